This design comes from an exercise in tuning for a short achievable clock period and few clock cycles on the open sky130 flow, not from production work. The RTL was checked by simulation tests, not by an equivalence proof against the original design. Runs are listed by start time; runs that overlapped did not see each other's results, and the first one shown may already differ from the original design. The series may have gaps, and a smaller design here may also do less where the tests do not look.

**flow/design.v**
```verilog
module CPU
  ( input             clk
  , input             rst
  , output     [15:0] addr
  , input      [ 7:0] data_in
  , output     [ 7:0] data_out
  , output            rd_enable
  , output            wr_enable
  , input      [7:0]  int_pending
  , output     [7:0]  int_clear
  );
  localparam U_RD    = 0;
  localparam U_WR    = 1;
  localparam U_FETCH = 2;
  localparam U_CBRD  = 3;
  localparam A_PC    = 4;
  localparam A_HL    = 5;
  localparam A_BC    = 6;
  localparam A_DE    = 7;
  localparam A_SP    = 8;
  localparam A_SPM1  = 9;
  localparam A_FFC   = 10;
  localparam A_FFZ   = 11;
  localparam A_WZ    = 12;
  localparam D_A     = 13;
  localparam D_B     = 14;
  localparam D_C     = 15;
  localparam D_D     = 16;
  localparam D_E     = 17;
  localparam D_H     = 18;
  localparam D_L     = 19;
  localparam D_F     = 20;
  localparam D_Z     = 21;
  localparam D_PCH   = 22;
  localparam D_PCL   = 23;
  localparam D_SPL   = 24;
  localparam D_SPH   = 25;
  localparam I_Z     = 26;
  localparam I_W     = 27;
  localparam I_A     = 28;
  localparam I_B     = 29;
  localparam I_C     = 30;
  localparam I_D     = 31;
  localparam I_E     = 32;
  localparam I_H     = 33;
  localparam I_L     = 34;
  localparam I_F     = 35;
  localparam I_SPL   = 36;
  localparam I_SPH   = 37;
  localparam I_ZINC  = 38;
  localparam I_ZDEC  = 39;
  localparam I_ZRES  = 40;
  localparam I_ZSET  = 41;
  localparam I_ZROT  = 42;
  localparam P_INC   = 43;
  localparam P_DZ    = 44;
  localparam P_WZ    = 45;
  localparam P_RST   = 46;
  localparam P_INT   = 47;
  localparam P_JR    = 48;
  localparam P_HL1   = 49;
  localparam S_INC   = 50;
  localparam S_DEC   = 51;
  localparam S_INCC  = 52;
  localparam H_INC   = 53;
  localparam H_DEC   = 54;
  localparam WZ_INC  = 55;
  localparam IME_SET = 56;
  localparam U_TAIL  = 57;
  localparam U_DISP0 = 58;
  localparam U_WAIT  = 59;
  localparam U_HANG  = 60;
  localparam U_DISP1 = 61;
  localparam U_DISP2 = 62;
  localparam U_ACK   = 63;
  localparam U_BND   = 64;    
  localparam U_STEP  = 65;    
  localparam I_ZDAA  = 66;    
  localparam IME_CLR = 67;
  localparam UW      = 68;
  reg [15:0] pc;
  reg [15:0] sp;
  reg [15:0] spm1;     
  reg [7:0]  a, b, c, d, e, h, l;
  reg        zf, nf, hf, cf;
  reg        ime;
  reg [UW-1:0] u;      
  reg        bub;      
  reg [7:0]  ir;       
  reg        cb;
  reg [2:0]  t;        
  reg [7:0]  z, w;     
  reg        tc;       
  reg        irq_r;    
  reg [15:0] addr_r;
  reg [7:0]  dout_r;
  reg        rd_r, wr_r;
  reg [7:0]  iclr;
  assign addr      = addr_r;
  assign data_out  = dout_r;
  assign rd_enable = rd_r;
  assign wr_enable = wr_r;
  assign int_clear = iclr;
  wire [15:0] bc = {b, c};
  wire [15:0] de = {d, e};
  wire [15:0] hl = {h, l};
  wire [15:0] wz = {w, z};
  function [16:0] add16;         
    input [15:0] x;
    input [15:0] y;
    input        ci;
    reg   [15:0] g, p, gg, pp, gn, pn;
    integer i, k;
    begin
      g = x & y;
      p = x ^ y;
      gg = g;
      pp = p;
      gg[0] = g[0] | (p[0] & ci);
      for (k = 1; k < 16; k = k * 2) begin
        gn = gg;
        pn = pp;
        for (i = k; i < 16; i = i + 1) begin
          gn[i] = gg[i] | (pp[i] & gg[i-k]);
          pn[i] = pp[i] & pp[i-k];
        end
        gg = gn;
        pp = pn;
      end
      add16 = {gg[15], p ^ {gg[14:0], ci}};
    end
  endfunction
  function [9:0] add8;           
    input [7:0] x;
    input [7:0] y;
    input       ci;
    reg   [7:0] g, p, gg, pp, gn, pn;
    integer i, k;
    begin
      g = x & y;
      p = x ^ y;
      gg = g;
      pp = p;
      gg[0] = g[0] | (p[0] & ci);
      for (k = 1; k < 8; k = k * 2) begin
        gn = gg;
        pn = pp;
        for (i = k; i < 8; i = i + 1) begin
          gn[i] = gg[i] | (pp[i] & gg[i-k]);
          pn[i] = pp[i] & pp[i-k];
        end
        gg = gn;
        pp = pn;
      end
      add8 = {gg[7], gg[3], p ^ {gg[6:0], ci}};
    end
  endfunction
  function [15:0] inc16;
    input [15:0] x;
    integer i;
    begin
      for (i = 0; i < 16; i = i + 1)
        inc16[i] = x[i] ^ ((x & ((16'd1 << i) - 16'd1)) == ((16'd1 << i) - 16'd1));
    end
  endfunction
  function [15:0] dec16;
    input [15:0] x;
    integer i;
    begin
      for (i = 0; i < 16; i = i + 1)
        dec16[i] = x[i] ^ ((x & ((16'd1 << i) - 16'd1)) == 16'd0);
    end
  endfunction
  function [7:0] inc8;
    input [7:0] x;
    integer i;
    begin
      for (i = 0; i < 8; i = i + 1)
        inc8[i] = x[i] ^ ((x & ((8'd1 << i) - 8'd1)) == ((8'd1 << i) - 8'd1));
    end
  endfunction
  function [7:0] dec8;
    input [7:0] x;
    integer i;
    begin
      for (i = 0; i < 8; i = i + 1)
        dec8[i] = x[i] ^ ((x & ((8'd1 << i) - 8'd1)) == 8'd0);
    end
  endfunction
  function [UW-1:0] ucode;
    input [7:0] op;
    input       cbf;
    input [2:0] st;
    input       cnd;
    reg   [UW-1:0] m;
    reg   [2:0] y;
    reg   [2:0] zz;
    reg   [1:0] p;
    begin
      m  = {UW{1'b0}};
      y  = op[5:3];
      zz = op[2:0];
      p  = op[5:4];
      if (cbf) begin
        if (zz != 3'd6) m[U_BND] = 1'b1;
        else if (op[7:6] == 2'b01) begin
          if (st == 3'd0) begin m[U_RD] = 1; m[A_HL] = 1; m[I_Z] = 1; end
          else m[U_BND] = 1;
        end else begin
          case (st)
            3'd0: begin
              m[U_RD] = 1; m[A_HL] = 1;
              case (op[7:6])
                2'b00: m[I_ZROT] = 1;
                2'b10: m[I_ZRES] = 1;
                default: m[I_ZSET] = 1;
              endcase
            end
            3'd1: begin m[U_WR] = 1; m[A_HL] = 1; m[D_Z] = 1; end
            default: m[U_BND] = 1;
          endcase
        end
      end else begin
        casez (op)
          8'b00??0001: begin
            case (st)
              3'd0: begin
                m[U_RD] = 1; m[A_PC] = 1; m[P_INC] = 1;
                case (p)
                  2'd0: m[I_C] = 1;
                  2'd1: m[I_E] = 1;
                  2'd2: m[I_L] = 1;
                  default: m[I_SPL] = 1;
                endcase
              end
              3'd1: begin
                m[U_RD] = 1; m[A_PC] = 1; m[P_INC] = 1;
                case (p)
                  2'd0: m[I_B] = 1;
                  2'd1: m[I_D] = 1;
                  2'd2: m[I_H] = 1;
                  default: m[I_SPH] = 1;
                endcase
              end
              default: m[U_BND] = 1;
            endcase
          end
          8'b000?0010: begin
            if (st == 3'd0) begin
              m[U_WR] = 1; m[D_A] = 1;
              if (op[4]) m[A_DE] = 1; else m[A_BC] = 1;
            end else m[U_BND] = 1;
          end
          8'b001?0010: begin
            if (st == 3'd0) begin
              m[U_WR] = 1; m[D_A] = 1; m[A_HL] = 1;
              if (op[4]) m[H_DEC] = 1; else m[H_INC] = 1;
            end else m[U_BND] = 1;
          end
          8'b000?1010: begin
            if (st == 3'd0) begin
              m[U_RD] = 1; m[I_A] = 1;
              if (op[4]) m[A_DE] = 1; else m[A_BC] = 1;
            end else m[U_BND] = 1;
          end
          8'b001?1010: begin
            if (st == 3'd0) begin
              m[U_RD] = 1; m[I_A] = 1; m[A_HL] = 1;
              if (op[4]) m[H_DEC] = 1; else m[H_INC] = 1;
            end else m[U_BND] = 1;
          end
          8'b0011010?: begin
            case (st)
              3'd0: begin
                m[U_RD] = 1; m[A_HL] = 1;
                if (op[0]) m[I_ZDEC] = 1; else m[I_ZINC] = 1;
              end
              3'd1: begin m[U_WR] = 1; m[A_HL] = 1; m[D_Z] = 1; end
              default: m[U_BND] = 1;
            endcase
          end
          8'b00110110: begin
            case (st)
              3'd0: begin m[U_RD] = 1; m[A_PC] = 1; m[P_INC] = 1; m[I_Z] = 1; end
              3'd1: begin m[U_WR] = 1; m[A_HL] = 1; m[D_Z] = 1; end
              default: m[U_BND] = 1;
            endcase
          end
          8'b00???110: begin
            if (st == 3'd0) begin
              m[U_RD] = 1; m[A_PC] = 1; m[P_INC] = 1;
              case (y)
                3'd0: m[I_B] = 1;
                3'd1: m[I_C] = 1;
                3'd2: m[I_D] = 1;
                3'd3: m[I_E] = 1;
                3'd4: m[I_H] = 1;
                3'd5: m[I_L] = 1;
                default: m[I_A] = 1;
              endcase
            end else m[U_BND] = 1;
          end
          8'b00001000: begin
            case (st)
              3'd0: begin m[U_RD] = 1; m[A_PC] = 1; m[P_INC] = 1; m[I_Z] = 1; end
              3'd1: begin m[U_RD] = 1; m[A_PC] = 1; m[P_INC] = 1; m[I_W] = 1; end
              3'd2: begin m[U_WR] = 1; m[A_WZ] = 1; m[D_SPL] = 1; m[WZ_INC] = 1; end
              3'd3: begin m[U_WR] = 1; m[A_WZ] = 1; m[D_SPH] = 1; end
              default: m[U_BND] = 1;
            endcase
          end
          8'b00011000, 8'b001??000: begin
            case (st)
              3'd0: begin m[U_RD] = 1; m[A_PC] = 1; m[P_INC] = 1; m[I_Z] = 1; end
              3'd1: begin
                if (cnd || !op[5]) m[P_JR] = 1;
                else m[U_BND] = 1;
              end
              default: m[U_BND] = 1;
            endcase
          end
          8'b00100111: begin
            if (st == 3'd0) m[I_ZDAA] = 1;
            else m[U_BND] = 1;
          end
          8'b00000000, 8'b00???011, 8'b00??1001, 8'b00???10?, 8'b00???111: begin
            m[U_BND] = 1;
          end
          8'b01110110: begin
            m[U_WAIT] = 1;
          end
          8'b01110???: begin
            if (st == 3'd0) begin
              m[U_WR] = 1; m[A_HL] = 1;
              case (zz)
                3'd0: m[D_B] = 1;
                3'd1: m[D_C] = 1;
                3'd2: m[D_D] = 1;
                3'd3: m[D_E] = 1;
                3'd4: m[D_H] = 1;
                3'd5: m[D_L] = 1;
                default: m[D_A] = 1;
              endcase
            end else m[U_BND] = 1;
          end
          8'b01???110: begin
            if (st == 3'd0) begin
              m[U_RD] = 1; m[A_HL] = 1;
              case (y)
                3'd0: m[I_B] = 1;
                3'd1: m[I_C] = 1;
                3'd2: m[I_D] = 1;
                3'd3: m[I_E] = 1;
                3'd4: m[I_H] = 1;
                3'd5: m[I_L] = 1;
                default: m[I_A] = 1;
              endcase
            end else m[U_BND] = 1;
          end
          8'b01??????: m[U_BND] = 1;
          8'b10???110: begin
            if (st == 3'd0) begin m[U_RD] = 1; m[A_HL] = 1; m[I_Z] = 1; end
            else m[U_BND] = 1;
          end
          8'b10??????: m[U_BND] = 1;
          8'b110??000: begin
            case (st)
              3'd0: begin m[U_RD] = 1; m[A_SP] = 1; m[I_Z] = 1; m[S_INCC] = 1; end
              3'd1: begin
                if (cnd) begin m[U_RD] = 1; m[A_SP] = 1; m[S_INC] = 1; m[P_DZ] = 1; end
                else m[U_BND] = 1;
              end
              default: m[U_BND] = 1;
            endcase
          end
          8'b11??0001: begin
            case (st)
              3'd0: begin
                m[U_RD] = 1; m[A_SP] = 1; m[S_INC] = 1;
                case (p)
                  2'd0: m[I_C] = 1;
                  2'd1: m[I_E] = 1;
                  2'd2: m[I_L] = 1;
                  default: m[I_F] = 1;
                endcase
              end
              3'd1: begin
                m[U_RD] = 1; m[A_SP] = 1; m[S_INC] = 1;
                case (p)
                  2'd0: m[I_B] = 1;
                  2'd1: m[I_D] = 1;
                  2'd2: m[I_H] = 1;
                  default: m[I_A] = 1;
                endcase
              end
              default: m[U_BND] = 1;
            endcase
          end
          8'b110??010, 8'b11000011: begin
            case (st)
              3'd0: begin m[U_RD] = 1; m[A_PC] = 1; m[P_INC] = 1; m[I_Z] = 1; end
              3'd1: begin
                m[U_RD] = 1; m[A_PC] = 1;
                if (cnd || op[0]) m[P_DZ] = 1; else m[P_INC] = 1;
              end
              default: m[U_BND] = 1;
            endcase
          end
          8'b110??100, 8'b11001101: begin
            case (st)
              3'd0: begin m[U_RD] = 1; m[A_PC] = 1; m[P_INC] = 1; m[I_Z] = 1; end
              3'd1: begin m[U_RD] = 1; m[A_PC] = 1; m[P_INC] = 1; m[I_W] = 1; end
              3'd2: begin
                if (cnd || op[0]) begin
                  m[U_WR] = 1; m[A_SPM1] = 1; m[D_PCH] = 1; m[S_DEC] = 1;
                end else m[U_BND] = 1;
              end
              3'd3: begin m[U_WR] = 1; m[A_SPM1] = 1; m[D_PCL] = 1; m[S_DEC] = 1; m[P_WZ] = 1; end
              default: m[U_BND] = 1;
            endcase
          end
          8'b11??0101: begin
            case (st)
              3'd0: begin
                m[U_WR] = 1; m[A_SPM1] = 1; m[S_DEC] = 1;
                case (p)
                  2'd0: m[D_B] = 1;
                  2'd1: m[D_D] = 1;
                  2'd2: m[D_H] = 1;
                  default: m[D_A] = 1;
                endcase
              end
              3'd1: begin
                m[U_WR] = 1; m[A_SPM1] = 1; m[S_DEC] = 1;
                case (p)
                  2'd0: m[D_C] = 1;
                  2'd1: m[D_E] = 1;
                  2'd2: m[D_L] = 1;
                  default: m[D_F] = 1;
                endcase
              end
              default: m[U_BND] = 1;
            endcase
          end
          8'b11???110, 8'b11101000, 8'b11111000: begin
            if (st == 3'd0) begin m[U_RD] = 1; m[A_PC] = 1; m[P_INC] = 1; m[I_Z] = 1; end
            else m[U_BND] = 1;
          end
          8'b11???111: begin
            case (st)
              3'd0: begin m[U_WR] = 1; m[A_SPM1] = 1; m[D_PCH] = 1; m[S_DEC] = 1; end
              3'd1: begin m[U_WR] = 1; m[A_SPM1] = 1; m[D_PCL] = 1; m[S_DEC] = 1; m[P_RST] = 1; end
              default: m[U_BND] = 1;
            endcase
          end
          8'b110?1001: begin
            case (st)
              3'd0: begin m[U_RD] = 1; m[A_SP] = 1; m[S_INC] = 1; m[I_Z] = 1; end
              3'd1: begin
                m[U_RD] = 1; m[A_SP] = 1; m[S_INC] = 1; m[P_DZ] = 1;
                if (op[4]) m[IME_SET] = 1;
              end
              default: m[U_BND] = 1;
            endcase
          end
          8'b11001011: begin
            m[U_RD] = 1; m[A_PC] = 1; m[P_INC] = 1; m[U_CBRD] = 1;
          end
          8'b111?0000: begin
            case (st)
              3'd0: begin m[U_RD] = 1; m[A_PC] = 1; m[P_INC] = 1; m[I_Z] = 1; end
              3'd1: begin
                m[A_FFZ] = 1;
                if (op[4]) begin m[U_RD] = 1; m[I_A] = 1; end
                else begin m[U_WR] = 1; m[D_A] = 1; end
              end
              default: m[U_BND] = 1;
            endcase
          end
          8'b111?0010: begin
            if (st == 3'd0) begin
              m[A_FFC] = 1;
              if (op[4]) begin m[U_RD] = 1; m[I_A] = 1; end
              else begin m[U_WR] = 1; m[D_A] = 1; end
            end else m[U_BND] = 1;
          end
          8'b111?1001: m[U_BND] = 1;
          8'b1111?011: begin
            if (st == 3'd0) begin
              if (op[3]) m[IME_SET] = 1; else m[IME_CLR] = 1;
            end else m[U_BND] = 1;
          end
          8'b111?1010: begin
            case (st)
              3'd0: begin m[U_RD] = 1; m[A_PC] = 1; m[P_INC] = 1; m[I_Z] = 1; end
              3'd1: begin m[U_RD] = 1; m[A_PC] = 1; m[P_INC] = 1; m[I_W] = 1; end
              3'd2: begin
                m[A_WZ] = 1;
                if (op[4]) begin m[U_RD] = 1; m[I_A] = 1; end
                else begin m[U_WR] = 1; m[D_A] = 1; end
              end
              default: m[U_BND] = 1;
            endcase
          end
          default: m[U_HANG] = 1;
        endcase
      end
      ucode = m;
    end
  endfunction
  function [UW-1:0] resolve;
    input [UW-1:0] mi;
    input          dsp;
    input          jhl;
    reg   [UW-1:0] m;
    begin
      m = mi;
      if (mi[U_BND]) begin
        m = {UW{1'b0}};
        m[U_TAIL] = 1'b1;
        if (dsp) m[U_DISP0] = 1'b1;
        else begin
          m[U_RD] = 1; m[U_FETCH] = 1;
          if (jhl) begin m[A_HL] = 1; m[P_HL1] = 1; end
          else begin m[A_PC] = 1; m[P_INC] = 1; end
        end
      end else if (!mi[U_WAIT] && !mi[U_HANG] && !mi[U_CBRD]) begin
        m[U_STEP] = 1'b1;
      end
      resolve = m;
    end
  endfunction
  localparam R_A = 0;
  localparam N_A = 8;
  localparam X_SUB = 16, X_CINC = 17, X_CINNC = 18, X_CIN1 = 19, X_DEC = 20;
  localparam Y_A = 21;
  localparam S_A = 28;
  localparam C_ADD = 36, C_AND = 37, C_XOR = 38, C_OR = 39, C_IDU = 40, C_ROT = 41,
             C_RES = 42, C_SET = 43, C_CPL = 44, C_MOV = 45;
  localparam W_A = 46;
  localparam F_ALU = 53, F_INCDEC = 54, F_ROTA = 55, F_CBROT = 56, F_BIT = 57, F_DAA = 58,
             F_CPL = 59, F_SCF = 60, F_CCF = 61, F_ADDHL = 62, F_ADDSP = 63, F_HLID = 64,
             F_CBHL = 65;
  localparam Q_INC16 = 66, Q_DEC16 = 67, Q_BC = 68, Q_DE = 69, Q_HL = 70, Q_SP = 71,
             Q_ADDHL = 72, Q_ADDSP = 73, Q_LDHLSP = 74, Q_LDSPHL = 75;
  localparam T_A = 76;
  localparam TW = 83;
  function [2:0] ridx;
    input [2:0] r;
    begin
      case (r)
        3'd0: ridx = 3'd1;
        3'd1: ridx = 3'd2;
        3'd2: ridx = 3'd3;
        3'd3: ridx = 3'd4;
        3'd4: ridx = 3'd5;
        3'd5: ridx = 3'd6;
        3'd6: ridx = 3'd7;    
        default: ridx = 3'd0;
      endcase
    end
  endfunction
  function [TW-1:0] tdec;
    input [7:0] op;
    input       cbf;
    reg   [TW-1:0] m;
    reg   [2:0] y;
    reg   [2:0] zz;
    reg   [1:0] p;
    begin
      m  = {TW{1'b0}};
      y  = op[5:3];
      zz = op[2:0];
      p  = op[5:4];
      if (cbf) begin
        m[S_A + ridx(zz)] = 1'b1;
        if (zz != 3'd6) begin
          if (op[7:6] != 2'b01) m[W_A + ridx(zz)] = 1'b1;
          case (op[7:6])
            2'b00: begin m[C_ROT] = 1; m[F_CBROT] = 1; end
            2'b01: m[F_BIT] = 1;
            2'b10: m[C_RES] = 1;
            default: m[C_SET] = 1;
          endcase
        end else begin
          case (op[7:6])
            2'b00: m[F_CBHL] = 1;
            2'b01: m[F_BIT] = 1;
            default: ;
          endcase
        end
      end else begin
        casez (op)
          8'b10??????, 8'b11???110: begin
            m[(y == 3'd2 || y == 3'd3 || y == 3'd7 ? N_A : R_A)
              + (op[7:6] == 2'b11 ? 3'd7 : ridx(zz))] = 1'b1;
            case (y)
              3'd0: begin m[C_ADD] = 1; end
              3'd1: begin m[C_ADD] = 1; m[X_CINC] = 1; end
              3'd2: begin m[C_ADD] = 1; m[X_SUB] = 1; m[X_CIN1] = 1; end
              3'd3: begin m[C_ADD] = 1; m[X_SUB] = 1; m[X_CINNC] = 1; end
              3'd4: m[C_AND] = 1;
              3'd5: m[C_XOR] = 1;
              3'd6: m[C_OR] = 1;
              default: begin m[C_ADD] = 1; m[X_SUB] = 1; m[X_CIN1] = 1; end
            endcase
            if (y != 3'd7) m[W_A] = 1;
            m[F_ALU] = 1;
          end
          8'b0011010?: begin
            m[F_HLID] = 1;
          end
          8'b00???10?: begin
            m[Y_A + ridx(y)] = 1'b1;
            m[W_A + ridx(y)] = 1'b1;
            m[C_IDU] = 1; m[F_INCDEC] = 1;
            if (op[0]) m[X_DEC] = 1;
          end
          8'b000??111: begin
            m[S_A] = 1; m[W_A] = 1; m[C_ROT] = 1; m[F_ROTA] = 1;
          end
          8'b00100111: begin m[R_A + 7] = 1; m[W_A] = 1; m[C_ADD] = 1; m[F_DAA] = 1; end
          8'b00101111: begin m[W_A] = 1; m[C_CPL] = 1; m[F_CPL] = 1; end
          8'b00110111: m[F_SCF] = 1;
          8'b00111111: m[F_CCF] = 1;
          8'b00??0011, 8'b00??1011: begin
            if (op[3]) m[Q_DEC16] = 1; else m[Q_INC16] = 1;
            case (p)
              2'd0: m[Q_BC] = 1;
              2'd1: m[Q_DE] = 1;
              2'd2: m[Q_HL] = 1;
              default: m[Q_SP] = 1;
            endcase
          end
          8'b00??1001: begin
            m[Q_ADDHL] = 1; m[F_ADDHL] = 1;
            case (p)
              2'd0: m[Q_BC] = 1;
              2'd1: m[Q_DE] = 1;
              2'd2: m[Q_HL] = 1;
              default: m[Q_SP] = 1;
            endcase
          end
          8'b01110110: ;
          8'b01??????: begin
            if (zz != 3'd6 && y != 3'd6) begin
              m[S_A + ridx(zz)] = 1'b1;
              m[W_A + ridx(y)] = 1'b1;
              m[C_MOV] = 1;
            end
          end
          8'b11101000: begin m[Q_ADDSP] = 1; m[F_ADDSP] = 1; end
          8'b11111000: begin m[Q_LDHLSP] = 1; m[F_ADDSP] = 1; end
          8'b11111001: m[Q_LDSPHL] = 1;
          default: ;
        endcase
      end
      m[T_A + 6:T_A] = m[W_A + 6:W_A];
      if (m[Q_INC16] || m[Q_DEC16]) begin
        if (m[Q_BC]) begin m[T_A + 1] = 1; m[T_A + 2] = 1; end
        if (m[Q_DE]) begin m[T_A + 3] = 1; m[T_A + 4] = 1; end
        if (m[Q_HL]) begin m[T_A + 5] = 1; m[T_A + 6] = 1; end
      end
      if (m[Q_ADDHL] || m[Q_LDHLSP]) begin m[T_A + 5] = 1; m[T_A + 6] = 1; end
      tdec = m;
    end
  endfunction
  reg [TW-1:0] td;      
  wire [UW-1:0] uc_f0, uc_f1, uc_c0, uc_c1;
  wire [TW-1:0] td_f, td_c;
  CPU_dec dec
    ( .d(data_in)
    , .uc_f0(uc_f0), .uc_f1(uc_f1), .uc_c0(uc_c0), .uc_c1(uc_c1)
    , .td_f(td_f), .td_c(td_c)
    );
  wire [7:0] rhs_x = ({8{td[R_A]}}   & a) | ({8{td[R_A+1]}} & b) | ({8{td[R_A+2]}} & c)
                   | ({8{td[R_A+3]}} & d) | ({8{td[R_A+4]}} & e) | ({8{td[R_A+5]}} & h)
                   | ({8{td[R_A+6]}} & l) | ({8{td[R_A+7]}} & z)
                   | ({8{td[N_A]}}   & ~a) | ({8{td[N_A+1]}} & ~b) | ({8{td[N_A+2]}} & ~c)
                   | ({8{td[N_A+3]}} & ~d) | ({8{td[N_A+4]}} & ~e) | ({8{td[N_A+5]}} & ~h)
                   | ({8{td[N_A+6]}} & ~l) | ({8{td[N_A+7]}} & ~z);
  wire       cin    = td[X_CIN1] | (td[X_CINC] & cf) | (td[X_CINNC] & !cf);
  wire [9:0] sum_x  = add8(a, rhs_x, cin);
  wire [7:0] sum    = sum_x[7:0];
  wire       sum_h  = sum_x[8] ^ td[X_SUB];
  wire       sum_c  = sum_x[9] ^ td[X_SUB];
  wire [7:0] add_p  = a ^ rhs_x;
  wire [7:0] add_k  = a | rhs_x;
  wire       z_add  = &(add_p ~^ {add_k[6:0], cin});
  wire [7:0] src_y = ({8{td[Y_A]}}   & a) | ({8{td[Y_A+1]}} & b) | ({8{td[Y_A+2]}} & c)
                   | ({8{td[Y_A+3]}} & d) | ({8{td[Y_A+4]}} & e) | ({8{td[Y_A+5]}} & h)
                   | ({8{td[Y_A+6]}} & l);
  wire [7:0] idu_r = td[X_DEC] ? dec8(src_y) : inc8(src_y);
  wire       z_idu = td[X_DEC] ? (src_y == 8'h01) : (src_y == 8'hff);
  wire       h_idu = td[X_DEC] ? (src_y[3:0] == 4'h0) : (src_y[3:0] == 4'hf);
  wire [7:0] src_r = ({8{td[S_A]}}   & a) | ({8{td[S_A+1]}} & b) | ({8{td[S_A+2]}} & c)
                   | ({8{td[S_A+3]}} & d) | ({8{td[S_A+4]}} & e) | ({8{td[S_A+5]}} & h)
                   | ({8{td[S_A+6]}} & l) | ({8{td[S_A+7]}} & z);
  wire [2:0] rop = cb ? ir[5:3] : {1'b0, ir[4:3]};
  reg  [7:0] rot_r;
  reg        rot_c;
  always @* begin
    case (rop)
      3'd0: begin rot_r = {src_r[6:0], src_r[7]}; rot_c = src_r[7]; end
      3'd1: begin rot_r = {src_r[0], src_r[7:1]}; rot_c = src_r[0]; end
      3'd2: begin rot_r = {src_r[6:0], cf};       rot_c = src_r[7]; end
      3'd3: begin rot_r = {cf, src_r[7:1]};       rot_c = src_r[0]; end
      3'd4: begin rot_r = {src_r[6:0], 1'b0};     rot_c = src_r[7]; end
      3'd5: begin rot_r = {src_r[7], src_r[7:1]}; rot_c = src_r[0]; end
      3'd6: begin rot_r = {src_r[3:0], src_r[7:4]}; rot_c = 1'b0; end
      default: begin rot_r = {1'b0, src_r[7:1]};  rot_c = src_r[0]; end
    endcase
  end
  wire [7:0] bmask = 8'd1 << ir[5:3];
  wire       bit_z = (src_r & bmask) == 8'h00;
  wire [7:0] res8 = ({8{td[C_ADD]}} & sum)
                  | ({8{td[C_AND]}} & (a & rhs_x))
                  | ({8{td[C_XOR]}} & (a ^ rhs_x))
                  | ({8{td[C_OR]}}  & (a | rhs_x))
                  | ({8{td[C_IDU]}} & idu_r)
                  | ({8{td[C_ROT]}} & rot_r)
                  | ({8{td[C_RES]}} & (src_r & ~bmask))
                  | ({8{td[C_SET]}} & (src_r | bmask))
                  | ({8{td[C_CPL]}} & ~a)
                  | ({8{td[C_MOV]}} & src_r);
  wire       res_z = (td[C_ADD] & z_add)
                   | (td[C_AND] & ((a & rhs_x) == 8'h00))
                   | (td[C_XOR] & (a == rhs_x))
                   | (td[C_OR]  & ((a | rhs_x) == 8'h00))
                   | (td[C_IDU] & z_idu)
                   | (td[C_ROT] & (rot_r == 8'h00));
  wire       z_z   = z == 8'h00;
  reg [7:0] daa_k;
  reg       daa_c;
  always @* begin
    daa_k = 8'h00;
    daa_c = cf;
    if (nf) begin
      if (cf && hf)  daa_k = 8'h9a;
      else if (cf)   daa_k = 8'ha0;
      else if (hf)   daa_k = 8'hfa;
    end else begin
      if (cf || a > 8'h99) begin
        daa_c = 1'b1;
        if (hf || a[3:0] > 4'h9) daa_k = 8'h66;
        else                     daa_k = 8'h60;
      end else if (hf || a[3:0] > 4'h9) begin
        daa_k = 8'h06;
      end
    end
  end
  wire [15:0] q_rr = ({16{td[Q_BC]}} & bc) | ({16{td[Q_DE]}} & de)
                   | ({16{td[Q_HL]}} & hl) | ({16{td[Q_SP]}} & sp);
  wire [15:0] q_id    = td[Q_DEC16] ? dec16(q_rr) : inc16(q_rr);
  wire [16:0] q_addhl = add16(hl, q_rr, 1'b0);
  wire [16:0] q_addlo = add16({4'd0, hl[11:0]}, {4'd0, q_rr[11:0]}, 1'b0);
  wire        q_h12   = q_addlo[12];
  wire [15:0] sext_z  = {{8{z[7]}}, z};
  wire [16:0] q_spe_x = add16(sp, sext_z, 1'b0);
  wire [15:0] q_spe   = q_spe_x[15:0];
  wire [9:0]  q_spe_l = add8(sp[7:0], z, 1'b0);
  wire [15:0] sext_zm1 = {z == 8'h00 ? 8'hff : {8{z[7]}}, dec8(z)};
  wire [16:0] q_spem1x = add16(sp, sext_zm1, 1'b0);
  wire [15:0] q_spem1  = q_spem1x[15:0];
  wire [UW-1:0] ue   = u & {UW{!bub}};      
  wire          tail = ue[U_TAIL];
  reg ime_n;
  always @* begin
    ime_n = ime;
    if (ue[IME_SET]) ime_n = 1'b1;
    if (ue[IME_CLR]) ime_n = 1'b0;
    if (ue[U_DISP0]) ime_n = 1'b0;
  end
  reg cond;
  always @* begin
    case (ir[4:3])
      2'd0: cond = !zf;
      2'd1: cond = zf;
      2'd2: cond = !cf;
      default: cond = cf;
    endcase
  end
  wire          disp = ime & irq_r;
  wire [UW-1:0] uc_f = disp ? uc_f1 : uc_f0;
  wire [UW-1:0] uc_c = disp ? uc_c1 : uc_c0;
  wire          disp_n = ((ime | u[IME_SET]) & !u[IME_CLR]) & irq_r;
  wire [UW-1:0] uc_s00, uc_s01, uc_s10, uc_s11;
  CPU_seq seq
    ( .s({cb, t, ir})
    , .uc_s00(uc_s00), .uc_s01(uc_s01), .uc_s10(uc_s10), .uc_s11(uc_s11)
    );
  wire [UW-1:0] uc_b0, uc_b1;
  CPU_dec dec_b
    ( .d(ir)
    , .uc_f0(uc_b0), .uc_f1(uc_b1), .uc_c0(), .uc_c1()
    , .td_f(), .td_c()
    );
  reg [UW-1:0] u_w;       
  reg [UW-1:0] u_d;       
  always @* begin
    u_w = {UW{1'b0}};
    if (irq_r) begin
      if (ime) u_w[U_DISP0] = 1'b1;
      else begin u_w[U_RD] = 1; u_w[U_FETCH] = 1; u_w[A_PC] = 1; u_w[P_INC] = 1; end
    end else u_w[U_WAIT] = 1'b1;
    u_d = {UW{1'b0}};
    if (u[U_HANG]) u_d[U_HANG] = 1'b1;
    if (u[U_DISP0]) begin
      u_d[U_WR] = 1; u_d[A_SPM1] = 1; u_d[D_PCH] = 1; u_d[S_DEC] = 1; u_d[U_DISP1] = 1;
    end
    if (u[U_DISP1]) begin
      u_d[U_WR] = 1; u_d[A_SPM1] = 1; u_d[D_PCL] = 1; u_d[S_DEC] = 1; u_d[P_INT] = 1; u_d[U_DISP2] = 1;
    end
    if (u[U_DISP2]) begin
      u_d[U_RD] = 1; u_d[U_FETCH] = 1; u_d[A_PC] = 1; u_d[P_INC] = 1; u_d[U_TAIL] = 1; u_d[U_ACK] = 1;
    end
  end
  wire g_b0 = bub & !disp;
  wire g_b1 = bub &  disp;
  wire g_f0 = !bub & u[U_FETCH] & !disp;
  wire g_f1 = !bub & u[U_FETCH] &  disp;
  wire g_c0 = !bub & u[U_CBRD]  & !disp;
  wire g_c1 = !bub & u[U_CBRD]  &  disp;
  wire g_n00 = !bub & u[U_STEP] & !cond & !disp_n;
  wire g_n01 = !bub & u[U_STEP] & !cond &  disp_n;
  wire g_n10 = !bub & u[U_STEP] &  cond & !disp_n;
  wire g_n11 = !bub & u[U_STEP] &  cond &  disp_n;
  wire g_w  = !bub & u[U_WAIT];
  wire [UW-1:0] u_n;
  wire [15:0]   addr_n;
  wire [7:0]    dout_n;
  wire          rd_n, wr_n, hz;
  reg [7:0] vec;
  reg [7:0] vbit;
  always @* begin
    vec  = pc[7:0];
    vbit = 8'h00;
    if (int_pending[0])      begin vec = 8'h40; vbit = 8'h01; end
    else if (int_pending[1]) begin vec = 8'h48; vbit = 8'h02; end
    else if (int_pending[2]) begin vec = 8'h50; vbit = 8'h04; end
    else if (int_pending[3]) begin vec = 8'h58; vbit = 8'h08; end
    else if (int_pending[4]) begin vec = 8'h60; vbit = 8'h10; end
  end
  wire [15:0] pc1   = inc16(pc);
  wire [15:0] hl1   = inc16(hl);
  wire [15:0] hlm1  = dec16(hl);
  wire [15:0] sp1   = inc16(sp);
  wire [15:0] spm2  = dec16(spm1);
  wire [15:0] spd   = dec16(sp);
  wire [16:0] pc_jrx = add16(pc, sext_z, 1'b0);
  wire [15:0] pc_jr = pc_jrx[15:0];
  wire [15:0] wz1   = inc16(wz);
  reg [7:0] zrot;
  reg       zrot_c;
  always @* begin
    case (ir[5:3])
      3'd0: begin zrot = {data_in[6:0], data_in[7]}; zrot_c = data_in[7]; end
      3'd1: begin zrot = {data_in[0], data_in[7:1]}; zrot_c = data_in[0]; end
      3'd2: begin zrot = {data_in[6:0], cf};         zrot_c = data_in[7]; end
      3'd3: begin zrot = {cf, data_in[7:1]};         zrot_c = data_in[0]; end
      3'd4: begin zrot = {data_in[6:0], 1'b0};       zrot_c = data_in[7]; end
      3'd5: begin zrot = {data_in[7], data_in[7:1]}; zrot_c = data_in[0]; end
      3'd6: begin zrot = {data_in[3:0], data_in[7:4]}; zrot_c = 1'b0; end
      default: begin zrot = {1'b0, data_in[7:1]};    zrot_c = data_in[0]; end
    endcase
  end
  reg [15:0] pc_n, sp_n, spm1_n;
  reg [7:0]  z_n;
  always @* begin
    pc_n = pc;
    if (ue[P_INC])      pc_n = pc1;
    if (ue[P_DZ])       pc_n = {data_in, z};
    if (ue[P_WZ])       pc_n = wz;
    if (ue[P_RST])      pc_n = {10'd0, ir[5:3], 3'b000};
    if (ue[P_INT])      pc_n = {8'h00, vec};
    if (ue[P_JR])       pc_n = pc_jr;
    if (ue[P_HL1])      pc_n = hl1;
    sp_n = sp;
    spm1_n = spd;
    if (ue[S_INC] || (ue[S_INCC] && cond)) begin sp_n = sp1; spm1_n = sp; end
    if (ue[S_DEC])  begin sp_n = spm1; spm1_n = spm2; end
    if (ue[I_SPL])  sp_n = {sp[15:8], data_in};
    if (ue[I_SPH])  sp_n = {data_in, sp[7:0]};
    if (tail && td[Q_SP] && td[Q_INC16]) begin sp_n = sp1; spm1_n = sp; end
    if (tail && td[Q_SP] && td[Q_DEC16]) begin sp_n = spm1; spm1_n = spm2; end
    if (tail && td[Q_ADDSP])  begin sp_n = q_spe; spm1_n = q_spem1; end
    if (tail && td[Q_LDSPHL]) begin sp_n = hl; spm1_n = hlm1; end
    z_n = z;
    if (ue[I_Z])    z_n = data_in;
    if (ue[I_ZINC]) z_n = inc8(data_in);
    if (ue[I_ZDEC]) z_n = dec8(data_in);
    if (ue[I_ZRES]) z_n = data_in & ~bmask;
    if (ue[I_ZSET]) z_n = data_in | bmask;
    if (ue[I_ZROT]) z_n = zrot;
    if (ue[I_ZDAA]) z_n = daa_k;
    if (ue[WZ_INC]) z_n = wz1[7:0];
  end
  CPU_nxt nxt
    ( .uc_f0(uc_f0), .uc_f1(uc_f1), .uc_c0(uc_c0), .uc_c1(uc_c1)
    , .uc_b0(uc_b0), .uc_b1(uc_b1), .uc_s00(uc_s00), .uc_s01(uc_s01), .uc_s10(uc_s10), .uc_s11(uc_s11)
    , .u_w(u_w), .u_d(u_d)
    , .g_f0(g_f0), .g_f1(g_f1), .g_c0(g_c0), .g_c1(g_c1), .g_b0(g_b0), .g_b1(g_b1)
    , .g_n00(g_n00), .g_n01(g_n01), .g_n10(g_n10), .g_n11(g_n11), .g_w(g_w)
    , .tw(td[T_A+6:T_A])
    , .pc_n(pc_n), .hl(hl), .bc(bc), .de(de), .sp_n(sp_n), .spm1_n(spm1_n)
    , .wza(u[WZ_INC] ? wz1 : {data_in, z}), .ffz(data_in)
    , .a(a), .b(b), .c(c), .d(d), .e(e), .h(h), .l(l), .f({zf, nf, hf, cf, 4'h0})
    , .z_n(z_n), .sp(sp)
    , .u_n(u_n), .addr_n(addr_n), .dout_n(dout_n), .rd_n(rd_n), .wr_n(wr_n), .hz(hz)
    );
  always @(posedge clk) begin
    if (rst) begin
      pc <= 16'h0000; sp <= 16'h0000; spm1 <= 16'hffff;
      a <= 8'h00; b <= 8'h00; c <= 8'h00; d <= 8'h00;
      e <= 8'h00; h <= 8'h00; l <= 8'h00;
      zf <= 1'b0; nf <= 1'b0; hf <= 1'b0; cf <= 1'b0;
      ime <= 1'b0;
      u <= {UW{1'b0}};
      u[U_FETCH] <= 1'b1; u[P_INC] <= 1'b1;
      bub <= 1'b0;
      irq_r <= 1'b0;
      ir <= 8'h00; cb <= 1'b0; t <= 3'd0;
      td <= {TW{1'b0}};
      iclr <= 8'h00;
      addr_r <= 16'h0000; dout_r <= 8'h00; rd_r <= 1'b1; wr_r <= 1'b0;
    end else begin
      u     <= u_n;
      bub   <= hz;
      ime   <= ime_n;
      irq_r <= |(int_pending & ~iclr & ~(u[U_DISP2] ? vbit : 8'h00));
      iclr  <= u[U_DISP2] ? vbit : 8'h00;
      addr_r <= addr_n;
      dout_r <= dout_n;
      rd_r   <= rd_n;
      wr_r   <= wr_n;
      if (ue[U_FETCH]) begin
        ir <= data_in; cb <= 1'b0; t <= 3'd0;
        td <= td_f;
      end else if (ue[U_CBRD]) begin
        ir <= data_in; cb <= 1'b1; t <= 3'd0;
        td <= td_c;
      end else if (ue[U_DISP0]) begin
        ir <= 8'h00; cb <= 1'b0; t <= 3'd0;
        td <= {TW{1'b0}};
      end else if (!bub && !u[U_WAIT] && !u[U_HANG]) begin
        t <= t + 3'd1;
      end
      pc   <= pc_n;
      sp   <= sp_n;
      spm1 <= spm1_n;
      z    <= z_n;
      if (ue[I_ZROT]) tc <= zrot_c;
      if (ue[I_ZDAA]) tc <= daa_c;
      if (ue[I_W])    w <= data_in;
      if (ue[WZ_INC]) w <= wz1[15:8];
      if (ue[I_A]) a <= data_in;
      else if (tail && td[W_A]) a <= res8;
      if (ue[I_B]) b <= data_in;
      else if (tail && td[W_A+1]) b <= res8;
      else if (tail && td[Q_BC] && (td[Q_INC16] || td[Q_DEC16])) b <= q_id[15:8];
      if (ue[I_C]) c <= data_in;
      else if (tail && td[W_A+2]) c <= res8;
      else if (tail && td[Q_BC] && (td[Q_INC16] || td[Q_DEC16])) c <= q_id[7:0];
      if (ue[I_D]) d <= data_in;
      else if (tail && td[W_A+3]) d <= res8;
      else if (tail && td[Q_DE] && (td[Q_INC16] || td[Q_DEC16])) d <= q_id[15:8];
      if (ue[I_E]) e <= data_in;
      else if (tail && td[W_A+4]) e <= res8;
      else if (tail && td[Q_DE] && (td[Q_INC16] || td[Q_DEC16])) e <= q_id[7:0];
      if (ue[I_H]) h <= data_in;
      else if (ue[H_INC]) h <= hl1[15:8];
      else if (ue[H_DEC]) h <= hlm1[15:8];
      else if (tail && td[W_A+5]) h <= res8;
      else if (tail && td[Q_HL] && (td[Q_INC16] || td[Q_DEC16])) h <= q_id[15:8];
      else if (tail && td[Q_ADDHL]) h <= q_addhl[15:8];
      else if (tail && td[Q_LDHLSP]) h <= q_spe[15:8];
      if (ue[I_L]) l <= data_in;
      else if (ue[H_INC]) l <= hl1[7:0];
      else if (ue[H_DEC]) l <= hlm1[7:0];
      else if (tail && td[W_A+6]) l <= res8;
      else if (tail && td[Q_HL] && (td[Q_INC16] || td[Q_DEC16])) l <= q_id[7:0];
      else if (tail && td[Q_ADDHL]) l <= q_addhl[7:0];
      else if (tail && td[Q_LDHLSP]) l <= q_spe[7:0];
      if (ue[I_F]) begin
        zf <= data_in[7]; nf <= data_in[6]; hf <= data_in[5]; cf <= data_in[4];
      end else if (tail) begin
        if (td[F_ALU]) begin
          zf <= res_z; nf <= td[X_SUB];
          hf <= td[C_ADD] ? sum_h : td[C_AND];
          cf <= td[C_ADD] & sum_c;
        end
        if (td[F_INCDEC]) begin
          zf <= res_z; nf <= td[X_DEC]; hf <= h_idu;
        end
        if (td[F_ROTA]) begin
          zf <= 1'b0; nf <= 1'b0; hf <= 1'b0; cf <= rot_c;
        end
        if (td[F_CBROT]) begin
          zf <= res_z; nf <= 1'b0; hf <= 1'b0; cf <= rot_c;
        end
        if (td[F_BIT]) begin
          zf <= bit_z; nf <= 1'b0; hf <= 1'b1;
        end
        if (td[F_DAA]) begin
          zf <= res_z; hf <= 1'b0; cf <= tc;
        end
        if (td[F_CPL]) begin nf <= 1'b1; hf <= 1'b1; end
        if (td[F_SCF]) begin nf <= 1'b0; hf <= 1'b0; cf <= 1'b1; end
        if (td[F_CCF]) begin nf <= 1'b0; hf <= 1'b0; cf <= !cf; end
        if (td[F_ADDHL]) begin nf <= 1'b0; hf <= q_h12; cf <= q_addhl[16]; end
        if (td[F_ADDSP]) begin zf <= 1'b0; nf <= 1'b0; hf <= q_spe_l[8]; cf <= q_spe_l[9]; end
        if (td[F_HLID]) begin
          zf <= z_z; nf <= ir[0];
          hf <= ir[0] ? (z[3:0] == 4'hf) : (z[3:0] == 4'h0);
        end
        if (td[F_CBHL]) begin
          zf <= z_z; nf <= 1'b0; hf <= 1'b0; cf <= tc;
        end
      end
    end
  end
endmodule
module CPU_nxt
  ( input  [67:0] uc_f0, uc_f1, uc_c0, uc_c1, uc_b0, uc_b1, uc_s00, uc_s01, uc_s10, uc_s11
  , input  [67:0] u_w, u_d
  , input         g_f0, g_f1, g_c0, g_c1, g_b0, g_b1, g_n00, g_n01, g_n10, g_n11, g_w
  , input  [6:0]  tw         
  , input  [15:0] pc_n, hl, bc, de, sp_n, spm1_n, wza
  , input  [7:0]  ffz
  , input  [7:0]  a, b, c, d, e, h, l, f, z_n
  , input  [15:0] sp
  , output [67:0] u_n
  , output [15:0] addr_n
  , output [7:0]  dout_n
  , output        rd_n, wr_n, hz
  );
  localparam U_RD    = 0;
  localparam U_WR    = 1;
  localparam U_FETCH = 2;
  localparam U_CBRD  = 3;
  localparam A_PC    = 4;
  localparam A_HL    = 5;
  localparam A_BC    = 6;
  localparam A_DE    = 7;
  localparam A_SP    = 8;
  localparam A_SPM1  = 9;
  localparam A_FFC   = 10;
  localparam A_FFZ   = 11;
  localparam A_WZ    = 12;
  localparam D_A     = 13;
  localparam D_B     = 14;
  localparam D_C     = 15;
  localparam D_D     = 16;
  localparam D_E     = 17;
  localparam D_H     = 18;
  localparam D_L     = 19;
  localparam D_F     = 20;
  localparam D_Z     = 21;
  localparam D_PCH   = 22;
  localparam D_PCL   = 23;
  localparam D_SPL   = 24;
  localparam D_SPH   = 25;
  localparam I_Z     = 26;
  localparam I_W     = 27;
  localparam I_A     = 28;
  localparam I_B     = 29;
  localparam I_C     = 30;
  localparam I_D     = 31;
  localparam I_E     = 32;
  localparam I_H     = 33;
  localparam I_L     = 34;
  localparam I_F     = 35;
  localparam I_SPL   = 36;
  localparam I_SPH   = 37;
  localparam I_ZINC  = 38;
  localparam I_ZDEC  = 39;
  localparam I_ZRES  = 40;
  localparam I_ZSET  = 41;
  localparam I_ZROT  = 42;
  localparam P_INC   = 43;
  localparam P_DZ    = 44;
  localparam P_WZ    = 45;
  localparam P_RST   = 46;
  localparam P_INT   = 47;
  localparam P_JR    = 48;
  localparam P_HL1   = 49;
  localparam S_INC   = 50;
  localparam S_DEC   = 51;
  localparam S_INCC  = 52;
  localparam H_INC   = 53;
  localparam H_DEC   = 54;
  localparam WZ_INC  = 55;
  localparam IME_SET = 56;
  localparam U_TAIL  = 57;
  localparam U_DISP0 = 58;
  localparam U_WAIT  = 59;
  localparam U_HANG  = 60;
  localparam U_DISP1 = 61;
  localparam U_DISP2 = 62;
  localparam U_ACK   = 63;
  localparam U_BND   = 64;    
  localparam U_STEP  = 65;    
  localparam I_ZDAA  = 66;    
  localparam IME_CLR = 67;
  localparam UW      = 68;
  assign u_n = ({UW{g_f0}} & uc_f0) | ({UW{g_f1}} & uc_f1)
             | ({UW{g_c0}} & uc_c0) | ({UW{g_c1}} & uc_c1)
             | ({UW{g_b0}} & uc_b0) | ({UW{g_b1}} & uc_b1)
             | ({UW{g_n00}} & uc_s00) | ({UW{g_n01}} & uc_s01)
             | ({UW{g_n10}} & uc_s10) | ({UW{g_n11}} & uc_s11)
             | ({UW{g_w}}  & u_w)   | u_d;
  function hzd;
    input [UW-1:0] m;
    begin
      hzd = (m[A_HL]  & (tw[5] | tw[6]))
          | (m[A_BC]  & (tw[1] | tw[2]))
          | (m[A_DE]  & (tw[3] | tw[4]))
          | (m[A_FFC] &  tw[2])
          | (m[D_A]   &  tw[0])
          | (m[D_B]   &  tw[1])
          | (m[D_C]   &  tw[2])
          | (m[D_D]   &  tw[3])
          | (m[D_E]   &  tw[4])
          | (m[D_H]   &  tw[5])
          | (m[D_L]   &  tw[6]);
    end
  endfunction
  assign hz = (g_f0 & hzd(uc_f0)) | (g_f1 & hzd(uc_f1));
  assign addr_n = ({16{u_n[A_PC]}}   & pc_n)
                | ({16{u_n[A_HL]}}   & hl)
                | ({16{u_n[A_BC]}}   & bc)
                | ({16{u_n[A_DE]}}   & de)
                | ({16{u_n[A_SP]}}   & sp_n)
                | ({16{u_n[A_SPM1]}} & spm1_n)
                | ({16{u_n[A_FFC]}}  & {8'hff, c})
                | ({16{u_n[A_FFZ]}}  & {8'hff, ffz})
                | ({16{u_n[A_WZ]}}   & wza);
  assign dout_n = ({8{u_n[D_A]}}   & a)
                | ({8{u_n[D_B]}}   & b)
                | ({8{u_n[D_C]}}   & c)
                | ({8{u_n[D_D]}}   & d)
                | ({8{u_n[D_E]}}   & e)
                | ({8{u_n[D_H]}}   & h)
                | ({8{u_n[D_L]}}   & l)
                | ({8{u_n[D_F]}}   & f)
                | ({8{u_n[D_Z]}}   & z_n)
                | ({8{u_n[D_PCH]}} & pc_n[15:8])
                | ({8{u_n[D_PCL]}} & pc_n[7:0])
                | ({8{u_n[D_SPL]}} & sp[7:0])
                | ({8{u_n[D_SPH]}} & sp[15:8]);
  assign rd_n = u_n[U_RD] & !hz;
  assign wr_n = u_n[U_WR] & !hz;
endmodule
module CPU_dec
  ( input  [7:0] d
  , output [67:0] uc_f0
  , output [67:0] uc_f1
  , output [67:0] uc_c0
  , output [67:0] uc_c1
  , output [82:0] td_f
  , output [82:0] td_c
  );
  assign uc_f0[0] = ((d & 8'h92) == 8'h0) | ((d & 8'ha1) == 8'h1) | ((d & 8'h45) == 8'h1) | ((d & 8'h45) == 8'h4) | ((d & 8'h88) == 8'h8) | ((d & 8'h3a) == 8'h8) | ((d & 8'hb) == 8'ha) | ((d & 8'h51) == 8'h11) | ((d & 8'h62) == 8'h20) | ((d & 8'hd0) == 8'h40) | ((d & 8'h61) == 8'h40) | ((d & 8'hc0) == 8'h80) | ((d & 8'hb4) == 8'h80) | ((d & 8'h86) == 8'h80) | ((d & 8'h87) == 8'h86) | ((d & 8'h93) == 8'h92);
  assign uc_f0[1] = ((d & 8'hcf) == 8'h2) | ((d & 8'hfc) == 8'h70) | ((d & 8'hfa) == 8'h70) | ((d & 8'hf9) == 8'h71) | ((d & 8'hcd) == 8'hc5) | ((d & 8'hc7) == 8'hc7) | ((d & 8'hff) == 8'he2);
  assign uc_f0[2] = ((d & 8'hbb) == 8'h0) | ((d & 8'ha3) == 8'h3) | ((d & 8'h47) == 8'h3) | ((d & 8'ha6) == 8'h4) | ((d & 8'h96) == 8'h4) | ((d & 8'h89) == 8'h9) | ((d & 8'h8e) == 8'hc) | ((d & 8'h53) == 8'h13) | ((d & 8'h2f) == 8'h29) | ((d & 8'he4) == 8'h40) | ((d & 8'hd4) == 8'h40) | ((d & 8'hd1) == 8'h41) | ((d & 8'hcc) == 8'h48) | ((d & 8'hc4) == 8'h80) | ((d & 8'hc2) == 8'h80) | ((d & 8'hc1) == 8'h81);
  assign uc_f0[3] = ((d & 8'hff) == 8'hcb);
  assign uc_f0[4] = ((d & 8'h92) == 8'h0) | ((d & 8'ha1) == 8'h1) | ((d & 8'h45) == 8'h1) | ((d & 8'h37) == 8'h3) | ((d & 8'h27) == 8'h4) | ((d & 8'hc7) == 8'h6) | ((d & 8'h8a) == 8'h8) | ((d & 8'h89) == 8'h9) | ((d & 8'h3e) == 8'hc) | ((d & 8'h53) == 8'h13) | ((d & 8'h66) == 8'h20) | ((d & 8'h3e) == 8'h38) | ((d & 8'he2) == 8'h40) | ((d & 8'hd4) == 8'h40) | ((d & 8'hd1) == 8'h41) | ((d & 8'h67) == 8'h42) | ((d & 8'h4f) == 8'h4a) | ((d & 8'hc4) == 8'h80) | ((d & 8'hc2) == 8'h80) | ((d & 8'hc1) == 8'h81) | ((d & 8'ha7) == 8'ha0) | ((d & 8'hc7) == 8'hc6);
  assign uc_f0[5] = ((d & 8'he7) == 8'h22) | ((d & 8'hbe) == 8'h34) | ((d & 8'he7) == 8'h46) | ((d & 8'hd7) == 8'h46) | ((d & 8'hcf) == 8'h4e) | ((d & 8'hfc) == 8'h70) | ((d & 8'hf9) == 8'h71) | ((d & 8'hc7) == 8'h86) | ((d & 8'hff) == 8'he9);
  assign uc_f0[6] = ((d & 8'hf7) == 8'h2);
  assign uc_f0[7] = ((d & 8'hf7) == 8'h12);
  assign uc_f0[8] = ((d & 8'he6) == 8'hc0) | ((d & 8'hcf) == 8'hc1);
  assign uc_f0[9] = ((d & 8'hcd) == 8'hc5) | ((d & 8'hc7) == 8'hc7);
  assign uc_f0[10] = ((d & 8'hef) == 8'he2);
  assign uc_f0[11] = 1'b0;
  assign uc_f0[12] = 1'b0;
  assign uc_f0[13] = ((d & 8'hcf) == 8'h2) | ((d & 8'hff) == 8'h77) | ((d & 8'hff) == 8'he2) | ((d & 8'hff) == 8'hf5);
  assign uc_f0[14] = ((d & 8'hff) == 8'h70) | ((d & 8'hff) == 8'hc5);
  assign uc_f0[15] = ((d & 8'hff) == 8'h71);
  assign uc_f0[16] = ((d & 8'hff) == 8'h72) | ((d & 8'hff) == 8'hd5);
  assign uc_f0[17] = ((d & 8'hff) == 8'h73);
  assign uc_f0[18] = ((d & 8'hff) == 8'h74) | ((d & 8'hff) == 8'he5);
  assign uc_f0[19] = ((d & 8'hff) == 8'h75);
  assign uc_f0[20] = 1'b0;
  assign uc_f0[21] = 1'b0;
  assign uc_f0[22] = ((d & 8'hc7) == 8'hc7);
  assign uc_f0[23] = 1'b0;
  assign uc_f0[24] = 1'b0;
  assign uc_f0[25] = 1'b0;
  assign uc_f0[26] = ((d & 8'hcf) == 8'h8) | ((d & 8'he7) == 8'h20) | ((d & 8'h7f) == 8'h36) | ((d & 8'h87) == 8'h86) | ((d & 8'he1) == 8'hc0) | ((d & 8'hc7) == 8'hc0) | ((d & 8'hfe) == 8'hc2) | ((d & 8'hfa) == 8'hc8) | ((d & 8'hee) == 8'hc8) | ((d & 8'hcb) == 8'hca);
  assign uc_f0[27] = 1'b0;
  assign uc_f0[28] = ((d & 8'hcf) == 8'ha) | ((d & 8'hbf) == 8'h3e) | ((d & 8'hff) == 8'hf2);
  assign uc_f0[29] = ((d & 8'hbf) == 8'h6);
  assign uc_f0[30] = ((d & 8'hff) == 8'h1) | ((d & 8'hbf) == 8'he) | ((d & 8'hff) == 8'hc1);
  assign uc_f0[31] = ((d & 8'hbf) == 8'h16);
  assign uc_f0[32] = ((d & 8'hff) == 8'h11) | ((d & 8'hbf) == 8'h1e) | ((d & 8'hff) == 8'hd1);
  assign uc_f0[33] = ((d & 8'hbf) == 8'h26);
  assign uc_f0[34] = ((d & 8'hff) == 8'h21) | ((d & 8'hbf) == 8'h2e) | ((d & 8'hff) == 8'he1);
  assign uc_f0[35] = ((d & 8'hff) == 8'hf1);
  assign uc_f0[36] = ((d & 8'hff) == 8'h31);
  assign uc_f0[37] = 1'b0;
  assign uc_f0[38] = ((d & 8'hff) == 8'h34);
  assign uc_f0[39] = ((d & 8'hff) == 8'h35);
  assign uc_f0[40] = 1'b0;
  assign uc_f0[41] = 1'b0;
  assign uc_f0[42] = 1'b0;
  assign uc_f0[43] = ((d & 8'h92) == 8'h0) | ((d & 8'ha1) == 8'h1) | ((d & 8'h45) == 8'h1) | ((d & 8'h37) == 8'h3) | ((d & 8'h27) == 8'h4) | ((d & 8'hc7) == 8'h6) | ((d & 8'h8a) == 8'h8) | ((d & 8'h89) == 8'h9) | ((d & 8'h3e) == 8'hc) | ((d & 8'h53) == 8'h13) | ((d & 8'h66) == 8'h20) | ((d & 8'h3e) == 8'h38) | ((d & 8'he2) == 8'h40) | ((d & 8'hd4) == 8'h40) | ((d & 8'hd1) == 8'h41) | ((d & 8'h67) == 8'h42) | ((d & 8'h4f) == 8'h4a) | ((d & 8'hc4) == 8'h80) | ((d & 8'hc2) == 8'h80) | ((d & 8'hc1) == 8'h81) | ((d & 8'ha7) == 8'ha0) | ((d & 8'hc7) == 8'hc6);
  assign uc_f0[44] = 1'b0;
  assign uc_f0[45] = 1'b0;
  assign uc_f0[46] = 1'b0;
  assign uc_f0[47] = 1'b0;
  assign uc_f0[48] = 1'b0;
  assign uc_f0[49] = ((d & 8'hff) == 8'he9);
  assign uc_f0[50] = ((d & 8'he7) == 8'hc1) | ((d & 8'hcf) == 8'hc1);
  assign uc_f0[51] = ((d & 8'hcd) == 8'hc5) | ((d & 8'hc7) == 8'hc7);
  assign uc_f0[52] = ((d & 8'he7) == 8'hc0);
  assign uc_f0[53] = ((d & 8'hf7) == 8'h22);
  assign uc_f0[54] = ((d & 8'hf7) == 8'h32);
  assign uc_f0[55] = 1'b0;
  assign uc_f0[56] = ((d & 8'hff) == 8'hfb);
  assign uc_f0[57] = ((d & 8'hbb) == 8'h0) | ((d & 8'ha3) == 8'h3) | ((d & 8'h47) == 8'h3) | ((d & 8'ha6) == 8'h4) | ((d & 8'h96) == 8'h4) | ((d & 8'h89) == 8'h9) | ((d & 8'h8e) == 8'hc) | ((d & 8'h53) == 8'h13) | ((d & 8'h2f) == 8'h29) | ((d & 8'he4) == 8'h40) | ((d & 8'hd4) == 8'h40) | ((d & 8'hd1) == 8'h41) | ((d & 8'hcc) == 8'h48) | ((d & 8'hc4) == 8'h80) | ((d & 8'hc2) == 8'h80) | ((d & 8'hc1) == 8'h81);
  assign uc_f0[58] = 1'b0;
  assign uc_f0[59] = ((d & 8'hff) == 8'h76);
  assign uc_f0[60] = ((d & 8'hff) == 8'h10) | ((d & 8'hf7) == 8'hd3) | ((d & 8'hdf) == 8'hdd) | ((d & 8'hf7) == 8'he3) | ((d & 8'he7) == 8'he4) | ((d & 8'hee) == 8'hec);
  assign uc_f0[61] = 1'b0;
  assign uc_f0[62] = 1'b0;
  assign uc_f0[63] = 1'b0;
  assign uc_f0[64] = 1'b0;
  assign uc_f0[65] = ((d & 8'hcf) == 8'h1) | ((d & 8'hc3) == 8'h2) | ((d & 8'h47) == 8'h6) | ((d & 8'h27) == 8'h6) | ((d & 8'h17) == 8'h6) | ((d & 8'hcd) == 8'h8) | ((d & 8'hf) == 8'he) | ((d & 8'he5) == 8'h20) | ((d & 8'hfe) == 8'h26) | ((d & 8'hba) == 8'h30) | ((d & 8'h7c) == 8'h70) | ((d & 8'h79) == 8'h71) | ((d & 8'hf8) == 8'hc0) | ((d & 8'he6) == 8'hc0) | ((d & 8'he1) == 8'hc0) | ((d & 8'hc5) == 8'hc0) | ((d & 8'hcb) == 8'hc1) | ((d & 8'hf4) == 8'hc4) | ((d & 8'hc6) == 8'hc6) | ((d & 8'hf2) == 8'hf2);
  assign uc_f0[66] = ((d & 8'hff) == 8'h27);
  assign uc_f0[67] = ((d & 8'hff) == 8'hf3);
  assign uc_f1[0] = ((d & 8'hcf) == 8'h1) | ((d & 8'h47) == 8'h6) | ((d & 8'h27) == 8'h6) | ((d & 8'h17) == 8'h6) | ((d & 8'hcd) == 8'h8) | ((d & 8'hf) == 8'he) | ((d & 8'hee) == 8'h20) | ((d & 8'hfa) == 8'h30) | ((d & 8'hf4) == 8'hc0) | ((d & 8'he6) == 8'hc0) | ((d & 8'he1) == 8'hc0) | ((d & 8'hce) == 8'hc0) | ((d & 8'hfa) == 8'hc8) | ((d & 8'hcd) == 8'hc8) | ((d & 8'hd3) == 8'hd2);
  assign uc_f1[1] = ((d & 8'hcf) == 8'h2) | ((d & 8'hfc) == 8'h70) | ((d & 8'hfa) == 8'h70) | ((d & 8'hf9) == 8'h71) | ((d & 8'hcd) == 8'hc5) | ((d & 8'hc7) == 8'hc7) | ((d & 8'hff) == 8'he2);
  assign uc_f1[2] = 1'b0;
  assign uc_f1[3] = ((d & 8'hff) == 8'hcb);
  assign uc_f1[4] = ((d & 8'hcf) == 8'h1) | ((d & 8'hc7) == 8'h6) | ((d & 8'hcf) == 8'h8) | ((d & 8'he7) == 8'h20) | ((d & 8'hf6) == 8'hc2) | ((d & 8'he3) == 8'hc2) | ((d & 8'he5) == 8'hc4) | ((d & 8'hc7) == 8'hc6) | ((d & 8'hcb) == 8'hca) | ((d & 8'hfe) == 8'hcc) | ((d & 8'he7) == 8'he0);
  assign uc_f1[5] = ((d & 8'he7) == 8'h22) | ((d & 8'hbe) == 8'h34) | ((d & 8'he7) == 8'h46) | ((d & 8'hd7) == 8'h46) | ((d & 8'hcf) == 8'h4e) | ((d & 8'hfc) == 8'h70) | ((d & 8'hf9) == 8'h71) | ((d & 8'hc7) == 8'h86);
  assign uc_f1[6] = ((d & 8'hf7) == 8'h2);
  assign uc_f1[7] = ((d & 8'hf7) == 8'h12);
  assign uc_f1[8] = ((d & 8'he6) == 8'hc0) | ((d & 8'hcf) == 8'hc1);
  assign uc_f1[9] = ((d & 8'hcd) == 8'hc5) | ((d & 8'hc7) == 8'hc7);
  assign uc_f1[10] = ((d & 8'hef) == 8'he2);
  assign uc_f1[11] = 1'b0;
  assign uc_f1[12] = 1'b0;
  assign uc_f1[13] = ((d & 8'hcf) == 8'h2) | ((d & 8'hff) == 8'h77) | ((d & 8'hff) == 8'he2) | ((d & 8'hff) == 8'hf5);
  assign uc_f1[14] = ((d & 8'hff) == 8'h70) | ((d & 8'hff) == 8'hc5);
  assign uc_f1[15] = ((d & 8'hff) == 8'h71);
  assign uc_f1[16] = ((d & 8'hff) == 8'h72) | ((d & 8'hff) == 8'hd5);
  assign uc_f1[17] = ((d & 8'hff) == 8'h73);
  assign uc_f1[18] = ((d & 8'hff) == 8'h74) | ((d & 8'hff) == 8'he5);
  assign uc_f1[19] = ((d & 8'hff) == 8'h75);
  assign uc_f1[20] = 1'b0;
  assign uc_f1[21] = 1'b0;
  assign uc_f1[22] = ((d & 8'hc7) == 8'hc7);
  assign uc_f1[23] = 1'b0;
  assign uc_f1[24] = 1'b0;
  assign uc_f1[25] = 1'b0;
  assign uc_f1[26] = ((d & 8'hcf) == 8'h8) | ((d & 8'he7) == 8'h20) | ((d & 8'h7f) == 8'h36) | ((d & 8'h87) == 8'h86) | ((d & 8'he1) == 8'hc0) | ((d & 8'hc7) == 8'hc0) | ((d & 8'hfe) == 8'hc2) | ((d & 8'hfa) == 8'hc8) | ((d & 8'hee) == 8'hc8) | ((d & 8'hcb) == 8'hca);
  assign uc_f1[27] = 1'b0;
  assign uc_f1[28] = ((d & 8'hcf) == 8'ha) | ((d & 8'hbf) == 8'h3e) | ((d & 8'hff) == 8'hf2);
  assign uc_f1[29] = ((d & 8'hbf) == 8'h6);
  assign uc_f1[30] = ((d & 8'hff) == 8'h1) | ((d & 8'hbf) == 8'he) | ((d & 8'hff) == 8'hc1);
  assign uc_f1[31] = ((d & 8'hbf) == 8'h16);
  assign uc_f1[32] = ((d & 8'hff) == 8'h11) | ((d & 8'hbf) == 8'h1e) | ((d & 8'hff) == 8'hd1);
  assign uc_f1[33] = ((d & 8'hbf) == 8'h26);
  assign uc_f1[34] = ((d & 8'hff) == 8'h21) | ((d & 8'hbf) == 8'h2e) | ((d & 8'hff) == 8'he1);
  assign uc_f1[35] = ((d & 8'hff) == 8'hf1);
  assign uc_f1[36] = ((d & 8'hff) == 8'h31);
  assign uc_f1[37] = 1'b0;
  assign uc_f1[38] = ((d & 8'hff) == 8'h34);
  assign uc_f1[39] = ((d & 8'hff) == 8'h35);
  assign uc_f1[40] = 1'b0;
  assign uc_f1[41] = 1'b0;
  assign uc_f1[42] = 1'b0;
  assign uc_f1[43] = ((d & 8'hcf) == 8'h1) | ((d & 8'hc7) == 8'h6) | ((d & 8'hcf) == 8'h8) | ((d & 8'he7) == 8'h20) | ((d & 8'hf6) == 8'hc2) | ((d & 8'he3) == 8'hc2) | ((d & 8'he5) == 8'hc4) | ((d & 8'hc7) == 8'hc6) | ((d & 8'hcb) == 8'hca) | ((d & 8'hfe) == 8'hcc) | ((d & 8'he7) == 8'he0);
  assign uc_f1[44] = 1'b0;
  assign uc_f1[45] = 1'b0;
  assign uc_f1[46] = 1'b0;
  assign uc_f1[47] = 1'b0;
  assign uc_f1[48] = 1'b0;
  assign uc_f1[49] = 1'b0;
  assign uc_f1[50] = ((d & 8'he7) == 8'hc1) | ((d & 8'hcf) == 8'hc1);
  assign uc_f1[51] = ((d & 8'hcd) == 8'hc5) | ((d & 8'hc7) == 8'hc7);
  assign uc_f1[52] = ((d & 8'he7) == 8'hc0);
  assign uc_f1[53] = ((d & 8'hf7) == 8'h22);
  assign uc_f1[54] = ((d & 8'hf7) == 8'h32);
  assign uc_f1[55] = 1'b0;
  assign uc_f1[56] = ((d & 8'hff) == 8'hfb);
  assign uc_f1[57] = ((d & 8'hbb) == 8'h0) | ((d & 8'ha3) == 8'h3) | ((d & 8'h47) == 8'h3) | ((d & 8'ha6) == 8'h4) | ((d & 8'h96) == 8'h4) | ((d & 8'h89) == 8'h9) | ((d & 8'h8e) == 8'hc) | ((d & 8'h53) == 8'h13) | ((d & 8'h2f) == 8'h29) | ((d & 8'he4) == 8'h40) | ((d & 8'hd4) == 8'h40) | ((d & 8'hd1) == 8'h41) | ((d & 8'hcc) == 8'h48) | ((d & 8'hc4) == 8'h80) | ((d & 8'hc2) == 8'h80) | ((d & 8'hc1) == 8'h81);
  assign uc_f1[58] = ((d & 8'hbb) == 8'h0) | ((d & 8'ha3) == 8'h3) | ((d & 8'h47) == 8'h3) | ((d & 8'ha6) == 8'h4) | ((d & 8'h96) == 8'h4) | ((d & 8'h89) == 8'h9) | ((d & 8'h8e) == 8'hc) | ((d & 8'h53) == 8'h13) | ((d & 8'h2f) == 8'h29) | ((d & 8'he4) == 8'h40) | ((d & 8'hd4) == 8'h40) | ((d & 8'hd1) == 8'h41) | ((d & 8'hcc) == 8'h48) | ((d & 8'hc4) == 8'h80) | ((d & 8'hc2) == 8'h80) | ((d & 8'hc1) == 8'h81);
  assign uc_f1[59] = ((d & 8'hff) == 8'h76);
  assign uc_f1[60] = ((d & 8'hff) == 8'h10) | ((d & 8'hf7) == 8'hd3) | ((d & 8'hdf) == 8'hdd) | ((d & 8'hf7) == 8'he3) | ((d & 8'he7) == 8'he4) | ((d & 8'hee) == 8'hec);
  assign uc_f1[61] = 1'b0;
  assign uc_f1[62] = 1'b0;
  assign uc_f1[63] = 1'b0;
  assign uc_f1[64] = 1'b0;
  assign uc_f1[65] = ((d & 8'hcf) == 8'h1) | ((d & 8'hc3) == 8'h2) | ((d & 8'h47) == 8'h6) | ((d & 8'h27) == 8'h6) | ((d & 8'h17) == 8'h6) | ((d & 8'hcd) == 8'h8) | ((d & 8'hf) == 8'he) | ((d & 8'he5) == 8'h20) | ((d & 8'hfe) == 8'h26) | ((d & 8'hba) == 8'h30) | ((d & 8'h7c) == 8'h70) | ((d & 8'h79) == 8'h71) | ((d & 8'hf8) == 8'hc0) | ((d & 8'he6) == 8'hc0) | ((d & 8'he1) == 8'hc0) | ((d & 8'hc5) == 8'hc0) | ((d & 8'hcb) == 8'hc1) | ((d & 8'hf4) == 8'hc4) | ((d & 8'hc6) == 8'hc6) | ((d & 8'hf2) == 8'hf2);
  assign uc_f1[66] = ((d & 8'hff) == 8'h27);
  assign uc_f1[67] = ((d & 8'hff) == 8'hf3);
  assign uc_c0[0] = 1'b1;
  assign uc_c0[1] = 1'b0;
  assign uc_c0[2] = ((d & 8'h4) == 8'h0) | ((d & 8'h2) == 8'h0) | ((d & 8'h1) == 8'h1);
  assign uc_c0[3] = 1'b0;
  assign uc_c0[4] = ((d & 8'h4) == 8'h0) | ((d & 8'h2) == 8'h0) | ((d & 8'h1) == 8'h1);
  assign uc_c0[5] = ((d & 8'h7) == 8'h6);
  assign uc_c0[6] = 1'b0;
  assign uc_c0[7] = 1'b0;
  assign uc_c0[8] = 1'b0;
  assign uc_c0[9] = 1'b0;
  assign uc_c0[10] = 1'b0;
  assign uc_c0[11] = 1'b0;
  assign uc_c0[12] = 1'b0;
  assign uc_c0[13] = 1'b0;
  assign uc_c0[14] = 1'b0;
  assign uc_c0[15] = 1'b0;
  assign uc_c0[16] = 1'b0;
  assign uc_c0[17] = 1'b0;
  assign uc_c0[18] = 1'b0;
  assign uc_c0[19] = 1'b0;
  assign uc_c0[20] = 1'b0;
  assign uc_c0[21] = 1'b0;
  assign uc_c0[22] = 1'b0;
  assign uc_c0[23] = 1'b0;
  assign uc_c0[24] = 1'b0;
  assign uc_c0[25] = 1'b0;
  assign uc_c0[26] = ((d & 8'hc7) == 8'h46);
  assign uc_c0[27] = 1'b0;
  assign uc_c0[28] = 1'b0;
  assign uc_c0[29] = 1'b0;
  assign uc_c0[30] = 1'b0;
  assign uc_c0[31] = 1'b0;
  assign uc_c0[32] = 1'b0;
  assign uc_c0[33] = 1'b0;
  assign uc_c0[34] = 1'b0;
  assign uc_c0[35] = 1'b0;
  assign uc_c0[36] = 1'b0;
  assign uc_c0[37] = 1'b0;
  assign uc_c0[38] = 1'b0;
  assign uc_c0[39] = 1'b0;
  assign uc_c0[40] = ((d & 8'hc7) == 8'h86);
  assign uc_c0[41] = ((d & 8'hc7) == 8'hc6);
  assign uc_c0[42] = ((d & 8'hc7) == 8'h6);
  assign uc_c0[43] = ((d & 8'h4) == 8'h0) | ((d & 8'h2) == 8'h0) | ((d & 8'h1) == 8'h1);
  assign uc_c0[44] = 1'b0;
  assign uc_c0[45] = 1'b0;
  assign uc_c0[46] = 1'b0;
  assign uc_c0[47] = 1'b0;
  assign uc_c0[48] = 1'b0;
  assign uc_c0[49] = 1'b0;
  assign uc_c0[50] = 1'b0;
  assign uc_c0[51] = 1'b0;
  assign uc_c0[52] = 1'b0;
  assign uc_c0[53] = 1'b0;
  assign uc_c0[54] = 1'b0;
  assign uc_c0[55] = 1'b0;
  assign uc_c0[56] = 1'b0;
  assign uc_c0[57] = ((d & 8'h4) == 8'h0) | ((d & 8'h2) == 8'h0) | ((d & 8'h1) == 8'h1);
  assign uc_c0[58] = 1'b0;
  assign uc_c0[59] = 1'b0;
  assign uc_c0[60] = 1'b0;
  assign uc_c0[61] = 1'b0;
  assign uc_c0[62] = 1'b0;
  assign uc_c0[63] = 1'b0;
  assign uc_c0[64] = 1'b0;
  assign uc_c0[65] = ((d & 8'h7) == 8'h6);
  assign uc_c0[66] = 1'b0;
  assign uc_c0[67] = 1'b0;
  assign uc_c1[0] = ((d & 8'h7) == 8'h6);
  assign uc_c1[1] = 1'b0;
  assign uc_c1[2] = 1'b0;
  assign uc_c1[3] = 1'b0;
  assign uc_c1[4] = 1'b0;
  assign uc_c1[5] = ((d & 8'h7) == 8'h6);
  assign uc_c1[6] = 1'b0;
  assign uc_c1[7] = 1'b0;
  assign uc_c1[8] = 1'b0;
  assign uc_c1[9] = 1'b0;
  assign uc_c1[10] = 1'b0;
  assign uc_c1[11] = 1'b0;
  assign uc_c1[12] = 1'b0;
  assign uc_c1[13] = 1'b0;
  assign uc_c1[14] = 1'b0;
  assign uc_c1[15] = 1'b0;
  assign uc_c1[16] = 1'b0;
  assign uc_c1[17] = 1'b0;
  assign uc_c1[18] = 1'b0;
  assign uc_c1[19] = 1'b0;
  assign uc_c1[20] = 1'b0;
  assign uc_c1[21] = 1'b0;
  assign uc_c1[22] = 1'b0;
  assign uc_c1[23] = 1'b0;
  assign uc_c1[24] = 1'b0;
  assign uc_c1[25] = 1'b0;
  assign uc_c1[26] = ((d & 8'hc7) == 8'h46);
  assign uc_c1[27] = 1'b0;
  assign uc_c1[28] = 1'b0;
  assign uc_c1[29] = 1'b0;
  assign uc_c1[30] = 1'b0;
  assign uc_c1[31] = 1'b0;
  assign uc_c1[32] = 1'b0;
  assign uc_c1[33] = 1'b0;
  assign uc_c1[34] = 1'b0;
  assign uc_c1[35] = 1'b0;
  assign uc_c1[36] = 1'b0;
  assign uc_c1[37] = 1'b0;
  assign uc_c1[38] = 1'b0;
  assign uc_c1[39] = 1'b0;
  assign uc_c1[40] = ((d & 8'hc7) == 8'h86);
  assign uc_c1[41] = ((d & 8'hc7) == 8'hc6);
  assign uc_c1[42] = ((d & 8'hc7) == 8'h6);
  assign uc_c1[43] = 1'b0;
  assign uc_c1[44] = 1'b0;
  assign uc_c1[45] = 1'b0;
  assign uc_c1[46] = 1'b0;
  assign uc_c1[47] = 1'b0;
  assign uc_c1[48] = 1'b0;
  assign uc_c1[49] = 1'b0;
  assign uc_c1[50] = 1'b0;
  assign uc_c1[51] = 1'b0;
  assign uc_c1[52] = 1'b0;
  assign uc_c1[53] = 1'b0;
  assign uc_c1[54] = 1'b0;
  assign uc_c1[55] = 1'b0;
  assign uc_c1[56] = 1'b0;
  assign uc_c1[57] = ((d & 8'h4) == 8'h0) | ((d & 8'h2) == 8'h0) | ((d & 8'h1) == 8'h1);
  assign uc_c1[58] = ((d & 8'h4) == 8'h0) | ((d & 8'h2) == 8'h0) | ((d & 8'h1) == 8'h1);
  assign uc_c1[59] = 1'b0;
  assign uc_c1[60] = 1'b0;
  assign uc_c1[61] = 1'b0;
  assign uc_c1[62] = 1'b0;
  assign uc_c1[63] = 1'b0;
  assign uc_c1[64] = 1'b0;
  assign uc_c1[65] = ((d & 8'h7) == 8'h6);
  assign uc_c1[66] = 1'b0;
  assign uc_c1[67] = 1'b0;
  assign td_f[0] = ((d & 8'hd7) == 8'h87) | ((d & 8'hef) == 8'ha7);
  assign td_f[1] = ((d & 8'hd7) == 8'h80) | ((d & 8'hef) == 8'ha0);
  assign td_f[2] = ((d & 8'hd7) == 8'h81) | ((d & 8'hef) == 8'ha1);
  assign td_f[3] = ((d & 8'hd7) == 8'h82) | ((d & 8'hef) == 8'ha2);
  assign td_f[4] = ((d & 8'hd7) == 8'h83) | ((d & 8'hef) == 8'ha3);
  assign td_f[5] = ((d & 8'hd7) == 8'h84) | ((d & 8'hef) == 8'ha4);
  assign td_f[6] = ((d & 8'hd7) == 8'h85) | ((d & 8'hef) == 8'ha5);
  assign td_f[7] = ((d & 8'hff) == 8'h27) | ((d & 8'h97) == 8'h86) | ((d & 8'haf) == 8'ha6);
  assign td_f[8] = ((d & 8'hf7) == 8'h97) | ((d & 8'hdf) == 8'h9f);
  assign td_f[9] = ((d & 8'hf7) == 8'h90) | ((d & 8'hdf) == 8'h98);
  assign td_f[10] = ((d & 8'hf7) == 8'h91) | ((d & 8'hdf) == 8'h99);
  assign td_f[11] = ((d & 8'hf7) == 8'h92) | ((d & 8'hdf) == 8'h9a);
  assign td_f[12] = ((d & 8'hf7) == 8'h93) | ((d & 8'hdf) == 8'h9b);
  assign td_f[13] = ((d & 8'hf7) == 8'h94) | ((d & 8'hdf) == 8'h9c);
  assign td_f[14] = ((d & 8'hf7) == 8'h95) | ((d & 8'hdf) == 8'h9d);
  assign td_f[15] = ((d & 8'hb7) == 8'h96) | ((d & 8'h9f) == 8'h9e);
  assign td_f[16] = ((d & 8'hf0) == 8'h90) | ((d & 8'hb7) == 8'h96) | ((d & 8'hd8) == 8'h98) | ((d & 8'h9f) == 8'h9e);
  assign td_f[17] = ((d & 8'hf8) == 8'h88) | ((d & 8'hbf) == 8'h8e);
  assign td_f[18] = ((d & 8'hf8) == 8'h98) | ((d & 8'hbf) == 8'h9e);
  assign td_f[19] = ((d & 8'hf8) == 8'h90) | ((d & 8'hbf) == 8'h96) | ((d & 8'hf8) == 8'hb8) | ((d & 8'hbf) == 8'hbe);
  assign td_f[20] = ((d & 8'he7) == 8'h5) | ((d & 8'hd7) == 8'h5) | ((d & 8'hcf) == 8'hd);
  assign td_f[21] = ((d & 8'hfe) == 8'h3c);
  assign td_f[22] = ((d & 8'hfe) == 8'h4);
  assign td_f[23] = ((d & 8'hfe) == 8'hc);
  assign td_f[24] = ((d & 8'hfe) == 8'h14);
  assign td_f[25] = ((d & 8'hfe) == 8'h1c);
  assign td_f[26] = ((d & 8'hfe) == 8'h24);
  assign td_f[27] = ((d & 8'hfe) == 8'h2c);
  assign td_f[28] = ((d & 8'ha7) == 8'h7) | ((d & 8'hd7) == 8'h47) | ((d & 8'hcf) == 8'h4f);
  assign td_f[29] = ((d & 8'he7) == 8'h40) | ((d & 8'hd7) == 8'h40) | ((d & 8'hcf) == 8'h48);
  assign td_f[30] = ((d & 8'he7) == 8'h41) | ((d & 8'hd7) == 8'h41) | ((d & 8'hcf) == 8'h49);
  assign td_f[31] = ((d & 8'he7) == 8'h42) | ((d & 8'hd7) == 8'h42) | ((d & 8'hcf) == 8'h4a);
  assign td_f[32] = ((d & 8'he7) == 8'h43) | ((d & 8'hd7) == 8'h43) | ((d & 8'hcf) == 8'h4b);
  assign td_f[33] = ((d & 8'he7) == 8'h44) | ((d & 8'hd7) == 8'h44) | ((d & 8'hcf) == 8'h4c);
  assign td_f[34] = ((d & 8'he7) == 8'h45) | ((d & 8'hd7) == 8'h45) | ((d & 8'hcf) == 8'h4d);
  assign td_f[35] = 1'b0;
  assign td_f[36] = ((d & 8'hff) == 8'h27) | ((d & 8'he0) == 8'h80) | ((d & 8'ha7) == 8'h86) | ((d & 8'hd8) == 8'h98) | ((d & 8'h9f) == 8'h9e);
  assign td_f[37] = ((d & 8'hf8) == 8'ha0) | ((d & 8'hbf) == 8'ha6);
  assign td_f[38] = ((d & 8'hf8) == 8'ha8) | ((d & 8'hbf) == 8'hae);
  assign td_f[39] = ((d & 8'hf8) == 8'hb0) | ((d & 8'hbf) == 8'hb6);
  assign td_f[40] = ((d & 8'he6) == 8'h4) | ((d & 8'hd6) == 8'h4) | ((d & 8'hce) == 8'hc);
  assign td_f[41] = ((d & 8'he7) == 8'h7);
  assign td_f[42] = 1'b0;
  assign td_f[43] = 1'b0;
  assign td_f[44] = ((d & 8'hff) == 8'h2f);
  assign td_f[45] = ((d & 8'he4) == 8'h40) | ((d & 8'he2) == 8'h40) | ((d & 8'hd4) == 8'h40) | ((d & 8'hd2) == 8'h40) | ((d & 8'he1) == 8'h41) | ((d & 8'hd1) == 8'h41) | ((d & 8'hcc) == 8'h48) | ((d & 8'hca) == 8'h48) | ((d & 8'hc9) == 8'h49);
  assign td_f[46] = ((d & 8'h67) == 8'h7) | ((d & 8'h57) == 8'h7) | ((d & 8'hbe) == 8'h3c) | ((d & 8'hfc) == 8'h78) | ((d & 8'hf9) == 8'h79) | ((d & 8'he0) == 8'h80) | ((d & 8'hd0) == 8'h80) | ((d & 8'hc8) == 8'h80) | ((d & 8'ha7) == 8'h86) | ((d & 8'h97) == 8'h86) | ((d & 8'h8f) == 8'h86);
  assign td_f[47] = ((d & 8'hbe) == 8'h4) | ((d & 8'hfc) == 8'h40) | ((d & 8'hf9) == 8'h41);
  assign td_f[48] = ((d & 8'hbe) == 8'hc) | ((d & 8'hfc) == 8'h48) | ((d & 8'hf9) == 8'h49);
  assign td_f[49] = ((d & 8'hbe) == 8'h14) | ((d & 8'hfc) == 8'h50) | ((d & 8'hf9) == 8'h51);
  assign td_f[50] = ((d & 8'hbe) == 8'h1c) | ((d & 8'hfc) == 8'h58) | ((d & 8'hf9) == 8'h59);
  assign td_f[51] = ((d & 8'hbe) == 8'h24) | ((d & 8'hfc) == 8'h60) | ((d & 8'hf9) == 8'h61);
  assign td_f[52] = ((d & 8'hbe) == 8'h2c) | ((d & 8'hfc) == 8'h68) | ((d & 8'hf9) == 8'h69);
  assign td_f[53] = ((d & 8'hc0) == 8'h80) | ((d & 8'h87) == 8'h86);
  assign td_f[54] = ((d & 8'he6) == 8'h4) | ((d & 8'hd6) == 8'h4) | ((d & 8'hce) == 8'hc);
  assign td_f[55] = ((d & 8'he7) == 8'h7);
  assign td_f[56] = 1'b0;
  assign td_f[57] = 1'b0;
  assign td_f[58] = ((d & 8'hff) == 8'h27);
  assign td_f[59] = ((d & 8'hff) == 8'h2f);
  assign td_f[60] = ((d & 8'hff) == 8'h37);
  assign td_f[61] = ((d & 8'hff) == 8'h3f);
  assign td_f[62] = ((d & 8'hcf) == 8'h9);
  assign td_f[63] = ((d & 8'hef) == 8'he8);
  assign td_f[64] = ((d & 8'hfe) == 8'h34);
  assign td_f[65] = 1'b0;
  assign td_f[66] = ((d & 8'hcf) == 8'h3);
  assign td_f[67] = ((d & 8'hcf) == 8'hb);
  assign td_f[68] = ((d & 8'hf7) == 8'h3) | ((d & 8'hfd) == 8'h9);
  assign td_f[69] = ((d & 8'hf7) == 8'h13) | ((d & 8'hfd) == 8'h19);
  assign td_f[70] = ((d & 8'hf7) == 8'h23) | ((d & 8'hfd) == 8'h29);
  assign td_f[71] = ((d & 8'hf7) == 8'h33) | ((d & 8'hfd) == 8'h39);
  assign td_f[72] = ((d & 8'hcf) == 8'h9);
  assign td_f[73] = ((d & 8'hff) == 8'he8);
  assign td_f[74] = ((d & 8'hff) == 8'hf8);
  assign td_f[75] = ((d & 8'hff) == 8'hf9);
  assign td_f[76] = ((d & 8'h67) == 8'h7) | ((d & 8'h57) == 8'h7) | ((d & 8'hbe) == 8'h3c) | ((d & 8'hfc) == 8'h78) | ((d & 8'hf9) == 8'h79) | ((d & 8'he0) == 8'h80) | ((d & 8'hd0) == 8'h80) | ((d & 8'hc8) == 8'h80) | ((d & 8'ha7) == 8'h86) | ((d & 8'h97) == 8'h86) | ((d & 8'h8f) == 8'h86);
  assign td_f[77] = ((d & 8'hf7) == 8'h3) | ((d & 8'hbe) == 8'h4) | ((d & 8'hfc) == 8'h40) | ((d & 8'hf9) == 8'h41);
  assign td_f[78] = ((d & 8'hf7) == 8'h3) | ((d & 8'hbe) == 8'hc) | ((d & 8'hfc) == 8'h48) | ((d & 8'hf9) == 8'h49);
  assign td_f[79] = ((d & 8'hf7) == 8'h13) | ((d & 8'hbe) == 8'h14) | ((d & 8'hfc) == 8'h50) | ((d & 8'hf9) == 8'h51);
  assign td_f[80] = ((d & 8'hf7) == 8'h13) | ((d & 8'hbe) == 8'h1c) | ((d & 8'hfc) == 8'h58) | ((d & 8'hf9) == 8'h59);
  assign td_f[81] = ((d & 8'hcf) == 8'h9) | ((d & 8'hf7) == 8'h23) | ((d & 8'hbe) == 8'h24) | ((d & 8'hfc) == 8'h60) | ((d & 8'hf9) == 8'h61) | ((d & 8'hff) == 8'hf8);
  assign td_f[82] = ((d & 8'hcf) == 8'h9) | ((d & 8'hf7) == 8'h23) | ((d & 8'hbe) == 8'h2c) | ((d & 8'hfc) == 8'h68) | ((d & 8'hf9) == 8'h69) | ((d & 8'hff) == 8'hf8);
  assign td_c[0] = 1'b0;
  assign td_c[1] = 1'b0;
  assign td_c[2] = 1'b0;
  assign td_c[3] = 1'b0;
  assign td_c[4] = 1'b0;
  assign td_c[5] = 1'b0;
  assign td_c[6] = 1'b0;
  assign td_c[7] = 1'b0;
  assign td_c[8] = 1'b0;
  assign td_c[9] = 1'b0;
  assign td_c[10] = 1'b0;
  assign td_c[11] = 1'b0;
  assign td_c[12] = 1'b0;
  assign td_c[13] = 1'b0;
  assign td_c[14] = 1'b0;
  assign td_c[15] = 1'b0;
  assign td_c[16] = 1'b0;
  assign td_c[17] = 1'b0;
  assign td_c[18] = 1'b0;
  assign td_c[19] = 1'b0;
  assign td_c[20] = 1'b0;
  assign td_c[21] = 1'b0;
  assign td_c[22] = 1'b0;
  assign td_c[23] = 1'b0;
  assign td_c[24] = 1'b0;
  assign td_c[25] = 1'b0;
  assign td_c[26] = 1'b0;
  assign td_c[27] = 1'b0;
  assign td_c[28] = ((d & 8'h7) == 8'h7);
  assign td_c[29] = ((d & 8'h7) == 8'h0);
  assign td_c[30] = ((d & 8'h7) == 8'h1);
  assign td_c[31] = ((d & 8'h7) == 8'h2);
  assign td_c[32] = ((d & 8'h7) == 8'h3);
  assign td_c[33] = ((d & 8'h7) == 8'h4);
  assign td_c[34] = ((d & 8'h7) == 8'h5);
  assign td_c[35] = ((d & 8'h7) == 8'h6);
  assign td_c[36] = 1'b0;
  assign td_c[37] = 1'b0;
  assign td_c[38] = 1'b0;
  assign td_c[39] = 1'b0;
  assign td_c[40] = 1'b0;
  assign td_c[41] = ((d & 8'hc4) == 8'h0) | ((d & 8'hc2) == 8'h0) | ((d & 8'hc1) == 8'h1);
  assign td_c[42] = ((d & 8'hc4) == 8'h80) | ((d & 8'hc2) == 8'h80) | ((d & 8'hc1) == 8'h81);
  assign td_c[43] = ((d & 8'hc4) == 8'hc0) | ((d & 8'hc2) == 8'hc0) | ((d & 8'hc1) == 8'hc1);
  assign td_c[44] = 1'b0;
  assign td_c[45] = 1'b0;
  assign td_c[46] = ((d & 8'h47) == 8'h7) | ((d & 8'h87) == 8'h87);
  assign td_c[47] = ((d & 8'h47) == 8'h0) | ((d & 8'h87) == 8'h80);
  assign td_c[48] = ((d & 8'h47) == 8'h1) | ((d & 8'h87) == 8'h81);
  assign td_c[49] = ((d & 8'h47) == 8'h2) | ((d & 8'h87) == 8'h82);
  assign td_c[50] = ((d & 8'h47) == 8'h3) | ((d & 8'h87) == 8'h83);
  assign td_c[51] = ((d & 8'h47) == 8'h4) | ((d & 8'h87) == 8'h84);
  assign td_c[52] = ((d & 8'h47) == 8'h5) | ((d & 8'h87) == 8'h85);
  assign td_c[53] = 1'b0;
  assign td_c[54] = 1'b0;
  assign td_c[55] = 1'b0;
  assign td_c[56] = ((d & 8'hc4) == 8'h0) | ((d & 8'hc2) == 8'h0) | ((d & 8'hc1) == 8'h1);
  assign td_c[57] = ((d & 8'hc0) == 8'h40);
  assign td_c[58] = 1'b0;
  assign td_c[59] = 1'b0;
  assign td_c[60] = 1'b0;
  assign td_c[61] = 1'b0;
  assign td_c[62] = 1'b0;
  assign td_c[63] = 1'b0;
  assign td_c[64] = 1'b0;
  assign td_c[65] = ((d & 8'hc7) == 8'h6);
  assign td_c[66] = 1'b0;
  assign td_c[67] = 1'b0;
  assign td_c[68] = 1'b0;
  assign td_c[69] = 1'b0;
  assign td_c[70] = 1'b0;
  assign td_c[71] = 1'b0;
  assign td_c[72] = 1'b0;
  assign td_c[73] = 1'b0;
  assign td_c[74] = 1'b0;
  assign td_c[75] = 1'b0;
  assign td_c[76] = ((d & 8'h47) == 8'h7) | ((d & 8'h87) == 8'h87);
  assign td_c[77] = ((d & 8'h47) == 8'h0) | ((d & 8'h87) == 8'h80);
  assign td_c[78] = ((d & 8'h47) == 8'h1) | ((d & 8'h87) == 8'h81);
  assign td_c[79] = ((d & 8'h47) == 8'h2) | ((d & 8'h87) == 8'h82);
  assign td_c[80] = ((d & 8'h47) == 8'h3) | ((d & 8'h87) == 8'h83);
  assign td_c[81] = ((d & 8'h47) == 8'h4) | ((d & 8'h87) == 8'h84);
  assign td_c[82] = ((d & 8'h47) == 8'h5) | ((d & 8'h87) == 8'h85);
endmodule
module CPU_seq
  ( input  [11:0] s    
  , output [67:0] uc_s00
  , output [67:0] uc_s01
  , output [67:0] uc_s10
  , output [67:0] uc_s11
  );
  assign uc_s00[0] = ((s & 12'hb90) == 12'h0) | ((s & 12'h5) == 12'h1) | ((s & 12'h8a2) == 12'h2) | ((s & 12'h88c) == 12'hc) | ((s & 12'h30e) == 12'hc) | ((s & 12'h2a) == 12'h28) | ((s & 12'h34) == 12'h30) | ((s & 12'ha61) == 12'h40) | ((s & 12'hc0) == 12'h40) | ((s & 12'h983) == 12'h82) | ((s & 12'h108) == 12'h100) | ((s & 12'h106) == 12'h106) | ((s & 12'h110) == 12'h110) | ((s & 12'h300) == 12'h300);
  assign uc_s00[1] = ((s & 12'h1fc) == 12'h34) | ((s & 12'h18d) == 12'h85) | ((s & 12'h187) == 12'h87) | ((s & 12'h1bb) == 12'ha0) | ((s & 12'h3ba) == 12'h108) | ((s & 12'h30f) == 12'h10d) | ((s & 12'h136) == 12'h122) | ((s & 12'h302) == 12'h200) | ((s & 12'h940) == 12'h800) | ((s & 12'h980) == 12'h880);
  assign uc_s00[2] = ((s & 12'h8a2) == 12'h2) | ((s & 12'h894) == 12'h4) | ((s & 12'h88c) == 12'hc) | ((s & 12'ha5) == 12'h20) | ((s & 12'h2e) == 12'h22) | ((s & 12'h27) == 12'h23) | ((s & 12'h2a) == 12'h28) | ((s & 12'hc0) == 12'h40) | ((s & 12'h67) == 12'h40) | ((s & 12'h887) == 12'h86) | ((s & 12'h108) == 12'h100) | ((s & 12'h105) == 12'h101) | ((s & 12'h106) == 12'h106) | ((s & 12'h190) == 12'h110) | ((s & 12'h1a1) == 12'h180) | ((s & 12'h220) == 12'h220) | ((s & 12'h300) == 12'h300);
  assign uc_s00[3] = 1'b0;
  assign uc_s00[4] = ((s & 12'hb90) == 12'h0) | ((s & 12'h85) == 12'h1) | ((s & 12'h106) == 12'h2) | ((s & 12'h8a4) == 12'h4) | ((s & 12'h30e) == 12'hc) | ((s & 12'ha4) == 12'h20) | ((s & 12'h929) == 12'h28) | ((s & 12'ha61) == 12'h40) | ((s & 12'hc0) == 12'h40) | ((s & 12'h983) == 12'h82) | ((s & 12'h108) == 12'h100) | ((s & 12'h105) == 12'h101) | ((s & 12'h106) == 12'h106) | ((s & 12'h112) == 12'h110) | ((s & 12'h300) == 12'h300);
  assign uc_s00[5] = ((s & 12'h1fc) == 12'h34) | ((s & 12'h940) == 12'h800) | ((s & 12'h980) == 12'h880);
  assign uc_s00[6] = 1'b0;
  assign uc_s00[7] = 1'b0;
  assign uc_s00[8] = ((s & 12'h187) == 12'h81);
  assign uc_s00[9] = ((s & 12'h18d) == 12'h85) | ((s & 12'h187) == 12'h87) | ((s & 12'h30f) == 12'h10d) | ((s & 12'h304) == 12'h204);
  assign uc_s00[10] = 1'b0;
  assign uc_s00[11] = ((s & 12'h1ab) == 12'ha0);
  assign uc_s00[12] = ((s & 12'h3ba) == 12'h108) | ((s & 12'h126) == 12'h122) | ((s & 12'h380) == 12'h200);
  assign uc_s00[13] = ((s & 12'h1bb) == 12'ha0) | ((s & 12'h136) == 12'h122);
  assign uc_s00[14] = 1'b0;
  assign uc_s00[15] = ((s & 12'h13f) == 12'h5);
  assign uc_s00[16] = 1'b0;
  assign uc_s00[17] = ((s & 12'h137) == 12'h15);
  assign uc_s00[18] = 1'b0;
  assign uc_s00[19] = ((s & 12'h136) == 12'h24);
  assign uc_s00[20] = ((s & 12'h1b6) == 12'hb4);
  assign uc_s00[21] = ((s & 12'h1fc) == 12'h34) | ((s & 12'h940) == 12'h800) | ((s & 12'h980) == 12'h880);
  assign uc_s00[22] = ((s & 12'h30f) == 12'h10d);
  assign uc_s00[23] = ((s & 12'h187) == 12'h87) | ((s & 12'h304) == 12'h204);
  assign uc_s00[24] = ((s & 12'h3ba) == 12'h108);
  assign uc_s00[25] = ((s & 12'h380) == 12'h200);
  assign uc_s00[26] = 1'b0;
  assign uc_s00[27] = ((s & 12'h327) == 12'h4) | ((s & 12'h3ba) == 12'h8) | ((s & 12'h30e) == 12'hc) | ((s & 12'h3af) == 12'haa);
  assign uc_s00[28] = ((s & 12'h1be) == 12'hb0) | ((s & 12'h136) == 12'h132);
  assign uc_s00[29] = ((s & 12'h13f) == 12'h1);
  assign uc_s00[30] = 1'b0;
  assign uc_s00[31] = ((s & 12'h13d) == 12'h11);
  assign uc_s00[32] = 1'b0;
  assign uc_s00[33] = ((s & 12'h135) == 12'h21);
  assign uc_s00[34] = 1'b0;
  assign uc_s00[35] = 1'b0;
  assign uc_s00[36] = 1'b0;
  assign uc_s00[37] = ((s & 12'h175) == 12'h31);
  assign uc_s00[38] = 1'b0;
  assign uc_s00[39] = 1'b0;
  assign uc_s00[40] = 1'b0;
  assign uc_s00[41] = 1'b0;
  assign uc_s00[42] = 1'b0;
  assign uc_s00[43] = ((s & 12'hb90) == 12'h0) | ((s & 12'h85) == 12'h1) | ((s & 12'h8a2) == 12'h2) | ((s & 12'h88c) == 12'hc) | ((s & 12'h30e) == 12'hc) | ((s & 12'h1e) == 12'h12) | ((s & 12'ha4) == 12'h20) | ((s & 12'h12c) == 12'h28) | ((s & 12'ha61) == 12'h40) | ((s & 12'hc0) == 12'h40) | ((s & 12'h983) == 12'h82) | ((s & 12'h108) == 12'h100) | ((s & 12'h105) == 12'h101) | ((s & 12'h106) == 12'h106) | ((s & 12'h112) == 12'h110) | ((s & 12'h300) == 12'h300);
  assign uc_s00[44] = ((s & 12'h117) == 12'h3) | ((s & 12'h12d) == 12'h9);
  assign uc_s00[45] = ((s & 12'h304) == 12'h204);
  assign uc_s00[46] = ((s & 12'h187) == 12'h87);
  assign uc_s00[47] = 1'b0;
  assign uc_s00[48] = ((s & 12'h1ba) == 12'h18);
  assign uc_s00[49] = 1'b0;
  assign uc_s00[50] = ((s & 12'h187) == 12'h81);
  assign uc_s00[51] = ((s & 12'h18d) == 12'h85) | ((s & 12'h187) == 12'h87) | ((s & 12'h30f) == 12'h10d) | ((s & 12'h304) == 12'h204);
  assign uc_s00[52] = 1'b0;
  assign uc_s00[53] = 1'b0;
  assign uc_s00[54] = 1'b0;
  assign uc_s00[55] = ((s & 12'h3ba) == 12'h108);
  assign uc_s00[56] = ((s & 12'h11b) == 12'h19);
  assign uc_s00[57] = ((s & 12'h8a2) == 12'h2) | ((s & 12'h894) == 12'h4) | ((s & 12'h88c) == 12'hc) | ((s & 12'ha5) == 12'h20) | ((s & 12'h2e) == 12'h22) | ((s & 12'h27) == 12'h23) | ((s & 12'h2a) == 12'h28) | ((s & 12'hc0) == 12'h40) | ((s & 12'h67) == 12'h40) | ((s & 12'h887) == 12'h86) | ((s & 12'h108) == 12'h100) | ((s & 12'h105) == 12'h101) | ((s & 12'h106) == 12'h106) | ((s & 12'h190) == 12'h110) | ((s & 12'h1a1) == 12'h180) | ((s & 12'h220) == 12'h220) | ((s & 12'h300) == 12'h300);
  assign uc_s00[58] = 1'b0;
  assign uc_s00[59] = 1'b0;
  assign uc_s00[60] = 1'b0;
  assign uc_s00[61] = 1'b0;
  assign uc_s00[62] = 1'b0;
  assign uc_s00[63] = 1'b0;
  assign uc_s00[64] = 1'b0;
  assign uc_s00[65] = ((s & 12'h2b3) == 12'h0) | ((s & 12'h1a2) == 12'h0) | ((s & 12'h143) == 12'h1) | ((s & 12'h121) == 12'h1) | ((s & 12'h126) == 12'h4) | ((s & 12'h20f) == 12'hd) | ((s & 12'h1fc) == 12'h34) | ((s & 12'h166) == 12'h42) | ((s & 12'h185) == 12'h85) | ((s & 12'h1aa) == 12'ha0) | ((s & 12'h2af) == 12'haa) | ((s & 12'h940) == 12'h800) | ((s & 12'h980) == 12'h880);
  assign uc_s00[66] = 1'b0;
  assign uc_s00[67] = 1'b0;
  assign uc_s01[0] = ((s & 12'h3b2) == 12'h0) | ((s & 12'h145) == 12'h1) | ((s & 12'h327) == 12'h4) | ((s & 12'h30e) == 12'hc) | ((s & 12'h166) == 12'h42) | ((s & 12'h187) == 12'h81) | ((s & 12'h38f) == 12'h8a) | ((s & 12'h1bb) == 12'hb0) | ((s & 12'h136) == 12'h132);
  assign uc_s01[1] = ((s & 12'h1fc) == 12'h34) | ((s & 12'h18d) == 12'h85) | ((s & 12'h187) == 12'h87) | ((s & 12'h1bb) == 12'ha0) | ((s & 12'h3ba) == 12'h108) | ((s & 12'h30f) == 12'h10d) | ((s & 12'h136) == 12'h122) | ((s & 12'h302) == 12'h200) | ((s & 12'h940) == 12'h800) | ((s & 12'h980) == 12'h880);
  assign uc_s01[2] = 1'b0;
  assign uc_s01[3] = 1'b0;
  assign uc_s01[4] = ((s & 12'h3b2) == 12'h0) | ((s & 12'h145) == 12'h1) | ((s & 12'h327) == 12'h4) | ((s & 12'h30e) == 12'hc) | ((s & 12'h166) == 12'h42) | ((s & 12'h38f) == 12'h8a);
  assign uc_s01[5] = ((s & 12'h1fc) == 12'h34) | ((s & 12'h940) == 12'h800) | ((s & 12'h980) == 12'h880);
  assign uc_s01[6] = 1'b0;
  assign uc_s01[7] = 1'b0;
  assign uc_s01[8] = ((s & 12'h187) == 12'h81);
  assign uc_s01[9] = ((s & 12'h18d) == 12'h85) | ((s & 12'h187) == 12'h87) | ((s & 12'h30f) == 12'h10d) | ((s & 12'h304) == 12'h204);
  assign uc_s01[10] = 1'b0;
  assign uc_s01[11] = ((s & 12'h1ab) == 12'ha0);
  assign uc_s01[12] = ((s & 12'h3ba) == 12'h108) | ((s & 12'h126) == 12'h122) | ((s & 12'h380) == 12'h200);
  assign uc_s01[13] = ((s & 12'h1bb) == 12'ha0) | ((s & 12'h136) == 12'h122);
  assign uc_s01[14] = 1'b0;
  assign uc_s01[15] = ((s & 12'h13f) == 12'h5);
  assign uc_s01[16] = 1'b0;
  assign uc_s01[17] = ((s & 12'h137) == 12'h15);
  assign uc_s01[18] = 1'b0;
  assign uc_s01[19] = ((s & 12'h136) == 12'h24);
  assign uc_s01[20] = ((s & 12'h1b6) == 12'hb4);
  assign uc_s01[21] = ((s & 12'h1fc) == 12'h34) | ((s & 12'h940) == 12'h800) | ((s & 12'h980) == 12'h880);
  assign uc_s01[22] = ((s & 12'h30f) == 12'h10d);
  assign uc_s01[23] = ((s & 12'h187) == 12'h87) | ((s & 12'h304) == 12'h204);
  assign uc_s01[24] = ((s & 12'h3ba) == 12'h108);
  assign uc_s01[25] = ((s & 12'h380) == 12'h200);
  assign uc_s01[26] = 1'b0;
  assign uc_s01[27] = ((s & 12'h327) == 12'h4) | ((s & 12'h3ba) == 12'h8) | ((s & 12'h30e) == 12'hc) | ((s & 12'h3af) == 12'haa);
  assign uc_s01[28] = ((s & 12'h1be) == 12'hb0) | ((s & 12'h136) == 12'h132);
  assign uc_s01[29] = ((s & 12'h13f) == 12'h1);
  assign uc_s01[30] = 1'b0;
  assign uc_s01[31] = ((s & 12'h13d) == 12'h11);
  assign uc_s01[32] = 1'b0;
  assign uc_s01[33] = ((s & 12'h135) == 12'h21);
  assign uc_s01[34] = 1'b0;
  assign uc_s01[35] = 1'b0;
  assign uc_s01[36] = 1'b0;
  assign uc_s01[37] = ((s & 12'h175) == 12'h31);
  assign uc_s01[38] = 1'b0;
  assign uc_s01[39] = 1'b0;
  assign uc_s01[40] = 1'b0;
  assign uc_s01[41] = 1'b0;
  assign uc_s01[42] = 1'b0;
  assign uc_s01[43] = ((s & 12'h3b2) == 12'h0) | ((s & 12'h145) == 12'h1) | ((s & 12'h327) == 12'h4) | ((s & 12'h30e) == 12'hc) | ((s & 12'h1a7) == 12'h82) | ((s & 12'h38f) == 12'h8a);
  assign uc_s01[44] = ((s & 12'h117) == 12'h3) | ((s & 12'h12d) == 12'h9);
  assign uc_s01[45] = ((s & 12'h304) == 12'h204);
  assign uc_s01[46] = ((s & 12'h187) == 12'h87);
  assign uc_s01[47] = 1'b0;
  assign uc_s01[48] = ((s & 12'h1ba) == 12'h18);
  assign uc_s01[49] = 1'b0;
  assign uc_s01[50] = ((s & 12'h187) == 12'h81);
  assign uc_s01[51] = ((s & 12'h18d) == 12'h85) | ((s & 12'h187) == 12'h87) | ((s & 12'h30f) == 12'h10d) | ((s & 12'h304) == 12'h204);
  assign uc_s01[52] = 1'b0;
  assign uc_s01[53] = 1'b0;
  assign uc_s01[54] = 1'b0;
  assign uc_s01[55] = ((s & 12'h3ba) == 12'h108);
  assign uc_s01[56] = ((s & 12'h11b) == 12'h19);
  assign uc_s01[57] = ((s & 12'h8a2) == 12'h2) | ((s & 12'h894) == 12'h4) | ((s & 12'h88c) == 12'hc) | ((s & 12'ha5) == 12'h20) | ((s & 12'h2e) == 12'h22) | ((s & 12'h27) == 12'h23) | ((s & 12'h2a) == 12'h28) | ((s & 12'hc0) == 12'h40) | ((s & 12'h67) == 12'h40) | ((s & 12'h887) == 12'h86) | ((s & 12'h108) == 12'h100) | ((s & 12'h105) == 12'h101) | ((s & 12'h106) == 12'h106) | ((s & 12'h190) == 12'h110) | ((s & 12'h1a1) == 12'h180) | ((s & 12'h220) == 12'h220) | ((s & 12'h300) == 12'h300);
  assign uc_s01[58] = ((s & 12'h8a2) == 12'h2) | ((s & 12'h894) == 12'h4) | ((s & 12'h88c) == 12'hc) | ((s & 12'ha5) == 12'h20) | ((s & 12'h2e) == 12'h22) | ((s & 12'h27) == 12'h23) | ((s & 12'h2a) == 12'h28) | ((s & 12'hc0) == 12'h40) | ((s & 12'h67) == 12'h40) | ((s & 12'h887) == 12'h86) | ((s & 12'h108) == 12'h100) | ((s & 12'h105) == 12'h101) | ((s & 12'h106) == 12'h106) | ((s & 12'h190) == 12'h110) | ((s & 12'h1a1) == 12'h180) | ((s & 12'h220) == 12'h220) | ((s & 12'h300) == 12'h300);
  assign uc_s01[59] = 1'b0;
  assign uc_s01[60] = 1'b0;
  assign uc_s01[61] = 1'b0;
  assign uc_s01[62] = 1'b0;
  assign uc_s01[63] = 1'b0;
  assign uc_s01[64] = 1'b0;
  assign uc_s01[65] = ((s & 12'h2b3) == 12'h0) | ((s & 12'h1a2) == 12'h0) | ((s & 12'h143) == 12'h1) | ((s & 12'h121) == 12'h1) | ((s & 12'h126) == 12'h4) | ((s & 12'h20f) == 12'hd) | ((s & 12'h1fc) == 12'h34) | ((s & 12'h166) == 12'h42) | ((s & 12'h185) == 12'h85) | ((s & 12'h1aa) == 12'ha0) | ((s & 12'h2af) == 12'haa) | ((s & 12'h940) == 12'h800) | ((s & 12'h980) == 12'h880);
  assign uc_s01[66] = 1'b0;
  assign uc_s01[67] = 1'b0;
  assign uc_s10[0] = ((s & 12'h334) == 12'h0) | ((s & 12'h5) == 12'h1) | ((s & 12'h892) == 12'h2) | ((s & 12'hb25) == 12'h4) | ((s & 12'h88c) == 12'hc) | ((s & 12'h16) == 12'h12) | ((s & 12'hc0) == 12'h40) | ((s & 12'h64) == 12'h40) | ((s & 12'h34a) == 12'h48) | ((s & 12'h54) == 12'h50) | ((s & 12'h983) == 12'h82) | ((s & 12'h109) == 12'h101) | ((s & 12'h106) == 12'h106) | ((s & 12'h114) == 12'h110) | ((s & 12'h122) == 12'h120) | ((s & 12'h300) == 12'h300);
  assign uc_s10[1] = ((s & 12'h1fc) == 12'h34) | ((s & 12'h18d) == 12'h85) | ((s & 12'h187) == 12'h87) | ((s & 12'h1bb) == 12'ha0) | ((s & 12'h3ba) == 12'h108) | ((s & 12'h30e) == 12'h10c) | ((s & 12'h136) == 12'h122) | ((s & 12'h387) == 12'h184) | ((s & 12'h302) == 12'h200) | ((s & 12'h940) == 12'h800) | ((s & 12'h980) == 12'h880);
  assign uc_s10[2] = ((s & 12'h892) == 12'h2) | ((s & 12'h86) == 12'h2) | ((s & 12'h8a4) == 12'h4) | ((s & 12'h88c) == 12'hc) | ((s & 12'h2e) == 12'h22) | ((s & 12'h27) == 12'h23) | ((s & 12'hc0) == 12'h40) | ((s & 12'h6a) == 12'h68) | ((s & 12'h887) == 12'h86) | ((s & 12'h109) == 12'h101) | ((s & 12'h106) == 12'h106) | ((s & 12'h190) == 12'h110) | ((s & 12'h122) == 12'h120) | ((s & 12'h164) == 12'h140) | ((s & 12'h220) == 12'h220) | ((s & 12'h300) == 12'h300);
  assign uc_s10[3] = 1'b0;
  assign uc_s10[4] = ((s & 12'hb70) == 12'h0) | ((s & 12'h85) == 12'h1) | ((s & 12'h823) == 12'h2) | ((s & 12'h106) == 12'h2) | ((s & 12'h894) == 12'h4) | ((s & 12'h88c) == 12'hc) | ((s & 12'h30e) == 12'hc) | ((s & 12'hc0) == 12'h40) | ((s & 12'h347) == 12'h44) | ((s & 12'h6a) == 12'h68) | ((s & 12'h983) == 12'h82) | ((s & 12'h109) == 12'h101) | ((s & 12'h106) == 12'h106) | ((s & 12'h190) == 12'h110) | ((s & 12'h1a0) == 12'h120) | ((s & 12'h146) == 12'h140) | ((s & 12'h300) == 12'h300);
  assign uc_s10[5] = ((s & 12'h1fc) == 12'h34) | ((s & 12'h940) == 12'h800) | ((s & 12'h980) == 12'h880);
  assign uc_s10[6] = 1'b0;
  assign uc_s10[7] = 1'b0;
  assign uc_s10[8] = ((s & 12'h166) == 12'h40) | ((s & 12'h187) == 12'h81);
  assign uc_s10[9] = ((s & 12'h18d) == 12'h85) | ((s & 12'h187) == 12'h87) | ((s & 12'h30e) == 12'h10c) | ((s & 12'h387) == 12'h184) | ((s & 12'h304) == 12'h204);
  assign uc_s10[10] = 1'b0;
  assign uc_s10[11] = ((s & 12'h1ab) == 12'ha0);
  assign uc_s10[12] = ((s & 12'h3ba) == 12'h108) | ((s & 12'h126) == 12'h122) | ((s & 12'h380) == 12'h200);
  assign uc_s10[13] = ((s & 12'h1bb) == 12'ha0) | ((s & 12'h136) == 12'h122);
  assign uc_s10[14] = 1'b0;
  assign uc_s10[15] = ((s & 12'h13f) == 12'h5);
  assign uc_s10[16] = 1'b0;
  assign uc_s10[17] = ((s & 12'h137) == 12'h15);
  assign uc_s10[18] = 1'b0;
  assign uc_s10[19] = ((s & 12'h136) == 12'h24);
  assign uc_s10[20] = ((s & 12'h1b6) == 12'hb4);
  assign uc_s10[21] = ((s & 12'h1fc) == 12'h34) | ((s & 12'h940) == 12'h800) | ((s & 12'h980) == 12'h880);
  assign uc_s10[22] = ((s & 12'h30e) == 12'h10c) | ((s & 12'h387) == 12'h184);
  assign uc_s10[23] = ((s & 12'h187) == 12'h87) | ((s & 12'h304) == 12'h204);
  assign uc_s10[24] = ((s & 12'h3ba) == 12'h108);
  assign uc_s10[25] = ((s & 12'h380) == 12'h200);
  assign uc_s10[26] = 1'b0;
  assign uc_s10[27] = ((s & 12'h327) == 12'h4) | ((s & 12'h3ba) == 12'h8) | ((s & 12'h30e) == 12'hc) | ((s & 12'h3af) == 12'haa);
  assign uc_s10[28] = ((s & 12'h1be) == 12'hb0) | ((s & 12'h136) == 12'h132);
  assign uc_s10[29] = ((s & 12'h13f) == 12'h1);
  assign uc_s10[30] = 1'b0;
  assign uc_s10[31] = ((s & 12'h13d) == 12'h11);
  assign uc_s10[32] = 1'b0;
  assign uc_s10[33] = ((s & 12'h135) == 12'h21);
  assign uc_s10[34] = 1'b0;
  assign uc_s10[35] = 1'b0;
  assign uc_s10[36] = 1'b0;
  assign uc_s10[37] = ((s & 12'h175) == 12'h31);
  assign uc_s10[38] = 1'b0;
  assign uc_s10[39] = 1'b0;
  assign uc_s10[40] = 1'b0;
  assign uc_s10[41] = 1'b0;
  assign uc_s10[42] = 1'b0;
  assign uc_s10[43] = ((s & 12'hb70) == 12'h0) | ((s & 12'h85) == 12'h1) | ((s & 12'h8a2) == 12'h2) | ((s & 12'h894) == 12'h4) | ((s & 12'h88c) == 12'hc) | ((s & 12'h30e) == 12'hc) | ((s & 12'h126) == 12'h22) | ((s & 12'hc0) == 12'h40) | ((s & 12'h6a) == 12'h68) | ((s & 12'hb85) == 12'h84) | ((s & 12'h109) == 12'h101) | ((s & 12'h106) == 12'h106) | ((s & 12'h190) == 12'h110) | ((s & 12'h122) == 12'h120) | ((s & 12'h164) == 12'h140) | ((s & 12'h300) == 12'h300);
  assign uc_s10[44] = ((s & 12'h117) == 12'h3) | ((s & 12'h12d) == 12'h9) | ((s & 12'h1a5) == 12'h80);
  assign uc_s10[45] = ((s & 12'h304) == 12'h204);
  assign uc_s10[46] = ((s & 12'h187) == 12'h87);
  assign uc_s10[47] = 1'b0;
  assign uc_s10[48] = ((s & 12'h19a) == 12'h18) | ((s & 12'h167) == 12'h20);
  assign uc_s10[49] = 1'b0;
  assign uc_s10[50] = ((s & 12'h166) == 12'h40) | ((s & 12'h187) == 12'h81);
  assign uc_s10[51] = ((s & 12'h18d) == 12'h85) | ((s & 12'h187) == 12'h87) | ((s & 12'h30e) == 12'h10c) | ((s & 12'h387) == 12'h184) | ((s & 12'h304) == 12'h204);
  assign uc_s10[52] = 1'b0;
  assign uc_s10[53] = 1'b0;
  assign uc_s10[54] = 1'b0;
  assign uc_s10[55] = ((s & 12'h3ba) == 12'h108);
  assign uc_s10[56] = ((s & 12'h11b) == 12'h19);
  assign uc_s10[57] = ((s & 12'h892) == 12'h2) | ((s & 12'h86) == 12'h2) | ((s & 12'h8a4) == 12'h4) | ((s & 12'h88c) == 12'hc) | ((s & 12'h2e) == 12'h22) | ((s & 12'h27) == 12'h23) | ((s & 12'hc0) == 12'h40) | ((s & 12'h6a) == 12'h68) | ((s & 12'h887) == 12'h86) | ((s & 12'h109) == 12'h101) | ((s & 12'h106) == 12'h106) | ((s & 12'h190) == 12'h110) | ((s & 12'h122) == 12'h120) | ((s & 12'h164) == 12'h140) | ((s & 12'h220) == 12'h220) | ((s & 12'h300) == 12'h300);
  assign uc_s10[58] = 1'b0;
  assign uc_s10[59] = 1'b0;
  assign uc_s10[60] = 1'b0;
  assign uc_s10[61] = 1'b0;
  assign uc_s10[62] = 1'b0;
  assign uc_s10[63] = 1'b0;
  assign uc_s10[64] = 1'b0;
  assign uc_s10[65] = ((s & 12'h2b3) == 12'h0) | ((s & 12'h142) == 12'h0) | ((s & 12'h227) == 12'h4) | ((s & 12'h20e) == 12'hc) | ((s & 12'h1fc) == 12'h34) | ((s & 12'h164) == 12'h40) | ((s & 12'h18a) == 12'h80) | ((s & 12'h185) == 12'h85) | ((s & 12'h2af) == 12'haa) | ((s & 12'h302) == 12'h200) | ((s & 12'h940) == 12'h800) | ((s & 12'h980) == 12'h880);
  assign uc_s10[66] = 1'b0;
  assign uc_s10[67] = 1'b0;
  assign uc_s11[0] = ((s & 12'h145) == 12'h1) | ((s & 12'h33a) == 12'h8) | ((s & 12'h164) == 12'h40) | ((s & 12'h3a3) == 12'h80) | ((s & 12'h187) == 12'h81) | ((s & 12'h38f) == 12'h8a) | ((s & 12'h19e) == 12'h90) | ((s & 12'h136) == 12'h132);
  assign uc_s11[1] = ((s & 12'h1fc) == 12'h34) | ((s & 12'h18d) == 12'h85) | ((s & 12'h187) == 12'h87) | ((s & 12'h1bb) == 12'ha0) | ((s & 12'h3ba) == 12'h108) | ((s & 12'h30e) == 12'h10c) | ((s & 12'h136) == 12'h122) | ((s & 12'h387) == 12'h184) | ((s & 12'h302) == 12'h200) | ((s & 12'h940) == 12'h800) | ((s & 12'h980) == 12'h880);
  assign uc_s11[2] = 1'b0;
  assign uc_s11[3] = 1'b0;
  assign uc_s11[4] = ((s & 12'h3b2) == 12'h0) | ((s & 12'h145) == 12'h1) | ((s & 12'h327) == 12'h4) | ((s & 12'h30e) == 12'hc) | ((s & 12'h166) == 12'h42) | ((s & 12'h38f) == 12'h8a);
  assign uc_s11[5] = ((s & 12'h1fc) == 12'h34) | ((s & 12'h940) == 12'h800) | ((s & 12'h980) == 12'h880);
  assign uc_s11[6] = 1'b0;
  assign uc_s11[7] = 1'b0;
  assign uc_s11[8] = ((s & 12'h166) == 12'h40) | ((s & 12'h187) == 12'h81);
  assign uc_s11[9] = ((s & 12'h18d) == 12'h85) | ((s & 12'h187) == 12'h87) | ((s & 12'h30e) == 12'h10c) | ((s & 12'h387) == 12'h184) | ((s & 12'h304) == 12'h204);
  assign uc_s11[10] = 1'b0;
  assign uc_s11[11] = ((s & 12'h1ab) == 12'ha0);
  assign uc_s11[12] = ((s & 12'h3ba) == 12'h108) | ((s & 12'h126) == 12'h122) | ((s & 12'h380) == 12'h200);
  assign uc_s11[13] = ((s & 12'h1bb) == 12'ha0) | ((s & 12'h136) == 12'h122);
  assign uc_s11[14] = 1'b0;
  assign uc_s11[15] = ((s & 12'h13f) == 12'h5);
  assign uc_s11[16] = 1'b0;
  assign uc_s11[17] = ((s & 12'h137) == 12'h15);
  assign uc_s11[18] = 1'b0;
  assign uc_s11[19] = ((s & 12'h136) == 12'h24);
  assign uc_s11[20] = ((s & 12'h1b6) == 12'hb4);
  assign uc_s11[21] = ((s & 12'h1fc) == 12'h34) | ((s & 12'h940) == 12'h800) | ((s & 12'h980) == 12'h880);
  assign uc_s11[22] = ((s & 12'h30e) == 12'h10c) | ((s & 12'h387) == 12'h184);
  assign uc_s11[23] = ((s & 12'h187) == 12'h87) | ((s & 12'h304) == 12'h204);
  assign uc_s11[24] = ((s & 12'h3ba) == 12'h108);
  assign uc_s11[25] = ((s & 12'h380) == 12'h200);
  assign uc_s11[26] = 1'b0;
  assign uc_s11[27] = ((s & 12'h327) == 12'h4) | ((s & 12'h3ba) == 12'h8) | ((s & 12'h30e) == 12'hc) | ((s & 12'h3af) == 12'haa);
  assign uc_s11[28] = ((s & 12'h1be) == 12'hb0) | ((s & 12'h136) == 12'h132);
  assign uc_s11[29] = ((s & 12'h13f) == 12'h1);
  assign uc_s11[30] = 1'b0;
  assign uc_s11[31] = ((s & 12'h13d) == 12'h11);
  assign uc_s11[32] = 1'b0;
  assign uc_s11[33] = ((s & 12'h135) == 12'h21);
  assign uc_s11[34] = 1'b0;
  assign uc_s11[35] = 1'b0;
  assign uc_s11[36] = 1'b0;
  assign uc_s11[37] = ((s & 12'h175) == 12'h31);
  assign uc_s11[38] = 1'b0;
  assign uc_s11[39] = 1'b0;
  assign uc_s11[40] = 1'b0;
  assign uc_s11[41] = 1'b0;
  assign uc_s11[42] = 1'b0;
  assign uc_s11[43] = ((s & 12'h3b2) == 12'h0) | ((s & 12'h145) == 12'h1) | ((s & 12'h327) == 12'h4) | ((s & 12'h30e) == 12'hc) | ((s & 12'h3af) == 12'haa);
  assign uc_s11[44] = ((s & 12'h117) == 12'h3) | ((s & 12'h12d) == 12'h9) | ((s & 12'h1a5) == 12'h80);
  assign uc_s11[45] = ((s & 12'h304) == 12'h204);
  assign uc_s11[46] = ((s & 12'h187) == 12'h87);
  assign uc_s11[47] = 1'b0;
  assign uc_s11[48] = ((s & 12'h19a) == 12'h18) | ((s & 12'h167) == 12'h20);
  assign uc_s11[49] = 1'b0;
  assign uc_s11[50] = ((s & 12'h166) == 12'h40) | ((s & 12'h187) == 12'h81);
  assign uc_s11[51] = ((s & 12'h18d) == 12'h85) | ((s & 12'h187) == 12'h87) | ((s & 12'h30e) == 12'h10c) | ((s & 12'h387) == 12'h184) | ((s & 12'h304) == 12'h204);
  assign uc_s11[52] = 1'b0;
  assign uc_s11[53] = 1'b0;
  assign uc_s11[54] = 1'b0;
  assign uc_s11[55] = ((s & 12'h3ba) == 12'h108);
  assign uc_s11[56] = ((s & 12'h11b) == 12'h19);
  assign uc_s11[57] = ((s & 12'h892) == 12'h2) | ((s & 12'h86) == 12'h2) | ((s & 12'h8a4) == 12'h4) | ((s & 12'h88c) == 12'hc) | ((s & 12'h2e) == 12'h22) | ((s & 12'h27) == 12'h23) | ((s & 12'hc0) == 12'h40) | ((s & 12'h6a) == 12'h68) | ((s & 12'h887) == 12'h86) | ((s & 12'h109) == 12'h101) | ((s & 12'h106) == 12'h106) | ((s & 12'h190) == 12'h110) | ((s & 12'h122) == 12'h120) | ((s & 12'h164) == 12'h140) | ((s & 12'h220) == 12'h220) | ((s & 12'h300) == 12'h300);
  assign uc_s11[58] = ((s & 12'h892) == 12'h2) | ((s & 12'h86) == 12'h2) | ((s & 12'h8a4) == 12'h4) | ((s & 12'h88c) == 12'hc) | ((s & 12'h2e) == 12'h22) | ((s & 12'h27) == 12'h23) | ((s & 12'hc0) == 12'h40) | ((s & 12'h6a) == 12'h68) | ((s & 12'h887) == 12'h86) | ((s & 12'h109) == 12'h101) | ((s & 12'h106) == 12'h106) | ((s & 12'h190) == 12'h110) | ((s & 12'h122) == 12'h120) | ((s & 12'h164) == 12'h140) | ((s & 12'h220) == 12'h220) | ((s & 12'h300) == 12'h300);
  assign uc_s11[59] = 1'b0;
  assign uc_s11[60] = 1'b0;
  assign uc_s11[61] = 1'b0;
  assign uc_s11[62] = 1'b0;
  assign uc_s11[63] = 1'b0;
  assign uc_s11[64] = 1'b0;
  assign uc_s11[65] = ((s & 12'h2b3) == 12'h0) | ((s & 12'h142) == 12'h0) | ((s & 12'h227) == 12'h4) | ((s & 12'h20e) == 12'hc) | ((s & 12'h1fc) == 12'h34) | ((s & 12'h164) == 12'h40) | ((s & 12'h18a) == 12'h80) | ((s & 12'h185) == 12'h85) | ((s & 12'h2af) == 12'haa) | ((s & 12'h302) == 12'h200) | ((s & 12'h940) == 12'h800) | ((s & 12'h980) == 12'h880);
  assign uc_s11[66] = 1'b0;
  assign uc_s11[67] = 1'b0;
endmodule
```
**flow/flow/run.sh**
```bash
#!/bin/bash
# Standard ORFS layout (standard.sh, standard synthesis), with a
# tighter setup target for the timing repair steps so that the layout is
# optimised beyond the 10 ns clock. Make's output goes to flow_make.log.
set -euo pipefail
bash standard.sh SETUP_SLACK_MARGIN=8 finish > flow_make.log 2>&1
```
**flow/standard.sh**
```bash
#!/bin/bash
# synth_recipe.tcl (not shown) runs the flow's synth.tcl, then flattens the netlist and writes it again
# the make line also repeats each setting of config.mk as NAME=value (left out here)
make -C /OpenROAD-flow-scripts/flow DESIGN_CONFIG=/design/flow/config.mk WORK_HOME=/design/flow/orfs CLKGATE_MAP_FILE= SYNTH_SCRIPT=/design/flow/synth_recipe.tcl "${@:-finish}"
```
**flow/config.mk**
```make
export PLATFORM = sky130hd
export DESIGN_NAME = CPU
export DESIGN_NICKNAME = CPU
export VERILOG_FILES = /design/flow/design.v
export SDC_FILE = /design/flow/constraint.sdc
export NUM_CORES = 8
export LEC_CHECK = 0
export CAP_MARGIN = 20
export CORE_MARGIN = 2
export CORE_UTILIZATION = 45
export SLEW_MARGIN = 20
export SYNTH_HIERARCHICAL = 1
```
**flow/constraint.sdc**
```tcl
create_clock -name core_clock -period 10.0 [get_ports {clk}]
set_input_delay 2.0000 -clock core_clock [delete_from_list [all_inputs] [get_ports {clk}]]
set_output_delay 2.0000 -clock core_clock [all_outputs]
set_load 0.01 [all_outputs]
```
==> results.ini, run 1 <==
[timing]
fin_skew_ns = 0.03654
tightest_slew_ns = 1.190
setup_viol = 0
finalMaxSlewViolations = 0
min_period_ns = 4.565
timing.final.crit_share = 0.4565
rsz0062_at_grt = true
fin_setup_tns_ns = 0
timing.fmax_mhz = 219.1
timing.slew.headroom = 0.2007
hold_viol_final = 0

[worst_setup_path]
crit_path_start_kind = input port
cp_top_family = compound AO/OA/AOI/OAI gates
slowest_delay_ns = 0.84
cp_cell_sequence = buf_16, buf_6, clkinvlp_4, buf_8, nor2_1, a311oi_1, o211ai_1, a22oi_2, buf_6, nand3_4, buf_6, a22oi_2, nand4_1, nor2b_1
required_ns = 10.52
critPathMostFrequentCell = buf_6
crit_path_start = data_in[2]
critical_path_buf_inv_count = 6
cp_max_fo = 7
critPathArrivalTime_ns = 5.08
regToRegStartpoint = z[0]
end_kind = register
worstSetupPathType = input port to register
slowest_stage = o211ai_1

[final_layout]
stdcell_count = 6803
stdcell_area_um2 = 51690
drive_gt1_frac = 0.3079
final_nets = 5751
area_growth_pct = 31.20

[logic_synthesis]
ys_warn_count = 8
mappedNetlistArea_um2 = 39400
syn_avg_cell_area_um2 = 7.225
syn_inst = 5453

[cts]
clock_latency_ns = 0.62
cts_htree_levels = 2
numCtsBuffers = 39
cts.sinks = 295
cts-root-buf = clkbuf_16
cts_tree = yes
path_clk_slew_ns = 0.06
ctsHoldBuffers = 0
clk_path_buf_depth = 3

[grt]
grt_overflow = 0
track_usage = 0.4946
grt_pass1_vias = 44240
grt_first_pass_wirelength_um = 326800
antenna_found_initial = 13
grt_max_degree = 86

[floorplan]
io_pins = 52
num_rows = 108
start_util = 0.4542
core_um2 = 86750
fp.dieW_um = 299.9
die_y_um = 299.9
dieArea_um2 = 89940

[hold_path]
min_from = td[17]
hold_class = register to register

[detailed_routing]
routedWlPerCell_um = 34.91
viasPerCell = 7.202
drtIter0Drc = 10890
ant_nets = 0
vias = 49000
wirelength_um = 237500
drc = 0
dr.pass1.iters = 14

[place]
dp_hpwl_um = 142000
placed_area_um2 = 38630
gp_congestion = 1.073
dpl.cell_count = 6192
port_buffers = 48

[flow_run]
maxCapViolCount = 0

[outcome]
status = timing/DRC/antenna clean

through the flow:
stage	setup WS (ns)	hold slack, ns	utilization
3_3_place_gp	4.130	0.5071	0.4453
6_report	5.435	0.5563	0.5959
4_1_cts	5.965	0.5434	0.5687
3_5_place_dp	4.093	0.5269	0.4453
2_1_floorplan	5.894	0.4792	-
5_1_grt	5.482	0.5890	0.5956
per-layer routing:
layer / part of all wire / global-route usage
met1: 0.34 / 0.5896
met2: 0.39 / 0.6897
met3: 0.16 / 0.2025
met4: 0.11 / 0.4071
met5: 0.0017 / 0.01481
state kept, by name (all words and copies together), names as in the netlist, 2 cells and up:
register,cells
sp,16
iclr,5
dout_r,8
c,8
l,8
pc,16
w,8
spm1,16
u,42
td,83
z,8
d,8
a,8
addr_r,16
b,8
ir,8
h,8
t,2
e,8
layout by cell type (no fill, tap or decap), types with 48 or more instances in the layout:
cell,n
nand2_1,292
ha_1,71
nand3_1,145
o211ai_1,68
buf_4,333
nor3_1,78
xor2_1,63
a21oi_1,242
buf_16,51
a22oi_1,418
nor2_1,404
o21ai_0,138
a222oi_1,139
dfxtp_2,58
xnor2_1,67
nand4_1,64
inv_1,101
and4_1,76
dfxtp_1,172
mux2i_1,57
dfxtp_4,48
buf_12,78
nor2b_1,85
a22oi_2,70
conb_1,499
nor2_4,53
buf_6,155
nand2b_1,68
cell type report:
type / instances / area (um2)
inverters: 143 / 685.7
well taps: 1155 / 1445
clock buffers: 52 / 1157
repair buffers: 674 / 8363
diodes: 10 / 25.02
clock inverters: 18 / 260.3
repair inverters: 5 / 55.05
fillers: 7570 / 35060
multi-input cells: 4451 / 33370
flip-flops and latches: 295 / 6329
worst register-to-register path: cells and delay by family (launching register included):
kind | cells | cell delay, ns
mux | 1 | 0.24
simple gates | 1 | 0.54
flops | 1 | 0.47
xor+xnor | 1 | 0.16
compound gates | 9 | 1.69
fa+ha+maj | 2 | 0.56
buf+inv | 3 | 0.31
path summary, 6_finish.rpt:
path,to,slack (ns),cells after the start
hold / removal,td[17],0.56,2
setup reg to reg,h[6],5.90,17
setup / recovery,addr_r[13],5.43,14
hold reg to reg,td[17],0.56,2
timing repair:
action                                   CTS  global route
cloned                                    65             4
endpoints found under the setup margin   343           343
pin swaps                                363           262
resized for setup                       1283           282
setup buffers                            354           107
Testbench counts, summed over its fixed seeds: cycles 1,293,434.
Power of run 1 is not shown: the default activity estimate is doubtful for this run.
==> run 2, diff against run 1 <==
--- a/flow/design.v
+++ b/flow/design.v
@@ -78,5 +78,6 @@
   localparam I_ZDAA  = 66;    
   localparam IME_CLR = 67;
-  localparam UW      = 68;
+  localparam U_BOOT  = 68;    
+  localparam UW      = 69;
   reg [15:0] pc;
   reg [15:0] sp;
@@ -93,4 +94,5 @@
   reg        tc;       
   reg        irq_r;    
+  reg [7:0]  opb;      
   reg [15:0] addr_r;
   reg [7:0]  dout_r;
@@ -531,19 +533,17 @@
     end
   endfunction
-  localparam R_A = 0;
-  localparam N_A = 8;
-  localparam X_SUB = 16, X_CINC = 17, X_CINNC = 18, X_CIN1 = 19, X_DEC = 20;
-  localparam Y_A = 21;
-  localparam S_A = 28;
-  localparam C_ADD = 36, C_AND = 37, C_XOR = 38, C_OR = 39, C_IDU = 40, C_ROT = 41,
-             C_RES = 42, C_SET = 43, C_CPL = 44, C_MOV = 45;
-  localparam W_A = 46;
-  localparam F_ALU = 53, F_INCDEC = 54, F_ROTA = 55, F_CBROT = 56, F_BIT = 57, F_DAA = 58,
-             F_CPL = 59, F_SCF = 60, F_CCF = 61, F_ADDHL = 62, F_ADDSP = 63, F_HLID = 64,
-             F_CBHL = 65;
-  localparam Q_INC16 = 66, Q_DEC16 = 67, Q_BC = 68, Q_DE = 69, Q_HL = 70, Q_SP = 71,
-             Q_ADDHL = 72, Q_ADDSP = 73, Q_LDHLSP = 74, Q_LDSPHL = 75;
-  localparam T_A = 76;
-  localparam TW = 83;
+  localparam X_SUB = 0, X_CINC = 1, X_CINNC = 2, X_CIN1 = 3, X_DEC = 4;
+  localparam C_ADD = 5, C_AND = 6, C_XOR = 7, C_OR = 8, C_IDU = 9, C_ROT = 10,
+             C_RES = 11, C_SET = 12, C_CPL = 13, C_MOV = 14;
+  localparam W_A = 15;
+  localparam F_ALU = 22, F_INCDEC = 23, F_ROTA = 24, F_CBROT = 25, F_BIT = 26, F_DAA = 27,
+             F_CPL = 28, F_SCF = 29, F_CCF = 30, F_ADDHL = 31, F_ADDSP = 32, F_HLID = 33,
+             F_CBHL = 34;
+  localparam Q_INC16 = 35, Q_DEC16 = 36, Q_BC = 37, Q_DE = 38, Q_HL = 39, Q_SP = 40,
+             Q_ADDHL = 41, Q_ADDSP = 42, Q_LDHLSP = 43, Q_LDSPHL = 44;
+  localparam T_A = 45;
+  localparam TQ_A = 52;
+  localparam B_A = 59;
+  localparam TW = 66;
   function [2:0] ridx;
     input [2:0] r;
@@ -556,5 +556,4 @@
         3'd4: ridx = 3'd5;
         3'd5: ridx = 3'd6;
-        3'd6: ridx = 3'd7;    
         default: ridx = 3'd0;
       endcase
@@ -574,6 +573,6 @@
       p  = op[5:4];
       if (cbf) begin
-        m[S_A + ridx(zz)] = 1'b1;
         if (zz != 3'd6) begin
+          m[B_A + ridx(zz)] = 1'b1;
           if (op[7:6] != 2'b01) m[W_A + ridx(zz)] = 1'b1;
           case (op[7:6])
@@ -593,6 +592,5 @@
         casez (op)
           8'b10??????, 8'b11???110: begin
-            m[(y == 3'd2 || y == 3'd3 || y == 3'd7 ? N_A : R_A)
-              + (op[7:6] == 2'b11 ? 3'd7 : ridx(zz))] = 1'b1;
+            if (op[7:6] == 2'b10 && zz != 3'd6) m[B_A + ridx(zz)] = 1'b1;
             case (y)
               3'd0: begin m[C_ADD] = 1; end
@@ -612,5 +610,5 @@
           end
           8'b00???10?: begin
-            m[Y_A + ridx(y)] = 1'b1;
+            m[B_A + ridx(y)] = 1'b1;
             m[W_A + ridx(y)] = 1'b1;
             m[C_IDU] = 1; m[F_INCDEC] = 1;
@@ -618,7 +616,7 @@
           end
           8'b000??111: begin
-            m[S_A] = 1; m[W_A] = 1; m[C_ROT] = 1; m[F_ROTA] = 1;
+            m[B_A] = 1; m[W_A] = 1; m[C_ROT] = 1; m[F_ROTA] = 1;
           end
-          8'b00100111: begin m[R_A + 7] = 1; m[W_A] = 1; m[C_ADD] = 1; m[F_DAA] = 1; end
+          8'b00100111: begin m[W_A] = 1; m[C_ADD] = 1; m[F_DAA] = 1; end
           8'b00101111: begin m[W_A] = 1; m[C_CPL] = 1; m[F_CPL] = 1; end
           8'b00110111: m[F_SCF] = 1;
@@ -645,5 +643,5 @@
           8'b01??????: begin
             if (zz != 3'd6 && y != 3'd6) begin
-              m[S_A + ridx(zz)] = 1'b1;
+              m[B_A + ridx(zz)] = 1'b1;
               m[W_A + ridx(y)] = 1'b1;
               m[C_MOV] = 1;
@@ -656,28 +654,24 @@
         endcase
       end
-      m[T_A + 6:T_A] = m[W_A + 6:W_A];
       if (m[Q_INC16] || m[Q_DEC16]) begin
-        if (m[Q_BC]) begin m[T_A + 1] = 1; m[T_A + 2] = 1; end
-        if (m[Q_DE]) begin m[T_A + 3] = 1; m[T_A + 4] = 1; end
-        if (m[Q_HL]) begin m[T_A + 5] = 1; m[T_A + 6] = 1; end
+        if (m[Q_BC]) begin m[TQ_A + 1] = 1; m[TQ_A + 2] = 1; end
+        if (m[Q_DE]) begin m[TQ_A + 3] = 1; m[TQ_A + 4] = 1; end
+        if (m[Q_HL]) begin m[TQ_A + 5] = 1; m[TQ_A + 6] = 1; end
       end
-      if (m[Q_ADDHL] || m[Q_LDHLSP]) begin m[T_A + 5] = 1; m[T_A + 6] = 1; end
+      if (m[Q_ADDHL] || m[Q_LDHLSP]) begin m[TQ_A + 5] = 1; m[TQ_A + 6] = 1; end
+      m[T_A + 6:T_A] = m[W_A + 6:W_A] | m[TQ_A + 6:TQ_A];
       tdec = m;
     end
   endfunction
   reg [TW-1:0] td;      
-  wire [UW-1:0] uc_f0, uc_f1, uc_c0, uc_c1;
-  wire [TW-1:0] td_f, td_c;
+  wire          g_f = !bub & u[U_FETCH];
+  wire          g_c = !bub & u[U_CBRD];
+  wire [UW-1:0] lu;
+  wire [TW-1:0] ltd;
   CPU_dec dec
-    ( .d(data_in)
-    , .uc_f0(uc_f0), .uc_f1(uc_f1), .uc_c0(uc_c0), .uc_c1(uc_c1)
-    , .td_f(td_f), .td_c(td_c)
+    ( .x({g_f, g_c, disp, data_in})
+    , .lu(lu), .ltd(ltd)
     );
-  wire [7:0] rhs_x = ({8{td[R_A]}}   & a) | ({8{td[R_A+1]}} & b) | ({8{td[R_A+2]}} & c)
-                   | ({8{td[R_A+3]}} & d) | ({8{td[R_A+4]}} & e) | ({8{td[R_A+5]}} & h)
-                   | ({8{td[R_A+6]}} & l) | ({8{td[R_A+7]}} & z)
-                   | ({8{td[N_A]}}   & ~a) | ({8{td[N_A+1]}} & ~b) | ({8{td[N_A+2]}} & ~c)
-                   | ({8{td[N_A+3]}} & ~d) | ({8{td[N_A+4]}} & ~e) | ({8{td[N_A+5]}} & ~h)
-                   | ({8{td[N_A+6]}} & ~l) | ({8{td[N_A+7]}} & ~z);
+  wire [7:0] rhs_x  = opb ^ {8{td[X_SUB]}};
   wire       cin    = td[X_CIN1] | (td[X_CINC] & cf) | (td[X_CINNC] & !cf);
   wire [9:0] sum_x  = add8(a, rhs_x, cin);
@@ -688,13 +682,8 @@
   wire [7:0] add_k  = a | rhs_x;
   wire       z_add  = &(add_p ~^ {add_k[6:0], cin});
-  wire [7:0] src_y = ({8{td[Y_A]}}   & a) | ({8{td[Y_A+1]}} & b) | ({8{td[Y_A+2]}} & c)
-                   | ({8{td[Y_A+3]}} & d) | ({8{td[Y_A+4]}} & e) | ({8{td[Y_A+5]}} & h)
-                   | ({8{td[Y_A+6]}} & l);
-  wire [7:0] idu_r = td[X_DEC] ? dec8(src_y) : inc8(src_y);
-  wire       z_idu = td[X_DEC] ? (src_y == 8'h01) : (src_y == 8'hff);
-  wire       h_idu = td[X_DEC] ? (src_y[3:0] == 4'h0) : (src_y[3:0] == 4'hf);
-  wire [7:0] src_r = ({8{td[S_A]}}   & a) | ({8{td[S_A+1]}} & b) | ({8{td[S_A+2]}} & c)
-                   | ({8{td[S_A+3]}} & d) | ({8{td[S_A+4]}} & e) | ({8{td[S_A+5]}} & h)
-                   | ({8{td[S_A+6]}} & l) | ({8{td[S_A+7]}} & z);
+  wire [7:0] idu_r = td[X_DEC] ? dec8(opb) : inc8(opb);
+  wire       z_idu = td[X_DEC] ? (opb == 8'h01) : (opb == 8'hff);
+  wire       h_idu = td[X_DEC] ? (opb[3:0] == 4'h0) : (opb[3:0] == 4'hf);
+  wire [7:0] src_r = opb;
   wire [2:0] rop = cb ? ir[5:3] : {1'b0, ir[4:3]};
   reg  [7:0] rot_r;
@@ -715,7 +704,7 @@
   wire       bit_z = (src_r & bmask) == 8'h00;
   wire [7:0] res8 = ({8{td[C_ADD]}} & sum)
-                  | ({8{td[C_AND]}} & (a & rhs_x))
-                  | ({8{td[C_XOR]}} & (a ^ rhs_x))
-                  | ({8{td[C_OR]}}  & (a | rhs_x))
+                  | ({8{td[C_AND]}} & (a & opb))
+                  | ({8{td[C_XOR]}} & (a ^ opb))
+                  | ({8{td[C_OR]}}  & (a | opb))
                   | ({8{td[C_IDU]}} & idu_r)
                   | ({8{td[C_ROT]}} & rot_r)
@@ -725,7 +714,7 @@
                   | ({8{td[C_MOV]}} & src_r);
   wire       res_z = (td[C_ADD] & z_add)
-                   | (td[C_AND] & ((a & rhs_x) == 8'h00))
-                   | (td[C_XOR] & (a == rhs_x))
-                   | (td[C_OR]  & ((a | rhs_x) == 8'h00))
+                   | (td[C_AND] & ((a & opb) == 8'h00))
+                   | (td[C_XOR] & (a == opb))
+                   | (td[C_OR]  & ((a | opb) == 8'h00))
                    | (td[C_IDU] & z_idu)
                    | (td[C_ROT] & (rot_r == 8'h00));
@@ -782,6 +771,4 @@
   end
   wire          disp = ime & irq_r;
-  wire [UW-1:0] uc_f = disp ? uc_f1 : uc_f0;
-  wire [UW-1:0] uc_c = disp ? uc_c1 : uc_c0;
   wire          disp_n = ((ime | u[IME_SET]) & !u[IME_CLR]) & irq_r;
   wire [UW-1:0] uc_s00, uc_s01, uc_s10, uc_s11;
@@ -791,8 +778,8 @@
     );
   wire [UW-1:0] uc_b0, uc_b1;
-  CPU_dec dec_b
+  wire [TW-1:0] td_b;
+  CPU_decb dec_b
     ( .d(ir)
-    , .uc_f0(uc_b0), .uc_f1(uc_b1), .uc_c0(), .uc_c1()
-    , .td_f(), .td_c()
+    , .uc_f0(uc_b0), .uc_f1(uc_b1), .td_f(td_b)
     );
   reg [UW-1:0] u_w;       
@@ -805,4 +792,5 @@
     end else u_w[U_WAIT] = 1'b1;
     u_d = {UW{1'b0}};
+    if (u[U_BOOT]) begin u_d[U_RD] = 1; u_d[U_FETCH] = 1; u_d[A_PC] = 1; u_d[P_INC] = 1; end
     if (u[U_HANG]) u_d[U_HANG] = 1'b1;
     if (u[U_DISP0]) begin
@@ -818,8 +806,4 @@
   wire g_b0 = bub & !disp;
   wire g_b1 = bub &  disp;
-  wire g_f0 = !bub & u[U_FETCH] & !disp;
-  wire g_f1 = !bub & u[U_FETCH] &  disp;
-  wire g_c0 = !bub & u[U_CBRD]  & !disp;
-  wire g_c1 = !bub & u[U_CBRD]  &  disp;
   wire g_n00 = !bub & u[U_STEP] & !cond & !disp_n;
   wire g_n01 = !bub & u[U_STEP] & !cond &  disp_n;
@@ -828,4 +812,6 @@
   wire g_w  = !bub & u[U_WAIT];
   wire [UW-1:0] u_n;
+  wire [7:0]    z_n, opb_n;
+  wire          tc_n;
   wire [15:0]   addr_n;
   wire [7:0]    dout_n;
@@ -851,20 +837,5 @@
   wire [15:0] pc_jr = pc_jrx[15:0];
   wire [15:0] wz1   = inc16(wz);
-  reg [7:0] zrot;
-  reg       zrot_c;
-  always @* begin
-    case (ir[5:3])
-      3'd0: begin zrot = {data_in[6:0], data_in[7]}; zrot_c = data_in[7]; end
-      3'd1: begin zrot = {data_in[0], data_in[7:1]}; zrot_c = data_in[0]; end
-      3'd2: begin zrot = {data_in[6:0], cf};         zrot_c = data_in[7]; end
-      3'd3: begin zrot = {cf, data_in[7:1]};         zrot_c = data_in[0]; end
-      3'd4: begin zrot = {data_in[6:0], 1'b0};       zrot_c = data_in[7]; end
-      3'd5: begin zrot = {data_in[7], data_in[7:1]}; zrot_c = data_in[0]; end
-      3'd6: begin zrot = {data_in[3:0], data_in[7:4]}; zrot_c = 1'b0; end
-      default: begin zrot = {1'b0, data_in[7:1]};    zrot_c = data_in[0]; end
-    endcase
-  end
   reg [15:0] pc_n, sp_n, spm1_n;
-  reg [7:0]  z_n;
   always @* begin
     pc_n = pc;
@@ -886,28 +857,38 @@
     if (tail && td[Q_ADDSP])  begin sp_n = q_spe; spm1_n = q_spem1; end
     if (tail && td[Q_LDSPHL]) begin sp_n = hl; spm1_n = hlm1; end
-    z_n = z;
-    if (ue[I_Z])    z_n = data_in;
-    if (ue[I_ZINC]) z_n = inc8(data_in);
-    if (ue[I_ZDEC]) z_n = dec8(data_in);
-    if (ue[I_ZRES]) z_n = data_in & ~bmask;
-    if (ue[I_ZSET]) z_n = data_in | bmask;
-    if (ue[I_ZROT]) z_n = zrot;
-    if (ue[I_ZDAA]) z_n = daa_k;
-    if (ue[WZ_INC]) z_n = wz1[7:0];
   end
   CPU_nxt nxt
-    ( .uc_f0(uc_f0), .uc_f1(uc_f1), .uc_c0(uc_c0), .uc_c1(uc_c1)
+    ( .lu(lu)
     , .uc_b0(uc_b0), .uc_b1(uc_b1), .uc_s00(uc_s00), .uc_s01(uc_s01), .uc_s10(uc_s10), .uc_s11(uc_s11)
     , .u_w(u_w), .u_d(u_d)
-    , .g_f0(g_f0), .g_f1(g_f1), .g_c0(g_c0), .g_c1(g_c1), .g_b0(g_b0), .g_b1(g_b1)
+    , .g_b0(g_b0), .g_b1(g_b1)
     , .g_n00(g_n00), .g_n01(g_n01), .g_n10(g_n10), .g_n11(g_n11), .g_w(g_w)
-    , .tw(td[T_A+6:T_A])
+    , .tw(td[T_A+6:T_A]), .tq(td[TQ_A+6:TQ_A]), .bsel(ltd[B_A+6:B_A])
     , .pc_n(pc_n), .hl(hl), .bc(bc), .de(de), .sp_n(sp_n), .spm1_n(spm1_n)
     , .wza(u[WZ_INC] ? wz1 : {data_in, z}), .ffz(data_in)
     , .a(a), .b(b), .c(c), .d(d), .e(e), .h(h), .l(l), .f({zf, nf, hf, cf, 4'h0})
-    , .z_n(z_n), .sp(sp)
+    , .sp(sp)
+    , .din(data_in), .z(z), .opb(opb), .res8(res8), .daa_k(daa_k), .wz1lo(wz1[7:0])
+    , .rop(ir[5:3]), .cf(cf)
+    , .s_z(ue[I_Z]), .s_zinc(ue[I_ZINC]), .s_zdec(ue[I_ZDEC]), .s_zres(ue[I_ZRES])
+    , .s_zset(ue[I_ZSET]), .s_zrot(ue[I_ZROT]), .s_zdaa(ue[I_ZDAA]), .s_wzinc(ue[WZ_INC])
+    , .s_fetch(ue[U_FETCH]), .s_cbrd(ue[U_CBRD]), .s_bub(bub), .tail(tail)
+    , .wsel(td[W_A+6:W_A]), .bsel_l(ltd[B_A+6:B_A]), .bsel_b(td_b[B_A+6:B_A])
     , .u_n(u_n), .addr_n(addr_n), .dout_n(dout_n), .rd_n(rd_n), .wr_n(wr_n), .hz(hz)
+    , .z_n(z_n), .tc_n(tc_n), .opb_n(opb_n)
     );
+  function [7:0] rsel7;
+    input [6:0] sel;
+    input [7:0] ra, rb, rc, rd, re, rh, rl;
+    begin
+      rsel7 = ({8{sel[0]}} & ra) | ({8{sel[1]}} & rb) | ({8{sel[2]}} & rc)
+            | ({8{sel[3]}} & rd) | ({8{sel[4]}} & re) | ({8{sel[5]}} & rh)
+            | ({8{sel[6]}} & rl);
+    end
+  endfunction
   always @(posedge clk) begin
+    addr_r <= addr_n;
+    dout_r <= dout_n;
+    opb    <= opb_n;
     if (rst) begin
       pc <= 16'h0000; sp <= 16'h0000; spm1 <= 16'hffff;
@@ -917,5 +898,5 @@
       ime <= 1'b0;
       u <= {UW{1'b0}};
-      u[U_FETCH] <= 1'b1; u[P_INC] <= 1'b1;
+      u[U_BOOT] <= 1'b1;
       bub <= 1'b0;
       irq_r <= 1'b0;
@@ -923,5 +904,5 @@
       td <= {TW{1'b0}};
       iclr <= 8'h00;
-      addr_r <= 16'h0000; dout_r <= 8'h00; rd_r <= 1'b1; wr_r <= 1'b0;
+      rd_r <= 1'b0; wr_r <= 1'b0;
     end else begin
       u     <= u_n;
@@ -930,17 +911,13 @@
       irq_r <= |(int_pending & ~iclr & ~(u[U_DISP2] ? vbit : 8'h00));
       iclr  <= u[U_DISP2] ? vbit : 8'h00;
-      addr_r <= addr_n;
-      dout_r <= dout_n;
       rd_r   <= rd_n;
       wr_r   <= wr_n;
+      td <= ltd | ({TW{!(ue[U_FETCH] | ue[U_CBRD] | ue[U_DISP0])}} & td);
       if (ue[U_FETCH]) begin
         ir <= data_in; cb <= 1'b0; t <= 3'd0;
-        td <= td_f;
       end else if (ue[U_CBRD]) begin
         ir <= data_in; cb <= 1'b1; t <= 3'd0;
-        td <= td_c;
       end else if (ue[U_DISP0]) begin
         ir <= 8'h00; cb <= 1'b0; t <= 3'd0;
-        td <= {TW{1'b0}};
       end else if (!bub && !u[U_WAIT] && !u[U_HANG]) begin
         t <= t + 3'd1;
@@ -950,5 +927,5 @@
       spm1 <= spm1_n;
       z    <= z_n;
-      if (ue[I_ZROT]) tc <= zrot_c;
+      if (ue[I_ZROT]) tc <= tc_n;
       if (ue[I_ZDAA]) tc <= daa_c;
       if (ue[I_W])    w <= data_in;
@@ -1022,16 +999,27 @@
 endmodule
 module CPU_nxt
-  ( input  [67:0] uc_f0, uc_f1, uc_c0, uc_c1, uc_b0, uc_b1, uc_s00, uc_s01, uc_s10, uc_s11
-  , input  [67:0] u_w, u_d
-  , input         g_f0, g_f1, g_c0, g_c1, g_b0, g_b1, g_n00, g_n01, g_n10, g_n11, g_w
+  ( input  [68:0] lu, uc_b0, uc_b1, uc_s00, uc_s01, uc_s10, uc_s11
+  , input  [68:0] u_w, u_d
+  , input         g_b0, g_b1, g_n00, g_n01, g_n10, g_n11, g_w
   , input  [6:0]  tw         
+  , input  [6:0]  tq         
+  , input  [6:0]  bsel       
   , input  [15:0] pc_n, hl, bc, de, sp_n, spm1_n, wza
   , input  [7:0]  ffz
-  , input  [7:0]  a, b, c, d, e, h, l, f, z_n
+  , input  [7:0]  a, b, c, d, e, h, l, f
   , input  [15:0] sp
-  , output [67:0] u_n
+  , input  [7:0]  din, z, opb, res8, daa_k, wz1lo
+  , input  [2:0]  rop
+  , input         cf
+  , input         s_z, s_zinc, s_zdec, s_zres, s_zset, s_zrot, s_zdaa, s_wzinc
+  , input         s_fetch, s_cbrd, s_bub, tail
+  , input  [6:0]  wsel, bsel_l, bsel_b
+  , output [68:0] u_n
   , output [15:0] addr_n
   , output [7:0]  dout_n
   , output        rd_n, wr_n, hz
+  , output [7:0]  z_n
+  , output        tc_n
+  , output [7:0]  opb_n
   );
   localparam U_RD    = 0;
@@ -1103,7 +1091,72 @@
   localparam I_ZDAA  = 66;    
   localparam IME_CLR = 67;
-  localparam UW      = 68;
-  assign u_n = ({UW{g_f0}} & uc_f0) | ({UW{g_f1}} & uc_f1)
-             | ({UW{g_c0}} & uc_c0) | ({UW{g_c1}} & uc_c1)
+  localparam U_BOOT  = 68;    
+  localparam UW      = 69;
+  wire [7:0] bmask = 8'd1 << rop;
+  reg  [7:0] zrot;
+  reg        zrot_c;
+  always @* begin
+    case (rop)
+      3'd0: begin zrot = {din[6:0], din[7]}; zrot_c = din[7]; end
+      3'd1: begin zrot = {din[0], din[7:1]}; zrot_c = din[0]; end
+      3'd2: begin zrot = {din[6:0], cf};     zrot_c = din[7]; end
+      3'd3: begin zrot = {cf, din[7:1]};     zrot_c = din[0]; end
+      3'd4: begin zrot = {din[6:0], 1'b0};   zrot_c = din[7]; end
+      3'd5: begin zrot = {din[7], din[7:1]}; zrot_c = din[0]; end
+      3'd6: begin zrot = {din[3:0], din[7:4]}; zrot_c = 1'b0; end
+      default: begin zrot = {1'b0, din[7:1]}; zrot_c = din[0]; end
+    endcase
+  end
+  function [7:0] inc8;
+    input [7:0] x;
+    integer i;
+    begin
+      for (i = 0; i < 8; i = i + 1)
+        inc8[i] = x[i] ^ ((x & ((8'd1 << i) - 8'd1)) == ((8'd1 << i) - 8'd1));
+    end
+  endfunction
+  function [7:0] dec8;
+    input [7:0] x;
+    integer i;
+    begin
+      for (i = 0; i < 8; i = i + 1)
+        dec8[i] = x[i] ^ ((x & ((8'd1 << i) - 8'd1)) == 8'd0);
+    end
+  endfunction
+  wire s_zhold = !(s_z | s_zinc | s_zdec | s_zres | s_zset | s_zrot | s_zdaa | s_wzinc);
+  assign z_n = ({8{s_z}}    & din)
+             | ({8{s_zinc}} & inc8(din))
+             | ({8{s_zdec}} & dec8(din))
+             | ({8{s_zres}} & (din & ~bmask))
+             | ({8{s_zset}} & (din | bmask))
+             | ({8{s_zrot}} & zrot)
+             | ({8{s_zdaa}} & daa_k)
+             | ({8{s_wzinc}} & wz1lo)
+             | ({8{s_zhold}} & z);
+  assign tc_n = zrot_c;
+  wire [6:0] wt = wsel & {7{tail}};
+  wire [7:0] fa = wt[0] ? res8 : a;
+  wire [7:0] fb = wt[1] ? res8 : b;
+  wire [7:0] fc = wt[2] ? res8 : c;
+  wire [7:0] fd = wt[3] ? res8 : d;
+  wire [7:0] fe = wt[4] ? res8 : e;
+  wire [7:0] fh = wt[5] ? res8 : h;
+  wire [7:0] fl = wt[6] ? res8 : l;
+  function [7:0] rsel7;
+    input [6:0] sel;
+    input [7:0] ra, rb, rc, rd, re, rh, rl;
+    begin
+      rsel7 = ({8{sel[0]}} & ra) | ({8{sel[1]}} & rb) | ({8{sel[2]}} & rc)
+            | ({8{sel[3]}} & rd) | ({8{sel[4]}} & re) | ({8{sel[5]}} & rh)
+            | ({8{sel[6]}} & rl);
+    end
+  endfunction
+  wire s_ohold = !(s_fetch | s_cbrd | s_bub | s_z | s_zdaa);
+  assign opb_n = rsel7(bsel_l, fa, fb, fc, fd, fe, fh, fl)
+               | ({8{s_bub}}   & rsel7(bsel_b, a, b, c, d, e, h, l))
+               | ({8{s_z}}     & din)
+               | ({8{s_zdaa}}  & daa_k)
+               | ({8{s_ohold}} & opb);
+  assign u_n = lu
              | ({UW{g_b0}} & uc_b0) | ({UW{g_b1}} & uc_b1)
              | ({UW{g_n00}} & uc_s00) | ({UW{g_n01}} & uc_s01)
@@ -1126,5 +1179,5 @@
     end
   endfunction
-  assign hz = (g_f0 & hzd(uc_f0)) | (g_f1 & hzd(uc_f1));
+  assign hz = hzd(lu) | |(bsel & tq);
   assign addr_n = ({16{u_n[A_PC]}}   & pc_n)
                 | ({16{u_n[A_HL]}}   & hl)
@@ -1153,11 +1206,150 @@
 endmodule
 module CPU_dec
+  ( input  [10:0] x    
+  , output [68:0] lu
+  , output [65:0] ltd
+  );
+  assign lu[0] = ((x & 11'h300) == 11'h200) | ((x & 11'h207) == 11'h206) | ((x & 11'h592) == 11'h400) | ((x & 11'h5a1) == 11'h401) | ((x & 11'h545) == 11'h401) | ((x & 11'h4cf) == 11'h401) | ((x & 11'h447) == 11'h406) | ((x & 11'h427) == 11'h406) | ((x & 11'h417) == 11'h406) | ((x & 11'h588) == 11'h408) | ((x & 11'h50e) == 11'h408) | ((x & 11'h4cd) == 11'h408) | ((x & 11'h40f) == 11'h40e) | ((x & 11'h554) == 11'h414) | ((x & 11'h4e7) == 11'h420) | ((x & 11'h4fa) == 11'h430) | ((x & 11'h5e0) == 11'h440) | ((x & 11'h5d0) == 11'h440) | ((x & 11'h5c0) == 11'h480) | ((x & 11'h4f4) == 11'h4c0) | ((x & 11'h4e6) == 11'h4c0) | ((x & 11'h4e1) == 11'h4c0) | ((x & 11'h4ce) == 11'h4c0) | ((x & 11'h4fa) == 11'h4c8) | ((x & 11'h4cd) == 11'h4c8) | ((x & 11'h4d3) == 11'h4d2);
+  assign lu[1] = ((x & 11'h4cf) == 11'h402) | ((x & 11'h4fc) == 11'h470) | ((x & 11'h4fa) == 11'h470) | ((x & 11'h4f9) == 11'h471) | ((x & 11'h4cd) == 11'h4c5) | ((x & 11'h4c7) == 11'h4c7) | ((x & 11'h4ff) == 11'h4e2);
+  assign lu[2] = ((x & 11'h304) == 11'h200) | ((x & 11'h302) == 11'h200) | ((x & 11'h301) == 11'h201) | ((x & 11'h5bb) == 11'h400) | ((x & 11'h5a3) == 11'h403) | ((x & 11'h547) == 11'h403) | ((x & 11'h5a6) == 11'h404) | ((x & 11'h596) == 11'h404) | ((x & 11'h589) == 11'h409) | ((x & 11'h58e) == 11'h40c) | ((x & 11'h553) == 11'h413) | ((x & 11'h52f) == 11'h429) | ((x & 11'h5e4) == 11'h440) | ((x & 11'h5d4) == 11'h440) | ((x & 11'h5d1) == 11'h441) | ((x & 11'h5cc) == 11'h448) | ((x & 11'h5c4) == 11'h480) | ((x & 11'h5c2) == 11'h480) | ((x & 11'h5c1) == 11'h481);
+  assign lu[3] = ((x & 11'h4ff) == 11'h4cb);
+  assign lu[4] = ((x & 11'h304) == 11'h200) | ((x & 11'h302) == 11'h200) | ((x & 11'h301) == 11'h201) | ((x & 11'h592) == 11'h400) | ((x & 11'h5a1) == 11'h401) | ((x & 11'h545) == 11'h401) | ((x & 11'h4cf) == 11'h401) | ((x & 11'h527) == 11'h404) | ((x & 11'h4c7) == 11'h406) | ((x & 11'h58a) == 11'h408) | ((x & 11'h4cf) == 11'h408) | ((x & 11'h589) == 11'h409) | ((x & 11'h553) == 11'h413) | ((x & 11'h4e7) == 11'h420) | ((x & 11'h53e) == 11'h438) | ((x & 11'h5e4) == 11'h440) | ((x & 11'h5d4) == 11'h440) | ((x & 11'h5d1) == 11'h441) | ((x & 11'h5cc) == 11'h448) | ((x & 11'h5c4) == 11'h480) | ((x & 11'h5c2) == 11'h480) | ((x & 11'h5c1) == 11'h481) | ((x & 11'h4f6) == 11'h4c2) | ((x & 11'h4e3) == 11'h4c2) | ((x & 11'h4e5) == 11'h4c4) | ((x & 11'h4c7) == 11'h4c6) | ((x & 11'h4cb) == 11'h4ca) | ((x & 11'h4fe) == 11'h4cc) | ((x & 11'h4e7) == 11'h4e0);
+  assign lu[5] = ((x & 11'h207) == 11'h206) | ((x & 11'h4e7) == 11'h422) | ((x & 11'h4be) == 11'h434) | ((x & 11'h4e7) == 11'h446) | ((x & 11'h4d7) == 11'h446) | ((x & 11'h4cf) == 11'h44e) | ((x & 11'h4fc) == 11'h470) | ((x & 11'h4f9) == 11'h471) | ((x & 11'h4c7) == 11'h486) | ((x & 11'h5ff) == 11'h4e9);
+  assign lu[6] = ((x & 11'h4f7) == 11'h402);
+  assign lu[7] = ((x & 11'h4f7) == 11'h412);
+  assign lu[8] = ((x & 11'h4e6) == 11'h4c0) | ((x & 11'h4cf) == 11'h4c1);
+  assign lu[9] = ((x & 11'h4cd) == 11'h4c5) | ((x & 11'h4c7) == 11'h4c7);
+  assign lu[10] = ((x & 11'h4ef) == 11'h4e2);
+  assign lu[11] = 1'b0;
+  assign lu[12] = 1'b0;
+  assign lu[13] = ((x & 11'h4cf) == 11'h402) | ((x & 11'h4ff) == 11'h477) | ((x & 11'h4ff) == 11'h4e2) | ((x & 11'h4ff) == 11'h4f5);
+  assign lu[14] = ((x & 11'h4ff) == 11'h470) | ((x & 11'h4ff) == 11'h4c5);
+  assign lu[15] = ((x & 11'h4ff) == 11'h471);
+  assign lu[16] = ((x & 11'h4ff) == 11'h472) | ((x & 11'h4ff) == 11'h4d5);
+  assign lu[17] = ((x & 11'h4ff) == 11'h473);
+  assign lu[18] = ((x & 11'h4ff) == 11'h474) | ((x & 11'h4ff) == 11'h4e5);
+  assign lu[19] = ((x & 11'h4ff) == 11'h475);
+  assign lu[20] = 1'b0;
+  assign lu[21] = 1'b0;
+  assign lu[22] = ((x & 11'h4c7) == 11'h4c7);
+  assign lu[23] = 1'b0;
+  assign lu[24] = 1'b0;
+  assign lu[25] = 1'b0;
+  assign lu[26] = ((x & 11'h2c7) == 11'h246) | ((x & 11'h4cf) == 11'h408) | ((x & 11'h4e7) == 11'h420) | ((x & 11'h47f) == 11'h436) | ((x & 11'h487) == 11'h486) | ((x & 11'h4e1) == 11'h4c0) | ((x & 11'h4c7) == 11'h4c0) | ((x & 11'h4fe) == 11'h4c2) | ((x & 11'h4fa) == 11'h4c8) | ((x & 11'h4ee) == 11'h4c8) | ((x & 11'h4cb) == 11'h4ca);
+  assign lu[27] = 1'b0;
+  assign lu[28] = ((x & 11'h4cf) == 11'h40a) | ((x & 11'h4bf) == 11'h43e) | ((x & 11'h4ff) == 11'h4f2);
+  assign lu[29] = ((x & 11'h4bf) == 11'h406);
+  assign lu[30] = ((x & 11'h4ff) == 11'h401) | ((x & 11'h4bf) == 11'h40e) | ((x & 11'h4ff) == 11'h4c1);
+  assign lu[31] = ((x & 11'h4bf) == 11'h416);
+  assign lu[32] = ((x & 11'h4ff) == 11'h411) | ((x & 11'h4bf) == 11'h41e) | ((x & 11'h4ff) == 11'h4d1);
+  assign lu[33] = ((x & 11'h4bf) == 11'h426);
+  assign lu[34] = ((x & 11'h4ff) == 11'h421) | ((x & 11'h4bf) == 11'h42e) | ((x & 11'h4ff) == 11'h4e1);
+  assign lu[35] = ((x & 11'h4ff) == 11'h4f1);
+  assign lu[36] = ((x & 11'h4ff) == 11'h431);
+  assign lu[37] = 1'b0;
+  assign lu[38] = ((x & 11'h4ff) == 11'h434);
+  assign lu[39] = ((x & 11'h4ff) == 11'h435);
+  assign lu[40] = ((x & 11'h2c7) == 11'h286);
+  assign lu[41] = ((x & 11'h2c7) == 11'h2c6);
+  assign lu[42] = ((x & 11'h2c7) == 11'h206);
+  assign lu[43] = ((x & 11'h304) == 11'h200) | ((x & 11'h302) == 11'h200) | ((x & 11'h301) == 11'h201) | ((x & 11'h592) == 11'h400) | ((x & 11'h5a1) == 11'h401) | ((x & 11'h545) == 11'h401) | ((x & 11'h4cf) == 11'h401) | ((x & 11'h527) == 11'h404) | ((x & 11'h4c7) == 11'h406) | ((x & 11'h58a) == 11'h408) | ((x & 11'h4cf) == 11'h408) | ((x & 11'h589) == 11'h409) | ((x & 11'h553) == 11'h413) | ((x & 11'h4e7) == 11'h420) | ((x & 11'h53e) == 11'h438) | ((x & 11'h5e4) == 11'h440) | ((x & 11'h5d4) == 11'h440) | ((x & 11'h5d1) == 11'h441) | ((x & 11'h5cc) == 11'h448) | ((x & 11'h5c4) == 11'h480) | ((x & 11'h5c2) == 11'h480) | ((x & 11'h5c1) == 11'h481) | ((x & 11'h4f6) == 11'h4c2) | ((x & 11'h4e3) == 11'h4c2) | ((x & 11'h4e5) == 11'h4c4) | ((x & 11'h4c7) == 11'h4c6) | ((x & 11'h4cb) == 11'h4ca) | ((x & 11'h4fe) == 11'h4cc) | ((x & 11'h4e7) == 11'h4e0);
+  assign lu[44] = 1'b0;
+  assign lu[45] = 1'b0;
+  assign lu[46] = 1'b0;
+  assign lu[47] = 1'b0;
+  assign lu[48] = 1'b0;
+  assign lu[49] = ((x & 11'h5ff) == 11'h4e9);
+  assign lu[50] = ((x & 11'h4e7) == 11'h4c1) | ((x & 11'h4cf) == 11'h4c1);
+  assign lu[51] = ((x & 11'h4cd) == 11'h4c5) | ((x & 11'h4c7) == 11'h4c7);
+  assign lu[52] = ((x & 11'h4e7) == 11'h4c0);
+  assign lu[53] = ((x & 11'h4f7) == 11'h422);
+  assign lu[54] = ((x & 11'h4f7) == 11'h432);
+  assign lu[55] = 1'b0;
+  assign lu[56] = ((x & 11'h4ff) == 11'h4fb);
+  assign lu[57] = ((x & 11'h204) == 11'h200) | ((x & 11'h202) == 11'h200) | ((x & 11'h201) == 11'h201) | ((x & 11'h4bb) == 11'h400) | ((x & 11'h4a3) == 11'h403) | ((x & 11'h447) == 11'h403) | ((x & 11'h4a6) == 11'h404) | ((x & 11'h496) == 11'h404) | ((x & 11'h489) == 11'h409) | ((x & 11'h48e) == 11'h40c) | ((x & 11'h453) == 11'h413) | ((x & 11'h42f) == 11'h429) | ((x & 11'h4e4) == 11'h440) | ((x & 11'h4d4) == 11'h440) | ((x & 11'h4d1) == 11'h441) | ((x & 11'h4cc) == 11'h448) | ((x & 11'h4c4) == 11'h480) | ((x & 11'h4c2) == 11'h480) | ((x & 11'h4c1) == 11'h481);
+  assign lu[58] = ((x & 11'h304) == 11'h300) | ((x & 11'h302) == 11'h300) | ((x & 11'h301) == 11'h301) | ((x & 11'h5bb) == 11'h500) | ((x & 11'h5a3) == 11'h503) | ((x & 11'h547) == 11'h503) | ((x & 11'h5a6) == 11'h504) | ((x & 11'h596) == 11'h504) | ((x & 11'h589) == 11'h509) | ((x & 11'h58e) == 11'h50c) | ((x & 11'h553) == 11'h513) | ((x & 11'h52f) == 11'h529) | ((x & 11'h5e4) == 11'h540) | ((x & 11'h5d4) == 11'h540) | ((x & 11'h5d1) == 11'h541) | ((x & 11'h5cc) == 11'h548) | ((x & 11'h5c4) == 11'h580) | ((x & 11'h5c2) == 11'h580) | ((x & 11'h5c1) == 11'h581);
+  assign lu[59] = ((x & 11'h4ff) == 11'h476);
+  assign lu[60] = ((x & 11'h4ff) == 11'h410) | ((x & 11'h4f7) == 11'h4d3) | ((x & 11'h4df) == 11'h4dd) | ((x & 11'h4f7) == 11'h4e3) | ((x & 11'h4e7) == 11'h4e4) | ((x & 11'h4ee) == 11'h4ec);
+  assign lu[61] = 1'b0;
+  assign lu[62] = 1'b0;
+  assign lu[63] = 1'b0;
+  assign lu[64] = 1'b0;
+  assign lu[65] = ((x & 11'h207) == 11'h206) | ((x & 11'h4cf) == 11'h401) | ((x & 11'h4c3) == 11'h402) | ((x & 11'h427) == 11'h406) | ((x & 11'h417) == 11'h406) | ((x & 11'h4cd) == 11'h408) | ((x & 11'h40f) == 11'h40e) | ((x & 11'h4e5) == 11'h420) | ((x & 11'h4fe) == 11'h426) | ((x & 11'h4ba) == 11'h430) | ((x & 11'h47c) == 11'h470) | ((x & 11'h479) == 11'h471) | ((x & 11'h487) == 11'h486) | ((x & 11'h4f8) == 11'h4c0) | ((x & 11'h4f2) == 11'h4c0) | ((x & 11'h4e6) == 11'h4c0) | ((x & 11'h4e1) == 11'h4c0) | ((x & 11'h4c5) == 11'h4c0) | ((x & 11'h4cb) == 11'h4c1) | ((x & 11'h4c6) == 11'h4c6) | ((x & 11'h4f2) == 11'h4f2) | ((x & 11'h600) == 11'h600);
+  assign lu[66] = ((x & 11'h4ff) == 11'h427);
+  assign lu[67] = ((x & 11'h4ff) == 11'h4f3);
+  assign lu[68] = 1'b0;
+  wire [9:0] y = {x[10:9], x[7:0]};
+  assign ltd[0] = ((y & 10'h2f0) == 10'h290) | ((y & 10'h2b7) == 10'h296) | ((y & 10'h2d8) == 10'h298) | ((y & 10'h29f) == 10'h29e);
+  assign ltd[1] = ((y & 10'h2f8) == 10'h288) | ((y & 10'h2bf) == 10'h28e);
+  assign ltd[2] = ((y & 10'h2f8) == 10'h298) | ((y & 10'h2bf) == 10'h29e);
+  assign ltd[3] = ((y & 10'h2f8) == 10'h290) | ((y & 10'h2bf) == 10'h296) | ((y & 10'h2f8) == 10'h2b8) | ((y & 10'h2bf) == 10'h2be);
+  assign ltd[4] = ((y & 10'h2e7) == 10'h205) | ((y & 10'h2d7) == 10'h205) | ((y & 10'h2cf) == 10'h20d);
+  assign ltd[5] = ((y & 10'h2ff) == 10'h227) | ((y & 10'h2e0) == 10'h280) | ((y & 10'h2a7) == 10'h286) | ((y & 10'h2d8) == 10'h298) | ((y & 10'h29f) == 10'h29e);
+  assign ltd[6] = ((y & 10'h2f8) == 10'h2a0) | ((y & 10'h2bf) == 10'h2a6);
+  assign ltd[7] = ((y & 10'h2f8) == 10'h2a8) | ((y & 10'h2bf) == 10'h2ae);
+  assign ltd[8] = ((y & 10'h2f8) == 10'h2b0) | ((y & 10'h2bf) == 10'h2b6);
+  assign ltd[9] = ((y & 10'h2e6) == 10'h204) | ((y & 10'h2d6) == 10'h204) | ((y & 10'h2ce) == 10'h20c);
+  assign ltd[10] = ((y & 10'h1c4) == 10'h100) | ((y & 10'h1c2) == 10'h100) | ((y & 10'h1c1) == 10'h101) | ((y & 10'h2e7) == 10'h207);
+  assign ltd[11] = ((y & 10'h1c4) == 10'h180) | ((y & 10'h1c2) == 10'h180) | ((y & 10'h1c1) == 10'h181);
+  assign ltd[12] = ((y & 10'h1c4) == 10'h1c0) | ((y & 10'h1c2) == 10'h1c0) | ((y & 10'h1c1) == 10'h1c1);
+  assign ltd[13] = ((y & 10'h2ff) == 10'h22f);
+  assign ltd[14] = ((y & 10'h2e4) == 10'h240) | ((y & 10'h2e2) == 10'h240) | ((y & 10'h2d4) == 10'h240) | ((y & 10'h2d2) == 10'h240) | ((y & 10'h2e1) == 10'h241) | ((y & 10'h2d1) == 10'h241) | ((y & 10'h2cc) == 10'h248) | ((y & 10'h2ca) == 10'h248) | ((y & 10'h2c9) == 10'h249);
+  assign ltd[15] = ((y & 10'h147) == 10'h107) | ((y & 10'h187) == 10'h187) | ((y & 10'h267) == 10'h207) | ((y & 10'h257) == 10'h207) | ((y & 10'h2be) == 10'h23c) | ((y & 10'h2fc) == 10'h278) | ((y & 10'h2f9) == 10'h279) | ((y & 10'h2e0) == 10'h280) | ((y & 10'h2d0) == 10'h280) | ((y & 10'h2c8) == 10'h280) | ((y & 10'h2a7) == 10'h286) | ((y & 10'h297) == 10'h286) | ((y & 10'h28f) == 10'h286);
+  assign ltd[16] = ((y & 10'h147) == 10'h100) | ((y & 10'h187) == 10'h180) | ((y & 10'h2be) == 10'h204) | ((y & 10'h2fc) == 10'h240) | ((y & 10'h2f9) == 10'h241);
+  assign ltd[17] = ((y & 10'h147) == 10'h101) | ((y & 10'h187) == 10'h181) | ((y & 10'h2be) == 10'h20c) | ((y & 10'h2fc) == 10'h248) | ((y & 10'h2f9) == 10'h249);
+  assign ltd[18] = ((y & 10'h147) == 10'h102) | ((y & 10'h187) == 10'h182) | ((y & 10'h2be) == 10'h214) | ((y & 10'h2fc) == 10'h250) | ((y & 10'h2f9) == 10'h251);
+  assign ltd[19] = ((y & 10'h147) == 10'h103) | ((y & 10'h187) == 10'h183) | ((y & 10'h2be) == 10'h21c) | ((y & 10'h2fc) == 10'h258) | ((y & 10'h2f9) == 10'h259);
+  assign ltd[20] = ((y & 10'h147) == 10'h104) | ((y & 10'h187) == 10'h184) | ((y & 10'h2be) == 10'h224) | ((y & 10'h2fc) == 10'h260) | ((y & 10'h2f9) == 10'h261);
+  assign ltd[21] = ((y & 10'h147) == 10'h105) | ((y & 10'h187) == 10'h185) | ((y & 10'h2be) == 10'h22c) | ((y & 10'h2fc) == 10'h268) | ((y & 10'h2f9) == 10'h269);
+  assign ltd[22] = ((y & 10'h2c0) == 10'h280) | ((y & 10'h287) == 10'h286);
+  assign ltd[23] = ((y & 10'h2e6) == 10'h204) | ((y & 10'h2d6) == 10'h204) | ((y & 10'h2ce) == 10'h20c);
+  assign ltd[24] = ((y & 10'h2e7) == 10'h207);
+  assign ltd[25] = ((y & 10'h1c4) == 10'h100) | ((y & 10'h1c2) == 10'h100) | ((y & 10'h1c1) == 10'h101);
+  assign ltd[26] = ((y & 10'h1c0) == 10'h140);
+  assign ltd[27] = ((y & 10'h2ff) == 10'h227);
+  assign ltd[28] = ((y & 10'h2ff) == 10'h22f);
+  assign ltd[29] = ((y & 10'h2ff) == 10'h237);
+  assign ltd[30] = ((y & 10'h2ff) == 10'h23f);
+  assign ltd[31] = ((y & 10'h2cf) == 10'h209);
+  assign ltd[32] = ((y & 10'h2ef) == 10'h2e8);
+  assign ltd[33] = ((y & 10'h2fe) == 10'h234);
+  assign ltd[34] = ((y & 10'h1c7) == 10'h106);
+  assign ltd[35] = ((y & 10'h2cf) == 10'h203);
+  assign ltd[36] = ((y & 10'h2cf) == 10'h20b);
+  assign ltd[37] = ((y & 10'h2f7) == 10'h203) | ((y & 10'h2fd) == 10'h209);
+  assign ltd[38] = ((y & 10'h2f7) == 10'h213) | ((y & 10'h2fd) == 10'h219);
+  assign ltd[39] = ((y & 10'h2f7) == 10'h223) | ((y & 10'h2fd) == 10'h229);
+  assign ltd[40] = ((y & 10'h2f7) == 10'h233) | ((y & 10'h2fd) == 10'h239);
+  assign ltd[41] = ((y & 10'h2cf) == 10'h209);
+  assign ltd[42] = ((y & 10'h2ff) == 10'h2e8);
+  assign ltd[43] = ((y & 10'h2ff) == 10'h2f8);
+  assign ltd[44] = ((y & 10'h2ff) == 10'h2f9);
+  assign ltd[45] = ((y & 10'h147) == 10'h107) | ((y & 10'h187) == 10'h187) | ((y & 10'h267) == 10'h207) | ((y & 10'h257) == 10'h207) | ((y & 10'h2be) == 10'h23c) | ((y & 10'h2fc) == 10'h278) | ((y & 10'h2f9) == 10'h279) | ((y & 10'h2e0) == 10'h280) | ((y & 10'h2d0) == 10'h280) | ((y & 10'h2c8) == 10'h280) | ((y & 10'h2a7) == 10'h286) | ((y & 10'h297) == 10'h286) | ((y & 10'h28f) == 10'h286);
+  assign ltd[46] = ((y & 10'h147) == 10'h100) | ((y & 10'h187) == 10'h180) | ((y & 10'h2f7) == 10'h203) | ((y & 10'h2be) == 10'h204) | ((y & 10'h2fc) == 10'h240) | ((y & 10'h2f9) == 10'h241);
+  assign ltd[47] = ((y & 10'h147) == 10'h101) | ((y & 10'h187) == 10'h181) | ((y & 10'h2f7) == 10'h203) | ((y & 10'h2be) == 10'h20c) | ((y & 10'h2fc) == 10'h248) | ((y & 10'h2f9) == 10'h249);
+  assign ltd[48] = ((y & 10'h147) == 10'h102) | ((y & 10'h187) == 10'h182) | ((y & 10'h2f7) == 10'h213) | ((y & 10'h2be) == 10'h214) | ((y & 10'h2fc) == 10'h250) | ((y & 10'h2f9) == 10'h251);
+  assign ltd[49] = ((y & 10'h147) == 10'h103) | ((y & 10'h187) == 10'h183) | ((y & 10'h2f7) == 10'h213) | ((y & 10'h2be) == 10'h21c) | ((y & 10'h2fc) == 10'h258) | ((y & 10'h2f9) == 10'h259);
+  assign ltd[50] = ((y & 10'h147) == 10'h104) | ((y & 10'h187) == 10'h184) | ((y & 10'h2cf) == 10'h209) | ((y & 10'h2f7) == 10'h223) | ((y & 10'h2be) == 10'h224) | ((y & 10'h2fc) == 10'h260) | ((y & 10'h2f9) == 10'h261) | ((y & 10'h2ff) == 10'h2f8);
+  assign ltd[51] = ((y & 10'h147) == 10'h105) | ((y & 10'h187) == 10'h185) | ((y & 10'h2cf) == 10'h209) | ((y & 10'h2f7) == 10'h223) | ((y & 10'h2be) == 10'h22c) | ((y & 10'h2fc) == 10'h268) | ((y & 10'h2f9) == 10'h269) | ((y & 10'h2ff) == 10'h2f8);
+  assign ltd[52] = 1'b0;
+  assign ltd[53] = ((y & 10'h2f7) == 10'h203);
+  assign ltd[54] = ((y & 10'h2f7) == 10'h203);
+  assign ltd[55] = ((y & 10'h2f7) == 10'h213);
+  assign ltd[56] = ((y & 10'h2f7) == 10'h213);
+  assign ltd[57] = ((y & 10'h2cf) == 10'h209) | ((y & 10'h2f7) == 10'h223) | ((y & 10'h2ff) == 10'h2f8);
+  assign ltd[58] = ((y & 10'h2cf) == 10'h209) | ((y & 10'h2f7) == 10'h223) | ((y & 10'h2ff) == 10'h2f8);
+  assign ltd[59] = ((y & 10'h107) == 10'h107) | ((y & 10'h2a7) == 10'h207) | ((y & 10'h2fe) == 10'h23c) | ((y & 10'h2d7) == 10'h247) | ((y & 10'h2cf) == 10'h24f) | ((y & 10'h2c7) == 10'h287);
+  assign ltd[60] = ((y & 10'h107) == 10'h100) | ((y & 10'h2fe) == 10'h204) | ((y & 10'h2e7) == 10'h240) | ((y & 10'h2d7) == 10'h240) | ((y & 10'h2cf) == 10'h248) | ((y & 10'h2c7) == 10'h280);
+  assign ltd[61] = ((y & 10'h107) == 10'h101) | ((y & 10'h2fe) == 10'h20c) | ((y & 10'h2e7) == 10'h241) | ((y & 10'h2d7) == 10'h241) | ((y & 10'h2cf) == 10'h249) | ((y & 10'h2c7) == 10'h281);
+  assign ltd[62] = ((y & 10'h107) == 10'h102) | ((y & 10'h2fe) == 10'h214) | ((y & 10'h2e7) == 10'h242) | ((y & 10'h2d7) == 10'h242) | ((y & 10'h2cf) == 10'h24a) | ((y & 10'h2c7) == 10'h282);
+  assign ltd[63] = ((y & 10'h107) == 10'h103) | ((y & 10'h2fe) == 10'h21c) | ((y & 10'h2e7) == 10'h243) | ((y & 10'h2d7) == 10'h243) | ((y & 10'h2cf) == 10'h24b) | ((y & 10'h2c7) == 10'h283);
+  assign ltd[64] = ((y & 10'h107) == 10'h104) | ((y & 10'h2fe) == 10'h224) | ((y & 10'h2e7) == 10'h244) | ((y & 10'h2d7) == 10'h244) | ((y & 10'h2cf) == 10'h24c) | ((y & 10'h2c7) == 10'h284);
+  assign ltd[65] = ((y & 10'h107) == 10'h105) | ((y & 10'h2fe) == 10'h22c) | ((y & 10'h2e7) == 10'h245) | ((y & 10'h2d7) == 10'h245) | ((y & 10'h2cf) == 10'h24d) | ((y & 10'h2c7) == 10'h285);
+endmodule
+module CPU_decb
   ( input  [7:0] d
-  , output [67:0] uc_f0
-  , output [67:0] uc_f1
-  , output [67:0] uc_c0
-  , output [67:0] uc_c1
-  , output [82:0] td_f
-  , output [82:0] td_c
+  , output [68:0] uc_f0
+  , output [68:0] uc_f1
+  , output [65:0] td_f
   );
   assign uc_f0[0] = ((d & 8'h92) == 8'h0) | ((d & 8'ha1) == 8'h1) | ((d & 8'h45) == 8'h1) | ((d & 8'h45) == 8'h4) | ((d & 8'h88) == 8'h8) | ((d & 8'h3a) == 8'h8) | ((d & 8'hb) == 8'ha) | ((d & 8'h51) == 8'h11) | ((d & 8'h62) == 8'h20) | ((d & 8'hd0) == 8'h40) | ((d & 8'h61) == 8'h40) | ((d & 8'hc0) == 8'h80) | ((d & 8'hb4) == 8'h80) | ((d & 8'h86) == 8'h80) | ((d & 8'h87) == 8'h86) | ((d & 8'h93) == 8'h92);
@@ -1229,4 +1421,5 @@
   assign uc_f0[66] = ((d & 8'hff) == 8'h27);
   assign uc_f0[67] = ((d & 8'hff) == 8'hf3);
+  assign uc_f0[68] = 1'b0;
   assign uc_f1[0] = ((d & 8'hcf) == 8'h1) | ((d & 8'h47) == 8'h6) | ((d & 8'h27) == 8'h6) | ((d & 8'h17) == 8'h6) | ((d & 8'hcd) == 8'h8) | ((d & 8'hf) == 8'he) | ((d & 8'hee) == 8'h20) | ((d & 8'hfa) == 8'h30) | ((d & 8'hf4) == 8'hc0) | ((d & 8'he6) == 8'hc0) | ((d & 8'he1) == 8'hc0) | ((d & 8'hce) == 8'hc0) | ((d & 8'hfa) == 8'hc8) | ((d & 8'hcd) == 8'hc8) | ((d & 8'hd3) == 8'hd2);
   assign uc_f1[1] = ((d & 8'hcf) == 8'h2) | ((d & 8'hfc) == 8'h70) | ((d & 8'hfa) == 8'h70) | ((d & 8'hf9) == 8'h71) | ((d & 8'hcd) == 8'hc5) | ((d & 8'hc7) == 8'hc7) | ((d & 8'hff) == 8'he2);
@@ -1297,313 +1490,78 @@
   assign uc_f1[66] = ((d & 8'hff) == 8'h27);
   assign uc_f1[67] = ((d & 8'hff) == 8'hf3);
-  assign uc_c0[0] = 1'b1;
-  assign uc_c0[1] = 1'b0;
-  assign uc_c0[2] = ((d & 8'h4) == 8'h0) | ((d & 8'h2) == 8'h0) | ((d & 8'h1) == 8'h1);
-  assign uc_c0[3] = 1'b0;
-  assign uc_c0[4] = ((d & 8'h4) == 8'h0) | ((d & 8'h2) == 8'h0) | ((d & 8'h1) == 8'h1);
-  assign uc_c0[5] = ((d & 8'h7) == 8'h6);
-  assign uc_c0[6] = 1'b0;
-  assign uc_c0[7] = 1'b0;
-  assign uc_c0[8] = 1'b0;
-  assign uc_c0[9] = 1'b0;
-  assign uc_c0[10] = 1'b0;
-  assign uc_c0[11] = 1'b0;
-  assign uc_c0[12] = 1'b0;
-  assign uc_c0[13] = 1'b0;
-  assign uc_c0[14] = 1'b0;
-  assign uc_c0[15] = 1'b0;
-  assign uc_c0[16] = 1'b0;
-  assign uc_c0[17] = 1'b0;
-  assign uc_c0[18] = 1'b0;
-  assign uc_c0[19] = 1'b0;
-  assign uc_c0[20] = 1'b0;
-  assign uc_c0[21] = 1'b0;
-  assign uc_c0[22] = 1'b0;
-  assign uc_c0[23] = 1'b0;
-  assign uc_c0[24] = 1'b0;
-  assign uc_c0[25] = 1'b0;
-  assign uc_c0[26] = ((d & 8'hc7) == 8'h46);
-  assign uc_c0[27] = 1'b0;
-  assign uc_c0[28] = 1'b0;
-  assign uc_c0[29] = 1'b0;
-  assign uc_c0[30] = 1'b0;
-  assign uc_c0[31] = 1'b0;
-  assign uc_c0[32] = 1'b0;
-  assign uc_c0[33] = 1'b0;
-  assign uc_c0[34] = 1'b0;
-  assign uc_c0[35] = 1'b0;
-  assign uc_c0[36] = 1'b0;
-  assign uc_c0[37] = 1'b0;
-  assign uc_c0[38] = 1'b0;
-  assign uc_c0[39] = 1'b0;
-  assign uc_c0[40] = ((d & 8'hc7) == 8'h86);
-  assign uc_c0[41] = ((d & 8'hc7) == 8'hc6);
-  assign uc_c0[42] = ((d & 8'hc7) == 8'h6);
-  assign uc_c0[43] = ((d & 8'h4) == 8'h0) | ((d & 8'h2) == 8'h0) | ((d & 8'h1) == 8'h1);
-  assign uc_c0[44] = 1'b0;
-  assign uc_c0[45] = 1'b0;
-  assign uc_c0[46] = 1'b0;
-  assign uc_c0[47] = 1'b0;
-  assign uc_c0[48] = 1'b0;
-  assign uc_c0[49] = 1'b0;
-  assign uc_c0[50] = 1'b0;
-  assign uc_c0[51] = 1'b0;
-  assign uc_c0[52] = 1'b0;
-  assign uc_c0[53] = 1'b0;
-  assign uc_c0[54] = 1'b0;
-  assign uc_c0[55] = 1'b0;
-  assign uc_c0[56] = 1'b0;
-  assign uc_c0[57] = ((d & 8'h4) == 8'h0) | ((d & 8'h2) == 8'h0) | ((d & 8'h1) == 8'h1);
-  assign uc_c0[58] = 1'b0;
-  assign uc_c0[59] = 1'b0;
-  assign uc_c0[60] = 1'b0;
-  assign uc_c0[61] = 1'b0;
-  assign uc_c0[62] = 1'b0;
-  assign uc_c0[63] = 1'b0;
-  assign uc_c0[64] = 1'b0;
-  assign uc_c0[65] = ((d & 8'h7) == 8'h6);
-  assign uc_c0[66] = 1'b0;
-  assign uc_c0[67] = 1'b0;
-  assign uc_c1[0] = ((d & 8'h7) == 8'h6);
-  assign uc_c1[1] = 1'b0;
-  assign uc_c1[2] = 1'b0;
-  assign uc_c1[3] = 1'b0;
-  assign uc_c1[4] = 1'b0;
-  assign uc_c1[5] = ((d & 8'h7) == 8'h6);
-  assign uc_c1[6] = 1'b0;
-  assign uc_c1[7] = 1'b0;
-  assign uc_c1[8] = 1'b0;
-  assign uc_c1[9] = 1'b0;
-  assign uc_c1[10] = 1'b0;
-  assign uc_c1[11] = 1'b0;
-  assign uc_c1[12] = 1'b0;
-  assign uc_c1[13] = 1'b0;
-  assign uc_c1[14] = 1'b0;
-  assign uc_c1[15] = 1'b0;
-  assign uc_c1[16] = 1'b0;
-  assign uc_c1[17] = 1'b0;
-  assign uc_c1[18] = 1'b0;
-  assign uc_c1[19] = 1'b0;
-  assign uc_c1[20] = 1'b0;
-  assign uc_c1[21] = 1'b0;
-  assign uc_c1[22] = 1'b0;
-  assign uc_c1[23] = 1'b0;
-  assign uc_c1[24] = 1'b0;
-  assign uc_c1[25] = 1'b0;
-  assign uc_c1[26] = ((d & 8'hc7) == 8'h46);
-  assign uc_c1[27] = 1'b0;
-  assign uc_c1[28] = 1'b0;
-  assign uc_c1[29] = 1'b0;
-  assign uc_c1[30] = 1'b0;
-  assign uc_c1[31] = 1'b0;
-  assign uc_c1[32] = 1'b0;
-  assign uc_c1[33] = 1'b0;
-  assign uc_c1[34] = 1'b0;
-  assign uc_c1[35] = 1'b0;
-  assign uc_c1[36] = 1'b0;
-  assign uc_c1[37] = 1'b0;
-  assign uc_c1[38] = 1'b0;
-  assign uc_c1[39] = 1'b0;
-  assign uc_c1[40] = ((d & 8'hc7) == 8'h86);
-  assign uc_c1[41] = ((d & 8'hc7) == 8'hc6);
-  assign uc_c1[42] = ((d & 8'hc7) == 8'h6);
-  assign uc_c1[43] = 1'b0;
-  assign uc_c1[44] = 1'b0;
-  assign uc_c1[45] = 1'b0;
-  assign uc_c1[46] = 1'b0;
-  assign uc_c1[47] = 1'b0;
-  assign uc_c1[48] = 1'b0;
-  assign uc_c1[49] = 1'b0;
-  assign uc_c1[50] = 1'b0;
-  assign uc_c1[51] = 1'b0;
-  assign uc_c1[52] = 1'b0;
-  assign uc_c1[53] = 1'b0;
-  assign uc_c1[54] = 1'b0;
-  assign uc_c1[55] = 1'b0;
-  assign uc_c1[56] = 1'b0;
-  assign uc_c1[57] = ((d & 8'h4) == 8'h0) | ((d & 8'h2) == 8'h0) | ((d & 8'h1) == 8'h1);
-  assign uc_c1[58] = ((d & 8'h4) == 8'h0) | ((d & 8'h2) == 8'h0) | ((d & 8'h1) == 8'h1);
-  assign uc_c1[59] = 1'b0;
-  assign uc_c1[60] = 1'b0;
-  assign uc_c1[61] = 1'b0;
-  assign uc_c1[62] = 1'b0;
-  assign uc_c1[63] = 1'b0;
-  assign uc_c1[64] = 1'b0;
-  assign uc_c1[65] = ((d & 8'h7) == 8'h6);
-  assign uc_c1[66] = 1'b0;
-  assign uc_c1[67] = 1'b0;
-  assign td_f[0] = ((d & 8'hd7) == 8'h87) | ((d & 8'hef) == 8'ha7);
-  assign td_f[1] = ((d & 8'hd7) == 8'h80) | ((d & 8'hef) == 8'ha0);
-  assign td_f[2] = ((d & 8'hd7) == 8'h81) | ((d & 8'hef) == 8'ha1);
-  assign td_f[3] = ((d & 8'hd7) == 8'h82) | ((d & 8'hef) == 8'ha2);
-  assign td_f[4] = ((d & 8'hd7) == 8'h83) | ((d & 8'hef) == 8'ha3);
-  assign td_f[5] = ((d & 8'hd7) == 8'h84) | ((d & 8'hef) == 8'ha4);
-  assign td_f[6] = ((d & 8'hd7) == 8'h85) | ((d & 8'hef) == 8'ha5);
-  assign td_f[7] = ((d & 8'hff) == 8'h27) | ((d & 8'h97) == 8'h86) | ((d & 8'haf) == 8'ha6);
-  assign td_f[8] = ((d & 8'hf7) == 8'h97) | ((d & 8'hdf) == 8'h9f);
-  assign td_f[9] = ((d & 8'hf7) == 8'h90) | ((d & 8'hdf) == 8'h98);
-  assign td_f[10] = ((d & 8'hf7) == 8'h91) | ((d & 8'hdf) == 8'h99);
-  assign td_f[11] = ((d & 8'hf7) == 8'h92) | ((d & 8'hdf) == 8'h9a);
-  assign td_f[12] = ((d & 8'hf7) == 8'h93) | ((d & 8'hdf) == 8'h9b);
-  assign td_f[13] = ((d & 8'hf7) == 8'h94) | ((d & 8'hdf) == 8'h9c);
-  assign td_f[14] = ((d & 8'hf7) == 8'h95) | ((d & 8'hdf) == 8'h9d);
-  assign td_f[15] = ((d & 8'hb7) == 8'h96) | ((d & 8'h9f) == 8'h9e);
-  assign td_f[16] = ((d & 8'hf0) == 8'h90) | ((d & 8'hb7) == 8'h96) | ((d & 8'hd8) == 8'h98) | ((d & 8'h9f) == 8'h9e);
-  assign td_f[17] = ((d & 8'hf8) == 8'h88) | ((d & 8'hbf) == 8'h8e);
-  assign td_f[18] = ((d & 8'hf8) == 8'h98) | ((d & 8'hbf) == 8'h9e);
-  assign td_f[19] = ((d & 8'hf8) == 8'h90) | ((d & 8'hbf) == 8'h96) | ((d & 8'hf8) == 8'hb8) | ((d & 8'hbf) == 8'hbe);
-  assign td_f[20] = ((d & 8'he7) == 8'h5) | ((d & 8'hd7) == 8'h5) | ((d & 8'hcf) == 8'hd);
-  assign td_f[21] = ((d & 8'hfe) == 8'h3c);
-  assign td_f[22] = ((d & 8'hfe) == 8'h4);
-  assign td_f[23] = ((d & 8'hfe) == 8'hc);
-  assign td_f[24] = ((d & 8'hfe) == 8'h14);
-  assign td_f[25] = ((d & 8'hfe) == 8'h1c);
-  assign td_f[26] = ((d & 8'hfe) == 8'h24);
-  assign td_f[27] = ((d & 8'hfe) == 8'h2c);
-  assign td_f[28] = ((d & 8'ha7) == 8'h7) | ((d & 8'hd7) == 8'h47) | ((d & 8'hcf) == 8'h4f);
-  assign td_f[29] = ((d & 8'he7) == 8'h40) | ((d & 8'hd7) == 8'h40) | ((d & 8'hcf) == 8'h48);
-  assign td_f[30] = ((d & 8'he7) == 8'h41) | ((d & 8'hd7) == 8'h41) | ((d & 8'hcf) == 8'h49);
-  assign td_f[31] = ((d & 8'he7) == 8'h42) | ((d & 8'hd7) == 8'h42) | ((d & 8'hcf) == 8'h4a);
-  assign td_f[32] = ((d & 8'he7) == 8'h43) | ((d & 8'hd7) == 8'h43) | ((d & 8'hcf) == 8'h4b);
-  assign td_f[33] = ((d & 8'he7) == 8'h44) | ((d & 8'hd7) == 8'h44) | ((d & 8'hcf) == 8'h4c);
-  assign td_f[34] = ((d & 8'he7) == 8'h45) | ((d & 8'hd7) == 8'h45) | ((d & 8'hcf) == 8'h4d);
-  assign td_f[35] = 1'b0;
-  assign td_f[36] = ((d & 8'hff) == 8'h27) | ((d & 8'he0) == 8'h80) | ((d & 8'ha7) == 8'h86) | ((d & 8'hd8) == 8'h98) | ((d & 8'h9f) == 8'h9e);
-  assign td_f[37] = ((d & 8'hf8) == 8'ha0) | ((d & 8'hbf) == 8'ha6);
-  assign td_f[38] = ((d & 8'hf8) == 8'ha8) | ((d & 8'hbf) == 8'hae);
-  assign td_f[39] = ((d & 8'hf8) == 8'hb0) | ((d & 8'hbf) == 8'hb6);
-  assign td_f[40] = ((d & 8'he6) == 8'h4) | ((d & 8'hd6) == 8'h4) | ((d & 8'hce) == 8'hc);
-  assign td_f[41] = ((d & 8'he7) == 8'h7);
-  assign td_f[42] = 1'b0;
-  assign td_f[43] = 1'b0;
-  assign td_f[44] = ((d & 8'hff) == 8'h2f);
-  assign td_f[45] = ((d & 8'he4) == 8'h40) | ((d & 8'he2) == 8'h40) | ((d & 8'hd4) == 8'h40) | ((d & 8'hd2) == 8'h40) | ((d & 8'he1) == 8'h41) | ((d & 8'hd1) == 8'h41) | ((d & 8'hcc) == 8'h48) | ((d & 8'hca) == 8'h48) | ((d & 8'hc9) == 8'h49);
-  assign td_f[46] = ((d & 8'h67) == 8'h7) | ((d & 8'h57) == 8'h7) | ((d & 8'hbe) == 8'h3c) | ((d & 8'hfc) == 8'h78) | ((d & 8'hf9) == 8'h79) | ((d & 8'he0) == 8'h80) | ((d & 8'hd0) == 8'h80) | ((d & 8'hc8) == 8'h80) | ((d & 8'ha7) == 8'h86) | ((d & 8'h97) == 8'h86) | ((d & 8'h8f) == 8'h86);
-  assign td_f[47] = ((d & 8'hbe) == 8'h4) | ((d & 8'hfc) == 8'h40) | ((d & 8'hf9) == 8'h41);
-  assign td_f[48] = ((d & 8'hbe) == 8'hc) | ((d & 8'hfc) == 8'h48) | ((d & 8'hf9) == 8'h49);
-  assign td_f[49] = ((d & 8'hbe) == 8'h14) | ((d & 8'hfc) == 8'h50) | ((d & 8'hf9) == 8'h51);
-  assign td_f[50] = ((d & 8'hbe) == 8'h1c) | ((d & 8'hfc) == 8'h58) | ((d & 8'hf9) == 8'h59);
-  assign td_f[51] = ((d & 8'hbe) == 8'h24) | ((d & 8'hfc) == 8'h60) | ((d & 8'hf9) == 8'h61);
-  assign td_f[52] = ((d & 8'hbe) == 8'h2c) | ((d & 8'hfc) == 8'h68) | ((d & 8'hf9) == 8'h69);
-  assign td_f[53] = ((d & 8'hc0) == 8'h80) | ((d & 8'h87) == 8'h86);
-  assign td_f[54] = ((d & 8'he6) == 8'h4) | ((d & 8'hd6) == 8'h4) | ((d & 8'hce) == 8'hc);
-  assign td_f[55] = ((d & 8'he7) == 8'h7);
-  assign td_f[56] = 1'b0;
-  assign td_f[57] = 1'b0;
-  assign td_f[58] = ((d & 8'hff) == 8'h27);
-  assign td_f[59] = ((d & 8'hff) == 8'h2f);
-  assign td_f[60] = ((d & 8'hff) == 8'h37);
-  assign td_f[61] = ((d & 8'hff) == 8'h3f);
-  assign td_f[62] = ((d & 8'hcf) == 8'h9);
-  assign td_f[63] = ((d & 8'hef) == 8'he8);
-  assign td_f[64] = ((d & 8'hfe) == 8'h34);
-  assign td_f[65] = 1'b0;
-  assign td_f[66] = ((d & 8'hcf) == 8'h3);
-  assign td_f[67] = ((d & 8'hcf) == 8'hb);
-  assign td_f[68] = ((d & 8'hf7) == 8'h3) | ((d & 8'hfd) == 8'h9);
-  assign td_f[69] = ((d & 8'hf7) == 8'h13) | ((d & 8'hfd) == 8'h19);
-  assign td_f[70] = ((d & 8'hf7) == 8'h23) | ((d & 8'hfd) == 8'h29);
-  assign td_f[71] = ((d & 8'hf7) == 8'h33) | ((d & 8'hfd) == 8'h39);
-  assign td_f[72] = ((d & 8'hcf) == 8'h9);
-  assign td_f[73] = ((d & 8'hff) == 8'he8);
-  assign td_f[74] = ((d & 8'hff) == 8'hf8);
-  assign td_f[75] = ((d & 8'hff) == 8'hf9);
-  assign td_f[76] = ((d & 8'h67) == 8'h7) | ((d & 8'h57) == 8'h7) | ((d & 8'hbe) == 8'h3c) | ((d & 8'hfc) == 8'h78) | ((d & 8'hf9) == 8'h79) | ((d & 8'he0) == 8'h80) | ((d & 8'hd0) == 8'h80) | ((d & 8'hc8) == 8'h80) | ((d & 8'ha7) == 8'h86) | ((d & 8'h97) == 8'h86) | ((d & 8'h8f) == 8'h86);
-  assign td_f[77] = ((d & 8'hf7) == 8'h3) | ((d & 8'hbe) == 8'h4) | ((d & 8'hfc) == 8'h40) | ((d & 8'hf9) == 8'h41);
-  assign td_f[78] = ((d & 8'hf7) == 8'h3) | ((d & 8'hbe) == 8'hc) | ((d & 8'hfc) == 8'h48) | ((d & 8'hf9) == 8'h49);
-  assign td_f[79] = ((d & 8'hf7) == 8'h13) | ((d & 8'hbe) == 8'h14) | ((d & 8'hfc) == 8'h50) | ((d & 8'hf9) == 8'h51);
-  assign td_f[80] = ((d & 8'hf7) == 8'h13) | ((d & 8'hbe) == 8'h1c) | ((d & 8'hfc) == 8'h58) | ((d & 8'hf9) == 8'h59);
-  assign td_f[81] = ((d & 8'hcf) == 8'h9) | ((d & 8'hf7) == 8'h23) | ((d & 8'hbe) == 8'h24) | ((d & 8'hfc) == 8'h60) | ((d & 8'hf9) == 8'h61) | ((d & 8'hff) == 8'hf8);
-  assign td_f[82] = ((d & 8'hcf) == 8'h9) | ((d & 8'hf7) == 8'h23) | ((d & 8'hbe) == 8'h2c) | ((d & 8'hfc) == 8'h68) | ((d & 8'hf9) == 8'h69) | ((d & 8'hff) == 8'hf8);
-  assign td_c[0] = 1'b0;
-  assign td_c[1] = 1'b0;
-  assign td_c[2] = 1'b0;
-  assign td_c[3] = 1'b0;
-  assign td_c[4] = 1'b0;
-  assign td_c[5] = 1'b0;
-  assign td_c[6] = 1'b0;
-  assign td_c[7] = 1'b0;
-  assign td_c[8] = 1'b0;
-  assign td_c[9] = 1'b0;
-  assign td_c[10] = 1'b0;
-  assign td_c[11] = 1'b0;
-  assign td_c[12] = 1'b0;
-  assign td_c[13] = 1'b0;
-  assign td_c[14] = 1'b0;
-  assign td_c[15] = 1'b0;
-  assign td_c[16] = 1'b0;
-  assign td_c[17] = 1'b0;
-  assign td_c[18] = 1'b0;
-  assign td_c[19] = 1'b0;
-  assign td_c[20] = 1'b0;
-  assign td_c[21] = 1'b0;
-  assign td_c[22] = 1'b0;
-  assign td_c[23] = 1'b0;
-  assign td_c[24] = 1'b0;
-  assign td_c[25] = 1'b0;
-  assign td_c[26] = 1'b0;
-  assign td_c[27] = 1'b0;
-  assign td_c[28] = ((d & 8'h7) == 8'h7);
-  assign td_c[29] = ((d & 8'h7) == 8'h0);
-  assign td_c[30] = ((d & 8'h7) == 8'h1);
-  assign td_c[31] = ((d & 8'h7) == 8'h2);
-  assign td_c[32] = ((d & 8'h7) == 8'h3);
-  assign td_c[33] = ((d & 8'h7) == 8'h4);
-  assign td_c[34] = ((d & 8'h7) == 8'h5);
-  assign td_c[35] = ((d & 8'h7) == 8'h6);
-  assign td_c[36] = 1'b0;
-  assign td_c[37] = 1'b0;
-  assign td_c[38] = 1'b0;
-  assign td_c[39] = 1'b0;
-  assign td_c[40] = 1'b0;
-  assign td_c[41] = ((d & 8'hc4) == 8'h0) | ((d & 8'hc2) == 8'h0) | ((d & 8'hc1) == 8'h1);
-  assign td_c[42] = ((d & 8'hc4) == 8'h80) | ((d & 8'hc2) == 8'h80) | ((d & 8'hc1) == 8'h81);
-  assign td_c[43] = ((d & 8'hc4) == 8'hc0) | ((d & 8'hc2) == 8'hc0) | ((d & 8'hc1) == 8'hc1);
-  assign td_c[44] = 1'b0;
-  assign td_c[45] = 1'b0;
-  assign td_c[46] = ((d & 8'h47) == 8'h7) | ((d & 8'h87) == 8'h87);
-  assign td_c[47] = ((d & 8'h47) == 8'h0) | ((d & 8'h87) == 8'h80);
-  assign td_c[48] = ((d & 8'h47) == 8'h1) | ((d & 8'h87) == 8'h81);
-  assign td_c[49] = ((d & 8'h47) == 8'h2) | ((d & 8'h87) == 8'h82);
-  assign td_c[50] = ((d & 8'h47) == 8'h3) | ((d & 8'h87) == 8'h83);
-  assign td_c[51] = ((d & 8'h47) == 8'h4) | ((d & 8'h87) == 8'h84);
-  assign td_c[52] = ((d & 8'h47) == 8'h5) | ((d & 8'h87) == 8'h85);
-  assign td_c[53] = 1'b0;
-  assign td_c[54] = 1'b0;
-  assign td_c[55] = 1'b0;
-  assign td_c[56] = ((d & 8'hc4) == 8'h0) | ((d & 8'hc2) == 8'h0) | ((d & 8'hc1) == 8'h1);
-  assign td_c[57] = ((d & 8'hc0) == 8'h40);
-  assign td_c[58] = 1'b0;
-  assign td_c[59] = 1'b0;
-  assign td_c[60] = 1'b0;
-  assign td_c[61] = 1'b0;
-  assign td_c[62] = 1'b0;
-  assign td_c[63] = 1'b0;
-  assign td_c[64] = 1'b0;
-  assign td_c[65] = ((d & 8'hc7) == 8'h6);
-  assign td_c[66] = 1'b0;
-  assign td_c[67] = 1'b0;
-  assign td_c[68] = 1'b0;
-  assign td_c[69] = 1'b0;
-  assign td_c[70] = 1'b0;
-  assign td_c[71] = 1'b0;
-  assign td_c[72] = 1'b0;
-  assign td_c[73] = 1'b0;
-  assign td_c[74] = 1'b0;
-  assign td_c[75] = 1'b0;
-  assign td_c[76] = ((d & 8'h47) == 8'h7) | ((d & 8'h87) == 8'h87);
-  assign td_c[77] = ((d & 8'h47) == 8'h0) | ((d & 8'h87) == 8'h80);
-  assign td_c[78] = ((d & 8'h47) == 8'h1) | ((d & 8'h87) == 8'h81);
-  assign td_c[79] = ((d & 8'h47) == 8'h2) | ((d & 8'h87) == 8'h82);
-  assign td_c[80] = ((d & 8'h47) == 8'h3) | ((d & 8'h87) == 8'h83);
-  assign td_c[81] = ((d & 8'h47) == 8'h4) | ((d & 8'h87) == 8'h84);
-  assign td_c[82] = ((d & 8'h47) == 8'h5) | ((d & 8'h87) == 8'h85);
+  assign uc_f1[68] = 1'b0;
+  assign td_f[0] = ((d & 8'hf0) == 8'h90) | ((d & 8'hb7) == 8'h96) | ((d & 8'hd8) == 8'h98) | ((d & 8'h9f) == 8'h9e);
+  assign td_f[1] = ((d & 8'hf8) == 8'h88) | ((d & 8'hbf) == 8'h8e);
+  assign td_f[2] = ((d & 8'hf8) == 8'h98) | ((d & 8'hbf) == 8'h9e);
+  assign td_f[3] = ((d & 8'hf8) == 8'h90) | ((d & 8'hbf) == 8'h96) | ((d & 8'hf8) == 8'hb8) | ((d & 8'hbf) == 8'hbe);
+  assign td_f[4] = ((d & 8'he7) == 8'h5) | ((d & 8'hd7) == 8'h5) | ((d & 8'hcf) == 8'hd);
+  assign td_f[5] = ((d & 8'hff) == 8'h27) | ((d & 8'he0) == 8'h80) | ((d & 8'ha7) == 8'h86) | ((d & 8'hd8) == 8'h98) | ((d & 8'h9f) == 8'h9e);
+  assign td_f[6] = ((d & 8'hf8) == 8'ha0) | ((d & 8'hbf) == 8'ha6);
+  assign td_f[7] = ((d & 8'hf8) == 8'ha8) | ((d & 8'hbf) == 8'hae);
+  assign td_f[8] = ((d & 8'hf8) == 8'hb0) | ((d & 8'hbf) == 8'hb6);
+  assign td_f[9] = ((d & 8'he6) == 8'h4) | ((d & 8'hd6) == 8'h4) | ((d & 8'hce) == 8'hc);
+  assign td_f[10] = ((d & 8'he7) == 8'h7);
+  assign td_f[11] = 1'b0;
+  assign td_f[12] = 1'b0;
+  assign td_f[13] = ((d & 8'hff) == 8'h2f);
+  assign td_f[14] = ((d & 8'he4) == 8'h40) | ((d & 8'he2) == 8'h40) | ((d & 8'hd4) == 8'h40) | ((d & 8'hd2) == 8'h40) | ((d & 8'he1) == 8'h41) | ((d & 8'hd1) == 8'h41) | ((d & 8'hcc) == 8'h48) | ((d & 8'hca) == 8'h48) | ((d & 8'hc9) == 8'h49);
+  assign td_f[15] = ((d & 8'h67) == 8'h7) | ((d & 8'h57) == 8'h7) | ((d & 8'hbe) == 8'h3c) | ((d & 8'hfc) == 8'h78) | ((d & 8'hf9) == 8'h79) | ((d & 8'he0) == 8'h80) | ((d & 8'hd0) == 8'h80) | ((d & 8'hc8) == 8'h80) | ((d & 8'ha7) == 8'h86) | ((d & 8'h97) == 8'h86) | ((d & 8'h8f) == 8'h86);
+  assign td_f[16] = ((d & 8'hbe) == 8'h4) | ((d & 8'hfc) == 8'h40) | ((d & 8'hf9) == 8'h41);
+  assign td_f[17] = ((d & 8'hbe) == 8'hc) | ((d & 8'hfc) == 8'h48) | ((d & 8'hf9) == 8'h49);
+  assign td_f[18] = ((d & 8'hbe) == 8'h14) | ((d & 8'hfc) == 8'h50) | ((d & 8'hf9) == 8'h51);
+  assign td_f[19] = ((d & 8'hbe) == 8'h1c) | ((d & 8'hfc) == 8'h58) | ((d & 8'hf9) == 8'h59);
+  assign td_f[20] = ((d & 8'hbe) == 8'h24) | ((d & 8'hfc) == 8'h60) | ((d & 8'hf9) == 8'h61);
+  assign td_f[21] = ((d & 8'hbe) == 8'h2c) | ((d & 8'hfc) == 8'h68) | ((d & 8'hf9) == 8'h69);
+  assign td_f[22] = ((d & 8'hc0) == 8'h80) | ((d & 8'h87) == 8'h86);
+  assign td_f[23] = ((d & 8'he6) == 8'h4) | ((d & 8'hd6) == 8'h4) | ((d & 8'hce) == 8'hc);
+  assign td_f[24] = ((d & 8'he7) == 8'h7);
+  assign td_f[25] = 1'b0;
+  assign td_f[26] = 1'b0;
+  assign td_f[27] = ((d & 8'hff) == 8'h27);
+  assign td_f[28] = ((d & 8'hff) == 8'h2f);
+  assign td_f[29] = ((d & 8'hff) == 8'h37);
+  assign td_f[30] = ((d & 8'hff) == 8'h3f);
+  assign td_f[31] = ((d & 8'hcf) == 8'h9);
+  assign td_f[32] = ((d & 8'hef) == 8'he8);
+  assign td_f[33] = ((d & 8'hfe) == 8'h34);
+  assign td_f[34] = 1'b0;
+  assign td_f[35] = ((d & 8'hcf) == 8'h3);
+  assign td_f[36] = ((d & 8'hcf) == 8'hb);
+  assign td_f[37] = ((d & 8'hf7) == 8'h3) | ((d & 8'hfd) == 8'h9);
+  assign td_f[38] = ((d & 8'hf7) == 8'h13) | ((d & 8'hfd) == 8'h19);
+  assign td_f[39] = ((d & 8'hf7) == 8'h23) | ((d & 8'hfd) == 8'h29);
+  assign td_f[40] = ((d & 8'hf7) == 8'h33) | ((d & 8'hfd) == 8'h39);
+  assign td_f[41] = ((d & 8'hcf) == 8'h9);
+  assign td_f[42] = ((d & 8'hff) == 8'he8);
+  assign td_f[43] = ((d & 8'hff) == 8'hf8);
+  assign td_f[44] = ((d & 8'hff) == 8'hf9);
+  assign td_f[45] = ((d & 8'h67) == 8'h7) | ((d & 8'h57) == 8'h7) | ((d & 8'hbe) == 8'h3c) | ((d & 8'hfc) == 8'h78) | ((d & 8'hf9) == 8'h79) | ((d & 8'he0) == 8'h80) | ((d & 8'hd0) == 8'h80) | ((d & 8'hc8) == 8'h80) | ((d & 8'ha7) == 8'h86) | ((d & 8'h97) == 8'h86) | ((d & 8'h8f) == 8'h86);
+  assign td_f[46] = ((d & 8'hf7) == 8'h3) | ((d & 8'hbe) == 8'h4) | ((d & 8'hfc) == 8'h40) | ((d & 8'hf9) == 8'h41);
+  assign td_f[47] = ((d & 8'hf7) == 8'h3) | ((d & 8'hbe) == 8'hc) | ((d & 8'hfc) == 8'h48) | ((d & 8'hf9) == 8'h49);
+  assign td_f[48] = ((d & 8'hf7) == 8'h13) | ((d & 8'hbe) == 8'h14) | ((d & 8'hfc) == 8'h50) | ((d & 8'hf9) == 8'h51);
+  assign td_f[49] = ((d & 8'hf7) == 8'h13) | ((d & 8'hbe) == 8'h1c) | ((d & 8'hfc) == 8'h58) | ((d & 8'hf9) == 8'h59);
+  assign td_f[50] = ((d & 8'hcf) == 8'h9) | ((d & 8'hf7) == 8'h23) | ((d & 8'hbe) == 8'h24) | ((d & 8'hfc) == 8'h60) | ((d & 8'hf9) == 8'h61) | ((d & 8'hff) == 8'hf8);
+  assign td_f[51] = ((d & 8'hcf) == 8'h9) | ((d & 8'hf7) == 8'h23) | ((d & 8'hbe) == 8'h2c) | ((d & 8'hfc) == 8'h68) | ((d & 8'hf9) == 8'h69) | ((d & 8'hff) == 8'hf8);
+  assign td_f[52] = 1'b0;
+  assign td_f[53] = ((d & 8'hf7) == 8'h3);
+  assign td_f[54] = ((d & 8'hf7) == 8'h3);
+  assign td_f[55] = ((d & 8'hf7) == 8'h13);
+  assign td_f[56] = ((d & 8'hf7) == 8'h13);
+  assign td_f[57] = ((d & 8'hcf) == 8'h9) | ((d & 8'hf7) == 8'h23) | ((d & 8'hff) == 8'hf8);
+  assign td_f[58] = ((d & 8'hcf) == 8'h9) | ((d & 8'hf7) == 8'h23) | ((d & 8'hff) == 8'hf8);
+  assign td_f[59] = ((d & 8'ha7) == 8'h7) | ((d & 8'hfe) == 8'h3c) | ((d & 8'hd7) == 8'h47) | ((d & 8'hcf) == 8'h4f) | ((d & 8'hc7) == 8'h87);
+  assign td_f[60] = ((d & 8'hfe) == 8'h4) | ((d & 8'he7) == 8'h40) | ((d & 8'hd7) == 8'h40) | ((d & 8'hcf) == 8'h48) | ((d & 8'hc7) == 8'h80);
+  assign td_f[61] = ((d & 8'hfe) == 8'hc) | ((d & 8'he7) == 8'h41) | ((d & 8'hd7) == 8'h41) | ((d & 8'hcf) == 8'h49) | ((d & 8'hc7) == 8'h81);
+  assign td_f[62] = ((d & 8'hfe) == 8'h14) | ((d & 8'he7) == 8'h42) | ((d & 8'hd7) == 8'h42) | ((d & 8'hcf) == 8'h4a) | ((d & 8'hc7) == 8'h82);
+  assign td_f[63] = ((d & 8'hfe) == 8'h1c) | ((d & 8'he7) == 8'h43) | ((d & 8'hd7) == 8'h43) | ((d & 8'hcf) == 8'h4b) | ((d & 8'hc7) == 8'h83);
+  assign td_f[64] = ((d & 8'hfe) == 8'h24) | ((d & 8'he7) == 8'h44) | ((d & 8'hd7) == 8'h44) | ((d & 8'hcf) == 8'h4c) | ((d & 8'hc7) == 8'h84);
+  assign td_f[65] = ((d & 8'hfe) == 8'h2c) | ((d & 8'he7) == 8'h45) | ((d & 8'hd7) == 8'h45) | ((d & 8'hcf) == 8'h4d) | ((d & 8'hc7) == 8'h85);
 endmodule
 module CPU_seq
   ( input  [11:0] s    
-  , output [67:0] uc_s00
-  , output [67:0] uc_s01
-  , output [67:0] uc_s10
-  , output [67:0] uc_s11
+  , output [68:0] uc_s00
+  , output [68:0] uc_s01
+  , output [68:0] uc_s10
+  , output [68:0] uc_s11
   );
   assign uc_s00[0] = ((s & 12'hb90) == 12'h0) | ((s & 12'h5) == 12'h1) | ((s & 12'h8a2) == 12'h2) | ((s & 12'h88c) == 12'hc) | ((s & 12'h30e) == 12'hc) | ((s & 12'h2a) == 12'h28) | ((s & 12'h34) == 12'h30) | ((s & 12'ha61) == 12'h40) | ((s & 12'hc0) == 12'h40) | ((s & 12'h983) == 12'h82) | ((s & 12'h108) == 12'h100) | ((s & 12'h106) == 12'h106) | ((s & 12'h110) == 12'h110) | ((s & 12'h300) == 12'h300);
@@ -1675,4 +1633,5 @@
   assign uc_s00[66] = 1'b0;
   assign uc_s00[67] = 1'b0;
+  assign uc_s00[68] = 1'b0;
   assign uc_s01[0] = ((s & 12'h3b2) == 12'h0) | ((s & 12'h145) == 12'h1) | ((s & 12'h327) == 12'h4) | ((s & 12'h30e) == 12'hc) | ((s & 12'h166) == 12'h42) | ((s & 12'h187) == 12'h81) | ((s & 12'h38f) == 12'h8a) | ((s & 12'h1bb) == 12'hb0) | ((s & 12'h136) == 12'h132);
   assign uc_s01[1] = ((s & 12'h1fc) == 12'h34) | ((s & 12'h18d) == 12'h85) | ((s & 12'h187) == 12'h87) | ((s & 12'h1bb) == 12'ha0) | ((s & 12'h3ba) == 12'h108) | ((s & 12'h30f) == 12'h10d) | ((s & 12'h136) == 12'h122) | ((s & 12'h302) == 12'h200) | ((s & 12'h940) == 12'h800) | ((s & 12'h980) == 12'h880);
@@ -1743,4 +1702,5 @@
   assign uc_s01[66] = 1'b0;
   assign uc_s01[67] = 1'b0;
+  assign uc_s01[68] = 1'b0;
   assign uc_s10[0] = ((s & 12'h334) == 12'h0) | ((s & 12'h5) == 12'h1) | ((s & 12'h892) == 12'h2) | ((s & 12'hb25) == 12'h4) | ((s & 12'h88c) == 12'hc) | ((s & 12'h16) == 12'h12) | ((s & 12'hc0) == 12'h40) | ((s & 12'h64) == 12'h40) | ((s & 12'h34a) == 12'h48) | ((s & 12'h54) == 12'h50) | ((s & 12'h983) == 12'h82) | ((s & 12'h109) == 12'h101) | ((s & 12'h106) == 12'h106) | ((s & 12'h114) == 12'h110) | ((s & 12'h122) == 12'h120) | ((s & 12'h300) == 12'h300);
   assign uc_s10[1] = ((s & 12'h1fc) == 12'h34) | ((s & 12'h18d) == 12'h85) | ((s & 12'h187) == 12'h87) | ((s & 12'h1bb) == 12'ha0) | ((s & 12'h3ba) == 12'h108) | ((s & 12'h30e) == 12'h10c) | ((s & 12'h136) == 12'h122) | ((s & 12'h387) == 12'h184) | ((s & 12'h302) == 12'h200) | ((s & 12'h940) == 12'h800) | ((s & 12'h980) == 12'h880);
@@ -1811,4 +1771,5 @@
   assign uc_s10[66] = 1'b0;
   assign uc_s10[67] = 1'b0;
+  assign uc_s10[68] = 1'b0;
   assign uc_s11[0] = ((s & 12'h145) == 12'h1) | ((s & 12'h33a) == 12'h8) | ((s & 12'h164) == 12'h40) | ((s & 12'h3a3) == 12'h80) | ((s & 12'h187) == 12'h81) | ((s & 12'h38f) == 12'h8a) | ((s & 12'h19e) == 12'h90) | ((s & 12'h136) == 12'h132);
   assign uc_s11[1] = ((s & 12'h1fc) == 12'h34) | ((s & 12'h18d) == 12'h85) | ((s & 12'h187) == 12'h87) | ((s & 12'h1bb) == 12'ha0) | ((s & 12'h3ba) == 12'h108) | ((s & 12'h30e) == 12'h10c) | ((s & 12'h136) == 12'h122) | ((s & 12'h387) == 12'h184) | ((s & 12'h302) == 12'h200) | ((s & 12'h940) == 12'h800) | ((s & 12'h980) == 12'h880);
@@ -1879,3 +1840,4 @@
   assign uc_s11[66] = 1'b0;
   assign uc_s11[67] = 1'b0;
+  assign uc_s11[68] = 1'b0;
 endmodule
==> flow/flow/run.sh (replaced) <==
#!/bin/bash
set -euo pipefail
bash standard.sh SETUP_SLACK_MARGIN=8 ADDER_MAP_FILE= finish > flow_make.log 2>&1
==> run 2 against run 1 <==
Compared with the run above:
- worst setup slack better by 0.59 ns
- area after synthesis is 9.2% lower
- largest cell class unchanged
- global-route usage is 1.4 points higher
- still clean
- register-to-register slack better by 0.17 ns
==> results.ini, run 2 <==
[worst_setup_path]
cp_max_fo = 8  ; was 7
reg2reg_depth = 14  ; was 17
regToRegStartpoint = l[1]  ; was z[0]
critPathMostFrequentCell = buf_12  ; was buf_6
rrSetupSlack_ns = 6.07  ; was 5.90 ns
critical_path_buf_inv_count = 5  ; was 6
crit_path_start_kind = input port  ; unchanged
cp_cell_sequence = buf_12, buf_16, buf_12, clkinvlp_4, nand2_4, or3_4, a21oi_2, a2111o_1, a211oi_2, nand4_1, buf_6, a22o_1, a221oi_2, nand3_1  ; was buf_16, buf_6, clkinvlp_4, buf_8, nor2_1, a311oi_1, o211ai_1, a22oi_2, buf_6, nand3_4, buf_6, a22oi_2, nand4_1, nor2b_1
end_kind = register  ; unchanged
timing.rr.end = addr_r[14]  ; was h[6]
worstSetupPathType = input port to register  ; unchanged
slowest_stage = a2111o_1  ; was o211ai_1
required_ns = 10.45  ; was 10.52 ns
cp_top_family = compound AO/OA/AOI/OAI gates  ; unchanged
slowest_delay_ns = 0.50  ; was 0.84 ns
critPathArrivalTime_ns = 4.43  ; was 5.08 ns

[floorplan]
dieArea_um2 = 81760  ; was 89940 um2
io_pins = 52  ; unchanged
start_util = 0.4535  ; was 0.4542
fp.dieW_um = 285.9  ; was 299.9 um
num_rows = 103  ; was 108
core_um2 = 78870  ; was 86750 um2
die_y_um = 285.9  ; was 299.9 um

[cts]
clk_path_buf_depth = 3  ; unchanged
path_clk_slew_ns = 0.06  ; about the same
cts-root-buf = clkbuf_16  ; unchanged
clock_latency_ns = 0.60  ; was 0.62 ns
numCtsBuffers = 36  ; was 39
cts_tree = yes  ; unchanged
cts.sinks = 280  ; was 295
cts_htree_levels = 2  ; unchanged

[grt]
grt.busiest_layer = met2  ; unchanged
grt_overflow = 0  ; unchanged
grt_pass1_vias = 42170  ; was 44.24k
grt_max_degree = 67  ; was 86
met2_usage = 0.7025  ; was 0.6897
grt_util_met3 = 0.2252  ; was 0.2025
met1_usage = 0.6085  ; was 0.5896
track_usage = 0.5086  ; was 0.4946
grt_first_pass_wirelength_um = 306500  ; was 326800 um
antenna_found_initial = 14  ; was 13

[detailed_routing]
drc = 0  ; unchanged
drtIter0Drc = 8393  ; was 10.89k
vias = 46500  ; was 49.00k
viasPerCell = 7.204  ; was 7.202
routedWlPerCell_um = 34.20  ; was 34.91 um
ant_nets = 0  ; unchanged
dr.pass1.iters = 15  ; was 14
wirelength_um = 220700  ; was 237500 um

[final_layout]
biggestRegsByFlops = td (59), u (43)  ; was td (83), u (42)
largest_register_ffs = 59  ; was 83
regMostFlops = td  ; unchanged
fill_cells = 6619  ; was 7570
final_util = 0.6370  ; was 0.5959
area_growth_pct = 40.47  ; was 31.20%
final_nets = 5391  ; was 5751
final_cell_mix = nor2_1, nand2_1, buf_4, conb_1, a21oi_1  ; was conb_1, a22oi_1, nor2_1, buf_4, nand2_1
drive_gt1_frac = 0.3335  ; was 0.3079
stdcell_area_um2 = 50240  ; was 51690 um2
final_common_cell = nor2_1  ; was conb_1

[timing]
timing.slew.headroom = 0.08036  ; was 0.2007
min_period_ns = 3.972  ; was 4.565 ns
fin_setup_tns_ns = 0  ; unchanged
timing.final.crit_share = 0.3972  ; was 0.4565
setup_viol = 0  ; unchanged
finalMaxSlewViolations = 0  ; unchanged
timing.fmax_mhz = 251.8  ; was 219.1 MHz
rsz0062_at_grt = true  ; unchanged
fin_skew_ns = 0.02596  ; was 0.03654 ns
hold_viol_final = 0  ; unchanged
tightest_slew_ns = 1.377  ; was 1.190 ns

[place]
port_buffers = 48  ; unchanged
gp_congestion = 1.048  ; was 1.073
dp_hpwl_um = 133500  ; was 142000 um
placed_area_um2 = 36350  ; was 38630 um2

[hold_path]
min_to = td[1]  ; was td[17]
hold_class = register to register  ; unchanged
hold_path_depth = 1  ; was 2
min_from = td[1]  ; was td[17]

[logic_synthesis]
ys_warn_count = 8  ; unchanged
mappedNetlistArea_um2 = 35770  ; was 39400 um2
syn_avg_cell_area_um2 = 7.016  ; was 7.225 um2
syn_inst = 5098  ; was 5453

[outcome]
status = timing/DRC/antenna clean  ; unchanged

[flow_run]
maxCapViolCount = 0  ; unchanged

[run 2: cell type report]
type                       instances  area, um2  share of cell area
clock inverter                    14      167.7            0.003337
tap                             1050       1314             0.02615
timing repair buffer             732       8992              0.1790
antenna                            7      17.52           0.0003486
sequential                       280       5951              0.1184
inverter                          94      427.9            0.008517
timing repair inverter            10      203.9            0.004059
multi-input combinational       4219      32110              0.6390
clock buffer                      49       1064             0.02117
[run 2: per-stage QoR]
stage          setup slack (ns)  hold WS (ns)  cells
2_1_floorplan             5.934        0.4424   5405
3_3_place_gp              3.647        0.4584   5802
3_5_place_dp              3.641        0.4650   5803
4_1_cts                   6.079        0.4779   6309
5_1_grt                   5.975        0.5059   6453
6_report                  6.028        0.4817   6455
[run 2: how the worst max path moves through the flow]
stage	start	to	slack, ns	depth (start not counted)
2_1_floorplan	data_in[7]	addr_r[7]	5.93	12
3_3_place_gp	data_in[4]	addr_r[2]	3.65	12
3_5_place_dp	data_in[4]	addr_r[2]	3.64	12
4_1_cts	data_in[4]	addr_r[1]	6.08	12
5_1_grt	data_in[7]	addr_r[5]	5.97	13
6_report	data_in[7]	addr_r[1]	6.03	14
[run 2: what timing repair did]
| item | in CTS | in global routing |
|---|---|---|
| cloned | 56 | 7 |
| setup buffers | 387 | 132 |
| setup endpoints to repair | 328 | 328 |
| hold buffers | 0 | 0 |
| gates resized for setup | 1310 | 386 |
| pin swaps | 350 | 309 |
[run 2: metal layers]
| layer | wire length, um | share of wire | up-vias |
|---|---|---|---|
| met5 | 99 | 0.00045 | - |
| met4 | 23370 | 0.11 | 12 |
| met3 | 36170 | 0.16 | 1274 |
| met2 | 85070 | 0.39 | 4217 |
| met1 | 76030 | 0.34 | 21870 |
| li1 | - | - | 19130 |
Testbench counts for the RTL of run 2, summed over its fixed seeds: cycles 1,298,802.
Power of run 2 is not shown: the default activity estimate is doubtful for this run.
==> run 3: too many edits to list; what changed since run 2 <==
flow/design.v: 1843 -> 1633 lines; modules unchanged: 0
  CPU: edited, 999 -> 982 lines, shown in part
  CPU_nxt: edited, 207 -> 252 lines
  CPU_act: new, 154 lines, not shown
  CPU_nxp: new, 83 lines
  CPU_seq: edited, 284 -> 162 lines
  removed: CPU_dec, CPU_decb
==> module CPU, changes in run 3, first 65 of 548 lines <==
@@ -10,75 +10,84 @@
   , output     [7:0]  int_clear
   );
-  localparam U_RD    = 0;
-  localparam U_WR    = 1;
-  localparam U_FETCH = 2;
-  localparam U_CBRD  = 3;
-  localparam A_PC    = 4;
-  localparam A_HL    = 5;
-  localparam A_BC    = 6;
-  localparam A_DE    = 7;
-  localparam A_SP    = 8;
-  localparam A_SPM1  = 9;
-  localparam A_FFC   = 10;
-  localparam A_FFZ   = 11;
-  localparam A_WZ    = 12;
-  localparam D_A     = 13;
-  localparam D_B     = 14;
-  localparam D_C     = 15;
-  localparam D_D     = 16;
-  localparam D_E     = 17;
-  localparam D_H     = 18;
-  localparam D_L     = 19;
-  localparam D_F     = 20;
-  localparam D_Z     = 21;
-  localparam D_PCH   = 22;
-  localparam D_PCL   = 23;
-  localparam D_SPL   = 24;
-  localparam D_SPH   = 25;
-  localparam I_Z     = 26;
-  localparam I_W     = 27;
-  localparam I_A     = 28;
-  localparam I_B     = 29;
-  localparam I_C     = 30;
-  localparam I_D     = 31;
-  localparam I_E     = 32;
-  localparam I_H     = 33;
-  localparam I_L     = 34;
-  localparam I_F     = 35;
-  localparam I_SPL   = 36;
-  localparam I_SPH   = 37;
-  localparam I_ZINC  = 38;
-  localparam I_ZDEC  = 39;
-  localparam I_ZRES  = 40;
-  localparam I_ZSET  = 41;
-  localparam I_ZROT  = 42;
-  localparam P_INC   = 43;
-  localparam P_DZ    = 44;
-  localparam P_WZ    = 45;
-  localparam P_RST   = 46;
-  localparam P_INT   = 47;
-  localparam P_JR    = 48;
-  localparam P_HL1   = 49;
-  localparam S_INC   = 50;
-  localparam S_DEC   = 51;
-  localparam S_INCC  = 52;
-  localparam H_INC   = 53;
-  localparam H_DEC   = 54;
-  localparam WZ_INC  = 55;
-  localparam IME_SET = 56;
-  localparam U_TAIL  = 57;
-  localparam U_DISP0 = 58;
-  localparam U_WAIT  = 59;
-  localparam U_HANG  = 60;
-  localparam U_DISP1 = 61;
==> module CPU_nxt as of run 3 <==
module CPU_nxt
  ( input  [77:0] u
  , input         bub
  , input  [77:0] nx_ir, nx_nb, sq0, sq1
  , input         cond, irq, disp, nbv_n
  , input  [6:0]  tw         
  , input  [6:0]  tq         
  , input  [6:0]  bsel_ir, bsel_nb   
  , input  [15:0] pc_n, pc, pc1, pc2, hl, bc, de, sp_n, spm1_n, wza
  , input  [7:0]  ffz
  , input  [7:0]  a, b, c, d, e, h, l, f
  , input  [15:0] sp
  , input  [7:0]  din, z, opb, res8, daa_k, wz1lo
  , input  [2:0]  rop
  , input         cf
  , input         s_z, s_zinc, s_zdec, s_zres, s_zset, s_zrot, s_zdaa, s_wzinc
  , input         tail
  , input  [6:0]  wsel
  , output [77:0] u_n
  , output [15:0] addr_n
  , output [7:0]  dout_n
  , output        rd_n, wr_n, hz
  , output [7:0]  z_n
  , output        tc_n
  , output [7:0]  opb_n
  );
  localparam U_RD    = 0;     
  localparam U_WR    = 1;     
  localparam U_FB    = 2;     
  localparam U_PF    = 3;     
  localparam U_FNB   = 4;     
  localparam A_PC    = 5;
  localparam A_HL    = 6;
  localparam A_BC    = 7;
  localparam A_DE    = 8;
  localparam A_SP    = 9;
  localparam A_SPM1  = 10;
  localparam A_FFC   = 11;
  localparam A_FFZ   = 12;
  localparam A_WZ    = 13;
  localparam A_PC1   = 14;    
  localparam D_A     = 15;
  localparam D_B     = 16;
  localparam D_C     = 17;
  localparam D_D     = 18;
  localparam D_E     = 19;
  localparam D_H     = 20;
  localparam D_L     = 21;
  localparam D_F     = 22;
  localparam D_Z     = 23;
  localparam D_PCH   = 24;
  localparam D_PCL   = 25;
  localparam D_SPL   = 26;
  localparam D_SPH   = 27;
  localparam I_Z     = 28;
  localparam I_W     = 29;
  localparam I_A     = 30;
  localparam I_B     = 31;
  localparam I_C     = 32;
  localparam I_D     = 33;
  localparam I_E     = 34;
  localparam I_H     = 35;
  localparam I_L     = 36;
  localparam I_F     = 37;
  localparam I_SPL   = 38;
  localparam I_SPH   = 39;
  localparam I_ZINC  = 40;
  localparam I_ZDEC  = 41;
  localparam I_ZRES  = 42;
  localparam I_ZSET  = 43;
  localparam I_ZROT  = 44;
  localparam I_ZDAA  = 45;    
  localparam I_NB    = 46;    
  localparam P_INC   = 47;
  localparam P_DZ    = 48;
  localparam P_WZ    = 49;
  localparam P_RST   = 50;
  localparam P_INT   = 51;
  localparam P_JR    = 52;
  localparam P_HL1   = 53;
  localparam P_JRC   = 54;    
  localparam P_DZC   = 55;    
  localparam S_INC   = 56;
  localparam S_DEC   = 57;
  localparam S_INCC  = 58;    
  localparam H_INC   = 59;
  localparam H_DEC   = 60;
  localparam WZ_INC  = 61;
  localparam IME_SET = 62;
  localparam IME_CLR = 63;
  localparam U_TAIL  = 64;    
  localparam U_DISP0 = 65;
  localparam U_DISP1 = 66;
  localparam U_DISP2 = 67;
  localparam U_ACK   = 68;
  localparam U_WAIT  = 69;
  localparam U_HANG  = 70;
  localparam U_BOOT  = 71;
  localparam U_STEP  = 72;    
  localparam U_CBRD  = 73;    
  localparam U_BND   = 74;    
  localparam U_JPHL  = 75;    
  localparam P_HL0   = 76;    
  localparam U_DISPX = 77;    
  localparam UW      = 78;
  wire [UW-1:0] ue = u & {UW{!bub}};
  wire          g_pf  = ue[U_PF];
  wire          g_fnb = ue[U_FNB];
  wire          pfx   = g_pf | g_fnb;
  wire [UW-1:0] sq = cond ? sq1 : sq0;
  reg [UW-1:0] m;
  always @* begin
    m = {UW{1'b0}};
    if (ue[U_FB]) begin
      m[U_RD] = 1'b1; m[U_PF] = 1'b1; m[A_PC] = 1'b1;
    end
    if (ue[U_STEP]) m = m | sq;
    if (ue[U_WAIT]) begin
      if (irq) m[U_BND] = 1'b1; else m[U_WAIT] = 1'b1;
    end
    if (ue[U_HANG]) m[U_HANG] = 1'b1;
    if (ue[U_BOOT]) m[U_BND] = 1'b1;
    if (ue[U_DISP0]) m[U_DISPX] = 1'b1;
    if (ue[U_DISPX]) begin
      m[U_WR] = 1; m[A_SPM1] = 1; m[D_PCH] = 1; m[S_DEC] = 1; m[U_DISP1] = 1;
    end
    if (ue[U_DISP1]) begin
      m[U_WR] = 1; m[A_SPM1] = 1; m[D_PCL] = 1; m[S_DEC] = 1; m[P_INT] = 1; m[U_DISP2] = 1;
    end
    if (ue[U_DISP2]) m[U_BND] = 1'b1;
  end
  reg [UW-1:0] r;
  always @* begin
    r = m;
    r[U_BND] = 1'b0; r[U_JPHL] = 1'b0; r[U_CBRD] = 1'b0;
    if (m[U_BND]) begin
      r = {UW{1'b0}};
      if (!ue[U_BOOT] && !ue[U_DISP2] && !ue[U_WAIT]) r[U_TAIL] = 1'b1;
      if (ue[U_DISP2]) begin r[U_TAIL] = 1'b1; r[U_ACK] = 1'b1; end
      if (disp && !ue[U_BOOT] && !ue[U_DISP2]) r[U_DISP0] = 1'b1;
      else if (nbv_n) begin r[U_RD] = 1; r[U_FNB] = 1; r[A_PC1] = 1; end
      else begin r[U_RD] = 1; r[U_FB] = 1; r[A_PC] = 1; r[P_INC] = 1; end
    end
    r = r | ({UW{g_pf}} & nx_ir) | ({UW{g_fnb}} & nx_nb);
  end
  assign u_n = bub ? u : r;
  assign hz = tail & (
              (u_n[A_HL]  & (tw[5] | tw[6]))
            | (u_n[A_BC]  & (tw[1] | tw[2]))
            | (u_n[A_DE]  & (tw[3] | tw[4]))
            | (u_n[A_FFC] &  tw[2])
            | (u_n[D_A]   &  tw[0])
            | (u_n[D_B]   &  tw[1])
            | (u_n[D_C]   &  tw[2])
            | (u_n[D_D]   &  tw[3])
            | (u_n[D_E]   &  tw[4])
            | (u_n[D_H]   &  tw[5])
            | (u_n[D_L]   &  tw[6])
            | (g_fnb & |(bsel_nb & tq)));
  wire [15:0] pcx   = g_pf ? pc1 : pc2;
  wire [15:0] pc_rd = pfx ? pcx : pc_n;
  wire [15:0] pc_f1 = pfx ? pcx : pc1;
  wire [15:0] pc_wr = g_pf ? pc : ((g_fnb | ue[P_INC]) ? pc1 : pc);
  assign addr_n = ({16{u_n[A_PC]}}   & pc_rd)
                | ({16{u_n[A_PC1]}}  & pc_f1)
                | ({16{u_n[A_HL]}}   & hl)
                | ({16{u_n[A_BC]}}   & bc)
                | ({16{u_n[A_DE]}}   & de)
                | ({16{u_n[A_SP]}}   & sp_n)
                | ({16{u_n[A_SPM1]}} & spm1_n)
                | ({16{u_n[A_FFC]}}  & {8'hff, c})
                | ({16{u_n[A_FFZ]}}  & {8'hff, ffz})
                | ({16{u_n[A_WZ]}}   & wza);
  assign dout_n = ({8{u_n[D_A]}}   & a)
                | ({8{u_n[D_B]}}   & b)
                | ({8{u_n[D_C]}}   & c)
                | ({8{u_n[D_D]}}   & d)
                | ({8{u_n[D_E]}}   & e)
                | ({8{u_n[D_H]}}   & h)
                | ({8{u_n[D_L]}}   & l)
                | ({8{u_n[D_F]}}   & f)
                | ({8{u_n[D_Z]}}   & (pfx ? din : z_w))
                | ({8{u_n[D_PCH]}} & pc_wr[15:8])
                | ({8{u_n[D_PCL]}} & pc_wr[7:0])
                | ({8{u_n[D_SPL]}} & sp[7:0])
                | ({8{u_n[D_SPH]}} & sp[15:8]);
  assign rd_n = u_n[U_RD];
  assign wr_n = u_n[U_WR] & !hz;
  wire [7:0] bmask = 8'd1 << rop;
  reg  [7:0] zrot;
  reg        zrot_c;
  always @* begin
    case (rop)
      3'd0: begin zrot = {din[6:0], din[7]}; zrot_c = din[7]; end
      3'd1: begin zrot = {din[0], din[7:1]}; zrot_c = din[0]; end
      3'd2: begin zrot = {din[6:0], cf};     zrot_c = din[7]; end
      3'd3: begin zrot = {cf, din[7:1]};     zrot_c = din[0]; end
      3'd4: begin zrot = {din[6:0], 1'b0};   zrot_c = din[7]; end
      3'd5: begin zrot = {din[7], din[7:1]}; zrot_c = din[0]; end
      3'd6: begin zrot = {din[3:0], din[7:4]}; zrot_c = 1'b0; end
      default: begin zrot = {1'b0, din[7:1]}; zrot_c = din[0]; end
    endcase
  end
  function [7:0] inc8;
    input [7:0] x;
    integer i;
    begin
      for (i = 0; i < 8; i = i + 1)
        inc8[i] = x[i] ^ ((x & ((8'd1 << i) - 8'd1)) == ((8'd1 << i) - 8'd1));
    end
  endfunction
  function [7:0] dec8;
    input [7:0] x;
    integer i;
    begin
      for (i = 0; i < 8; i = i + 1)
        dec8[i] = x[i] ^ ((x & ((8'd1 << i) - 8'd1)) == 8'd0);
    end
  endfunction
  wire s_zhold = !(s_z | s_zinc | s_zdec | s_zres | s_zset | s_zrot | s_zdaa | s_wzinc);
  assign z_n = ({8{s_z}}    & din)
             | ({8{s_zinc}} & inc8(din))
             | ({8{s_zdec}} & dec8(din))
             | ({8{s_zres}} & (din & ~bmask))
             | ({8{s_zset}} & (din | bmask))
             | ({8{s_zrot}} & zrot)
             | ({8{s_zdaa}} & daa_k)
             | ({8{s_wzinc}} & wz1lo)
             | ({8{s_zhold}} & z);
  assign tc_n = zrot_c;
  wire [7:0] z_w = ({8{ue[I_Z]}}   & din)
                 | ({8{s_zinc}} & inc8(din))
                 | ({8{s_zdec}} & dec8(din))
                 | ({8{s_zres}} & (din & ~bmask))
                 | ({8{s_zset}} & (din | bmask))
                 | ({8{s_zrot}} & zrot)
                 | ({8{s_zdaa}} & daa_k)
                 | ({8{s_wzinc}} & wz1lo)
                 | ({8{!(ue[I_Z] | s_zinc | s_zdec | s_zres | s_zset | s_zrot | s_zdaa | s_wzinc)}} & z);
  wire [6:0] wt = wsel & {7{tail}};
  wire [6:0] bs = (bsel_ir & {7{g_pf | bub}}) | (bsel_nb & {7{g_fnb}});
  wire       s_rsel = |bs;
  wire       s_fwd  = |(bs & wt);      
  wire s_ohold = !(s_rsel | s_z | s_zdaa);
  wire [7:0] rsel = ({8{bs[0]}} & a) | ({8{bs[1]}} & b) | ({8{bs[2]}} & c)
                  | ({8{bs[3]}} & d) | ({8{bs[4]}} & e) | ({8{bs[5]}} & h)
                  | ({8{bs[6]}} & l);
  assign opb_n = (s_fwd ? res8 : rsel)
               | ({8{s_z & !s_rsel}}    & din)
               | ({8{s_zdaa}} & daa_k)
               | ({8{s_ohold}} & opb);
endmodule
==> module CPU_nxp as of run 3 <==
module CPU_nxp
  ( input  [9:0] x    
  , output [77:0] m
  );
  assign m[0] = ((x & 10'h292) == 10'h0) | ((x & 10'h2a1) == 10'h1) | ((x & 10'h245) == 10'h1) | ((x & 10'h1cf) == 10'h1) | ((x & 10'h2a4) == 10'h4) | ((x & 10'h295) == 10'h4) | ((x & 10'h1dd) == 10'h8) | ((x & 10'h1cf) == 10'ha) | ((x & 10'h251) == 10'h11) | ((x & 10'h1e7) == 10'h20) | ((x & 10'h2a8) == 10'h28) | ((x & 10'h1fa) == 10'h30) | ((x & 10'h2d0) == 10'h40) | ((x & 10'h261) == 10'h40) | ((x & 10'he7) == 10'h46) | ((x & 10'hd7) == 10'h46) | ((x & 10'h24e) == 10'h48) | ((x & 10'hcf) == 10'h4e) | ((x & 10'h2c0) == 10'h80) | ((x & 10'h287) == 10'h86) | ((x & 10'hc7) == 10'h86) | ((x & 10'h1f4) == 10'hc0) | ((x & 10'h1e6) == 10'hc0) | ((x & 10'h1e3) == 10'hc0) | ((x & 10'h1cf) == 10'hc1) | ((x & 10'h1fa) == 10'hc8) | ((x & 10'h1cf) == 10'hca) | ((x & 10'h1dd) == 10'hd0) | ((x & 10'h300) == 10'h100) | ((x & 10'h107) == 10'h106);
  assign m[1] = ((x & 10'h1cf) == 10'h2) | ((x & 10'h1fb) == 10'h32) | ((x & 10'h1fc) == 10'h70) | ((x & 10'h1fa) == 10'h70) | ((x & 10'h17d) == 10'h75) | ((x & 10'h1cd) == 10'hc5) | ((x & 10'h1c7) == 10'hc7) | ((x & 10'h1fd) == 10'he0);
  assign m[2] = ((x & 10'h3e7) == 10'h6) | ((x & 10'h3d7) == 10'h6) | ((x & 10'h3cf) == 10'he) | ((x & 10'h3c7) == 10'hc6) | ((x & 10'h3fe) == 10'he8) | ((x & 10'h3ef) == 10'he8);
  assign m[3] = ((x & 10'h1ff) == 10'hcb);
  assign m[4] = ((x & 10'h2bb) == 10'h0) | ((x & 10'h2a3) == 10'h3) | ((x & 10'h247) == 10'h3) | ((x & 10'h2a6) == 10'h4) | ((x & 10'h296) == 10'h4) | ((x & 10'h289) == 10'h9) | ((x & 10'h28e) == 10'hc) | ((x & 10'h253) == 10'h13) | ((x & 10'h23f) == 10'h39) | ((x & 10'h2e4) == 10'h40) | ((x & 10'h2d4) == 10'h40) | ((x & 10'h2d1) == 10'h41) | ((x & 10'h2cc) == 10'h48) | ((x & 10'h2c4) == 10'h80) | ((x & 10'h2c2) == 10'h80) | ((x & 10'h2c1) == 10'h81) | ((x & 10'h304) == 10'h100) | ((x & 10'h302) == 10'h100) | ((x & 10'h301) == 10'h101);
  assign m[5] = ((x & 10'h1cf) == 10'h1) | ((x & 10'h3e7) == 10'h6) | ((x & 10'h3d7) == 10'h6) | ((x & 10'h1df) == 10'h8) | ((x & 10'h3cf) == 10'he) | ((x & 10'h1e7) == 10'h20) | ((x & 10'h1f6) == 10'hc2) | ((x & 10'h1e7) == 10'hc2) | ((x & 10'h1e7) == 10'hc4) | ((x & 10'h3c7) == 10'hc6) | ((x & 10'h1cf) == 10'hca) | ((x & 10'h1fe) == 10'hcc) | ((x & 10'h3ed) == 10'he8);
  assign m[6] = ((x & 10'h1e7) == 10'h22) | ((x & 10'h1be) == 10'h34) | ((x & 10'h7f) == 10'h36) | ((x & 10'he7) == 10'h46) | ((x & 10'hd7) == 10'h46) | ((x & 10'hcf) == 10'h4e) | ((x & 10'h1fc) == 10'h70) | ((x & 10'h1f9) == 10'h71) | ((x & 10'hc7) == 10'h86) | ((x & 10'h3ff) == 10'he9) | ((x & 10'h107) == 10'h106);
  assign m[7] = ((x & 10'h1f7) == 10'h2);
  assign m[8] = ((x & 10'h1f7) == 10'h12);
  assign m[9] = ((x & 10'h1e6) == 10'hc0) | ((x & 10'h1cf) == 10'hc1);
  assign m[10] = ((x & 10'h1cd) == 10'hc5) | ((x & 10'h1c7) == 10'hc7);
  assign m[11] = ((x & 10'h1ef) == 10'he2);
  assign m[12] = ((x & 10'h1ef) == 10'he0);
  assign m[13] = 1'b0;
  assign m[14] = ((x & 10'h2bb) == 10'h0) | ((x & 10'h2a3) == 10'h3) | ((x & 10'h247) == 10'h3) | ((x & 10'h2a6) == 10'h4) | ((x & 10'h296) == 10'h4) | ((x & 10'h289) == 10'h9) | ((x & 10'h28e) == 10'hc) | ((x & 10'h253) == 10'h13) | ((x & 10'h23f) == 10'h39) | ((x & 10'h2e4) == 10'h40) | ((x & 10'h2d4) == 10'h40) | ((x & 10'h2d1) == 10'h41) | ((x & 10'h2cc) == 10'h48) | ((x & 10'h2c4) == 10'h80) | ((x & 10'h2c2) == 10'h80) | ((x & 10'h2c1) == 10'h81) | ((x & 10'h304) == 10'h100) | ((x & 10'h302) == 10'h100) | ((x & 10'h301) == 10'h101);
  assign m[15] = ((x & 10'h1cf) == 10'h2) | ((x & 10'h1ff) == 10'h77) | ((x & 10'h1fd) == 10'he0) | ((x & 10'h1ff) == 10'hf5);
  assign m[16] = ((x & 10'h1ff) == 10'h70) | ((x & 10'h1ff) == 10'hc5);
  assign m[17] = ((x & 10'h1ff) == 10'h71);
  assign m[18] = ((x & 10'h1ff) == 10'h72) | ((x & 10'h1ff) == 10'hd5);
  assign m[19] = ((x & 10'h1ff) == 10'h73);
  assign m[20] = ((x & 10'h1ff) == 10'h74) | ((x & 10'h1ff) == 10'he5);
  assign m[21] = ((x & 10'h1ff) == 10'h75);
  assign m[22] = 1'b0;
  assign m[23] = ((x & 10'h1ff) == 10'h36);
  assign m[24] = ((x & 10'h1c7) == 10'hc7);
  assign m[25] = 1'b0;
  assign m[26] = 1'b0;
  assign m[27] = 1'b0;
  assign m[28] = ((x & 10'h1c7) == 10'h86) | ((x & 10'h1e7) == 10'hc0) | ((x & 10'h1ee) == 10'hc8) | ((x & 10'h1c7) == 10'h146);
  assign m[29] = ((x & 10'h1ff) == 10'h8) | ((x & 10'h1e7) == 10'hc4) | ((x & 10'h1fe) == 10'hcc) | ((x & 10'h1ef) == 10'hea);
  assign m[30] = ((x & 10'h1cf) == 10'ha) | ((x & 10'h1ff) == 10'h7e) | ((x & 10'h1fd) == 10'hf0);
  assign m[31] = ((x & 10'h1ff) == 10'h1) | ((x & 10'h1ff) == 10'h46);
  assign m[32] = ((x & 10'h1ff) == 10'h4e) | ((x & 10'h1ff) == 10'hc1);
  assign m[33] = ((x & 10'h1ff) == 10'h11) | ((x & 10'h1ff) == 10'h56);
  assign m[34] = ((x & 10'h1ff) == 10'h5e) | ((x & 10'h1ff) == 10'hd1);
  assign m[35] = ((x & 10'h1ff) == 10'h21) | ((x & 10'h1ff) == 10'h66);
  assign m[36] = ((x & 10'h1ff) == 10'h6e) | ((x & 10'h1ff) == 10'he1);
  assign m[37] = ((x & 10'h1ff) == 10'hf1);
  assign m[38] = 1'b0;
  assign m[39] = ((x & 10'h1ff) == 10'h31);
  assign m[40] = ((x & 10'h1ff) == 10'h34);
  assign m[41] = ((x & 10'h1ff) == 10'h35);
  assign m[42] = ((x & 10'h1c7) == 10'h186);
  assign m[43] = ((x & 10'h1c7) == 10'h1c6);
  assign m[44] = ((x & 10'h1c7) == 10'h106);
  assign m[45] = ((x & 10'h1ff) == 10'h27);
  assign m[46] = ((x & 10'h1e7) == 10'h20);
  assign m[47] = ((x & 10'h1cf) == 10'h1) | ((x & 10'h3e7) == 10'h6) | ((x & 10'h3d7) == 10'h6) | ((x & 10'h1ff) == 10'h8) | ((x & 10'h3cf) == 10'he) | ((x & 10'h1e7) == 10'hc4) | ((x & 10'h3c7) == 10'hc6) | ((x & 10'h1fe) == 10'hcc) | ((x & 10'h3ed) == 10'he8) | ((x & 10'h1ef) == 10'hea);
  assign m[48] = ((x & 10'h1ff) == 10'hc3);
  assign m[49] = 1'b0;
  assign m[50] = 1'b0;
  assign m[51] = 1'b0;
  assign m[52] = ((x & 10'h1ff) == 10'h18);
  assign m[53] = ((x & 10'h3ff) == 10'he9);
  assign m[54] = ((x & 10'h1e7) == 10'h20);
  assign m[55] = ((x & 10'h1e7) == 10'hc2);
  assign m[56] = ((x & 10'h1e7) == 10'hc1) | ((x & 10'h1cf) == 10'hc1);
  assign m[57] = ((x & 10'h1cd) == 10'hc5) | ((x & 10'h1c7) == 10'hc7);
  assign m[58] = ((x & 10'h1e7) == 10'hc0);
  assign m[59] = ((x & 10'h1f7) == 10'h22);
  assign m[60] = ((x & 10'h1f7) == 10'h32);
  assign m[61] = 1'b0;
  assign m[62] = ((x & 10'h1ff) == 10'hfb);
  assign m[63] = ((x & 10'h1ff) == 10'hf3);
  assign m[64] = ((x & 10'hbb) == 10'h0) | ((x & 10'h47) == 10'h3) | ((x & 10'h1e4) == 10'h4) | ((x & 10'h1d5) == 10'h4) | ((x & 10'ha6) == 10'h4) | ((x & 10'h96) == 10'h4) | ((x & 10'ha5) == 10'h5) | ((x & 10'h89) == 10'h9) | ((x & 10'h1cc) == 10'hc) | ((x & 10'h8e) == 10'hc) | ((x & 10'h53) == 10'h13) | ((x & 10'he4) == 10'h40) | ((x & 10'hd4) == 10'h40) | ((x & 10'hd1) == 10'h41) | ((x & 10'hcc) == 10'h48) | ((x & 10'hc4) == 10'h80) | ((x & 10'hc2) == 10'h80) | ((x & 10'hc1) == 10'h81) | ((x & 10'hae) == 10'ha8) | ((x & 10'h1c7) == 10'hc6) | ((x & 10'h104) == 10'h100) | ((x & 10'h102) == 10'h100) | ((x & 10'h101) == 10'h101);
  assign m[65] = ((x & 10'h2bb) == 10'h200) | ((x & 10'h247) == 10'h203) | ((x & 10'h3e4) == 10'h204) | ((x & 10'h3d5) == 10'h204) | ((x & 10'h2a6) == 10'h204) | ((x & 10'h296) == 10'h204) | ((x & 10'h2a5) == 10'h205) | ((x & 10'h289) == 10'h209) | ((x & 10'h3cc) == 10'h20c) | ((x & 10'h253) == 10'h213) | ((x & 10'h2e4) == 10'h240) | ((x & 10'h2d4) == 10'h240) | ((x & 10'h2d1) == 10'h241) | ((x & 10'h2cc) == 10'h248) | ((x & 10'h2ca) == 10'h248) | ((x & 10'h2c4) == 10'h280) | ((x & 10'h2c2) == 10'h280) | ((x & 10'h2c1) == 10'h281) | ((x & 10'h2ae) == 10'h2a8) | ((x & 10'h3c7) == 10'h2c6) | ((x & 10'h304) == 10'h300) | ((x & 10'h302) == 10'h300) | ((x & 10'h301) == 10'h301);
  assign m[66] = 1'b0;
  assign m[67] = 1'b0;
  assign m[68] = 1'b0;
  assign m[69] = ((x & 10'h1ff) == 10'h76);
  assign m[70] = ((x & 10'h1ff) == 10'h10) | ((x & 10'h1f7) == 10'hd3) | ((x & 10'h1df) == 10'hdd) | ((x & 10'h1f7) == 10'he3) | ((x & 10'h1e7) == 10'he4) | ((x & 10'h1ee) == 10'hec);
  assign m[71] = 1'b0;
  assign m[72] = ((x & 10'h1cf) == 10'h1) | ((x & 10'h1c7) == 10'h2) | ((x & 10'h1cd) == 10'h8) | ((x & 10'h1e5) == 10'h20) | ((x & 10'h1ff) == 10'h27) | ((x & 10'h1f9) == 10'h30) | ((x & 10'h1ba) == 10'h30) | ((x & 10'he7) == 10'h46) | ((x & 10'hd7) == 10'h46) | ((x & 10'hcf) == 10'h4e) | ((x & 10'h17c) == 10'h70) | ((x & 10'h179) == 10'h71) | ((x & 10'hc7) == 10'h86) | ((x & 10'h1f2) == 10'hc0) | ((x & 10'h1e6) == 10'hc0) | ((x & 10'h1e3) == 10'hc0) | ((x & 10'h1ce) == 10'hc0) | ((x & 10'h1f9) == 10'hc1) | ((x & 10'h1cb) == 10'hc1) | ((x & 10'h1c7) == 10'hc2) | ((x & 10'h1c7) == 10'hc7) | ((x & 10'h1f6) == 10'hf2) | ((x & 10'h107) == 10'h106);
  assign m[73] = 1'b0;
  assign m[74] = 1'b0;
  assign m[75] = 1'b0;
  assign m[76] = ((x & 10'h3ff) == 10'h2e9);
  assign m[77] = 1'b0;
endmodule
==> module CPU_seq as of run 3 <==
module CPU_seq
  ( input  [11:0] s    
  , output [77:0] uc_s0
  , output [77:0] uc_s1
  );
  assign uc_s0[0] = ((s & 12'h392) == 12'h0) | ((s & 12'h125) == 12'h1) | ((s & 12'h327) == 12'h4) | ((s & 12'h30e) == 12'hc) | ((s & 12'h166) == 12'h20) | ((s & 12'h166) == 12'h42) | ((s & 12'h187) == 12'h81) | ((s & 12'h38f) == 12'h8a) | ((s & 12'h1bb) == 12'hb0) | ((s & 12'h136) == 12'h132);
  assign uc_s0[1] = ((s & 12'h1fc) == 12'h34) | ((s & 12'h18d) == 12'h85) | ((s & 12'h187) == 12'h87) | ((s & 12'h1bb) == 12'ha0) | ((s & 12'h3ba) == 12'h108) | ((s & 12'h30f) == 12'h10d) | ((s & 12'h136) == 12'h122) | ((s & 12'h302) == 12'h200) | ((s & 12'h940) == 12'h800) | ((s & 12'h980) == 12'h880);
  assign uc_s0[2] = 1'b0;
  assign uc_s0[3] = 1'b0;
  assign uc_s0[4] = 1'b0;
  assign uc_s0[5] = ((s & 12'h392) == 12'h0) | ((s & 12'h145) == 12'h1) | ((s & 12'h327) == 12'h4) | ((s & 12'h30e) == 12'hc) | ((s & 12'h166) == 12'h20) | ((s & 12'h166) == 12'h42) | ((s & 12'h38f) == 12'h8a);
  assign uc_s0[6] = ((s & 12'h1fc) == 12'h34) | ((s & 12'h940) == 12'h800) | ((s & 12'h980) == 12'h880);
  assign uc_s0[7] = 1'b0;
  assign uc_s0[8] = 1'b0;
  assign uc_s0[9] = ((s & 12'h187) == 12'h81);
  assign uc_s0[10] = ((s & 12'h18d) == 12'h85) | ((s & 12'h187) == 12'h87) | ((s & 12'h30f) == 12'h10d) | ((s & 12'h304) == 12'h204);
  assign uc_s0[11] = 1'b0;
  assign uc_s0[12] = ((s & 12'h1ab) == 12'ha0);
  assign uc_s0[13] = ((s & 12'h3ba) == 12'h108) | ((s & 12'h126) == 12'h122) | ((s & 12'h380) == 12'h200);
  assign uc_s0[14] = 1'b0;
  assign uc_s0[15] = ((s & 12'h1bb) == 12'ha0) | ((s & 12'h136) == 12'h122);
  assign uc_s0[16] = 1'b0;
  assign uc_s0[17] = ((s & 12'h13f) == 12'h5);
  assign uc_s0[18] = 1'b0;
  assign uc_s0[19] = ((s & 12'h137) == 12'h15);
  assign uc_s0[20] = 1'b0;
  assign uc_s0[21] = ((s & 12'h136) == 12'h24);
  assign uc_s0[22] = ((s & 12'h1b6) == 12'hb4);
  assign uc_s0[23] = ((s & 12'h1fc) == 12'h34) | ((s & 12'h940) == 12'h800) | ((s & 12'h980) == 12'h880);
  assign uc_s0[24] = ((s & 12'h30f) == 12'h10d);
  assign uc_s0[25] = ((s & 12'h187) == 12'h87) | ((s & 12'h304) == 12'h204);
  assign uc_s0[26] = ((s & 12'h3ba) == 12'h108);
  assign uc_s0[27] = ((s & 12'h380) == 12'h200);
  assign uc_s0[28] = 1'b0;
  assign uc_s0[29] = ((s & 12'h327) == 12'h4) | ((s & 12'h3ba) == 12'h8) | ((s & 12'h30e) == 12'hc) | ((s & 12'h3af) == 12'haa);
  assign uc_s0[30] = ((s & 12'h1be) == 12'hb0) | ((s & 12'h136) == 12'h132);
  assign uc_s0[31] = ((s & 12'h13f) == 12'h1);
  assign uc_s0[32] = 1'b0;
  assign uc_s0[33] = ((s & 12'h13d) == 12'h11);
  assign uc_s0[34] = 1'b0;
  assign uc_s0[35] = ((s & 12'h135) == 12'h21);
  assign uc_s0[36] = 1'b0;
  assign uc_s0[37] = 1'b0;
  assign uc_s0[38] = 1'b0;
  assign uc_s0[39] = ((s & 12'h175) == 12'h31);
  assign uc_s0[40] = 1'b0;
  assign uc_s0[41] = 1'b0;
  assign uc_s0[42] = 1'b0;
  assign uc_s0[43] = 1'b0;
  assign uc_s0[44] = 1'b0;
  assign uc_s0[45] = 1'b0;
  assign uc_s0[46] = ((s & 12'h167) == 12'h20);
  assign uc_s0[47] = ((s & 12'h3b2) == 12'h0) | ((s & 12'h145) == 12'h1) | ((s & 12'h327) == 12'h4) | ((s & 12'h30e) == 12'hc) | ((s & 12'h3af) == 12'haa);
  assign uc_s0[48] = ((s & 12'h117) == 12'h3) | ((s & 12'h12d) == 12'h9);
  assign uc_s0[49] = ((s & 12'h304) == 12'h204);
  assign uc_s0[50] = ((s & 12'h187) == 12'h87);
  assign uc_s0[51] = 1'b0;
  assign uc_s0[52] = ((s & 12'h1ba) == 12'h18);
  assign uc_s0[53] = 1'b0;
  assign uc_s0[54] = ((s & 12'h167) == 12'h20);
  assign uc_s0[55] = ((s & 12'h1a7) == 12'h82);
  assign uc_s0[56] = ((s & 12'h187) == 12'h81);
  assign uc_s0[57] = ((s & 12'h18d) == 12'h85) | ((s & 12'h187) == 12'h87) | ((s & 12'h30f) == 12'h10d) | ((s & 12'h304) == 12'h204);
  assign uc_s0[58] = 1'b0;
  assign uc_s0[59] = 1'b0;
  assign uc_s0[60] = 1'b0;
  assign uc_s0[61] = ((s & 12'h3ba) == 12'h108);
  assign uc_s0[62] = ((s & 12'h11b) == 12'h19);
  assign uc_s0[63] = 1'b0;
  assign uc_s0[64] = 1'b0;
  assign uc_s0[65] = 1'b0;
  assign uc_s0[66] = 1'b0;
  assign uc_s0[67] = 1'b0;
  assign uc_s0[68] = 1'b0;
  assign uc_s0[69] = 1'b0;
  assign uc_s0[70] = 1'b0;
  assign uc_s0[71] = 1'b0;
  assign uc_s0[72] = ((s & 12'h2b3) == 12'h0) | ((s & 12'h142) == 12'h0) | ((s & 12'h121) == 12'h1) | ((s & 12'h126) == 12'h4) | ((s & 12'h20f) == 12'hd) | ((s & 12'h1fc) == 12'h34) | ((s & 12'h166) == 12'h42) | ((s & 12'h185) == 12'h85) | ((s & 12'h1aa) == 12'ha0) | ((s & 12'h2af) == 12'haa) | ((s & 12'h940) == 12'h800) | ((s & 12'h980) == 12'h880);
  assign uc_s0[73] = 1'b0;
  assign uc_s0[74] = ((s & 12'h892) == 12'h2) | ((s & 12'h86) == 12'h2) | ((s & 12'h8a4) == 12'h4) | ((s & 12'h88c) == 12'hc) | ((s & 12'h2e) == 12'h22) | ((s & 12'h27) == 12'h23) | ((s & 12'hc0) == 12'h40) | ((s & 12'h67) == 12'h40) | ((s & 12'h6a) == 12'h68) | ((s & 12'h887) == 12'h86) | ((s & 12'h108) == 12'h100) | ((s & 12'h105) == 12'h101) | ((s & 12'h106) == 12'h106) | ((s & 12'h112) == 12'h110) | ((s & 12'h1a0) == 12'h120) | ((s & 12'h1a1) == 12'h180) | ((s & 12'h220) == 12'h220) | ((s & 12'h300) == 12'h300);
  assign uc_s0[75] = 1'b0;
  assign uc_s0[76] = 1'b0;
  assign uc_s0[77] = 1'b0;
  assign uc_s1[0] = ((s & 12'h145) == 12'h1) | ((s & 12'h33a) == 12'h8) | ((s & 12'h166) == 12'h20) | ((s & 12'h164) == 12'h40) | ((s & 12'h3a3) == 12'h80) | ((s & 12'h187) == 12'h81) | ((s & 12'h38f) == 12'h8a) | ((s & 12'h19e) == 12'h90) | ((s & 12'h136) == 12'h132);
  assign uc_s1[1] = ((s & 12'h1fc) == 12'h34) | ((s & 12'h18d) == 12'h85) | ((s & 12'h187) == 12'h87) | ((s & 12'h1bb) == 12'ha0) | ((s & 12'h3ba) == 12'h108) | ((s & 12'h30e) == 12'h10c) | ((s & 12'h136) == 12'h122) | ((s & 12'h387) == 12'h184) | ((s & 12'h302) == 12'h200) | ((s & 12'h940) == 12'h800) | ((s & 12'h980) == 12'h880);
  assign uc_s1[2] = 1'b0;
  assign uc_s1[3] = 1'b0;
  assign uc_s1[4] = 1'b0;
  assign uc_s1[5] = ((s & 12'h392) == 12'h0) | ((s & 12'h145) == 12'h1) | ((s & 12'h327) == 12'h4) | ((s & 12'h30e) == 12'hc) | ((s & 12'h166) == 12'h20) | ((s & 12'h166) == 12'h42) | ((s & 12'h38f) == 12'h8a);
  assign uc_s1[6] = ((s & 12'h1fc) == 12'h34) | ((s & 12'h940) == 12'h800) | ((s & 12'h980) == 12'h880);
  assign uc_s1[7] = 1'b0;
  assign uc_s1[8] = 1'b0;
  assign uc_s1[9] = ((s & 12'h166) == 12'h40) | ((s & 12'h187) == 12'h81);
  assign uc_s1[10] = ((s & 12'h18d) == 12'h85) | ((s & 12'h187) == 12'h87) | ((s & 12'h30e) == 12'h10c) | ((s & 12'h387) == 12'h184) | ((s & 12'h304) == 12'h204);
  assign uc_s1[11] = 1'b0;
  assign uc_s1[12] = ((s & 12'h1ab) == 12'ha0);
  assign uc_s1[13] = ((s & 12'h3ba) == 12'h108) | ((s & 12'h126) == 12'h122) | ((s & 12'h380) == 12'h200);
  assign uc_s1[14] = 1'b0;
  assign uc_s1[15] = ((s & 12'h1bb) == 12'ha0) | ((s & 12'h136) == 12'h122);
  assign uc_s1[16] = 1'b0;
  assign uc_s1[17] = ((s & 12'h13f) == 12'h5);
  assign uc_s1[18] = 1'b0;
  assign uc_s1[19] = ((s & 12'h137) == 12'h15);
  assign uc_s1[20] = 1'b0;
  assign uc_s1[21] = ((s & 12'h136) == 12'h24);
  assign uc_s1[22] = ((s & 12'h1b6) == 12'hb4);
  assign uc_s1[23] = ((s & 12'h1fc) == 12'h34) | ((s & 12'h940) == 12'h800) | ((s & 12'h980) == 12'h880);
  assign uc_s1[24] = ((s & 12'h30e) == 12'h10c) | ((s & 12'h387) == 12'h184);
  assign uc_s1[25] = ((s & 12'h187) == 12'h87) | ((s & 12'h304) == 12'h204);
  assign uc_s1[26] = ((s & 12'h3ba) == 12'h108);
  assign uc_s1[27] = ((s & 12'h380) == 12'h200);
  assign uc_s1[28] = 1'b0;
  assign uc_s1[29] = ((s & 12'h327) == 12'h4) | ((s & 12'h3ba) == 12'h8) | ((s & 12'h30e) == 12'hc) | ((s & 12'h3af) == 12'haa);
  assign uc_s1[30] = ((s & 12'h1be) == 12'hb0) | ((s & 12'h136) == 12'h132);
  assign uc_s1[31] = ((s & 12'h13f) == 12'h1);
  assign uc_s1[32] = 1'b0;
  assign uc_s1[33] = ((s & 12'h13d) == 12'h11);
  assign uc_s1[34] = 1'b0;
  assign uc_s1[35] = ((s & 12'h135) == 12'h21);
  assign uc_s1[36] = 1'b0;
  assign uc_s1[37] = 1'b0;
  assign uc_s1[38] = 1'b0;
  assign uc_s1[39] = ((s & 12'h175) == 12'h31);
  assign uc_s1[40] = 1'b0;
  assign uc_s1[41] = 1'b0;
  assign uc_s1[42] = 1'b0;
  assign uc_s1[43] = 1'b0;
  assign uc_s1[44] = 1'b0;
  assign uc_s1[45] = 1'b0;
  assign uc_s1[46] = ((s & 12'h167) == 12'h20);
  assign uc_s1[47] = ((s & 12'h3b2) == 12'h0) | ((s & 12'h145) == 12'h1) | ((s & 12'h327) == 12'h4) | ((s & 12'h30e) == 12'hc) | ((s & 12'h3af) == 12'haa);
  assign uc_s1[48] = ((s & 12'h117) == 12'h3) | ((s & 12'h12d) == 12'h9) | ((s & 12'h167) == 12'h40);
  assign uc_s1[49] = ((s & 12'h304) == 12'h204);
  assign uc_s1[50] = ((s & 12'h187) == 12'h87);
  assign uc_s1[51] = 1'b0;
  assign uc_s1[52] = ((s & 12'h1ba) == 12'h18);
  assign uc_s1[53] = 1'b0;
  assign uc_s1[54] = ((s & 12'h167) == 12'h20);
  assign uc_s1[55] = ((s & 12'h1a7) == 12'h82);
  assign uc_s1[56] = ((s & 12'h166) == 12'h40) | ((s & 12'h187) == 12'h81);
  assign uc_s1[57] = ((s & 12'h18d) == 12'h85) | ((s & 12'h187) == 12'h87) | ((s & 12'h30e) == 12'h10c) | ((s & 12'h387) == 12'h184) | ((s & 12'h304) == 12'h204);
  assign uc_s1[58] = 1'b0;
  assign uc_s1[59] = 1'b0;
  assign uc_s1[60] = 1'b0;
  assign uc_s1[61] = ((s & 12'h3ba) == 12'h108);
  assign uc_s1[62] = ((s & 12'h11b) == 12'h19);
  assign uc_s1[63] = 1'b0;
  assign uc_s1[64] = 1'b0;
  assign uc_s1[65] = 1'b0;
  assign uc_s1[66] = 1'b0;
  assign uc_s1[67] = 1'b0;
  assign uc_s1[68] = 1'b0;
  assign uc_s1[69] = 1'b0;
  assign uc_s1[70] = 1'b0;
  assign uc_s1[71] = 1'b0;
  assign uc_s1[72] = ((s & 12'h2b3) == 12'h0) | ((s & 12'h142) == 12'h0) | ((s & 12'h227) == 12'h4) | ((s & 12'h20e) == 12'hc) | ((s & 12'h1fc) == 12'h34) | ((s & 12'h164) == 12'h40) | ((s & 12'h18a) == 12'h80) | ((s & 12'h185) == 12'h85) | ((s & 12'h2af) == 12'haa) | ((s & 12'h302) == 12'h200) | ((s & 12'h940) == 12'h800) | ((s & 12'h980) == 12'h880);
  assign uc_s1[73] = 1'b0;
  assign uc_s1[74] = ((s & 12'h892) == 12'h2) | ((s & 12'h86) == 12'h2) | ((s & 12'h8a4) == 12'h4) | ((s & 12'h88c) == 12'hc) | ((s & 12'h2e) == 12'h22) | ((s & 12'h27) == 12'h23) | ((s & 12'hc0) == 12'h40) | ((s & 12'h6a) == 12'h68) | ((s & 12'h887) == 12'h86) | ((s & 12'h109) == 12'h101) | ((s & 12'h106) == 12'h106) | ((s & 12'h190) == 12'h110) | ((s & 12'h122) == 12'h120) | ((s & 12'h164) == 12'h140) | ((s & 12'h220) == 12'h220) | ((s & 12'h300) == 12'h300);
  assign uc_s1[75] = 1'b0;
  assign uc_s1[76] = 1'b0;
  assign uc_s1[77] = 1'b0;
endmodule
==> flow/flow/run.sh (replaced) <==
#!/bin/bash
# Standard ORFS layout through standard.sh (its synthesis script,
# the design's constraints), with a tighter setup target for the timing
# repair steps (SETUP_SLACK_MARGIN=8) so that the layout is optimised well
# beyond the 10 ns clock. Make's output goes to flow_make.log; ORFS writes
# each tool's log under orfs/logs/.
set -euo pipefail
bash standard.sh SETUP_SLACK_MARGIN=8 finish > flow_make.log 2>&1
==> run 3 against run 2 <==
Compared with the run above:
- non-clock buffer count up 276
- critical path type is now register to register
- maximum frequency up 0.47%
- clock-buffer cell count up 20
- sequential share of layout area down 0.064 points
- cell count up 9.6%
- design area up 17%
- synthesized cell count up 4.1%
==> results.ini, run 3 <==
[worst_setup_path]
reg2reg_depth = 16  ; was 14
crit_path_start_kind = register  ; was input port
slowest_stage = a22oi_1  ; was a2111o_1
cp_cell_sequence = buf_4, buf_6, buf_6, clkbuf_16, buf_4, nand2_4, nor4_2, buf_4, a21oi_1, nand4_1, a22oi_1, o21ai_2, o41ai_4, buf_12, o22ai_1, or3_1  ; was buf_12, buf_16, buf_12, clkinvlp_4, nand2_4, or3_4, a21oi_2, a2111o_1, a211oi_2, nand4_1, buf_6, a22o_1, a221oi_2, nand3_1
critPathMostFrequentCell = buf_4  ; was buf_12
critical_path_buf_inv_count = 7  ; was 5
critPathArrivalTime_ns = 4.47  ; was 4.43 ns
timing.rr.end = addr_r[4]  ; was addr_r[14]
end_kind = register  ; unchanged
cp_top_family = compound AO/OA/AOI/OAI gates  ; unchanged
cp_max_fo = 16  ; was 8
required_ns = 10.52  ; was 10.45 ns
regToRegStartpoint = nb[6]  ; was l[1]
rrSetupSlack_ns = 6.05  ; was 6.07 ns
worstSetupPathType = register to register  ; was input port to register
slowest_delay_ns = 0.59  ; was 0.50 ns

[floorplan]
io_pins = 52  ; unchanged
num_rows = 106  ; was 103
die_y_um = 294.7  ; was 285.9 um
start_util = 0.4543  ; was 0.4535
dieArea_um2 = 86820  ; was 81760 um2
core_um2 = 83690  ; was 78870 um2
fp.dieW_um = 294.7  ; was 285.9 um

[flow_run]
maxCapViolCount = 0  ; unchanged

[timing]
tightest_slew_ns = 1.208  ; was 1.377 ns
timing.final.crit_share = 0.3953  ; was 0.3972
setup_viol = 0  ; unchanged
hold_viol_final = 0  ; unchanged
rsz0062_at_grt = true  ; unchanged
fin_skew_ns = 0.02994  ; was 0.02596 ns
timing.fmax_mhz = 253.0  ; was 251.8 MHz
timing.slew.headroom = 0.1719  ; was 0.08036
min_period_ns = 3.953  ; was 3.972 ns
finalMaxSlewViolations = 0  ; unchanged
fin_setup_tns_ns = 0  ; unchanged

[detailed_routing]
vias = 54770  ; was 46.50k
routedWlPerCell_um = 37.78  ; was 34.20 um
drc = 0  ; unchanged
drtIter0Drc = 11980  ; was 8393
wirelength_um = 267200  ; was 220700 um
viasPerCell = 7.745  ; was 7.204
dr.pass1.iters = 17  ; was 15
ant_nets = 0  ; unchanged

[final_layout]
final_common_cell = buf_4  ; was nor2_1
fill_cells = 6216  ; was 6619
multiInputGateArea_um2 = 35530  ; was 32110 um2
drive_gt1_frac = 0.4013  ; was 0.3335
final_nets = 6014  ; was 5391
largest_register_ffs = 73  ; was 59
area_growth_pct = 54.51  ; was 40.47%
regMostFlops = u  ; was td
final_cell_mix = buf_4, nor2_1, nand2_1, buf_6, a21oi_1  ; was nor2_1, nand2_1, buf_4, conb_1, a21oi_1
biggestRegsByFlops = u (73), td (59)  ; was td (59), u (43)
regArea_um2 = 6919  ; was 5951 um2

[cts]
cts.sinks = 319  ; was 280
ctsHoldBuffers = 0  ; unchanged
cts_tree = yes  ; unchanged
clock_latency_ns = 0.65  ; was 0.60 ns
cts_htree_levels = 2  ; unchanged
numCtsBuffers = 44  ; was 36
clk_path_buf_depth = 3  ; unchanged
cts-root-buf = clkbuf_16  ; unchanged
path_clk_slew_ns = 0.06  ; about the same

[grt]
track_usage = 0.5690  ; was 0.5086
antenna_found_initial = 25  ; was 14
grt_max_degree = 71  ; was 67
grt_first_pass_wirelength_um = 359400  ; was 306500 um
grt_pass1_vias = 48350  ; was 42.17k
grt_overflow = 0  ; unchanged

[place]
gp_congestion = 1.050  ; was 1.048
dp_hpwl_um = 147100  ; was 133500 um
port_buffers = 48  ; unchanged

[hold_path]
hold_class = register to register  ; unchanged
min_from = td[56]  ; was td[1]
hold_path_depth = 2  ; was 1
min_to = td[56]  ; was td[1]

[logic_synthesis]
mappedNetlistArea_um2 = 38020  ; was 35770 um2
ys_warn_count = 8  ; unchanged
syn_inst = 5307  ; was 5098
syn_avg_cell_area_um2 = 7.163  ; was 7.016 um2

[outcome]
status = timing/DRC/antenna clean  ; unchanged

-- run 3: cell types whose count changed in the layout (fill, tap and decap cells not counted), moves of 51 or more --
| cell | previous run | this run |
|---|---|---|
| inv_1 | 68 | 143 |
| xnor2_1 | 122 | 66 |
| a22o_1 | 144 | 29 |
| conb_1 | 311 | 122 |
| mux2i_1 | 52 | 106 |
| o21a_1 | 20 | 71 |
| buf_4 | 351 | 540 |
| ha_1 | 0 | 70 |
| nand3_1 | 163 | 90 |
| o211ai_1 | 66 | 120 |
| nor2_1 | 365 | 419 |
| a22oi_1 | 192 | 141 |
-- run 3: tightest hold or removal path, cell delays in order, from the launching register on --
cell and delay [ns]:
dfxtp_1 0.32, a21oi_1 0.12, nor2_1 0.05
-- run 3: final cells by class --
class	count	area share
Multi-Input combinational cell	4305	0.6049
Timing Repair Buffer	1008	0.2092
Sequential cell	319	0.1178
Tap cell	1134	0.02416
Clock buffer	69	0.02350
Inverter	188	0.01468
Timing Repair inverter	8	0.002279
Clock inverter	11	0.002215
Antenna cell	30	0.001278
-- run 3: what timing repair did --
action	in CTS	in global routing
setup endpoints to repair	375	373
gates resized for setup	1667	458
setup buffers	570	200
cloned	112	6
pin swaps	445	330
-- run 3: how the worst max path moves through the flow --
stage	from	end	slack, ns	cells past startpoint
2_1_floorplan	data_in[0]	z[5]	6.10	10
3_3_place_gp	ir[4]	addr_r[11]	4.68	10
3_5_place_dp	ir[4]	addr_r[11]	4.56	10
4_1_cts	nb[3]	addr_r[11]	6.32	18
5_1_grt	nb[3]	addr_r[15]	6.07	18
6_report	nb[6]	addr_r[4]	6.05	16
-- run 3: stage by stage --
| step | util | hold slack [ns] | cell area (um2) | worst slack [ns] | std cells |
|---|---|---|---|---|---|
| finish | 0.7019 | 0.5246 | 58740 | 6.047 | 7072 |
| global route | 0.7013 | 0.5535 | 58690 | 6.069 | 7054 |
| CTS | 0.6533 | 0.5128 | 54670 | 6.321 | 6836 |
| detailed placement | 0.4683 | 0.5030 | 39190 | 4.563 | 6074 |
| global placement | 0.4683 | 0.4909 | 39190 | 4.685 | 6074 |
| floorplan | - | 0.4677 | 40790 | 6.104 | 5423 |
-- run 3: layer usage --
metal,vias to the layer above,GRT usage,share of wire
met5,-,0.03800,0.0042
met4,40,0.4294,0.11
met3,2238,0.2870,0.18
met2,6077,0.7688,0.37
met1,25380,0.6769,0.33
li1,21030,-,-
Testbench counts for the RTL of run 3, summed over its fixed seeds: cycles 1,345,818.
Power of run 3 is not shown: the default activity estimate is doubtful for this run.
==> run 4, diff against run 3 <==
--- a/flow/design.v
+++ b/flow/design.v
@@ -666,16 +666,25 @@
   wire          pfx  = g_pf | g_fnb;
   wire          disp_pf = ime & irq_r;       
-  wire [UW-1:0] dm_ir, dm_nb, nx_ir, nx_nb, fa_ir, fa_nb;
+  reg  [UW-1:0] nx0_ir, nx1_ir, nx0_nb, nx1_nb;
+  reg  [2:0]    cl_ir, cl_nb;
+  wire [UW-1:0] fa_ir, fa_nb;
   wire [TW-1:0] td_ir, td_nb;
-  wire [2:0]    cl_ir, cl_nb;     
-  CPU_act act_i (.x({cb, ir}),   .fa(fa_ir), .cl(cl_ir), .td(td_ir));
-  CPU_act act_n (.x({1'b0, nb}), .fa(fa_nb), .cl(cl_nb), .td(td_nb));
-  CPU_nxp nxp_i (.x({disp_pf, cb, ir}),   .m(nx_ir));
-  CPU_nxp nxp_n (.x({disp_pf, 1'b0, nb}), .m(nx_nb));
+  CPU_act act_i (.x({cb, ir}),   .fa(fa_ir), .cl(), .td(td_ir));
+  CPU_act act_n (.x({1'b0, nb}), .fa(fa_nb), .cl(), .td(td_nb));
+  wire [UW-1:0] nx_ir = disp_pf ? nx1_ir : nx0_ir;
+  wire [UW-1:0] nx_nb = disp_pf ? nx1_nb : nx0_nb;
   wire [TW-1:0] dtd = g_fnb ? td_nb : td_ir;
   wire opnd = g_fnb ? cl_nb[2] : cl_ir[2];   
   wire cbp  = g_fnb ? cl_nb[1] : cl_ir[1];   
-  wire [UW-1:0] sq0, sq1;
-  CPU_seq seq (.s({cb, t, ir}), .uc_s0(sq0), .uc_s1(sq1));
+  wire          cbsel = pfx & cbp;
+  wire [UW-1:0] nx0_d, nx1_d;
+  wire [2:0]    cl_d;
+  CPU_nxp nxp_d (.x({cbsel, data_in}), .m0(nx0_d), .m1(nx1_d), .cl(cl_d));
+  reg  [UW-1:0] sq0, sq1;
+  wire [UW-1:0] sq0_n, sq1_n;
+  wire [7:0]    xop = g_fnb ? nb : ir;
+  wire          xcb = g_fnb ? 1'b0 : cb;
+  CPU_seq seq (.s(pfx ? {xcb, (opnd ? 3'd1 : 3'd0), xop} : {cb, t + 3'd1, ir}),
+               .uc_s0(sq0_n), .uc_s1(sq1_n));
   wire [7:0] rhs_x  = opb ^ {8{td[X_SUB]}};
   wire       cin    = td[X_CIN1] | (td[X_CINC] & cf) | (td[X_CINNC] & !cf);
@@ -779,4 +788,5 @@
   end
   wire disp_n = ime_n & irq_r;
+  reg [7:0] ip_r;
   reg [7:0] vec;
   reg [7:0] vbit;
@@ -784,12 +794,13 @@
     vec  = pc[7:0];
     vbit = 8'h00;
-    if (int_pending[0])      begin vec = 8'h40; vbit = 8'h01; end
-    else if (int_pending[1]) begin vec = 8'h48; vbit = 8'h02; end
-    else if (int_pending[2]) begin vec = 8'h50; vbit = 8'h04; end
-    else if (int_pending[3]) begin vec = 8'h58; vbit = 8'h08; end
-    else if (int_pending[4]) begin vec = 8'h60; vbit = 8'h10; end
+    if (ip_r[0])      begin vec = 8'h40; vbit = 8'h01; end
+    else if (ip_r[1]) begin vec = 8'h48; vbit = 8'h02; end
+    else if (ip_r[2]) begin vec = 8'h50; vbit = 8'h04; end
+    else if (ip_r[3]) begin vec = 8'h58; vbit = 8'h08; end
+    else if (ip_r[4]) begin vec = 8'h60; vbit = 8'h10; end
   end
   wire [15:0] pc1   = inc16(pc);
-  wire [15:0] pc2   = inc16(pc1);
+  wire [15:0] pc2x  = inc16({1'b0, pc[15:1]});
+  wire [15:0] pc2   = {pc2x[14:0], pc[0]};     
   wire [15:0] hl1   = inc16(hl);
   wire [15:0] hlm1  = dec16(hl);
@@ -797,9 +808,12 @@
   wire [15:0] spm2  = dec16(spm1);
   wire [15:0] spd   = dec16(sp);
-  wire [9:0]  pc_jrl = add8(pc[7:0], z, 1'b0);
-  wire [7:0]  pch_p  = inc8(pc[15:8]);
-  wire [7:0]  pch_m  = dec8(pc[15:8]);
-  wire [15:0] pc_jr  = {z[7] ? (pc_jrl[9] ? pc[15:8] : pch_m) : (pc_jrl[9] ? pch_p : pc[15:8]),
-                        pc_jrl[7:0]};
+  wire [15:0] pcx_t  = g_pf ? pc1 : pc2;
+  wire [9:0]  pjr_l  = add8(pcx_t[7:0], data_in, 1'b0);
+  wire [7:0]  pjr_hp = inc8(pcx_t[15:8]);
+  wire [7:0]  pjr_hm = dec8(pcx_t[15:8]);
+  wire [15:0] pjr_n  = {data_in[7] ? (pjr_l[9] ? pcx_t[15:8] : pjr_hm)
+                                   : (pjr_l[9] ? pjr_hp : pcx_t[15:8]), pjr_l[7:0]};
+  reg  [15:0] pjr;
+  wire [15:0] pc_jr = pjr;
   wire [15:0] wz1   = inc16(wz);
   wire [UW-1:0] act = ue | ({UW{g_pf}} & fa_ir) | ({UW{g_fnb}} & fa_nb);
@@ -866,4 +880,14 @@
     opb    <= opb_n;
     if (nb_ld) nb <= data_in;
+    if (pfx) pjr <= pjr_n;
+    if (nb_ld) begin
+      cl_nb <= cl_d; nx0_nb <= nx0_d; nx1_nb <= nx1_d;
+    end
+    if (ue[U_FB] || cbsel) begin
+      cl_ir <= cl_d; nx0_ir <= nx0_d; nx1_ir <= nx1_d;
+    end else if (g_fnb) begin
+      cl_ir <= cl_nb; nx0_ir <= nx0_nb; nx1_ir <= nx1_nb;
+    end
+    if (!bub) begin sq0 <= sq0_n; sq1 <= sq1_n; end
     if (rst) begin
       pc <= 16'h0000; sp <= 16'h0000; spm1 <= 16'hffff;
@@ -876,4 +900,5 @@
       bub <= 1'b0;
       irq_r <= 1'b0;
+      ip_r <= 8'h00;
       nbv <= 1'b0;
       ir <= 8'h00; cb <= 1'b0; t <= 3'd0;
@@ -887,4 +912,5 @@
       nbv   <= nbv_n;
       irq_r <= |(int_pending & ~iclr & ~(u[U_DISP2] ? vbit : 8'h00));
+      ip_r  <= int_pending;
       iclr  <= u[U_DISP2] ? vbit : 8'h00;
       rd_r  <= rd_n;
@@ -1388,85 +1414,168 @@
 endmodule
 module CPU_nxp
-  ( input  [9:0] x    
-  , output [77:0] m
+  ( input  [8:0] x    
+  , output [77:0] m0
+  , output [77:0] m1
+  , output [2:0] cl
   );
-  assign m[0] = ((x & 10'h292) == 10'h0) | ((x & 10'h2a1) == 10'h1) | ((x & 10'h245) == 10'h1) | ((x & 10'h1cf) == 10'h1) | ((x & 10'h2a4) == 10'h4) | ((x & 10'h295) == 10'h4) | ((x & 10'h1dd) == 10'h8) | ((x & 10'h1cf) == 10'ha) | ((x & 10'h251) == 10'h11) | ((x & 10'h1e7) == 10'h20) | ((x & 10'h2a8) == 10'h28) | ((x & 10'h1fa) == 10'h30) | ((x & 10'h2d0) == 10'h40) | ((x & 10'h261) == 10'h40) | ((x & 10'he7) == 10'h46) | ((x & 10'hd7) == 10'h46) | ((x & 10'h24e) == 10'h48) | ((x & 10'hcf) == 10'h4e) | ((x & 10'h2c0) == 10'h80) | ((x & 10'h287) == 10'h86) | ((x & 10'hc7) == 10'h86) | ((x & 10'h1f4) == 10'hc0) | ((x & 10'h1e6) == 10'hc0) | ((x & 10'h1e3) == 10'hc0) | ((x & 10'h1cf) == 10'hc1) | ((x & 10'h1fa) == 10'hc8) | ((x & 10'h1cf) == 10'hca) | ((x & 10'h1dd) == 10'hd0) | ((x & 10'h300) == 10'h100) | ((x & 10'h107) == 10'h106);
-  assign m[1] = ((x & 10'h1cf) == 10'h2) | ((x & 10'h1fb) == 10'h32) | ((x & 10'h1fc) == 10'h70) | ((x & 10'h1fa) == 10'h70) | ((x & 10'h17d) == 10'h75) | ((x & 10'h1cd) == 10'hc5) | ((x & 10'h1c7) == 10'hc7) | ((x & 10'h1fd) == 10'he0);
-  assign m[2] = ((x & 10'h3e7) == 10'h6) | ((x & 10'h3d7) == 10'h6) | ((x & 10'h3cf) == 10'he) | ((x & 10'h3c7) == 10'hc6) | ((x & 10'h3fe) == 10'he8) | ((x & 10'h3ef) == 10'he8);
-  assign m[3] = ((x & 10'h1ff) == 10'hcb);
-  assign m[4] = ((x & 10'h2bb) == 10'h0) | ((x & 10'h2a3) == 10'h3) | ((x & 10'h247) == 10'h3) | ((x & 10'h2a6) == 10'h4) | ((x & 10'h296) == 10'h4) | ((x & 10'h289) == 10'h9) | ((x & 10'h28e) == 10'hc) | ((x & 10'h253) == 10'h13) | ((x & 10'h23f) == 10'h39) | ((x & 10'h2e4) == 10'h40) | ((x & 10'h2d4) == 10'h40) | ((x & 10'h2d1) == 10'h41) | ((x & 10'h2cc) == 10'h48) | ((x & 10'h2c4) == 10'h80) | ((x & 10'h2c2) == 10'h80) | ((x & 10'h2c1) == 10'h81) | ((x & 10'h304) == 10'h100) | ((x & 10'h302) == 10'h100) | ((x & 10'h301) == 10'h101);
-  assign m[5] = ((x & 10'h1cf) == 10'h1) | ((x & 10'h3e7) == 10'h6) | ((x & 10'h3d7) == 10'h6) | ((x & 10'h1df) == 10'h8) | ((x & 10'h3cf) == 10'he) | ((x & 10'h1e7) == 10'h20) | ((x & 10'h1f6) == 10'hc2) | ((x & 10'h1e7) == 10'hc2) | ((x & 10'h1e7) == 10'hc4) | ((x & 10'h3c7) == 10'hc6) | ((x & 10'h1cf) == 10'hca) | ((x & 10'h1fe) == 10'hcc) | ((x & 10'h3ed) == 10'he8);
-  assign m[6] = ((x & 10'h1e7) == 10'h22) | ((x & 10'h1be) == 10'h34) | ((x & 10'h7f) == 10'h36) | ((x & 10'he7) == 10'h46) | ((x & 10'hd7) == 10'h46) | ((x & 10'hcf) == 10'h4e) | ((x & 10'h1fc) == 10'h70) | ((x & 10'h1f9) == 10'h71) | ((x & 10'hc7) == 10'h86) | ((x & 10'h3ff) == 10'he9) | ((x & 10'h107) == 10'h106);
-  assign m[7] = ((x & 10'h1f7) == 10'h2);
-  assign m[8] = ((x & 10'h1f7) == 10'h12);
-  assign m[9] = ((x & 10'h1e6) == 10'hc0) | ((x & 10'h1cf) == 10'hc1);
-  assign m[10] = ((x & 10'h1cd) == 10'hc5) | ((x & 10'h1c7) == 10'hc7);
-  assign m[11] = ((x & 10'h1ef) == 10'he2);
-  assign m[12] = ((x & 10'h1ef) == 10'he0);
-  assign m[13] = 1'b0;
-  assign m[14] = ((x & 10'h2bb) == 10'h0) | ((x & 10'h2a3) == 10'h3) | ((x & 10'h247) == 10'h3) | ((x & 10'h2a6) == 10'h4) | ((x & 10'h296) == 10'h4) | ((x & 10'h289) == 10'h9) | ((x & 10'h28e) == 10'hc) | ((x & 10'h253) == 10'h13) | ((x & 10'h23f) == 10'h39) | ((x & 10'h2e4) == 10'h40) | ((x & 10'h2d4) == 10'h40) | ((x & 10'h2d1) == 10'h41) | ((x & 10'h2cc) == 10'h48) | ((x & 10'h2c4) == 10'h80) | ((x & 10'h2c2) == 10'h80) | ((x & 10'h2c1) == 10'h81) | ((x & 10'h304) == 10'h100) | ((x & 10'h302) == 10'h100) | ((x & 10'h301) == 10'h101);
-  assign m[15] = ((x & 10'h1cf) == 10'h2) | ((x & 10'h1ff) == 10'h77) | ((x & 10'h1fd) == 10'he0) | ((x & 10'h1ff) == 10'hf5);
-  assign m[16] = ((x & 10'h1ff) == 10'h70) | ((x & 10'h1ff) == 10'hc5);
-  assign m[17] = ((x & 10'h1ff) == 10'h71);
-  assign m[18] = ((x & 10'h1ff) == 10'h72) | ((x & 10'h1ff) == 10'hd5);
-  assign m[19] = ((x & 10'h1ff) == 10'h73);
-  assign m[20] = ((x & 10'h1ff) == 10'h74) | ((x & 10'h1ff) == 10'he5);
-  assign m[21] = ((x & 10'h1ff) == 10'h75);
-  assign m[22] = 1'b0;
-  assign m[23] = ((x & 10'h1ff) == 10'h36);
-  assign m[24] = ((x & 10'h1c7) == 10'hc7);
-  assign m[25] = 1'b0;
-  assign m[26] = 1'b0;
-  assign m[27] = 1'b0;
-  assign m[28] = ((x & 10'h1c7) == 10'h86) | ((x & 10'h1e7) == 10'hc0) | ((x & 10'h1ee) == 10'hc8) | ((x & 10'h1c7) == 10'h146);
-  assign m[29] = ((x & 10'h1ff) == 10'h8) | ((x & 10'h1e7) == 10'hc4) | ((x & 10'h1fe) == 10'hcc) | ((x & 10'h1ef) == 10'hea);
-  assign m[30] = ((x & 10'h1cf) == 10'ha) | ((x & 10'h1ff) == 10'h7e) | ((x & 10'h1fd) == 10'hf0);
-  assign m[31] = ((x & 10'h1ff) == 10'h1) | ((x & 10'h1ff) == 10'h46);
-  assign m[32] = ((x & 10'h1ff) == 10'h4e) | ((x & 10'h1ff) == 10'hc1);
-  assign m[33] = ((x & 10'h1ff) == 10'h11) | ((x & 10'h1ff) == 10'h56);
-  assign m[34] = ((x & 10'h1ff) == 10'h5e) | ((x & 10'h1ff) == 10'hd1);
-  assign m[35] = ((x & 10'h1ff) == 10'h21) | ((x & 10'h1ff) == 10'h66);
-  assign m[36] = ((x & 10'h1ff) == 10'h6e) | ((x & 10'h1ff) == 10'he1);
-  assign m[37] = ((x & 10'h1ff) == 10'hf1);
-  assign m[38] = 1'b0;
-  assign m[39] = ((x & 10'h1ff) == 10'h31);
-  assign m[40] = ((x & 10'h1ff) == 10'h34);
-  assign m[41] = ((x & 10'h1ff) == 10'h35);
-  assign m[42] = ((x & 10'h1c7) == 10'h186);
-  assign m[43] = ((x & 10'h1c7) == 10'h1c6);
-  assign m[44] = ((x & 10'h1c7) == 10'h106);
-  assign m[45] = ((x & 10'h1ff) == 10'h27);
-  assign m[46] = ((x & 10'h1e7) == 10'h20);
-  assign m[47] = ((x & 10'h1cf) == 10'h1) | ((x & 10'h3e7) == 10'h6) | ((x & 10'h3d7) == 10'h6) | ((x & 10'h1ff) == 10'h8) | ((x & 10'h3cf) == 10'he) | ((x & 10'h1e7) == 10'hc4) | ((x & 10'h3c7) == 10'hc6) | ((x & 10'h1fe) == 10'hcc) | ((x & 10'h3ed) == 10'he8) | ((x & 10'h1ef) == 10'hea);
-  assign m[48] = ((x & 10'h1ff) == 10'hc3);
-  assign m[49] = 1'b0;
-  assign m[50] = 1'b0;
-  assign m[51] = 1'b0;
-  assign m[52] = ((x & 10'h1ff) == 10'h18);
-  assign m[53] = ((x & 10'h3ff) == 10'he9);
-  assign m[54] = ((x & 10'h1e7) == 10'h20);
-  assign m[55] = ((x & 10'h1e7) == 10'hc2);
-  assign m[56] = ((x & 10'h1e7) == 10'hc1) | ((x & 10'h1cf) == 10'hc1);
-  assign m[57] = ((x & 10'h1cd) == 10'hc5) | ((x & 10'h1c7) == 10'hc7);
-  assign m[58] = ((x & 10'h1e7) == 10'hc0);
-  assign m[59] = ((x & 10'h1f7) == 10'h22);
-  assign m[60] = ((x & 10'h1f7) == 10'h32);
-  assign m[61] = 1'b0;
-  assign m[62] = ((x & 10'h1ff) == 10'hfb);
-  assign m[63] = ((x & 10'h1ff) == 10'hf3);
-  assign m[64] = ((x & 10'hbb) == 10'h0) | ((x & 10'h47) == 10'h3) | ((x & 10'h1e4) == 10'h4) | ((x & 10'h1d5) == 10'h4) | ((x & 10'ha6) == 10'h4) | ((x & 10'h96) == 10'h4) | ((x & 10'ha5) == 10'h5) | ((x & 10'h89) == 10'h9) | ((x & 10'h1cc) == 10'hc) | ((x & 10'h8e) == 10'hc) | ((x & 10'h53) == 10'h13) | ((x & 10'he4) == 10'h40) | ((x & 10'hd4) == 10'h40) | ((x & 10'hd1) == 10'h41) | ((x & 10'hcc) == 10'h48) | ((x & 10'hc4) == 10'h80) | ((x & 10'hc2) == 10'h80) | ((x & 10'hc1) == 10'h81) | ((x & 10'hae) == 10'ha8) | ((x & 10'h1c7) == 10'hc6) | ((x & 10'h104) == 10'h100) | ((x & 10'h102) == 10'h100) | ((x & 10'h101) == 10'h101);
-  assign m[65] = ((x & 10'h2bb) == 10'h200) | ((x & 10'h247) == 10'h203) | ((x & 10'h3e4) == 10'h204) | ((x & 10'h3d5) == 10'h204) | ((x & 10'h2a6) == 10'h204) | ((x & 10'h296) == 10'h204) | ((x & 10'h2a5) == 10'h205) | ((x & 10'h289) == 10'h209) | ((x & 10'h3cc) == 10'h20c) | ((x & 10'h253) == 10'h213) | ((x & 10'h2e4) == 10'h240) | ((x & 10'h2d4) == 10'h240) | ((x & 10'h2d1) == 10'h241) | ((x & 10'h2cc) == 10'h248) | ((x & 10'h2ca) == 10'h248) | ((x & 10'h2c4) == 10'h280) | ((x & 10'h2c2) == 10'h280) | ((x & 10'h2c1) == 10'h281) | ((x & 10'h2ae) == 10'h2a8) | ((x & 10'h3c7) == 10'h2c6) | ((x & 10'h304) == 10'h300) | ((x & 10'h302) == 10'h300) | ((x & 10'h301) == 10'h301);
-  assign m[66] = 1'b0;
-  assign m[67] = 1'b0;
-  assign m[68] = 1'b0;
-  assign m[69] = ((x & 10'h1ff) == 10'h76);
-  assign m[70] = ((x & 10'h1ff) == 10'h10) | ((x & 10'h1f7) == 10'hd3) | ((x & 10'h1df) == 10'hdd) | ((x & 10'h1f7) == 10'he3) | ((x & 10'h1e7) == 10'he4) | ((x & 10'h1ee) == 10'hec);
-  assign m[71] = 1'b0;
-  assign m[72] = ((x & 10'h1cf) == 10'h1) | ((x & 10'h1c7) == 10'h2) | ((x & 10'h1cd) == 10'h8) | ((x & 10'h1e5) == 10'h20) | ((x & 10'h1ff) == 10'h27) | ((x & 10'h1f9) == 10'h30) | ((x & 10'h1ba) == 10'h30) | ((x & 10'he7) == 10'h46) | ((x & 10'hd7) == 10'h46) | ((x & 10'hcf) == 10'h4e) | ((x & 10'h17c) == 10'h70) | ((x & 10'h179) == 10'h71) | ((x & 10'hc7) == 10'h86) | ((x & 10'h1f2) == 10'hc0) | ((x & 10'h1e6) == 10'hc0) | ((x & 10'h1e3) == 10'hc0) | ((x & 10'h1ce) == 10'hc0) | ((x & 10'h1f9) == 10'hc1) | ((x & 10'h1cb) == 10'hc1) | ((x & 10'h1c7) == 10'hc2) | ((x & 10'h1c7) == 10'hc7) | ((x & 10'h1f6) == 10'hf2) | ((x & 10'h107) == 10'h106);
-  assign m[73] = 1'b0;
-  assign m[74] = 1'b0;
-  assign m[75] = 1'b0;
-  assign m[76] = ((x & 10'h3ff) == 10'h2e9);
-  assign m[77] = 1'b0;
+  assign m0[0] = ((x & 9'h92) == 9'h0) | ((x & 9'ha1) == 9'h1) | ((x & 9'h45) == 9'h1) | ((x & 9'h35) == 9'h1) | ((x & 9'h17) == 9'h1) | ((x & 9'ha4) == 9'h4) | ((x & 9'h17) == 9'h6) | ((x & 9'h3a) == 9'h8) | ((x & 9'h8a) == 9'ha) | ((x & 9'hb) == 9'ha) | ((x & 9'h51) == 9'h11) | ((x & 9'h62) == 9'h20) | ((x & 9'ha8) == 9'h28) | ((x & 9'hd0) == 9'h40) | ((x & 9'h61) == 9'h40) | ((x & 9'h4e) == 9'h48) | ((x & 9'hc0) == 9'h80) | ((x & 9'h96) == 9'h90) | ((x & 9'h93) == 9'h92) | ((x & 9'h100) == 9'h100);
+  assign m0[1] = ((x & 9'h1cf) == 9'h2) | ((x & 9'h1fb) == 9'h32) | ((x & 9'h1fc) == 9'h70) | ((x & 9'h1fa) == 9'h70) | ((x & 9'h1f9) == 9'h71) | ((x & 9'h1cd) == 9'hc5) | ((x & 9'h1c7) == 9'hc7) | ((x & 9'h1fd) == 9'he0);
+  assign m0[2] = ((x & 9'h1e7) == 9'h6) | ((x & 9'h1d7) == 9'h6) | ((x & 9'h1cf) == 9'he) | ((x & 9'h1c7) == 9'hc6) | ((x & 9'h1fe) == 9'he8) | ((x & 9'h1ef) == 9'he8);
+  assign m0[3] = ((x & 9'h1ff) == 9'hcb);
+  assign m0[4] = ((x & 9'hbb) == 9'h0) | ((x & 9'ha3) == 9'h3) | ((x & 9'h47) == 9'h3) | ((x & 9'ha6) == 9'h4) | ((x & 9'h96) == 9'h4) | ((x & 9'h89) == 9'h9) | ((x & 9'h8e) == 9'hc) | ((x & 9'h53) == 9'h13) | ((x & 9'h3f) == 9'h39) | ((x & 9'he4) == 9'h40) | ((x & 9'hd4) == 9'h40) | ((x & 9'hd1) == 9'h41) | ((x & 9'hcc) == 9'h48) | ((x & 9'hc4) == 9'h80) | ((x & 9'hc2) == 9'h80) | ((x & 9'hc1) == 9'h81) | ((x & 9'h104) == 9'h100) | ((x & 9'h102) == 9'h100) | ((x & 9'h101) == 9'h101);
+  assign m0[5] = ((x & 9'h1cf) == 9'h1) | ((x & 9'h1e7) == 9'h6) | ((x & 9'h1d7) == 9'h6) | ((x & 9'h1df) == 9'h8) | ((x & 9'h1cf) == 9'he) | ((x & 9'h1e7) == 9'h20) | ((x & 9'h1f6) == 9'hc2) | ((x & 9'h1e3) == 9'hc2) | ((x & 9'h1e5) == 9'hc4) | ((x & 9'h1c7) == 9'hc6) | ((x & 9'h1fe) == 9'hcc) | ((x & 9'h1ed) == 9'he8);
+  assign m0[6] = ((x & 9'h1e7) == 9'h22) | ((x & 9'h1be) == 9'h34) | ((x & 9'h7f) == 9'h36) | ((x & 9'he7) == 9'h46) | ((x & 9'hd7) == 9'h46) | ((x & 9'hcf) == 9'h4e) | ((x & 9'h1fc) == 9'h70) | ((x & 9'h1f9) == 9'h71) | ((x & 9'hc7) == 9'h86) | ((x & 9'h1ff) == 9'he9) | ((x & 9'h107) == 9'h106);
+  assign m0[7] = ((x & 9'h1f7) == 9'h2);
+  assign m0[8] = ((x & 9'h1f7) == 9'h12);
+  assign m0[9] = ((x & 9'h1e6) == 9'hc0) | ((x & 9'h1cf) == 9'hc1);
+  assign m0[10] = ((x & 9'h1cd) == 9'hc5) | ((x & 9'h1c7) == 9'hc7);
+  assign m0[11] = ((x & 9'h1ef) == 9'he2);
+  assign m0[12] = ((x & 9'h1ef) == 9'he0);
+  assign m0[13] = 1'b0;
+  assign m0[14] = ((x & 9'hbb) == 9'h0) | ((x & 9'ha3) == 9'h3) | ((x & 9'h47) == 9'h3) | ((x & 9'ha6) == 9'h4) | ((x & 9'h96) == 9'h4) | ((x & 9'h89) == 9'h9) | ((x & 9'h8e) == 9'hc) | ((x & 9'h53) == 9'h13) | ((x & 9'h3f) == 9'h39) | ((x & 9'he4) == 9'h40) | ((x & 9'hd4) == 9'h40) | ((x & 9'hd1) == 9'h41) | ((x & 9'hcc) == 9'h48) | ((x & 9'hc4) == 9'h80) | ((x & 9'hc2) == 9'h80) | ((x & 9'hc1) == 9'h81) | ((x & 9'h104) == 9'h100) | ((x & 9'h102) == 9'h100) | ((x & 9'h101) == 9'h101);
+  assign m0[15] = ((x & 9'h1cf) == 9'h2) | ((x & 9'h1ff) == 9'h77) | ((x & 9'h1fd) == 9'he0) | ((x & 9'h1ff) == 9'hf5);
+  assign m0[16] = ((x & 9'h1ff) == 9'h70) | ((x & 9'h1ff) == 9'hc5);
+  assign m0[17] = ((x & 9'h1ff) == 9'h71);
+  assign m0[18] = ((x & 9'h1ff) == 9'h72) | ((x & 9'h1ff) == 9'hd5);
+  assign m0[19] = ((x & 9'h1ff) == 9'h73);
+  assign m0[20] = ((x & 9'h1ff) == 9'h74) | ((x & 9'h1ff) == 9'he5);
+  assign m0[21] = ((x & 9'h1ff) == 9'h75);
+  assign m0[22] = 1'b0;
+  assign m0[23] = ((x & 9'h1ff) == 9'h36);
+  assign m0[24] = ((x & 9'h1c7) == 9'hc7);
+  assign m0[25] = 1'b0;
+  assign m0[26] = 1'b0;
+  assign m0[27] = 1'b0;
+  assign m0[28] = ((x & 9'h1c7) == 9'h86) | ((x & 9'h1e7) == 9'hc0) | ((x & 9'h1ee) == 9'hc8) | ((x & 9'h1c7) == 9'h146);
+  assign m0[29] = ((x & 9'h1ff) == 9'h8) | ((x & 9'h1e7) == 9'hc4) | ((x & 9'h1fe) == 9'hcc) | ((x & 9'h1ef) == 9'hea);
+  assign m0[30] = ((x & 9'h1cf) == 9'ha) | ((x & 9'h1ff) == 9'h7e) | ((x & 9'h1fd) == 9'hf0);
+  assign m0[31] = ((x & 9'h1ff) == 9'h1) | ((x & 9'h1ff) == 9'h46);
+  assign m0[32] = ((x & 9'h1ff) == 9'h4e) | ((x & 9'h1ff) == 9'hc1);
+  assign m0[33] = ((x & 9'h1ff) == 9'h11) | ((x & 9'h1ff) == 9'h56);
+  assign m0[34] = ((x & 9'h1ff) == 9'h5e) | ((x & 9'h1ff) == 9'hd1);
+  assign m0[35] = ((x & 9'h1ff) == 9'h21) | ((x & 9'h1ff) == 9'h66);
+  assign m0[36] = ((x & 9'h1ff) == 9'h6e) | ((x & 9'h1ff) == 9'he1);
+  assign m0[37] = ((x & 9'h1ff) == 9'hf1);
+  assign m0[38] = 1'b0;
+  assign m0[39] = ((x & 9'h1ff) == 9'h31);
+  assign m0[40] = ((x & 9'h1ff) == 9'h34);
+  assign m0[41] = ((x & 9'h1ff) == 9'h35);
+  assign m0[42] = ((x & 9'h1c7) == 9'h186);
+  assign m0[43] = ((x & 9'h1c7) == 9'h1c6);
+  assign m0[44] = ((x & 9'h1c7) == 9'h106);
+  assign m0[45] = ((x & 9'h1ff) == 9'h27);
+  assign m0[46] = ((x & 9'h1e7) == 9'h20);
+  assign m0[47] = ((x & 9'h1cf) == 9'h1) | ((x & 9'h1e7) == 9'h6) | ((x & 9'h1d7) == 9'h6) | ((x & 9'h1ff) == 9'h8) | ((x & 9'h1cf) == 9'he) | ((x & 9'h1e5) == 9'hc4) | ((x & 9'h1c7) == 9'hc6) | ((x & 9'h1fe) == 9'hcc) | ((x & 9'h1ed) == 9'he8);
+  assign m0[48] = ((x & 9'h1ff) == 9'hc3);
+  assign m0[49] = 1'b0;
+  assign m0[50] = 1'b0;
+  assign m0[51] = 1'b0;
+  assign m0[52] = ((x & 9'h1ff) == 9'h18);
+  assign m0[53] = ((x & 9'h1ff) == 9'he9);
+  assign m0[54] = ((x & 9'h1e7) == 9'h20);
+  assign m0[55] = ((x & 9'h1e7) == 9'hc2);
+  assign m0[56] = ((x & 9'h1e7) == 9'hc1) | ((x & 9'h1cf) == 9'hc1);
+  assign m0[57] = ((x & 9'h1cd) == 9'hc5) | ((x & 9'h1c7) == 9'hc7);
+  assign m0[58] = ((x & 9'h1e7) == 9'hc0);
+  assign m0[59] = ((x & 9'h1f7) == 9'h22);
+  assign m0[60] = ((x & 9'h1f7) == 9'h32);
+  assign m0[61] = 1'b0;
+  assign m0[62] = ((x & 9'h1ff) == 9'hfb);
+  assign m0[63] = ((x & 9'h1ff) == 9'hf3);
+  assign m0[64] = ((x & 9'hbb) == 9'h0) | ((x & 9'h47) == 9'h3) | ((x & 9'h1e4) == 9'h4) | ((x & 9'h1d5) == 9'h4) | ((x & 9'h96) == 9'h4) | ((x & 9'ha5) == 9'h5) | ((x & 9'h89) == 9'h9) | ((x & 9'h1cc) == 9'hc) | ((x & 9'h8e) == 9'hc) | ((x & 9'h53) == 9'h13) | ((x & 9'he4) == 9'h40) | ((x & 9'he2) == 9'h40) | ((x & 9'hd4) == 9'h40) | ((x & 9'hd1) == 9'h41) | ((x & 9'hcc) == 9'h48) | ((x & 9'h6e) == 9'h68) | ((x & 9'hc4) == 9'h80) | ((x & 9'hc2) == 9'h80) | ((x & 9'hc1) == 9'h81) | ((x & 9'h1c7) == 9'hc6) | ((x & 9'h104) == 9'h100) | ((x & 9'h102) == 9'h100) | ((x & 9'h101) == 9'h101);
+  assign m0[65] = 1'b0;
+  assign m0[66] = 1'b0;
+  assign m0[67] = 1'b0;
+  assign m0[68] = 1'b0;
+  assign m0[69] = ((x & 9'h1ff) == 9'h76);
+  assign m0[70] = ((x & 9'h1ff) == 9'h10) | ((x & 9'h1f7) == 9'hd3) | ((x & 9'h1df) == 9'hdd) | ((x & 9'h1f7) == 9'he3) | ((x & 9'h1e7) == 9'he4) | ((x & 9'h1ee) == 9'hec);
+  assign m0[71] = 1'b0;
+  assign m0[72] = ((x & 9'h1cf) == 9'h1) | ((x & 9'h1c7) == 9'h2) | ((x & 9'h1cd) == 9'h8) | ((x & 9'h1e5) == 9'h20) | ((x & 9'h1ff) == 9'h27) | ((x & 9'h1f9) == 9'h30) | ((x & 9'h1ba) == 9'h30) | ((x & 9'he7) == 9'h46) | ((x & 9'hd7) == 9'h46) | ((x & 9'hcf) == 9'h4e) | ((x & 9'h17c) == 9'h70) | ((x & 9'h179) == 9'h71) | ((x & 9'hc7) == 9'h86) | ((x & 9'h1fc) == 9'hc0) | ((x & 9'h1f2) == 9'hc0) | ((x & 9'h1e6) == 9'hc0) | ((x & 9'h1e3) == 9'hc0) | ((x & 9'h1ce) == 9'hc0) | ((x & 9'h1cb) == 9'hc1) | ((x & 9'h1c7) == 9'hc2) | ((x & 9'h1c7) == 9'hc7) | ((x & 9'h1f6) == 9'hf2) | ((x & 9'h107) == 9'h106);
+  assign m0[73] = 1'b0;
+  assign m0[74] = 1'b0;
+  assign m0[75] = 1'b0;
+  assign m0[76] = 1'b0;
+  assign m0[77] = 1'b0;
+  assign m1[0] = ((x & 9'h1cf) == 9'h1) | ((x & 9'h1dd) == 9'h8) | ((x & 9'h1cf) == 9'ha) | ((x & 9'h1e7) == 9'h20) | ((x & 9'h1fa) == 9'h30) | ((x & 9'he7) == 9'h46) | ((x & 9'hd7) == 9'h46) | ((x & 9'hcf) == 9'h4e) | ((x & 9'hc7) == 9'h86) | ((x & 9'h1f4) == 9'hc0) | ((x & 9'h1e6) == 9'hc0) | ((x & 9'h1e3) == 9'hc0) | ((x & 9'h1cf) == 9'hc1) | ((x & 9'h1fa) == 9'hc8) | ((x & 9'h1cf) == 9'hca) | ((x & 9'h1dd) == 9'hd0) | ((x & 9'h107) == 9'h106);
+  assign m1[1] = ((x & 9'h1cf) == 9'h2) | ((x & 9'h1fb) == 9'h32) | ((x & 9'h1fc) == 9'h70) | ((x & 9'h1fa) == 9'h70) | ((x & 9'h1f9) == 9'h71) | ((x & 9'h1cd) == 9'hc5) | ((x & 9'h1c7) == 9'hc7) | ((x & 9'h1fd) == 9'he0);
+  assign m1[2] = 1'b0;
+  assign m1[3] = ((x & 9'h1ff) == 9'hcb);
+  assign m1[4] = 1'b0;
+  assign m1[5] = ((x & 9'h1cf) == 9'h1) | ((x & 9'h1df) == 9'h8) | ((x & 9'h1e7) == 9'h20) | ((x & 9'h1f6) == 9'hc2) | ((x & 9'h1e7) == 9'hc2) | ((x & 9'h1e7) == 9'hc4) | ((x & 9'h1cf) == 9'hca) | ((x & 9'h1fe) == 9'hcc);
+  assign m1[6] = ((x & 9'h1e7) == 9'h22) | ((x & 9'h1be) == 9'h34) | ((x & 9'h7f) == 9'h36) | ((x & 9'he7) == 9'h46) | ((x & 9'hd7) == 9'h46) | ((x & 9'hcf) == 9'h4e) | ((x & 9'h1fc) == 9'h70) | ((x & 9'h1f9) == 9'h71) | ((x & 9'hc7) == 9'h86) | ((x & 9'h107) == 9'h106);
+  assign m1[7] = ((x & 9'h1f7) == 9'h2);
+  assign m1[8] = ((x & 9'h1f7) == 9'h12);
+  assign m1[9] = ((x & 9'h1e6) == 9'hc0) | ((x & 9'h1cf) == 9'hc1);
+  assign m1[10] = ((x & 9'h1cd) == 9'hc5) | ((x & 9'h1c7) == 9'hc7);
+  assign m1[11] = ((x & 9'h1ef) == 9'he2);
+  assign m1[12] = ((x & 9'h1ef) == 9'he0);
+  assign m1[13] = 1'b0;
+  assign m1[14] = 1'b0;
+  assign m1[15] = ((x & 9'h1cf) == 9'h2) | ((x & 9'h1ff) == 9'h77) | ((x & 9'h1fd) == 9'he0) | ((x & 9'h1ff) == 9'hf5);
+  assign m1[16] = ((x & 9'h1ff) == 9'h70) | ((x & 9'h1ff) == 9'hc5);
+  assign m1[17] = ((x & 9'h1ff) == 9'h71);
+  assign m1[18] = ((x & 9'h1ff) == 9'h72) | ((x & 9'h1ff) == 9'hd5);
+  assign m1[19] = ((x & 9'h1ff) == 9'h73);
+  assign m1[20] = ((x & 9'h1ff) == 9'h74) | ((x & 9'h1ff) == 9'he5);
+  assign m1[21] = ((x & 9'h1ff) == 9'h75);
+  assign m1[22] = 1'b0;
+  assign m1[23] = ((x & 9'h1ff) == 9'h36);
+  assign m1[24] = ((x & 9'h1c7) == 9'hc7);
+  assign m1[25] = 1'b0;
+  assign m1[26] = 1'b0;
+  assign m1[27] = 1'b0;
+  assign m1[28] = ((x & 9'h1c7) == 9'h86) | ((x & 9'h1e7) == 9'hc0) | ((x & 9'h1ee) == 9'hc8) | ((x & 9'h1c7) == 9'h146);
+  assign m1[29] = ((x & 9'h1ff) == 9'h8) | ((x & 9'h1e7) == 9'hc4) | ((x & 9'h1fe) == 9'hcc) | ((x & 9'h1ef) == 9'hea);
+  assign m1[30] = ((x & 9'h1cf) == 9'ha) | ((x & 9'h1ff) == 9'h7e) | ((x & 9'h1fd) == 9'hf0);
+  assign m1[31] = ((x & 9'h1ff) == 9'h1) | ((x & 9'h1ff) == 9'h46);
+  assign m1[32] = ((x & 9'h1ff) == 9'h4e) | ((x & 9'h1ff) == 9'hc1);
+  assign m1[33] = ((x & 9'h1ff) == 9'h11) | ((x & 9'h1ff) == 9'h56);
+  assign m1[34] = ((x & 9'h1ff) == 9'h5e) | ((x & 9'h1ff) == 9'hd1);
+  assign m1[35] = ((x & 9'h1ff) == 9'h21) | ((x & 9'h1ff) == 9'h66);
+  assign m1[36] = ((x & 9'h1ff) == 9'h6e) | ((x & 9'h1ff) == 9'he1);
+  assign m1[37] = ((x & 9'h1ff) == 9'hf1);
+  assign m1[38] = 1'b0;
+  assign m1[39] = ((x & 9'h1ff) == 9'h31);
+  assign m1[40] = ((x & 9'h1ff) == 9'h34);
+  assign m1[41] = ((x & 9'h1ff) == 9'h35);
+  assign m1[42] = ((x & 9'h1c7) == 9'h186);
+  assign m1[43] = ((x & 9'h1c7) == 9'h1c6);
+  assign m1[44] = ((x & 9'h1c7) == 9'h106);
+  assign m1[45] = ((x & 9'h1ff) == 9'h27);
+  assign m1[46] = ((x & 9'h1e7) == 9'h20);
+  assign m1[47] = ((x & 9'h1cf) == 9'h1) | ((x & 9'h1ff) == 9'h8) | ((x & 9'h1e7) == 9'hc4) | ((x & 9'h1fe) == 9'hcc) | ((x & 9'h1ef) == 9'hea);
+  assign m1[48] = ((x & 9'h1ff) == 9'hc3);
+  assign m1[49] = 1'b0;
+  assign m1[50] = 1'b0;
+  assign m1[51] = 1'b0;
+  assign m1[52] = ((x & 9'h1ff) == 9'h18);
+  assign m1[53] = 1'b0;
+  assign m1[54] = ((x & 9'h1e7) == 9'h20);
+  assign m1[55] = ((x & 9'h1e7) == 9'hc2);
+  assign m1[56] = ((x & 9'h1e7) == 9'hc1) | ((x & 9'h1cf) == 9'hc1);
+  assign m1[57] = ((x & 9'h1cd) == 9'hc5) | ((x & 9'h1c7) == 9'hc7);
+  assign m1[58] = ((x & 9'h1e7) == 9'hc0);
+  assign m1[59] = ((x & 9'h1f7) == 9'h22);
+  assign m1[60] = ((x & 9'h1f7) == 9'h32);
+  assign m1[61] = 1'b0;
+  assign m1[62] = ((x & 9'h1ff) == 9'hfb);
+  assign m1[63] = ((x & 9'h1ff) == 9'hf3);
+  assign m1[64] = ((x & 9'hbb) == 9'h0) | ((x & 9'h47) == 9'h3) | ((x & 9'h1e4) == 9'h4) | ((x & 9'h1d5) == 9'h4) | ((x & 9'h96) == 9'h4) | ((x & 9'ha5) == 9'h5) | ((x & 9'h89) == 9'h9) | ((x & 9'h1cc) == 9'hc) | ((x & 9'h8e) == 9'hc) | ((x & 9'h53) == 9'h13) | ((x & 9'he4) == 9'h40) | ((x & 9'he2) == 9'h40) | ((x & 9'hd4) == 9'h40) | ((x & 9'hd1) == 9'h41) | ((x & 9'hcc) == 9'h48) | ((x & 9'h6e) == 9'h68) | ((x & 9'hc4) == 9'h80) | ((x & 9'hc2) == 9'h80) | ((x & 9'hc1) == 9'h81) | ((x & 9'h1c7) == 9'hc6) | ((x & 9'h104) == 9'h100) | ((x & 9'h102) == 9'h100) | ((x & 9'h101) == 9'h101);
+  assign m1[65] = ((x & 9'hbb) == 9'h0) | ((x & 9'h47) == 9'h3) | ((x & 9'h1e4) == 9'h4) | ((x & 9'h1d5) == 9'h4) | ((x & 9'h96) == 9'h4) | ((x & 9'ha5) == 9'h5) | ((x & 9'h89) == 9'h9) | ((x & 9'h1cc) == 9'hc) | ((x & 9'h8e) == 9'hc) | ((x & 9'h53) == 9'h13) | ((x & 9'he4) == 9'h40) | ((x & 9'he2) == 9'h40) | ((x & 9'hd4) == 9'h40) | ((x & 9'hd1) == 9'h41) | ((x & 9'hcc) == 9'h48) | ((x & 9'h6e) == 9'h68) | ((x & 9'hc4) == 9'h80) | ((x & 9'hc2) == 9'h80) | ((x & 9'hc1) == 9'h81) | ((x & 9'h1c7) == 9'hc6) | ((x & 9'h104) == 9'h100) | ((x & 9'h102) == 9'h100) | ((x & 9'h101) == 9'h101);
+  assign m1[66] = 1'b0;
+  assign m1[67] = 1'b0;
+  assign m1[68] = 1'b0;
+  assign m1[69] = ((x & 9'h1ff) == 9'h76);
+  assign m1[70] = ((x & 9'h1ff) == 9'h10) | ((x & 9'h1f7) == 9'hd3) | ((x & 9'h1df) == 9'hdd) | ((x & 9'h1f7) == 9'he3) | ((x & 9'h1e7) == 9'he4) | ((x & 9'h1ee) == 9'hec);
+  assign m1[71] = 1'b0;
+  assign m1[72] = ((x & 9'h1cf) == 9'h1) | ((x & 9'h1c7) == 9'h2) | ((x & 9'h1cd) == 9'h8) | ((x & 9'h1e5) == 9'h20) | ((x & 9'h1ff) == 9'h27) | ((x & 9'h1f9) == 9'h30) | ((x & 9'h1ba) == 9'h30) | ((x & 9'he7) == 9'h46) | ((x & 9'hd7) == 9'h46) | ((x & 9'hcf) == 9'h4e) | ((x & 9'h17c) == 9'h70) | ((x & 9'h179) == 9'h71) | ((x & 9'hc7) == 9'h86) | ((x & 9'h1fc) == 9'hc0) | ((x & 9'h1f2) == 9'hc0) | ((x & 9'h1e6) == 9'hc0) | ((x & 9'h1e3) == 9'hc0) | ((x & 9'h1ce) == 9'hc0) | ((x & 9'h1cb) == 9'hc1) | ((x & 9'h1c7) == 9'hc2) | ((x & 9'h1c7) == 9'hc7) | ((x & 9'h1f6) == 9'hf2) | ((x & 9'h107) == 9'h106);
+  assign m1[73] = 1'b0;
+  assign m1[74] = 1'b0;
+  assign m1[75] = 1'b0;
+  assign m1[76] = ((x & 9'h1ff) == 9'he9);
+  assign m1[77] = 1'b0;
+  assign cl[0] = ((x & 9'hbb) == 9'h0) | ((x & 9'ha3) == 9'h3) | ((x & 9'h47) == 9'h3) | ((x & 9'ha6) == 9'h4) | ((x & 9'h96) == 9'h4) | ((x & 9'h89) == 9'h9) | ((x & 9'h8e) == 9'hc) | ((x & 9'h53) == 9'h13) | ((x & 9'h3f) == 9'h39) | ((x & 9'he4) == 9'h40) | ((x & 9'hd4) == 9'h40) | ((x & 9'hd1) == 9'h41) | ((x & 9'hcc) == 9'h48) | ((x & 9'hc4) == 9'h80) | ((x & 9'hc2) == 9'h80) | ((x & 9'hc1) == 9'h81) | ((x & 9'h104) == 9'h100) | ((x & 9'h102) == 9'h100) | ((x & 9'h101) == 9'h101);
+  assign cl[1] = ((x & 9'h1ff) == 9'hcb);
+  assign cl[2] = ((x & 9'h1cf) == 9'h1) | ((x & 9'h1c7) == 9'h6) | ((x & 9'h1cf) == 9'h8) | ((x & 9'h1e7) == 9'h20) | ((x & 9'h1f6) == 9'hc2) | ((x & 9'h1e3) == 9'hc2) | ((x & 9'h1e5) == 9'hc4) | ((x & 9'h1c7) == 9'hc6) | ((x & 9'h1cb) == 9'hca) | ((x & 9'h1fe) == 9'hcc) | ((x & 9'h1e7) == 9'he0);
 endmodule
 module CPU_seq
==> run 4 against run 3 <==
Compared with the run above:
- still clean
- worst hold slack got worse by 0.0015 ns
- non-clock buffer count up 329
- clock skew increased by 0.0098 ns
- first-iteration DRC count is 14% lower
- worst setup slack improved by 0.18 ns
- cell count grew 21%
- synthesized cell count is 12% higher
- critical path type is now input port to register
- highest routed layer unchanged
==> results.ini, run 4 <==
[hold_path]
hold_path_depth = 2  ; unchanged
hold_class = register to register  ; unchanged
min_from = td[57]  ; was td[56]
min_to = td[57]  ; was td[56]

[timing]
rsz0062_at_grt = true  ; unchanged
tightest_slew_ns = 1.224  ; was 1.208 ns
timing.slew.headroom = 0.1826  ; was 0.1719
timing.fmax_mhz = 265.0  ; was 253.0 MHz
finalMaxSlewViolations = 0  ; unchanged
fin_skew_ns = 0.03977  ; was 0.02994 ns
timing.final.crit_share = 0.3774  ; was 0.3953
min_period_ns = 3.774  ; was 3.953 ns
hold_viol_final = 0  ; unchanged
setup_viol = 0  ; unchanged
fin_setup_tns_ns = 0  ; unchanged

[detailed_routing]
dr.pass1.iters = 15  ; was 17
wl_met1_um = 108100  ; was 88150 um
wl_met2_um = 127100  ; was 99130 um
ant_nets = 0  ; unchanged
viasPerCell = 7.149  ; was 7.745
top_layer = met5  ; unchanged
routedWlPerCell_um = 36.88  ; was 37.78 um
wirelength_um = 316900  ; was 267200 um
drtIter0Drc = 10320  ; was 11.98k
vias = 61420  ; was 54.77k
route.met3.wl_um = 49780  ; was 48220 um
drc = 0  ; unchanged

[cts]
cts-root-buf = clkbuf_16  ; unchanged
numCtsBuffers = 93  ; was 44
path_clk_slew_ns = 0.07  ; was 0.06 ns
ctsHoldBuffers = 0  ; unchanged
cts_tree = yes  ; unchanged
cts.sinks = 784  ; was 319
clock_latency_ns = 0.76  ; was 0.65 ns
clk_path_buf_depth = 3  ; unchanged
cts_htree_levels = 3  ; was 2

[worst_setup_path]
crit_path_start_kind = input port  ; was register
rrSetupSlack_ns = 6.30  ; was 6.05 ns
required_ns = 10.49  ; was 10.52 ns
regToRegStartpoint = cf  ; was nb[6]
critPathArrivalTime_ns = 4.26  ; was 4.47 ns
end_kind = register  ; unchanged
timing.rr.end = addr_r[10]  ; was addr_r[4]
reg2reg_depth = 16  ; unchanged
cp_max_fo = 6  ; was 16
worstSetupPathType = input port to register  ; was register to register

[floorplan]
core_um2 = 121400  ; was 83690 um2
fp.dieW_um = 353.2  ; was 294.7 um
dieArea_um2 = 124700  ; was 86820 um2
die_y_um = 353.2  ; was 294.7 um
num_rows = 128  ; was 106
start_util = 0.4520  ; was 0.4543
io_pins = 52  ; unchanged

[flow_run]
maxCapViolCount = 0  ; unchanged

[final_layout]
final_common_cell = buf_4  ; unchanged
biggestRegsByFlops = sq0 (74), sq1 (74)  ; was u (73), td (59)
final_cell_mix = buf_4, edfxtp_1, nor2_1, buf_6, nand2_1  ; was buf_4, nor2_1, nand2_1, buf_6, a21oi_1
final_nets = 7018  ; was 6014
drive_gt1_frac = 0.4641  ; was 0.4013
area_growth_pct = 53.12  ; was 54.51%

[place]
dp_hpwl_um = 166100  ; was 147100 um
port_buffers = 48  ; unchanged
gp_congestion = 1.054  ; was 1.050

[logic_synthesis]
ys_warn_count = 8  ; unchanged
syn_avg_cell_area_um2 = 9.193  ; was 7.163 um2
syn_inst = 5969  ; was 5307
mappedNetlistArea_um2 = 54870  ; was 38020 um2

[grt]
grt_overflow = 0  ; unchanged
grt_first_pass_wirelength_um = 418100  ; was 359400 um
track_usage = 0.4603  ; was 0.5690
grt_pass1_vias = 56200  ; was 48.35k
grt_max_degree = 64  ; was 71
antenna_found_initial = 18  ; was 25

[outcome]
status = timing/DRC/antenna clean  ; unchanged

-- run 4: timing repair --
action                      CTS  global route
gates cloned                168            22
buffers inserted            749           283
pin swaps                   515           491
resized for setup          1881           595
setup endpoints to repair  1045          1032
-- run 4: final cells by class --
class / instances / area, um2
clock inverter: 46 / 515.5
timing repair buffer: 1337 / 17170
clock buffer: 128 / 2641
fill: 8481 / 37380
multi-input combinational: 4486 / 40000
tap: 1625 / 2033
timing repair inverter: 3 / 25.02
sequential: 784 / 20840
inverter: 172 / 772.0
antenna: 11 / 27.53
-- run 4: how the worst max path moves through the flow --
| stage | start | to | slack [ns] | depth (start not counted) |
|---|---|---|---|---|
| after floorplan | data_in[0] | pjr[15] | 5.75 | 10 |
| after global placement | data_in[5] | nx0_ir[64] | 4.87 | 7 |
| after detailed placement | data_in[5] | nx0_ir[64] | 4.87 | 7 |
| after CTS | data_in[0] | pjr[15] | 6.23 | 11 |
| after global routing | data_in[0] | pjr[15] | 6.24 | 11 |
| final | data_in[0] | nx1_ir[64] | 6.23 | 13 |
-- run 4: stage by stage --
step	instances	worst slack [ns]	util	instance area, um2	hold slack (ns)
floorplan	6090	5.746	-	59510	0.4654
global placement	7183	4.869	0.4744	57590	0.5088
detailed placement	7185	4.874	0.4745	57600	0.5251
CTS	8276	6.232	0.6468	78510	0.5192
global route	8583	6.242	0.6919	83990	0.5448
finish	8592	6.226	0.6921	84020	0.5231
-- run 4: critical path, stage by stage --
cell	delay, ns
buf_16	0.10
buf_4	0.11
buf_6	0.09
buf_12	0.13
buf_12	0.16
buf_12	0.12
buf_16	0.14
nand2b_4	0.18
nor3_2	0.10
nor4_1	0.44
nand4_1	0.21
buf_6	0.19
mux2_2	0.28
-- run 4: per-layer routing --
| metal | global-route usage | vias to the layer above |
|---|---|---|
| li1 | - | 24260 |
| met1 | 0.5640 | 29600 |
| met2 | 0.6560 | 5598 |
| met3 | 0.1879 | 1950 |
| met4 | 0.3199 | 12 |
| met5 | 0 | - |
Testbench counts for the RTL of run 4, summed over its fixed seeds: cycles 1,345,818.
Power of run 4 is not shown: the default activity estimate is doubtful for this run.
==> run 5, diff against run 4 <==
--- a/flow/design.v
+++ b/flow/design.v
@@ -88,5 +88,12 @@
   localparam P_HL0   = 76;    
   localparam U_DISPX = 77;    
-  localparam UW      = 78;
+  localparam U_FNBX  = 78;    
+  localparam K_RST1  = 79;    
+  localparam K_RET1  = 80;    
+  localparam K_RETI1 = 81;    
+  localparam K_RETC1 = 82;    
+  localparam K_END   = 83;    
+  localparam D_PCX   = 84;    
+  localparam UW      = 85;
   reg [15:0] pc;       
   reg [15:0] sp;
@@ -503,9 +510,5 @@
           end
           8'b111?1001: m[U_BND] = 1;
-          8'b1111?011: begin
-            if (st == 3'd0) begin
-              if (op[3]) m[IME_SET] = 1; else m[IME_CLR] = 1;
-            end else m[U_BND] = 1;
-          end
+          8'b1111?011: m[U_BND] = 1;
           8'b111?1010: begin
             case (st)
@@ -665,26 +668,48 @@
   wire          g_fnb = ue[U_FNB];
   wire          pfx  = g_pf | g_fnb;
-  wire          disp_pf = ime & irq_r;       
-  reg  [UW-1:0] nx0_ir, nx1_ir, nx0_nb, nx1_nb;
-  reg  [2:0]    cl_ir, cl_nb;
+  reg  [6:0]    cl_ir, cl_nb;
+  wire          ei_ir = cl_ir[5];
+  wire          di_ir = cl_ir[6];
+  wire          ei_nb = cl_nb[5];
+  wire          di_nb = cl_nb[6];
+  wire          ei_x  = g_fnb ? ei_nb : ei_ir;
+  wire          di_x  = g_fnb ? di_nb : di_ir;
+  wire          disp_ir = irq_r & (ei_ir | (ime & !di_ir));
+  wire          disp_nb = irq_r & (ei_nb | (ime & !di_nb));
+  reg  [UW-1:0] nx0_ir, nx0_nb;
   wire [UW-1:0] fa_ir, fa_nb;
   wire [TW-1:0] td_ir, td_nb;
   CPU_act act_i (.x({cb, ir}),   .fa(fa_ir), .cl(), .td(td_ir));
   CPU_act act_n (.x({1'b0, nb}), .fa(fa_nb), .cl(), .td(td_nb));
-  wire [UW-1:0] nx_ir = disp_pf ? nx1_ir : nx0_ir;
-  wire [UW-1:0] nx_nb = disp_pf ? nx1_nb : nx0_nb;
+  function [UW-1:0] nxd;
+    input [UW-1:0] m0;
+    input          dsp;
+    reg   [UW-1:0] m;
+    begin
+      m = m0;
+      if (dsp && (m0[U_FB] || m0[U_FNB])) begin
+        m = {UW{1'b0}};
+        m[U_DISP0] = 1'b1; m[U_TAIL] = 1'b1;
+        if (m0[A_HL]) m[P_HL0] = 1'b1;
+      end
+      nxd = m;
+    end
+  endfunction
+  wire [UW-1:0] nx_ir = nxd(nx0_ir, disp_ir);
+  wire [UW-1:0] nx_nb = nxd(nx0_nb, disp_nb);
   wire [TW-1:0] dtd = g_fnb ? td_nb : td_ir;
   wire opnd = g_fnb ? cl_nb[2] : cl_ir[2];   
   wire cbp  = g_fnb ? cl_nb[1] : cl_ir[1];   
   wire          cbsel = pfx & cbp;
-  wire [UW-1:0] nx0_d, nx1_d;
-  wire [2:0]    cl_d;
-  CPU_nxp nxp_d (.x({cbsel, data_in}), .m0(nx0_d), .m1(nx1_d), .cl(cl_d));
+  wire [UW-1:0] nx0_d;
+  wire [6:0]    cl_d;
+  CPU_nxp nxp_d (.x({cbsel, data_in}), .m0(nx0_d), .cl(cl_d));
   reg  [UW-1:0] sq0, sq1;
   wire [UW-1:0] sq0_n, sq1_n;
   wire [7:0]    xop = g_fnb ? nb : ir;
   wire          xcb = g_fnb ? 1'b0 : cb;
+  wire [UW-1:0] sqm;     
   CPU_seq seq (.s(pfx ? {xcb, (opnd ? 3'd1 : 3'd0), xop} : {cb, t + 3'd1, ir}),
-               .uc_s0(sq0_n), .uc_s1(sq1_n));
+               .uc_s0(sq0_n), .uc_s1(sq1_n), .dmask(sqm));
   wire [7:0] rhs_x  = opb ^ {8{td[X_SUB]}};
   wire       cin    = td[X_CIN1] | (td[X_CINC] & cf) | (td[X_CINNC] & !cf);
@@ -767,4 +792,5 @@
   wire [15:0] q_spe   = q_spe_x[15:0];
   wire [9:0]  q_spe_l = add8(sp[7:0], z, 1'b0);
+  wire [15:0] q16     = td[Q_ADDHL] ? q_addhl[15:0] : (td[Q_LDHLSP] ? q_spe : q_id);
   function cc;
     input [1:0] sel;
@@ -783,4 +809,6 @@
   always @* begin
     ime_n = ime;
+    if (pfx && ei_x) ime_n = 1'b1;
+    if (pfx && di_x) ime_n = 1'b0;
     if (ue[IME_SET]) ime_n = 1'b1;
     if (ue[IME_CLR]) ime_n = 1'b0;
@@ -810,10 +838,9 @@
   wire [15:0] pcx_t  = g_pf ? pc1 : pc2;
   wire [9:0]  pjr_l  = add8(pcx_t[7:0], data_in, 1'b0);
-  wire [7:0]  pjr_hp = inc8(pcx_t[15:8]);
-  wire [7:0]  pjr_hm = dec8(pcx_t[15:8]);
-  wire [15:0] pjr_n  = {data_in[7] ? (pjr_l[9] ? pcx_t[15:8] : pjr_hm)
-                                   : (pjr_l[9] ? pjr_hp : pcx_t[15:8]), pjr_l[7:0]};
-  reg  [15:0] pjr;
-  wire [15:0] pc_jr = pjr;
+  reg  [7:0]  pjr;
+  reg         pjr_c, pjr_s;
+  wire [7:0]  pch_p  = inc8(pc[15:8]);
+  wire [7:0]  pch_m  = dec8(pc[15:8]);
+  wire [15:0] pc_jr  = {pjr_s ? (pjr_c ? pc[15:8] : pch_m) : (pjr_c ? pch_p : pc[15:8]), pjr};
   wire [15:0] wz1   = inc16(wz);
   wire [UW-1:0] act = ue | ({UW{g_pf}} & fa_ir) | ({UW{g_fnb}} & fa_nb);
@@ -837,5 +864,5 @@
   wire nb_ld = (pfx & !opnd) | ue[I_NB];
   wire nb_wr = wr_r & nbv & (addr_r == pc);   
-  wire nbv_n = !(jump | ue[U_DISP0] | nb_wr) & (nb_ld | (nbv & !ue[U_FNB]));
+  wire nbv_n = !(jump | ue[U_DISP0] | nb_wr) & (nb_ld | (nbv & !ue[U_FNB] & !ue[U_FNBX]));
   reg [15:0] sp_n, spm1_n;
   reg [15:0] sp_b;      
@@ -853,4 +880,52 @@
     if (act[I_SPH]) sp_n = {data_in, sp[7:0]};
   end
+  wire s_rst  = data_in[7:6] == 2'b11 && data_in[2:0] == 3'b111;
+  wire s_ret  = {data_in[7:5], data_in[3:0]} == 7'b1101001;
+  wire s_retc = {data_in[7:5], data_in[2:0]} == 6'b110000;
+  wire s_jphl = data_in == 8'he9;
+  wire s_halt = data_in == 8'h76;
+  wire fb_ok  = ue[U_FB];
+  wire fb_sp  = fb_ok & !(tail & td[Q_ADDSP]);
+  wire fb_hl  = fb_ok & !(tail & (td[TQ_A+5] | td[TQ_A+6])) & !(ime & irq_r);
+  wire nx_fnb = (g_pf & nx_ir[U_FNB]) | (g_fnb & nx_nb[U_FNB]);
+  wire nx_sp  = nx_fnb & !(g_fnb ? cl_nb[3] : cl_ir[3]);
+  wire nx_hl  = nx_fnb & !(g_fnb ? cl_nb[4] : cl_ir[4])
+              & !(tail & (td[TQ_A+5] | td[TQ_A+6]));
+  wire fbr_rst = fb_sp & s_rst;
+  wire fbr_ret = fb_ok & (s_ret | s_retc);
+  wire fbr_jp  = fb_hl & s_jphl;
+  wire nfr_rst = nx_sp & s_rst;
+  wire nfr_ret = nx_sp & s_ret;
+  wire nfr_jp  = nx_hl & s_jphl;
+  wire o_fb  = fbr_rst | fbr_ret | fbr_jp;      
+  wire o_nf  = nfr_rst | nfr_ret | nfr_jp;      
+  wire o_rst = fbr_rst | nfr_rst;
+  wire o_ret = fbr_ret | nfr_ret;
+  wire o_jp  = fbr_jp | nfr_jp;
+  wire o_hlt = (fb_ok | nx_fnb) & s_halt;
+  wire o_nx  = nfr_rst | nfr_ret | (nx_fnb & s_halt);   
+  wire ovr   = o_rst | o_ret | o_jp | o_hlt;
+  reg  [3:0] nbs;       
+  wire       nbs_ok = nbv & !ue[I_NB];
+  wire       td_sp  = (td[Q_SP] & (td[Q_INC16] | td[Q_DEC16])) | td[Q_LDSPHL] | td[Q_ADDSP];
+  wire       td_hl  = td[T_A+5] | td[T_A+6] | ue[I_H] | ue[I_L] | ue[H_INC] | ue[H_DEC];
+  wire [3:0] nsx    = nbs & {4{nbs_ok}} & {!td_sp, !td_sp, !td_hl, 1'b1};
+  reg [UW-1:0] uset, uclr;
+  always @* begin
+    uset = {UW{1'b0}};
+    uclr = {UW{1'b0}};
+    uclr[U_RD] = ovr; uclr[U_PF] = ovr; uclr[U_FNB] = ovr;
+    uclr[A_PC] = ovr; uclr[A_PC1] = ovr;
+    uset[U_WR] = o_rst; uset[A_SPM1] = o_rst; uset[D_PCX] = o_rst; uset[S_DEC] = o_rst;
+    uset[K_RST1] = o_rst;
+    uset[U_RD] = o_ret | o_jp; uset[A_SP] = o_ret; uset[I_Z] = o_ret;
+    uset[S_INC] = o_ret & !s_retc; uset[S_INCC] = o_ret & s_retc;
+    uset[K_RET1] = o_ret & !s_retc & !data_in[4];
+    uset[K_RETI1] = o_ret & !s_retc & data_in[4];
+    uset[K_RETC1] = o_ret & s_retc;
+    uset[U_FB] = o_jp; uset[A_HL] = o_jp; uset[P_HL1] = o_jp; uset[U_TAIL] = nfr_jp;
+    uset[U_WAIT] = o_hlt;
+    uset[U_FNBX] = o_nx; uset[P_INC] = o_nx;
+  end
   wire [UW-1:0] u_n;
   wire [7:0]    z_n, opb_n;
@@ -860,5 +935,5 @@
   wire          rd_n, wr_n, hz;
   CPU_nxt nxt
-    ( .u(u), .bub(bub), .nx_ir(nx_ir), .nx_nb(nx_nb), .sq0(sq0), .sq1(sq1), .cond(cond)
+    ( .u(u), .bub(bub), .nx_ir(nx_ir), .nx_nb(nx_nb), .sq0(sq0), .sq1(sq1), .sqm(sqm), .cond(cond)
     , .irq(irq_r), .disp(disp_n), .nbv_n(nbv_n)
     , .tw(td[T_A+6:T_A]), .tq(td[TQ_A+6:TQ_A]), .bsel_ir(td_ir[B_A+6:B_A]), .bsel_nb(td_nb[B_A+6:B_A])
@@ -872,4 +947,5 @@
     , .s_zset(ue[I_ZSET]), .s_zrot(ue[I_ZROT]), .s_zdaa(ue[I_ZDAA]), .s_wzinc(ue[WZ_INC])
     , .tail(tail), .wsel(td[W_A+6:W_A])
+    , .q16(q16), .nsx(nsx), .nbret(nb[4]), .o_fb(o_fb), .o_nf(o_nf), .o_rst(o_rst), .o_ret(o_ret), .o_jp(o_jp), .o_hlt(o_hlt)
     , .u_n(u_n), .addr_n(addr_n), .dout_n(dout_n), .rd_n(rd_n), .wr_n(wr_n), .hz(hz)
     , .z_n(z_n), .tc_n(tc_n), .opb_n(opb_n)
@@ -880,12 +956,13 @@
     opb    <= opb_n;
     if (nb_ld) nb <= data_in;
-    if (pfx) pjr <= pjr_n;
+    if (nb_ld) nbs <= {s_rst, s_ret, s_jphl, s_halt};
+    if (pfx) begin pjr <= pjr_l[7:0]; pjr_c <= pjr_l[9]; pjr_s <= data_in[7]; end
     if (nb_ld) begin
-      cl_nb <= cl_d; nx0_nb <= nx0_d; nx1_nb <= nx1_d;
+      cl_nb <= cl_d; nx0_nb <= nx0_d;
     end
     if (ue[U_FB] || cbsel) begin
-      cl_ir <= cl_d; nx0_ir <= nx0_d; nx1_ir <= nx1_d;
+      cl_ir <= cl_d; nx0_ir <= nx0_d;
     end else if (g_fnb) begin
-      cl_ir <= cl_nb; nx0_ir <= nx0_nb; nx1_ir <= nx1_nb;
+      cl_ir <= cl_nb; nx0_ir <= nx0_nb;
     end
     if (!bub) begin sq0 <= sq0_n; sq1 <= sq1_n; end
@@ -907,5 +984,5 @@
       rd_r <= 1'b0; wr_r <= 1'b0;
     end else begin
-      u     <= u_n;
+      u     <= (u_n & ~uclr) | uset;
       bub   <= hz;
       ime   <= ime_n;
@@ -918,4 +995,7 @@
       if (ue[U_FB]) begin
         ir <= data_in; cb <= 1'b0; t <= 3'd0;
+      end else if (ue[U_FNBX]) begin
+        ir <= nb; cb <= 1'b0; cl_ir <= cl_nb;
+        td <= {TW{1'b0}};
       end else if (pfx) begin
         if (cbp) begin
@@ -1008,7 +1088,7 @@
 endmodule
 module CPU_nxt
-  ( input  [77:0] u
+  ( input  [84:0] u
   , input         bub
-  , input  [77:0] nx_ir, nx_nb, sq0, sq1
+  , input  [84:0] nx_ir, nx_nb, sq0, sq1, sqm
   , input         cond, irq, disp, nbv_n
   , input  [6:0]  tw         
@@ -1025,5 +1105,9 @@
   , input         tail
   , input  [6:0]  wsel
-  , output [77:0] u_n
+  , input         o_fb, o_nf, o_rst, o_ret, o_jp, o_hlt   
+  , input  [15:0] q16        
+  , input  [3:0]  nsx        
+  , input         nbret      
+  , output [84:0] u_n
   , output [15:0] addr_n
   , output [7:0]  dout_n
@@ -1111,10 +1195,17 @@
   localparam P_HL0   = 76;    
   localparam U_DISPX = 77;    
-  localparam UW      = 78;
+  localparam U_FNBX  = 78;    
+  localparam K_RST1  = 79;    
+  localparam K_RET1  = 80;    
+  localparam K_RETI1 = 81;    
+  localparam K_RETC1 = 82;    
+  localparam K_END   = 83;    
+  localparam D_PCX   = 84;    
+  localparam UW      = 85;
   wire [UW-1:0] ue = u & {UW{!bub}};
   wire          g_pf  = ue[U_PF];
   wire          g_fnb = ue[U_FNB];
   wire          pfx   = g_pf | g_fnb;
-  wire [UW-1:0] sq = cond ? sq1 : sq0;
+  wire [UW-1:0] sq = (sq0 & ~sqm) | ((cond ? sq1 : sq0) & sqm);
   reg [UW-1:0] m;
   always @* begin
@@ -1137,4 +1228,12 @@
     end
     if (ue[U_DISP2]) m[U_BND] = 1'b1;
+    if (ue[K_RST1]) begin
+      m[U_WR] = 1; m[A_SPM1] = 1; m[D_PCL] = 1; m[S_DEC] = 1; m[P_RST] = 1; m[K_END] = 1;
+    end
+    if (ue[K_RET1] | ue[K_RETI1] | (ue[K_RETC1] & cond)) begin
+      m[U_RD] = 1; m[A_SP] = 1; m[S_INC] = 1; m[P_DZ] = 1; m[K_END] = 1;
+    end
+    if (ue[K_RETI1]) m[IME_SET] = 1'b1;
+    if (ue[K_END] | (ue[K_RETC1] & !cond)) m[U_BND] = 1'b1;
   end
   reg [UW-1:0] r;
@@ -1144,8 +1243,24 @@
     if (m[U_BND]) begin
       r = {UW{1'b0}};
-      if (!ue[U_BOOT] && !ue[U_DISP2] && !ue[U_WAIT]) r[U_TAIL] = 1'b1;
+      if (!ue[U_BOOT] && !ue[U_DISP2] && !ue[U_WAIT] && !ue[K_END] && !ue[K_RETC1])
+        r[U_TAIL] = 1'b1;
       if (ue[U_DISP2]) begin r[U_TAIL] = 1'b1; r[U_ACK] = 1'b1; end
       if (disp && !ue[U_BOOT] && !ue[U_DISP2]) r[U_DISP0] = 1'b1;
-      else if (nbv_n) begin r[U_RD] = 1; r[U_FNB] = 1; r[A_PC1] = 1; end
+      else if (nbv_n) begin
+        if (nsx[3]) begin
+          r[U_WR] = 1; r[A_SPM1] = 1; r[D_PCX] = 1; r[S_DEC] = 1; r[K_RST1] = 1;
+          r[U_FNBX] = 1; r[P_INC] = 1;
+        end else if (nsx[2]) begin
+          r[U_RD] = 1; r[A_SP] = 1; r[I_Z] = 1; r[S_INC] = 1;
+          if (nbret) r[K_RETI1] = 1; else r[K_RET1] = 1;
+          r[U_FNBX] = 1; r[P_INC] = 1;
+        end else if (nsx[1]) begin
+          r[U_FB] = 1; r[U_RD] = 1; r[A_HL] = 1; r[P_HL1] = 1;
+        end else if (nsx[0]) begin
+          r[U_WAIT] = 1; r[U_FNBX] = 1; r[P_INC] = 1;
+        end else begin
+          r[U_RD] = 1; r[U_FNB] = 1; r[A_PC1] = 1;
+        end
+      end
       else begin r[U_RD] = 1; r[U_FB] = 1; r[A_PC] = 1; r[P_INC] = 1; end
     end
@@ -1154,37 +1269,45 @@
   assign u_n = bub ? u : r;
   assign hz = tail & (
-              (u_n[A_HL]  & (tw[5] | tw[6]))
-            | (u_n[A_BC]  & (tw[1] | tw[2]))
-            | (u_n[A_DE]  & (tw[3] | tw[4]))
-            | (u_n[A_FFC] &  tw[2])
-            | (u_n[D_A]   &  tw[0])
-            | (u_n[D_B]   &  tw[1])
-            | (u_n[D_C]   &  tw[2])
-            | (u_n[D_D]   &  tw[3])
-            | (u_n[D_E]   &  tw[4])
-            | (u_n[D_H]   &  tw[5])
-            | (u_n[D_L]   &  tw[6])
-            | (g_fnb & |(bsel_nb & tq)));
+              (u_n[A_HL]  & (tq[5] | tq[6]))
+            | (u_n[A_BC]  & (tq[1] | tq[2]))
+            | (u_n[A_DE]  & (tq[3] | tq[4]))
+            | (u_n[A_FFC] &  tq[2])
+            | (u_n[D_B]   &  tq[1])
+            | (u_n[D_C]   &  tq[2])
+            | (u_n[D_D]   &  tq[3])
+            | (u_n[D_E]   &  tq[4])
+            | (u_n[D_H]   &  tq[5])
+            | (u_n[D_L]   &  tq[6]));
+  wire [6:0] wq = wsel & {7{tail}};
+  wire [7:0] ka = wq[0] ? res8 : a;
+  wire [7:0] kb = wq[1] ? res8 : b;
+  wire [7:0] kc = wq[2] ? res8 : c;
+  wire [7:0] kd = wq[3] ? res8 : d;
+  wire [7:0] ke = wq[4] ? res8 : e;
+  wire [7:0] kh = wq[5] ? res8 : h;
+  wire [7:0] kl = wq[6] ? res8 : l;
   wire [15:0] pcx   = g_pf ? pc1 : pc2;
-  wire [15:0] pc_rd = pfx ? pcx : pc_n;
-  wire [15:0] pc_f1 = pfx ? pcx : pc1;
+  wire [15:0] pc_f0 = pfx ? pcx : pc1;
+  wire [15:0] oa    = ({16{o_rst}} & spm1_n) | ({16{o_ret}} & sp_n) | ({16{o_jp}} & {kh, kl});
+  wire [15:0] pc_rd = o_fb ? oa : (pfx ? pcx : pc_n);
+  wire [15:0] pc_f1 = o_nf ? oa : pc_f0;
   wire [15:0] pc_wr = g_pf ? pc : ((g_fnb | ue[P_INC]) ? pc1 : pc);
   assign addr_n = ({16{u_n[A_PC]}}   & pc_rd)
                 | ({16{u_n[A_PC1]}}  & pc_f1)
-                | ({16{u_n[A_HL]}}   & hl)
-                | ({16{u_n[A_BC]}}   & bc)
-                | ({16{u_n[A_DE]}}   & de)
+                | ({16{u_n[A_HL]}}   & {kh, kl})
+                | ({16{u_n[A_BC]}}   & {kb, kc})
+                | ({16{u_n[A_DE]}}   & {kd, ke})
                 | ({16{u_n[A_SP]}}   & sp_n)
                 | ({16{u_n[A_SPM1]}} & spm1_n)
-                | ({16{u_n[A_FFC]}}  & {8'hff, c})
+                | ({16{u_n[A_FFC]}}  & {8'hff, kc})
                 | ({16{u_n[A_FFZ]}}  & {8'hff, ffz})
                 | ({16{u_n[A_WZ]}}   & wza);
-  assign dout_n = ({8{u_n[D_A]}}   & a)
-                | ({8{u_n[D_B]}}   & b)
-                | ({8{u_n[D_C]}}   & c)
-                | ({8{u_n[D_D]}}   & d)
-                | ({8{u_n[D_E]}}   & e)
-                | ({8{u_n[D_H]}}   & h)
-                | ({8{u_n[D_L]}}   & l)
+  assign dout_n = ({8{u_n[D_A]}}   & ka)
+                | ({8{u_n[D_B]}}   & kb)
+                | ({8{u_n[D_C]}}   & kc)
+                | ({8{u_n[D_D]}}   & kd)
+                | ({8{u_n[D_E]}}   & ke)
+                | ({8{u_n[D_H]}}   & kh)
+                | ({8{u_n[D_L]}}   & kl)
                 | ({8{u_n[D_F]}}   & f)
                 | ({8{u_n[D_Z]}}   & (pfx ? din : z_w))
@@ -1192,7 +1315,9 @@
                 | ({8{u_n[D_PCL]}} & pc_wr[7:0])
                 | ({8{u_n[D_SPL]}} & sp[7:0])
-                | ({8{u_n[D_SPH]}} & sp[15:8]);
-  assign rd_n = u_n[U_RD];
-  assign wr_n = u_n[U_WR] & !hz;
+                | ({8{u_n[D_SPH]}} & sp[15:8])
+                | ({8{u_n[D_PCX]}} & pc_f0[15:8])
+                | ({8{o_rst}} & (pfx ? pc_f0[15:8] : pc_n[15:8]));
+  assign rd_n = u_n[U_RD] & !(o_rst | o_hlt);
+  assign wr_n = (u_n[U_WR] | o_rst) & !hz;
   wire [7:0] bmask = 8'd1 << rop;
   reg  [7:0] zrot;
@@ -1250,9 +1375,12 @@
   wire       s_rsel = |bs;
   wire       s_fwd  = |(bs & wt);      
+  wire [6:0] qt     = tq & {7{tail}};
+  wire       s_q    = |(bs & qt);      
+  wire       s_qh   = |(bs & qt & 7'b0101010);    
   wire s_ohold = !(s_rsel | s_z | s_zdaa);
   wire [7:0] rsel = ({8{bs[0]}} & a) | ({8{bs[1]}} & b) | ({8{bs[2]}} & c)
                   | ({8{bs[3]}} & d) | ({8{bs[4]}} & e) | ({8{bs[5]}} & h)
                   | ({8{bs[6]}} & l);
-  assign opb_n = (s_fwd ? res8 : rsel)
+  assign opb_n = (s_q ? (s_qh ? q16[15:8] : q16[7:0]) : (s_fwd ? res8 : rsel))
                | ({8{s_z & !s_rsel}}    & din)
                | ({8{s_zdaa}} & daa_k)
@@ -1261,5 +1389,5 @@
 module CPU_act
   ( input  [8:0] x    
-  , output [77:0] fa   
+  , output [84:0] fa   
   , output [2:0] cl    
   , output [65:0] td   
@@ -1343,5 +1471,12 @@
   assign fa[76] = 1'b0;
   assign fa[77] = 1'b0;
-  assign cl[0] = ((x & 9'hbb) == 9'h0) | ((x & 9'ha3) == 9'h3) | ((x & 9'h47) == 9'h3) | ((x & 9'ha6) == 9'h4) | ((x & 9'h96) == 9'h4) | ((x & 9'h89) == 9'h9) | ((x & 9'h8e) == 9'hc) | ((x & 9'h53) == 9'h13) | ((x & 9'h3f) == 9'h39) | ((x & 9'he4) == 9'h40) | ((x & 9'hd4) == 9'h40) | ((x & 9'hd1) == 9'h41) | ((x & 9'hcc) == 9'h48) | ((x & 9'hc4) == 9'h80) | ((x & 9'hc2) == 9'h80) | ((x & 9'hc1) == 9'h81) | ((x & 9'h104) == 9'h100) | ((x & 9'h102) == 9'h100) | ((x & 9'h101) == 9'h101);
+  assign fa[78] = 1'b0;
+  assign fa[79] = 1'b0;
+  assign fa[80] = 1'b0;
+  assign fa[81] = 1'b0;
+  assign fa[82] = 1'b0;
+  assign fa[83] = 1'b0;
+  assign fa[84] = 1'b0;
+  assign cl[0] = ((x & 9'hbb) == 9'h0) | ((x & 9'ha3) == 9'h3) | ((x & 9'h47) == 9'h3) | ((x & 9'ha6) == 9'h4) | ((x & 9'h96) == 9'h4) | ((x & 9'h89) == 9'h9) | ((x & 9'h8e) == 9'hc) | ((x & 9'h53) == 9'h13) | ((x & 9'h3d) == 9'h39) | ((x & 9'he4) == 9'h40) | ((x & 9'hd4) == 9'h40) | ((x & 9'hd1) == 9'h41) | ((x & 9'hcc) == 9'h48) | ((x & 9'hc4) == 9'h80) | ((x & 9'hc2) == 9'h80) | ((x & 9'hc1) == 9'h81) | ((x & 9'hb7) == 9'hb3) | ((x & 9'h104) == 9'h100) | ((x & 9'h102) == 9'h100) | ((x & 9'h101) == 9'h101);
   assign cl[1] = ((x & 9'h1ff) == 9'hcb);
   assign cl[2] = ((x & 9'h1cf) == 9'h1) | ((x & 9'h1c7) == 9'h6) | ((x & 9'h1cf) == 9'h8) | ((x & 9'h1e7) == 9'h20) | ((x & 9'h1f6) == 9'hc2) | ((x & 9'h1e3) == 9'hc2) | ((x & 9'h1e5) == 9'hc4) | ((x & 9'h1c7) == 9'hc6) | ((x & 9'h1cb) == 9'hca) | ((x & 9'h1fe) == 9'hcc) | ((x & 9'h1e7) == 9'he0);
@@ -1415,13 +1550,12 @@
 module CPU_nxp
   ( input  [8:0] x    
-  , output [77:0] m0
-  , output [77:0] m1
-  , output [2:0] cl
+  , output [84:0] m0
+  , output [6:0] cl    
   );
-  assign m0[0] = ((x & 9'h92) == 9'h0) | ((x & 9'ha1) == 9'h1) | ((x & 9'h45) == 9'h1) | ((x & 9'h35) == 9'h1) | ((x & 9'h17) == 9'h1) | ((x & 9'ha4) == 9'h4) | ((x & 9'h17) == 9'h6) | ((x & 9'h3a) == 9'h8) | ((x & 9'h8a) == 9'ha) | ((x & 9'hb) == 9'ha) | ((x & 9'h51) == 9'h11) | ((x & 9'h62) == 9'h20) | ((x & 9'ha8) == 9'h28) | ((x & 9'hd0) == 9'h40) | ((x & 9'h61) == 9'h40) | ((x & 9'h4e) == 9'h48) | ((x & 9'hc0) == 9'h80) | ((x & 9'h96) == 9'h90) | ((x & 9'h93) == 9'h92) | ((x & 9'h100) == 9'h100);
+  assign m0[0] = ((x & 9'h92) == 9'h0) | ((x & 9'ha1) == 9'h1) | ((x & 9'h45) == 9'h1) | ((x & 9'h35) == 9'h1) | ((x & 9'ha4) == 9'h4) | ((x & 9'h95) == 9'h4) | ((x & 9'h3a) == 9'h8) | ((x & 9'h8a) == 9'ha) | ((x & 9'hb) == 9'ha) | ((x & 9'h51) == 9'h11) | ((x & 9'h62) == 9'h20) | ((x & 9'ha8) == 9'h28) | ((x & 9'hd0) == 9'h40) | ((x & 9'h61) == 9'h40) | ((x & 9'h4e) == 9'h48) | ((x & 9'hc0) == 9'h80) | ((x & 9'h87) == 9'h81) | ((x & 9'h87) == 9'h86) | ((x & 9'hb4) == 9'hb0) | ((x & 9'h100) == 9'h100);
   assign m0[1] = ((x & 9'h1cf) == 9'h2) | ((x & 9'h1fb) == 9'h32) | ((x & 9'h1fc) == 9'h70) | ((x & 9'h1fa) == 9'h70) | ((x & 9'h1f9) == 9'h71) | ((x & 9'h1cd) == 9'hc5) | ((x & 9'h1c7) == 9'hc7) | ((x & 9'h1fd) == 9'he0);
   assign m0[2] = ((x & 9'h1e7) == 9'h6) | ((x & 9'h1d7) == 9'h6) | ((x & 9'h1cf) == 9'he) | ((x & 9'h1c7) == 9'hc6) | ((x & 9'h1fe) == 9'he8) | ((x & 9'h1ef) == 9'he8);
   assign m0[3] = ((x & 9'h1ff) == 9'hcb);
-  assign m0[4] = ((x & 9'hbb) == 9'h0) | ((x & 9'ha3) == 9'h3) | ((x & 9'h47) == 9'h3) | ((x & 9'ha6) == 9'h4) | ((x & 9'h96) == 9'h4) | ((x & 9'h89) == 9'h9) | ((x & 9'h8e) == 9'hc) | ((x & 9'h53) == 9'h13) | ((x & 9'h3f) == 9'h39) | ((x & 9'he4) == 9'h40) | ((x & 9'hd4) == 9'h40) | ((x & 9'hd1) == 9'h41) | ((x & 9'hcc) == 9'h48) | ((x & 9'hc4) == 9'h80) | ((x & 9'hc2) == 9'h80) | ((x & 9'hc1) == 9'h81) | ((x & 9'h104) == 9'h100) | ((x & 9'h102) == 9'h100) | ((x & 9'h101) == 9'h101);
+  assign m0[4] = ((x & 9'hbb) == 9'h0) | ((x & 9'ha3) == 9'h3) | ((x & 9'h47) == 9'h3) | ((x & 9'ha6) == 9'h4) | ((x & 9'h96) == 9'h4) | ((x & 9'h89) == 9'h9) | ((x & 9'h8e) == 9'hc) | ((x & 9'h53) == 9'h13) | ((x & 9'h3d) == 9'h39) | ((x & 9'he4) == 9'h40) | ((x & 9'hd4) == 9'h40) | ((x & 9'hd1) == 9'h41) | ((x & 9'hcc) == 9'h48) | ((x & 9'hc4) == 9'h80) | ((x & 9'hc2) == 9'h80) | ((x & 9'hc1) == 9'h81) | ((x & 9'hb7) == 9'hb3) | ((x & 9'h104) == 9'h100) | ((x & 9'h102) == 9'h100) | ((x & 9'h101) == 9'h101);
   assign m0[5] = ((x & 9'h1cf) == 9'h1) | ((x & 9'h1e7) == 9'h6) | ((x & 9'h1d7) == 9'h6) | ((x & 9'h1df) == 9'h8) | ((x & 9'h1cf) == 9'he) | ((x & 9'h1e7) == 9'h20) | ((x & 9'h1f6) == 9'hc2) | ((x & 9'h1e3) == 9'hc2) | ((x & 9'h1e5) == 9'hc4) | ((x & 9'h1c7) == 9'hc6) | ((x & 9'h1fe) == 9'hcc) | ((x & 9'h1ed) == 9'he8);
   assign m0[6] = ((x & 9'h1e7) == 9'h22) | ((x & 9'h1be) == 9'h34) | ((x & 9'h7f) == 9'h36) | ((x & 9'he7) == 9'h46) | ((x & 9'hd7) == 9'h46) | ((x & 9'hcf) == 9'h4e) | ((x & 9'h1fc) == 9'h70) | ((x & 9'h1f9) == 9'h71) | ((x & 9'hc7) == 9'h86) | ((x & 9'h1ff) == 9'he9) | ((x & 9'h107) == 9'h106);
@@ -1433,5 +1567,5 @@
   assign m0[12] = ((x & 9'h1ef) == 9'he0);
   assign m0[13] = 1'b0;
-  assign m0[14] = ((x & 9'hbb) == 9'h0) | ((x & 9'ha3) == 9'h3) | ((x & 9'h47) == 9'h3) | ((x & 9'ha6) == 9'h4) | ((x & 9'h96) == 9'h4) | ((x & 9'h89) == 9'h9) | ((x & 9'h8e) == 9'hc) | ((x & 9'h53) == 9'h13) | ((x & 9'h3f) == 9'h39) | ((x & 9'he4) == 9'h40) | ((x & 9'hd4) == 9'h40) | ((x & 9'hd1) == 9'h41) | ((x & 9'hcc) == 9'h48) | ((x & 9'hc4) == 9'h80) | ((x & 9'hc2) == 9'h80) | ((x & 9'hc1) == 9'h81) | ((x & 9'h104) == 9'h100) | ((x & 9'h102) == 9'h100) | ((x & 9'h101) == 9'h101);
+  assign m0[14] = ((x & 9'hbb) == 9'h0) | ((x & 9'ha3) == 9'h3) | ((x & 9'h47) == 9'h3) | ((x & 9'ha6) == 9'h4) | ((x & 9'h96) == 9'h4) | ((x & 9'h89) == 9'h9) | ((x & 9'h8e) == 9'hc) | ((x & 9'h53) == 9'h13) | ((x & 9'h3d) == 9'h39) | ((x & 9'he4) == 9'h40) | ((x & 9'hd4) == 9'h40) | ((x & 9'hd1) == 9'h41) | ((x & 9'hcc) == 9'h48) | ((x & 9'hc4) == 9'h80) | ((x & 9'hc2) == 9'h80) | ((x & 9'hc1) == 9'h81) | ((x & 9'hb7) == 9'hb3) | ((x & 9'h104) == 9'h100) | ((x & 9'h102) == 9'h100) | ((x & 9'h101) == 9'h101);
   assign m0[15] = ((x & 9'h1cf) == 9'h2) | ((x & 9'h1ff) == 9'h77) | ((x & 9'h1fd) == 9'he0) | ((x & 9'h1ff) == 9'hf5);
   assign m0[16] = ((x & 9'h1ff) == 9'h70) | ((x & 9'h1ff) == 9'hc5);
@@ -1481,7 +1615,7 @@
   assign m0[60] = ((x & 9'h1f7) == 9'h32);
   assign m0[61] = 1'b0;
-  assign m0[62] = ((x & 9'h1ff) == 9'hfb);
-  assign m0[63] = ((x & 9'h1ff) == 9'hf3);
-  assign m0[64] = ((x & 9'hbb) == 9'h0) | ((x & 9'h47) == 9'h3) | ((x & 9'h1e4) == 9'h4) | ((x & 9'h1d5) == 9'h4) | ((x & 9'h96) == 9'h4) | ((x & 9'ha5) == 9'h5) | ((x & 9'h89) == 9'h9) | ((x & 9'h1cc) == 9'hc) | ((x & 9'h8e) == 9'hc) | ((x & 9'h53) == 9'h13) | ((x & 9'he4) == 9'h40) | ((x & 9'he2) == 9'h40) | ((x & 9'hd4) == 9'h40) | ((x & 9'hd1) == 9'h41) | ((x & 9'hcc) == 9'h48) | ((x & 9'h6e) == 9'h68) | ((x & 9'hc4) == 9'h80) | ((x & 9'hc2) == 9'h80) | ((x & 9'hc1) == 9'h81) | ((x & 9'h1c7) == 9'hc6) | ((x & 9'h104) == 9'h100) | ((x & 9'h102) == 9'h100) | ((x & 9'h101) == 9'h101);
+  assign m0[62] = 1'b0;
+  assign m0[63] = 1'b0;
+  assign m0[64] = ((x & 9'hbb) == 9'h0) | ((x & 9'h47) == 9'h3) | ((x & 9'h1e4) == 9'h4) | ((x & 9'h1d5) == 9'h4) | ((x & 9'h96) == 9'h4) | ((x & 9'ha5) == 9'h5) | ((x & 9'h89) == 9'h9) | ((x & 9'h1cc) == 9'hc) | ((x & 9'h8e) == 9'hc) | ((x & 9'h53) == 9'h13) | ((x & 9'he4) == 9'h40) | ((x & 9'he2) == 9'h40) | ((x & 9'hd4) == 9'h40) | ((x & 9'hd1) == 9'h41) | ((x & 9'hcc) == 9'h48) | ((x & 9'h6e) == 9'h68) | ((x & 9'hc4) == 9'h80) | ((x & 9'hc2) == 9'h80) | ((x & 9'hc1) == 9'h81) | ((x & 9'hb7) == 9'hb3) | ((x & 9'h1c7) == 9'hc6) | ((x & 9'h104) == 9'h100) | ((x & 9'h102) == 9'h100) | ((x & 9'h101) == 9'h101);
   assign m0[65] = 1'b0;
   assign m0[66] = 1'b0;
@@ -1491,5 +1625,5 @@
   assign m0[70] = ((x & 9'h1ff) == 9'h10) | ((x & 9'h1f7) == 9'hd3) | ((x & 9'h1df) == 9'hdd) | ((x & 9'h1f7) == 9'he3) | ((x & 9'h1e7) == 9'he4) | ((x & 9'h1ee) == 9'hec);
   assign m0[71] = 1'b0;
-  assign m0[72] = ((x & 9'h1cf) == 9'h1) | ((x & 9'h1c7) == 9'h2) | ((x & 9'h1cd) == 9'h8) | ((x & 9'h1e5) == 9'h20) | ((x & 9'h1ff) == 9'h27) | ((x & 9'h1f9) == 9'h30) | ((x & 9'h1ba) == 9'h30) | ((x & 9'he7) == 9'h46) | ((x & 9'hd7) == 9'h46) | ((x & 9'hcf) == 9'h4e) | ((x & 9'h17c) == 9'h70) | ((x & 9'h179) == 9'h71) | ((x & 9'hc7) == 9'h86) | ((x & 9'h1fc) == 9'hc0) | ((x & 9'h1f2) == 9'hc0) | ((x & 9'h1e6) == 9'hc0) | ((x & 9'h1e3) == 9'hc0) | ((x & 9'h1ce) == 9'hc0) | ((x & 9'h1cb) == 9'hc1) | ((x & 9'h1c7) == 9'hc2) | ((x & 9'h1c7) == 9'hc7) | ((x & 9'h1f6) == 9'hf2) | ((x & 9'h107) == 9'h106);
+  assign m0[72] = ((x & 9'h1cf) == 9'h1) | ((x & 9'h1c7) == 9'h2) | ((x & 9'h1cd) == 9'h8) | ((x & 9'h1e5) == 9'h20) | ((x & 9'h1ff) == 9'h27) | ((x & 9'h1ba) == 9'h30) | ((x & 9'h7f) == 9'h36) | ((x & 9'he7) == 9'h46) | ((x & 9'hd7) == 9'h46) | ((x & 9'hcf) == 9'h4e) | ((x & 9'h17d) == 9'h70) | ((x & 9'h1f9) == 9'h71) | ((x & 9'hc7) == 9'h86) | ((x & 9'h1fc) == 9'hc0) | ((x & 9'h1f2) == 9'hc0) | ((x & 9'h1e6) == 9'hc0) | ((x & 9'h1e3) == 9'hc0) | ((x & 9'h1cd) == 9'hc0) | ((x & 9'h1cb) == 9'hc1) | ((x & 9'h1c7) == 9'hc2) | ((x & 9'h1c7) == 9'hc7) | ((x & 9'h107) == 9'h106);
   assign m0[73] = 1'b0;
   assign m0[74] = 1'b0;
@@ -1497,97 +1631,32 @@
   assign m0[76] = 1'b0;
   assign m0[77] = 1'b0;
-  assign m1[0] = ((x & 9'h1cf) == 9'h1) | ((x & 9'h1dd) == 9'h8) | ((x & 9'h1cf) == 9'ha) | ((x & 9'h1e7) == 9'h20) | ((x & 9'h1fa) == 9'h30) | ((x & 9'he7) == 9'h46) | ((x & 9'hd7) == 9'h46) | ((x & 9'hcf) == 9'h4e) | ((x & 9'hc7) == 9'h86) | ((x & 9'h1f4) == 9'hc0) | ((x & 9'h1e6) == 9'hc0) | ((x & 9'h1e3) == 9'hc0) | ((x & 9'h1cf) == 9'hc1) | ((x & 9'h1fa) == 9'hc8) | ((x & 9'h1cf) == 9'hca) | ((x & 9'h1dd) == 9'hd0) | ((x & 9'h107) == 9'h106);
-  assign m1[1] = ((x & 9'h1cf) == 9'h2) | ((x & 9'h1fb) == 9'h32) | ((x & 9'h1fc) == 9'h70) | ((x & 9'h1fa) == 9'h70) | ((x & 9'h1f9) == 9'h71) | ((x & 9'h1cd) == 9'hc5) | ((x & 9'h1c7) == 9'hc7) | ((x & 9'h1fd) == 9'he0);
-  assign m1[2] = 1'b0;
-  assign m1[3] = ((x & 9'h1ff) == 9'hcb);
-  assign m1[4] = 1'b0;
-  assign m1[5] = ((x & 9'h1cf) == 9'h1) | ((x & 9'h1df) == 9'h8) | ((x & 9'h1e7) == 9'h20) | ((x & 9'h1f6) == 9'hc2) | ((x & 9'h1e7) == 9'hc2) | ((x & 9'h1e7) == 9'hc4) | ((x & 9'h1cf) == 9'hca) | ((x & 9'h1fe) == 9'hcc);
-  assign m1[6] = ((x & 9'h1e7) == 9'h22) | ((x & 9'h1be) == 9'h34) | ((x & 9'h7f) == 9'h36) | ((x & 9'he7) == 9'h46) | ((x & 9'hd7) == 9'h46) | ((x & 9'hcf) == 9'h4e) | ((x & 9'h1fc) == 9'h70) | ((x & 9'h1f9) == 9'h71) | ((x & 9'hc7) == 9'h86) | ((x & 9'h107) == 9'h106);
-  assign m1[7] = ((x & 9'h1f7) == 9'h2);
-  assign m1[8] = ((x & 9'h1f7) == 9'h12);
-  assign m1[9] = ((x & 9'h1e6) == 9'hc0) | ((x & 9'h1cf) == 9'hc1);
-  assign m1[10] = ((x & 9'h1cd) == 9'hc5) | ((x & 9'h1c7) == 9'hc7);
-  assign m1[11] = ((x & 9'h1ef) == 9'he2);
-  assign m1[12] = ((x & 9'h1ef) == 9'he0);
-  assign m1[13] = 1'b0;
-  assign m1[14] = 1'b0;
-  assign m1[15] = ((x & 9'h1cf) == 9'h2) | ((x & 9'h1ff) == 9'h77) | ((x & 9'h1fd) == 9'he0) | ((x & 9'h1ff) == 9'hf5);
-  assign m1[16] = ((x & 9'h1ff) == 9'h70) | ((x & 9'h1ff) == 9'hc5);
-  assign m1[17] = ((x & 9'h1ff) == 9'h71);
-  assign m1[18] = ((x & 9'h1ff) == 9'h72) | ((x & 9'h1ff) == 9'hd5);
-  assign m1[19] = ((x & 9'h1ff) == 9'h73);
-  assign m1[20] = ((x & 9'h1ff) == 9'h74) | ((x & 9'h1ff) == 9'he5);
-  assign m1[21] = ((x & 9'h1ff) == 9'h75);
-  assign m1[22] = 1'b0;
-  assign m1[23] = ((x & 9'h1ff) == 9'h36);
-  assign m1[24] = ((x & 9'h1c7) == 9'hc7);
-  assign m1[25] = 1'b0;
-  assign m1[26] = 1'b0;
-  assign m1[27] = 1'b0;
-  assign m1[28] = ((x & 9'h1c7) == 9'h86) | ((x & 9'h1e7) == 9'hc0) | ((x & 9'h1ee) == 9'hc8) | ((x & 9'h1c7) == 9'h146);
-  assign m1[29] = ((x & 9'h1ff) == 9'h8) | ((x & 9'h1e7) == 9'hc4) | ((x & 9'h1fe) == 9'hcc) | ((x & 9'h1ef) == 9'hea);
-  assign m1[30] = ((x & 9'h1cf) == 9'ha) | ((x & 9'h1ff) == 9'h7e) | ((x & 9'h1fd) == 9'hf0);
-  assign m1[31] = ((x & 9'h1ff) == 9'h1) | ((x & 9'h1ff) == 9'h46);
-  assign m1[32] = ((x & 9'h1ff) == 9'h4e) | ((x & 9'h1ff) == 9'hc1);
-  assign m1[33] = ((x & 9'h1ff) == 9'h11) | ((x & 9'h1ff) == 9'h56);
-  assign m1[34] = ((x & 9'h1ff) == 9'h5e) | ((x & 9'h1ff) == 9'hd1);
-  assign m1[35] = ((x & 9'h1ff) == 9'h21) | ((x & 9'h1ff) == 9'h66);
-  assign m1[36] = ((x & 9'h1ff) == 9'h6e) | ((x & 9'h1ff) == 9'he1);
-  assign m1[37] = ((x & 9'h1ff) == 9'hf1);
-  assign m1[38] = 1'b0;
-  assign m1[39] = ((x & 9'h1ff) == 9'h31);
-  assign m1[40] = ((x & 9'h1ff) == 9'h34);
-  assign m1[41] = ((x & 9'h1ff) == 9'h35);
-  assign m1[42] = ((x & 9'h1c7) == 9'h186);
-  assign m1[43] = ((x & 9'h1c7) == 9'h1c6);
-  assign m1[44] = ((x & 9'h1c7) == 9'h106);
-  assign m1[45] = ((x & 9'h1ff) == 9'h27);
-  assign m1[46] = ((x & 9'h1e7) == 9'h20);
-  assign m1[47] = ((x & 9'h1cf) == 9'h1) | ((x & 9'h1ff) == 9'h8) | ((x & 9'h1e7) == 9'hc4) | ((x & 9'h1fe) == 9'hcc) | ((x & 9'h1ef) == 9'hea);
-  assign m1[48] = ((x & 9'h1ff) == 9'hc3);
-  assign m1[49] = 1'b0;
-  assign m1[50] = 1'b0;
-  assign m1[51] = 1'b0;
-  assign m1[52] = ((x & 9'h1ff) == 9'h18);
-  assign m1[53] = 1'b0;
-  assign m1[54] = ((x & 9'h1e7) == 9'h20);
-  assign m1[55] = ((x & 9'h1e7) == 9'hc2);
-  assign m1[56] = ((x & 9'h1e7) == 9'hc1) | ((x & 9'h1cf) == 9'hc1);
-  assign m1[57] = ((x & 9'h1cd) == 9'hc5) | ((x & 9'h1c7) == 9'hc7);
-  assign m1[58] = ((x & 9'h1e7) == 9'hc0);
-  assign m1[59] = ((x & 9'h1f7) == 9'h22);
-  assign m1[60] = ((x & 9'h1f7) == 9'h32);
-  assign m1[61] = 1'b0;
-  assign m1[62] = ((x & 9'h1ff) == 9'hfb);
-  assign m1[63] = ((x & 9'h1ff) == 9'hf3);
-  assign m1[64] = ((x & 9'hbb) == 9'h0) | ((x & 9'h47) == 9'h3) | ((x & 9'h1e4) == 9'h4) | ((x & 9'h1d5) == 9'h4) | ((x & 9'h96) == 9'h4) | ((x & 9'ha5) == 9'h5) | ((x & 9'h89) == 9'h9) | ((x & 9'h1cc) == 9'hc) | ((x & 9'h8e) == 9'hc) | ((x & 9'h53) == 9'h13) | ((x & 9'he4) == 9'h40) | ((x & 9'he2) == 9'h40) | ((x & 9'hd4) == 9'h40) | ((x & 9'hd1) == 9'h41) | ((x & 9'hcc) == 9'h48) | ((x & 9'h6e) == 9'h68) | ((x & 9'hc4) == 9'h80) | ((x & 9'hc2) == 9'h80) | ((x & 9'hc1) == 9'h81) | ((x & 9'h1c7) == 9'hc6) | ((x & 9'h104) == 9'h100) | ((x & 9'h102) == 9'h100) | ((x & 9'h101) == 9'h101);
-  assign m1[65] = ((x & 9'hbb) == 9'h0) | ((x & 9'h47) == 9'h3) | ((x & 9'h1e4) == 9'h4) | ((x & 9'h1d5) == 9'h4) | ((x & 9'h96) == 9'h4) | ((x & 9'ha5) == 9'h5) | ((x & 9'h89) == 9'h9) | ((x & 9'h1cc) == 9'hc) | ((x & 9'h8e) == 9'hc) | ((x & 9'h53) == 9'h13) | ((x & 9'he4) == 9'h40) | ((x & 9'he2) == 9'h40) | ((x & 9'hd4) == 9'h40) | ((x & 9'hd1) == 9'h41) | ((x & 9'hcc) == 9'h48) | ((x & 9'h6e) == 9'h68) | ((x & 9'hc4) == 9'h80) | ((x & 9'hc2) == 9'h80) | ((x & 9'hc1) == 9'h81) | ((x & 9'h1c7) == 9'hc6) | ((x & 9'h104) == 9'h100) | ((x & 9'h102) == 9'h100) | ((x & 9'h101) == 9'h101);
-  assign m1[66] = 1'b0;
-  assign m1[67] = 1'b0;
-  assign m1[68] = 1'b0;
-  assign m1[69] = ((x & 9'h1ff) == 9'h76);
-  assign m1[70] = ((x & 9'h1ff) == 9'h10) | ((x & 9'h1f7) == 9'hd3) | ((x & 9'h1df) == 9'hdd) | ((x & 9'h1f7) == 9'he3) | ((x & 9'h1e7) == 9'he4) | ((x & 9'h1ee) == 9'hec);
-  assign m1[71] = 1'b0;
-  assign m1[72] = ((x & 9'h1cf) == 9'h1) | ((x & 9'h1c7) == 9'h2) | ((x & 9'h1cd) == 9'h8) | ((x & 9'h1e5) == 9'h20) | ((x & 9'h1ff) == 9'h27) | ((x & 9'h1f9) == 9'h30) | ((x & 9'h1ba) == 9'h30) | ((x & 9'he7) == 9'h46) | ((x & 9'hd7) == 9'h46) | ((x & 9'hcf) == 9'h4e) | ((x & 9'h17c) == 9'h70) | ((x & 9'h179) == 9'h71) | ((x & 9'hc7) == 9'h86) | ((x & 9'h1fc) == 9'hc0) | ((x & 9'h1f2) == 9'hc0) | ((x & 9'h1e6) == 9'hc0) | ((x & 9'h1e3) == 9'hc0) | ((x & 9'h1ce) == 9'hc0) | ((x & 9'h1cb) == 9'hc1) | ((x & 9'h1c7) == 9'hc2) | ((x & 9'h1c7) == 9'hc7) | ((x & 9'h1f6) == 9'hf2) | ((x & 9'h107) == 9'h106);
-  assign m1[73] = 1'b0;
-  assign m1[74] = 1'b0;
-  assign m1[75] = 1'b0;
-  assign m1[76] = ((x & 9'h1ff) == 9'he9);
-  assign m1[77] = 1'b0;
-  assign cl[0] = ((x & 9'hbb) == 9'h0) | ((x & 9'ha3) == 9'h3) | ((x & 9'h47) == 9'h3) | ((x & 9'ha6) == 9'h4) | ((x & 9'h96) == 9'h4) | ((x & 9'h89) == 9'h9) | ((x & 9'h8e) == 9'hc) | ((x & 9'h53) == 9'h13) | ((x & 9'h3f) == 9'h39) | ((x & 9'he4) == 9'h40) | ((x & 9'hd4) == 9'h40) | ((x & 9'hd1) == 9'h41) | ((x & 9'hcc) == 9'h48) | ((x & 9'hc4) == 9'h80) | ((x & 9'hc2) == 9'h80) | ((x & 9'hc1) == 9'h81) | ((x & 9'h104) == 9'h100) | ((x & 9'h102) == 9'h100) | ((x & 9'h101) == 9'h101);
+  assign m0[78] = 1'b0;
+  assign m0[79] = 1'b0;
+  assign m0[80] = 1'b0;
+  assign m0[81] = 1'b0;
+  assign m0[82] = 1'b0;
+  assign m0[83] = 1'b0;
+  assign m0[84] = 1'b0;
+  assign cl[0] = ((x & 9'hbb) == 9'h0) | ((x & 9'ha3) == 9'h3) | ((x & 9'h47) == 9'h3) | ((x & 9'ha6) == 9'h4) | ((x & 9'h96) == 9'h4) | ((x & 9'h89) == 9'h9) | ((x & 9'h8e) == 9'hc) | ((x & 9'h53) == 9'h13) | ((x & 9'h3d) == 9'h39) | ((x & 9'he4) == 9'h40) | ((x & 9'hd4) == 9'h40) | ((x & 9'hd1) == 9'h41) | ((x & 9'hcc) == 9'h48) | ((x & 9'hc4) == 9'h80) | ((x & 9'hc2) == 9'h80) | ((x & 9'hc1) == 9'h81) | ((x & 9'hb7) == 9'hb3) | ((x & 9'h104) == 9'h100) | ((x & 9'h102) == 9'h100) | ((x & 9'h101) == 9'h101);
   assign cl[1] = ((x & 9'h1ff) == 9'hcb);
   assign cl[2] = ((x & 9'h1cf) == 9'h1) | ((x & 9'h1c7) == 9'h6) | ((x & 9'h1cf) == 9'h8) | ((x & 9'h1e7) == 9'h20) | ((x & 9'h1f6) == 9'hc2) | ((x & 9'h1e3) == 9'hc2) | ((x & 9'h1e5) == 9'hc4) | ((x & 9'h1c7) == 9'hc6) | ((x & 9'h1cb) == 9'hca) | ((x & 9'h1fe) == 9'hcc) | ((x & 9'h1e7) == 9'he0);
+  assign cl[3] = ((x & 9'h1f7) == 9'h33) | ((x & 9'h1ff) == 9'he8) | ((x & 9'h1ff) == 9'hf9);
+  assign cl[4] = ((x & 9'h1cf) == 9'h9) | ((x & 9'h1b7) == 9'h23) | ((x & 9'h1b6) == 9'h24) | ((x & 9'h1f4) == 9'h60) | ((x & 9'h1f1) == 9'h61) | ((x & 9'h1ff) == 9'hf8) | ((x & 9'h146) == 9'h104) | ((x & 9'h186) == 9'h184);
+  assign cl[5] = ((x & 9'h1ff) == 9'hfb);
+  assign cl[6] = ((x & 9'h1ff) == 9'hf3);
 endmodule
 module CPU_seq
   ( input  [11:0] s    
-  , output [77:0] uc_s0
-  , output [77:0] uc_s1
+  , output [84:0] uc_s0
+  , output [84:0] uc_s1
+  , output [84:0] dmask    
   );
-  assign uc_s0[0] = ((s & 12'h392) == 12'h0) | ((s & 12'h125) == 12'h1) | ((s & 12'h327) == 12'h4) | ((s & 12'h30e) == 12'hc) | ((s & 12'h166) == 12'h20) | ((s & 12'h166) == 12'h42) | ((s & 12'h187) == 12'h81) | ((s & 12'h38f) == 12'h8a) | ((s & 12'h1bb) == 12'hb0) | ((s & 12'h136) == 12'h132);
+  assign dmask = 85'h5000301000001000603;
+  assign uc_s0[0] = ((s & 12'h392) == 12'h0) | ((s & 12'h125) == 12'h1) | ((s & 12'h327) == 12'h4) | ((s & 12'h30e) == 12'hc) | ((s & 12'h166) == 12'h20) | ((s & 12'h166) == 12'h42) | ((s & 12'h34e) == 12'h4a) | ((s & 12'h185) == 12'h81) | ((s & 12'h1bb) == 12'hb0) | ((s & 12'h136) == 12'h132);
   assign uc_s0[1] = ((s & 12'h1fc) == 12'h34) | ((s & 12'h18d) == 12'h85) | ((s & 12'h187) == 12'h87) | ((s & 12'h1bb) == 12'ha0) | ((s & 12'h3ba) == 12'h108) | ((s & 12'h30f) == 12'h10d) | ((s & 12'h136) == 12'h122) | ((s & 12'h302) == 12'h200) | ((s & 12'h940) == 12'h800) | ((s & 12'h980) == 12'h880);
   assign uc_s0[2] = 1'b0;
   assign uc_s0[3] = 1'b0;
   assign uc_s0[4] = 1'b0;
-  assign uc_s0[5] = ((s & 12'h392) == 12'h0) | ((s & 12'h145) == 12'h1) | ((s & 12'h327) == 12'h4) | ((s & 12'h30e) == 12'hc) | ((s & 12'h166) == 12'h20) | ((s & 12'h166) == 12'h42) | ((s & 12'h38f) == 12'h8a);
+  assign uc_s0[5] = ((s & 12'h392) == 12'h0) | ((s & 12'h145) == 12'h1) | ((s & 12'h327) == 12'h4) | ((s & 12'h30e) == 12'hc) | ((s & 12'h166) == 12'h20) | ((s & 12'h166) == 12'h42) | ((s & 12'h34e) == 12'h4a);
   assign uc_s0[6] = ((s & 12'h1fc) == 12'h34) | ((s & 12'h940) == 12'h800) | ((s & 12'h980) == 12'h880);
   assign uc_s0[7] = 1'b0;
@@ -1613,5 +1682,5 @@
   assign uc_s0[27] = ((s & 12'h380) == 12'h200);
   assign uc_s0[28] = 1'b0;
-  assign uc_s0[29] = ((s & 12'h327) == 12'h4) | ((s & 12'h3ba) == 12'h8) | ((s & 12'h30e) == 12'hc) | ((s & 12'h3af) == 12'haa);
+  assign uc_s0[29] = ((s & 12'h327) == 12'h4) | ((s & 12'h3ba) == 12'h8) | ((s & 12'h30e) == 12'hc) | ((s & 12'h3ae) == 12'haa);
   assign uc_s0[30] = ((s & 12'h1be) == 12'hb0) | ((s & 12'h136) == 12'h132);
   assign uc_s0[31] = ((s & 12'h13f) == 12'h1);
@@ -1631,6 +1700,6 @@
   assign uc_s0[45] = 1'b0;
   assign uc_s0[46] = ((s & 12'h167) == 12'h20);
-  assign uc_s0[47] = ((s & 12'h3b2) == 12'h0) | ((s & 12'h145) == 12'h1) | ((s & 12'h327) == 12'h4) | ((s & 12'h30e) == 12'hc) | ((s & 12'h3af) == 12'haa);
-  assign uc_s0[48] = ((s & 12'h117) == 12'h3) | ((s & 12'h12d) == 12'h9);
+  assign uc_s0[47] = ((s & 12'h3b2) == 12'h0) | ((s & 12'h145) == 12'h1) | ((s & 12'h327) == 12'h4) | ((s & 12'h30e) == 12'hc) | ((s & 12'h3ae) == 12'haa);
+  assign uc_s0[48] = ((s & 12'h117) == 12'h3) | ((s & 12'h10d) == 12'h9);
   assign uc_s0[49] = ((s & 12'h304) == 12'h204);
   assign uc_s0[50] = ((s & 12'h187) == 12'h87);
@@ -1646,5 +1715,5 @@
   assign uc_s0[60] = 1'b0;
   assign uc_s0[61] = ((s & 12'h3ba) == 12'h108);
-  assign uc_s0[62] = ((s & 12'h11b) == 12'h19);
+  assign uc_s0[62] = ((s & 12'h11d) == 12'h19);
   assign uc_s0[63] = 1'b0;
   assign uc_s0[64] = 1'b0;
@@ -1656,16 +1725,23 @@
   assign uc_s0[70] = 1'b0;
   assign uc_s0[71] = 1'b0;
-  assign uc_s0[72] = ((s & 12'h2b3) == 12'h0) | ((s & 12'h142) == 12'h0) | ((s & 12'h121) == 12'h1) | ((s & 12'h126) == 12'h4) | ((s & 12'h20f) == 12'hd) | ((s & 12'h1fc) == 12'h34) | ((s & 12'h166) == 12'h42) | ((s & 12'h185) == 12'h85) | ((s & 12'h1aa) == 12'ha0) | ((s & 12'h2af) == 12'haa) | ((s & 12'h940) == 12'h800) | ((s & 12'h980) == 12'h880);
+  assign uc_s0[72] = ((s & 12'h2b3) == 12'h0) | ((s & 12'h142) == 12'h0) | ((s & 12'h126) == 12'h4) | ((s & 12'h20f) == 12'hd) | ((s & 12'h1fc) == 12'h34) | ((s & 12'h166) == 12'h42) | ((s & 12'h26e) == 12'h6a) | ((s & 12'h181) == 12'h81) | ((s & 12'h1aa) == 12'ha0) | ((s & 12'h940) == 12'h800) | ((s & 12'h980) == 12'h880);
   assign uc_s0[73] = 1'b0;
-  assign uc_s0[74] = ((s & 12'h892) == 12'h2) | ((s & 12'h86) == 12'h2) | ((s & 12'h8a4) == 12'h4) | ((s & 12'h88c) == 12'hc) | ((s & 12'h2e) == 12'h22) | ((s & 12'h27) == 12'h23) | ((s & 12'hc0) == 12'h40) | ((s & 12'h67) == 12'h40) | ((s & 12'h6a) == 12'h68) | ((s & 12'h887) == 12'h86) | ((s & 12'h108) == 12'h100) | ((s & 12'h105) == 12'h101) | ((s & 12'h106) == 12'h106) | ((s & 12'h112) == 12'h110) | ((s & 12'h1a0) == 12'h120) | ((s & 12'h1a1) == 12'h180) | ((s & 12'h220) == 12'h220) | ((s & 12'h300) == 12'h300);
+  assign uc_s0[74] = ((s & 12'h892) == 12'h2) | ((s & 12'h86) == 12'h2) | ((s & 12'h8a4) == 12'h4) | ((s & 12'h88c) == 12'hc) | ((s & 12'h2e) == 12'h22) | ((s & 12'hc0) == 12'h40) | ((s & 12'h67) == 12'h40) | ((s & 12'h6a) == 12'h68) | ((s & 12'h887) == 12'h86) | ((s & 12'h108) == 12'h100) | ((s & 12'h105) == 12'h101) | ((s & 12'h106) == 12'h106) | ((s & 12'h112) == 12'h110) | ((s & 12'h1a0) == 12'h120) | ((s & 12'h1a1) == 12'h180) | ((s & 12'h220) == 12'h220) | ((s & 12'h300) == 12'h300);
   assign uc_s0[75] = 1'b0;
   assign uc_s0[76] = 1'b0;
   assign uc_s0[77] = 1'b0;
-  assign uc_s1[0] = ((s & 12'h145) == 12'h1) | ((s & 12'h33a) == 12'h8) | ((s & 12'h166) == 12'h20) | ((s & 12'h164) == 12'h40) | ((s & 12'h3a3) == 12'h80) | ((s & 12'h187) == 12'h81) | ((s & 12'h38f) == 12'h8a) | ((s & 12'h19e) == 12'h90) | ((s & 12'h136) == 12'h132);
+  assign uc_s0[78] = 1'b0;
+  assign uc_s0[79] = 1'b0;
+  assign uc_s0[80] = 1'b0;
+  assign uc_s0[81] = 1'b0;
+  assign uc_s0[82] = 1'b0;
+  assign uc_s0[83] = 1'b0;
+  assign uc_s0[84] = 1'b0;
+  assign uc_s1[0] = ((s & 12'h145) == 12'h1) | ((s & 12'h33a) == 12'h8) | ((s & 12'h166) == 12'h20) | ((s & 12'h164) == 12'h40) | ((s & 12'h34e) == 12'h4a) | ((s & 12'h3a3) == 12'h80) | ((s & 12'h185) == 12'h81) | ((s & 12'h19e) == 12'h90) | ((s & 12'h136) == 12'h132);
   assign uc_s1[1] = ((s & 12'h1fc) == 12'h34) | ((s & 12'h18d) == 12'h85) | ((s & 12'h187) == 12'h87) | ((s & 12'h1bb) == 12'ha0) | ((s & 12'h3ba) == 12'h108) | ((s & 12'h30e) == 12'h10c) | ((s & 12'h136) == 12'h122) | ((s & 12'h387) == 12'h184) | ((s & 12'h302) == 12'h200) | ((s & 12'h940) == 12'h800) | ((s & 12'h980) == 12'h880);
   assign uc_s1[2] = 1'b0;
   assign uc_s1[3] = 1'b0;
   assign uc_s1[4] = 1'b0;
-  assign uc_s1[5] = ((s & 12'h392) == 12'h0) | ((s & 12'h145) == 12'h1) | ((s & 12'h327) == 12'h4) | ((s & 12'h30e) == 12'hc) | ((s & 12'h166) == 12'h20) | ((s & 12'h166) == 12'h42) | ((s & 12'h38f) == 12'h8a);
+  assign uc_s1[5] = ((s & 12'h392) == 12'h0) | ((s & 12'h145) == 12'h1) | ((s & 12'h327) == 12'h4) | ((s & 12'h30e) == 12'hc) | ((s & 12'h166) == 12'h20) | ((s & 12'h166) == 12'h42) | ((s & 12'h34e) == 12'h4a);
   assign uc_s1[6] = ((s & 12'h1fc) == 12'h34) | ((s & 12'h940) == 12'h800) | ((s & 12'h980) == 12'h880);
   assign uc_s1[7] = 1'b0;
@@ -1691,5 +1767,5 @@
   assign uc_s1[27] = ((s & 12'h380) == 12'h200);
   assign uc_s1[28] = 1'b0;
-  assign uc_s1[29] = ((s & 12'h327) == 12'h4) | ((s & 12'h3ba) == 12'h8) | ((s & 12'h30e) == 12'hc) | ((s & 12'h3af) == 12'haa);
+  assign uc_s1[29] = ((s & 12'h327) == 12'h4) | ((s & 12'h3ba) == 12'h8) | ((s & 12'h30e) == 12'hc) | ((s & 12'h3ae) == 12'haa);
   assign uc_s1[30] = ((s & 12'h1be) == 12'hb0) | ((s & 12'h136) == 12'h132);
   assign uc_s1[31] = ((s & 12'h13f) == 12'h1);
@@ -1709,6 +1785,6 @@
   assign uc_s1[45] = 1'b0;
   assign uc_s1[46] = ((s & 12'h167) == 12'h20);
-  assign uc_s1[47] = ((s & 12'h3b2) == 12'h0) | ((s & 12'h145) == 12'h1) | ((s & 12'h327) == 12'h4) | ((s & 12'h30e) == 12'hc) | ((s & 12'h3af) == 12'haa);
-  assign uc_s1[48] = ((s & 12'h117) == 12'h3) | ((s & 12'h12d) == 12'h9) | ((s & 12'h167) == 12'h40);
+  assign uc_s1[47] = ((s & 12'h3b2) == 12'h0) | ((s & 12'h145) == 12'h1) | ((s & 12'h327) == 12'h4) | ((s & 12'h30e) == 12'hc) | ((s & 12'h3ae) == 12'haa);
+  assign uc_s1[48] = ((s & 12'h117) == 12'h3) | ((s & 12'h10d) == 12'h9) | ((s & 12'h167) == 12'h40);
   assign uc_s1[49] = ((s & 12'h304) == 12'h204);
   assign uc_s1[50] = ((s & 12'h187) == 12'h87);
@@ -1724,5 +1800,5 @@
   assign uc_s1[60] = 1'b0;
   assign uc_s1[61] = ((s & 12'h3ba) == 12'h108);
-  assign uc_s1[62] = ((s & 12'h11b) == 12'h19);
+  assign uc_s1[62] = ((s & 12'h11d) == 12'h19);
   assign uc_s1[63] = 1'b0;
   assign uc_s1[64] = 1'b0;
@@ -1734,9 +1810,16 @@
   assign uc_s1[70] = 1'b0;
   assign uc_s1[71] = 1'b0;
-  assign uc_s1[72] = ((s & 12'h2b3) == 12'h0) | ((s & 12'h142) == 12'h0) | ((s & 12'h227) == 12'h4) | ((s & 12'h20e) == 12'hc) | ((s & 12'h1fc) == 12'h34) | ((s & 12'h164) == 12'h40) | ((s & 12'h18a) == 12'h80) | ((s & 12'h185) == 12'h85) | ((s & 12'h2af) == 12'haa) | ((s & 12'h302) == 12'h200) | ((s & 12'h940) == 12'h800) | ((s & 12'h980) == 12'h880);
+  assign uc_s1[72] = ((s & 12'h2b3) == 12'h0) | ((s & 12'h142) == 12'h0) | ((s & 12'h227) == 12'h4) | ((s & 12'h20e) == 12'hc) | ((s & 12'h1fc) == 12'h34) | ((s & 12'h164) == 12'h40) | ((s & 12'h26e) == 12'h6a) | ((s & 12'h18a) == 12'h80) | ((s & 12'h181) == 12'h81) | ((s & 12'h302) == 12'h200) | ((s & 12'h940) == 12'h800) | ((s & 12'h980) == 12'h880);
   assign uc_s1[73] = 1'b0;
-  assign uc_s1[74] = ((s & 12'h892) == 12'h2) | ((s & 12'h86) == 12'h2) | ((s & 12'h8a4) == 12'h4) | ((s & 12'h88c) == 12'hc) | ((s & 12'h2e) == 12'h22) | ((s & 12'h27) == 12'h23) | ((s & 12'hc0) == 12'h40) | ((s & 12'h6a) == 12'h68) | ((s & 12'h887) == 12'h86) | ((s & 12'h109) == 12'h101) | ((s & 12'h106) == 12'h106) | ((s & 12'h190) == 12'h110) | ((s & 12'h122) == 12'h120) | ((s & 12'h164) == 12'h140) | ((s & 12'h220) == 12'h220) | ((s & 12'h300) == 12'h300);
+  assign uc_s1[74] = ((s & 12'h892) == 12'h2) | ((s & 12'h86) == 12'h2) | ((s & 12'h8a4) == 12'h4) | ((s & 12'h88c) == 12'hc) | ((s & 12'h2e) == 12'h22) | ((s & 12'hc0) == 12'h40) | ((s & 12'h6a) == 12'h68) | ((s & 12'h887) == 12'h86) | ((s & 12'h109) == 12'h101) | ((s & 12'h106) == 12'h106) | ((s & 12'h190) == 12'h110) | ((s & 12'h122) == 12'h120) | ((s & 12'h164) == 12'h140) | ((s & 12'h220) == 12'h220) | ((s & 12'h300) == 12'h300);
   assign uc_s1[75] = 1'b0;
   assign uc_s1[76] = 1'b0;
   assign uc_s1[77] = 1'b0;
+  assign uc_s1[78] = 1'b0;
+  assign uc_s1[79] = 1'b0;
+  assign uc_s1[80] = 1'b0;
+  assign uc_s1[81] = 1'b0;
+  assign uc_s1[82] = 1'b0;
+  assign uc_s1[83] = 1'b0;
+  assign uc_s1[84] = 1'b0;
 endmodule
==> run 5 against run 4 <==
Compared with the run above:
- worst hold slack got worse by 0.026 ns
- critical endpoint is now wr_r
- cell count grew 5.4%
- flip-flop and latch count fell by 110
- largest cell class unchanged
- wire length increased by 6.1%
- clock-buffer cell count is 12 lower
- die area fell by 3.0%
- critical path depth grew 2
- first-iteration DRC count grew 6.7%
==> results.ini, run 5 <==
[outcome]
status = timing/DRC/antenna clean  ; unchanged

[final_layout]
stdcell_area_um2 = 81250  ; was 84020 um2
area_growth_pct = 52.74  ; was 53.12%
final_cell_mix = nand2_1, buf_4, nor2_1, edfxtp_1, buf_6  ; was buf_4, edfxtp_1, nor2_1, buf_6, nand2_1
biggestRegsByFlops = sq0 (81), sq1 (81)  ; was sq0 (74), sq1 (74)
stdcell_count = 9056  ; was 8592
final_common_cell = nand2_1  ; was buf_4
drive_gt1_frac = 0.4064  ; was 0.4641
fill_cells = 8504  ; was 8481
final_nets = 7578  ; was 7018

[logic_synthesis]
syn_inst = 6582  ; was 5969
ys_warn_count = 8  ; unchanged
syn_avg_cell_area_um2 = 8.082  ; was 9.193 um2
mappedNetlistArea_um2 = 53190  ; was 54870 um2

[timing]
timing.final.crit_share = 0.3973  ; was 0.3774
hold_viol_final = 0  ; unchanged
setup_viol = 0  ; unchanged
fin_setup_tns_ns = 0  ; unchanged
timing.final.ws_setup_ns = 6.027  ; was 6.226 ns
rsz0062_at_grt = true  ; unchanged
tightest_slew_ns = 1.197  ; was 1.224 ns
timing.fmax_mhz = 251.7  ; was 265.0 MHz
timing.slew.headroom = 0.2022  ; was 0.1826
fin_skew_ns = 0.1027  ; was 0.03977 ns
finalMaxSlewViolations = 0  ; unchanged
min_period_ns = 3.973  ; was 3.774 ns

[flow_run]
maxCapViolCount = 0  ; unchanged

[place]
placed_area_um2 = 54530  ; was 57600 um2
dp_hpwl_um = 192000  ; was 166100 um
gp_congestion = 1.049  ; was 1.054
dpl.cell_count = 7788  ; was 7185
port_buffers = 48  ; unchanged
pre_cts_slack_ns = 4.312  ; was 4.874 ns

[floorplan]
dieArea_um2 = 121000  ; was 124700 um2
fp.dieW_um = 347.8  ; was 353.2 um
die_y_um = 347.8  ; was 353.2 um
start_util = 0.4523  ; was 0.4520
core_um2 = 117600  ; was 121400 um2
io_pins = 52  ; unchanged
num_rows = 126  ; was 128

[grt]
grt_max_degree = 78  ; was 64
grt_first_pass_wirelength_um = 441700  ; was 418100 um
grt_pass1_vias = 57100  ; was 56.20k
antenna_found_initial = 29  ; was 18
track_usage = 0.5109  ; was 0.4603
grt_overflow = 0  ; unchanged

[cts]
cts_tree = yes  ; unchanged
numCtsBuffers = 82  ; was 93
cts_htree_levels = 3  ; unchanged
path_clk_slew_ns = 0.06  ; was 0.07 ns
cts.sinks = 674  ; was 784
ctsHoldBuffers = 0  ; unchanged
clock_latency_ns = 0.77  ; was 0.76 ns
clk_path_buf_depth = 3  ; unchanged
cts-root-buf = clkbuf_16  ; unchanged

[detailed_routing]
viasPerCell = 7.047  ; was 7.149
routedWlPerCell_um = 37.13  ; was 36.88 um
vias = 63820  ; was 61.42k
drtIter0Drc = 11020  ; was 10.32k
drc = 0  ; unchanged
ant_nets = 0  ; unchanged
wirelength_um = 336200  ; was 316900 um
dr.pass1.iters = 12  ; was 15

[worst_setup_path]
critPathArrivalTime_ns = 4.58  ; was 4.26 ns
crit_path_start_kind = register  ; was input port
end_kind = register  ; unchanged
cp_max_fo = 56  ; was 6
worstSetupPathType = register to register  ; was input port to register
required_ns = 10.60  ; was 10.49 ns

[hold_path]
hold_class = register to register  ; unchanged

run 5: metal layers:
metal	vias to the layer above	track usage	wire length, um
li1	25410	-	-
met1	30340	0.6205	115500
met2	5936	0.7345	134500
met3	2115	0.1737	48770
met4	28	0.4072	37230
met5	-	0.006403	238
run 5: per-stage QoR:
stage	utilization	hold slack, ns
3_5_place_dp	0.4636	0.4703
6_report	0.6908	0.4973
3_3_place_gp	0.4635	0.4674
2_1_floorplan	-	0.4577
5_1_grt	0.6906	0.5097
4_1_cts	0.6317	0.4806
run 5: what timing repair did:
item	4_1_cts	5_1_grt
setup endpoints to repair	893	856
pin swaps	511	585
gates cloned	121	17
gates resized for setup	2191	888
buffers inserted	657	307
run 5: critical path, stage by stage (launching register included):
cell	delay [ns]
dfxtp_1	0.43
nor2b_1	0.21
o21ai_1	0.19
o21bai_4	0.29
buf_12	0.20
and2_1	0.28
a221o_1	0.43
o21ai_0	0.21
o31ai_4	0.14
buf_6	0.18
buf_12	0.13
o21ai_1	0.16
nand3_1	0.17
o31a_1	0.40
o21ba_1	0.23
nor2b_1	0.11
run 5: final cells by class:
type / instances / area [um2] / area share
clock buffers: 116 / 2321 / 0.02857
diodes: 15 / 37.54 / 0.0004620
multi-input cells: 5174 / 41790 / 0.5143
repair buffers: 1317 / 16430 / 0.2022
clock inverters: 35 / 491.7 / 0.006052
inverters: 185 / 827.0 / 0.01018
flip-flops and latches: 674 / 17400 / 0.2142
well taps: 1536 / 1922 / 0.02365
repair inverters: 4 / 33.78 / 0.0004158
run 5: final timing paths:
| check | startpoint | end | slack [ns] | cells past startpoint |
|---|---|---|---|---|
| min | ip_r[1] | iclr[1] | 0.50 | 1 |
| max reg2reg | ime | wr_r | 6.03 | 15 |
| max | ime | wr_r | 6.03 | 15 |
| min reg2reg | ip_r[1] | iclr[1] | 0.50 | 1 |
Testbench counts for the RTL of run 5, summed over its fixed seeds: cycles 1,280,117.
Power of run 5 is not shown: the default activity estimate is doubtful for this run.
==> run 6, diff against run 5 <==
--- a/flow/design.v
+++ b/flow/design.v
@@ -95,5 +95,6 @@
   localparam K_END   = 83;    
   localparam D_PCX   = 84;    
-  localparam UW      = 85;
+  localparam U_RPL   = 85;    
+  localparam UW      = 86;
   reg [15:0] pc;       
   reg [15:0] sp;
@@ -103,5 +104,5 @@
   reg        ime;
   reg [UW-1:0] u;      
-  reg        bub;      
+  reg [UW-1:0] ur;     
   reg [7:0]  ir;       
   reg        cb;
@@ -663,5 +664,5 @@
   endfunction
   reg [TW-1:0] td;      
-  wire [UW-1:0] ue   = u & {UW{!bub}};      
+  wire [UW-1:0] ue   = u;                   
   wire          tail = ue[U_TAIL];
   wire          g_pf = ue[U_PF];
@@ -874,7 +875,7 @@
     if (tail && td[Q_SP] && td[Q_INC16]) begin sp_n = sp1; spm1_n = sp; end
     if (tail && td[Q_SP] && td[Q_DEC16]) begin sp_n = spm1; spm1_n = spm2; end
-    if (tail && td[Q_ADDSP])  sp_n = q_spe;    
     if (tail && td[Q_LDSPHL]) begin sp_n = hl; spm1_n = hlm1; end
     sp_b = sp_n;
+    if (tail && td[Q_ADDSP])  sp_n = q_spe;    
     if (act[I_SPL]) sp_n = {sp_n[15:8], data_in};
     if (act[I_SPH]) sp_n = {data_in, sp[7:0]};
@@ -893,5 +894,5 @@
               & !(tail & (td[TQ_A+5] | td[TQ_A+6]));
   wire fbr_rst = fb_sp & s_rst;
-  wire fbr_ret = fb_ok & (s_ret | s_retc);
+  wire fbr_ret = fb_sp & (s_ret | s_retc);
   wire fbr_jp  = fb_hl & s_jphl;
   wire nfr_rst = nx_sp & s_rst;
@@ -935,9 +936,9 @@
   wire          rd_n, wr_n, hz;
   CPU_nxt nxt
-    ( .u(u), .bub(bub), .nx_ir(nx_ir), .nx_nb(nx_nb), .sq0(sq0), .sq1(sq1), .sqm(sqm), .cond(cond)
+    ( .u(u), .ur(ur), .nx_ir(nx_ir), .nx_nb(nx_nb), .sq0(sq0), .sq1(sq1), .sqm(sqm), .cond(cond)
     , .irq(irq_r), .disp(disp_n), .nbv_n(nbv_n)
     , .tw(td[T_A+6:T_A]), .tq(td[TQ_A+6:TQ_A]), .bsel_ir(td_ir[B_A+6:B_A]), .bsel_nb(td_nb[B_A+6:B_A])
     , .pc_n(pc_s), .pc(pc), .pc1(pc1), .pc2(pc2), .hl(hl), .bc(bc), .de(de), .sp_n(sp_b), .spm1_n(spm1_n)
-    , .wza(bub ? wz : (u[WZ_INC] ? wz1 : {data_in, z})), .ffz(bub ? z : data_in)
+    , .wza(u[U_RPL] ? wz : (u[WZ_INC] ? wz1 : {data_in, z})), .ffz(u[U_RPL] ? z : data_in)
     , .a(a), .b(b), .c(c), .d(d), .e(e), .h(h), .l(l), .f({zf, nf, hf, cf, 4'h0})
     , .sp(sp)
@@ -966,5 +967,6 @@
       cl_ir <= cl_nb; nx0_ir <= nx0_nb;
     end
-    if (!bub) begin sq0 <= sq0_n; sq1 <= sq1_n; end
+    if (!u[U_RPL]) begin sq0 <= sq0_n; sq1 <= sq1_n; end
+    ur <= (u_n & ~uclr) | uset;
     if (rst) begin
       pc <= 16'h0000; sp <= 16'h0000; spm1 <= 16'hffff;
@@ -975,5 +977,4 @@
       u <= {UW{1'b0}};
       u[U_BOOT] <= 1'b1;
-      bub <= 1'b0;
       irq_r <= 1'b0;
       ip_r <= 8'h00;
@@ -984,6 +985,8 @@
       rd_r <= 1'b0; wr_r <= 1'b0;
     end else begin
-      u     <= (u_n & ~uclr) | uset;
-      bub   <= hz;
+      if (hz) begin
+        u <= {UW{1'b0}}; u[U_RPL] <= 1'b1;
+      end else
+        u <= (u_n & ~uclr) | uset;
       ime   <= ime_n;
       nbv   <= nbv_n;
@@ -1088,7 +1091,7 @@
 endmodule
 module CPU_nxt
-  ( input  [84:0] u
-  , input         bub
-  , input  [84:0] nx_ir, nx_nb, sq0, sq1, sqm
+  ( input  [85:0] u
+  , input  [85:0] ur
+  , input  [85:0] nx_ir, nx_nb, sq0, sq1, sqm
   , input         cond, irq, disp, nbv_n
   , input  [6:0]  tw         
@@ -1109,5 +1112,5 @@
   , input  [3:0]  nsx        
   , input         nbret      
-  , output [84:0] u_n
+  , output [85:0] u_n
   , output [15:0] addr_n
   , output [7:0]  dout_n
@@ -1202,6 +1205,7 @@
   localparam K_END   = 83;    
   localparam D_PCX   = 84;    
-  localparam UW      = 85;
-  wire [UW-1:0] ue = u & {UW{!bub}};
+  localparam U_RPL   = 85;    
+  localparam UW      = 86;
+  wire [UW-1:0] ue = u;
   wire          g_pf  = ue[U_PF];
   wire          g_fnb = ue[U_FNB];
@@ -1236,4 +1240,5 @@
     if (ue[K_RETI1]) m[IME_SET] = 1'b1;
     if (ue[K_END] | (ue[K_RETC1] & !cond)) m[U_BND] = 1'b1;
+    if (ue[U_RPL]) m = m | ur;
   end
   reg [UW-1:0] r;
@@ -1267,16 +1272,16 @@
     r = r | ({UW{g_pf}} & nx_ir) | ({UW{g_fnb}} & nx_nb);
   end
-  assign u_n = bub ? u : r;
-  assign hz = tail & (
-              (u_n[A_HL]  & (tq[5] | tq[6]))
-            | (u_n[A_BC]  & (tq[1] | tq[2]))
-            | (u_n[A_DE]  & (tq[3] | tq[4]))
-            | (u_n[A_FFC] &  tq[2])
-            | (u_n[D_B]   &  tq[1])
-            | (u_n[D_C]   &  tq[2])
-            | (u_n[D_D]   &  tq[3])
-            | (u_n[D_E]   &  tq[4])
-            | (u_n[D_H]   &  tq[5])
-            | (u_n[D_L]   &  tq[6]));
+  assign u_n = r;
+  assign hz = tail & g_fnb & (
+              (nx_nb[A_HL]  & (tq[5] | tq[6]))
+            | (nx_nb[A_BC]  & (tq[1] | tq[2]))
+            | (nx_nb[A_DE]  & (tq[3] | tq[4]))
+            | (nx_nb[A_FFC] &  tq[2])
+            | (nx_nb[D_B]   &  tq[1])
+            | (nx_nb[D_C]   &  tq[2])
+            | (nx_nb[D_D]   &  tq[3])
+            | (nx_nb[D_E]   &  tq[4])
+            | (nx_nb[D_H]   &  tq[5])
+            | (nx_nb[D_L]   &  tq[6]));
   wire [6:0] wq = wsel & {7{tail}};
   wire [7:0] ka = wq[0] ? res8 : a;
@@ -1372,5 +1377,5 @@
                  | ({8{!(ue[I_Z] | s_zinc | s_zdec | s_zres | s_zset | s_zrot | s_zdaa | s_wzinc)}} & z);
   wire [6:0] wt = wsel & {7{tail}};
-  wire [6:0] bs = (bsel_ir & {7{g_pf | bub}}) | (bsel_nb & {7{g_fnb}});
+  wire [6:0] bs = (bsel_ir & {7{g_pf | ue[U_RPL]}}) | (bsel_nb & {7{g_fnb}});
   wire       s_rsel = |bs;
   wire       s_fwd  = |(bs & wt);      
@@ -1389,5 +1394,5 @@
 module CPU_act
   ( input  [8:0] x    
-  , output [84:0] fa   
+  , output [85:0] fa   
   , output [2:0] cl    
   , output [65:0] td   
@@ -1478,4 +1483,5 @@
   assign fa[83] = 1'b0;
   assign fa[84] = 1'b0;
+  assign fa[85] = 1'b0;
   assign cl[0] = ((x & 9'hbb) == 9'h0) | ((x & 9'ha3) == 9'h3) | ((x & 9'h47) == 9'h3) | ((x & 9'ha6) == 9'h4) | ((x & 9'h96) == 9'h4) | ((x & 9'h89) == 9'h9) | ((x & 9'h8e) == 9'hc) | ((x & 9'h53) == 9'h13) | ((x & 9'h3d) == 9'h39) | ((x & 9'he4) == 9'h40) | ((x & 9'hd4) == 9'h40) | ((x & 9'hd1) == 9'h41) | ((x & 9'hcc) == 9'h48) | ((x & 9'hc4) == 9'h80) | ((x & 9'hc2) == 9'h80) | ((x & 9'hc1) == 9'h81) | ((x & 9'hb7) == 9'hb3) | ((x & 9'h104) == 9'h100) | ((x & 9'h102) == 9'h100) | ((x & 9'h101) == 9'h101);
   assign cl[1] = ((x & 9'h1ff) == 9'hcb);
@@ -1550,5 +1556,5 @@
 module CPU_nxp
   ( input  [8:0] x    
-  , output [84:0] m0
+  , output [85:0] m0
   , output [6:0] cl    
   );
@@ -1638,4 +1644,5 @@
   assign m0[83] = 1'b0;
   assign m0[84] = 1'b0;
+  assign m0[85] = 1'b0;
   assign cl[0] = ((x & 9'hbb) == 9'h0) | ((x & 9'ha3) == 9'h3) | ((x & 9'h47) == 9'h3) | ((x & 9'ha6) == 9'h4) | ((x & 9'h96) == 9'h4) | ((x & 9'h89) == 9'h9) | ((x & 9'h8e) == 9'hc) | ((x & 9'h53) == 9'h13) | ((x & 9'h3d) == 9'h39) | ((x & 9'he4) == 9'h40) | ((x & 9'hd4) == 9'h40) | ((x & 9'hd1) == 9'h41) | ((x & 9'hcc) == 9'h48) | ((x & 9'hc4) == 9'h80) | ((x & 9'hc2) == 9'h80) | ((x & 9'hc1) == 9'h81) | ((x & 9'hb7) == 9'hb3) | ((x & 9'h104) == 9'h100) | ((x & 9'h102) == 9'h100) | ((x & 9'h101) == 9'h101);
   assign cl[1] = ((x & 9'h1ff) == 9'hcb);
@@ -1648,9 +1655,9 @@
 module CPU_seq
   ( input  [11:0] s    
-  , output [84:0] uc_s0
-  , output [84:0] uc_s1
-  , output [84:0] dmask    
+  , output [85:0] uc_s0
+  , output [85:0] uc_s1
+  , output [85:0] dmask    
   );
-  assign dmask = 85'h5000301000001000603;
+  assign dmask = 86'h5000301000001000603;
   assign uc_s0[0] = ((s & 12'h392) == 12'h0) | ((s & 12'h125) == 12'h1) | ((s & 12'h327) == 12'h4) | ((s & 12'h30e) == 12'hc) | ((s & 12'h166) == 12'h20) | ((s & 12'h166) == 12'h42) | ((s & 12'h34e) == 12'h4a) | ((s & 12'h185) == 12'h81) | ((s & 12'h1bb) == 12'hb0) | ((s & 12'h136) == 12'h132);
   assign uc_s0[1] = ((s & 12'h1fc) == 12'h34) | ((s & 12'h18d) == 12'h85) | ((s & 12'h187) == 12'h87) | ((s & 12'h1bb) == 12'ha0) | ((s & 12'h3ba) == 12'h108) | ((s & 12'h30f) == 12'h10d) | ((s & 12'h136) == 12'h122) | ((s & 12'h302) == 12'h200) | ((s & 12'h940) == 12'h800) | ((s & 12'h980) == 12'h880);
@@ -1738,4 +1745,5 @@
   assign uc_s0[83] = 1'b0;
   assign uc_s0[84] = 1'b0;
+  assign uc_s0[85] = 1'b0;
   assign uc_s1[0] = ((s & 12'h145) == 12'h1) | ((s & 12'h33a) == 12'h8) | ((s & 12'h166) == 12'h20) | ((s & 12'h164) == 12'h40) | ((s & 12'h34e) == 12'h4a) | ((s & 12'h3a3) == 12'h80) | ((s & 12'h185) == 12'h81) | ((s & 12'h19e) == 12'h90) | ((s & 12'h136) == 12'h132);
   assign uc_s1[1] = ((s & 12'h1fc) == 12'h34) | ((s & 12'h18d) == 12'h85) | ((s & 12'h187) == 12'h87) | ((s & 12'h1bb) == 12'ha0) | ((s & 12'h3ba) == 12'h108) | ((s & 12'h30e) == 12'h10c) | ((s & 12'h136) == 12'h122) | ((s & 12'h387) == 12'h184) | ((s & 12'h302) == 12'h200) | ((s & 12'h940) == 12'h800) | ((s & 12'h980) == 12'h880);
@@ -1823,3 +1831,4 @@
   assign uc_s1[83] = 1'b0;
   assign uc_s1[84] = 1'b0;
+  assign uc_s1[85] = 1'b0;
 endmodule
==> run 6 against run 5 <==
Compared with the run above:
- largest cell class unchanged
- cell count hardly changed
- worst setup slack better by 0.11 ns
- non-clock buffer count rose by 24
- flip-flop and latch count rose by 62
- critical path type unchanged
- global-route usage shrank 0.80 points
- die area is 2.5% higher
- sequential share of layout area grew 1.3 points
- critical endpoint is now addr_r[12]
- critical path depth decreased by 5
- clock-buffer cell count is 17 higher
- design area up 1.7%
- still clean on timing, DRC and antenna
- synthesized cell count shrank 2.3%
- first-iteration DRC count up 5.7%
==> results.ini, run 6 <==
[outcome]
status = timing/DRC/antenna clean  ; unchanged

[timing]
timing.final.ws_setup_ns = 6.133  ; was 6.027 ns
tightest_slew_ns = 1.165  ; was 1.197 ns
timing.fmax_mhz = 258.6  ; was 251.7 MHz
timing.final.crit_share = 0.3867  ; was 0.3973
timing.slew.headroom = 0.2231  ; was 0.2022
hold_viol_final = 0  ; unchanged
finalMaxSlewViolations = 0  ; unchanged
fin_skew_ns = 0.05234  ; was 0.1027 ns
min_period_ns = 3.867  ; was 3.973 ns
rsz0062_at_grt = true  ; unchanged
setup_viol = 0  ; unchanged
fin_setup_tns_ns = 0  ; unchanged

[cts]
path_clk_slew_ns = 0.07  ; was 0.06 ns
cts.sinks = 736  ; was 674
cts-root-buf = clkbuf_16  ; unchanged
cts_htree_levels = 3  ; unchanged
numCtsBuffers = 88  ; was 82
clock_latency_ns = 0.76  ; was 0.77 ns
clk_path_buf_depth = 3  ; unchanged
cts_tree = yes  ; unchanged

[floorplan]
start_util = 0.4539  ; was 0.4523
num_rows = 127  ; was 126
core_um2 = 120100  ; was 117600 um2
dieArea_um2 = 124000  ; was 121000 um2
die_y_um = 352.1  ; was 347.8 um
fp.dieW_um = 352.1  ; was 347.8 um
io_pins = 52  ; unchanged

[logic_synthesis]
syn_inst = 6431  ; was 6582
mappedNetlistArea_um2 = 54530  ; was 53190 um2
ys_warn_count = 8  ; unchanged
syn_avg_cell_area_um2 = 8.479  ; was 8.082 um2

[worst_setup_path]
cp_max_fo = 26  ; was 56
end_kind = register  ; unchanged
cp_top_family = compound AO/OA/AOI/OAI gates  ; unchanged
regToRegStartpoint = u[64]  ; was ime
slowest_delay_ns = 0.51  ; was 0.43 ns
cp_cell_sequence = buf_4, nand2_2, and2_1, o21ai_2, inv_1, buf_6, a222oi_1, a21oi_1, a2111oi_2, nand3_1  ; was nor2b_1, o21ai_1, o21bai_4, buf_12, and2_1, a221o_1, o21ai_0, o31ai_4, buf_6, buf_12, o21ai_1, nand3_1, o31a_1, o21ba_1, nor2b_1
crit_path_start_kind = register  ; unchanged
critical_path_buf_inv_count = 3  ; unchanged
crit_path_start = u[64]  ; was ime
critPathArrivalTime_ns = 4.48  ; was 4.58 ns
worstSetupPathType = register to register  ; unchanged
slowest_stage = a222oi_1  ; was dfxtp_1
required_ns = 10.62  ; was 10.60 ns

[detailed_routing]
viasPerCell = 7.093  ; was 7.047
wirelength_um = 337400  ; was 336200 um
vias = 64210  ; was 63.82k
ant_nets = 0  ; unchanged
routedWlPerCell_um = 37.27  ; was 37.13 um
dr.pass1.iters = 13  ; was 12
drc = 0  ; unchanged
drtIter0Drc = 11640  ; was 11.02k

[grt]
grt_max_degree = 73  ; was 78
antenna_found_initial = 30  ; was 29
track_usage = 0.5028  ; was 0.5109
grt_first_pass_wirelength_um = 448300  ; was 441700 um
grt_pass1_vias = 58380  ; was 57.10k
grt_overflow = 0  ; unchanged

[place]
dp_hpwl_um = 182700  ; was 192000 um
placed_area_um2 = 57120  ; was 54530 um2
port_buffers = 48  ; unchanged
pre_cts_slack_ns = 4.520  ; was 4.312 ns
gp_congestion = 1.047  ; was 1.049

[hold_path]
min_from = sp[7]  ; was ip_r[1]
hold_class = register to register  ; unchanged

[final_layout]
area_growth_pct = 51.59  ; was 52.74%
final_util = 0.6881  ; was 0.6908
stdcell_area_um2 = 82660  ; was 81250 um2
final_cell_mix = buf_4, nand2_1, nor2_1, edfxtp_1, buf_6  ; was nand2_1, buf_4, nor2_1, edfxtp_1, buf_6
fill_cells = 8719  ; was 8504
final_nets = 7481  ; was 7578
drive_gt1_frac = 0.4199  ; was 0.4064
final_common_cell = buf_4  ; was nand2_1

[flow_run]
maxCapViolCount = 0  ; unchanged

## run 6: metrics by stage
stage / instances / hold WS [ns]
floorplan: 6645 / 0.3998
global placement: 7703 / 0.4623
detailed placement: 7703 / 0.4710
CTS: 8742 / 0.4574
global route: 9035 / 0.5025
finish: 9053 / 0.4881
## run 6: final timing paths
check | endpoint | slack, ns | cells past startpoint
setup reg to reg | addr_r[12] | 6.13 | 10
setup / recovery | addr_r[12] | 6.13 | 10
hold / removal | sp[7] | 0.49 | 1
hold reg to reg | sp[7] | 0.49 | 1
## run 6: metal layers
metal / up-vias / global-route usage / share of wire
met4: 30 / 0.4317 / 0.12
met2: 5968 / 0.7061 / 0.39
met5: - / 0.01038 / 0.0013
met1: 30570 / 0.5857 / 0.33
met3: 2276 / 0.2141 / 0.16
li1: 25360 / - / -
## run 6: layout make-up
type | instances | area, um2 | share of cell area
well taps | 1612 | 2017 | 0.02440
flip-flops and latches | 736 | 18740 | 0.2267
clock buffers | 133 | 2610 | 0.03157
diodes | 25 | 62.56 | 0.0007568
repair buffers | 1341 | 16340 | 0.1977
clock inverters | 31 | 407.9 | 0.004934
repair inverters | 2 | 38.79 | 0.0004692
multi-input cells | 4972 | 41520 | 0.5022
inverters | 201 | 924.6 | 0.01119
## run 6: worst register-to-register path: cells and delay by family (launching register included)
kind                   cells  cell delay [ns]
AOI/OAI and AO/OA          4             1.62
buffers and inverters      3             0.81
and+or+nand+nor            3             0.98
DFF                        1             0.33
## run 6: timing repair
item                                    in CTS  in global routing
pin swaps                                  478                386
endpoints found under the setup margin     969                917
gates resized for setup                   1939                639
gates cloned                               130                 10
setup buffers                              745                275
hold buffers                                 0                  0
Testbench counts for the RTL of run 6, summed over its fixed seeds: cycles 1,280,129.
Power of run 6 is not shown: the default activity estimate is doubtful for this run.
==> run 7, diff against run 6 <==
--- a/flow/design.v
+++ b/flow/design.v
@@ -713,5 +713,5 @@
   CPU_seq seq (.s(pfx ? {xcb, (opnd ? 3'd1 : 3'd0), xop} : {cb, t + 3'd1, ir}),
                .uc_s0(sq0_n), .uc_s1(sq1_n), .dmask(sqm));
-  wire [7:0] rhs_x  = opb ^ {8{td[X_SUB]}};
+  wire [7:0] rhs_x  = opb;    
   wire       cin    = td[X_CIN1] | (td[X_CINC] & cf) | (td[X_CINNC] & !cf);
   wire [9:0] sum_x0 = add8(a, rhs_x, 1'b0);
@@ -881,9 +881,4 @@
     if (act[I_SPH]) sp_n = {data_in, sp[7:0]};
   end
-  wire s_rst  = data_in[7:6] == 2'b11 && data_in[2:0] == 3'b111;
-  wire s_ret  = {data_in[7:5], data_in[3:0]} == 7'b1101001;
-  wire s_retc = {data_in[7:5], data_in[2:0]} == 6'b110000;
-  wire s_jphl = data_in == 8'he9;
-  wire s_halt = data_in == 8'h76;
   wire fb_ok  = ue[U_FB];
   wire fb_sp  = fb_ok & !(tail & td[Q_ADDSP]);
@@ -893,18 +888,13 @@
   wire nx_hl  = nx_fnb & !(g_fnb ? cl_nb[4] : cl_ir[4])
               & !(tail & (td[TQ_A+5] | td[TQ_A+6]));
-  wire fbr_rst = fb_sp & s_rst;
-  wire fbr_ret = fb_sp & (s_ret | s_retc);
-  wire fbr_jp  = fb_hl & s_jphl;
-  wire nfr_rst = nx_sp & s_rst;
-  wire nfr_ret = nx_sp & s_ret;
-  wire nfr_jp  = nx_hl & s_jphl;
-  wire o_fb  = fbr_rst | fbr_ret | fbr_jp;      
-  wire o_nf  = nfr_rst | nfr_ret | nfr_jp;      
-  wire o_rst = fbr_rst | nfr_rst;
-  wire o_ret = fbr_ret | nfr_ret;
-  wire o_jp  = fbr_jp | nfr_jp;
-  wire o_hlt = (fb_ok | nx_fnb) & s_halt;
-  wire o_nx  = nfr_rst | nfr_ret | (nx_fnb & s_halt);   
-  wire ovr   = o_rst | o_ret | o_jp | o_hlt;
+  wire s_rst, s_ret, s_retc, s_jphl, s_halt;
+  wire o_fb, o_nf, o_rst, o_ret, o_jp, o_hlt, o_nx, ovr, nfr_jp;
+  CPU_spc spc
+    ( .d(data_in), .fb_ok(fb_ok), .fb_sp(fb_sp), .fb_hl(fb_hl)
+    , .nx_fnb(nx_fnb), .nx_sp(nx_sp), .nx_hl(nx_hl)
+    , .s_rst(s_rst), .s_ret(s_ret), .s_retc(s_retc), .s_jphl(s_jphl), .s_halt(s_halt)
+    , .o_fb(o_fb), .o_nf(o_nf), .o_rst(o_rst), .o_ret(o_ret), .o_jp(o_jp), .o_hlt(o_hlt)
+    , .o_nx(o_nx), .ovr(ovr), .nfr_jp(nfr_jp)
+    );
   reg  [3:0] nbs;       
   wire       nbs_ok = nbv & !ue[I_NB];
@@ -950,4 +940,5 @@
     , .q16(q16), .nsx(nsx), .nbret(nb[4]), .o_fb(o_fb), .o_nf(o_nf), .o_rst(o_rst), .o_ret(o_ret), .o_jp(o_jp), .o_hlt(o_hlt)
     , .u_n(u_n), .addr_n(addr_n), .dout_n(dout_n), .rd_n(rd_n), .wr_n(wr_n), .hz(hz)
+    , .osub(pfx ? dtd[X_SUB] : td[X_SUB])
     , .z_n(z_n), .tc_n(tc_n), .opb_n(opb_n)
     );
@@ -1118,4 +1109,5 @@
   , output [7:0]  z_n
   , output        tc_n
+  , input         osub       
   , output [7:0]  opb_n
   );
@@ -1387,8 +1379,35 @@
                   | ({8{bs[3]}} & d) | ({8{bs[4]}} & e) | ({8{bs[5]}} & h)
                   | ({8{bs[6]}} & l);
-  assign opb_n = (s_q ? (s_qh ? q16[15:8] : q16[7:0]) : (s_fwd ? res8 : rsel))
-               | ({8{s_z & !s_rsel}}    & din)
-               | ({8{s_zdaa}} & daa_k)
-               | ({8{s_ohold}} & opb);
+  wire [7:0] opb_v = (s_q ? (s_qh ? q16[15:8] : q16[7:0]) : (s_fwd ? res8 : rsel))
+                   | ({8{s_z & !s_rsel}}    & din)
+                   | ({8{s_zdaa}} & daa_k);
+  assign opb_n = s_ohold ? opb : (opb_v ^ {8{osub}});
+endmodule
+module CPU_spc
+  ( input  [7:0] d
+  , input        fb_ok, fb_sp, fb_hl       
+  , input        nx_fnb, nx_sp, nx_hl      
+  , output       s_rst, s_ret, s_retc, s_jphl, s_halt
+  , output       o_fb, o_nf, o_rst, o_ret, o_jp, o_hlt, o_nx, ovr, nfr_jp
+  );
+  assign s_rst  = d[7:6] == 2'b11 && d[2:0] == 3'b111;
+  assign s_ret  = {d[7:5], d[3:0]} == 7'b1101001;
+  assign s_retc = {d[7:5], d[2:0]} == 6'b110000;
+  assign s_jphl = d == 8'he9;
+  assign s_halt = d == 8'h76;
+  wire fbr_rst = fb_sp & s_rst;
+  wire fbr_ret = fb_sp & (s_ret | s_retc);
+  wire fbr_jp  = fb_hl & s_jphl;
+  wire nfr_rst = nx_sp & s_rst;
+  wire nfr_ret = nx_sp & s_ret;
+  assign nfr_jp = nx_hl & s_jphl;
+  assign o_fb  = fbr_rst | fbr_ret | fbr_jp;      
+  assign o_nf  = nfr_rst | nfr_ret | nfr_jp;      
+  assign o_rst = fbr_rst | nfr_rst;
+  assign o_ret = fbr_ret | nfr_ret;
+  assign o_jp  = fbr_jp | nfr_jp;
+  assign o_hlt = (fb_ok | nx_fnb) & s_halt;
+  assign o_nx  = nfr_rst | nfr_ret | (nx_fnb & s_halt);   
+  assign ovr   = o_rst | o_ret | o_jp | o_hlt;
 endmodule
 module CPU_act
--- a/flow/config.mk
+++ b/flow/config.mk
@@ -8,5 +8,5 @@
 export CAP_MARGIN = 20
 export CORE_MARGIN = 2
-export CORE_UTILIZATION = 45
+export CORE_UTILIZATION = 40
 export SLEW_MARGIN = 20
 export SYNTH_HIERARCHICAL = 1
==> run 7 against run 6 <==
Compared with the run above:
- global-route usage is 6.8 points lower
- flip-flop and latch count stayed put
- maximum frequency increased by 3.3%
- area after synthesis fell by 1.2%
- sequential share of layout area rose by 0.29 points
==> results.ini, run 7 <==
[outcome]
status = timing/DRC/antenna clean  ; unchanged

[logic_synthesis]
syn_avg_cell_area_um2 = 8.457  ; was 8.479 um2
mappedNetlistArea_um2 = 53870  ; was 54530 um2
ys_warn_count = 8  ; unchanged
syn_inst = 6370  ; was 6431

[place]
dpl.cell_count = 7795  ; was 7703
port_buffers = 48  ; unchanged
pre_cts_slack_ns = 4.654  ; was 4.520 ns
gp_congestion = 1.031  ; was 1.047
dp_hpwl_um = 183700  ; was 182700 um

[worst_setup_path]
end_kind = register  ; unchanged
worstSetupPathType = register to register  ; unchanged
cp_max_fo = 16  ; was 26
reg2reg_depth = 12  ; was 10
timing.rr.end = addr_r[1]  ; was addr_r[12]
required_ns = 10.55  ; was 10.62 ns
crit_path_start = u[4]  ; was u[64]
critPathArrivalTime_ns = 4.29  ; was 4.48 ns
rrSetupSlack_ns = 6.25  ; was 6.13 ns
regToRegStartpoint = u[4]  ; was u[64]
crit_path_start_kind = register  ; unchanged

[timing]
hold_viol_final = 0  ; unchanged
finalMaxSlewViolations = 0  ; unchanged
fin_setup_tns_ns = 0  ; unchanged
tightest_slew_ns = 1.291  ; was 1.165 ns
timing.fmax_mhz = 267.0  ; was 258.6 MHz
fin_skew_ns = 0.07499  ; was 0.05234 ns
timing.final.ws_setup_ns = 6.255  ; was 6.133 ns
timing.final.crit_share = 0.3745  ; was 0.3867
min_period_ns = 3.745  ; was 3.867 ns
rsz0062_at_grt = true  ; unchanged
timing.slew.headroom = 0.1303  ; was 0.2231
setup_viol = 0  ; unchanged

[detailed_routing]
viasPerCell = 6.967  ; was 7.093
dr.pass1.iters = 11  ; was 13
routedWlPerCell_um = 36.71  ; was 37.27 um
ant_nets = 0  ; unchanged
drtIter0Drc = 11360  ; was 11.64k
wirelength_um = 333600  ; was 337400 um
drc = 0  ; unchanged
vias = 63320  ; was 64.21k

[grt]
grt_overflow = 0  ; unchanged
track_usage = 0.4352  ; was 0.5028
grt_max_degree = 56  ; was 73
antenna_found_initial = 24  ; was 30
grt_pass1_vias = 55990  ; was 58.38k
grt_first_pass_wirelength_um = 427800  ; was 448300 um

[floorplan]
num_rows = 134  ; was 127
die_y_um = 371.0  ; was 352.1 um
start_util = 0.4032  ; was 0.4539
core_um2 = 133600  ; was 120100 um2
io_pins = 52  ; unchanged
dieArea_um2 = 137600  ; was 124000 um2
fp.dieW_um = 371.0  ; was 352.1 um

[hold_path]
hold_class = register to register  ; unchanged
min_from = ip_r[2]  ; was sp[7]
hold_path_depth = 2  ; was 1
min_to = iclr[2]  ; was sp[7]

[cts]
path_clk_slew_ns = 0.07  ; about the same
cts_htree_levels = 3  ; unchanged
cts.sinks = 736  ; unchanged
ctsHoldBuffers = 0  ; unchanged
cts-root-buf = clkbuf_16  ; unchanged
clock_latency_ns = 0.77  ; was 0.76 ns
clk_path_buf_depth = 3  ; unchanged
cts_tree = yes  ; unchanged
numCtsBuffers = 88  ; unchanged

[final_layout]
stdcell_count = 9089  ; was 9053
final_nets = 7353  ; was 7481
final_cell_mix = buf_4, nand2_1, nor2_1, edfxtp_1, buf_6  ; unchanged
final_common_cell = buf_4  ; unchanged
drive_gt1_frac = 0.4291  ; was 0.4199
area_growth_pct = 51.71  ; was 51.59%

[flow_run]
maxCapViolCount = 0  ; unchanged

run 7: repair_timing:
item                        CTS  global route
resized for setup          1783           728
pin swaps                   472           507
cloned                      117            29
setup endpoints to repair   986           820
buffers inserted            596           368
run 7: how the worst max path moves through the flow:
| stage | end | cells past startpoint |
|---|---|---|
| floorplan | dout_r[5] | 11 |
| global placement | addr_r[5] | 12 |
| detailed placement | addr_r[10] | 10 |
| CTS | addr_r[13] | 13 |
| global route | addr_r[1] | 12 |
| finish | addr_r[1] | 12 |
run 7: critical path, cell delays in order, from the launching register on:
cell and delay [ns]:
dfxtp_4 0.40, buf_12 0.14, buf_16 0.15, buf_16 0.20, a211oi_1 0.27, nor3_1 0.13
nor4b_1 0.52, nand2_1 0.23, o21ai_1 0.44, o221a_4 0.34, clkinv_2 0.21, a221oi_1 0.34
nand4_1 0.13
run 7: final cells by class:
cell class                 count  area, um2
fill                       10450      51900
multi-input combinational   4907      40800
sequential                   736      18770
timing repair buffer        1295      15810
clock buffer                 120       2485
tap                         1768       2212
inverter                     197      918.4
clock inverter                46      645.6
timing repair inverter         2      46.29
antenna                       18      45.04
run 7: through the flow:
step	utilization	hold WS (ns)	area (um2)
finish	0.6116	0.5155	81730
global route	0.6113	0.5264	81690
CTS	0.5596	0.5001	74780
detailed placement	0.4262	0.4913	56950
global placement	0.4261	0.4893	56940
floorplan	-	0.4009	58300
run 7: metal layers:
metal	wire length [um]	global-route usage
met1	113300	0.5329
met2	132300	0.6275
met3	49850	0.1442
met4	38050	0.3370
met5	170	0
Testbench counts for the RTL of run 7, summed over its fixed seeds: cycles 1,280,129.
Power of run 7 is not shown: the default activity estimate is doubtful for this run.
==> run 8, diff against run 7 <==
--- a/flow/design.v
+++ b/flow/design.v
@@ -937,5 +937,5 @@
     , .s_z(act[I_Z]), .s_zinc(ue[I_ZINC]), .s_zdec(ue[I_ZDEC]), .s_zres(ue[I_ZRES])
     , .s_zset(ue[I_ZSET]), .s_zrot(ue[I_ZROT]), .s_zdaa(ue[I_ZDAA]), .s_wzinc(ue[WZ_INC])
-    , .tail(tail), .wsel(td[W_A+6:W_A])
+    , .tail(tail), .wsel(wqr), .tqt(qwr)
     , .q16(q16), .nsx(nsx), .nbret(nb[4]), .o_fb(o_fb), .o_nf(o_nf), .o_rst(o_rst), .o_ret(o_ret), .o_jp(o_jp), .o_hlt(o_hlt)
     , .u_n(u_n), .addr_n(addr_n), .dout_n(dout_n), .rd_n(rd_n), .wr_n(wr_n), .hz(hz)
@@ -943,4 +943,14 @@
     , .z_n(z_n), .tc_n(tc_n), .opb_n(opb_n)
     );
+  wire [UW-1:0] u_nx = hz ? {{(UW-U_RPL-1){1'b0}}, 1'b1, {U_RPL{1'b0}}} : ((u_n & ~uclr) | uset);
+  reg  [TW-1:0] td_n;
+  always @* begin
+    td_n = td;
+    if (ue[U_FB]) td_n = td;
+    else if (ue[U_FNBX]) td_n = {TW{1'b0}};
+    else if (pfx) td_n = dtd;
+    else if (ue[U_DISP0]) td_n = {TW{1'b0}};
+  end
+  reg  [6:0]    wqr, qwr;    
   always @(posedge clk) begin
     addr_r <= addr_n;
@@ -973,11 +983,11 @@
       ir <= 8'h00; cb <= 1'b0; t <= 3'd0;
       td <= {TW{1'b0}};
+      wqr <= 7'd0; qwr <= 7'd0;
       iclr <= 8'h00;
       rd_r <= 1'b0; wr_r <= 1'b0;
     end else begin
-      if (hz) begin
-        u <= {UW{1'b0}}; u[U_RPL] <= 1'b1;
-      end else
-        u <= (u_n & ~uclr) | uset;
+      u     <= u_nx;
+      wqr   <= td_n[W_A+6:W_A] & {7{u_nx[U_TAIL]}};
+      qwr   <= td_n[TQ_A+6:TQ_A] & {7{u_nx[U_TAIL]}};
       ime   <= ime_n;
       nbv   <= nbv_n;
@@ -1098,5 +1108,6 @@
   , input         s_z, s_zinc, s_zdec, s_zres, s_zset, s_zrot, s_zdaa, s_wzinc
   , input         tail
-  , input  [6:0]  wsel
+  , input  [6:0]  wsel       
+  , input  [6:0]  tqt        
   , input         o_fb, o_nf, o_rst, o_ret, o_jp, o_hlt   
   , input  [15:0] q16        
@@ -1276,5 +1287,5 @@
             | (nx_nb[D_H]   &  tq[5])
             | (nx_nb[D_L]   &  tq[6]));
-  wire [6:0] wq = wsel & {7{tail}};
+  wire [6:0] wq = wsel;
   wire [7:0] ka = wq[0] ? res8 : a;
   wire [7:0] kb = wq[1] ? res8 : b;
@@ -1368,9 +1379,9 @@
                  | ({8{s_wzinc}} & wz1lo)
                  | ({8{!(ue[I_Z] | s_zinc | s_zdec | s_zres | s_zset | s_zrot | s_zdaa | s_wzinc)}} & z);
-  wire [6:0] wt = wsel & {7{tail}};
+  wire [6:0] wt = wsel;
   wire [6:0] bs = (bsel_ir & {7{g_pf | ue[U_RPL]}}) | (bsel_nb & {7{g_fnb}});
   wire       s_rsel = |bs;
   wire       s_fwd  = |(bs & wt);      
-  wire [6:0] qt     = tq & {7{tail}};
+  wire [6:0] qt     = tqt;
   wire       s_q    = |(bs & qt);      
   wire       s_qh   = |(bs & qt & 7'b0101010);    
==> run 8 against run 7 <==
Compared with the run above:
- global-route usage fell by 0.40 points
- clock-buffer cell count fell by 2
- clock skew is 0.00056 ns lower
- wire length down 3.2%
- still clean on timing, DRC and antenna
- sequential share of layout area rose by 0.87 points
- die area down 0.12%
- via count is 1.5% lower
- design area down 2.5%
- register-to-register slack worse by 0.32 ns
- flip-flop and latch count grew 14
- worst hold slack worse by 0.018 ns
==> results.ini, run 8 <==
[place]
dp_hpwl_um = 179500  ; was 183700 um
gp_congestion = 1.062  ; was 1.031
dpl.cell_count = 7709  ; was 7795
port_buffers = 48  ; unchanged

[final_layout]
fill_cells = 10710  ; was 10.45k
final_nets = 7191  ; was 7353
multiInputGateArea_um2 = 39790  ; was 40800 um2
final_common_cell = buf_4  ; unchanged
stdcell_count = 8923  ; was 9089
final_cell_mix = buf_4, nand2_1, nor2_1, edfxtp_1, buf_6  ; unchanged
area_growth_pct = 48.06  ; was 51.71%
regArea_um2 = 18980  ; was 18770 um2
drive_gt1_frac = 0.4095  ; was 0.4291

[grt]
grt_pass1_vias = 55900  ; was 55.99k
grt_max_degree = 77  ; was 56
grt_first_pass_wirelength_um = 426100  ; was 427800 um
track_usage = 0.4312  ; was 0.4352
grt_overflow = 0  ; unchanged
antenna_found_initial = 22  ; was 24

[worst_setup_path]
end_kind = register  ; unchanged
worstSetupPathType = register to register  ; unchanged
cp_max_fo = 3  ; was 16
critPathArrivalTime_ns = 4.74  ; was 4.29 ns
required_ns = 10.67  ; was 10.55 ns
crit_path_start_kind = register  ; unchanged

[detailed_routing]
dr.pass1.iters = 15  ; was 11
top_layer = met5  ; unchanged
wirelength_um = 323100  ; was 333600 um
ant_nets = 0  ; unchanged
vias = 62370  ; was 63.32k
wl_met2_um = 128400  ; was 132300 um
wl_met1_um = 110300  ; was 113300 um
drtIter0Drc = 11370  ; was 11.36k
route.met3.wl_um = 49080  ; was 49850 um
drc = 0  ; unchanged
routedWlPerCell_um = 36.21  ; was 36.71 um
viasPerCell = 6.990  ; was 6.967

[timing]
rsz0062_at_grt = true  ; unchanged
timing.final.crit_share = 0.4070  ; was 0.3745
timing.fmax_mhz = 245.7  ; was 267.0 MHz
whs_ns = 0.4977  ; was 0.5155 ns
tightest_slew_ns = 1.254  ; was 1.291 ns
min_period_ns = 4.070  ; was 3.745 ns
fin_setup_tns_ns = 0  ; unchanged
fin_skew_ns = 0.07444  ; was 0.07499 ns
timing.slew.headroom = 0.1592  ; was 0.1303
finalMaxSlewViolations = 0  ; unchanged
hold_viol_final = 0  ; unchanged
setup_viol = 0  ; unchanged

[floorplan]
num_rows = 134  ; unchanged
io_pins = 52  ; unchanged
dieArea_um2 = 137500  ; was 137600 um2
fp.dieW_um = 370.8  ; was 371.0 um
core_um2 = 133500  ; was 133600 um2
start_util = 0.4032  ; about the same
die_y_um = 370.8  ; was 371.0 um

[cts]
cts_tree = yes  ; unchanged
clock_latency_ns = 0.77  ; about the same
numCtsBuffers = 90  ; was 88
clk_path_buf_depth = 3  ; unchanged
cts-root-buf = clkbuf_16  ; unchanged
path_clk_slew_ns = 0.06  ; was 0.07 ns
ctsHoldBuffers = 0  ; unchanged
cts.sinks = 750  ; was 736
cts_htree_levels = 3  ; unchanged

[flow_run]
maxCapViolCount = 0  ; unchanged

[logic_synthesis]
syn_avg_cell_area_um2 = 8.534  ; was 8.457 um2
ys_warn_count = 8  ; unchanged
mappedNetlistArea_um2 = 53810  ; was 53870 um2
syn_inst = 6305  ; was 6370

[outcome]
status = timing/DRC/antenna clean  ; unchanged

[hold_path]
hold_class = register to register  ; unchanged

-- run 8: changes by cell type in the layout (fill, tap and decap cells not counted), sizes merged, moves of 15 or more --
| cell | delta |
|---|---|
| buf | -106 |
| a22oi | +52 |
| a21oi | +33 |
| a211oi | -31 |
| nand2 | -26 |
| inv | -19 |
| mux2i | -18 |
| clkbuf | -17 |
| a2bb2oi | +16 |
| xor2 | +16 |
| a31oi | -15 |
| mux2 | +15 |
| o22ai | -15 |
-- run 8: cell type report --
cell class	count	area share
clock buffer	118	0.03229
inverter	176	0.01068
antenna	13	0.0004083
timing repair buffer	1177	0.1834
clock inverter	50	0.007570
sequential	750	0.2383
multi-input combinational	4870	0.4995
tap	1768	0.02777
timing repair inverter	1	0.0001099
-- run 8: final timing paths --
kind              start     end  slack, ns  cells after the start
setup / recovery   z[1]  opb[7]       5.93                     15
hold / removal     t[1]    t[1]       0.50                      2
setup reg to reg   z[1]  opb[7]       5.93                     15
hold reg to reg    t[1]    t[1]       0.50                      2
-- run 8: per-stage QoR --
stage / worst slack [ns] / instance area, um2 / util
floorplan: 6.175 / 58130 / -
global placement: 4.770 / 56590 / 0.4240
detailed placement: 4.763 / 56600 / 0.4241
CTS: 5.966 / 73960 / 0.5542
global route: 5.954 / 79640 / 0.5968
finish: 5.930 / 79670 / 0.5969
-- run 8: layer usage --
layer / track usage / vias up
li1: - / 24580
met1: 0.5199 / 29760
met2: 0.6132 / 5924
met3: 0.1669 / 2085
met4: 0.3330 / 24
met5: 0.007692 / -
-- run 8: repair_timing --
item,CTS,global route
setup endpoints to repair,1029,852
gates resized for setup,1640,670
setup buffers,591,303
gates cloned,121,17
pin swaps,367,372
-- run 8: worst max-delay path, stage by stage (launching register included) --
cell and delay [ns]:
edfxtp_1 0.58, buf_6 0.21, ha_4 0.22, a211oi_4 0.24, o21bai_4 0.13, o31a_1 0.31
a221o_1 0.43, a41oi_2 0.18, mux2i_2 0.33, nor3_1 0.07, a21oi_1 0.16, o21ai_1 0.09
mux2_4 0.34, a211oi_4 0.25, mux2i_1 0.27, o21a_1 0.16
Testbench counts for the RTL of run 8, summed over its fixed seeds: cycles 1,280,129.
Power of run 8 is not shown: the default activity estimate is doubtful for this run.
==> run 9, diff against run 8 <==
--- a/flow/config.mk
+++ b/flow/config.mk
@@ -8,5 +8,5 @@
 export CAP_MARGIN = 20
 export CORE_MARGIN = 2
-export CORE_UTILIZATION = 40
+export CORE_UTILIZATION = 35
 export SLEW_MARGIN = 20
 export SYNTH_HIERARCHICAL = 1
==> run 9 against run 8 <==
Compared with the run above:
- worst setup slack improved by 0.23 ns
- design area is 2.0% higher
- first-iteration DRC count down 10%
- area after synthesis did not move
- maximum frequency up 6.1%
- via count fell by 0.64%
- non-clock buffer count is 82 higher
- utilization is 6.3 points lower
- cell count rose by 3.8%
- flip-flop and latch count stayed put
- die area up 14%
- highest routed layer unchanged
==> results.ini, run 9 <==
[timing]
min_period_ns = 3.836  ; was 4.070 ns
setup_viol = 0  ; unchanged
finalMaxSlewViolations = 0  ; unchanged
timing.final.crit_share = 0.3836  ; was 0.4070
hold_viol_final = 0  ; unchanged
fin_skew_ns = 0.07427  ; was 0.07444 ns
fin_setup_tns_ns = 0  ; unchanged
timing.fmax_mhz = 260.7  ; was 245.7 MHz
rsz0062_at_grt = true  ; unchanged
whs_ns = 0.5101  ; was 0.4977 ns
tightest_slew_ns = 1.150  ; was 1.254 ns
timing.slew.headroom = 0.2333  ; was 0.1592

[logic_synthesis]
ys_warn_count = 8  ; unchanged
syn_avg_cell_area_um2 = 8.534  ; unchanged
mappedNetlistArea_um2 = 53810  ; unchanged
syn_inst = 6305  ; unchanged

[worst_setup_path]
worstSetupPathType = input port to register  ; was register to register
required_ns = 10.66  ; was 10.67 ns
slowest_stage = nor4_4  ; was edfxtp_1
cp_max_fo = 4  ; was 3
slowest_delay_ns = 0.42  ; was 0.58 ns
end_kind = register  ; unchanged
crit_path_start_kind = input port  ; was register
cp_cell_sequence = buf_12, buf_16, buf_12, buf_16, buf_12, buf_8, buf_6, buf_8, buf_12, nor2_4, nand2_2, nor4_4, a31oi_2, buf_4, o211ai_1, mux2_4  ; was buf_6, ha_4, a211oi_4, o21bai_4, o31a_1, a221o_1, a41oi_2, mux2i_2, nor3_1, a21oi_1, o21ai_1, mux2_4, a211oi_4, mux2i_1, o21a_1
critPathMostFrequentCell = buf_12  ; was a211oi_4
regToRegStartpoint = sp[3]  ; was z[1]
critPathArrivalTime_ns = 4.49  ; was 4.74 ns
crit_path_start = data_in[7]  ; was z[1]

[cts]
cts_htree_levels = 3  ; unchanged
cts-root-buf = clkbuf_16  ; unchanged
clock_latency_ns = 0.78  ; was 0.77 ns
numCtsBuffers = 86  ; was 90
ctsHoldBuffers = 0  ; unchanged
cts.sinks = 750  ; unchanged
clk_path_buf_depth = 3  ; unchanged
path_clk_slew_ns = 0.07  ; was 0.06 ns
cts_tree = yes  ; unchanged

[final_layout]
fill_cells = 12800  ; was 10.71k
final_cell_mix = buf_4, nand2_1, nor2_1, edfxtp_1, buf_6  ; unchanged
final_common_cell = buf_4  ; unchanged
multiInputGateArea_um2 = 40350  ; was 39790 um2
drive_gt1_frac = 0.4203  ; was 0.4095
regArea_um2 = 19030  ; was 18980 um2
area_growth_pct = 51.09  ; was 48.06%
final_nets = 7264  ; was 7191

[outcome]
status = timing/DRC/antenna clean  ; unchanged

[hold_path]
min_from = td[41]  ; was t[1]
hold_class = register to register  ; unchanged

[place]
dp_hpwl_um = 180500  ; was 179500 um
gp_congestion = 1.045  ; was 1.062
port_buffers = 48  ; unchanged

[floorplan]
die_y_um = 396.1  ; was 370.8 um
num_rows = 143  ; was 134
dieArea_um2 = 156900  ; was 137500 um2
io_pins = 52  ; unchanged
start_util = 0.3534  ; was 0.4032
core_um2 = 152300  ; was 133500 um2
fp.dieW_um = 396.1  ; was 370.8 um

[grt]
grt_first_pass_wirelength_um = 429400  ; was 426100 um
grt_overflow = 0  ; unchanged
antenna_found_initial = 23  ; was 22
track_usage = 0.3784  ; was 0.4312
grt_max_degree = 101  ; was 77
grt_pass1_vias = 56180  ; was 55.90k

[detailed_routing]
drtIter0Drc = 10180  ; was 11.37k
drc = 0  ; unchanged
vias = 61970  ; was 62.37k
wirelength_um = 323300  ; was 323100 um
ant_nets = 0  ; unchanged
routedWlPerCell_um = 34.91  ; was 36.21 um
viasPerCell = 6.693  ; was 6.990
dr.pass1.iters = 17  ; was 15

[flow_run]
maxCapViolCount = 0  ; unchanged

==> run 9: critical path, delay by kind of cell <==
kind | cells | cell delay [ns]
buffers and inverters | 10 | 1.32
AOI/OAI and AO/OA | 2 | 0.29
muxes | 1 | 0.22
and+or+nand+nor | 3 | 0.64
==> run 9: cell type report <==
type | count | area share
multi-input cells | 4861 | 0.4964
flip-flops and latches | 750 | 0.2341
repair buffers | 1259 | 0.1904
well taps | 2030 | 0.03124
clock buffers | 119 | 0.02987
inverters | 176 | 0.01073
clock inverters | 41 | 0.005510
repair inverters | 5 | 0.001200
diodes | 19 | 0.0005848
==> run 9: path summary, 6_finish.rpt <==
check                           slack, ns        end  cells past startpoint
worst min-delay path                 0.51     td[41]                      2
worst min register to register       0.51     td[41]                      2
worst max register to register       6.18     opb[7]                     14
worst max-delay path                 6.16  nx0_ir[5]                     16
==> run 9: what timing repair did <==
item / 4_1_cts / 5_1_grt
setup buffers: 666 / 304
resized for setup: 1842 / 635
setup endpoints to repair: 1035 / 939
pin swaps: 500 / 475
gates cloned: 115 / 19
==> run 9: per-stage QoR <==
step | utilization | setup WS [ns] | instance area [um2] | std cells
floorplan | - | 6.175 | 58130 | 6519
global placement | 0.3742 | 4.858 | 56980 | 7976
detailed placement | 0.3744 | 4.765 | 57000 | 7977
CTS | 0.4942 | 6.228 | 75250 | 8918
global route | 0.5337 | 6.141 | 81260 | 9243
finish | 0.5339 | 6.164 | 81300 | 9260
==> run 9: routing by layer <==
metal	vias up	share of wire	global-route usage
met3	1847	0.15	0.1343
met4	16	0.11	0.2773
met2	5561	0.40	0.5393
li1	24740	-	-
met1	29810	0.35	0.4685
met5	-	0.00047	0
Power of run 9 is not shown: the default activity estimate is doubtful for this run.
==> run 10, diff against run 9 <==
==> flow/design.v: back to that of run 7 <==
==> run 10 against run 9 <==
Compared with the run above:
- wire length down 0.60%
- global-route usage about the same
- utilization down 0.52 points
- non-clock buffer count down 31
- first-iteration DRC count up 1.5%
- synthesized cell count up 1.0%
- critical path type is now register to register
- still clean
- design area down 0.86%
- clock skew down 0.016 ns
- maximum frequency up 0.64%
==> results.ini, run 10 <==
[final_layout]
area_growth_pct = 49.61  ; was 51.09%
fill_cells = 13070  ; was 12.80k
final_nets = 7292  ; was 7264
final_cell_mix = buf_4, nand2_1, nor2_1, edfxtp_1, buf_6  ; unchanged
drive_gt1_frac = 0.4226  ; was 0.4203
regArea_um2 = 18760  ; was 19030 um2
final_common_cell = buf_4  ; unchanged
multiInputGateArea_um2 = 40550  ; was 40350 um2

[outcome]
status = timing/DRC/antenna clean  ; unchanged

[detailed_routing]
drtIter0Drc = 10340  ; was 10.18k
ant_nets = 0  ; unchanged
vias = 61790  ; was 61.97k
drc = 0  ; unchanged
routedWlPerCell_um = 34.65  ; was 34.91 um
wirelength_um = 321300  ; was 323300 um
viasPerCell = 6.662  ; was 6.693
dr.pass1.iters = 8  ; was 17

[logic_synthesis]
ys_warn_count = 8  ; unchanged
syn_avg_cell_area_um2 = 8.457  ; was 8.534 um2
mappedNetlistArea_um2 = 53870  ; was 53810 um2
syn_inst = 6370  ; was 6305

[grt]
track_usage = 0.3783  ; was 0.3784
grt_pass1_vias = 56440  ; was 56.18k
grt_first_pass_wirelength_um = 429700  ; was 429400 um
antenna_found_initial = 27  ; was 23
grt_max_degree = 58  ; was 101
grt_overflow = 0  ; unchanged

[worst_setup_path]
rrSetupSlack_ns = 6.19  ; was 6.18 ns
crit_path_start_kind = register  ; was input port
critPathArrivalTime_ns = 4.47  ; was 4.49 ns
worstSetupPathType = register to register  ; was input port to register
cp_max_fo = 4  ; unchanged
end_kind = register  ; unchanged
required_ns = 10.65  ; was 10.66 ns

[cts]
cts-root-buf = clkbuf_16  ; unchanged
clk_path_buf_depth = 3  ; unchanged
clock_latency_ns = 0.78  ; about the same
ctsHoldBuffers = 0  ; unchanged
cts_htree_levels = 3  ; unchanged
path_clk_slew_ns = 0.07  ; about the same
cts_tree = yes  ; unchanged
numCtsBuffers = 85  ; was 86
cts.sinks = 736  ; was 750

[hold_path]
hold_class = register to register  ; unchanged

[place]
dp_hpwl_um = 186000  ; was 180500 um
gp_congestion = 1.023  ; was 1.045
port_buffers = 48  ; unchanged

[timing]
timing.fmax_mhz = 262.4  ; was 260.7 MHz
min_period_ns = 3.811  ; was 3.836 ns
timing.final.crit_share = 0.3811  ; was 0.3836
setup_viol = 0  ; unchanged
fin_skew_ns = 0.05841  ; was 0.07427 ns
finalMaxSlewViolations = 0  ; unchanged
fin_setup_tns_ns = 0  ; unchanged
hold_viol_final = 0  ; unchanged
rsz0062_at_grt = true  ; unchanged
tightest_slew_ns = 1.043  ; was 1.150 ns
timing.slew.headroom = 0.2974  ; was 0.2333

[floorplan]
die_y_um = 396.3  ; was 396.1 um
io_pins = 52  ; unchanged
dieArea_um2 = 157100  ; was 156900 um2
start_util = 0.3534  ; about the same
fp.dieW_um = 396.3  ; was 396.1 um
core_um2 = 152400  ; was 152300 um2
num_rows = 143  ; unchanged

[flow_run]
maxCapViolCount = 0  ; unchanged

run 10: routing by layer:
layer / up-vias / GRT usage / share of wire
li1: 24840 / - / -
met1: 29640 / 0.4688 / 0.35
met2: 5441 / 0.5414 / 0.40
met3: 1844 / 0.1365 / 0.15
met4: 28 / 0.2682 / 0.10
met5: - / 0 / 0.00064
run 10: area by class of cell:
type / instances / share of cell area
Antenna cell: 7 / 0.0002173
Timing Repair inverter: 5 / 0.001226
Timing Repair Buffer: 1228 / 0.1834
Inverter: 197 / 0.01122
Sequential cell: 736 / 0.2327
Clock inverter: 40 / 0.006520
Multi-Input combinational cell: 4913 / 0.5031
Tap cell: 2030 / 0.03151
Clock buffer: 119 / 0.02999
run 10: path summary, 6_finish.rpt:
kind                            start         end  depth (start not counted)
worst min-delay path            u[63]         ime                          1
worst max register to register  sp[0]  addr_r[13]                         17
worst max-delay path            sp[0]  addr_r[13]                         17
worst min register to register  u[63]         ime                          1
run 10: timing repair:
action,CTS,global route
endpoints found under the hold margin,0,0
pin swaps,487,424
gates resized for setup,1868,579
setup endpoints to repair,979,741
gates cloned,103,21
buffers inserted,712,207
run 10: per-stage QoR:
step,util,hold slack [ns],setup WS (ns),cells,instance area (um2)
finish,0.5287,0.5044,6.189,9275,80600
global route,0.5286,0.5085,6.131,9270,80590
CTS,0.4978,0.4748,6.392,9040,75890
detailed placement,0.3760,0.4555,4.753,8066,57330
global placement,0.3760,0.4542,4.802,8066,57320
floorplan,-,0.4009,6.368,6583,58300
run 10: critical path: stages, from the launching register on:
cell,delay (ns)
dfxtp_4,0.37
inv_4,0.06
ha_4,0.13
or3b_4,0.41
nor4b_4,0.37
o2111ai_4,0.19
or3_4,0.47
buf_4,0.16
buf_6,0.11
buf_6,0.11
nor3_2,0.09
nor2_1,0.07
a311oi_2,0.26
o22a_4,0.26
a222oi_1,0.14
buf_4,0.16
a211o_1,0.29
nand4_1,0.09
Testbench counts for the RTL of run 10, summed over its fixed seeds: cycles 1,280,129.
Power of run 10 is not shown: the default activity estimate is doubtful for this run.

==> what the ideal ports hide <==
No port has a modelled driver above. Below, the same layouts with a new extraction and two added sets of constraints.
Step 1, drivers: a clkbuf_16 drives clk and a buf_2 each remaining input, both assumed.
Step 2 adds t to the input delays and takes it off the output delays; t is the mean of the earliest and latest rising clock arrival at the registers after step 1. Input paths then give back, and output paths get back, about the clock's delay inside the block.
a / b / c = no drivers / after step 1 / after step 2; a / b = the first two.
run	t, ns	setup slack, ns	cell pins on the clock port's net
run 1	0.669	5.435 / 5.413 / 4.743	1
run 2	0.662	6.028 / 5.812 / 5.150	1
run 3	0.714	6.047 / 6.047 / 5.886	1
run 4	0.821	6.226 / 6.017 / 5.196	1
run 5	0.796	6.027 / 6.027 / 5.314	1
run 6	0.812	6.133 / 6.133 / 5.327	1
run 7	0.821	6.255 / 6.109 / 5.289	1
run 8	0.820	5.930 / 5.930 / 5.347	1
run 9	0.825	6.164 / 6.177 / 5.375	1
run 10	0.822	6.189 / 6.189 / 5.637	1
After both steps every run listed still meets setup and hold. For run 4, which loses most, drivers alone change the setup slack by -0.209 ns; drivers and shift together by -1.030 ns.
